Source: an optimization exercise on an open RTL-to-GDS flow (aim: small area and a short achievable clock period). Production flows keep margins and buffers that such runs may drop. RTL that was checked went through simulation tests only; none was proved equivalent to the original. Order is by start time. A run may have started before the one above it ended, and the first run may already hold edits. The series may have gaps, and a smaller design here may also do less where the tests do not look. The RTL of runs 2 to 9, 16, 18 to 21, 23, 24 and 27 was laid out without a check of its function. The flow treats the clock pin as an ideal source, which a real chip does not have. No activity file was given, so power comes from the tool's default toggle rates.

==> design.v <==
module ffd #( parameter WIDTH = 32)
            ( input                  CLK, 
              input                  RESET,
              input                  EN,
              input      [WIDTH-1:0] D,
              output reg [WIDTH-1:0] Q );
always_ff @(posedge CLK)
  if (RESET)  Q <= 0;
  else if(EN) Q <= D;
endmodule
module mux2 #(parameter WIDTH = 32)
             ( input             S,
               input [WIDTH-1:0] D0,
               input [WIDTH-1:0] D1,
               output[WIDTH-1:0] Y);
assign Y = S ? D1 : D0;
endmodule
module mux4 #(parameter WIDTH = 32)
             ( input [1:0] S,
               input [WIDTH-1:0] D0, D1, D2, D3,
               output[WIDTH-1:0] Y);
assign Y = S[1] ? (S[0] ? D3 : D2)
                : (S[0] ? D1 : D0);
endmodule
module mux8 #(parameter WIDTH = 32)
             ( input [2:0]       S,
               input [WIDTH-1:0] D0, D1, D2, D3, D4, D5, D6, D7,
               output[WIDTH-1:0] Y);
assign Y = S[2] ? (S[1] ? (S[0] ? D7 : D6) :
                          (S[0] ? D5 : D4)):
                  (S[1] ? (S[0] ? D3 : D2) :
                          (S[0] ? D1 : D0));
endmodule
module signext( input  [15:0] a,
                output [31:0] y );
assign y = {{16{a[15]}}, a};
endmodule
module counter #(parameter SIZE = 8) (  input             CLK,
                                        input             RESET,
                                        input             EN,
                                        output [SIZE-1:0] OUT );
logic [SIZE-1:0] cnt;
always_ff@ (posedge CLK)
  if(RESET)
    cnt <= '0;
  else if(EN) cnt <= cnt + 1'b1;
assign OUT = cnt;
endmodule
module shift_reg_lf #(parameter SIZE = 8) ( input             CLK,
                                            input             RESET,
                                            input             IN,
                                            input             EN,
                                            output [SIZE-1:0] OUT );
logic [SIZE-1:0] sreg;
always_ff@ (posedge CLK)
  if(RESET)   sreg <= '0;
  else if(EN) sreg <= {IN, sreg[SIZE-1:1]}; 
assign OUT = sreg;
endmodule
module fpu_mul( input         CLK,
                input         RESET,
                input         EN,
                input  [31:0] A,
                input  [31:0] B,
                output [31:0] Z );
wire        a_sign, b_sign;
wire  [7:0] a_expt, b_expt;
wire [22:0] a_sig_part, b_sig_part;
wire [31:0] abin = A;  
wire [31:0] bbin = B;  
ffd #(32) areg(CLK, RESET, EN, A, {a_sign, a_expt, a_sig_part});
ffd #(32) breg(CLK, RESET, EN, B, {b_sign, b_expt, b_sig_part});
wire [23:0] a_sigd  = {1'b1, a_sig_part};               
wire [23:0] b_sigd  = {1'b1, b_sig_part};               
wire zero = ({a_expt, a_sig_part} == '0) | 
            ({b_expt, b_sig_part} == '0) ;
wire        new_sign  = a_sign ^ b_sign;
wire  [9:0] new_expt  = a_expt + b_expt - 7'd127;
wire [47:0] new_sigd  = a_sigd * b_sigd;
wire        zero_alu;
wire        sign_alu;
wire  [9:0] expt_alu;
wire [47:0] sigd_alu;
ffd #(60) cmp_reg(CLK, RESET, 1'b1, { zero,        
                                      new_sign,    
                                      new_expt,    
                                      new_sigd },  
                                    { zero_alu,
                                      sign_alu,
                                      expt_alu,
                                      sigd_alu });
wire zero_rnd = zero_alu;
wire sign_rnd = sign_alu;
wire  [9:0] expt_rnd = expt_alu;
wire [24:0] sigd_rnd;
round_mul the_roundm(sigd_alu, sigd_rnd );
wire zero_nrm = zero_rnd;
wire sign_nrm = sign_rnd;
wire  [9:0] expt_nrm = sigd_rnd[24] ? ( expt_rnd + 1'b1 ) : expt_rnd;
wire [23:0] sigd_nrm = sigd_rnd[24] ? sigd_rnd[24:1] : sigd_rnd[23:0]; 
wire [30:0] ret_val;          
wire ret_sign = sign_rnd;    
wire ret_zero = expt_nrm[9] | zero_rnd;
wire ret_inf = (expt_nrm[9:8] == 2'b01);
assign ret_val = ret_zero ? 31'd0          :
                  ret_inf ? {8'hFF, 23'h0} :
                            {expt_nrm[7:0], sigd_nrm[22:0]};
ffd #(32) zreg(CLK, RESET, 1'b1, {ret_sign, ret_val}, Z);
endmodule
module round_mul( input  [47:0] S_IN,
                  output [24:0] S_OUT );
wire [22:0] rndbits = S_IN[22:0];
logic [24:0] new_sig;
always_comb
  if(rndbits[22])
    begin
    if(rndbits[21:0] == '0)                       
      begin
      if(S_IN[23]) new_sig = S_IN[47:23] + 1'b1;   
      else         new_sig = S_IN[47:23];  
      end
    else new_sig = S_IN[47:23] + 1'b1;             
    end
  else new_sig = S_IN[47:23];              
assign S_OUT = new_sig;
endmodule
==> run.sh <==
#!/bin/bash
# synth_recipe.tcl (not shown) runs the flow's synth.tcl, then flattens the netlist and writes it again
# the make line also repeats each setting of config.mk as NAME=value (left out here)
make -C /OpenROAD-flow-scripts/flow DESIGN_CONFIG=/design/flow/config.mk WORK_HOME=/design/flow/orfs CLKGATE_MAP_FILE= SYNTH_SCRIPT=/design/flow/synth_recipe.tcl finish
==> config.mk <==
export PLATFORM = sky130hd
export DESIGN_NAME = fpu_mul
export DESIGN_NICKNAME = fpu_mul
export VERILOG_FILES = /design/flow/design.v
export SDC_FILE = /design/flow/constraint.sdc
export NUM_CORES = 4
export LEC_CHECK = 0
export CAP_MARGIN = 20
export CORE_MARGIN = 2
export CORE_UTILIZATION = 40
export SLEW_MARGIN = 20
==> constraint.sdc <==
create_clock -name core_clock -period 10.0 [get_ports {CLK}]
set_input_delay 2.0000 -clock core_clock [delete_from_list [all_inputs] [get_ports {CLK}]]
set_output_delay 2.0000 -clock core_clock [all_outputs]
set_load 0.01 [all_outputs]
==> results of run 1 <==
[final timing paths]
| check | start | to | slack (ns) |
|---|---|---|---|
| worst min register to register | cmp_reg.Q[58] | zreg.Q[31] | 0.44 |
| worst min-delay path | cmp_reg.Q[58] | zreg.Q[31] | 0.44 |
| worst max register to register | breg.Q[8] | cmp_reg.Q[46] | 1.81 |
| worst max-delay path | breg.Q[8] | cmp_reg.Q[46] | 1.81 |
[critical path: stages, from the launching register on]
cell	delay [ns]
dfxtp_1	0.84
clkinv_1	0.69
nor2_1	0.30
fa_1	0.47
fa_1	0.51
inv_1	0.05
fa_1	0.48
inv_1	0.05
fa_1	0.44
fa_1	0.52
fa_1	0.55
inv_1	0.05
fa_1	0.50
inv_1	0.05
ha_1	0.39
o211ai_1	0.12
a31oi_1	0.58
a311o_2	0.34
a31oi_1	0.13
o41ai_1	0.54
a21oi_1	0.15
mux2_2	0.31
[power breakdown]
group          internal [W]  switching [W]  leakage (nW)
clock network      0.000377       0.000333         0.295
logic              0.000587       0.000889          11.6
registers          0.000704      0.0000941          1.29
[state kept, by name (all words and copies together) (netlist names)]
signal and flops:
cmp_reg.Q 60, breg.Q 32, zreg.Q 32, areg.Q 32
[metrics by stage]
step                total power [W]  cells  instance area, sq um  hold WS (ns)
floorplan                   0.00179   2798                 24900         0.414
global route                0.00323   3667                 27300         0.463
global placement            0.00225   3636                 26700         0.420
CTS                         0.00301   3667                 27300         0.439
detailed placement          0.00228   3636                 26700         0.423
finish                      0.00298   3667                 27300         0.436
[cell type report]
type                    instances  area share (%)
multi-input cells            1902            69.6
flip-flops and latches        156            11.4
inverters                     604            8.29
repair buffers                137            4.64
well taps                     837            3.83
clock buffers                  17            1.56
clock inverters                14           0.650
[cells in the mapped netlist, types with 2 or more instances]
| master | n |
|---|---|
| inv_1 | 601 |
| fa_1 | 483 |
| nand2_1 | 294 |
| and2_1 | 261 |
| nor2_1 | 196 |
| ha_1 | 190 |
| dfxtp_1 | 156 |
| clkbuf_1 | 120 |
| a21oi_1 | 70 |
| mux2i_1 | 65 |
| xnor2_1 | 44 |
| o21ai_0 | 30 |
| xor2_1 | 28 |
| nand3_1 | 26 |
| nor2b_1 | 23 |
| nor4_1 | 21 |
| a21o_1 | 20 |
| a211oi_1 | 18 |
| nor3_1 | 17 |
| nand4_1 | 16 |
| and3_1 | 10 |
| o21bai_1 | 10 |
| a31oi_1 | 9 |
| buf_1 | 8 |
| and4_1 | 6 |
| mux2_2 | 6 |
| nand2b_1 | 6 |
| or3_1 | 6 |
| a211oi_2 | 5 |
| o211ai_1 | 5 |
| o22ai_1 | 4 |
| buf_2 | 3 |
| buf_6 | 3 |
| clkinv_1 | 3 |
| o31ai_1 | 3 |
| a21boi_0 | 2 |
| a41oi_1 | 2 |
| clkbuf_2 | 2 |
| nor3b_1 | 2 |
| o21a_1 | 2 |
| or2_2 | 2 |
[routing by layer]
layer  GRT usage, %  routed length, microns  vias up
met4           8.42                    2490        2
met3           4.37                    5410      113
met1           31.8                   31600     9286
met2           36.0                   31100      674
met5              0                      13        -
li1               -                       -     8432
[cell families (layout without fill, tap and decap cells)]
group / Yosys count / after routing / share of synthesized area, %
and+or+nand+nor: 890 / 890 / 17.3
DFF: 156 / 156 / 12.5
AOI/OAI and AO/OA: 195 / 195 / 5.12
buffers and inverters: 740 / 772 / 11.3
adders and majority gates: 673 / 673 / 48.3
xor gates and xnor gates: 73 / 73 / 2.59
muxes: 71 / 71 / 2.88
==> metrics.yaml, run 1 <==
outcome:
  status: "complete, no violations"
clock_tree:
  clkSinkCount: 156
  clk_pin_slew_ns: 0.07
  cts_setup_buffers: 0
  ctsHoldBuffers: 0
  htree_levels: 4
  clockBufferDepth: 2
  clockRootBuffer: "clkbuf_16"
  cts_tree: "yes"
  cts_resized: 0
  cts_buffers: 17
  clk_latency_ns: 0.49
logic_synthesis:
  syn_avg_cell_area_sq_um: 8.92
  yosysWarnings: 3
  synth-seq-area-share_pct: 12.5
  synth_cells: 2798
  synth_top_cells_by_area: "fa_1 39%, dfxtp_1 13%, ha_1 9.5%"
  yosysTopAreaCell: "fa_1"
  synth-seq-cells: 156
  syn_nets: 3538
  synth_ff_type: "dfxtp_1"
  synth_cell_type_count: 61
  yosysTopAreaCellShare_pct: 38.8
  ys_async_sr_fraction_pct: 0
  syn-cell-area_sq_um: 24900
  synth_edf_count: 0
layout:
  fin_util_pct: 44.3
  drive_above_1_share_pct: 3.46
  fill_cells: 6062
  regArea_sq_um: 3130
  final_common_cell: "inv_1"
  antennaDiodeCount: 0
  final_nets: 3558
  final_cell_mix: "601 x inv_1, 483 x fa_1, 294 x nand2_1"
  multiInputGateArea_sq_um: 19000
  syn_to_final_growth_pct: 9.64
global_route:
  antenna_found_initial: 1
  grt_pass1_wl_microns: 112000
  grt_pass1_vias: 19878
  globalRouteOverflowTotal: 0
  track_usage_pct: 23.0
  grt_max_degree: 83
job:
  drv_cap: 0
worst_hold_path:
  worstHoldPathCells: 1
  hold_path_class: "reg -> reg"
sta:
  worstMarginPinSlew_ns: 1.20
  setup_violations: 0
  finalCritPeriodShare_pct: 81.9
  rsz0062_at_grt: "no"
  finalWorstSetupSlack_ns: 1.81
  maxSlewHeadroom_pct: 20.0
  finalHoldViolations: 0
  max_freq_ghz: 0.122
  skew_ns: 0.0171
  tns_ns: 0
  slew_violations: 0
  fin_crit_ns: 8.19
floorplanning:
  fp.dieH_microns: 254
  die_x_microns: 254
  dieArea_sq_um: 64400
  start_util_pct: 40.4
  top_level_ports: 99
  rows: 91
  core_sq_um: 61700
pwr:
  power.density_nw_per_um2: 109
  power_leakage_nw: 13.2
  peakVddDrop_mv: 0.142
routing:
  drc: 0
  post_drt_wl_per_cell_microns: 19.3
  drt_first_iter_violations: 1133
  routed_wl_microns: 70600
  vias: 18507
  ant_nets: 0
  viasPerCell: 5.05
  first_pass_iters: 4
placement:
  io_buffers: 98
  place_ws_ns: 1.85
  dp_hpwl_microns: 54800
  place_congestion: 0.907
critical_path:
  critical_path_arrival_ns: 8.57
  worstSetupPathType: "reg -> reg"
  crit_path_end_kind: "flop"
  required_ns: 10.38
  reg2regPathDepth: 21
  cp-start-kind: "flop"
  crit_path_max_fanout: 18
==> run 2: changes to the inputs <==
==> design.v (replaced) <==
module fa ( input  a,
            input  b,
            input  ci,
            output s,
            output co );
assign s  = a ^ b ^ ci;
assign co = (a & b) | (ci & (a ^ b));
endmodule
module fpu_mul( input         CLK,
                input         RESET,
                input         EN,
                input  [31:0] A,
                input  [31:0] B,
                output [31:0] Z );
wire zero_in = (A[30:0] == 31'd0) | (B[30:0] == 31'd0);
reg        zero_r, sign_r;
reg [22:0] ma, mb;
reg  [7:0] ea, eb;
always_ff @(posedge CLK)
  if (RESET) begin
    zero_r <= 1'b1; sign_r <= 1'b0;
  end else if (EN) begin
    zero_r <= zero_in; sign_r <= A[31] ^ B[31];
  end
always_ff @(posedge CLK)
  if (EN) begin
    ma <= A[22:0]; mb <= B[22:0];
    ea <= A[30:23]; eb <= B[30:23];
  end
wire [9:0] e1 = {2'b00, ea} + {2'b00, eb} - 10'd127;
wire one0, two0, neg0;
wire [24:0] t0;
wire one1, two1, neg1;
wire [24:0] t1;
wire one2, two2, neg2;
wire [24:0] t2;
wire one3, two3, neg3;
wire [24:0] t3;
wire one4, two4, neg4;
wire [24:0] t4;
wire one5, two5, neg5;
wire [24:0] t5;
wire one6, two6, neg6;
wire [24:0] t6;
wire one7, two7, neg7;
wire [24:0] t7;
wire one8, two8, neg8;
wire [24:0] t8;
wire one9, two9, neg9;
wire [24:0] t9;
wire one10, two10, neg10;
wire [24:0] t10;
wire one11, two11, neg11;
wire [24:0] t11;
wire fs0, fc0;
wire hs0, hc0;
wire fs1, fc1;
wire fs2, fc2;
wire fs3, fc3;
wire hs1, hc1;
wire fs4, fc4;
wire fs5, fc5;
wire fs6, fc6;
wire fs7, fc7;
wire fs8, fc8;
wire fs9, fc9;
wire fs10, fc10;
wire fs11, fc11;
wire fs12, fc12;
wire hs2, hc2;
wire fs13, fc13;
wire fs14, fc14;
wire fs15, fc15;
wire fs16, fc16;
wire fs17, fc17;
wire fs18, fc18;
wire fs19, fc19;
wire fs20, fc20;
wire fs21, fc21;
wire fs22, fc22;
wire fs23, fc23;
wire fs24, fc24;
wire fs25, fc25;
wire hs3, hc3;
wire fs26, fc26;
wire fs27, fc27;
wire fs28, fc28;
wire fs29, fc29;
wire fs30, fc30;
wire fs31, fc31;
wire fs32, fc32;
wire fs33, fc33;
wire fs34, fc34;
wire fs35, fc35;
wire fs36, fc36;
wire hs4, hc4;
wire fs37, fc37;
wire fs38, fc38;
wire fs39, fc39;
wire fs40, fc40;
wire fs41, fc41;
wire fs42, fc42;
wire fs43, fc43;
wire fs44, fc44;
wire fs45, fc45;
wire fs46, fc46;
wire fs47, fc47;
wire fs48, fc48;
wire fs49, fc49;
wire hs5, hc5;
wire fs50, fc50;
wire fs51, fc51;
wire fs52, fc52;
wire fs53, fc53;
wire fs54, fc54;
wire fs55, fc55;
wire fs56, fc56;
wire fs57, fc57;
wire fs58, fc58;
wire fs59, fc59;
wire fs60, fc60;
wire fs61, fc61;
wire fs62, fc62;
wire fs63, fc63;
wire fs64, fc64;
wire hs6, hc6;
wire fs65, fc65;
wire fs66, fc66;
wire fs67, fc67;
wire fs68, fc68;
wire fs69, fc69;
wire fs70, fc70;
wire fs71, fc71;
wire fs72, fc72;
wire fs73, fc73;
wire fs74, fc74;
wire fs75, fc75;
wire fs76, fc76;
wire fs77, fc77;
wire fs78, fc78;
wire fs79, fc79;
wire fs80, fc80;
wire fs81, fc81;
wire fs82, fc82;
wire fs83, fc83;
wire fs84, fc84;
wire fs85, fc85;
wire fs86, fc86;
wire fs87, fc87;
wire fs88, fc88;
wire fs89, fc89;
wire fs90, fc90;
wire fs91, fc91;
wire hs7, hc7;
wire fs92, fc92;
wire fs93, fc93;
wire fs94, fc94;
wire fs95, fc95;
wire fs96, fc96;
wire fs97, fc97;
wire fs98, fc98;
wire fs99, fc99;
wire fs100, fc100;
wire fs101, fc101;
wire fs102, fc102;
wire fs103, fc103;
wire fs104, fc104;
wire fs105, fc105;
wire fs106, fc106;
wire fs107, fc107;
wire fs108, fc108;
wire fs109, fc109;
wire fs110, fc110;
wire fs111, fc111;
wire hs8, hc8;
wire fs112, fc112;
wire fs113, fc113;
wire fs114, fc114;
wire fs115, fc115;
wire fs116, fc116;
wire fs117, fc117;
wire fs118, fc118;
wire fs119, fc119;
wire fs120, fc120;
wire fs121, fc121;
wire fs122, fc122;
wire fs123, fc123;
wire fs124, fc124;
wire fs125, fc125;
wire fs126, fc126;
wire fs127, fc127;
wire fs128, fc128;
wire fs129, fc129;
wire fs130, fc130;
wire fs131, fc131;
wire fs132, fc132;
wire fs133, fc133;
wire fs134, fc134;
wire fs135, fc135;
wire fs136, fc136;
wire fs137, fc137;
wire fs138, fc138;
wire fs139, fc139;
wire fs140, fc140;
wire fs141, fc141;
wire fs142, fc142;
wire fs143, fc143;
wire fs144, fc144;
wire fs145, fc145;
wire fs146, fc146;
wire fs147, fc147;
wire fs148, fc148;
wire fs149, fc149;
wire fs150, fc150;
wire fs151, fc151;
wire fs152, fc152;
wire fs153, fc153;
wire fs154, fc154;
wire fs155, fc155;
wire fs156, fc156;
wire hs9, hc9;
wire fs157, fc157;
wire fs158, fc158;
wire fs159, fc159;
wire fs160, fc160;
wire fs161, fc161;
wire fs162, fc162;
wire fs163, fc163;
wire fs164, fc164;
wire fs165, fc165;
wire fs166, fc166;
wire fs167, fc167;
wire fs168, fc168;
wire fs169, fc169;
wire fs170, fc170;
wire fs171, fc171;
wire fs172, fc172;
wire fs173, fc173;
wire fs174, fc174;
wire fs175, fc175;
wire fs176, fc176;
wire fs177, fc177;
wire fs178, fc178;
wire fs179, fc179;
wire fs180, fc180;
wire fs181, fc181;
wire fs182, fc182;
wire fs183, fc183;
wire fs184, fc184;
wire fs185, fc185;
wire fs186, fc186;
wire fs187, fc187;
wire fs188, fc188;
wire fs189, fc189;
wire fs190, fc190;
wire fs191, fc191;
wire fs192, fc192;
wire fs193, fc193;
wire fs194, fc194;
wire fs195, fc195;
wire fs196, fc196;
wire fs197, fc197;
wire fs198, fc198;
wire fs199, fc199;
wire fs200, fc200;
wire fs201, fc201;
wire fs202, fc202;
wire fs203, fc203;
wire fs204, fc204;
wire fs205, fc205;
wire fs206, fc206;
wire fs207, fc207;
wire fs208, fc208;
wire fs209, fc209;
wire fs210, fc210;
wire fs211, fc211;
wire fs212, fc212;
wire fs213, fc213;
wire fs214, fc214;
wire fs215, fc215;
wire hs10, hc10;
wire fs216, fc216;
wire fs217, fc217;
wire fs218, fc218;
wire fs219, fc219;
wire fs220, fc220;
wire fs221, fc221;
wire fs222, fc222;
wire fs223, fc223;
wire fs224, fc224;
wire fs225, fc225;
wire fs226, fc226;
wire fs227, fc227;
wire fs228, fc228;
wire fs229, fc229;
wire fs230, fc230;
wire hs11, hc11;
wire fs231, fc231;
wire fs232, fc232;
wire fs233, fc233;
wire fs234, fc234;
wire fs235, fc235;
wire fs236, fc236;
wire fs237, fc237;
wire fs238, fc238;
wire fs239, fc239;
wire fs240, fc240;
wire fs241, fc241;
wire fs242, fc242;
wire fs243, fc243;
wire fs244, fc244;
wire fs245, fc245;
wire fs246, fc246;
wire fs247, fc247;
wire fs248, fc248;
wire fs249, fc249;
wire fs250, fc250;
wire fs251, fc251;
wire fs252, fc252;
wire fs253, fc253;
wire fs254, fc254;
wire fs255, fc255;
wire hs12, hc12;
wire fs256, fc256;
wire fs257, fc257;
wire fs258, fc258;
wire fs259, fc259;
wire fs260, fc260;
wire fs261, fc261;
wire fs262, fc262;
wire fs263, fc263;
wire fs264, fc264;
wire hs13, hc13;
wire fs265, fc265;
wire fs266, fc266;
wire fs267, fc267;
wire fs268, fc268;
wire fs269, fc269;
wire fs270, fc270;
wire fs271, fc271;
wire hs14, hc14;
wire fs272, fc272;
wire fs273, fc273;
wire fs274, fc274;
wire fs275, fc275;
wire fs276, fc276;
wire hs15, hc15;
wire fs277, fc277;
wire fs278, fc278;
wire fs279, fc279;
wire hs16, hc16;
wire hs17, hc17;
assign one0 = mb[0] ^ 1'b0;
assign two0 = (mb[1] & ~mb[0] & ~1'b0) | (~mb[1] & mb[0] & 1'b0);
assign neg0 = mb[1];
assign t0[0] = ((one0 & ma[0])) ^ neg0;
assign t0[1] = ((one0 & ma[1]) | (two0 & ma[0])) ^ neg0;
assign t0[2] = ((one0 & ma[2]) | (two0 & ma[1])) ^ neg0;
assign t0[3] = ((one0 & ma[3]) | (two0 & ma[2])) ^ neg0;
assign t0[4] = ((one0 & ma[4]) | (two0 & ma[3])) ^ neg0;
assign t0[5] = ((one0 & ma[5]) | (two0 & ma[4])) ^ neg0;
assign t0[6] = ((one0 & ma[6]) | (two0 & ma[5])) ^ neg0;
assign t0[7] = ((one0 & ma[7]) | (two0 & ma[6])) ^ neg0;
assign t0[8] = ((one0 & ma[8]) | (two0 & ma[7])) ^ neg0;
assign t0[9] = ((one0 & ma[9]) | (two0 & ma[8])) ^ neg0;
assign t0[10] = ((one0 & ma[10]) | (two0 & ma[9])) ^ neg0;
assign t0[11] = ((one0 & ma[11]) | (two0 & ma[10])) ^ neg0;
assign t0[12] = ((one0 & ma[12]) | (two0 & ma[11])) ^ neg0;
assign t0[13] = ((one0 & ma[13]) | (two0 & ma[12])) ^ neg0;
assign t0[14] = ((one0 & ma[14]) | (two0 & ma[13])) ^ neg0;
assign t0[15] = ((one0 & ma[15]) | (two0 & ma[14])) ^ neg0;
assign t0[16] = ((one0 & ma[16]) | (two0 & ma[15])) ^ neg0;
assign t0[17] = ((one0 & ma[17]) | (two0 & ma[16])) ^ neg0;
assign t0[18] = ((one0 & ma[18]) | (two0 & ma[17])) ^ neg0;
assign t0[19] = ((one0 & ma[19]) | (two0 & ma[18])) ^ neg0;
assign t0[20] = ((one0 & ma[20]) | (two0 & ma[19])) ^ neg0;
assign t0[21] = ((one0 & ma[21]) | (two0 & ma[20])) ^ neg0;
assign t0[22] = ((one0 & ma[22]) | (two0 & ma[21])) ^ neg0;
assign t0[23] = (one0 | (two0 & ma[22])) ^ neg0;
assign t0[24] = (two0) ^ neg0;
assign one1 = mb[2] ^ mb[1];
assign two1 = (mb[3] & ~mb[2] & ~mb[1]) | (~mb[3] & mb[2] & mb[1]);
assign neg1 = mb[3];
assign t1[0] = ((one1 & ma[0])) ^ neg1;
assign t1[1] = ((one1 & ma[1]) | (two1 & ma[0])) ^ neg1;
assign t1[2] = ((one1 & ma[2]) | (two1 & ma[1])) ^ neg1;
assign t1[3] = ((one1 & ma[3]) | (two1 & ma[2])) ^ neg1;
assign t1[4] = ((one1 & ma[4]) | (two1 & ma[3])) ^ neg1;
assign t1[5] = ((one1 & ma[5]) | (two1 & ma[4])) ^ neg1;
assign t1[6] = ((one1 & ma[6]) | (two1 & ma[5])) ^ neg1;
assign t1[7] = ((one1 & ma[7]) | (two1 & ma[6])) ^ neg1;
assign t1[8] = ((one1 & ma[8]) | (two1 & ma[7])) ^ neg1;
assign t1[9] = ((one1 & ma[9]) | (two1 & ma[8])) ^ neg1;
assign t1[10] = ((one1 & ma[10]) | (two1 & ma[9])) ^ neg1;
assign t1[11] = ((one1 & ma[11]) | (two1 & ma[10])) ^ neg1;
assign t1[12] = ((one1 & ma[12]) | (two1 & ma[11])) ^ neg1;
assign t1[13] = ((one1 & ma[13]) | (two1 & ma[12])) ^ neg1;
assign t1[14] = ((one1 & ma[14]) | (two1 & ma[13])) ^ neg1;
assign t1[15] = ((one1 & ma[15]) | (two1 & ma[14])) ^ neg1;
assign t1[16] = ((one1 & ma[16]) | (two1 & ma[15])) ^ neg1;
assign t1[17] = ((one1 & ma[17]) | (two1 & ma[16])) ^ neg1;
assign t1[18] = ((one1 & ma[18]) | (two1 & ma[17])) ^ neg1;
assign t1[19] = ((one1 & ma[19]) | (two1 & ma[18])) ^ neg1;
assign t1[20] = ((one1 & ma[20]) | (two1 & ma[19])) ^ neg1;
assign t1[21] = ((one1 & ma[21]) | (two1 & ma[20])) ^ neg1;
assign t1[22] = ((one1 & ma[22]) | (two1 & ma[21])) ^ neg1;
assign t1[23] = (one1 | (two1 & ma[22])) ^ neg1;
assign t1[24] = (two1) ^ neg1;
assign one2 = mb[4] ^ mb[3];
assign two2 = (mb[5] & ~mb[4] & ~mb[3]) | (~mb[5] & mb[4] & mb[3]);
assign neg2 = mb[5];
assign t2[0] = ((one2 & ma[0])) ^ neg2;
assign t2[1] = ((one2 & ma[1]) | (two2 & ma[0])) ^ neg2;
assign t2[2] = ((one2 & ma[2]) | (two2 & ma[1])) ^ neg2;
assign t2[3] = ((one2 & ma[3]) | (two2 & ma[2])) ^ neg2;
assign t2[4] = ((one2 & ma[4]) | (two2 & ma[3])) ^ neg2;
assign t2[5] = ((one2 & ma[5]) | (two2 & ma[4])) ^ neg2;
assign t2[6] = ((one2 & ma[6]) | (two2 & ma[5])) ^ neg2;
assign t2[7] = ((one2 & ma[7]) | (two2 & ma[6])) ^ neg2;
assign t2[8] = ((one2 & ma[8]) | (two2 & ma[7])) ^ neg2;
assign t2[9] = ((one2 & ma[9]) | (two2 & ma[8])) ^ neg2;
assign t2[10] = ((one2 & ma[10]) | (two2 & ma[9])) ^ neg2;
assign t2[11] = ((one2 & ma[11]) | (two2 & ma[10])) ^ neg2;
assign t2[12] = ((one2 & ma[12]) | (two2 & ma[11])) ^ neg2;
assign t2[13] = ((one2 & ma[13]) | (two2 & ma[12])) ^ neg2;
assign t2[14] = ((one2 & ma[14]) | (two2 & ma[13])) ^ neg2;
assign t2[15] = ((one2 & ma[15]) | (two2 & ma[14])) ^ neg2;
assign t2[16] = ((one2 & ma[16]) | (two2 & ma[15])) ^ neg2;
assign t2[17] = ((one2 & ma[17]) | (two2 & ma[16])) ^ neg2;
assign t2[18] = ((one2 & ma[18]) | (two2 & ma[17])) ^ neg2;
assign t2[19] = ((one2 & ma[19]) | (two2 & ma[18])) ^ neg2;
assign t2[20] = ((one2 & ma[20]) | (two2 & ma[19])) ^ neg2;
assign t2[21] = ((one2 & ma[21]) | (two2 & ma[20])) ^ neg2;
assign t2[22] = ((one2 & ma[22]) | (two2 & ma[21])) ^ neg2;
assign t2[23] = (one2 | (two2 & ma[22])) ^ neg2;
assign t2[24] = (two2) ^ neg2;
assign one3 = mb[6] ^ mb[5];
assign two3 = (mb[7] & ~mb[6] & ~mb[5]) | (~mb[7] & mb[6] & mb[5]);
assign neg3 = mb[7];
assign t3[0] = ((one3 & ma[0])) ^ neg3;
assign t3[1] = ((one3 & ma[1]) | (two3 & ma[0])) ^ neg3;
assign t3[2] = ((one3 & ma[2]) | (two3 & ma[1])) ^ neg3;
assign t3[3] = ((one3 & ma[3]) | (two3 & ma[2])) ^ neg3;
assign t3[4] = ((one3 & ma[4]) | (two3 & ma[3])) ^ neg3;
assign t3[5] = ((one3 & ma[5]) | (two3 & ma[4])) ^ neg3;
assign t3[6] = ((one3 & ma[6]) | (two3 & ma[5])) ^ neg3;
assign t3[7] = ((one3 & ma[7]) | (two3 & ma[6])) ^ neg3;
assign t3[8] = ((one3 & ma[8]) | (two3 & ma[7])) ^ neg3;
assign t3[9] = ((one3 & ma[9]) | (two3 & ma[8])) ^ neg3;
assign t3[10] = ((one3 & ma[10]) | (two3 & ma[9])) ^ neg3;
assign t3[11] = ((one3 & ma[11]) | (two3 & ma[10])) ^ neg3;
assign t3[12] = ((one3 & ma[12]) | (two3 & ma[11])) ^ neg3;
assign t3[13] = ((one3 & ma[13]) | (two3 & ma[12])) ^ neg3;
assign t3[14] = ((one3 & ma[14]) | (two3 & ma[13])) ^ neg3;
assign t3[15] = ((one3 & ma[15]) | (two3 & ma[14])) ^ neg3;
assign t3[16] = ((one3 & ma[16]) | (two3 & ma[15])) ^ neg3;
assign t3[17] = ((one3 & ma[17]) | (two3 & ma[16])) ^ neg3;
assign t3[18] = ((one3 & ma[18]) | (two3 & ma[17])) ^ neg3;
assign t3[19] = ((one3 & ma[19]) | (two3 & ma[18])) ^ neg3;
assign t3[20] = ((one3 & ma[20]) | (two3 & ma[19])) ^ neg3;
assign t3[21] = ((one3 & ma[21]) | (two3 & ma[20])) ^ neg3;
assign t3[22] = ((one3 & ma[22]) | (two3 & ma[21])) ^ neg3;
assign t3[23] = (one3 | (two3 & ma[22])) ^ neg3;
assign t3[24] = (two3) ^ neg3;
assign one4 = mb[8] ^ mb[7];
assign two4 = (mb[9] & ~mb[8] & ~mb[7]) | (~mb[9] & mb[8] & mb[7]);
assign neg4 = mb[9];
assign t4[0] = ((one4 & ma[0])) ^ neg4;
assign t4[1] = ((one4 & ma[1]) | (two4 & ma[0])) ^ neg4;
assign t4[2] = ((one4 & ma[2]) | (two4 & ma[1])) ^ neg4;
assign t4[3] = ((one4 & ma[3]) | (two4 & ma[2])) ^ neg4;
assign t4[4] = ((one4 & ma[4]) | (two4 & ma[3])) ^ neg4;
assign t4[5] = ((one4 & ma[5]) | (two4 & ma[4])) ^ neg4;
assign t4[6] = ((one4 & ma[6]) | (two4 & ma[5])) ^ neg4;
assign t4[7] = ((one4 & ma[7]) | (two4 & ma[6])) ^ neg4;
assign t4[8] = ((one4 & ma[8]) | (two4 & ma[7])) ^ neg4;
assign t4[9] = ((one4 & ma[9]) | (two4 & ma[8])) ^ neg4;
assign t4[10] = ((one4 & ma[10]) | (two4 & ma[9])) ^ neg4;
assign t4[11] = ((one4 & ma[11]) | (two4 & ma[10])) ^ neg4;
assign t4[12] = ((one4 & ma[12]) | (two4 & ma[11])) ^ neg4;
assign t4[13] = ((one4 & ma[13]) | (two4 & ma[12])) ^ neg4;
assign t4[14] = ((one4 & ma[14]) | (two4 & ma[13])) ^ neg4;
assign t4[15] = ((one4 & ma[15]) | (two4 & ma[14])) ^ neg4;
assign t4[16] = ((one4 & ma[16]) | (two4 & ma[15])) ^ neg4;
assign t4[17] = ((one4 & ma[17]) | (two4 & ma[16])) ^ neg4;
assign t4[18] = ((one4 & ma[18]) | (two4 & ma[17])) ^ neg4;
assign t4[19] = ((one4 & ma[19]) | (two4 & ma[18])) ^ neg4;
assign t4[20] = ((one4 & ma[20]) | (two4 & ma[19])) ^ neg4;
assign t4[21] = ((one4 & ma[21]) | (two4 & ma[20])) ^ neg4;
assign t4[22] = ((one4 & ma[22]) | (two4 & ma[21])) ^ neg4;
assign t4[23] = (one4 | (two4 & ma[22])) ^ neg4;
assign t4[24] = (two4) ^ neg4;
assign one5 = mb[10] ^ mb[9];
assign two5 = (mb[11] & ~mb[10] & ~mb[9]) | (~mb[11] & mb[10] & mb[9]);
assign neg5 = mb[11];
assign t5[0] = ((one5 & ma[0])) ^ neg5;
assign t5[1] = ((one5 & ma[1]) | (two5 & ma[0])) ^ neg5;
assign t5[2] = ((one5 & ma[2]) | (two5 & ma[1])) ^ neg5;
assign t5[3] = ((one5 & ma[3]) | (two5 & ma[2])) ^ neg5;
assign t5[4] = ((one5 & ma[4]) | (two5 & ma[3])) ^ neg5;
assign t5[5] = ((one5 & ma[5]) | (two5 & ma[4])) ^ neg5;
assign t5[6] = ((one5 & ma[6]) | (two5 & ma[5])) ^ neg5;
assign t5[7] = ((one5 & ma[7]) | (two5 & ma[6])) ^ neg5;
assign t5[8] = ((one5 & ma[8]) | (two5 & ma[7])) ^ neg5;
assign t5[9] = ((one5 & ma[9]) | (two5 & ma[8])) ^ neg5;
assign t5[10] = ((one5 & ma[10]) | (two5 & ma[9])) ^ neg5;
assign t5[11] = ((one5 & ma[11]) | (two5 & ma[10])) ^ neg5;
assign t5[12] = ((one5 & ma[12]) | (two5 & ma[11])) ^ neg5;
assign t5[13] = ((one5 & ma[13]) | (two5 & ma[12])) ^ neg5;
assign t5[14] = ((one5 & ma[14]) | (two5 & ma[13])) ^ neg5;
assign t5[15] = ((one5 & ma[15]) | (two5 & ma[14])) ^ neg5;
assign t5[16] = ((one5 & ma[16]) | (two5 & ma[15])) ^ neg5;
assign t5[17] = ((one5 & ma[17]) | (two5 & ma[16])) ^ neg5;
assign t5[18] = ((one5 & ma[18]) | (two5 & ma[17])) ^ neg5;
assign t5[19] = ((one5 & ma[19]) | (two5 & ma[18])) ^ neg5;
assign t5[20] = ((one5 & ma[20]) | (two5 & ma[19])) ^ neg5;
assign t5[21] = ((one5 & ma[21]) | (two5 & ma[20])) ^ neg5;
assign t5[22] = ((one5 & ma[22]) | (two5 & ma[21])) ^ neg5;
assign t5[23] = (one5 | (two5 & ma[22])) ^ neg5;
assign t5[24] = (two5) ^ neg5;
assign one6 = mb[12] ^ mb[11];
assign two6 = (mb[13] & ~mb[12] & ~mb[11]) | (~mb[13] & mb[12] & mb[11]);
assign neg6 = mb[13];
assign t6[0] = ((one6 & ma[0])) ^ neg6;
assign t6[1] = ((one6 & ma[1]) | (two6 & ma[0])) ^ neg6;
assign t6[2] = ((one6 & ma[2]) | (two6 & ma[1])) ^ neg6;
assign t6[3] = ((one6 & ma[3]) | (two6 & ma[2])) ^ neg6;
assign t6[4] = ((one6 & ma[4]) | (two6 & ma[3])) ^ neg6;
assign t6[5] = ((one6 & ma[5]) | (two6 & ma[4])) ^ neg6;
assign t6[6] = ((one6 & ma[6]) | (two6 & ma[5])) ^ neg6;
assign t6[7] = ((one6 & ma[7]) | (two6 & ma[6])) ^ neg6;
assign t6[8] = ((one6 & ma[8]) | (two6 & ma[7])) ^ neg6;
assign t6[9] = ((one6 & ma[9]) | (two6 & ma[8])) ^ neg6;
assign t6[10] = ((one6 & ma[10]) | (two6 & ma[9])) ^ neg6;
assign t6[11] = ((one6 & ma[11]) | (two6 & ma[10])) ^ neg6;
assign t6[12] = ((one6 & ma[12]) | (two6 & ma[11])) ^ neg6;
assign t6[13] = ((one6 & ma[13]) | (two6 & ma[12])) ^ neg6;
assign t6[14] = ((one6 & ma[14]) | (two6 & ma[13])) ^ neg6;
assign t6[15] = ((one6 & ma[15]) | (two6 & ma[14])) ^ neg6;
assign t6[16] = ((one6 & ma[16]) | (two6 & ma[15])) ^ neg6;
assign t6[17] = ((one6 & ma[17]) | (two6 & ma[16])) ^ neg6;
assign t6[18] = ((one6 & ma[18]) | (two6 & ma[17])) ^ neg6;
assign t6[19] = ((one6 & ma[19]) | (two6 & ma[18])) ^ neg6;
assign t6[20] = ((one6 & ma[20]) | (two6 & ma[19])) ^ neg6;
assign t6[21] = ((one6 & ma[21]) | (two6 & ma[20])) ^ neg6;
assign t6[22] = ((one6 & ma[22]) | (two6 & ma[21])) ^ neg6;
assign t6[23] = (one6 | (two6 & ma[22])) ^ neg6;
assign t6[24] = (two6) ^ neg6;
assign one7 = mb[14] ^ mb[13];
assign two7 = (mb[15] & ~mb[14] & ~mb[13]) | (~mb[15] & mb[14] & mb[13]);
assign neg7 = mb[15];
assign t7[0] = ((one7 & ma[0])) ^ neg7;
assign t7[1] = ((one7 & ma[1]) | (two7 & ma[0])) ^ neg7;
assign t7[2] = ((one7 & ma[2]) | (two7 & ma[1])) ^ neg7;
assign t7[3] = ((one7 & ma[3]) | (two7 & ma[2])) ^ neg7;
assign t7[4] = ((one7 & ma[4]) | (two7 & ma[3])) ^ neg7;
assign t7[5] = ((one7 & ma[5]) | (two7 & ma[4])) ^ neg7;
assign t7[6] = ((one7 & ma[6]) | (two7 & ma[5])) ^ neg7;
assign t7[7] = ((one7 & ma[7]) | (two7 & ma[6])) ^ neg7;
assign t7[8] = ((one7 & ma[8]) | (two7 & ma[7])) ^ neg7;
assign t7[9] = ((one7 & ma[9]) | (two7 & ma[8])) ^ neg7;
assign t7[10] = ((one7 & ma[10]) | (two7 & ma[9])) ^ neg7;
assign t7[11] = ((one7 & ma[11]) | (two7 & ma[10])) ^ neg7;
assign t7[12] = ((one7 & ma[12]) | (two7 & ma[11])) ^ neg7;
assign t7[13] = ((one7 & ma[13]) | (two7 & ma[12])) ^ neg7;
assign t7[14] = ((one7 & ma[14]) | (two7 & ma[13])) ^ neg7;
assign t7[15] = ((one7 & ma[15]) | (two7 & ma[14])) ^ neg7;
assign t7[16] = ((one7 & ma[16]) | (two7 & ma[15])) ^ neg7;
assign t7[17] = ((one7 & ma[17]) | (two7 & ma[16])) ^ neg7;
assign t7[18] = ((one7 & ma[18]) | (two7 & ma[17])) ^ neg7;
assign t7[19] = ((one7 & ma[19]) | (two7 & ma[18])) ^ neg7;
assign t7[20] = ((one7 & ma[20]) | (two7 & ma[19])) ^ neg7;
assign t7[21] = ((one7 & ma[21]) | (two7 & ma[20])) ^ neg7;
assign t7[22] = ((one7 & ma[22]) | (two7 & ma[21])) ^ neg7;
assign t7[23] = (one7 | (two7 & ma[22])) ^ neg7;
assign t7[24] = (two7) ^ neg7;
assign one8 = mb[16] ^ mb[15];
assign two8 = (mb[17] & ~mb[16] & ~mb[15]) | (~mb[17] & mb[16] & mb[15]);
assign neg8 = mb[17];
assign t8[0] = ((one8 & ma[0])) ^ neg8;
assign t8[1] = ((one8 & ma[1]) | (two8 & ma[0])) ^ neg8;
assign t8[2] = ((one8 & ma[2]) | (two8 & ma[1])) ^ neg8;
assign t8[3] = ((one8 & ma[3]) | (two8 & ma[2])) ^ neg8;
assign t8[4] = ((one8 & ma[4]) | (two8 & ma[3])) ^ neg8;
assign t8[5] = ((one8 & ma[5]) | (two8 & ma[4])) ^ neg8;
assign t8[6] = ((one8 & ma[6]) | (two8 & ma[5])) ^ neg8;
assign t8[7] = ((one8 & ma[7]) | (two8 & ma[6])) ^ neg8;
assign t8[8] = ((one8 & ma[8]) | (two8 & ma[7])) ^ neg8;
assign t8[9] = ((one8 & ma[9]) | (two8 & ma[8])) ^ neg8;
assign t8[10] = ((one8 & ma[10]) | (two8 & ma[9])) ^ neg8;
assign t8[11] = ((one8 & ma[11]) | (two8 & ma[10])) ^ neg8;
assign t8[12] = ((one8 & ma[12]) | (two8 & ma[11])) ^ neg8;
assign t8[13] = ((one8 & ma[13]) | (two8 & ma[12])) ^ neg8;
assign t8[14] = ((one8 & ma[14]) | (two8 & ma[13])) ^ neg8;
assign t8[15] = ((one8 & ma[15]) | (two8 & ma[14])) ^ neg8;
assign t8[16] = ((one8 & ma[16]) | (two8 & ma[15])) ^ neg8;
assign t8[17] = ((one8 & ma[17]) | (two8 & ma[16])) ^ neg8;
assign t8[18] = ((one8 & ma[18]) | (two8 & ma[17])) ^ neg8;
assign t8[19] = ((one8 & ma[19]) | (two8 & ma[18])) ^ neg8;
assign t8[20] = ((one8 & ma[20]) | (two8 & ma[19])) ^ neg8;
assign t8[21] = ((one8 & ma[21]) | (two8 & ma[20])) ^ neg8;
assign t8[22] = ((one8 & ma[22]) | (two8 & ma[21])) ^ neg8;
assign t8[23] = (one8 | (two8 & ma[22])) ^ neg8;
assign t8[24] = (two8) ^ neg8;
assign one9 = mb[18] ^ mb[17];
assign two9 = (mb[19] & ~mb[18] & ~mb[17]) | (~mb[19] & mb[18] & mb[17]);
assign neg9 = mb[19];
assign t9[0] = ((one9 & ma[0])) ^ neg9;
assign t9[1] = ((one9 & ma[1]) | (two9 & ma[0])) ^ neg9;
assign t9[2] = ((one9 & ma[2]) | (two9 & ma[1])) ^ neg9;
assign t9[3] = ((one9 & ma[3]) | (two9 & ma[2])) ^ neg9;
assign t9[4] = ((one9 & ma[4]) | (two9 & ma[3])) ^ neg9;
assign t9[5] = ((one9 & ma[5]) | (two9 & ma[4])) ^ neg9;
assign t9[6] = ((one9 & ma[6]) | (two9 & ma[5])) ^ neg9;
assign t9[7] = ((one9 & ma[7]) | (two9 & ma[6])) ^ neg9;
assign t9[8] = ((one9 & ma[8]) | (two9 & ma[7])) ^ neg9;
assign t9[9] = ((one9 & ma[9]) | (two9 & ma[8])) ^ neg9;
assign t9[10] = ((one9 & ma[10]) | (two9 & ma[9])) ^ neg9;
assign t9[11] = ((one9 & ma[11]) | (two9 & ma[10])) ^ neg9;
assign t9[12] = ((one9 & ma[12]) | (two9 & ma[11])) ^ neg9;
assign t9[13] = ((one9 & ma[13]) | (two9 & ma[12])) ^ neg9;
assign t9[14] = ((one9 & ma[14]) | (two9 & ma[13])) ^ neg9;
assign t9[15] = ((one9 & ma[15]) | (two9 & ma[14])) ^ neg9;
assign t9[16] = ((one9 & ma[16]) | (two9 & ma[15])) ^ neg9;
assign t9[17] = ((one9 & ma[17]) | (two9 & ma[16])) ^ neg9;
assign t9[18] = ((one9 & ma[18]) | (two9 & ma[17])) ^ neg9;
assign t9[19] = ((one9 & ma[19]) | (two9 & ma[18])) ^ neg9;
assign t9[20] = ((one9 & ma[20]) | (two9 & ma[19])) ^ neg9;
assign t9[21] = ((one9 & ma[21]) | (two9 & ma[20])) ^ neg9;
assign t9[22] = ((one9 & ma[22]) | (two9 & ma[21])) ^ neg9;
assign t9[23] = (one9 | (two9 & ma[22])) ^ neg9;
assign t9[24] = (two9) ^ neg9;
assign one10 = mb[20] ^ mb[19];
assign two10 = (mb[21] & ~mb[20] & ~mb[19]) | (~mb[21] & mb[20] & mb[19]);
assign neg10 = mb[21];
assign t10[0] = ((one10 & ma[0])) ^ neg10;
assign t10[1] = ((one10 & ma[1]) | (two10 & ma[0])) ^ neg10;
assign t10[2] = ((one10 & ma[2]) | (two10 & ma[1])) ^ neg10;
assign t10[3] = ((one10 & ma[3]) | (two10 & ma[2])) ^ neg10;
assign t10[4] = ((one10 & ma[4]) | (two10 & ma[3])) ^ neg10;
assign t10[5] = ((one10 & ma[5]) | (two10 & ma[4])) ^ neg10;
assign t10[6] = ((one10 & ma[6]) | (two10 & ma[5])) ^ neg10;
assign t10[7] = ((one10 & ma[7]) | (two10 & ma[6])) ^ neg10;
assign t10[8] = ((one10 & ma[8]) | (two10 & ma[7])) ^ neg10;
assign t10[9] = ((one10 & ma[9]) | (two10 & ma[8])) ^ neg10;
assign t10[10] = ((one10 & ma[10]) | (two10 & ma[9])) ^ neg10;
assign t10[11] = ((one10 & ma[11]) | (two10 & ma[10])) ^ neg10;
assign t10[12] = ((one10 & ma[12]) | (two10 & ma[11])) ^ neg10;
assign t10[13] = ((one10 & ma[13]) | (two10 & ma[12])) ^ neg10;
assign t10[14] = ((one10 & ma[14]) | (two10 & ma[13])) ^ neg10;
assign t10[15] = ((one10 & ma[15]) | (two10 & ma[14])) ^ neg10;
assign t10[16] = ((one10 & ma[16]) | (two10 & ma[15])) ^ neg10;
assign t10[17] = ((one10 & ma[17]) | (two10 & ma[16])) ^ neg10;
assign t10[18] = ((one10 & ma[18]) | (two10 & ma[17])) ^ neg10;
assign t10[19] = ((one10 & ma[19]) | (two10 & ma[18])) ^ neg10;
assign t10[20] = ((one10 & ma[20]) | (two10 & ma[19])) ^ neg10;
assign t10[21] = ((one10 & ma[21]) | (two10 & ma[20])) ^ neg10;
assign t10[22] = ((one10 & ma[22]) | (two10 & ma[21])) ^ neg10;
assign t10[23] = (one10 | (two10 & ma[22])) ^ neg10;
assign t10[24] = (two10) ^ neg10;
assign one11 = mb[22] ^ mb[21];
assign two11 = (1'b1 & ~mb[22] & ~mb[21]) | (~1'b1 & mb[22] & mb[21]);
assign neg11 = 1'b1;
assign t11[0] = ((one11 & ma[0])) ^ neg11;
assign t11[1] = ((one11 & ma[1]) | (two11 & ma[0])) ^ neg11;
assign t11[2] = ((one11 & ma[2]) | (two11 & ma[1])) ^ neg11;
assign t11[3] = ((one11 & ma[3]) | (two11 & ma[2])) ^ neg11;
assign t11[4] = ((one11 & ma[4]) | (two11 & ma[3])) ^ neg11;
assign t11[5] = ((one11 & ma[5]) | (two11 & ma[4])) ^ neg11;
assign t11[6] = ((one11 & ma[6]) | (two11 & ma[5])) ^ neg11;
assign t11[7] = ((one11 & ma[7]) | (two11 & ma[6])) ^ neg11;
assign t11[8] = ((one11 & ma[8]) | (two11 & ma[7])) ^ neg11;
assign t11[9] = ((one11 & ma[9]) | (two11 & ma[8])) ^ neg11;
assign t11[10] = ((one11 & ma[10]) | (two11 & ma[9])) ^ neg11;
assign t11[11] = ((one11 & ma[11]) | (two11 & ma[10])) ^ neg11;
assign t11[12] = ((one11 & ma[12]) | (two11 & ma[11])) ^ neg11;
assign t11[13] = ((one11 & ma[13]) | (two11 & ma[12])) ^ neg11;
assign t11[14] = ((one11 & ma[14]) | (two11 & ma[13])) ^ neg11;
assign t11[15] = ((one11 & ma[15]) | (two11 & ma[14])) ^ neg11;
assign t11[16] = ((one11 & ma[16]) | (two11 & ma[15])) ^ neg11;
assign t11[17] = ((one11 & ma[17]) | (two11 & ma[16])) ^ neg11;
assign t11[18] = ((one11 & ma[18]) | (two11 & ma[17])) ^ neg11;
assign t11[19] = ((one11 & ma[19]) | (two11 & ma[18])) ^ neg11;
assign t11[20] = ((one11 & ma[20]) | (two11 & ma[19])) ^ neg11;
assign t11[21] = ((one11 & ma[21]) | (two11 & ma[20])) ^ neg11;
assign t11[22] = ((one11 & ma[22]) | (two11 & ma[21])) ^ neg11;
assign t11[23] = (one11 | (two11 & ma[22])) ^ neg11;
assign t11[24] = (two11) ^ neg11;
fa u_fa0 (.a(neg1), .b(t0[2]), .ci(t1[0]), .s(fs0), .co(fc0));
assign hs0 = t0[3] ^ t1[1];
assign hc0 = t0[3] & t1[1];
fa u_fa1 (.a(neg2), .b(t0[4]), .ci(t1[2]), .s(fs1), .co(fc1));
fa u_fa2 (.a(t2[0]), .b(hc0), .ci(fs1), .s(fs2), .co(fc2));
fa u_fa3 (.a(t0[5]), .b(t1[3]), .ci(t2[1]), .s(fs3), .co(fc3));
assign hs1 = fc1 ^ fs3;
assign hc1 = fc1 & fs3;
fa u_fa4 (.a(neg3), .b(t0[6]), .ci(t1[4]), .s(fs4), .co(fc4));
fa u_fa5 (.a(t2[2]), .b(t3[0]), .ci(fc3), .s(fs5), .co(fc5));
fa u_fa6 (.a(fs4), .b(hc1), .ci(fs5), .s(fs6), .co(fc6));
fa u_fa7 (.a(t0[7]), .b(t1[5]), .ci(t2[3]), .s(fs7), .co(fc7));
fa u_fa8 (.a(t3[1]), .b(fc4), .ci(fs7), .s(fs8), .co(fc8));
fa u_fa9 (.a(fc5), .b(fs8), .ci(fc6), .s(fs9), .co(fc9));
fa u_fa10 (.a(neg4), .b(t0[8]), .ci(t1[6]), .s(fs10), .co(fc10));
fa u_fa11 (.a(t2[4]), .b(t3[2]), .ci(t4[0]), .s(fs11), .co(fc11));
fa u_fa12 (.a(fc7), .b(fs10), .ci(fs11), .s(fs12), .co(fc12));
assign hs2 = fc8 ^ fs12;
assign hc2 = fc8 & fs12;
fa u_fa13 (.a(t0[9]), .b(t1[7]), .ci(t2[5]), .s(fs13), .co(fc13));
fa u_fa14 (.a(t3[3]), .b(t4[1]), .ci(fc10), .s(fs14), .co(fc14));
fa u_fa15 (.a(fc11), .b(fs13), .ci(fc12), .s(fs15), .co(fc15));
fa u_fa16 (.a(fs14), .b(hc2), .ci(fs15), .s(fs16), .co(fc16));
fa u_fa17 (.a(neg5), .b(t0[10]), .ci(t1[8]), .s(fs17), .co(fc17));
fa u_fa18 (.a(t2[6]), .b(t3[4]), .ci(t4[2]), .s(fs18), .co(fc18));
fa u_fa19 (.a(t5[0]), .b(fc13), .ci(fs17), .s(fs19), .co(fc19));
fa u_fa20 (.a(fs18), .b(fc14), .ci(fs19), .s(fs20), .co(fc20));
fa u_fa21 (.a(fc15), .b(fs20), .ci(fc16), .s(fs21), .co(fc21));
fa u_fa22 (.a(t0[11]), .b(t1[9]), .ci(t2[7]), .s(fs22), .co(fc22));
fa u_fa23 (.a(t3[5]), .b(t4[3]), .ci(t5[1]), .s(fs23), .co(fc23));
fa u_fa24 (.a(fc17), .b(fc18), .ci(fs22), .s(fs24), .co(fc24));
fa u_fa25 (.a(fs23), .b(fc19), .ci(fs24), .s(fs25), .co(fc25));
assign hs3 = fc20 ^ fs25;
assign hc3 = fc20 & fs25;
fa u_fa26 (.a(neg6), .b(t0[12]), .ci(t1[10]), .s(fs26), .co(fc26));
fa u_fa27 (.a(t2[8]), .b(t3[6]), .ci(t4[4]), .s(fs27), .co(fc27));
fa u_fa28 (.a(t5[2]), .b(t6[0]), .ci(fc22), .s(fs28), .co(fc28));
fa u_fa29 (.a(fc23), .b(fs26), .ci(fs27), .s(fs29), .co(fc29));
fa u_fa30 (.a(fc24), .b(fs28), .ci(fs29), .s(fs30), .co(fc30));
fa u_fa31 (.a(fc25), .b(fs30), .ci(hc3), .s(fs31), .co(fc31));
fa u_fa32 (.a(t0[13]), .b(t1[11]), .ci(t2[9]), .s(fs32), .co(fc32));
fa u_fa33 (.a(t3[7]), .b(t4[5]), .ci(t5[3]), .s(fs33), .co(fc33));
fa u_fa34 (.a(t6[1]), .b(fc26), .ci(fc27), .s(fs34), .co(fc34));
fa u_fa35 (.a(fs32), .b(fs33), .ci(fc28), .s(fs35), .co(fc35));
fa u_fa36 (.a(fc29), .b(fs34), .ci(fs35), .s(fs36), .co(fc36));
assign hs4 = fc30 ^ fs36;
assign hc4 = fc30 & fs36;
fa u_fa37 (.a(neg7), .b(t0[14]), .ci(t1[12]), .s(fs37), .co(fc37));
fa u_fa38 (.a(t2[10]), .b(t3[8]), .ci(t4[6]), .s(fs38), .co(fc38));
fa u_fa39 (.a(t5[4]), .b(t6[2]), .ci(t7[0]), .s(fs39), .co(fc39));
fa u_fa40 (.a(fc32), .b(fc33), .ci(fs37), .s(fs40), .co(fc40));
fa u_fa41 (.a(fs38), .b(fs39), .ci(fc34), .s(fs41), .co(fc41));
fa u_fa42 (.a(fs40), .b(fc35), .ci(fs41), .s(fs42), .co(fc42));
fa u_fa43 (.a(fc36), .b(fs42), .ci(hc4), .s(fs43), .co(fc43));
fa u_fa44 (.a(t0[15]), .b(t1[13]), .ci(t2[11]), .s(fs44), .co(fc44));
fa u_fa45 (.a(t3[9]), .b(t4[7]), .ci(t5[5]), .s(fs45), .co(fc45));
fa u_fa46 (.a(t6[3]), .b(t7[1]), .ci(fc37), .s(fs46), .co(fc46));
fa u_fa47 (.a(fc38), .b(fc39), .ci(fs44), .s(fs47), .co(fc47));
fa u_fa48 (.a(fs45), .b(fc40), .ci(fs46), .s(fs48), .co(fc48));
fa u_fa49 (.a(fs47), .b(fc41), .ci(fs48), .s(fs49), .co(fc49));
assign hs5 = fc42 ^ fs49;
assign hc5 = fc42 & fs49;
fa u_fa50 (.a(neg8), .b(t0[16]), .ci(t1[14]), .s(fs50), .co(fc50));
fa u_fa51 (.a(t2[12]), .b(t3[10]), .ci(t4[8]), .s(fs51), .co(fc51));
fa u_fa52 (.a(t5[6]), .b(t6[4]), .ci(t7[2]), .s(fs52), .co(fc52));
fa u_fa53 (.a(t8[0]), .b(fc44), .ci(fc45), .s(fs53), .co(fc53));
fa u_fa54 (.a(fs50), .b(fs51), .ci(fs52), .s(fs54), .co(fc54));
fa u_fa55 (.a(fc46), .b(fc47), .ci(fs53), .s(fs55), .co(fc55));
fa u_fa56 (.a(fs54), .b(fc48), .ci(fs55), .s(fs56), .co(fc56));
fa u_fa57 (.a(fc49), .b(fs56), .ci(hc5), .s(fs57), .co(fc57));
fa u_fa58 (.a(t0[17]), .b(t1[15]), .ci(t2[13]), .s(fs58), .co(fc58));
fa u_fa59 (.a(t3[11]), .b(t4[9]), .ci(t5[7]), .s(fs59), .co(fc59));
fa u_fa60 (.a(t6[5]), .b(t7[3]), .ci(t8[1]), .s(fs60), .co(fc60));
fa u_fa61 (.a(fc50), .b(fc51), .ci(fc52), .s(fs61), .co(fc61));
fa u_fa62 (.a(fs58), .b(fs59), .ci(fs60), .s(fs62), .co(fc62));
fa u_fa63 (.a(fc53), .b(fc54), .ci(fs61), .s(fs63), .co(fc63));
fa u_fa64 (.a(fs62), .b(fc55), .ci(fs63), .s(fs64), .co(fc64));
assign hs6 = fc56 ^ fs64;
assign hc6 = fc56 & fs64;
fa u_fa65 (.a(neg9), .b(t0[18]), .ci(t1[16]), .s(fs65), .co(fc65));
fa u_fa66 (.a(t2[14]), .b(t3[12]), .ci(t4[10]), .s(fs66), .co(fc66));
fa u_fa67 (.a(t5[8]), .b(t6[6]), .ci(t7[4]), .s(fs67), .co(fc67));
fa u_fa68 (.a(t8[2]), .b(t9[0]), .ci(fc58), .s(fs68), .co(fc68));
fa u_fa69 (.a(fc59), .b(fc60), .ci(fs65), .s(fs69), .co(fc69));
fa u_fa70 (.a(fs66), .b(fs67), .ci(fc61), .s(fs70), .co(fc70));
fa u_fa71 (.a(fc62), .b(fs68), .ci(fs69), .s(fs71), .co(fc71));
fa u_fa72 (.a(fs70), .b(fc63), .ci(fs71), .s(fs72), .co(fc72));
fa u_fa73 (.a(fc64), .b(fs72), .ci(hc6), .s(fs73), .co(fc73));
fa u_fa74 (.a(t0[19]), .b(t1[17]), .ci(t2[15]), .s(fs74), .co(fc74));
fa u_fa75 (.a(t3[13]), .b(t4[11]), .ci(t5[9]), .s(fs75), .co(fc75));
fa u_fa76 (.a(t6[7]), .b(t7[5]), .ci(t8[3]), .s(fs76), .co(fc76));
fa u_fa77 (.a(t9[1]), .b(fc65), .ci(fc66), .s(fs77), .co(fc77));
fa u_fa78 (.a(fc67), .b(fs74), .ci(fs75), .s(fs78), .co(fc78));
fa u_fa79 (.a(fs76), .b(fc68), .ci(fc69), .s(fs79), .co(fc79));
fa u_fa80 (.a(fs77), .b(fs78), .ci(fc70), .s(fs80), .co(fc80));
fa u_fa81 (.a(fs79), .b(fc71), .ci(fs80), .s(fs81), .co(fc81));
fa u_fa82 (.a(fc72), .b(fs81), .ci(fc73), .s(fs82), .co(fc82));
fa u_fa83 (.a(neg10), .b(t0[20]), .ci(t1[18]), .s(fs83), .co(fc83));
fa u_fa84 (.a(t2[16]), .b(t3[14]), .ci(t4[12]), .s(fs84), .co(fc84));
fa u_fa85 (.a(t5[10]), .b(t6[8]), .ci(t7[6]), .s(fs85), .co(fc85));
fa u_fa86 (.a(t8[4]), .b(t9[2]), .ci(t10[0]), .s(fs86), .co(fc86));
fa u_fa87 (.a(fc74), .b(fc75), .ci(fc76), .s(fs87), .co(fc87));
fa u_fa88 (.a(fs83), .b(fs84), .ci(fs85), .s(fs88), .co(fc88));
fa u_fa89 (.a(fs86), .b(fc77), .ci(fc78), .s(fs89), .co(fc89));
fa u_fa90 (.a(fs87), .b(fs88), .ci(fc79), .s(fs90), .co(fc90));
fa u_fa91 (.a(fs89), .b(fc80), .ci(fs90), .s(fs91), .co(fc91));
assign hs7 = fc81 ^ fs91;
assign hc7 = fc81 & fs91;
fa u_fa92 (.a(t0[21]), .b(t1[19]), .ci(t2[17]), .s(fs92), .co(fc92));
fa u_fa93 (.a(t3[15]), .b(t4[13]), .ci(t5[11]), .s(fs93), .co(fc93));
fa u_fa94 (.a(t6[9]), .b(t7[7]), .ci(t8[5]), .s(fs94), .co(fc94));
fa u_fa95 (.a(t9[3]), .b(t10[1]), .ci(fc83), .s(fs95), .co(fc95));
fa u_fa96 (.a(fc84), .b(fc85), .ci(fc86), .s(fs96), .co(fc96));
fa u_fa97 (.a(fs92), .b(fs93), .ci(fs94), .s(fs97), .co(fc97));
fa u_fa98 (.a(fc87), .b(fc88), .ci(fs95), .s(fs98), .co(fc98));
fa u_fa99 (.a(fs96), .b(fs97), .ci(fc89), .s(fs99), .co(fc99));
fa u_fa100 (.a(fs98), .b(fc90), .ci(fs99), .s(fs100), .co(fc100));
fa u_fa101 (.a(fc91), .b(fs100), .ci(hc7), .s(fs101), .co(fc101));
assign fs102 = ~(t0[22] ^ t1[20]);
assign fc102 = t0[22] | t1[20];
fa u_fa103 (.a(t2[18]), .b(t3[16]), .ci(t4[14]), .s(fs103), .co(fc103));
fa u_fa104 (.a(t5[12]), .b(t6[10]), .ci(t7[8]), .s(fs104), .co(fc104));
fa u_fa105 (.a(t8[6]), .b(t9[4]), .ci(t10[2]), .s(fs105), .co(fc105));
fa u_fa106 (.a(t11[0]), .b(fs102), .ci(fc92), .s(fs106), .co(fc106));
fa u_fa107 (.a(fc93), .b(fc94), .ci(fs103), .s(fs107), .co(fc107));
fa u_fa108 (.a(fs104), .b(fs105), .ci(fc95), .s(fs108), .co(fc108));
fa u_fa109 (.a(fc96), .b(fc97), .ci(fs106), .s(fs109), .co(fc109));
fa u_fa110 (.a(fs107), .b(fs108), .ci(fc98), .s(fs110), .co(fc110));
fa u_fa111 (.a(fs109), .b(fc99), .ci(fs110), .s(fs111), .co(fc111));
assign hs8 = fc100 ^ fs111;
assign hc8 = fc100 & fs111;
fa u_fa112 (.a(t0[23]), .b(t1[21]), .ci(t2[19]), .s(fs112), .co(fc112));
fa u_fa113 (.a(t3[17]), .b(t4[15]), .ci(t5[13]), .s(fs113), .co(fc113));
fa u_fa114 (.a(t6[11]), .b(t7[9]), .ci(t8[7]), .s(fs114), .co(fc114));
fa u_fa115 (.a(t9[5]), .b(t10[3]), .ci(t11[1]), .s(fs115), .co(fc115));
fa u_fa116 (.a(fc102), .b(fc103), .ci(fc104), .s(fs116), .co(fc116));
fa u_fa117 (.a(fc105), .b(fs112), .ci(fs113), .s(fs117), .co(fc117));
fa u_fa118 (.a(fs114), .b(fs115), .ci(fc106), .s(fs118), .co(fc118));
fa u_fa119 (.a(fc107), .b(fs116), .ci(fs117), .s(fs119), .co(fc119));
fa u_fa120 (.a(fc108), .b(fs118), .ci(fc109), .s(fs120), .co(fc120));
fa u_fa121 (.a(fs119), .b(fc110), .ci(fs120), .s(fs121), .co(fc121));
fa u_fa122 (.a(fc111), .b(fs121), .ci(hc8), .s(fs122), .co(fc122));
fa u_fa123 (.a(ma[0]), .b(t0[24]), .ci(t1[22]), .s(fs123), .co(fc123));
fa u_fa124 (.a(t2[20]), .b(t3[18]), .ci(t4[16]), .s(fs124), .co(fc124));
fa u_fa125 (.a(t5[14]), .b(t6[12]), .ci(t7[10]), .s(fs125), .co(fc125));
fa u_fa126 (.a(t8[8]), .b(t9[6]), .ci(t10[4]), .s(fs126), .co(fc126));
fa u_fa127 (.a(t11[2]), .b(fc112), .ci(fc113), .s(fs127), .co(fc127));
fa u_fa128 (.a(fc114), .b(fc115), .ci(fs123), .s(fs128), .co(fc128));
fa u_fa129 (.a(fs124), .b(fs125), .ci(fs126), .s(fs129), .co(fc129));
fa u_fa130 (.a(fc116), .b(fc117), .ci(fs127), .s(fs130), .co(fc130));
fa u_fa131 (.a(fs128), .b(fs129), .ci(fc118), .s(fs131), .co(fc131));
fa u_fa132 (.a(fs130), .b(fc119), .ci(fc120), .s(fs132), .co(fc132));
fa u_fa133 (.a(fs131), .b(fc121), .ci(fs132), .s(fs133), .co(fc133));
assign fs134 = ~(ma[1] ^ ~neg0);
assign fc134 = ma[1] | ~neg0;
fa u_fa135 (.a(fs134), .b(t1[23]), .ci(t2[21]), .s(fs135), .co(fc135));
fa u_fa136 (.a(t3[19]), .b(t4[17]), .ci(t5[15]), .s(fs136), .co(fc136));
fa u_fa137 (.a(t6[13]), .b(t7[11]), .ci(t8[9]), .s(fs137), .co(fc137));
fa u_fa138 (.a(t9[7]), .b(t10[5]), .ci(t11[3]), .s(fs138), .co(fc138));
fa u_fa139 (.a(fc123), .b(fc124), .ci(fc125), .s(fs139), .co(fc139));
fa u_fa140 (.a(fc126), .b(fs135), .ci(fs136), .s(fs140), .co(fc140));
fa u_fa141 (.a(fs137), .b(fs138), .ci(fc127), .s(fs141), .co(fc141));
fa u_fa142 (.a(fc128), .b(fc129), .ci(fs139), .s(fs142), .co(fc142));
fa u_fa143 (.a(fs140), .b(fs141), .ci(fc130), .s(fs143), .co(fc143));
fa u_fa144 (.a(fs142), .b(fc131), .ci(fs143), .s(fs144), .co(fc144));
fa u_fa145 (.a(fc132), .b(fs144), .ci(fc133), .s(fs145), .co(fc145));
assign fs146 = ~(ma[2] ^ fc134);
assign fc146 = ma[2] | fc134;
fa u_fa147 (.a(t1[24]), .b(t2[22]), .ci(t3[20]), .s(fs147), .co(fc147));
fa u_fa148 (.a(t4[18]), .b(t5[16]), .ci(t6[14]), .s(fs148), .co(fc148));
fa u_fa149 (.a(t7[12]), .b(t8[10]), .ci(t9[8]), .s(fs149), .co(fc149));
fa u_fa150 (.a(t10[6]), .b(t11[4]), .ci(fs146), .s(fs150), .co(fc150));
fa u_fa151 (.a(fc135), .b(fc136), .ci(fc137), .s(fs151), .co(fc151));
fa u_fa152 (.a(fc138), .b(fs147), .ci(fs148), .s(fs152), .co(fc152));
fa u_fa153 (.a(fs149), .b(fs150), .ci(fc139), .s(fs153), .co(fc153));
fa u_fa154 (.a(fc140), .b(fs151), .ci(fs152), .s(fs154), .co(fc154));
fa u_fa155 (.a(fc141), .b(fs153), .ci(fc142), .s(fs155), .co(fc155));
fa u_fa156 (.a(fs154), .b(fc143), .ci(fs155), .s(fs156), .co(fc156));
assign hs9 = fc144 ^ fs156;
assign hc9 = fc144 & fs156;
fa u_fa157 (.a(ma[3]), .b(~neg1), .ci(t2[23]), .s(fs157), .co(fc157));
fa u_fa158 (.a(t3[21]), .b(t4[19]), .ci(t5[17]), .s(fs158), .co(fc158));
fa u_fa159 (.a(t6[15]), .b(t7[13]), .ci(t8[11]), .s(fs159), .co(fc159));
fa u_fa160 (.a(t9[9]), .b(t10[7]), .ci(t11[5]), .s(fs160), .co(fc160));
fa u_fa161 (.a(fc146), .b(fc147), .ci(fc148), .s(fs161), .co(fc161));
fa u_fa162 (.a(fc149), .b(fc150), .ci(fs157), .s(fs162), .co(fc162));
fa u_fa163 (.a(fs158), .b(fs159), .ci(fs160), .s(fs163), .co(fc163));
fa u_fa164 (.a(fc151), .b(fc152), .ci(fs161), .s(fs164), .co(fc164));
fa u_fa165 (.a(fs162), .b(fs163), .ci(fc153), .s(fs165), .co(fc165));
fa u_fa166 (.a(fs164), .b(fc154), .ci(fc155), .s(fs166), .co(fc166));
fa u_fa167 (.a(fs165), .b(fc156), .ci(fs166), .s(fs167), .co(fc167));
assign fs168 = ~(ma[4] ^ t2[24]);
assign fc168 = ma[4] | t2[24];
fa u_fa169 (.a(t3[22]), .b(t4[20]), .ci(t5[18]), .s(fs169), .co(fc169));
fa u_fa170 (.a(t6[16]), .b(t7[14]), .ci(t8[12]), .s(fs170), .co(fc170));
fa u_fa171 (.a(t9[10]), .b(t10[8]), .ci(t11[6]), .s(fs171), .co(fc171));
fa u_fa172 (.a(fs168), .b(fc157), .ci(fc158), .s(fs172), .co(fc172));
fa u_fa173 (.a(fc159), .b(fc160), .ci(fs169), .s(fs173), .co(fc173));
fa u_fa174 (.a(fs170), .b(fs171), .ci(fc161), .s(fs174), .co(fc174));
fa u_fa175 (.a(fc162), .b(fc163), .ci(fs172), .s(fs175), .co(fc175));
fa u_fa176 (.a(fs173), .b(fs174), .ci(fc164), .s(fs176), .co(fc176));
fa u_fa177 (.a(fs175), .b(fc165), .ci(fs176), .s(fs177), .co(fc177));
fa u_fa178 (.a(fc166), .b(fs177), .ci(fc167), .s(fs178), .co(fc178));
fa u_fa179 (.a(ma[5]), .b(~neg2), .ci(t3[23]), .s(fs179), .co(fc179));
fa u_fa180 (.a(t4[21]), .b(t5[19]), .ci(t6[17]), .s(fs180), .co(fc180));
fa u_fa181 (.a(t7[15]), .b(t8[13]), .ci(t9[11]), .s(fs181), .co(fc181));
fa u_fa182 (.a(t10[9]), .b(t11[7]), .ci(fc168), .s(fs182), .co(fc182));
fa u_fa183 (.a(fc169), .b(fc170), .ci(fc171), .s(fs183), .co(fc183));
fa u_fa184 (.a(fs179), .b(fs180), .ci(fs181), .s(fs184), .co(fc184));
fa u_fa185 (.a(fs182), .b(fc172), .ci(fc173), .s(fs185), .co(fc185));
fa u_fa186 (.a(fs183), .b(fs184), .ci(fc174), .s(fs186), .co(fc186));
fa u_fa187 (.a(fc175), .b(fs185), .ci(fc176), .s(fs187), .co(fc187));
fa u_fa188 (.a(fs186), .b(fc177), .ci(fs187), .s(fs188), .co(fc188));
assign fs189 = ~(ma[6] ^ t3[24]);
assign fc189 = ma[6] | t3[24];
fa u_fa190 (.a(t4[22]), .b(t5[20]), .ci(t6[18]), .s(fs190), .co(fc190));
fa u_fa191 (.a(t7[16]), .b(t8[14]), .ci(t9[12]), .s(fs191), .co(fc191));
fa u_fa192 (.a(t10[10]), .b(t11[8]), .ci(fs189), .s(fs192), .co(fc192));
fa u_fa193 (.a(fc179), .b(fc180), .ci(fc181), .s(fs193), .co(fc193));
fa u_fa194 (.a(fs190), .b(fs191), .ci(fc182), .s(fs194), .co(fc194));
fa u_fa195 (.a(fc183), .b(fs192), .ci(fc184), .s(fs195), .co(fc195));
fa u_fa196 (.a(fs193), .b(fs194), .ci(fc185), .s(fs196), .co(fc196));
fa u_fa197 (.a(fs195), .b(fc186), .ci(fs196), .s(fs197), .co(fc197));
fa u_fa198 (.a(fc187), .b(fs197), .ci(fc188), .s(fs198), .co(fc198));
fa u_fa199 (.a(ma[7]), .b(~neg3), .ci(t4[23]), .s(fs199), .co(fc199));
fa u_fa200 (.a(t5[21]), .b(t6[19]), .ci(t7[17]), .s(fs200), .co(fc200));
fa u_fa201 (.a(t8[15]), .b(t9[13]), .ci(t10[11]), .s(fs201), .co(fc201));
fa u_fa202 (.a(t11[9]), .b(fc189), .ci(fc190), .s(fs202), .co(fc202));
fa u_fa203 (.a(fc191), .b(fs199), .ci(fs200), .s(fs203), .co(fc203));
fa u_fa204 (.a(fs201), .b(fc192), .ci(fc193), .s(fs204), .co(fc204));
fa u_fa205 (.a(fs202), .b(fc194), .ci(fs203), .s(fs205), .co(fc205));
fa u_fa206 (.a(fs204), .b(fc195), .ci(fs205), .s(fs206), .co(fc206));
fa u_fa207 (.a(fc196), .b(fs206), .ci(fc197), .s(fs207), .co(fc207));
assign fs208 = ~(ma[8] ^ t4[24]);
assign fc208 = ma[8] | t4[24];
fa u_fa209 (.a(t5[22]), .b(t6[20]), .ci(t7[18]), .s(fs209), .co(fc209));
fa u_fa210 (.a(t8[16]), .b(t9[14]), .ci(t10[12]), .s(fs210), .co(fc210));
fa u_fa211 (.a(t11[10]), .b(fs208), .ci(fc199), .s(fs211), .co(fc211));
fa u_fa212 (.a(fc200), .b(fc201), .ci(fs209), .s(fs212), .co(fc212));
fa u_fa213 (.a(fs210), .b(fc202), .ci(fc203), .s(fs213), .co(fc213));
fa u_fa214 (.a(fs211), .b(fs212), .ci(fc204), .s(fs214), .co(fc214));
fa u_fa215 (.a(fs213), .b(fc205), .ci(fs214), .s(fs215), .co(fc215));
assign hs10 = fc206 ^ fs215;
assign hc10 = fc206 & fs215;
fa u_fa216 (.a(ma[9]), .b(~neg4), .ci(t5[23]), .s(fs216), .co(fc216));
fa u_fa217 (.a(t6[21]), .b(t7[19]), .ci(t8[17]), .s(fs217), .co(fc217));
fa u_fa218 (.a(t9[15]), .b(t10[13]), .ci(t11[11]), .s(fs218), .co(fc218));
fa u_fa219 (.a(fc208), .b(fc209), .ci(fc210), .s(fs219), .co(fc219));
fa u_fa220 (.a(fs216), .b(fs217), .ci(fs218), .s(fs220), .co(fc220));
fa u_fa221 (.a(fc211), .b(fc212), .ci(fs219), .s(fs221), .co(fc221));
fa u_fa222 (.a(fs220), .b(fc213), .ci(fs221), .s(fs222), .co(fc222));
fa u_fa223 (.a(fc214), .b(fs222), .ci(fc215), .s(fs223), .co(fc223));
assign fs224 = ~(ma[10] ^ t5[24]);
assign fc224 = ma[10] | t5[24];
fa u_fa225 (.a(t6[22]), .b(t7[20]), .ci(t8[18]), .s(fs225), .co(fc225));
fa u_fa226 (.a(t9[16]), .b(t10[14]), .ci(t11[12]), .s(fs226), .co(fc226));
fa u_fa227 (.a(fs224), .b(fc216), .ci(fc217), .s(fs227), .co(fc227));
fa u_fa228 (.a(fc218), .b(fs225), .ci(fs226), .s(fs228), .co(fc228));
fa u_fa229 (.a(fc219), .b(fc220), .ci(fs227), .s(fs229), .co(fc229));
fa u_fa230 (.a(fs228), .b(fc221), .ci(fs229), .s(fs230), .co(fc230));
assign hs11 = fc222 ^ fs230;
assign hc11 = fc222 & fs230;
fa u_fa231 (.a(ma[11]), .b(~neg5), .ci(t6[23]), .s(fs231), .co(fc231));
fa u_fa232 (.a(t7[21]), .b(t8[19]), .ci(t9[17]), .s(fs232), .co(fc232));
fa u_fa233 (.a(t10[15]), .b(t11[13]), .ci(fc224), .s(fs233), .co(fc233));
fa u_fa234 (.a(fc225), .b(fc226), .ci(fs231), .s(fs234), .co(fc234));
fa u_fa235 (.a(fs232), .b(fs233), .ci(fc227), .s(fs235), .co(fc235));
fa u_fa236 (.a(fc228), .b(fs234), .ci(fs235), .s(fs236), .co(fc236));
fa u_fa237 (.a(fc229), .b(fc230), .ci(fs236), .s(fs237), .co(fc237));
assign fs238 = ~(ma[12] ^ t6[24]);
assign fc238 = ma[12] | t6[24];
fa u_fa239 (.a(t7[22]), .b(t8[20]), .ci(t9[18]), .s(fs239), .co(fc239));
fa u_fa240 (.a(t10[16]), .b(t11[14]), .ci(fs238), .s(fs240), .co(fc240));
fa u_fa241 (.a(fc231), .b(fc232), .ci(fs239), .s(fs241), .co(fc241));
fa u_fa242 (.a(fc233), .b(fs240), .ci(fc234), .s(fs242), .co(fc242));
fa u_fa243 (.a(fs241), .b(fc235), .ci(fs242), .s(fs243), .co(fc243));
fa u_fa244 (.a(fc236), .b(fs243), .ci(fc237), .s(fs244), .co(fc244));
fa u_fa245 (.a(ma[13]), .b(~neg6), .ci(t7[23]), .s(fs245), .co(fc245));
fa u_fa246 (.a(t8[21]), .b(t9[19]), .ci(t10[17]), .s(fs246), .co(fc246));
fa u_fa247 (.a(t11[15]), .b(fc238), .ci(fc239), .s(fs247), .co(fc247));
fa u_fa248 (.a(fs245), .b(fs246), .ci(fc240), .s(fs248), .co(fc248));
fa u_fa249 (.a(fc241), .b(fs247), .ci(fs248), .s(fs249), .co(fc249));
fa u_fa250 (.a(fc242), .b(fs249), .ci(fc243), .s(fs250), .co(fc250));
assign fs251 = ~(ma[14] ^ t7[24]);
assign fc251 = ma[14] | t7[24];
fa u_fa252 (.a(t8[22]), .b(t9[20]), .ci(t10[18]), .s(fs252), .co(fc252));
fa u_fa253 (.a(t11[16]), .b(fs251), .ci(fc245), .s(fs253), .co(fc253));
fa u_fa254 (.a(fc246), .b(fs252), .ci(fc247), .s(fs254), .co(fc254));
fa u_fa255 (.a(fs253), .b(fc248), .ci(fs254), .s(fs255), .co(fc255));
assign hs12 = fc249 ^ fs255;
assign hc12 = fc249 & fs255;
fa u_fa256 (.a(ma[15]), .b(~neg7), .ci(t8[23]), .s(fs256), .co(fc256));
fa u_fa257 (.a(t9[21]), .b(t10[19]), .ci(t11[17]), .s(fs257), .co(fc257));
fa u_fa258 (.a(fc251), .b(fc252), .ci(fs256), .s(fs258), .co(fc258));
fa u_fa259 (.a(fs257), .b(fc253), .ci(fs258), .s(fs259), .co(fc259));
fa u_fa260 (.a(fc254), .b(fs259), .ci(fc255), .s(fs260), .co(fc260));
assign fs261 = ~(ma[16] ^ t8[24]);
assign fc261 = ma[16] | t8[24];
fa u_fa262 (.a(t9[22]), .b(t10[20]), .ci(t11[18]), .s(fs262), .co(fc262));
fa u_fa263 (.a(fs261), .b(fc256), .ci(fc257), .s(fs263), .co(fc263));
fa u_fa264 (.a(fs262), .b(fc258), .ci(fs263), .s(fs264), .co(fc264));
assign hs13 = fs264 ^ fc259;
assign hc13 = fs264 & fc259;
fa u_fa265 (.a(ma[17]), .b(~neg8), .ci(t9[23]), .s(fs265), .co(fc265));
fa u_fa266 (.a(t10[21]), .b(t11[19]), .ci(fc261), .s(fs266), .co(fc266));
fa u_fa267 (.a(fc262), .b(fs265), .ci(fs266), .s(fs267), .co(fc267));
fa u_fa268 (.a(fc263), .b(fs267), .ci(fc264), .s(fs268), .co(fc268));
assign fs269 = ~(ma[18] ^ t9[24]);
assign fc269 = ma[18] | t9[24];
fa u_fa270 (.a(t10[22]), .b(t11[20]), .ci(fs269), .s(fs270), .co(fc270));
fa u_fa271 (.a(fc265), .b(fc266), .ci(fs270), .s(fs271), .co(fc271));
assign hs14 = fc267 ^ fs271;
assign hc14 = fc267 & fs271;
fa u_fa272 (.a(ma[19]), .b(~neg9), .ci(t10[23]), .s(fs272), .co(fc272));
fa u_fa273 (.a(t11[21]), .b(fc269), .ci(fs272), .s(fs273), .co(fc273));
fa u_fa274 (.a(fc270), .b(fs273), .ci(fc271), .s(fs274), .co(fc274));
assign fs275 = ~(ma[20] ^ t10[24]);
assign fc275 = ma[20] | t10[24];
fa u_fa276 (.a(t11[22]), .b(fs275), .ci(fc272), .s(fs276), .co(fc276));
assign hs15 = fc273 ^ fs276;
assign hc15 = fc273 & fs276;
fa u_fa277 (.a(ma[21]), .b(~neg10), .ci(t11[23]), .s(fs277), .co(fc277));
fa u_fa278 (.a(fc275), .b(fs277), .ci(fc276), .s(fs278), .co(fc278));
assign fs279 = ~(ma[22] ^ t11[24]);
assign fc279 = ma[22] | t11[24];
assign hs16 = fs279 ^ fc277;
assign hc16 = fs279 & fc277;
assign hs17 = ~fc279;
assign hc17 = fc279;
wire [47:0] rowA = {hc16, fc278, hc15, fc274, hc14, fc268, hc13, fc260, hc12, fc250, fc244, fs244, hc11, fc223, hc10, fc207, fc198, fs198, fc178, fs178, hc9, fc145, fs145, fc122, fs122, fc101, fs101, fc82, fs82, fs73, fc57, fs57, fc43, fs43, fc31, fs31, fc21, fs21, fs16, fc9, fs9, fs6, fc2, fs2, fc0, fs0, t0[1], t0[0]};
wire [47:0] rowB = {hs17, hs16, fs278, hs15, fs274, hs14, fs268, hs13, fs260, hs12, fs250, 1'b0, fs237, hs11, fs223, hs10, fs207, 1'b0, fs188, 1'b0, fs167, hs9, 1'b0, fs133, 1'b0, hs8, 1'b0, hs7, 1'b0, 1'b0, hs6, 1'b0, hs5, 1'b0, hs4, 1'b0, hs3, 1'b0, 1'b0, hs2, 1'b0, 1'b0, hs1, 1'b0, hs0, 1'b0, 1'b0, neg0};
wire [22:0] lowsum = {1'b0, rowA[21:0]} + {1'b0, rowB[21:0]};
wire sticky1 = |lowsum[21:0];   
reg        zero2, sign2, c2, st2;
reg  [9:0] e2;
reg [47:22] hA, hB;
reg        rst_d;
always_ff @(posedge CLK) begin
  rst_d <= RESET;
  zero2 <= zero_r; sign2 <= sign_r; e2 <= e1; c2 <= lowsum[22]; st2 <= sticky1;
  hA <= rowA[47:22]; hB <= rowB[47:22];
end
wire [47:22] p = hA + hB + c2;
wire up = p[22] & (p[23] | st2);
wire [24:0] r = p[47:23] + up;
wire [9:0] en = r[24] ? e2 + 10'd1 : e2;
wire [22:0] f = r[24] ? r[23:1] : r[22:0];
wire ret_zero = en[9] | zero2;
wire ret_inf  = (en[9:8] == 2'b01);
wire [30:0] ret_val = ret_zero ? 31'd0 : ret_inf ? {8'hFF, 23'd0} : {en[7:0], f};
reg [31:0] z_r;
always_ff @(posedge CLK)
  if (RESET | rst_d) z_r <= 32'd0;
  else               z_r <= {sign2, ret_val};
assign Z = z_r;
endmodule
==> run 2 against run 1 <==
Compared with the run above: clock-buffer cell count unchanged; area after synthesis about the same; cell count up 6.4%; first-iteration DRC count rose to 2.8 times the previous value; synthesized cell count up 14%; wire length up 28%; via count up 32%; critical path depth up 4; sequential share of layout area up 2.6 points; die area about the same; still clean on timing, DRC and antenna.
==> metrics.yaml, run 2 <==
clock_tree:
  cts_resized: 0  # unchanged
  ctsHoldBuffers: 0  # unchanged
  cts_tree: "yes"
  clk_pin_slew_ns: 0.08  # about the same
  htree_levels: 4  # unchanged
  clockRootBuffer: "clkbuf_16"
  clk_latency_ns: 0.49  # about the same
  clkSinkCount: 158  # +1.3%
  cts_setup_buffers: 0  # unchanged
  clockBufferDepth: 2  # unchanged
  cts_buffers: 17  # unchanged
layout:
  final_cell_mix: "340 x a21oi_1, 295 x nor2_1, 292 x inv_1"
  final_common_cell: "a21oi_1"
  multiInputGateArea_sq_um: 18700  # -1.8%
  fin_util_pct: 43.6  # -0.74 points
  drive_above_1_share_pct: 5.19  # +1.7 points
  largest_register_ffs: 32  # -47%
  fill_cells: 6207  # +2.4%
  largest-register: "z_r"
  final_nets: 3467  # -2.6%
  syn_to_final_growth_pct: 7.71
  regArea_sq_um: 3780  # +21%
  top_regs: "z_r: 32 flops, hA: 26 flops"
logic_synthesis:
  synth.most_common_cell: "a21oi_1"
  synth_ff_type: "dfxtp_1"
  syn_nets: 3615  # +2.2%
  synth_fa_ha_area_share_pct: 27.9  # -20 points
  syn-cell-area_sq_um: 25000  # about the same
  yosysTopAreaCellShare_pct: 21.5  # -17 points
  synth_cell_type_count: 90  # +48%
  synthMuxAreaShare_pct: 0.611  # -2.3 points
  synth_top_cells_by_area: "fa_1 21%, dfxtp_1 7.7%, edfxtp_1 7.5%"
  synth_edf_count: 62  # +62
  ys_async_sr_fraction_pct: 0  # unchanged
  synthXorXnorAreaFrac_pct: 3.32  # +0.73 points
  synth-seq-area-share_pct: 15.2  # +2.6 points
  yosys-top-cells-count: "340 x a21oi_1, 297 x nor2_1, 292 x inv_1, 268 x fa_1, 261 x clkbuf_1"
  synth_top_family_by_area: "compound AO/OA/AOI/OAI gates"
  synthSimpleGateAreaFrac_pct: 14.2  # -3.1 points
  yosysTopAreaCell: "fa_1"
  syn_avg_cell_area_sq_um: 7.80  # -12%
  yosysWarnings: 1  # -2
  synth-seq-cells: 158  # +1.3%
  synth_cells: 3200  # +14%
  synth-compound-area-share_pct: 28.7  # +24 points
global_route:
  antenna_found_initial: 0  # -1
  track_usage_pct: 27.8  # +4.8 points
  grt_use_met2_pct: 41.2  # +5.2 points
  grtUsageMet1_pct: 39.0  # +7.2 points
  grt_max_degree: 103  # +24%
  globalRouteOverflowTotal: 0  # unchanged
  grt_pass1_vias: 22880  # +15%
  met3_usage_pct: 6.47  # +2.1 points
  grt_pass1_wl_microns: 138000  # +23%
  globalRoute.busiestLayer: "met2"
worst_hold_path:
  hold_path_class: "reg -> reg"
  worstHoldPathCells: 0  # -1
sta:
  skew_ns: 0.0154  # -0.00174 ns
  finalHoldViolations: 0  # unchanged
  setup_violations: 0  # unchanged
  rsz0062_at_grt: "no"
  finalCritPeriodShare_pct: 74.5  # -7.5 points
  max_freq_ghz: 0.134  # +10%
  worstMarginPinSlew_ns: 1.08  # -0.121 ns
  slew_violations: 0  # unchanged
  maxSlewHeadroom_pct: 28.2  # +8.2 points
  fin_crit_ns: 7.45  # -0.748 ns
  tns_ns: 0  # unchanged
routing:
  vias: 24495  # +32%
  ant_nets: 0  # unchanged
  viasPerCell: 6.28  # +24%
  drc: 0  # unchanged
  post_drt_wl_per_cell_microns: 23.1  # +20%
  routed_wl_microns: 90100  # +28%
  first_pass_iters: 6  # +2
  drt_first_iter_violations: 3147  # +180%
placement:
  io_buffers: 98  # unchanged
  dp_hpwl_microns: 62800  # +15%
  place_congestion: 0.935  # +3.1%
floorplanning:
  top_level_ports: 99  # unchanged
  start_util_pct: 40.5  # about the same
  core_sq_um: 61700  # unchanged
  dieArea_sq_um: 64400  # about the same
  die_x_microns: 254  # about the same
  fp.dieH_microns: 254  # about the same
  rows: 91  # unchanged
critical_path:
  cp-start-kind: "flop"
  reg2regPathDepth: 25  # +19%
  crit_path_end_kind: "flop"
  worstSetupPathType: "reg -> reg"
  crit_path_max_fanout: 26  # +8
  required_ns: 10.35  # -0.03 ns
  critical_path_arrival_ns: 7.80  # -0.77 ns
outcome:
  status: "complete, no violations"
job:
  drv_cap: 0  # unchanged
run 2: cell type report:
| cell class | count | area share [%] |
|---|---|---|
| Inverter | 313 | 4.37 |
| Antenna cell | 1 | 0.00931 |
| Clock inverter | 15 | 0.642 |
| Multi-Input combinational cell | 2384 | 69.5 |
| Sequential cell | 158 | 14.1 |
| Clock buffer | 17 | 1.58 |
| Timing Repair Buffer | 178 | 5.89 |
| Tap cell | 837 | 3.89 |
run 2: path summary, 6_finish.rpt:
check	start	end	slack [ns]
max reg2reg	mb[2]	st2	2.55
min reg2reg	sign_r	sign2	0.36
min	sign_r	sign2	0.36
max	mb[2]	st2	2.55
run 2: through the flow:
step,std cells,cell area (sq um),hold slack [ns],worst slack (ns)
global route,3902,26900,0.366,2.11
floorplan,3200,25000,0.326,3.92
detailed placement,3869,26300,0.341,2.69
CTS,3901,26900,0.357,2.69
global placement,3869,26300,0.337,3.02
finish,3903,26900,0.356,2.55
run 2: metal layers:
| metal | vias up | share of wire (%) |
|---|---|---|
| li1 | 11005 | - |
| met1 | 11785 | 42 |
| met2 | 1494 | 43 |
| met3 | 211 | 11 |
| met4 | 0 | 3.7 |
| met5 | - | 0 |
run 2: cell families (layout without fill, tap and decap cells):
logic type | after synthesis | after routing
AOI/OAI and AO/OA | 1098 | 1098
and+or+nand+nor | 770 | 770
buffers and inverters | 658 | 523
adders and majority gates | 408 | 408
DFF | 158 | 158
xor gates and xnor gates | 93 | 93
muxes | 15 | 15
other | 0 | 1
run 2: worst max-delay path: stages, from the launching register on:
cell and delay, ns:
edfxtp_1 0.92, clkinv_1 0.62, nor2_1 0.71, a22oi_1 0.15
o22ai_1 0.18, a21oi_1 0.11, fa_1 0.46, fa_1 0.49
inv_1 0.06, fa_1 0.51, inv_1 0.05, fa_1 0.46
fa_1 0.41, inv_1 0.09, fa_1 0.17, inv_1 0.04
ha_1 0.35, o21ai_0 0.11, nand3_1 0.11, o2111ai_1 0.11
a31oi_1 0.17, nand4_1 0.11, a211oi_1 0.21, o2111ai_1 0.14
nor4_1 0.37, o2111ai_1 0.17
Power of run 2 is not shown: the default activity estimate is doubtful for this run.
==> run 3: changes to the inputs <==
--- a/config.mk
+++ b/config.mk
@@ -5,7 +5,10 @@
 export SDC_FILE = /design/flow/constraint.sdc
 export NUM_CORES = 4
 export LEC_CHECK = 0
+export ABC_CLOCK_PERIOD_IN_PS = 4000
 export CAP_MARGIN = 20
 export CORE_MARGIN = 2
 export CORE_UTILIZATION = 40
+export SETUP_SLACK_MARGIN = 5
 export SLEW_MARGIN = 20
+export SYNTH_HIERARCHICAL = 1
==> run 3 against run 2 <==
Compared with the run above: still clean on timing, DRC and antenna; clock-buffer cell count stayed put; flip-flop and latch count unchanged; first-iteration DRC count is 7.5% higher; critical path depth is 4 lower; cell count decreased by 3.1%; worst setup slack improved by 1.4 ns; final area grew 9.3%; critical path type unchanged.
==> metrics.yaml, run 3 <==
outcome:
  status: "complete, no violations"
critical_path:
  cp-start-kind: "flop"
  crit_slowest_cell: "fa_1"
  required_ns: 10.33  # -0.02 ns
  crit_path_max_fanout: 46  # +77%
  critPathMaxStageDelay_ns: 0.50  # -0.42 ns
  reg2regPathDepth: 21  # -16%
  r2r-end: "st2"
  cp_top_family: "adder cells"
  critical_path_arrival_ns: 6.40  # -1.40 ns
  rr_startpoint: "ma[3]"
  crit_chain: "clkbuf_8, nor2_1, a211oi_1, nor2_1, a221oi_4, fa_1, fa_2, fa_1, fa_1, ha_2, fa_2, fa_2, ha_4, and3_1, o21ai_0, a32oi_1, nand4_1, nor4b_2, nand3_1, a2111oi_2, o2111ai_1"
  crit_buf_inv: 1  # -4
  worstSetupPathType: "reg -> reg"
  r2r_slack_ns: 3.93  # +1.37 ns
  crit_path_end_kind: "flop"
global_route:
  grt_pass1_vias: 23225  # +1.5%
  grt_use_met2_pct: 45.6  # +4.4 points
  globalRouteOverflowTotal: 0  # unchanged
  grt_pass1_wl_microns: 145000  # +5.4%
  met3_usage_pct: 6.70  # +0.23 points
  track_usage_pct: 30.3  # +2.5 points
  grt_max_degree: 56  # -46%
  antenna_found_initial: 1  # +1
  grtUsageMet1_pct: 40.4  # +1.4 points
  globalRoute.busiestLayer: "met2"
logic_synthesis:
  yosys-top-cells-count: "302 x a21oi_1, 277 x clkbuf_1, 272 x nand2_1, 269 x fa_1, 267 x nor2_1"
  syn_avg_cell_area_sq_um: 8.16  # +4.6%
  yosysWarnings: 7  # +6
  synth_cells: 2983  # -6.8%
  syn-cell-area_sq_um: 24300  # -2.5%
  yosysTopAreaCellShare_pct: 22.1  # +0.64 points
  yosysTopAreaCell: "fa_1"
  synth_cell_type_count: 92  # +2.2%
  synth_top_cells_by_area: "fa_1 22%, dfxtp_1 7.9%, edfxtp_1 7.6%"
  synth_edf_count: 62  # unchanged
  synth-seq-area-share_pct: 15.5  # +0.39 points
  synth-seq-cells: 158  # unchanged
  synth.most_common_cell: "a21oi_1"
  syn_nets: 3399  # -6.0%
  ys_async_sr_fraction_pct: 0  # unchanged
  synth_ff_type: "dfxtp_1"
routing:
  ant_nets: 0  # unchanged
  viasPerCell: 6.56  # +4.6%
  post_drt_wl_per_cell_microns: 25.8  # +12%
  vias: 24823  # +1.3%
  first_pass_iters: 8  # +2
  drt_first_iter_violations: 3384  # +7.5%
  drc: 0  # unchanged
  routed_wl_microns: 97600  # +8.3%
floorplanning:
  top_level_ports: 99  # unchanged
  rows: 90  # -1.1%
  start_util_pct: 40.4  # -0.058 points
  dieArea_sq_um: 62800  # -2.5%
  die_x_microns: 251  # -1.2%
  core_sq_um: 60200  # -2.4%
  fp.dieH_microns: 251  # -1.2%
layout:
  top_regs: "z_r: 32 flops, hA: 26 flops"
  largest_register_ffs: 32  # unchanged
  largest-register: "z_r"
  antennaDiodeCount: 0  # -1
  multiInputGateArea_sq_um: 19600  # +4.6%
  final_common_cell: "a21oi_1"
  design_area_sq_um: 29400  # +9.3%
  final_nets: 3404  # -1.8%
  final_cell_mix: "291 x a21oi_1, 258 x nand2_1, 241 x nor2_1"
  regArea_sq_um: 3780  # unchanged
  fill_cells: 5564  # -10%
  drive_above_1_share_pct: 15.4  # +10 points
  syn_to_final_growth_pct: 20.7
worst_hold_path:
  hp-start: "sign_r"
  hold_path_class: "reg -> reg"
  whs_endpoint: "sign2"
  worstHoldPathCells: 0  # unchanged
placement:
  dpl_cell_area_sq_um: 25700  # -2.2%
  dp_hpwl_microns: 61900  # -1.4%
  place_ws_ns: 2.99  # +0.299 ns
  place_congestion: 0.989  # +5.9%
  io_buffers: 98  # unchanged
clock_tree:
  cts_tree: "yes"
  cts_buffers: 17  # unchanged
  ctsHoldBuffers: 0  # unchanged
  clkSinkCount: 158  # unchanged
  clockBufferDepth: 2  # unchanged
  clk_pin_slew_ns: 0.08  # about the same
  clk_latency_ns: 0.46  # -0.03 ns
  clockRootBuffer: "clkbuf_16"
  htree_levels: 4  # unchanged
sta:
  finalCritPeriodShare_pct: 60.7  # -14 points
  skew_ns: 0.0180  # +0.00259 ns
  tns_ns: 0  # unchanged
  finalHoldViolations: 0  # unchanged
  rsz0062_at_grt: "yes"
  setup_violations: 0  # unchanged
  max_freq_ghz: 0.165  # +23%
  slew_violations: 0  # unchanged
  maxSlewHeadroom_pct: 36.2  # +8.0 points
  worstMarginPinSlew_ns: 0.952  # -0.125 ns
  finalWorstSetupSlack_ns: 3.93  # +1.37 ns
  fin_crit_ns: 6.07  # -1.37 ns
job:
  drv_cap: 0  # unchanged
[run 3: cell types whose count changed in the layout (fill, tap and decap cells not counted), sizes merged, moves of 30 or more]
cell,previous run,this run
a21oi,342,304
a221oi,63,93
buf,81,207
inv,304,70
maj3,60,104
o22a,0,32
[run 3: logic make-up (layout without fill, tap and decap cells)]
logic type               count (synthesis)  in the layout  share of synthesized area, %
XOR/XNOR                                78             78                          2.84
AO/OA/AOI/OAI                         1035           1035                          28.0
flip-flops                             158            158                          15.5
multiplexers                            38             38                          1.58
buffers and inverters                  435            452                          6.85
adder cells (fa/ha/maj)                453            453                          30.5
AND/OR/NAND/NOR                        786            787                          14.7
[run 3: per-layer routing]
layer | share of wire [%] | wire, microns | vias to the layer above
li1 | - | - | 10879
met4 | 6.7 | 6520 | 2
met5 | 0.010 | 10 | -
met3 | 11 | 10900 | 369
met1 | 39 | 38300 | 12010
met2 | 43 | 41900 | 1563
[run 3: how the worst max path moves through the flow]
stage | start | end | slack (ns) | cells past startpoint
CTS | mb[13] | st2 | 4.02 | 21
floorplan | mb[11] | st2 | 4.45 | 21
finish | ma[3] | st2 | 3.93 | 21
global placement | mb[7] | st2 | 3.16 | 23
detailed placement | mb[7] | st2 | 2.99 | 23
global route | ma[10] | st2 | 3.72 | 23
[run 3: per-module statistics from Yosys, one instance, submodules excluded]
module	cells	times used	flops+latches	area (sq um)
fa	1	267	0	20.0
fpu_mul	2716	1	158	19000
[run 3: layout make-up]
class	instances	area share, %
Multi-Input combinational cell	2391	66.5
Timing Repair Buffer	331	13.7
Timing Repair inverter	6	0.111
Clock buffer	17	1.45
Tap cell	782	3.33
Clock inverter	15	0.694
Inverter	83	1.34
Sequential cell	158	12.9
[run 3: per-stage QoR]
stage | util (%) | cells | hold WS, ns
finish | 48.8 | 3783 | 0.354
global route | 48.8 | 3783 | 0.365
CTS | 48.0 | 3757 | 0.355
detailed placement | 42.6 | 3588 | 0.339
global placement | 42.6 | 3588 | 0.337
floorplan | - | 2983 | 0.326
[run 3: repair_timing]
action,4_1_cts,5_1_grt
setup buffers,106,22
endpoints found under the hold margin,0,0
endpoints found under the setup margin,26,12
gates resized for setup,238,60
pin swaps,32,28
cloned,31,4
Power of run 3 is not shown: the default activity estimate is doubtful for this run.
==> run 4: changes to the inputs <==
--- a/config.mk
+++ b/config.mk
@@ -5,7 +5,7 @@
 export SDC_FILE = /design/flow/constraint.sdc
 export NUM_CORES = 4
 export LEC_CHECK = 0
-export ABC_CLOCK_PERIOD_IN_PS = 4000
+export ABC_AREA = 1
 export CAP_MARGIN = 20
 export CORE_MARGIN = 2
 export CORE_UTILIZATION = 40
==> run 4 against run 3 <==
Compared with the run above: still clean on timing, DRC and antenna; clock skew up 0.0049 ns; via count down 33%; die area down 21%; cell count down 22%; sequential share of layout area up 3.2 points; critical path depth down 3; critical endpoint unchanged; highest routed layer is now met4.
==> metrics.yaml, run 4 <==
logic_synthesis:
  synth_cell_type_count: 40  # -57%
  synth-seq-area-share_pct: 19.6  # +4.1 points
  ys_async_sr_fraction_pct: 0  # unchanged
  synth_cells: 2188  # -27%
  syn_nets: 2604  # -23%
  synth_ff_type: "dfxtp_1"
  syn-cell-area_sq_um: 19300  # -21%
  synth_edf_count: 62  # unchanged
  yosysTopAreaCellShare_pct: 27.9  # +5.8 points
  synth_top_cells_by_area: "fa_1 28%, xor2_1 13%, dfxtp_1 10%"
  synth.most_common_cell: "nand2_1"
  yosys-top-cells-count: "338 x nand2_1, 296 x xor2_1, 269 x fa_1, 264 x o22ai_1, 230 x inv_1"
  yosysWarnings: 7  # unchanged
  synth-seq-cells: 158  # unchanged
  yosysTopAreaCell: "fa_1"
  syn_avg_cell_area_sq_um: 8.81  # +7.9%
routing:
  viasPerCell: 5.67  # -14%
  ant_nets: 0  # unchanged
  vias: 16687  # -33%
  post_drt_wl_per_cell_microns: 21.7  # -16%
  drc: 0  # unchanged
  routed_wl_microns: 63900  # -35%
  drt_first_iter_violations: 1812  # -46%
  first_pass_iters: 6  # -2
job:
  drv_cap: 0  # unchanged
clock_tree:
  clockRootBuffer: "clkbuf_16"
  clkSinkCount: 158  # unchanged
  htree_levels: 4  # unchanged
  clk_pin_slew_ns: 0.08  # about the same
  cts_tree: "yes"
  cts_buffers: 17  # unchanged
  clk_latency_ns: 0.48  # +0.02 ns
  ctsHoldBuffers: 0  # unchanged
  clockBufferDepth: 2  # unchanged
critical_path:
  cp-start-kind: "flop"
  worstSetupPathType: "reg -> reg"
  critical_path_arrival_ns: 5.73  # -0.67 ns
  required_ns: 10.36  # +0.03 ns
  crit_path_max_fanout: 25  # -46%
  crit_path_end_kind: "flop"
global_route:
  grt_pass1_wl_microns: 96200  # -34%
  grtUsageMet1_pct: 34.2  # -6.3 points
  grt_max_degree: 66  # +18%
  track_usage_pct: 25.3  # -5.0 points
  antenna_found_initial: 0  # -1
  grt_use_met2_pct: 37.5  # -8.1 points
  globalRouteOverflowTotal: 0  # unchanged
  grt_pass1_vias: 16568  # -29%
  met3_usage_pct: 7.64  # +0.94 points
  globalRoute.busiestLayer: "met2"
floorplanning:
  start_util_pct: 40.4  # +0.042 points
  core_sq_um: 47600  # -21%
  top_level_ports: 99  # unchanged
  fp.dieH_microns: 223  # -11%
  die_x_microns: 223  # -11%
  rows: 80  # -11%
  dieArea_sq_um: 49900  # -21%
layout:
  final_cell_mix: "326 x nand2_1, 288 x xor2_1, 244 x o22ai_1"
  final_common_cell: "nand2_1"
  largest_register_ffs: 32  # unchanged
  multiInputGateArea_sq_um: 14700  # -25%
  syn_to_final_growth_pct: 21.8
  regArea_sq_um: 3780  # unchanged
  fill_cells: 4404  # -21%
  antennaDiodeCount: 0  # unchanged
  largest-register: "z_r"
  top_regs: "z_r: 32 flops, hA: 26 flops"
  drive_above_1_share_pct: 16.0  # +0.61 points
  final_nets: 2732  # -20%
placement:
  io_buffers: 98  # unchanged
  place_congestion: 0.872  # -12%
  dp_hpwl_microns: 42800  # -31%
sta:
  setup_violations: 0  # unchanged
  rsz0062_at_grt: "yes"
  fin_crit_ns: 5.36  # -0.711 ns
  skew_ns: 0.0229  # +0.00488 ns
  finalCritPeriodShare_pct: 53.6  # -7.1 points
  tns_ns: 0  # unchanged
  slew_violations: 0  # unchanged
  finalHoldViolations: 0  # unchanged
  worstMarginPinSlew_ns: 0.924  # -0.0278 ns
  max_freq_ghz: 0.186  # +13%
  maxSlewHeadroom_pct: 38.2  # +2.0 points
worst_hold_path:
  hold_path_class: "reg -> reg"
outcome:
  status: "complete, no violations"
==> run 4: cell types whose count changed after synthesis, moves of 93 or more <==
cell      change
a21oi_1     -266
a221oi_1     -93
clkbuf_1    -177
inv_1       +149
maj3_1      -104
nor2_1      -140
o21ai_0     -124
o22ai_1     +150
xor2_1      +261
==> run 4: metal layers <==
layer  share of wire, %  vias to the layer above  wire, microns
li1                   -                     7447              -
met4                4.3                        0           2730
met3                 11                      197           7060
met2                 43                     1005          27600
met1                 41                     8038          26500
met5                  0                        -              0
==> run 4: worst max-delay path, cell delays in order (launching register included) <==
cell and delay (ns):
edfxtp_1 0.38, inv_2 0.52, o22ai_1 0.24, xor2_1 0.23, fa_2 0.40, fa_2 0.56
fa_1 0.44, fa_1 0.50, fa_2 0.41, ha_4 0.29, nand4_1 0.15, nor2_2 0.16
nand4_1 0.12, nand3_2 0.16, nand3_2 0.08, xnor2_1 0.12, or2_2 0.30, nor2_2 0.10
nand3_1 0.07
==> run 4: metrics by stage <==
step,cells,hold slack [ns],instance area (sq um),setup slack (ns),util [%]
2_1_floorplan,2188,0.331,19600,4.94,-
3_3_place_gp,2800,0.335,20900,3.88,43.8
3_5_place_dp,2800,0.339,20900,3.76,43.8
4_1_cts,2908,0.353,22800,4.69,47.8
5_1_grt,2944,0.359,23500,4.39,49.3
6_report,2944,0.351,23500,4.64,49.3
==> run 4: final cells by class <==
class                      instances  share of cell area (%)
clock inverter                    12                   0.421
sequential                       158                    16.1
clock buffer                      20                    1.90
timing repair inverter            10                   0.277
inverter                         243                    4.13
tap                              615                    3.28
multi-input combinational       1657                    62.5
timing repair buffer             229                    11.3
==> run 4: repair_timing <==
action / in CTS / in global routing
setup endpoints to repair: 17 / 10
pin swaps: 33 / 56
gates cloned: 26 / 7
setup buffers: 50 / 29
resized for setup: 127 / 83
==> run 4: final timing paths <==
check	depth (start not counted)	slack, ns	startpoint	end
max	18	4.64	ma[6]	st2
min	0	0.35	zero_r	zero2
max reg2reg	18	4.64	ma[6]	st2
min reg2reg	0	0.35	zero_r	zero2
==> run 4: Yosys stat by module, one instance, submodules excluded <==
module / cell area, sq um / flops+latches
fa: 20.0 / 0
fpu_mul: 13900 / 158
==> run 4: logic make-up (layout without fill, tap and decap cells) <==
logic type,after synthesis,after routing,synth area share (%)
AO/OA/AOI/OAI,357,359,11.1
XOR/XNOR,315,315,14.4
adder cells (fa/ha/maj),349,349,33.1
buffers and inverters,379,514,7.60
flip-flops,158,158,19.6
AND/OR/NAND/NOR,630,634,14.2
Power of run 4 is left out: the tool's default activity adds up to more than one toggle a clock period on the data nets, which glitch-free logic cannot reach.
==> run 5: too many edits to list; what changed since run 4 <==
design.v: 1044 -> 1040 lines; modules unchanged: 1
  fpu_mul: edited, 1036 -> 1032 lines, shown in part
==> module fpu_mul, changes in run 5, first 58 of 1687 lines <==
@@ -4,10 +4,35 @@
                 input  [31:0] A,
                 input  [31:0] B,
                 output [31:0] Z );
+wire [22:0] ma_in = A[22:0];
+wire [22:0] mb_in = B[22:0];
 wire zero_in = (A[30:0] == 31'd0) | (B[30:0] == 31'd0);
-reg        zero_r, sign_r;
-reg [22:0] ma, mb;
-reg  [7:0] ea, eb;
+wire [8:0] esum_in = {1'b0, A[30:23]} + {1'b0, B[30:23]};
+wire [24:0] yb = {1'b1, mb_in, 1'b0};    
+wire [11:0] one_in, two_in, neg_in;
+genvar gj;
+generate for (gj = 0; gj < 12; gj = gj + 1) begin : benc
+  wire y2 = yb[2*gj+2], y1 = yb[2*gj+1], y0 = yb[2*gj];
+  assign one_in[gj] = y1 ^ y0;
+  assign two_in[gj] = (y2 & ~y1 & ~y0) | (~y2 & y1 & y0);
+  assign neg_in[gj] = y2;
+end endgenerate
+wire [22:0] za, zb;    
+assign za[0] = 1'b1;
+assign zb[0] = 1'b1;
+generate for (gj = 1; gj < 23; gj = gj + 1) begin : tz
+  assign za[gj] = (ma_in[gj-1:0] == 0);
+  assign zb[gj] = (mb_in[gj-1:0] == 0);
+end endgenerate
+wire [22:0] zpair;
+generate for (gj = 0; gj < 23; gj = gj + 1) begin : zp
+  assign zpair[gj] = za[gj] & zb[22-gj];
+end endgenerate
+wire sticky_in = ~(|zpair);
+reg        zero_r, sign_r, sticky_r;
+reg  [8:0] esum_r;
+reg [22:0] ma;
+reg [11:0] one_r, two_r, neg_r;
 always_ff @(posedge CLK)
   if (RESET) begin
     zero_r <= 1'b1; sign_r <= 1'b0;
@@ -16,81 +41,77 @@
   end
 always_ff @(posedge CLK)
   if (EN) begin
-    ma <= A[22:0]; mb <= B[22:0];
-    ea <= A[30:23]; eb <= B[30:23];
+    ma <= ma_in; esum_r <= esum_in; sticky_r <= sticky_in;
+    one_r <= one_in; two_r <= two_in; neg_r <= neg_in;
   end
-wire [9:0] e1 = {2'b00, ea} + {2'b00, eb} - 10'd127;
-wire one0, two0, neg0;
 wire [24:0] t0;
-wire one1, two1, neg1;
 wire [24:0] t1;
-wire one2, two2, neg2;
 wire [24:0] t2;
-wire one3, two3, neg3;
 wire [24:0] t3;
-wire one4, two4, neg4;
==> run 5 against run 4 <==
Compared with the run above: clock-buffer cell count up 3; worst setup slack better by 0.80 ns; register-to-register slack better by 0.80 ns; global-route usage down 1.6 points; non-clock buffer count down 103; worst hold slack better by 0.057 ns.
==> metrics.yaml, run 5 <==
outcome:
  status: "complete, no violations"
sta:
  slew_violations: 0  # unchanged
  holdWs_ns: 0.408  # +0.0567 ns
  rsz0062_at_grt: "no"
  finalCritPeriodShare_pct: 45.6  # -8.0 points
  max_freq_ghz: 0.219  # +18%
  tns_ns: 0  # unchanged
  setup_violations: 0  # unchanged
  fin_crit_ns: 4.56  # -0.801 ns
  maxSlewHeadroom_pct: 28.9  # -9.4 points
  worstMarginPinSlew_ns: 1.07  # +0.141 ns
  skew_ns: 0.0104  # -0.0125 ns
  finalHoldViolations: 0  # unchanged
logic_synthesis:
  ys_async_sr_fraction_pct: 0  # unchanged
  yosys-top-cells-count: "363 x nand2_1, 302 x xor2_1, 278 x inv_1, 264 x o22ai_1, 251 x fa_1"
  synth.most_common_cell: "nand2_1"
  synth_top_cells_by_area: "fa_1 24%, xor2_1 13%, dfxtp_1 12%"
  syn-cell-area_sq_um: 20600  # +6.7%
  syn_avg_cell_area_sq_um: 8.81  # about the same
  synth_cells: 2333  # +6.6%
  yosysTopAreaCellShare_pct: 24.4  # -3.5 points
  yosysTopAreaCell: "fa_1"
  synth_cell_type_count: 53  # +33%
  synth_edf_count: 68  # +9.7%
  synth_ff_type: "dfxtp_1"
  syn_nets: 2757  # +5.9%
  yosysWarnings: 7  # unchanged
  synth-seq-area-share_pct: 21.6  # +2.0 points
  synth-seq-cells: 188  # +19%
layout:
  final_cell_mix: "363 x nand2_1, 302 x xor2_1, 278 x inv_1"
  drive_above_1_share_pct: 6.79  # -9.2 points
  top_regs: "hA: 36 flops, hB: 36 flops, z_r: 32 flops"
  antennaDiodeCount: 0  # unchanged
  final_nets: 2767  # +1.3%
  syn_to_final_growth_pct: 10.2
  final_common_cell: "nand2_1"
routing:
  ant_nets: 0  # unchanged
  first_pass_iters: 5  # -1
  viasPerCell: 5.47  # -3.4%
  post_drt_wl_per_cell_microns: 20.2  # -6.8%
  drt_first_iter_violations: 1494  # -18%
  vias: 16619  # -0.41%
  routed_wl_microns: 61400  # -3.9%
  drc: 0  # unchanged
clock_tree:
  clk_latency_ns: 0.47  # about the same
  cts_setup_buffers: 0  # -100%
  ctsHoldBuffers: 0  # unchanged
  cts_buffers: 17  # unchanged
  htree_levels: 4  # unchanged
  cts_resized: 0  # -100%
  cts_tree: "yes"
  clockBufferDepth: 2  # unchanged
  clk_pin_slew_ns: 0.07  # about the same
  clkSinkCount: 188  # +19%
  clockRootBuffer: "clkbuf_16"
floorplanning:
  dieArea_sq_um: 53200  # +6.6%
  start_util_pct: 40.2  # -0.21 points
  die_x_microns: 231  # +3.2%
  rows: 83  # +3.8%
  core_sq_um: 51100  # +7.2%
  fp.dieH_microns: 231  # +3.2%
  top_level_ports: 99  # unchanged
worst_hold_path:
  hold_path_class: "reg -> reg"
  hp-start: "sign2"
  worstHoldPathCells: 2  # +2
  whs_endpoint: "z_r[31]"
job:
  drv_cap: 0  # unchanged
critical_path:
  reg2regPathDepth: 9  # -9
  critical_path_arrival_ns: 4.90  # -0.83 ns
  cp-start-kind: "flop"
  worstSetupPathType: "reg -> reg"
  crit_chain: "inv_1, o22ai_1, xor2_1, fa_1, fa_1, fa_1, fa_1, fa_1, fa_1"
  crit_buf_inv: 1  # unchanged
  rr_startpoint: "ma[13]"
  crit_path_max_fanout: 24  # -4.0%
  cp_top_family: "adder cells"
  crit_start: "ma[13]"
  required_ns: 10.34  # -0.02 ns
  r2r_slack_ns: 5.44  # +0.80 ns
  r2r-end: "hB[24]"
  cp_common_cell: "fa_1"
  crit_path_end_kind: "flop"
  critPathMaxStageDelay_ns: 0.79  # +0.23 ns
  crit_slowest_cell: "inv_1"
placement:
  place_congestion: 0.925  # +6.0%
  dp_hpwl_microns: 45100  # +5.4%
  io_buffers: 98  # unchanged
global_route:
  grt_max_degree: 71  # +7.6%
  grt_pass1_vias: 17207  # +3.9%
  grt_pass1_wl_microns: 96900  # +0.77%
  track_usage_pct: 23.7  # -1.6 points
  antenna_found_initial: 1  # +1
  globalRouteOverflowTotal: 0  # unchanged
-- run 5: changes by cell type after synthesis, moves of 19 or more --
cell / before / now
a21oi_1: 36 / 55
ha_1: 80 / 106
dfxtp_1: 96 / 120
inv_1: 230 / 278
nand2_1: 338 / 363
-- run 5: layout make-up --
cell class | count | area [sq um]
multi-input cells | 1714 | 14400
clock buffers | 23 | 532
repair buffers | 126 | 1190
inverters | 296 | 1110
clock inverters | 9 | 87.6
well taps | 680 | 851
flip-flops and latches | 188 | 4440
fillers | 4996 | 28400
-- run 5: per-module statistics from Yosys, one instance, submodules excluded --
module,times used,cells
fa,250,1
fpu_mul,1,2083
-- run 5: routing by layer --
| metal | vias to the layer above | wire length [microns] | global-route usage [%] |
|---|---|---|---|
| li1 | 7645 | - | - |
| met1 | 7956 | 25400 | 30.5 |
| met2 | 833 | 27300 | 36.9 |
| met5 | - | 0 | 0 |
| met3 | 185 | 5620 | 6.00 |
| met4 | 0 | 3120 | 12.2 |
-- run 5: metrics by stage --
step                      cells  worst slack (ns)  util, %  instance area [sq um]
after floorplan            2333              5.94        -                  20600
after global placement     3004              5.43     43.1                  22000
after detailed placement   3004              5.48     43.1                  22000
after CTS                  3036              5.49     44.3                  22700
after global routing       3036              5.26     44.3                  22700
final                      3036              5.44     44.3                  22700
-- run 5: tightest hold or removal path, delay by kind of cell (launching register included) --
kind,cells,cell delay (ns)
flip-flops,1,0.30
buffers and inverters,1,0.04
AND/OR/NAND/NOR,1,0.03
-- run 5: how the worst max path moves through the flow --
stage	end	depth (start not counted)	slack (ns)
global placement	sticky_r	12	5.43
global route	hB[24]	9	5.26
finish	hB[24]	9	5.44
CTS	hB[24]	9	5.49
detailed placement	sticky_r	10	5.48
floorplan	hB[24]	9	5.94
-- run 5: kinds of logic after synthesis --
kind of cell             synth area share (%)
AO/OA/AOI/OAI                            11.7
XOR/XNOR                                 13.5
adder cells (fa/ha/maj)                  30.9
AND/OR/NAND/NOR                          13.9
multiplexers                            0.274
flip-flops                               21.6
buffers and inverters                    8.13
Power of run 5 is not shown: the default activity estimate is doubtful for this run.
==> run 6: changes to the inputs <==
==> flow/run.sh (new file) <==
#!/bin/bash
set -euo pipefail
MARGIN=$(cat flow/margin.txt 2>/dev/null || echo 6)
sed -E "s/SETUP_SLACK_MARGIN=[0-9.+-]+/SETUP_SLACK_MARGIN=${MARGIN}/" standard.sh > standard_margin.sh
grep -q "SETUP_SLACK_MARGIN=${MARGIN} " standard_margin.sh
bash standard_margin.sh > standard.log 2>&1
==> flow/margin.txt (new file) <==
6.5
==> standard.sh (new file) <==
#!/bin/bash
# synth_recipe.tcl (not shown) runs the flow's synth.tcl, then flattens the netlist and writes it again
# the make line also repeats each setting of config.mk as NAME=value (left out here)
make -C /OpenROAD-flow-scripts/flow DESIGN_CONFIG=/design/flow/config.mk WORK_HOME=/design/flow/orfs CLKGATE_MAP_FILE= SYNTH_SCRIPT=/design/flow/synth_recipe.tcl "${@:-finish}"
removed: run.sh
==> run 6 against run 5 <==
Compared with the run above: still clean; flip-flop and latch count unchanged; first-iteration DRC count increased by 54%; sequential share of layout area shrank 2.6 points; register-to-register slack improved by 0.68 ns; non-clock buffer count is 160 higher; global-route usage up 3.6 points; worst setup slack gained 0.68 ns; critical path depth increased by 1; worst hold slack got worse by 0.0023 ns; via count up 10%; die area unchanged; clock skew up 0.0063 ns; critical path type unchanged.
==> metrics.yaml, run 6 <==
critical_path:
  reg2regPathDepth: 10  # +1
  critical_path_arrival_ns: 4.30  # -0.60 ns
  rr_startpoint: "two_r[2]"
  crit_path_max_fanout: 5  # -79%
  crit_path_end_kind: "flop"
  required_ns: 10.41  # +0.07 ns
  cp-start-kind: "flop"
  r2r_slack_ns: 6.11  # +0.68 ns
  worstSetupPathType: "reg -> reg"
  r2r-end: "hB[29]"
placement:
  io_buffers: 98  # unchanged
  dp_hpwl_microns: 44700  # -0.89%
  dpl_cell_area_sq_um: 22100  # +0.18%
  place_congestion: 0.917  # -0.87%
logic_synthesis:
  synth_cell_type_count: 53  # unchanged
  syn_nets: 2757  # unchanged
  synth_edf_count: 68  # unchanged
  synth_top_cells_by_area: "fa_1 24%, xor2_1 13%, dfxtp_1 12%"
  synth_cells: 2333  # unchanged
  yosysWarnings: 7  # unchanged
  synth_ff_type: "dfxtp_1"
  synth-seq-cells: 188  # unchanged
  yosysTopAreaCell: "fa_1"
  syn-cell-area_sq_um: 20600  # unchanged
  ys_async_sr_fraction_pct: 0  # unchanged
  yosys-top-cells-count: "363 x nand2_1, 302 x xor2_1, 278 x inv_1, 264 x o22ai_1, 251 x fa_1"
  yosysTopAreaCellShare_pct: 24.4  # unchanged
  synth-seq-area-share_pct: 21.6  # unchanged
  synth.most_common_cell: "nand2_1"
  syn_avg_cell_area_sq_um: 8.81  # unchanged
routing:
  first_pass_iters: 7  # +2
  viasPerCell: 5.66  # +3.3%
  ant_nets: 0  # unchanged
  vias: 18345  # +10%
  post_drt_wl_per_cell_microns: 22.5  # +11%
  drt_first_iter_violations: 2302  # +54%
  drc: 0  # unchanged
  routed_wl_microns: 72900  # +19%
sta:
  finalHoldViolations: 0  # unchanged
  fin_crit_ns: 3.89  # -0.676 ns
  finalCritPeriodShare_pct: 38.9  # -6.8 points
  skew_ns: 0.0167  # +0.00632 ns
  maxSlewHeadroom_pct: 37.4  # +8.5 points
  rsz0062_at_grt: "yes"
  worstMarginPinSlew_ns: 0.938  # -0.128 ns
  setup_violations: 0  # unchanged
  max_freq_ghz: 0.257  # +17%
  tns_ns: 0  # unchanged
  slew_violations: 0  # unchanged
global_route:
  grt_pass1_vias: 18596  # +8.1%
  track_usage_pct: 27.3  # +3.6 points
  antenna_found_initial: 2  # +1
  globalRouteOverflowTotal: 0  # unchanged
  grt_pass1_wl_microns: 109000  # +13%
  grt_max_degree: 71  # unchanged
layout:
  syn_to_final_growth_pct: 26.8
  antennaDiodeCount: 0  # unchanged
  design_area_sq_um: 26100  # +15%
  fill_cells: 4651  # -6.9%
  final_common_cell: "nand2_1"
  final_cell_mix: "347 x nand2_1, 278 x xor2_1, 241 x inv_1"
  final_nets: 2974  # +7.5%
  drive_above_1_share_pct: 25.9  # +19 points
  top_regs: "hA: 36 flops, hB: 36 flops, z_r: 32 flops"
floorplanning:
  start_util_pct: 40.2  # unchanged
  core_sq_um: 51100  # unchanged
  top_level_ports: 99  # unchanged
  die_x_microns: 231  # unchanged
  fp.dieH_microns: 231  # unchanged
  rows: 83  # unchanged
  dieArea_sq_um: 53200  # unchanged
job:
  drv_cap: 0  # unchanged
clock_tree:
  clk_pin_slew_ns: 0.07  # about the same
  ctsHoldBuffers: 0  # unchanged
  htree_levels: 4  # unchanged
  clkSinkCount: 188  # unchanged
  clockBufferDepth: 2  # unchanged
  cts_buffers: 17  # unchanged
  cts_tree: "yes"
  clockRootBuffer: "clkbuf_16"
  clk_latency_ns: 0.48  # about the same
worst_hold_path:
  hp-start: "sign2"
  worstHoldPathCells: 2  # unchanged
  whs_endpoint: "z_r[31]"
  hold_path_class: "reg -> reg"
outcome:
  status: "complete, no violations"
-- run 6: Yosys stat by module (local to each module, per instance) --
| module | cells | times used |
|---|---|---|
| fa | 1 | 250 |
| fpu_mul | 2083 | 1 |
-- run 6: cell families after synthesis --
| logic type | Yosys count | share of synthesized area, % |
|---|---|---|
| compound gates | 394 | 11.7 |
| xor+xnor | 317 | 13.5 |
| fa+ha+maj | 357 | 30.9 |
| buf+inv | 431 | 8.13 |
| flops | 188 | 21.6 |
| mux | 5 | 0.274 |
| simple gates | 641 | 13.9 |
-- run 6: repair_timing --
item / 4_1_cts / 5_1_grt
pin swaps: 56 / 55
gates cloned: 44 / 4
setup buffers: 137 / 37
setup endpoints to repair: 92 / 88
gates resized for setup: 302 / 141
hold endpoints to repair: 0 / 0
-- run 6: final cells by class --
type / count / area (sq um) / area share [%]
tap: 680 / 851 / 3.26
clock inverter: 14 / 144 / 0.552
inverter: 296 / 1400 / 5.38
clock buffer: 18 / 439 / 1.68
timing repair buffer: 286 / 2700 / 10.4
timing repair inverter: 42 / 288 / 1.10
multi-input combinational: 1719 / 15800 / 60.6
sequential: 188 / 4440 / 17.1
-- run 6: how the worst max path moves through the flow --
stage | slack, ns | startpoint | cells past startpoint | to
global route | 6.05 | two_r[0] | 9 | hB[24]
global placement | 5.62 | B[3] | 10 | sticky_r
detailed placement | 5.62 | B[3] | 10 | sticky_r
finish | 6.11 | two_r[2] | 10 | hB[29]
floorplan | 6.41 | ma[15] | 10 | hB[27]
CTS | 6.23 | one_r[2] | 10 | hB[27]
-- run 6: worst max-delay path, stage by stage, from the launching register on --
cell and delay (ns):
edfxtp_1 0.55, buf_4 0.22, inv_4 0.09, o22ai_2 0.08
xor2_1 0.22, fa_2 0.51, fa_2 0.38, fa_2 0.39
fa_1 0.47, fa_2 0.36, fa_2 0.53
-- run 6: per-layer routing --
metal | share of wire (%) | global-route usage (%)
met5 | 0 | 0
met4 | 7.6 | 17.6
met3 | 12 | 8.15
met2 | 43 | 41.9
met1 | 37 | 33.4
-- run 6: per-stage QoR --
| step | setup WS [ns] | instances | hold slack (ns) | utilization [%] |
|---|---|---|---|---|
| after floorplan | 6.41 | 2333 | 0.323 | - |
| after global placement | 5.62 | 2989 | 0.397 | 43.2 |
| after detailed placement | 5.62 | 2989 | 0.396 | 43.2 |
| after CTS | 6.23 | 3202 | 0.408 | 49.3 |
| after global routing | 6.05 | 3243 | 0.424 | 51.0 |
| final | 6.11 | 3243 | 0.406 | 51.0 |
Power of run 6 is not shown: the default activity estimate is doubtful for this run.
## Run 7: large edit since run 6, in outline
design.v: 1040 -> 1028 lines; modules unchanged: 1
  fpu_mul: edited, 1032 -> 1020 lines, shown in part
==> module fpu_mul, changes in run 7, first 99 of 947 lines <==
@@ -80,46 +80,49 @@
 wire fs13, fc13;
 wire fs14, fc14;
 wire fs15, fc15;
-wire hs8, hc8;
 wire fs16, fc16;
 wire fs17, fc17;
 wire fs18, fc18;
 wire fs19, fc19;
-wire hs9, hc9;
 wire fs20, fc20;
 wire fs21, fc21;
 wire fs22, fc22;
 wire fs23, fc23;
 wire fs24, fc24;
-wire hs10, hc10;
 wire fs25, fc25;
 wire fs26, fc26;
 wire fs27, fc27;
 wire fs28, fc28;
 wire fs29, fc29;
-wire hs11, hc11;
 wire fs30, fc30;
+wire hs8, hc8;
 wire fs31, fc31;
 wire fs32, fc32;
 wire fs33, fc33;
 wire fs34, fc34;
 wire fs35, fc35;
-wire hs12, hc12;
+wire hs9, hc9;
 wire fs36, fc36;
 wire fs37, fc37;
 wire fs38, fc38;
+wire hs10, hc10;
 wire fs39, fc39;
+wire hs11, hc11;
+wire hs12, hc12;
+wire hs13, hc13;
 wire fs40, fc40;
+wire hs14, hc14;
 wire fs41, fc41;
-wire hs13, hc13;
+wire hs15, hc15;
 wire fs42, fc42;
 wire fs43, fc43;
+wire hs16, hc16;
 wire fs44, fc44;
 wire fs45, fc45;
+wire hs17, hc17;
 wire fs46, fc46;
 wire fs47, fc47;
 wire fs48, fc48;
-wire hs14, hc14;
 wire fs49, fc49;
 wire fs50, fc50;
 wire fs51, fc51;
@@ -127,7 +130,6 @@
 wire fs53, fc53;
 wire fs54, fc54;
 wire fs55, fc55;
-wire hs15, hc15;
 wire fs56, fc56;
 wire fs57, fc57;
 wire fs58, fc58;
@@ -136,7 +138,6 @@
 wire fs61, fc61;
 wire fs62, fc62;
 wire fs63, fc63;
-wire hs16, hc16;
 wire fs64, fc64;
 wire fs65, fc65;
 wire fs66, fc66;
@@ -145,7 +146,6 @@
 wire fs69, fc69;
 wire fs70, fc70;
 wire fs71, fc71;
-wire hs17, hc17;
 wire fs72, fc72;
 wire fs73, fc73;
 wire fs74, fc74;
@@ -155,7 +155,6 @@
 wire fs78, fc78;
 wire fs79, fc79;
 wire fs80, fc80;
-wire hs18, hc18;
 wire fs81, fc81;
 wire fs82, fc82;
 wire fs83, fc83;
@@ -165,7 +164,6 @@
 wire fs87, fc87;
 wire fs88, fc88;
 wire fs89, fc89;
-wire hs19, hc19;
 wire fs90, fc90;
 wire fs91, fc91;
 wire fs92, fc92;
@@ -176,7 +174,6 @@
 wire fs97, fc97;
==> flow/margin.txt (replaced) <==
6.0
==> run 7 against run 6 <==
Compared with the run above: worst hold slack gained 0.0056 ns; sequential share of layout area grew 1.6 points; global-route usage shrank 2.7 points; critical endpoint is now hB[33]; still clean on timing, DRC and antenna; critical path depth shrank 3; wire length shrank 8.3%.
==> metrics.yaml, run 7 <==
worst_hold_path:
  hp-start: "sign2"
  hold_path_class: "reg -> reg"
clock_tree:
  clockRootBuffer: "clkbuf_16"
  cts_buffers: 17  # unchanged
  clockBufferDepth: 2  # unchanged
  clkSinkCount: 184  # -2.1%
  cts_tree: "yes"
  htree_levels: 4  # unchanged
  clk_pin_slew_ns: 0.08  # about the same
  clk_latency_ns: 0.47  # about the same
  ctsHoldBuffers: 0  # unchanged
sta:
  skew_ns: 0.0314  # +0.0147 ns
  tns_ns: 0  # unchanged
  finalHoldViolations: 0  # unchanged
  rsz0062_at_grt: "yes"
  slew_violations: 0  # unchanged
  max_freq_ghz: 0.245  # -4.9%
  worstMarginPinSlew_ns: 0.965  # +0.0270 ns
  maxSlewHeadroom_pct: 35.6  # -1.8 points
  fin_crit_ns: 4.09  # +0.201 ns
  setup_violations: 0  # unchanged
  finalCritPeriodShare_pct: 40.9  # +2.0 points
critical_path:
  rr_startpoint: "two_r[7]"
  worstSetupPathType: "reg -> reg"
  crit_path_end_kind: "flop"
  required_ns: 10.33  # -0.08 ns
  critical_path_arrival_ns: 4.42  # +0.12 ns
  crit_path_max_fanout: 11  # +6
  cp-start-kind: "flop"
  crit_start: "two_r[7]"
logic_synthesis:
  synth-seq-cells: 184  # -2.1%
  synth-seq-area-share_pct: 21.6  # about the same
  synth.most_common_cell: "nand2_1"
  syn-cell-area_sq_um: 20200  # -1.8%
  yosysTopAreaCell: "fa_1"
  synth_edf_count: 68  # unchanged
  synth_cells: 2299  # -1.5%
  yosys-top-cells-count: "354 x nand2_1, 299 x xor2_1, 265 x inv_1, 263 x o22ai_1, 257 x fa_1"
  synth_ff_type: "dfxtp_1"
  syn_nets: 2716  # -1.5%
  syn_avg_cell_area_sq_um: 8.78  # -0.35%
  synth_top_cells_by_area: "fa_1 25%, xor2_1 13%, dfxtp_1 12%"
  ys_async_sr_fraction_pct: 0  # unchanged
  yosysWarnings: 7  # unchanged
  synth_cell_type_count: 44  # -17%
  yosysTopAreaCellShare_pct: 25.5  # +1.0 points
routing:
  drc: 0  # unchanged
  ant_nets: 0  # unchanged
  wl_met1_microns: 26600  # -1.8%
  viasPerCell: 5.58  # -1.4%
  drt_first_iter_violations: 1810  # -21%
  first_pass_iters: 6  # -1
  post_drt_wl_per_cell_microns: 21.5  # -4.1%
  vias: 17282  # -5.8%
  top_layer: "met4"
  wl_met2_microns: 30200  # -4.5%
  route.met3.wl_microns: 6620  # -24%
  routed_wl_microns: 66800  # -8.3%
floorplanning:
  core_sq_um: 50000  # -2.2%
  fp.dieH_microns: 229  # -0.89%
  die_x_microns: 229  # -0.89%
  top_level_ports: 99  # unchanged
  start_util_pct: 40.4  # +0.17 points
  dieArea_sq_um: 52300  # -1.8%
  rows: 82  # -1.2%
layout:
  antennaDiodeCount: 0  # unchanged
  final_common_cell: "nand2_1"
  fill_cells: 4789  # +3.0%
  final_cell_mix: "345 x nand2_1, 297 x xor2_1, 262 x o22ai_1"
  drive_above_1_share_pct: 11.5  # -14 points
  fin_cells: 3099  # -4.4%
  regArea_sq_um: 4360  # -1.8%
  syn_to_final_growth_pct: 16.0
  multiInputGateArea_sq_um: 14500  # -8.2%
  final_nets: 2831  # -4.8%
  top_regs: "hA: 34 flops, hB: 34 flops, z_r: 32 flops"
global_route:
  antenna_found_initial: 0  # -2
  grt_pass1_vias: 17342  # -6.7%
  globalRouteOverflowTotal: 0  # unchanged
  track_usage_pct: 24.6  # -2.7 points
  grt_max_degree: 71  # unchanged
  grt_pass1_wl_microns: 99400  # -9.0%
placement:
  place_congestion: 0.952  # +3.8%
  dp_hpwl_microns: 44700  # about the same
  dp_cells: 2962  # -0.90%
  io_buffers: 98  # unchanged
job:
  drv_cap: 0  # unchanged
outcome:
  status: "complete, no violations"
run 7: repair_timing:
item,CTS,global route
buffers inserted,9,72
setup endpoints to repair,64,65
cloned,11,13
pin swaps,1,8
gates resized for setup,38,65
run 7: cell families (layout without fill, tap and decap cells):
group           count (synthesis)  in the layout  share of synthesized area, %
compound gates                396            396                          11.7
xor+xnor                      319            319                          13.9
fa+ha+maj                     350            350                          31.3
buf+inv                       414            537                          7.91
flops                         184            184                          21.6
mux                             3              3                         0.167
simple gates                  633            638                          13.4
run 7: layout make-up:
cell class                      count  share of cell area [%]
Timing Repair Buffer              207                    7.88
Clock inverter                     13                   0.662
Sequential cell                   184                    18.6
Clock buffer                       19                    1.89
Multi-Input combinational cell   1706                    61.9
Tap cell                          672                    3.59
Timing Repair inverter             19                   0.545
Inverter                          279                    4.92
run 7: per-layer routing:
layer	GRT usage [%]	vias to the layer above
met5	0	-
met4	12.1	0
met3	5.85	226
met2	39.4	996
met1	31.1	8274
li1	-	7786
run 7: per-stage QoR:
stage               area (sq um)  hold WS, ns  setup slack, ns  util [%]
floorplan                  20200        0.323             6.29         -
global placement           21700        0.391             5.43      43.4
detailed placement         21700        0.400             5.39      43.4
CTS                        22500        0.411             5.95      45.1
global route               23400        0.434             5.96      46.9
finish                     23400        0.411             5.91      46.9
run 7: path summary, 6_finish.rpt:
kind | end | slack, ns | depth (start not counted)
max | hB[33] | 5.91 | 7
min | z_r[31] | 0.41 | 2
max reg2reg | hB[33] | 5.91 | 7
min reg2reg | z_r[31] | 0.41 | 2
run 7: Yosys stat by module, one instance, submodules excluded:
module	times used	flops+latches	cell area [sq um]	cells inside
fa	256	0	20.0	1
fpu_mul	1	184	15100	2043
run 7: critical path, cell delays in order, from the launching register on:
cell,delay [ns]
edfxtp_1,0.59
clkinvlp_2,0.69
o22ai_1,0.42
xor2_1,0.27
fa_1,0.49
fa_1,0.50
fa_1,0.57
fa_1,0.41
Power of run 7 is not shown: the default activity estimate is doubtful for this run.
## Run 8: large edit since run 7, in outline
design.v: 1028 -> 1040 lines; modules unchanged: 1
  fpu_mul: edited, 1020 -> 1032 lines, shown in part
==> module fpu_mul, changes in run 8, first 55 of 863 lines <==
@@ -4,11 +4,9 @@
                 input  [31:0] A,
                 input  [31:0] B,
                 output [31:0] Z );
-wire [22:0] ma_in = A[22:0];
-wire [22:0] mb_in = B[22:0];
 wire zero_in = (A[30:0] == 31'd0) | (B[30:0] == 31'd0);
 wire [8:0] esum_in = {1'b0, A[30:23]} + {1'b0, B[30:23]};
-wire [24:0] yb = {1'b1, mb_in, 1'b0};    
+wire [24:0] yb = {1'b1, B[22:0], 1'b0};    
 wire [11:0] one_in, two_in, neg_in;
 genvar gj;
 generate for (gj = 0; gj < 12; gj = gj + 1) begin : benc
@@ -17,22 +15,10 @@
   assign two_in[gj] = (y2 & ~y1 & ~y0) | (~y2 & y1 & y0);
   assign neg_in[gj] = y2;
 end endgenerate
-wire [22:0] za, zb;    
-assign za[0] = 1'b1;
-assign zb[0] = 1'b1;
-generate for (gj = 1; gj < 23; gj = gj + 1) begin : tz
-  assign za[gj] = (ma_in[gj-1:0] == 0);
-  assign zb[gj] = (mb_in[gj-1:0] == 0);
-end endgenerate
-wire [22:0] zpair;
-generate for (gj = 0; gj < 23; gj = gj + 1) begin : zp
-  assign zpair[gj] = za[gj] & zb[22-gj];
-end endgenerate
-wire sticky_in = ~(|zpair);
-reg        zero_r, sign_r, sticky_r;
+reg        zero_r, sign_r;
 reg  [8:0] esum_r;
 reg [22:0] ma;
-reg [11:0] one_r, two_r, neg_r;
+reg [11:0] one, two, neg;
 always_ff @(posedge CLK)
   if (RESET) begin
     zero_r <= 1'b1; sign_r <= 1'b0;
@@ -41,8 +27,8 @@
   end
 always_ff @(posedge CLK)
   if (EN) begin
-    ma <= ma_in; esum_r <= esum_in; sticky_r <= sticky_in;
-    one_r <= one_in; two_r <= two_in; neg_r <= neg_in;
+    ma <= A[22:0]; esum_r <= esum_in;
+    one <= one_in; two <= two_in; neg <= neg_in;
   end
 wire [24:0] t0;
 wire [24:0] t1;
@@ -352,317 +338,317 @@
 wire fs261, fc261;
 wire fs262, fc262;
 wire hs32, hc32;
-assign t0[0] = ((one_r[0] & ma[0])) ^ neg_r[0];
-assign t0[1] = ((one_r[0] & ma[1]) | (two_r[0] & ma[0])) ^ neg_r[0];
==> run 8 against run 7 <==
Compared with the run above: still clean on timing, DRC and antenna; fmax down 3.1%; clock-buffer cell count down 2; synthesized cell count down 7.7%; non-clock buffer count up 42; first-iteration DRC count up 12%; die area down 1.6%; flip-flop and latch count down 5; critical path depth up 18; global-route usage up 0.90 points.
==> metrics.yaml, run 8 <==
outcome:
  status: "complete, no violations"
layout:
  top_regs: "hA: 32 flops, hB: 32 flops, z_r: 32 flops"
  fin_cells: 2961  # -4.5%
  drive_above_1_share_pct: 15.6  # +4.1 points
  final_cell_mix: "296 x xor2_1, 258 x fa_1, 257 x o22ai_1"
  final_common_cell: "xor2_1"
  syn_to_final_growth_pct: 18.5
  final_nets: 2725  # -3.7%
global_route:
  track_usage_pct: 25.5  # +0.90 points
  grt_pass1_wl_microns: 98800  # -0.53%
  grt_pass1_vias: 17293  # -0.28%
  globalRouteOverflowTotal: 0  # unchanged
  grt_max_degree: 70  # -1.4%
  antenna_found_initial: 1  # +1
critical_path:
  crit_slowest_cell: "fa_2"
  crit_path_max_fanout: 6  # -5
  required_ns: 10.38  # +0.05 ns
  critical_path_arrival_ns: 4.60  # +0.18 ns
  cp-start-kind: "flop"
  critPathMaxStageDelay_ns: 0.42  # -0.27 ns
  cp_top_family: "simple AND/OR/NAND/NOR gates"
  crit_path_end_kind: "flop"
  worstSetupPathType: "reg -> reg"
  crit_buf_inv: 3  # +2
clock_tree:
  htree_levels: 4  # unchanged
  clockBufferDepth: 2  # unchanged
  clk_pin_slew_ns: 0.08  # about the same
  clockRootBuffer: "clkbuf_16"
  ctsHoldBuffers: 0  # unchanged
  clkSinkCount: 179  # -2.7%
  cts_tree: "yes"
  cts_buffers: 17  # unchanged
  clk_latency_ns: 0.48  # about the same
sta:
  finalWorstSetupSlack_ns: 5.78  # -0.131 ns
  fin_crit_ns: 4.22  # +0.131 ns
  slew_violations: 0  # unchanged
  worstMarginPinSlew_ns: 0.903  # -0.0624 ns
  finalHoldViolations: 0  # unchanged
  finalCritPeriodShare_pct: 42.2  # +1.3 points
  tns_ns: 0  # unchanged
  maxSlewHeadroom_pct: 39.2  # +3.6 points
  rsz0062_at_grt: "yes"
  skew_ns: 0.0146  # -0.0168 ns
  setup_violations: 0  # unchanged
  max_freq_ghz: 0.237  # -3.1%
logic_synthesis:
  synth_top_cells_by_area: "fa_1 26%, xor2_1 13%, dfxtp_1 11%"
  yosysWarnings: 7  # unchanged
  yosysTopAreaCellShare_pct: 26.2  # +0.73 points
  synth_ff_type: "dfxtp_1"
  syn_avg_cell_area_sq_um: 9.35  # +6.5%
  synth-seq-area-share_pct: 21.4  # -0.19 points
  yosysTopAreaCell: "fa_1"
  synth-seq-cells: 179  # -2.7%
  syn-cell-area_sq_um: 19900  # -1.7%
  ys_async_sr_fraction_pct: 0  # unchanged
  yosys-top-cells-count: "298 x xor2_1, 260 x fa_1, 257 x o22ai_1, 256 x nand2_1, 209 x inv_1"
  synth_cells: 2123  # -7.7%
  syn_nets: 2565  # -5.6%
  synth_edf_count: 67  # -1.5%
  synth.most_common_cell: "xor2_1"
  synth_cell_type_count: 52  # +18%
placement:
  dp_cells: 2777  # -6.2%
  place_ws_ns: 5.02  # -0.366 ns
  place_congestion: 0.894  # -6.1%
  dp_hpwl_microns: 41700  # -6.8%
  io_buffers: 98  # unchanged
routing:
  viasPerCell: 5.71  # +2.5%
  routed_wl_microns: 65000  # -2.6%
  wl_met1_microns: 25800  # -3.0%
  wl_met2_microns: 28500  # -5.7%
  drt_first_iter_violations: 2022  # +12%
  vias: 16921  # -2.1%
  drc: 0  # unchanged
  top_layer: "met4"
  route.met3.wl_microns: 7240  # +9.4%
  ant_nets: 0  # unchanged
  first_pass_iters: 6  # unchanged
  post_drt_wl_per_cell_microns: 22.0  # +1.9%
floorplanning:
  fp.dieH_microns: 227  # -0.82%
  core_sq_um: 49000  # -2.0%
  die_x_microns: 227  # -0.82%
  rows: 81  # -1.2%
  start_util_pct: 40.6  # +0.16 points
  top_level_ports: 99  # unchanged
  dieArea_sq_um: 51400  # -1.6%
worst_hold_path:
  hold_path_class: "reg -> reg"
job:
  drv_cap: 0  # unchanged
==> run 8: cell count changes in the layout (fill, tap and decap cells not counted), moves of 10 or more <==
| cell | delta |
|---|---|
| a21oi_2 | +10 |
| nor2_2 | -17 |
| inv_1 | -59 |
| ha_1 | +21 |
| nand3_1 | -27 |
| o21ai_0 | -17 |
| nor2_1 | -32 |
| o21ai_1 | +10 |
| buf_4 | +33 |
| nor2_4 | +12 |
| a21oi_1 | -14 |
| nand2_1 | -97 |
==> run 8: area by class of cell <==
cell class	count	area, sq um
flip-flops and latches	179	4260
repair inverters	23	160
inverters	230	992
clock inverters	15	159
clock buffers	17	425
diodes	1	2.50
multi-input cells	1583	14500
fillers	4546	25400
repair buffers	249	2230
well taps	664	831
==> run 8: per-layer routing <==
metal / GRT usage (%) / up-vias
met3: 6.79 / 263
li1: - / 7405
met4: 13.8 / 0
met1: 32.8 / 8151
met2: 39.0 / 1102
met5: 0 / -
==> run 8: path summary, 6_finish.rpt <==
| path | start | to | slack (ns) | cells after the start |
|---|---|---|---|---|
| worst min register to register | sign2 | z_r[31] | 0.43 | 2 |
| worst min-delay path | sign2 | z_r[31] | 0.43 | 2 |
| worst max register to register | hB[16] | z_r[11] | 5.78 | 25 |
| worst max-delay path | hB[16] | z_r[11] | 5.78 | 25 |
==> run 8: kinds of logic after synthesis <==
| kind of cell | synth area share, % |
|---|---|
| buffers and inverters | 7.13 |
| XOR/XNOR | 13.9 |
| AO/OA/AOI/OAI | 11.6 |
| AND/OR/NAND/NOR | 11.9 |
| adder cells (fa/ha/maj) | 33.5 |
| multiplexers | 0.511 |
| flip-flops | 21.4 |
==> run 8: repair_timing <==
action	CTS	global route
gates resized for setup	100	42
cloned	23	5
pin swaps	22	12
endpoints found under the setup margin	70	74
buffers inserted	81	42
==> run 8: modules after synthesis, one instance, submodules excluded <==
module   copies in the design  area [sq um]  flops+latches
fa                        256          20.0              0
fpu_mul                     1         14700            179
==> run 8: per-stage QoR <==
stage / util, % / hold slack, ns / cell area (sq um)
6_report: 48.1 / 0.425 / 23500
5_1_grt: 48.1 / 0.441 / 23500
4_1_cts: 47.0 / 0.422 / 23000
3_5_place_dp: 43.5 / 0.411 / 21300
3_3_place_gp: 43.5 / 0.391 / 21300
2_1_floorplan: - / 0.388 / 19900
==> run 8: worst min-delay path, cell delays in order (launching register included) <==
cell,delay [ns]
dfxtp_1,0.30
inv_1,0.05
nor2_1,0.04
Power of run 8 is not shown: the default activity estimate is doubtful for this run.
==> run 9: changes to the inputs <==
--- a/design.v
+++ b/design.v
@@ -27,6 +27,8 @@
 reg  [8:0] esum_r;
 reg [22:0] ma;
 reg [11:0] one, two, neg;
+reg [11:0] one_n, two_n, neg_n;    
+wire [11:0] oneh = ~one_n, twoh = ~two_n, negh = ~neg_n;
 always_ff @(posedge CLK)
   if (RESET) begin
     zero_r <= 1'b1; sign_r <= 1'b0;
@@ -37,6 +39,7 @@
   if (EN) begin
     ma <= A[22:0]; esum_r <= esum_in;
     one <= one_in; two <= two_in; neg <= neg_in;
+    one_n <= ~one_in; two_n <= ~two_in; neg_n <= ~neg_in;
   end
 wire [24:0] t0;
 wire [24:0] t1;
@@ -359,18 +362,18 @@
 assign t0[10] = ((one[0] & ma[10]) | (two[0] & ma[9])) ^ neg[0];
 assign t0[11] = ((one[0] & ma[11]) | (two[0] & ma[10])) ^ neg[0];
 assign t0[12] = ((one[0] & ma[12]) | (two[0] & ma[11])) ^ neg[0];
-assign t0[13] = ((one[0] & ma[13]) | (two[0] & ma[12])) ^ neg[0];
-assign t0[14] = ((one[0] & ma[14]) | (two[0] & ma[13])) ^ neg[0];
-assign t0[15] = ((one[0] & ma[15]) | (two[0] & ma[14])) ^ neg[0];
-assign t0[16] = ((one[0] & ma[16]) | (two[0] & ma[15])) ^ neg[0];
-assign t0[17] = ((one[0] & ma[17]) | (two[0] & ma[16])) ^ neg[0];
-assign t0[18] = ((one[0] & ma[18]) | (two[0] & ma[17])) ^ neg[0];
-assign t0[19] = ((one[0] & ma[19]) | (two[0] & ma[18])) ^ neg[0];
-assign t0[20] = ((one[0] & ma[20]) | (two[0] & ma[19])) ^ neg[0];
-assign t0[21] = ((one[0] & ma[21]) | (two[0] & ma[20])) ^ neg[0];
-assign t0[22] = ((one[0] & ma[22]) | (two[0] & ma[21])) ^ neg[0];
-assign t0[23] = (one[0] | (two[0] & ma[22])) ^ neg[0];
-assign t0[24] = (two[0]) ^ neg[0];
+assign t0[13] = ((oneh[0] & ma[13]) | (twoh[0] & ma[12])) ^ negh[0];
+assign t0[14] = ((oneh[0] & ma[14]) | (twoh[0] & ma[13])) ^ negh[0];
+assign t0[15] = ((oneh[0] & ma[15]) | (twoh[0] & ma[14])) ^ negh[0];
+assign t0[16] = ((oneh[0] & ma[16]) | (twoh[0] & ma[15])) ^ negh[0];
+assign t0[17] = ((oneh[0] & ma[17]) | (twoh[0] & ma[16])) ^ negh[0];
+assign t0[18] = ((oneh[0] & ma[18]) | (twoh[0] & ma[17])) ^ negh[0];
+assign t0[19] = ((oneh[0] & ma[19]) | (twoh[0] & ma[18])) ^ negh[0];
+assign t0[20] = ((oneh[0] & ma[20]) | (twoh[0] & ma[19])) ^ negh[0];
+assign t0[21] = ((oneh[0] & ma[21]) | (twoh[0] & ma[20])) ^ negh[0];
+assign t0[22] = ((oneh[0] & ma[22]) | (twoh[0] & ma[21])) ^ negh[0];
+assign t0[23] = (oneh[0] | (twoh[0] & ma[22])) ^ negh[0];
+assign t0[24] = (twoh[0]) ^ negh[0];
 assign t1[0] = ((one[1] & ma[0])) ^ neg[1];
 assign t1[1] = ((one[1] & ma[1]) | (two[1] & ma[0])) ^ neg[1];
 assign t1[2] = ((one[1] & ma[2]) | (two[1] & ma[1])) ^ neg[1];
@@ -384,18 +387,18 @@
 assign t1[10] = ((one[1] & ma[10]) | (two[1] & ma[9])) ^ neg[1];
 assign t1[11] = ((one[1] & ma[11]) | (two[1] & ma[10])) ^ neg[1];
 assign t1[12] = ((one[1] & ma[12]) | (two[1] & ma[11])) ^ neg[1];
-assign t1[13] = ((one[1] & ma[13]) | (two[1] & ma[12])) ^ neg[1];
-assign t1[14] = ((one[1] & ma[14]) | (two[1] & ma[13])) ^ neg[1];
-assign t1[15] = ((one[1] & ma[15]) | (two[1] & ma[14])) ^ neg[1];
-assign t1[16] = ((one[1] & ma[16]) | (two[1] & ma[15])) ^ neg[1];
-assign t1[17] = ((one[1] & ma[17]) | (two[1] & ma[16])) ^ neg[1];
-assign t1[18] = ((one[1] & ma[18]) | (two[1] & ma[17])) ^ neg[1];
-assign t1[19] = ((one[1] & ma[19]) | (two[1] & ma[18])) ^ neg[1];
-assign t1[20] = ((one[1] & ma[20]) | (two[1] & ma[19])) ^ neg[1];
-assign t1[21] = ((one[1] & ma[21]) | (two[1] & ma[20])) ^ neg[1];
-assign t1[22] = ((one[1] & ma[22]) | (two[1] & ma[21])) ^ neg[1];
-assign t1[23] = (one[1] | (two[1] & ma[22])) ^ neg[1];
-assign t1[24] = (two[1]) ^ neg[1];
+assign t1[13] = ((oneh[1] & ma[13]) | (twoh[1] & ma[12])) ^ negh[1];
+assign t1[14] = ((oneh[1] & ma[14]) | (twoh[1] & ma[13])) ^ negh[1];
+assign t1[15] = ((oneh[1] & ma[15]) | (twoh[1] & ma[14])) ^ negh[1];
+assign t1[16] = ((oneh[1] & ma[16]) | (twoh[1] & ma[15])) ^ negh[1];
+assign t1[17] = ((oneh[1] & ma[17]) | (twoh[1] & ma[16])) ^ negh[1];
+assign t1[18] = ((oneh[1] & ma[18]) | (twoh[1] & ma[17])) ^ negh[1];
+assign t1[19] = ((oneh[1] & ma[19]) | (twoh[1] & ma[18])) ^ negh[1];
+assign t1[20] = ((oneh[1] & ma[20]) | (twoh[1] & ma[19])) ^ negh[1];
+assign t1[21] = ((oneh[1] & ma[21]) | (twoh[1] & ma[20])) ^ negh[1];
+assign t1[22] = ((oneh[1] & ma[22]) | (twoh[1] & ma[21])) ^ negh[1];
+assign t1[23] = (oneh[1] | (twoh[1] & ma[22])) ^ negh[1];
+assign t1[24] = (twoh[1]) ^ negh[1];
 assign t2[0] = ((one[2] & ma[0])) ^ neg[2];
 assign t2[1] = ((one[2] & ma[1]) | (two[2] & ma[0])) ^ neg[2];
 assign t2[2] = ((one[2] & ma[2]) | (two[2] & ma[1])) ^ neg[2];
@@ -409,18 +412,18 @@
 assign t2[10] = ((one[2] & ma[10]) | (two[2] & ma[9])) ^ neg[2];
 assign t2[11] = ((one[2] & ma[11]) | (two[2] & ma[10])) ^ neg[2];
 assign t2[12] = ((one[2] & ma[12]) | (two[2] & ma[11])) ^ neg[2];
-assign t2[13] = ((one[2] & ma[13]) | (two[2] & ma[12])) ^ neg[2];
-assign t2[14] = ((one[2] & ma[14]) | (two[2] & ma[13])) ^ neg[2];
-assign t2[15] = ((one[2] & ma[15]) | (two[2] & ma[14])) ^ neg[2];
-assign t2[16] = ((one[2] & ma[16]) | (two[2] & ma[15])) ^ neg[2];
-assign t2[17] = ((one[2] & ma[17]) | (two[2] & ma[16])) ^ neg[2];
-assign t2[18] = ((one[2] & ma[18]) | (two[2] & ma[17])) ^ neg[2];
-assign t2[19] = ((one[2] & ma[19]) | (two[2] & ma[18])) ^ neg[2];
-assign t2[20] = ((one[2] & ma[20]) | (two[2] & ma[19])) ^ neg[2];
-assign t2[21] = ((one[2] & ma[21]) | (two[2] & ma[20])) ^ neg[2];
-assign t2[22] = ((one[2] & ma[22]) | (two[2] & ma[21])) ^ neg[2];
-assign t2[23] = (one[2] | (two[2] & ma[22])) ^ neg[2];
-assign t2[24] = (two[2]) ^ neg[2];
+assign t2[13] = ((oneh[2] & ma[13]) | (twoh[2] & ma[12])) ^ negh[2];
+assign t2[14] = ((oneh[2] & ma[14]) | (twoh[2] & ma[13])) ^ negh[2];
+assign t2[15] = ((oneh[2] & ma[15]) | (twoh[2] & ma[14])) ^ negh[2];
+assign t2[16] = ((oneh[2] & ma[16]) | (twoh[2] & ma[15])) ^ negh[2];
+assign t2[17] = ((oneh[2] & ma[17]) | (twoh[2] & ma[16])) ^ negh[2];
+assign t2[18] = ((oneh[2] & ma[18]) | (twoh[2] & ma[17])) ^ negh[2];
+assign t2[19] = ((oneh[2] & ma[19]) | (twoh[2] & ma[18])) ^ negh[2];
+assign t2[20] = ((oneh[2] & ma[20]) | (twoh[2] & ma[19])) ^ negh[2];
+assign t2[21] = ((oneh[2] & ma[21]) | (twoh[2] & ma[20])) ^ negh[2];
+assign t2[22] = ((oneh[2] & ma[22]) | (twoh[2] & ma[21])) ^ negh[2];
+assign t2[23] = (oneh[2] | (twoh[2] & ma[22])) ^ negh[2];
+assign t2[24] = (twoh[2]) ^ negh[2];
 assign t3[0] = ((one[3] & ma[0])) ^ neg[3];
 assign t3[1] = ((one[3] & ma[1]) | (two[3] & ma[0])) ^ neg[3];
 assign t3[2] = ((one[3] & ma[2]) | (two[3] & ma[1])) ^ neg[3];
@@ -434,18 +437,18 @@
 assign t3[10] = ((one[3] & ma[10]) | (two[3] & ma[9])) ^ neg[3];
 assign t3[11] = ((one[3] & ma[11]) | (two[3] & ma[10])) ^ neg[3];
 assign t3[12] = ((one[3] & ma[12]) | (two[3] & ma[11])) ^ neg[3];
-assign t3[13] = ((one[3] & ma[13]) | (two[3] & ma[12])) ^ neg[3];
-assign t3[14] = ((one[3] & ma[14]) | (two[3] & ma[13])) ^ neg[3];
-assign t3[15] = ((one[3] & ma[15]) | (two[3] & ma[14])) ^ neg[3];
-assign t3[16] = ((one[3] & ma[16]) | (two[3] & ma[15])) ^ neg[3];
-assign t3[17] = ((one[3] & ma[17]) | (two[3] & ma[16])) ^ neg[3];
-assign t3[18] = ((one[3] & ma[18]) | (two[3] & ma[17])) ^ neg[3];
-assign t3[19] = ((one[3] & ma[19]) | (two[3] & ma[18])) ^ neg[3];
-assign t3[20] = ((one[3] & ma[20]) | (two[3] & ma[19])) ^ neg[3];
-assign t3[21] = ((one[3] & ma[21]) | (two[3] & ma[20])) ^ neg[3];
-assign t3[22] = ((one[3] & ma[22]) | (two[3] & ma[21])) ^ neg[3];
-assign t3[23] = (one[3] | (two[3] & ma[22])) ^ neg[3];
-assign t3[24] = (two[3]) ^ neg[3];
+assign t3[13] = ((oneh[3] & ma[13]) | (twoh[3] & ma[12])) ^ negh[3];
+assign t3[14] = ((oneh[3] & ma[14]) | (twoh[3] & ma[13])) ^ negh[3];
+assign t3[15] = ((oneh[3] & ma[15]) | (twoh[3] & ma[14])) ^ negh[3];
+assign t3[16] = ((oneh[3] & ma[16]) | (twoh[3] & ma[15])) ^ negh[3];
+assign t3[17] = ((oneh[3] & ma[17]) | (twoh[3] & ma[16])) ^ negh[3];
+assign t3[18] = ((oneh[3] & ma[18]) | (twoh[3] & ma[17])) ^ negh[3];
+assign t3[19] = ((oneh[3] & ma[19]) | (twoh[3] & ma[18])) ^ negh[3];
+assign t3[20] = ((oneh[3] & ma[20]) | (twoh[3] & ma[19])) ^ negh[3];
+assign t3[21] = ((oneh[3] & ma[21]) | (twoh[3] & ma[20])) ^ negh[3];
+assign t3[22] = ((oneh[3] & ma[22]) | (twoh[3] & ma[21])) ^ negh[3];
+assign t3[23] = (oneh[3] | (twoh[3] & ma[22])) ^ negh[3];
+assign t3[24] = (twoh[3]) ^ negh[3];
 assign t4[0] = ((one[4] & ma[0])) ^ neg[4];
 assign t4[1] = ((one[4] & ma[1]) | (two[4] & ma[0])) ^ neg[4];
 assign t4[2] = ((one[4] & ma[2]) | (two[4] & ma[1])) ^ neg[4];
@@ -459,18 +462,18 @@
 assign t4[10] = ((one[4] & ma[10]) | (two[4] & ma[9])) ^ neg[4];
 assign t4[11] = ((one[4] & ma[11]) | (two[4] & ma[10])) ^ neg[4];
 assign t4[12] = ((one[4] & ma[12]) | (two[4] & ma[11])) ^ neg[4];
-assign t4[13] = ((one[4] & ma[13]) | (two[4] & ma[12])) ^ neg[4];
-assign t4[14] = ((one[4] & ma[14]) | (two[4] & ma[13])) ^ neg[4];
-assign t4[15] = ((one[4] & ma[15]) | (two[4] & ma[14])) ^ neg[4];
-assign t4[16] = ((one[4] & ma[16]) | (two[4] & ma[15])) ^ neg[4];
-assign t4[17] = ((one[4] & ma[17]) | (two[4] & ma[16])) ^ neg[4];
-assign t4[18] = ((one[4] & ma[18]) | (two[4] & ma[17])) ^ neg[4];
-assign t4[19] = ((one[4] & ma[19]) | (two[4] & ma[18])) ^ neg[4];
-assign t4[20] = ((one[4] & ma[20]) | (two[4] & ma[19])) ^ neg[4];
-assign t4[21] = ((one[4] & ma[21]) | (two[4] & ma[20])) ^ neg[4];
-assign t4[22] = ((one[4] & ma[22]) | (two[4] & ma[21])) ^ neg[4];
-assign t4[23] = (one[4] | (two[4] & ma[22])) ^ neg[4];
-assign t4[24] = (two[4]) ^ neg[4];
+assign t4[13] = ((oneh[4] & ma[13]) | (twoh[4] & ma[12])) ^ negh[4];
+assign t4[14] = ((oneh[4] & ma[14]) | (twoh[4] & ma[13])) ^ negh[4];
+assign t4[15] = ((oneh[4] & ma[15]) | (twoh[4] & ma[14])) ^ negh[4];
+assign t4[16] = ((oneh[4] & ma[16]) | (twoh[4] & ma[15])) ^ negh[4];
+assign t4[17] = ((oneh[4] & ma[17]) | (twoh[4] & ma[16])) ^ negh[4];
+assign t4[18] = ((oneh[4] & ma[18]) | (twoh[4] & ma[17])) ^ negh[4];
+assign t4[19] = ((oneh[4] & ma[19]) | (twoh[4] & ma[18])) ^ negh[4];
+assign t4[20] = ((oneh[4] & ma[20]) | (twoh[4] & ma[19])) ^ negh[4];
+assign t4[21] = ((oneh[4] & ma[21]) | (twoh[4] & ma[20])) ^ negh[4];
+assign t4[22] = ((oneh[4] & ma[22]) | (twoh[4] & ma[21])) ^ negh[4];
+assign t4[23] = (oneh[4] | (twoh[4] & ma[22])) ^ negh[4];
+assign t4[24] = (twoh[4]) ^ negh[4];
 assign t5[0] = ((one[5] & ma[0])) ^ neg[5];
 assign t5[1] = ((one[5] & ma[1]) | (two[5] & ma[0])) ^ neg[5];
 assign t5[2] = ((one[5] & ma[2]) | (two[5] & ma[1])) ^ neg[5];
@@ -484,18 +487,18 @@
 assign t5[10] = ((one[5] & ma[10]) | (two[5] & ma[9])) ^ neg[5];
 assign t5[11] = ((one[5] & ma[11]) | (two[5] & ma[10])) ^ neg[5];
 assign t5[12] = ((one[5] & ma[12]) | (two[5] & ma[11])) ^ neg[5];
-assign t5[13] = ((one[5] & ma[13]) | (two[5] & ma[12])) ^ neg[5];
-assign t5[14] = ((one[5] & ma[14]) | (two[5] & ma[13])) ^ neg[5];
-assign t5[15] = ((one[5] & ma[15]) | (two[5] & ma[14])) ^ neg[5];
-assign t5[16] = ((one[5] & ma[16]) | (two[5] & ma[15])) ^ neg[5];
-assign t5[17] = ((one[5] & ma[17]) | (two[5] & ma[16])) ^ neg[5];
-assign t5[18] = ((one[5] & ma[18]) | (two[5] & ma[17])) ^ neg[5];
-assign t5[19] = ((one[5] & ma[19]) | (two[5] & ma[18])) ^ neg[5];
-assign t5[20] = ((one[5] & ma[20]) | (two[5] & ma[19])) ^ neg[5];
-assign t5[21] = ((one[5] & ma[21]) | (two[5] & ma[20])) ^ neg[5];
-assign t5[22] = ((one[5] & ma[22]) | (two[5] & ma[21])) ^ neg[5];
-assign t5[23] = (one[5] | (two[5] & ma[22])) ^ neg[5];
-assign t5[24] = (two[5]) ^ neg[5];
+assign t5[13] = ((oneh[5] & ma[13]) | (twoh[5] & ma[12])) ^ negh[5];
+assign t5[14] = ((oneh[5] & ma[14]) | (twoh[5] & ma[13])) ^ negh[5];
+assign t5[15] = ((oneh[5] & ma[15]) | (twoh[5] & ma[14])) ^ negh[5];
+assign t5[16] = ((oneh[5] & ma[16]) | (twoh[5] & ma[15])) ^ negh[5];
+assign t5[17] = ((oneh[5] & ma[17]) | (twoh[5] & ma[16])) ^ negh[5];
+assign t5[18] = ((oneh[5] & ma[18]) | (twoh[5] & ma[17])) ^ negh[5];
+assign t5[19] = ((oneh[5] & ma[19]) | (twoh[5] & ma[18])) ^ negh[5];
+assign t5[20] = ((oneh[5] & ma[20]) | (twoh[5] & ma[19])) ^ negh[5];
+assign t5[21] = ((oneh[5] & ma[21]) | (twoh[5] & ma[20])) ^ negh[5];
+assign t5[22] = ((oneh[5] & ma[22]) | (twoh[5] & ma[21])) ^ negh[5];
+assign t5[23] = (oneh[5] | (twoh[5] & ma[22])) ^ negh[5];
+assign t5[24] = (twoh[5]) ^ negh[5];
 assign t6[0] = ((one[6] & ma[0])) ^ neg[6];
 assign t6[1] = ((one[6] & ma[1]) | (two[6] & ma[0])) ^ neg[6];
 assign t6[2] = ((one[6] & ma[2]) | (two[6] & ma[1])) ^ neg[6];
@@ -509,18 +512,18 @@
 assign t6[10] = ((one[6] & ma[10]) | (two[6] & ma[9])) ^ neg[6];
 assign t6[11] = ((one[6] & ma[11]) | (two[6] & ma[10])) ^ neg[6];
 assign t6[12] = ((one[6] & ma[12]) | (two[6] & ma[11])) ^ neg[6];
-assign t6[13] = ((one[6] & ma[13]) | (two[6] & ma[12])) ^ neg[6];
-assign t6[14] = ((one[6] & ma[14]) | (two[6] & ma[13])) ^ neg[6];
-assign t6[15] = ((one[6] & ma[15]) | (two[6] & ma[14])) ^ neg[6];
-assign t6[16] = ((one[6] & ma[16]) | (two[6] & ma[15])) ^ neg[6];
-assign t6[17] = ((one[6] & ma[17]) | (two[6] & ma[16])) ^ neg[6];
-assign t6[18] = ((one[6] & ma[18]) | (two[6] & ma[17])) ^ neg[6];
-assign t6[19] = ((one[6] & ma[19]) | (two[6] & ma[18])) ^ neg[6];
-assign t6[20] = ((one[6] & ma[20]) | (two[6] & ma[19])) ^ neg[6];
-assign t6[21] = ((one[6] & ma[21]) | (two[6] & ma[20])) ^ neg[6];
-assign t6[22] = ((one[6] & ma[22]) | (two[6] & ma[21])) ^ neg[6];
-assign t6[23] = (one[6] | (two[6] & ma[22])) ^ neg[6];
-assign t6[24] = (two[6]) ^ neg[6];
+assign t6[13] = ((oneh[6] & ma[13]) | (twoh[6] & ma[12])) ^ negh[6];
+assign t6[14] = ((oneh[6] & ma[14]) | (twoh[6] & ma[13])) ^ negh[6];
+assign t6[15] = ((oneh[6] & ma[15]) | (twoh[6] & ma[14])) ^ negh[6];
+assign t6[16] = ((oneh[6] & ma[16]) | (twoh[6] & ma[15])) ^ negh[6];
+assign t6[17] = ((oneh[6] & ma[17]) | (twoh[6] & ma[16])) ^ negh[6];
+assign t6[18] = ((oneh[6] & ma[18]) | (twoh[6] & ma[17])) ^ negh[6];
+assign t6[19] = ((oneh[6] & ma[19]) | (twoh[6] & ma[18])) ^ negh[6];
+assign t6[20] = ((oneh[6] & ma[20]) | (twoh[6] & ma[19])) ^ negh[6];
+assign t6[21] = ((oneh[6] & ma[21]) | (twoh[6] & ma[20])) ^ negh[6];
+assign t6[22] = ((oneh[6] & ma[22]) | (twoh[6] & ma[21])) ^ negh[6];
+assign t6[23] = (oneh[6] | (twoh[6] & ma[22])) ^ negh[6];
+assign t6[24] = (twoh[6]) ^ negh[6];
 assign t7[0] = ((one[7] & ma[0])) ^ neg[7];
 assign t7[1] = ((one[7] & ma[1]) | (two[7] & ma[0])) ^ neg[7];
 assign t7[2] = ((one[7] & ma[2]) | (two[7] & ma[1])) ^ neg[7];
@@ -534,18 +537,18 @@
 assign t7[10] = ((one[7] & ma[10]) | (two[7] & ma[9])) ^ neg[7];
 assign t7[11] = ((one[7] & ma[11]) | (two[7] & ma[10])) ^ neg[7];
 assign t7[12] = ((one[7] & ma[12]) | (two[7] & ma[11])) ^ neg[7];
-assign t7[13] = ((one[7] & ma[13]) | (two[7] & ma[12])) ^ neg[7];
-assign t7[14] = ((one[7] & ma[14]) | (two[7] & ma[13])) ^ neg[7];
-assign t7[15] = ((one[7] & ma[15]) | (two[7] & ma[14])) ^ neg[7];
-assign t7[16] = ((one[7] & ma[16]) | (two[7] & ma[15])) ^ neg[7];
-assign t7[17] = ((one[7] & ma[17]) | (two[7] & ma[16])) ^ neg[7];
-assign t7[18] = ((one[7] & ma[18]) | (two[7] & ma[17])) ^ neg[7];
-assign t7[19] = ((one[7] & ma[19]) | (two[7] & ma[18])) ^ neg[7];
-assign t7[20] = ((one[7] & ma[20]) | (two[7] & ma[19])) ^ neg[7];
-assign t7[21] = ((one[7] & ma[21]) | (two[7] & ma[20])) ^ neg[7];
-assign t7[22] = ((one[7] & ma[22]) | (two[7] & ma[21])) ^ neg[7];
-assign t7[23] = (one[7] | (two[7] & ma[22])) ^ neg[7];
-assign t7[24] = (two[7]) ^ neg[7];
+assign t7[13] = ((oneh[7] & ma[13]) | (twoh[7] & ma[12])) ^ negh[7];
+assign t7[14] = ((oneh[7] & ma[14]) | (twoh[7] & ma[13])) ^ negh[7];
+assign t7[15] = ((oneh[7] & ma[15]) | (twoh[7] & ma[14])) ^ negh[7];
+assign t7[16] = ((oneh[7] & ma[16]) | (twoh[7] & ma[15])) ^ negh[7];
+assign t7[17] = ((oneh[7] & ma[17]) | (twoh[7] & ma[16])) ^ negh[7];
+assign t7[18] = ((oneh[7] & ma[18]) | (twoh[7] & ma[17])) ^ negh[7];
+assign t7[19] = ((oneh[7] & ma[19]) | (twoh[7] & ma[18])) ^ negh[7];
+assign t7[20] = ((oneh[7] & ma[20]) | (twoh[7] & ma[19])) ^ negh[7];
+assign t7[21] = ((oneh[7] & ma[21]) | (twoh[7] & ma[20])) ^ negh[7];
+assign t7[22] = ((oneh[7] & ma[22]) | (twoh[7] & ma[21])) ^ negh[7];
+assign t7[23] = (oneh[7] | (twoh[7] & ma[22])) ^ negh[7];
+assign t7[24] = (twoh[7]) ^ negh[7];
 assign t8[0] = ((one[8] & ma[0])) ^ neg[8];
 assign t8[1] = ((one[8] & ma[1]) | (two[8] & ma[0])) ^ neg[8];
 assign t8[2] = ((one[8] & ma[2]) | (two[8] & ma[1])) ^ neg[8];
@@ -559,18 +562,18 @@
 assign t8[10] = ((one[8] & ma[10]) | (two[8] & ma[9])) ^ neg[8];
 assign t8[11] = ((one[8] & ma[11]) | (two[8] & ma[10])) ^ neg[8];
 assign t8[12] = ((one[8] & ma[12]) | (two[8] & ma[11])) ^ neg[8];
-assign t8[13] = ((one[8] & ma[13]) | (two[8] & ma[12])) ^ neg[8];
-assign t8[14] = ((one[8] & ma[14]) | (two[8] & ma[13])) ^ neg[8];
-assign t8[15] = ((one[8] & ma[15]) | (two[8] & ma[14])) ^ neg[8];
-assign t8[16] = ((one[8] & ma[16]) | (two[8] & ma[15])) ^ neg[8];
-assign t8[17] = ((one[8] & ma[17]) | (two[8] & ma[16])) ^ neg[8];
-assign t8[18] = ((one[8] & ma[18]) | (two[8] & ma[17])) ^ neg[8];
-assign t8[19] = ((one[8] & ma[19]) | (two[8] & ma[18])) ^ neg[8];
-assign t8[20] = ((one[8] & ma[20]) | (two[8] & ma[19])) ^ neg[8];
-assign t8[21] = ((one[8] & ma[21]) | (two[8] & ma[20])) ^ neg[8];
-assign t8[22] = ((one[8] & ma[22]) | (two[8] & ma[21])) ^ neg[8];
-assign t8[23] = (one[8] | (two[8] & ma[22])) ^ neg[8];
-assign t8[24] = (two[8]) ^ neg[8];
+assign t8[13] = ((oneh[8] & ma[13]) | (twoh[8] & ma[12])) ^ negh[8];
+assign t8[14] = ((oneh[8] & ma[14]) | (twoh[8] & ma[13])) ^ negh[8];
+assign t8[15] = ((oneh[8] & ma[15]) | (twoh[8] & ma[14])) ^ negh[8];
+assign t8[16] = ((oneh[8] & ma[16]) | (twoh[8] & ma[15])) ^ negh[8];
+assign t8[17] = ((oneh[8] & ma[17]) | (twoh[8] & ma[16])) ^ negh[8];
+assign t8[18] = ((oneh[8] & ma[18]) | (twoh[8] & ma[17])) ^ negh[8];
+assign t8[19] = ((oneh[8] & ma[19]) | (twoh[8] & ma[18])) ^ negh[8];
+assign t8[20] = ((oneh[8] & ma[20]) | (twoh[8] & ma[19])) ^ negh[8];
+assign t8[21] = ((oneh[8] & ma[21]) | (twoh[8] & ma[20])) ^ negh[8];
+assign t8[22] = ((oneh[8] & ma[22]) | (twoh[8] & ma[21])) ^ negh[8];
+assign t8[23] = (oneh[8] | (twoh[8] & ma[22])) ^ negh[8];
+assign t8[24] = (twoh[8]) ^ negh[8];
 assign t9[0] = ((one[9] & ma[0])) ^ neg[9];
 assign t9[1] = ((one[9] & ma[1]) | (two[9] & ma[0])) ^ neg[9];
 assign t9[2] = ((one[9] & ma[2]) | (two[9] & ma[1])) ^ neg[9];
@@ -584,18 +587,18 @@
 assign t9[10] = ((one[9] & ma[10]) | (two[9] & ma[9])) ^ neg[9];
 assign t9[11] = ((one[9] & ma[11]) | (two[9] & ma[10])) ^ neg[9];
 assign t9[12] = ((one[9] & ma[12]) | (two[9] & ma[11])) ^ neg[9];
-assign t9[13] = ((one[9] & ma[13]) | (two[9] & ma[12])) ^ neg[9];
-assign t9[14] = ((one[9] & ma[14]) | (two[9] & ma[13])) ^ neg[9];
-assign t9[15] = ((one[9] & ma[15]) | (two[9] & ma[14])) ^ neg[9];
-assign t9[16] = ((one[9] & ma[16]) | (two[9] & ma[15])) ^ neg[9];
-assign t9[17] = ((one[9] & ma[17]) | (two[9] & ma[16])) ^ neg[9];
-assign t9[18] = ((one[9] & ma[18]) | (two[9] & ma[17])) ^ neg[9];
-assign t9[19] = ((one[9] & ma[19]) | (two[9] & ma[18])) ^ neg[9];
-assign t9[20] = ((one[9] & ma[20]) | (two[9] & ma[19])) ^ neg[9];
-assign t9[21] = ((one[9] & ma[21]) | (two[9] & ma[20])) ^ neg[9];
-assign t9[22] = ((one[9] & ma[22]) | (two[9] & ma[21])) ^ neg[9];
-assign t9[23] = (one[9] | (two[9] & ma[22])) ^ neg[9];
-assign t9[24] = (two[9]) ^ neg[9];
+assign t9[13] = ((oneh[9] & ma[13]) | (twoh[9] & ma[12])) ^ negh[9];
+assign t9[14] = ((oneh[9] & ma[14]) | (twoh[9] & ma[13])) ^ negh[9];
+assign t9[15] = ((oneh[9] & ma[15]) | (twoh[9] & ma[14])) ^ negh[9];
+assign t9[16] = ((oneh[9] & ma[16]) | (twoh[9] & ma[15])) ^ negh[9];
+assign t9[17] = ((oneh[9] & ma[17]) | (twoh[9] & ma[16])) ^ negh[9];
+assign t9[18] = ((oneh[9] & ma[18]) | (twoh[9] & ma[17])) ^ negh[9];
+assign t9[19] = ((oneh[9] & ma[19]) | (twoh[9] & ma[18])) ^ negh[9];
+assign t9[20] = ((oneh[9] & ma[20]) | (twoh[9] & ma[19])) ^ negh[9];
+assign t9[21] = ((oneh[9] & ma[21]) | (twoh[9] & ma[20])) ^ negh[9];
+assign t9[22] = ((oneh[9] & ma[22]) | (twoh[9] & ma[21])) ^ negh[9];
+assign t9[23] = (oneh[9] | (twoh[9] & ma[22])) ^ negh[9];
+assign t9[24] = (twoh[9]) ^ negh[9];
 assign t10[0] = ((one[10] & ma[0])) ^ neg[10];
 assign t10[1] = ((one[10] & ma[1]) | (two[10] & ma[0])) ^ neg[10];
 assign t10[2] = ((one[10] & ma[2]) | (two[10] & ma[1])) ^ neg[10];
@@ -609,18 +612,18 @@
 assign t10[10] = ((one[10] & ma[10]) | (two[10] & ma[9])) ^ neg[10];
 assign t10[11] = ((one[10] & ma[11]) | (two[10] & ma[10])) ^ neg[10];
 assign t10[12] = ((one[10] & ma[12]) | (two[10] & ma[11])) ^ neg[10];
-assign t10[13] = ((one[10] & ma[13]) | (two[10] & ma[12])) ^ neg[10];
-assign t10[14] = ((one[10] & ma[14]) | (two[10] & ma[13])) ^ neg[10];
-assign t10[15] = ((one[10] & ma[15]) | (two[10] & ma[14])) ^ neg[10];
-assign t10[16] = ((one[10] & ma[16]) | (two[10] & ma[15])) ^ neg[10];
-assign t10[17] = ((one[10] & ma[17]) | (two[10] & ma[16])) ^ neg[10];
-assign t10[18] = ((one[10] & ma[18]) | (two[10] & ma[17])) ^ neg[10];
-assign t10[19] = ((one[10] & ma[19]) | (two[10] & ma[18])) ^ neg[10];
-assign t10[20] = ((one[10] & ma[20]) | (two[10] & ma[19])) ^ neg[10];
-assign t10[21] = ((one[10] & ma[21]) | (two[10] & ma[20])) ^ neg[10];
-assign t10[22] = ((one[10] & ma[22]) | (two[10] & ma[21])) ^ neg[10];
-assign t10[23] = (one[10] | (two[10] & ma[22])) ^ neg[10];
-assign t10[24] = (two[10]) ^ neg[10];
+assign t10[13] = ((oneh[10] & ma[13]) | (twoh[10] & ma[12])) ^ negh[10];
+assign t10[14] = ((oneh[10] & ma[14]) | (twoh[10] & ma[13])) ^ negh[10];
+assign t10[15] = ((oneh[10] & ma[15]) | (twoh[10] & ma[14])) ^ negh[10];
+assign t10[16] = ((oneh[10] & ma[16]) | (twoh[10] & ma[15])) ^ negh[10];
+assign t10[17] = ((oneh[10] & ma[17]) | (twoh[10] & ma[16])) ^ negh[10];
+assign t10[18] = ((oneh[10] & ma[18]) | (twoh[10] & ma[17])) ^ negh[10];
+assign t10[19] = ((oneh[10] & ma[19]) | (twoh[10] & ma[18])) ^ negh[10];
+assign t10[20] = ((oneh[10] & ma[20]) | (twoh[10] & ma[19])) ^ negh[10];
+assign t10[21] = ((oneh[10] & ma[21]) | (twoh[10] & ma[20])) ^ negh[10];
+assign t10[22] = ((oneh[10] & ma[22]) | (twoh[10] & ma[21])) ^ negh[10];
+assign t10[23] = (oneh[10] | (twoh[10] & ma[22])) ^ negh[10];
+assign t10[24] = (twoh[10]) ^ negh[10];
 assign t11[0] = ~((one[11] & ma[0]));
 assign t11[1] = ~((one[11] & ma[1]) | (two[11] & ma[0]));
 assign t11[2] = ~((one[11] & ma[2]) | (two[11] & ma[1]));
@@ -634,18 +637,18 @@
 assign t11[10] = ~((one[11] & ma[10]) | (two[11] & ma[9]));
 assign t11[11] = ~((one[11] & ma[11]) | (two[11] & ma[10]));
 assign t11[12] = ~((one[11] & ma[12]) | (two[11] & ma[11]));
-assign t11[13] = ~((one[11] & ma[13]) | (two[11] & ma[12]));
-assign t11[14] = ~((one[11] & ma[14]) | (two[11] & ma[13]));
-assign t11[15] = ~((one[11] & ma[15]) | (two[11] & ma[14]));
-assign t11[16] = ~((one[11] & ma[16]) | (two[11] & ma[15]));
-assign t11[17] = ~((one[11] & ma[17]) | (two[11] & ma[16]));
-assign t11[18] = ~((one[11] & ma[18]) | (two[11] & ma[17]));
-assign t11[19] = ~((one[11] & ma[19]) | (two[11] & ma[18]));
-assign t11[20] = ~((one[11] & ma[20]) | (two[11] & ma[19]));
-assign t11[21] = ~((one[11] & ma[21]) | (two[11] & ma[20]));
-assign t11[22] = ~((one[11] & ma[22]) | (two[11] & ma[21]));
-assign t11[23] = ~(one[11] | (two[11] & ma[22]));
-assign t11[24] = ~(two[11]);
+assign t11[13] = ~((oneh[11] & ma[13]) | (twoh[11] & ma[12]));
+assign t11[14] = ~((oneh[11] & ma[14]) | (twoh[11] & ma[13]));
+assign t11[15] = ~((oneh[11] & ma[15]) | (twoh[11] & ma[14]));
+assign t11[16] = ~((oneh[11] & ma[16]) | (twoh[11] & ma[15]));
+assign t11[17] = ~((oneh[11] & ma[17]) | (twoh[11] & ma[16]));
+assign t11[18] = ~((oneh[11] & ma[18]) | (twoh[11] & ma[17]));
+assign t11[19] = ~((oneh[11] & ma[19]) | (twoh[11] & ma[18]));
+assign t11[20] = ~((oneh[11] & ma[20]) | (twoh[11] & ma[19]));
+assign t11[21] = ~((oneh[11] & ma[21]) | (twoh[11] & ma[20]));
+assign t11[22] = ~((oneh[11] & ma[22]) | (twoh[11] & ma[21]));
+assign t11[23] = ~(oneh[11] | (twoh[11] & ma[22]));
+assign t11[24] = ~(twoh[11]);
 assign hs0 = neg[8] ^ t0[16];
 assign hc0 = neg[8] & t0[16];
 assign hs1 = t0[17] ^ t1[15];
@@ -679,7 +682,7 @@
 fa u_fa13 (.a(t2[20]), .b(t3[18]), .ci(t4[16]), .s(fs13), .co(fc13));
 fa u_fa14 (.a(t5[14]), .b(t6[12]), .ci(t7[10]), .s(fs14), .co(fc14));
 fa u_fa15 (.a(t8[8]), .b(t9[6]), .ci(t10[4]), .s(fs15), .co(fc15));
-fa u_fa16 (.a(~neg[0]), .b(~ma[1]), .ci(t1[23]), .s(fs16), .co(fc16));
+fa u_fa16 (.a(~negh[0]), .b(~ma[1]), .ci(t1[23]), .s(fs16), .co(fc16));
 fa u_fa17 (.a(t2[21]), .b(t3[19]), .ci(t4[17]), .s(fs17), .co(fc17));
 fa u_fa18 (.a(t5[15]), .b(t6[13]), .ci(t7[11]), .s(fs18), .co(fc18));
 fa u_fa19 (.a(t8[9]), .b(t9[7]), .ci(t10[5]), .s(fs19), .co(fc19));
@@ -687,7 +690,7 @@
 fa u_fa21 (.a(t2[22]), .b(t3[20]), .ci(t4[18]), .s(fs21), .co(fc21));
 fa u_fa22 (.a(t5[16]), .b(t6[14]), .ci(t7[12]), .s(fs22), .co(fc22));
 fa u_fa23 (.a(t8[10]), .b(t9[8]), .ci(t10[6]), .s(fs23), .co(fc23));
-fa u_fa24 (.a(ma[3]), .b(ma[2]), .ci(~neg[1]), .s(fs24), .co(fc24));
+fa u_fa24 (.a(ma[3]), .b(ma[2]), .ci(~negh[1]), .s(fs24), .co(fc24));
 fa u_fa25 (.a(t2[23]), .b(t3[21]), .ci(t4[19]), .s(fs25), .co(fc25));
 fa u_fa26 (.a(t5[17]), .b(t6[15]), .ci(t7[13]), .s(fs26), .co(fc26));
 fa u_fa27 (.a(t8[11]), .b(t9[9]), .ci(t10[7]), .s(fs27), .co(fc27));
@@ -697,7 +700,7 @@
 fa u_fa30 (.a(t6[16]), .b(t7[14]), .ci(t8[12]), .s(fs30), .co(fc30));
 assign hs8 = t9[10] ^ t10[8];
 assign hc8 = t9[10] & t10[8];
-fa u_fa31 (.a(ma[5]), .b(~neg[2]), .ci(t3[23]), .s(fs31), .co(fc31));
+fa u_fa31 (.a(ma[5]), .b(~negh[2]), .ci(t3[23]), .s(fs31), .co(fc31));
 fa u_fa32 (.a(t4[21]), .b(t5[19]), .ci(t6[17]), .s(fs32), .co(fc32));
 fa u_fa33 (.a(t7[15]), .b(t8[13]), .ci(t9[11]), .s(fs33), .co(fc33));
 assign fs34 = ~(ma[6] ^ t3[24]);
@@ -705,13 +708,13 @@
 fa u_fa35 (.a(t4[22]), .b(t5[20]), .ci(t6[18]), .s(fs35), .co(fc35));
 assign hs9 = t7[16] ^ t8[14];
 assign hc9 = t7[16] & t8[14];
-fa u_fa36 (.a(ma[7]), .b(~neg[3]), .ci(t4[23]), .s(fs36), .co(fc36));
+fa u_fa36 (.a(ma[7]), .b(~negh[3]), .ci(t4[23]), .s(fs36), .co(fc36));
 fa u_fa37 (.a(t5[21]), .b(t6[19]), .ci(t7[17]), .s(fs37), .co(fc37));
 assign fs38 = ~(ma[8] ^ t4[24]);
 assign fc38 = ma[8] | t4[24];
 assign hs10 = t5[22] ^ t6[20];
 assign hc10 = t5[22] & t6[20];
-fa u_fa39 (.a(ma[9]), .b(~neg[4]), .ci(t5[23]), .s(fs39), .co(fc39));
+fa u_fa39 (.a(ma[9]), .b(~negh[4]), .ci(t5[23]), .s(fs39), .co(fc39));
 assign hs11 = ~ma[10];
 assign hc11 = ma[10];
 assign hs12 = neg[5] ^ t0[10];
@@ -789,7 +792,7 @@
 fa u_fa100 (.a(hs11), .b(t5[24]), .ci(t6[22]), .s(fs100), .co(fc100));
 fa u_fa101 (.a(t7[20]), .b(t8[18]), .ci(t9[16]), .s(fs101), .co(fc101));
 fa u_fa102 (.a(t10[14]), .b(t11[12]), .ci(fc39), .s(fs102), .co(fc102));
-fa u_fa103 (.a(hc11), .b(ma[11]), .ci(~neg[5]), .s(fs103), .co(fc103));
+fa u_fa103 (.a(hc11), .b(ma[11]), .ci(~negh[5]), .s(fs103), .co(fc103));
 fa u_fa104 (.a(t6[23]), .b(t7[21]), .ci(t8[19]), .s(fs104), .co(fc104));
 fa u_fa105 (.a(t9[17]), .b(t10[15]), .ci(t11[13]), .s(fs105), .co(fc105));
 assign fs106 = ~(ma[12] ^ t6[24]);
@@ -797,13 +800,13 @@
 fa u_fa107 (.a(t7[22]), .b(t8[20]), .ci(t9[18]), .s(fs107), .co(fc107));
 assign hs18 = t10[16] ^ t11[14];
 assign hc18 = t10[16] & t11[14];
-fa u_fa108 (.a(ma[13]), .b(~neg[6]), .ci(t7[23]), .s(fs108), .co(fc108));
+fa u_fa108 (.a(ma[13]), .b(~negh[6]), .ci(t7[23]), .s(fs108), .co(fc108));
 fa u_fa109 (.a(t8[21]), .b(t9[19]), .ci(t10[17]), .s(fs109), .co(fc109));
 assign fs110 = ~(ma[14] ^ t7[24]);
 assign fc110 = ma[14] | t7[24];
 assign hs19 = t8[22] ^ t9[20];
 assign hc19 = t8[22] & t9[20];
-fa u_fa111 (.a(ma[15]), .b(~neg[7]), .ci(t8[23]), .s(fs111), .co(fc111));
+fa u_fa111 (.a(ma[15]), .b(~negh[7]), .ci(t8[23]), .s(fs111), .co(fc111));
 assign hs20 = ~ma[16];
 assign hc20 = ma[16];
 assign hs21 = neg[3] ^ t0[6];
@@ -878,13 +881,13 @@
 fa u_fa173 (.a(fc110), .b(hc19), .ci(fs111), .s(fs173), .co(fc173));
 fa u_fa174 (.a(hs20), .b(t8[24]), .ci(t9[22]), .s(fs174), .co(fc174));
 fa u_fa175 (.a(t10[20]), .b(t11[18]), .ci(fc111), .s(fs175), .co(fc175));
-fa u_fa176 (.a(hc20), .b(ma[17]), .ci(~neg[8]), .s(fs176), .co(fc176));
+fa u_fa176 (.a(hc20), .b(ma[17]), .ci(~negh[8]), .s(fs176), .co(fc176));
 fa u_fa177 (.a(t9[23]), .b(t10[21]), .ci(t11[19]), .s(fs177), .co(fc177));
 assign fs178 = ~(ma[18] ^ t9[24]);
 assign fc178 = ma[18] | t9[24];
 assign hs25 = t10[22] ^ t11[20];
 assign hc25 = t10[22] & t11[20];
-fa u_fa179 (.a(ma[19]), .b(~neg[9]), .ci(t10[23]), .s(fs179), .co(fc179));
+fa u_fa179 (.a(ma[19]), .b(~negh[9]), .ci(t10[23]), .s(fs179), .co(fc179));
 assign hs26 = ~ma[20];
 assign hc26 = ma[20];
 assign hs27 = neg[2] ^ t0[4];
@@ -930,7 +933,7 @@
 fa u_fa216 (.a(fc176), .b(fs178), .ci(hs25), .s(fs216), .co(fc216));
 fa u_fa217 (.a(t11[21]), .b(fc178), .ci(hc25), .s(fs217), .co(fc217));
 fa u_fa218 (.a(hs26), .b(t10[24]), .ci(t11[22]), .s(fs218), .co(fc218));
-fa u_fa219 (.a(hc26), .b(ma[21]), .ci(~neg[10]), .s(fs219), .co(fc219));
+fa u_fa219 (.a(hc26), .b(ma[21]), .ci(~negh[10]), .s(fs219), .co(fc219));
 assign hs29 = ~ma[22];
 assign hc29 = ma[22];
 assign hs30 = neg[1] ^ t0[2];
==> run 9 against run 8 <==
Compared with the run above: wire length fell by 5.5%; area after synthesis is 5.1% higher; synthesized cell count up 4.0%; register-to-register slack better by 0.29 ns; core utilization decreased by 1.5 points; critical endpoint is now hB[25]; first-iteration DRC count down 16%; worst setup slack better by 0.29 ns.
==> metrics.yaml, run 9 <==
sta:
  max_freq_ghz: 0.254  # +7.3%
  tns_ns: 0  # unchanged
  slew_violations: 0  # unchanged
  maxSlewHeadroom_pct: 22.8  # -16 points
  finalHoldViolations: 0  # unchanged
  finalWorstSetupSlack_ns: 6.07  # +0.287 ns
  skew_ns: 0.0532  # +0.0386 ns
  fin_crit_ns: 3.93  # -0.287 ns
  worstMarginPinSlew_ns: 1.16  # +0.255 ns
  rsz0062_at_grt: "yes"
  finalCritPeriodShare_pct: 39.3  # -2.9 points
  holdWs_ns: 0.421  # -0.00429 ns
  setup_violations: 0  # unchanged
clock_tree:
  cts_tree: "yes"
  clockRootBuffer: "clkbuf_16"
  ctsHoldBuffers: 0  # unchanged
  clockBufferDepth: 3  # +1
  clkSinkCount: 214  # +20%
  htree_levels: 1  # -3
  cts_buffers: 24  # +7
  clk_pin_slew_ns: 0.08  # about the same
  clk_latency_ns: 0.58  # +0.10 ns
worst_hold_path:
  worstHoldPathCells: 2  # unchanged
  hp-start: "sign2"
  hold_path_class: "reg -> reg"
  whs_endpoint: "z_r[31]"
layout:
  fill_cells: 4797  # +5.5%
  design_area_sq_um: 23900  # +1.7%
  final_common_cell: "xor2_1"
  drive_above_1_share_pct: 9.49  # -6.1 points
  top_regs: "hA: 32 flops, hB: 32 flops, z_r: 32 flops"
  syn_to_final_growth_pct: 14.7
  antennaDiodeCount: 0  # -1
  final_nets: 2731  # +0.22%
  final_cell_mix: "289 x xor2_1, 283 x nand2_1, 259 x o22ai_1"
global_route:
  grt_pass1_vias: 16743  # -3.2%
  antenna_found_initial: 1  # unchanged
  grt_pass1_wl_microns: 94100  # -4.9%
  met3_usage_pct: 5.64  # -1.2 points
  globalRouteOverflowTotal: 0  # unchanged
  grt_use_met2_pct: 34.2  # -4.8 points
  track_usage_pct: 22.5  # -2.9 points
  globalRoute.busiestLayer: "met2"
  grt_max_degree: 80  # +14%
  grtUsageMet1_pct: 31.0  # -1.8 points
placement:
  place_congestion: 0.947  # +5.9%
  dpl_cell_area_sq_um: 22200  # +4.4%
  place_ws_ns: 5.53  # +0.506 ns
  dp_hpwl_microns: 45200  # +8.3%
  io_buffers: 98  # unchanged
critical_path:
  crit_path_max_fanout: 6  # unchanged
  worstSetupPathType: "reg -> reg"
  r2r-end: "hB[25]"
  cp-start-kind: "flop"
  reg2regPathDepth: 9  # -64%
  required_ns: 10.42  # +0.04 ns
  r2r_slack_ns: 6.07  # +0.29 ns
  crit_path_end_kind: "flop"
  rr_startpoint: "ma[11]"
  critical_path_arrival_ns: 4.35  # -0.25 ns
routing:
  ant_nets: 0  # unchanged
  post_drt_wl_per_cell_microns: 20.6  # -6.3%
  drc: 0  # unchanged
  vias: 16458  # -2.7%
  routed_wl_microns: 61500  # -5.5%
  first_pass_iters: 6  # unchanged
  viasPerCell: 5.51  # -3.6%
  drt_first_iter_violations: 1702  # -16%
floorplanning:
  die_x_microns: 232  # +2.5%
  top_level_ports: 99  # unchanged
  dieArea_sq_um: 54000  # +5.0%
  start_util_pct: 40.6  # about the same
  fp.dieH_microns: 232  # +2.5%
  core_sq_um: 51400  # +5.0%
  rows: 83  # +2.5%
outcome:
  status: "complete, no violations"
logic_synthesis:
  synth_edf_count: 102  # +52%
  ys_async_sr_fraction_pct: 0  # unchanged
  yosysTopAreaCell: "fa_1"
  yosysTopAreaCellShare_pct: 24.9  # -1.3 points
  synth-seq-cells: 214  # +20%
  yosys-top-cells-count: "289 x xor2_1, 286 x nand2_1, 260 x fa_1, 259 x o22ai_1, 255 x inv_1"
  syn_avg_cell_area_sq_um: 9.45  # +1.1%
  yosysWarnings: 7  # unchanged
  synth_top_cells_by_area: "fa_1 25%, edfxtp_1 15%, xor2_1 12%"
  syn-cell-area_sq_um: 20900  # +5.1%
  synth_ff_type: "dfxtp_1"
  synth-seq-area-share_pct: 25.4  # +4.0 points
  synth_cells: 2207  # +4.0%
  synth_cell_type_count: 49  # -5.8%
  syn_nets: 2649  # +3.3%
  synth.most_common_cell: "xor2_1"
job:
  drv_cap: 0  # unchanged
## run 9: per-stage QoR
step	util [%]	std cells
CTS	45.4	2924
finish	46.5	2987
global placement	43.3	2864
global route	46.5	2987
detailed placement	43.3	2864
floorplan	-	2207
## run 9: kinds of logic after synthesis
group / after synthesis / synth area share [%]
and+or+nand+nor: 511 / 10.8
AOI/OAI and AO/OA: 390 / 11.3
buffers and inverters: 402 / 7.46
DFF: 214 / 25.4
adders and majority gates: 375 / 31.8
xor gates and xnor gates: 315 / 13.3
## run 9: final cells by class
class	instances	area, sq um	area share, %
clock buffer	31	701	2.93
clock inverter	13	150	0.628
inverter	268	1100	4.61
multi-input combinational	1595	14100	59.0
sequential	214	5310	22.2
tap	680	851	3.56
timing repair buffer	180	1650	6.90
timing repair inverter	6	42.5	0.178
## run 9: worst max path at each step
| stage | startpoint | to | slack, ns | depth (start not counted) |
|---|---|---|---|---|
| 6_report | ma[11] | hB[25] | 6.07 | 9 |
| 3_5_place_dp | hA[16] | z_r[0] | 5.53 | 19 |
| 5_1_grt | hA[16] | z_r[18] | 5.95 | 19 |
| 2_1_floorplan | neg[4] | cl2 | 6.27 | 12 |
| 4_1_cts | hA[16] | z_r[0] | 6.00 | 18 |
| 3_3_place_gp | hA[16] | z_r[1] | 5.63 | 19 |
## run 9: modules after synthesis (local to each module, per instance)
module   flops+latches  cells inside
fa                   0             1
fpu_mul            214          1951
## run 9: routing by layer
metal	vias up	part of all wire, %	wire length (microns)
li1	7490	-	-
met1	7924	43	26300
met2	885	43	26300
met3	157	10	6420
met4	2	4.0	2450
met5	-	0.018	11
## run 9: repair_timing
| item | 4_1_cts | 5_1_grt |
|---|---|---|
| endpoints found under the setup margin | 66 | 56 |
| gates resized for setup | 27 | 40 |
| gates cloned | 9 | 1 |
| pin swaps | 2 | 4 |
| buffers inserted | 7 | 62 |
## run 9: worst max-delay path: stages, from the launching register on
cell        delay, ns
edfxtp_1         0.52
clkinvlp_4       0.24
buf_4            0.20
o22ai_1          0.16
xor2_1           0.29
fa_1             0.51
fa_1             0.50
fa_1             0.41
fa_1             0.53
fa_1             0.40
Power of run 9 is not shown: the default activity estimate is doubtful for this run.
--- run 10: outline of the changes from run 9 ---
design.v: 1043 -> 1028 lines; modules unchanged: 1
  fpu_mul: edited, 1035 -> 1020 lines, shown in part
==> module fpu_mul, changes in run 10, first 56 of 861 lines <==
@@ -4,9 +4,11 @@
                 input  [31:0] A,
                 input  [31:0] B,
                 output [31:0] Z );
+wire [22:0] ma_in = A[22:0];
+wire [22:0] mb_in = B[22:0];
 wire zero_in = (A[30:0] == 31'd0) | (B[30:0] == 31'd0);
 wire [8:0] esum_in = {1'b0, A[30:23]} + {1'b0, B[30:23]};
-wire [24:0] yb = {1'b1, B[22:0], 1'b0};    
+wire [24:0] yb = {1'b1, mb_in, 1'b0};    
 wire [11:0] one_in, two_in, neg_in;
 genvar gj;
 generate for (gj = 0; gj < 12; gj = gj + 1) begin : benc
@@ -15,12 +17,22 @@
   assign two_in[gj] = (y2 & ~y1 & ~y0) | (~y2 & y1 & y0);
   assign neg_in[gj] = y2;
 end endgenerate
-reg        zero_r, sign_r;
+wire [22:0] za, zb;    
+assign za[0] = 1'b1;
+assign zb[0] = 1'b1;
+generate for (gj = 1; gj < 23; gj = gj + 1) begin : tz
+  assign za[gj] = (ma_in[gj-1:0] == 0);
+  assign zb[gj] = (mb_in[gj-1:0] == 0);
+end endgenerate
+wire [22:0] zpair;
+generate for (gj = 0; gj < 23; gj = gj + 1) begin : zp
+  assign zpair[gj] = za[gj] & zb[22-gj];
+end endgenerate
+wire sticky_in = ~(|zpair);
+reg        zero_r, sign_r, sticky_r;
 reg  [8:0] esum_r;
 reg [22:0] ma;
-reg [11:0] one, two, neg;
-reg [11:0] one_n, two_n, neg_n;    
-wire [11:0] oneh = ~one_n, twoh = ~two_n, negh = ~neg_n;
+reg [11:0] one_r, two_r, neg_r;
 always_ff @(posedge CLK)
   if (RESET) begin
     zero_r <= 1'b1; sign_r <= 1'b0;
@@ -29,9 +41,8 @@
   end
 always_ff @(posedge CLK)
   if (EN) begin
-    ma <= A[22:0]; esum_r <= esum_in;
-    one <= one_in; two <= two_in; neg <= neg_in;
-    one_n <= ~one_in; two_n <= ~two_in; neg_n <= ~neg_in;
+    ma <= ma_in; esum_r <= esum_in; sticky_r <= sticky_in;
+    one_r <= one_in; two_r <= two_in; neg_r <= neg_in;
   end
 wire [24:0] t0;
 wire [24:0] t1;
@@ -341,317 +352,317 @@
 wire fs261, fc261;
 wire fs262, fc262;
 wire hs32, hc32;
==> run 10 against run 9 <==
Compared with the run above: final area shrank 4.4%; largest cell class unchanged; flip-flop and latch count shrank 34; synthesized cell count grew 3.2%; worst setup slack lost 0.093 ns; clock skew shrank 0.033 ns; worst hold slack lost 0.0092 ns; critical path type unchanged; wire length grew 2.9%; register-to-register slack lost 0.09 ns; fmax shrank 2.3%.
==> metrics.yaml, run 10 <==
layout:
  fin_util_pct: 46.5  # about the same
  antennaDiodeCount: 0  # unchanged
  regArea_sq_um: 4280  # -19%
  final_nets: 2778  # +1.7%
  final_common_cell: "nand2_1"
  fin_cells: 3038  # +1.7%
  top_regs: "hA: 32 flops, hB: 32 flops, z_r: 32 flops"
  multiInputGateArea_sq_um: 14300  # +1.0%
  syn_to_final_growth_pct: 14.2
  drive_above_1_share_pct: 9.86  # +0.36 points
  final_cell_mix: "359 x nand2_1, 297 x xor2_1, 259 x o22ai_1"
  fill_cells: 4690  # -2.2%
global_route:
  grt_pass1_wl_microns: 94400  # +0.41%
  track_usage_pct: 23.4  # +0.81 points
  globalRouteOverflowTotal: 0  # unchanged
  antenna_found_initial: 0  # -1
  grt_max_degree: 71  # -11%
  grt_pass1_vias: 16636  # -0.64%
sta:
  max_freq_ghz: 0.248  # -2.3%
  fin_crit_ns: 4.02  # +0.0927 ns
  tns_ns: 0  # unchanged
  worstMarginPinSlew_ns: 0.868  # -0.290 ns
  finalCritPeriodShare_pct: 40.2  # +0.93 points
  finalWorstSetupSlack_ns: 5.98  # -0.0927 ns
  maxSlewHeadroom_pct: 42.1  # +19 points
  setup_violations: 0  # unchanged
  finalHoldViolations: 0  # unchanged
  skew_ns: 0.0203  # -0.0329 ns
  rsz0062_at_grt: "yes"
  slew_violations: 0  # unchanged
routing:
  route.met3.wl_microns: 6520  # +1.5%
  top_layer: "met4"
  first_pass_iters: 8  # +2
  wl_met2_microns: 28300  # +7.5%
  drc: 0  # unchanged
  routed_wl_microns: 63200  # +2.9%
  drt_first_iter_violations: 1772  # +4.1%
  post_drt_wl_per_cell_microns: 20.8  # +1.1%
  ant_nets: 0  # unchanged
  wl_met1_microns: 25300  # -3.6%
  vias: 16878  # +2.6%
  viasPerCell: 5.56  # +0.83%
critical_path:
  crit_path_max_fanout: 11  # +5
  r2r_slack_ns: 5.98  # -0.09 ns
  cp-start-kind: "flop"
  reg2regPathDepth: 7  # -2
  critical_path_arrival_ns: 4.37  # +0.02 ns
  cp_common_cell: "fa_1"
  r2r-end: "hB[33]"
  crit_path_end_kind: "flop"
  critical_path_depth: 7  # -2
  cp_top_family: "adder cells"
  setup.worst_path.end: "hB[33]"
  crit_slowest_cell: "clkinvlp_2"
  crit_start: "one_r[8]"
  required_ns: 10.35  # -0.07 ns
  crit_buf_inv: 1  # -1
  worstSetupPathType: "reg -> reg"
  rr_startpoint: "one_r[8]"
  crit_chain: "clkinvlp_2, o22ai_1, xor2_1, fa_1, fa_1, fa_1, fa_1"
  critPathMaxStageDelay_ns: 0.69  # +0.16 ns
floorplanning:
  core_sq_um: 49200  # -4.4%
  die_x_microns: 228  # -2.0%
  start_util_pct: 40.7  # +0.15 points
  rows: 81  # -2.4%
  fp.dieH_microns: 228  # -2.0%
  top_level_ports: 99  # unchanged
  dieArea_sq_um: 51900  # -4.0%
clock_tree:
  cts_buffers: 17  # -29%
  clockRootBuffer: "clkbuf_16"
  clkSinkCount: 180  # -16%
  htree_levels: 4  # +3
  clk_latency_ns: 0.49  # -0.09 ns
  clk_pin_slew_ns: 0.07  # about the same
  cts_tree: "yes"
  clockBufferDepth: 2  # -1
  ctsHoldBuffers: 0  # unchanged
logic_synthesis:
  yosys-top-cells-count: "363 x nand2_1, 298 x xor2_1, 268 x inv_1, 263 x o22ai_1, 257 x fa_1"
  synth_cell_type_count: 46  # -6.1%
  synth-seq-area-share_pct: 21.4  # -4.0 points
  yosysTopAreaCell: "fa_1"
  syn_nets: 2694  # +1.7%
  syn-cell-area_sq_um: 20000  # -4.0%
  synth_top_cells_by_area: "fa_1 26%, xor2_1 13%, dfxtp_1 11%"
  synth-seq-cells: 180  # -16%
  synth_ff_type: "dfxtp_1"
  yosysWarnings: 7  # unchanged
  yosysTopAreaCellShare_pct: 25.7  # +0.75 points
  synth_cells: 2277  # +3.2%
  synth.most_common_cell: "nand2_1"
  syn_avg_cell_area_sq_um: 8.80  # -7.0%
  synth_edf_count: 68  # -33%
  ys_async_sr_fraction_pct: 0  # unchanged
placement:
  dp_cells: 2936  # +2.5%
  place_ws_ns: 5.53  # -0.00410 ns
  place_congestion: 0.935  # -1.3%
  io_buffers: 98  # unchanged
  dp_hpwl_microns: 44000  # -2.6%
job:
  drv_cap: 0  # unchanged
worst_hold_path:
  hold_path_class: "reg -> reg"
outcome:
  status: "complete, no violations"
## run 10: repair_timing
action,4_1_cts,5_1_grt
resized for setup,19,41
gates cloned,4,17
pin swaps,1,6
setup buffers,4,45
setup endpoints to repair,57,62
## run 10: stage by stage
stage,instance area [sq um],hold slack [ns]
global route,22900,0.450
detailed placement,21500,0.403
floorplan,20000,0.323
global placement,21500,0.400
CTS,22300,0.415
finish,22900,0.412
## run 10: Yosys stat by module, one instance, submodules excluded
module	flip-flops and latches	copies in the design	cell area (sq um)	cells inside
fa	0	256	20.0	1
fpu_mul	180	1	14900	2021
## run 10: cell type report
cell class / count / area share [%]
Clock inverter: 11 / 0.574
Tap cell: 664 / 3.63
Timing Repair Buffer: 179 / 6.98
Sequential cell: 180 / 18.7
Multi-Input combinational cell: 1680 / 62.4
Inverter: 284 / 4.99
Clock buffer: 21 / 2.20
Timing Repair inverter: 19 / 0.536
## run 10: worst min-delay path by stage
stage,startpoint,end,slack (ns),depth (start not counted)
finish,sign2,z_r[31],0.41,2
global route,sign2,z_r[31],0.45,2
CTS,sign2,z_r[31],0.41,2
detailed placement,sign2,z_r[31],0.40,2
global placement,sign2,z_r[31],0.40,2
floorplan,sticky_r,st2,0.32,0
## run 10: logic make-up after synthesis
logic type | share of synthesized area [%]
AOI/OAI and AO/OA | 11.2
xor gates and xnor gates | 14.2
adders and majority gates | 31.5
buffers and inverters | 8.05
DFF | 21.4
muxes | 0.225
and+or+nand+nor | 13.4
## run 10: worst register-to-register path: stages (launching register included)
cell and delay [ns]:
edfxtp_1 0.55, clkinvlp_2 0.69, o22ai_1 0.43, xor2_1 0.24
fa_1 0.47, fa_1 0.50, fa_1 0.60, fa_1 0.42
## run 10: metal layers
metal | vias up | track usage [%]
met2 | 1046 | 37.1
li1 | 7614 | -
met1 | 7988 | 30.1
met4 | 0 | 11.4
met3 | 230 | 5.31
met5 | - | 0
Power of run 10 is not shown: the default activity estimate is doubtful for this run.
--- run 11: outline of the changes from run 10 ---
design.v: 1028 -> 1313 lines; modules unchanged: 1
  fpu_mul: edited, 1020 -> 1038 lines, shown in part
  add_cmp24: new, 254 lines, not shown
  carry_pfx: new, 13 lines
==> module fpu_mul, changes in run 11, first 55 of 874 lines <==
@@ -4,11 +4,9 @@
                 input  [31:0] A,
                 input  [31:0] B,
                 output [31:0] Z );
-wire [22:0] ma_in = A[22:0];
-wire [22:0] mb_in = B[22:0];
 wire zero_in = (A[30:0] == 31'd0) | (B[30:0] == 31'd0);
 wire [8:0] esum_in = {1'b0, A[30:23]} + {1'b0, B[30:23]};
-wire [24:0] yb = {1'b1, mb_in, 1'b0};    
+wire [24:0] yb = {1'b1, B[22:0], 1'b0};    
 wire [11:0] one_in, two_in, neg_in;
 genvar gj;
 generate for (gj = 0; gj < 12; gj = gj + 1) begin : benc
@@ -17,22 +15,10 @@
   assign two_in[gj] = (y2 & ~y1 & ~y0) | (~y2 & y1 & y0);
   assign neg_in[gj] = y2;
 end endgenerate
-wire [22:0] za, zb;    
-assign za[0] = 1'b1;
-assign zb[0] = 1'b1;
-generate for (gj = 1; gj < 23; gj = gj + 1) begin : tz
-  assign za[gj] = (ma_in[gj-1:0] == 0);
-  assign zb[gj] = (mb_in[gj-1:0] == 0);
-end endgenerate
-wire [22:0] zpair;
-generate for (gj = 0; gj < 23; gj = gj + 1) begin : zp
-  assign zpair[gj] = za[gj] & zb[22-gj];
-end endgenerate
-wire sticky_in = ~(|zpair);
-reg        zero_r, sign_r, sticky_r;
+reg        zero_r, sign_r;
 reg  [8:0] esum_r;
 reg [22:0] ma;
-reg [11:0] one_r, two_r, neg_r;
+reg [11:0] one, two, neg;
 always_ff @(posedge CLK)
   if (RESET) begin
     zero_r <= 1'b1; sign_r <= 1'b0;
@@ -41,8 +27,8 @@
   end
 always_ff @(posedge CLK)
   if (EN) begin
-    ma <= ma_in; esum_r <= esum_in; sticky_r <= sticky_in;
-    one_r <= one_in; two_r <= two_in; neg_r <= neg_in;
+    ma <= A[22:0]; esum_r <= esum_in;
+    one <= one_in; two <= two_in; neg <= neg_in;
   end
 wire [24:0] t0;
 wire [24:0] t1;
@@ -352,317 +338,317 @@
 wire fs261, fc261;
 wire fs262, fc262;
 wire hs32, hc32;
-assign t0[0] = ((one_r[0] & ma[0])) ^ neg_r[0];
-assign t0[1] = ((one_r[0] & ma[1]) | (two_r[0] & ma[0])) ^ neg_r[0];
==> module carry_pfx as of run 11 <==
module carry_pfx
                 ( input  [5:0] a,
                   input  [5:0] b,
                   input          ci,
                   output         co );
wire [6:0] c;
assign c[0] = ci;
genvar i;
generate for (i = 0; i < 6; i = i + 1) begin : cc
  assign c[i+1] = (a[i] & b[i]) | ((a[i] | b[i]) & c[i]);
end endgenerate
assign co = c[6];
endmodule
==> run 11 against run 10 <==
Compared with the run above: die area fell by 2.2%; non-clock buffer count rose by 44; still clean; first-iteration DRC count fell by 0.40%; core utilization rose by 0.56 points; highest routed layer unchanged; cell count fell by 7.6%.
==> metrics.yaml, run 11 <==
placement:
  dp_cells: 2667  # -9.2%
  place_congestion: 0.930  # -0.51%
  dp_hpwl_microns: 40700  # -7.5%
  io_buffers: 98  # unchanged
worst_hold_path:
  hold_path_class: "reg -> reg"
floorplanning:
  rows: 81  # unchanged
  fp.dieH_microns: 225  # -1.1%
  core_sq_um: 48600  # -1.0%
  start_util_pct: 40.2  # -0.50 points
  dieArea_sq_um: 50700  # -2.2%
  top_level_ports: 99  # unchanged
  die_x_microns: 225  # -1.1%
sta:
  rsz0062_at_grt: "no"
  setup_violations: 0  # unchanged
  slew_violations: 0  # unchanged
  finalCritPeriodShare_pct: 39.6  # -0.65 points
  worstMarginPinSlew_ns: 1.21  # +0.344 ns
  maxSlewHeadroom_pct: 18.9  # -23 points
  tns_ns: 0  # unchanged
  finalHoldViolations: 0  # unchanged
  max_freq_ghz: 0.253  # +1.6%
  skew_ns: 0.0270  # +0.00672 ns
  fin_crit_ns: 3.96  # -0.0653 ns
clock_tree:
  cts_tree: "yes"
  htree_levels: 4  # unchanged
  clockRootBuffer: "clkbuf_16"
  clk_pin_slew_ns: 0.07  # about the same
  clockBufferDepth: 2  # unchanged
  clkSinkCount: 179  # -0.56%
  cts_buffers: 17  # unchanged
  clk_latency_ns: 0.50  # about the same
layout:
  drive_above_1_share_pct: 13.3  # +3.5 points
  syn_to_final_growth_pct: 17.0
  fin_cells: 2808  # -7.6%
  antennaDiodeCount: 0  # unchanged
  final_nets: 2613  # -5.9%
  final_common_cell: "xor2_1"
  top_regs: "hA: 32 flops, hB: 32 flops, z_r: 32 flops"
  final_cell_mix: "294 x xor2_1, 260 x fa_1, 250 x o22ai_1"
logic_synthesis:
  syn_nets: 2495  # -7.4%
  synth-seq-cells: 179  # -0.56%
  synth-seq-area-share_pct: 21.7  # +0.34 points
  yosys-top-cells-count: "295 x xor2_1, 264 x fa_1, 252 x o22ai_1, 251 x nand2_1, 173 x inv_1"
  synth_ff_type: "dfxtp_1"
  synth_cell_type_count: 48  # +4.3%
  syn_avg_cell_area_sq_um: 9.53  # +8.3%
  synth_top_cells_by_area: "fa_1 27%, xor2_1 13%, dfxtp_1 11%"
  yosysTopAreaCell: "fa_1"
  yosysTopAreaCellShare_pct: 27.0  # +1.3 points
  syn-cell-area_sq_um: 19600  # -2.2%
  yosysWarnings: 7  # unchanged
  synth.most_common_cell: "xor2_1"
  synth_edf_count: 67  # -1.5%
  ys_async_sr_fraction_pct: 0  # unchanged
  synth_cells: 2055  # -9.7%
routing:
  first_pass_iters: 6  # -2
  drc: 0  # unchanged
  ant_nets: 0  # unchanged
  viasPerCell: 5.75  # +3.5%
  post_drt_wl_per_cell_microns: 22.2  # +6.5%
  top_layer: "met4"
  route.met3.wl_microns: 6720  # +3.1%
  wl_met2_microns: 27000  # -4.8%
  drt_first_iter_violations: 1765  # -0.40%
  routed_wl_microns: 62200  # -1.6%
  vias: 16151  # -4.3%
  wl_met1_microns: 24800  # -2.0%
critical_path:
  critPathMaxStageDelay_ns: 0.60  # -0.09 ns
  critical_path_arrival_ns: 4.32  # -0.05 ns
  cp_top_family: "adder cells"
  required_ns: 10.36  # about the same
  worstSetupPathType: "reg -> reg"
  cp-start-kind: "flop"
  crit_slowest_cell: "edfxtp_1"
  crit_buf_inv: 2  # +1
  cp_common_cell: "fa_1"
  crit_path_max_fanout: 11  # unchanged
  crit_chain: "clkinvlp_4, buf_4, o21ai_0, xor2_1, fa_1, fa_1, fa_1, fa_1, fa_1"
  crit_path_end_kind: "flop"
global_route:
  grt_pass1_wl_microns: 94600  # +0.15%
  track_usage_pct: 24.6  # +1.3 points
  grt_max_degree: 70  # -1.4%
  globalRouteOverflowTotal: 0  # unchanged
  grt_pass1_vias: 16395  # -1.4%
  antenna_found_initial: 0  # unchanged
job:
  drv_cap: 0  # unchanged
outcome:
  status: "complete, no violations"
-- run 11: cells by family (layout without fill, tap and decap cells) --
| kind of cell | count (synthesis) | in the layout | share of synthesized area, % |
|---|---|---|---|
| buf+inv | 330 | 458 | 6.44 |
| simple gates | 458 | 461 | 10.8 |
| fa+ha+maj | 373 | 373 | 34.0 |
| compound gates | 394 | 394 | 12.6 |
| mux | 8 | 8 | 0.460 |
| xor+xnor | 313 | 313 | 14.0 |
| flops | 179 | 179 | 21.7 |
-- run 11: modules after synthesis, one instance, submodules excluded --
module,area (sq um),flip-flops and latches,copies in the design,cells
fpu_mul,12700,179,1,1497
fa,20.0,0,256,1
carry_pfx,108,0,1,26
add_cmp24,1670,0,1,276
-- run 11: stage by stage --
stage          hold WS, ns  worst slack, ns  util (%)  instance area (sq um)
2_1_floorplan        0.388             6.19         -                  19600
3_5_place_dp         0.407             5.13      43.3                  21000
3_3_place_gp         0.400             5.30      43.3                  21000
6_report             0.418             6.04      47.1                  22900
5_1_grt              0.450             5.96      47.1                  22900
4_1_cts              0.421             5.96      45.5                  22200
-- run 11: final timing paths --
path,from,to,slack (ns),depth (start not counted)
worst max-delay path,one[5],hB[23],6.04,9
worst min-delay path,sign2,z_r[31],0.42,2
worst max register to register,one[5],hB[23],6.04,9
worst min register to register,sign2,z_r[31],0.42,2
-- run 11: what timing repair did --
item,4_1_cts,5_1_grt
setup buffers,32,56
pin swaps,2,8
setup endpoints to repair,69,70
gates cloned,17,4
resized for setup,39,58
hold buffers,0,0
-- run 11: worst min-delay path, delay by kind of cell (launching register included) --
family | cells | cell delay (ns)
DFF | 1 | 0.30
buffers and inverters | 1 | 0.05
and+or+nand+nor | 1 | 0.03
-- run 11: per-layer routing --
layer	track usage, %	vias up
met4	15.4	0
met5	0	-
met2	36.8	1041
li1	-	7143
met3	6.69	248
met1	31.7	7719
-- run 11: layout make-up --
| class | instances | area [sq um] |
|---|---|---|
| inverters | 187 | 846 |
| clock inverters | 13 | 158 |
| well taps | 622 | 778 |
| repair inverters | 16 | 113 |
| flip-flops and latches | 179 | 4250 |
| fillers | 4547 | 25700 |
| clock buffers | 19 | 464 |
| multi-input cells | 1549 | 14200 |
| repair buffers | 223 | 2110 |
Power of run 11 is not shown: the default activity estimate is doubtful for this run.
==> run 12: changes to the inputs <==
==> flow/margin.txt (replaced) <==
6.5
==> run 12 against run 11 <==
Compared with the run above: register-to-register slack improved by 0.11 ns; synthesized cell count did not move; worst hold slack lost 0.0098 ns; critical endpoint is now hB[31]; global-route usage grew 2.9 points; clock skew is 0.0057 ns higher; area after synthesis unchanged; worst setup slack better by 0.11 ns.
==> metrics.yaml, run 12 <==
outcome:
  status: "complete, no violations"
logic_synthesis:
  yosysTopAreaCellShare_pct: 27.0  # unchanged
  synth_cell_type_count: 48  # unchanged
  yosys-top-cells-count: "295 x xor2_1, 264 x fa_1, 252 x o22ai_1, 251 x nand2_1, 173 x inv_1"
  synth.most_common_cell: "xor2_1"
  yosysWarnings: 7  # unchanged
  syn-cell-area_sq_um: 19600  # unchanged
  synth_edf_count: 67  # unchanged
  synth-seq-cells: 179  # unchanged
  synth-seq-area-share_pct: 21.7  # unchanged
  yosysTopAreaCell: "fa_1"
  syn_nets: 2495  # unchanged
  ys_async_sr_fraction_pct: 0  # unchanged
  synth_top_cells_by_area: "fa_1 27%, xor2_1 13%, dfxtp_1 11%"
  synth_cells: 2055  # unchanged
  synth_ff_type: "dfxtp_1"
  syn_avg_cell_area_sq_um: 9.53  # unchanged
layout:
  fin_cells: 2902  # +3.3%
  fin_util_pct: 51.6  # +4.5 points
  final_common_cell: "xor2_1"
  final_cell_mix: "277 x xor2_1, 245 x nand2_1, 202 x o22ai_1"
  top_regs: "hA: 32 flops, hB: 32 flops, z_r: 32 flops"
  fill_cells: 4285  # -5.8%
  syn_to_final_growth_pct: 28.3
  final_nets: 2706  # +3.6%
  drive_above_1_share_pct: 25.2  # +12 points
clock_tree:
  clk_pin_slew_ns: 0.08  # about the same
  ctsHoldBuffers: 0  # unchanged
  cts_buffers: 17  # unchanged
  cts_tree: "yes"
  clkSinkCount: 179  # unchanged
  clockBufferDepth: 2  # unchanged
  clk_latency_ns: 0.51  # about the same
  clockRootBuffer: "clkbuf_16"
  htree_levels: 4  # unchanged
sta:
  fin_crit_ns: 3.85  # -0.108 ns
  slew_violations: 0  # unchanged
  finalHoldViolations: 0  # unchanged
  rsz0062_at_grt: "yes"
  max_freq_ghz: 0.260  # +2.8%
  maxSlewHeadroom_pct: 30.6  # +12 points
  tns_ns: 0  # unchanged
  skew_ns: 0.0327  # +0.00567 ns
  setup_violations: 0  # unchanged
  worstMarginPinSlew_ns: 1.04  # -0.173 ns
  finalCritPeriodShare_pct: 38.5  # -1.1 points
floorplanning:
  fp.dieH_microns: 225  # unchanged
  top_level_ports: 99  # unchanged
  core_sq_um: 48600  # unchanged
  die_x_microns: 225  # unchanged
  start_util_pct: 40.2  # unchanged
  rows: 81  # unchanged
  dieArea_sq_um: 50700  # unchanged
global_route:
  track_usage_pct: 27.6  # +2.9 points
  antenna_found_initial: 3  # +3
  grt_max_degree: 70  # unchanged
  globalRouteOverflowTotal: 0  # unchanged
  grt_pass1_wl_microns: 104000  # +9.6%
  grt_pass1_vias: 17313  # +5.6%
routing:
  first_pass_iters: 7  # +1
  ant_nets: 0  # unchanged
  drt_first_iter_violations: 2071  # +17%
  post_drt_wl_per_cell_microns: 24.1  # +8.9%
  viasPerCell: 5.90  # +2.6%
  vias: 17128  # +6.0%
  routed_wl_microns: 70000  # +13%
  drc: 0  # unchanged
critical_path:
  critical_path_arrival_ns: 4.23  # -0.09 ns
  crit_path_end_kind: "flop"
  rr_startpoint: "two[6]"
  crit_start: "two[6]"
  cp-start-kind: "flop"
  crit_path_max_fanout: 7  # -4
  required_ns: 10.38  # +0.02 ns
  worstSetupPathType: "reg -> reg"
placement:
  io_buffers: 98  # unchanged
  dp_cells: 2660  # -0.26%
  dp_hpwl_microns: 40900  # +0.43%
  place_congestion: 0.908  # -2.4%
worst_hold_path:
  hp-start: "sign2"
  hold_path_class: "reg -> reg"
job:
  drv_cap: 0  # unchanged
==> run 12: cell counts after synthesis <==
No cell type changed its count.
==> run 12: critical path, cell delays in order (launching register included) <==
cell,delay [ns]
edfxtp_1,0.44
clkinvlp_4,0.21
buf_6,0.20
o22ai_2,0.17
xor2_1,0.25
fa_1,0.49
fa_1,0.55
fa_2,0.46
fa_2,0.55
fa_2,0.42
==> run 12: timing repair <==
action                                  in CTS  in global routing
pin swaps                                   55                 65
cloned                                      37                  3
endpoints found under the setup margin      84                 74
gates resized for setup                    254                155
endpoints found under the hold margin        0                  0
setup buffers                              136                 33
==> run 12: modules after synthesis, one instance, submodules excluded <==
module     flops+latches  area, sq um  times used
fpu_mul              179        12700           1
add_cmp24              0         1670           1
carry_pfx              0          108           1
fa                     0         20.0         256
==> run 12: metrics by stage <==
stage	area, sq um	hold slack (ns)	setup WS, ns
detailed placement	21000	0.400	5.20
floorplan	19800	0.388	6.49
global placement	21000	0.394	5.31
global route	25100	0.424	6.11
finish	25100	0.408	6.15
CTS	24000	0.407	6.33
==> run 12: routing by layer <==
layer	vias to the layer above	track usage (%)	wire length [microns]
li1	7318	-	-
met1	8161	33.9	25800
met2	1257	41.4	29700
met3	390	8.74	8750
met4	2	18.4	5700
met5	-	0	13
==> run 12: path summary, 6_finish.rpt <==
path,cells after the start,slack [ns],to
worst max-delay path,9,6.15,hB[31]
worst min-delay path,2,0.41,z_r[31]
worst min register to register,2,0.41,z_r[31]
worst max register to register,9,6.15,hB[31]
==> run 12: logic make-up after synthesis <==
kind of cell,Yosys count,share of synthesized area [%]
xor+xnor,313,14.0
buf+inv,330,6.44
flops,179,21.7
simple gates,458,10.8
compound gates,394,12.6
fa+ha+maj,373,34.0
mux,8,0.460
==> run 12: cell type report <==
class | instances | area (sq um) | share of cell area [%]
diodes | 1 | 2.50 | 0.00996
repair inverters | 27 | 196 | 0.782
clock buffers | 17 | 425 | 1.69
well taps | 622 | 778 | 3.10
flip-flops and latches | 179 | 4260 | 16.9
multi-input cells | 1550 | 15200 | 60.3
repair buffers | 304 | 3170 | 12.6
clock inverters | 15 | 189 | 0.752
inverters | 187 | 943 | 3.76
Power of run 12 is not shown: the default activity estimate is doubtful for this run.
==> run 13: changes to the inputs <==
==> flow/margin.txt (replaced) <==
5.5
==> run 13 against run 12 <==
Compared with the run above: largest cell class unchanged; still clean; clock skew down 0.010 ns; worst setup slack worse by 0.51 ns; register-to-register slack worse by 0.51 ns.
==> metrics.yaml, run 13 <==
outcome:
  status: "complete, no violations"
floorplanning:
  die_x_microns: 225  # unchanged
  top_level_ports: 99  # unchanged
  start_util_pct: 40.2  # unchanged
  fp.dieH_microns: 225  # unchanged
  dieArea_sq_um: 50700  # unchanged
  rows: 81  # unchanged
  core_sq_um: 48600  # unchanged
sta:
  finalCritPeriodShare_pct: 43.6  # +5.1 points
  skew_ns: 0.0223  # -0.0104 ns
  finalHoldViolations: 0  # unchanged
  fin_crit_ns: 4.36  # +0.506 ns
  worstMarginPinSlew_ns: 1.10  # +0.0560 ns
  max_freq_ghz: 0.230  # -12%
  maxSlewHeadroom_pct: 26.9  # -3.7 points
  setup_violations: 0  # unchanged
  tns_ns: 0  # unchanged
  rsz0062_at_grt: "yes"
  slew_violations: 0  # unchanged
global_route:
  grt_pass1_wl_microns: 90100  # -13%
  track_usage_pct: 23.3  # -4.3 points
  grtUsageMet1_pct: 30.3  # -3.7 points
  globalRouteOverflowTotal: 0  # unchanged
  globalRoute.busiestLayer: "met2"
  grt_pass1_vias: 16030  # -7.4%
  grt_use_met2_pct: 35.2  # -6.2 points
  antenna_found_initial: 1  # -2
  grt_max_degree: 70  # unchanged
  met3_usage_pct: 6.11  # -2.6 points
critical_path:
  crit_buf_inv: 1  # -1
  cp-start-kind: "flop"
  cp_top_family: "adder cells"
  crit_path_max_fanout: 24  # +17
  crit_chain: "inv_1, o21ai_0, xor2_1, fa_1, fa_1, fa_1, fa_1, fa_1"
  crit_path_end_kind: "flop"
  required_ns: 10.37  # about the same
  crit_slowest_cell: "inv_1"
  worstSetupPathType: "reg -> reg"
  cp_common_cell: "fa_1"
  critPathMaxStageDelay_ns: 0.83  # +0.28 ns
  critical_path_arrival_ns: 4.72  # +0.49 ns
logic_synthesis:
  synth_top_cells_by_area: "fa_1 27%, xor2_1 13%, dfxtp_1 11%"
  yosysTopAreaCell: "fa_1"
  synth_cells: 2055  # unchanged
  synth_cell_type_count: 48  # unchanged
  syn-cell-area_sq_um: 19600  # unchanged
  yosys-top-cells-count: "295 x xor2_1, 264 x fa_1, 252 x o22ai_1, 251 x nand2_1, 173 x inv_1"
  ys_async_sr_fraction_pct: 0  # unchanged
  syn_avg_cell_area_sq_um: 9.53  # unchanged
  synth_ff_type: "dfxtp_1"
  synth-seq-area-share_pct: 21.7  # unchanged
  synth-seq-cells: 179  # unchanged
  synth_edf_count: 67  # unchanged
  syn_nets: 2495  # unchanged
  yosysTopAreaCellShare_pct: 27.0  # unchanged
  synth.most_common_cell: "xor2_1"
  yosysWarnings: 7  # unchanged
layout:
  final_nets: 2513  # -7.1%
  final_common_cell: "xor2_1"
  multiInputGateArea_sq_um: 14100  # -6.9%
  drive_above_1_share_pct: 7.77  # -17 points
  final_cell_mix: "295 x xor2_1, 263 x fa_1, 252 x o22ai_1"
  antennaDiodeCount: 0  # -1
  fill_cells: 4656  # +8.7%
  syn_to_final_growth_pct: 11.3
  regArea_sq_um: 4250  # about the same
  top_regs: "hA: 32 flops, hB: 32 flops, z_r: 32 flops"
clock_tree:
  ctsHoldBuffers: 0  # unchanged
  clk_pin_slew_ns: 0.07  # about the same
  cts_buffers: 17  # unchanged
  cts_tree: "yes"
  clockRootBuffer: "clkbuf_16"
  clockBufferDepth: 2  # unchanged
  clk_latency_ns: 0.50  # about the same
  clkSinkCount: 179  # unchanged
  htree_levels: 4  # unchanged
routing:
  drt_first_iter_violations: 1480  # -29%
  routed_wl_microns: 57700  # -18%
  ant_nets: 0  # unchanged
  post_drt_wl_per_cell_microns: 21.3  # -12%
  viasPerCell: 5.69  # -3.7%
  vias: 15397  # -10%
  drc: 0  # unchanged
  first_pass_iters: 6  # -1
placement:
  io_buffers: 98  # unchanged
  place_congestion: 0.930  # +2.5%
  dp_hpwl_microns: 40700  # -0.43%
worst_hold_path:
  hold_path_class: "reg -> reg"
job:
  drv_cap: 0  # unchanged
[run 13: changes by cell type in the layout (fill, tap and decap cells not counted), sizes merged, moves of 4 or more]
cell / delta
clkinvlp: -27
buf: -155
inv: +5
bufinv: -4
bufbuf: -5
[run 13: Yosys stat by module, one instance, submodules excluded]
module,cells,area (sq um),flops+latches
carry_pfx,26,108,0
add_cmp24,276,1670,0
fpu_mul,1497,12700,179
fa,1,20.0,0
[run 13: area by class of cell]
cell class	instances	area share [%]
well taps	622	3.57
repair buffers	141	6.07
flip-flops and latches	179	19.5
clock inverters	13	0.723
clock buffers	19	2.13
inverters	187	3.28
multi-input cells	1547	64.7
[run 13: per-layer routing]
layer / routed length [microns] / up-vias
li1: - / 6943
met1: 24300 / 7456
met2: 25200 / 823
met3: 5500 / 173
met4: 2730 / 2
met5: 9 / -
[run 13: kinds of logic (layout without fill, tap and decap cells)]
kind of cell | Yosys count | in the layout | share of synthesized area [%]
multiplexers | 8 | 8 | 0.460
AND/OR/NAND/NOR | 458 | 459 | 10.8
buffers and inverters | 330 | 360 | 6.44
flip-flops | 179 | 179 | 21.7
AO/OA/AOI/OAI | 394 | 394 | 12.6
adder cells (fa/ha/maj) | 373 | 373 | 34.0
XOR/XNOR | 313 | 313 | 14.0
[run 13: repair_timing]
item                       in CTS  in global routing
buffers inserted                0                  7
pin swaps                       0                  1
cloned                          0                  1
resized for setup               2                  7
setup endpoints to repair      31                 55
[run 13: through the flow]
stage               instances  setup WS, ns  utilization, %  area [sq um]  hold slack, ns
floorplan                2055          6.19               -         19600           0.388
global placement         2667          5.30            43.3         21000           0.400
detailed placement       2667          5.13            43.3         21000           0.407
CTS                      2699          5.52            44.5         21700           0.421
global route             2708          5.45            44.8         21800           0.450
finish                   2708          5.64            44.8         21800           0.416
[run 13: path summary, 6_finish.rpt]
path | slack, ns | cells after the start | startpoint | end
min | 0.42 | 2 | sign2 | z_r[31]
max | 5.64 | 8 | ma[17] | hB[23]
max reg2reg | 5.64 | 8 | ma[17] | hB[23]
min reg2reg | 0.42 | 2 | sign2 | z_r[31]
[run 13: worst min-delay path, delay by kind of cell (launching register included)]
family | cells | cell delay, ns
buffers and inverters | 1 | 0.05
DFF | 1 | 0.30
and+or+nand+nor | 1 | 0.03
Power of run 13 is not shown: the default activity estimate is doubtful for this run.
==> run 14: changes to the inputs <==
==> flow/run.sh (replaced) <==
#!/bin/bash
# Layout flow: the standard flow (standard.sh, the ORFS make targets) with
#  - the port buffers that ORFS inserts on every input and output made with
#    sky130_fd_sc_hd__buf_1 (BUFFER_PORTS_ARGS) instead of the default choice.
# Synthesis, floorplan, placement, CTS and routing are otherwise unchanged.
# Each ORFS step writes its full log under orfs/logs/; make's own output goes
# to standard.log here.
set -euo pipefail
MARGIN=$(cat flow/margin.txt 2>/dev/null || echo 6)
BUF=$(cat flow/portbuf.txt 2>/dev/null || echo sky130_fd_sc_hd__buf_1)
sed -E "s/SETUP_SLACK_MARGIN=[0-9.+-]+/SETUP_SLACK_MARGIN=${MARGIN} 'BUFFER_PORTS_ARGS=-buffer_cell ${BUF}'/" standard.sh > standard_margin.sh
grep -q "SETUP_SLACK_MARGIN=${MARGIN} " standard_margin.sh
bash standard_margin.sh > standard.log 2>&1
==> flow/margin.txt (replaced) <==
6.0
==> run 14 against run 13 <==
Compared with the run above: fmax grew 9.5%; flip-flop and latch count is the same; clock skew shrank 0.0014 ns; non-clock buffer count grew 85; synthesized cell count is the same; sequential share of layout area shrank 0.51 points; cell count grew 3.9%; global-route usage grew 2.1 points; wire length grew 12%; first-iteration DRC count grew 26%; worst hold slack gained 0.0028 ns; area after synthesis is the same; critical path type unchanged; largest cell class unchanged.
==> metrics.yaml, run 14 <==
layout:
  final_cell_mix: "293 x xor2_1, 258 x fa_1, 249 x o22ai_1"
  fill_cells: 4611  # -0.97%
  final_nets: 2618  # +4.2%
  drive_above_1_share_pct: 14.1  # +6.3 points
  multiInputGateArea_sq_um: 14300  # +1.0%
  antennaDiodeCount: 0  # unchanged
  final_common_cell: "xor2_1"
  top_regs: "hA: 32 flops, hB: 32 flops, z_r: 32 flops"
  syn_to_final_growth_pct: 14.3
  regArea_sq_um: 4260  # about the same
clock_tree:
  clockBufferDepth: 2  # unchanged
  htree_levels: 4  # unchanged
  cts_tree: "yes"
  clk_latency_ns: 0.50  # about the same
  ctsHoldBuffers: 0  # unchanged
  clockRootBuffer: "clkbuf_16"
  clkSinkCount: 179  # unchanged
  cts_buffers: 17  # unchanged
  clk_pin_slew_ns: 0.08  # about the same
critical_path:
  critical_path_arrival_ns: 4.34  # -0.38 ns
  crit_path_max_fanout: 9  # -63%
  worstSetupPathType: "reg -> reg"
  cp-start-kind: "flop"
  required_ns: 10.36  # about the same
  crit_path_end_kind: "flop"
logic_synthesis:
  yosysWarnings: 7  # unchanged
  synth-seq-area-share_pct: 21.7  # unchanged
  syn_nets: 2495  # unchanged
  syn_avg_cell_area_sq_um: 9.53  # unchanged
  yosys-top-cells-count: "295 x xor2_1, 264 x fa_1, 252 x o22ai_1, 251 x nand2_1, 173 x inv_1"
  yosysTopAreaCellShare_pct: 27.0  # unchanged
  synth_edf_count: 67  # unchanged
  ys_async_sr_fraction_pct: 0  # unchanged
  syn-cell-area_sq_um: 19600  # unchanged
  synth.most_common_cell: "xor2_1"
  yosysTopAreaCell: "fa_1"
  synth_top_cells_by_area: "fa_1 27%, xor2_1 13%, dfxtp_1 11%"
  synth-seq-cells: 179  # unchanged
  synth_ff_type: "dfxtp_1"
  synth_cell_type_count: 48  # unchanged
  synth_cells: 2055  # unchanged
sta:
  skew_ns: 0.0209  # -0.00138 ns
  slew_violations: 0  # unchanged
  max_freq_ghz: 0.251  # +9.5%
  fin_crit_ns: 3.98  # -0.378 ns
  tns_ns: 0  # unchanged
  finalHoldViolations: 0  # unchanged
  finalWorstSetupSlack_ns: 6.02  # +0.378 ns
  rsz0062_at_grt: "yes"
  worstMarginPinSlew_ns: 1.15  # +0.0504 ns
  maxSlewHeadroom_pct: 23.3  # -3.6 points
  setup_violations: 0  # unchanged
  finalCritPeriodShare_pct: 39.8  # -3.8 points
  holdWs_ns: 0.419  # +0.00285 ns
global_route:
  track_usage_pct: 25.4  # +2.1 points
  globalRouteOverflowTotal: 0  # unchanged
  grt_max_degree: 70  # unchanged
  grt_pass1_vias: 16378  # +2.2%
  antenna_found_initial: 2  # +1
  grt_pass1_wl_microns: 96800  # +7.3%
placement:
  place_ws_ns: 5.14  # +0.0149 ns
  dp_hpwl_microns: 40900  # +0.48%
  place_congestion: 0.938  # +0.90%
  io_buffers: 98  # unchanged
routing:
  drc: 0  # unchanged
  ant_nets: 0  # unchanged
  first_pass_iters: 6  # unchanged
  viasPerCell: 5.81  # +2.3%
  drt_first_iter_violations: 1871  # +26%
  vias: 16354  # +6.2%
  post_drt_wl_per_cell_microns: 23.0  # +7.7%
  routed_wl_microns: 64600  # +12%
floorplanning:
  start_util_pct: 40.2  # unchanged
  fp.dieH_microns: 225  # unchanged
  core_sq_um: 48600  # unchanged
  rows: 81  # unchanged
  die_x_microns: 225  # unchanged
  dieArea_sq_um: 50700  # unchanged
  top_level_ports: 99  # unchanged
outcome:
  status: "complete, no violations"
worst_hold_path:
  hold_path_class: "reg -> reg"
job:
  drv_cap: 0  # unchanged
## run 14: cell counts after synthesis
Identical to the previous run, type by type.
## run 14: logic make-up (layout without fill, tap and decap cells)
group,count (synthesis),in the layout,synth area share [%]
compound gates,394,394,12.6
xor+xnor,313,313,14.0
fa+ha+maj,373,373,34.0
buf+inv,330,462,6.44
flops,179,179,21.7
mux,8,8,0.460
simple gates,458,462,10.8
## run 14: what timing repair did
action                     CTS  global route
pin swaps                    3            15
gates cloned                19             5
setup endpoints to repair   68            67
gates resized for setup     41            55
setup buffers               48            43
## run 14: per-stage QoR
step	instances	instance area, sq um	utilization (%)
floorplan	2055	19600	-
global placement	2666	20400	42.0
detailed placement	2666	20400	42.0
CTS	2765	21700	44.6
global route	2813	22400	46.0
finish	2813	22400	46.0
## run 14: final timing paths
kind         startpoint  endpoint  slack, ns  depth (start not counted)
min reg2reg       sign2   z_r[31]       0.42                          2
max reg2reg      two[9]    hB[27]       6.02                          9
max              two[9]    hB[27]       6.02                          9
min               sign2   z_r[31]       0.42                          2
## run 14: area by class of cell
class,count,share of cell area [%]
clock inverter,15,0.945
sequential,179,19.0
inverter,187,3.62
clock buffer,17,1.90
tap,622,3.48
multi-input combinational,1550,63.7
timing repair inverter,17,0.537
timing repair buffer,226,6.85
## run 14: per-layer routing
layer	wire (microns)	GRT usage, %	vias up	part of all wire [%]
li1	-	-	7155	-
met1	25600	32.9	7863	40
met2	28100	38.7	1074	44
met3	6910	6.43	260	11
met4	3910	14.5	2	6.1
met5	13	0	-	0.020
## run 14: critical path: stages, from the launching register on
cell and delay [ns]:
edfxtp_1 0.71, clkinvlp_4 0.17, buf_4 0.22, o22ai_1 0.18, xor2_1 0.24, fa_1 0.47, fa_1 0.48, fa_1 0.43
fa_1 0.53, fa_1 0.40
## run 14: Yosys stat by module, one instance, submodules excluded
module	cells inside	copies in the design
add_cmp24	276	1
carry_pfx	26	1
fa	1	256
fpu_mul	1497	1
Power of run 14 is not shown: the default activity estimate is doubtful for this run.
==> run 15: changes to the inputs <==
--- a/config.mk
+++ b/config.mk
@@ -8,7 +8,7 @@
 export ABC_AREA = 1
 export CAP_MARGIN = 20
 export CORE_MARGIN = 2
-export CORE_UTILIZATION = 40
+export CORE_UTILIZATION = 60
 export SETUP_SLACK_MARGIN = 5
 export SLEW_MARGIN = 20
 export SYNTH_HIERARCHICAL = 1
==> run 15 against run 14 <==
Compared with the run above: core utilization is 22 points higher; first-iteration DRC count is 7.4% higher; wire length is 6.4% lower; register-to-register slack worse by 0.04 ns; via count is 0.79% higher; global-route usage is 11 points higher; area after synthesis stayed put; critical path depth is 1 higher; critical endpoint unchanged.
==> metrics.yaml, run 15 <==
outcome:
  status: "complete, no violations"
global_route:
  globalRouteOverflowTotal: 0  # unchanged
  antenna_found_initial: 2  # unchanged
  grt_pass1_wl_microns: 92100  # -4.8%
  grt_max_degree: 70  # unchanged
  track_usage_pct: 36.3  # +11 points
  grt_pass1_vias: 16583  # +1.3%
floorplanning:
  dieArea_sq_um: 34100  # -33%
  die_x_microns: 185  # -18%
  start_util_pct: 60.5  # +20 points
  rows: 66  # -19%
  fp.dieH_microns: 185  # -18%
  core_sq_um: 32400  # -33%
  top_level_ports: 99  # unchanged
logic_synthesis:
  yosysWarnings: 7  # unchanged
  synth-seq-area-share_pct: 21.7  # unchanged
  synth_ff_type: "dfxtp_1"
  synth-seq-cells: 179  # unchanged
  synth_cells: 2055  # unchanged
  yosysTopAreaCellShare_pct: 27.0  # unchanged
  syn_nets: 2495  # unchanged
  synth.most_common_cell: "xor2_1"
  yosys-top-cells-count: "295 x xor2_1, 264 x fa_1, 252 x o22ai_1, 251 x nand2_1, 173 x inv_1"
  syn_avg_cell_area_sq_um: 9.53  # unchanged
  syn-cell-area_sq_um: 19600  # unchanged
  yosysTopAreaCell: "fa_1"
  ys_async_sr_fraction_pct: 0  # unchanged
  synth_top_cells_by_area: "fa_1 27%, xor2_1 13%, dfxtp_1 11%"
  synth_edf_count: 67  # unchanged
  synth_cell_type_count: 48  # unchanged
critical_path:
  crit_start: "one[2]"
  reg2regPathDepth: 10  # +1
  setup.worst_path.end: "hB[27]"
  r2r-end: "hB[27]"
  r2r_slack_ns: 5.98  # -0.04 ns
  required_ns: 10.34  # -0.02 ns
  crit_path_max_fanout: 6  # -3
  rr_startpoint: "one[2]"
  crit_path_end_kind: "flop"
  worstSetupPathType: "reg -> reg"
  critical_path_arrival_ns: 4.37  # +0.03 ns
  cp-start-kind: "flop"
clock_tree:
  clkSinkCount: 179  # unchanged
  htree_levels: 4  # unchanged
  clk_pin_slew_ns: 0.07  # about the same
  cts_buffers: 17  # unchanged
  ctsHoldBuffers: 0  # unchanged
  clockBufferDepth: 2  # unchanged
  clockRootBuffer: "clkbuf_16"
  clk_latency_ns: 0.48  # -0.02 ns
  cts_tree: "yes"
layout:
  syn_to_final_growth_pct: 12.3
  final_common_cell: "xor2_1"
  fin_cells: 2619  # -6.9%
  final_cell_mix: "293 x xor2_1, 254 x fa_1, 249 x nand2_1, 249 x o22ai_1, 151 x inv_1"
  drive_above_1_share_pct: 13.4  # -0.69 points
  fill_cells: 2620  # -43%
  fin_util_pct: 67.9  # +22 points
  top_regs: "hA: 32 flops, hB: 32 flops, z_r: 32 flops"
  antennaDiodeCount: 0  # unchanged
  final_nets: 2604  # -0.53%
sta:
  skew_ns: 0.0328  # +0.0119 ns
  rsz0062_at_grt: "yes"
  maxSlewHeadroom_pct: 16.3  # -7.0 points
  worstMarginPinSlew_ns: 1.25  # +0.104 ns
  holdWs_ns: 0.407  # -0.0122 ns
  finalHoldViolations: 0  # unchanged
  fin_crit_ns: 4.02  # +0.0440 ns
  finalCritPeriodShare_pct: 40.2  # +0.44 points
  slew_violations: 0  # unchanged
  tns_ns: 0  # unchanged
  max_freq_ghz: 0.249  # -1.1%
  setup_violations: 0  # unchanged
placement:
  dp_cells: 2486  # -6.8%
  place_congestion: 0.951  # +1.4%
  dp_hpwl_microns: 39900  # -2.4%
  io_buffers: 98  # unchanged
job:
  drv_cap: 0  # unchanged
routing:
  drc: 0  # unchanged
  drt_first_iter_violations: 2009  # +7.4%
  routed_wl_microns: 60400  # -6.4%
  vias: 16483  # +0.79%
  first_pass_iters: 6  # unchanged
  post_drt_wl_per_cell_microns: 23.1  # +0.52%
  viasPerCell: 6.29  # +8.3%
  ant_nets: 0  # unchanged
worst_hold_path:
  hold_path_class: "reg -> reg"
-- run 15: cell types whose count changed in the layout (fill, tap and decap cells not counted), sizes merged, moves of 2 or more --
cell / before / now
buf: 222 / 208
bufinv: 0 / 2
clkinvlp: 38 / 42
inv: 169 / 164
nand2: 271 / 269
-- run 15: per-layer routing --
layer  GRT usage [%]  vias up  share of wire, %
li1                -     7130                 -
met1            47.0     7956                39
met2            55.3     1129                44
met3            12.1      266                13
met4            16.7        2               4.6
met5               0        -             0.022
-- run 15: layout make-up --
type	instances	area, sq um	area share (%)
timing repair inverter	19	133	0.603
sequential	179	4250	19.3
multi-input combinational	1549	14200	64.7
clock buffer	17	425	1.93
clock inverter	15	195	0.887
tap	442	553	2.51
timing repair buffer	211	1400	6.36
inverter	187	808	3.67
-- run 15: how the worst min path moves through the flow --
stage,startpoint,end,cells past startpoint
finish,sign2,z_r[31],2
floorplan,sign2,z_r[31],2
global route,sign2,z_r[31],2
CTS,sign2,z_r[31],2
global placement,sign2,z_r[31],2
detailed placement,sign2,z_r[31],2
-- run 15: critical path: stages (launching register included) --
cell	delay, ns
edfxtp_1	0.49
clkinvlp_4	0.30
buf_6	0.20
buf_12	0.12
o22ai_1	0.19
xor2_1	0.25
fa_1	0.51
fa_1	0.45
fa_1	0.42
fa_1	0.57
fa_1	0.40
-- run 15: cells by family (layout without fill, tap and decap cells) --
| logic type | count (synthesis) | after routing | synth area share [%] |
|---|---|---|---|
| mux | 8 | 8 | 0.460 |
| compound gates | 394 | 394 | 12.6 |
| xor+xnor | 313 | 313 | 14.0 |
| flops | 179 | 179 | 21.7 |
| simple gates | 458 | 461 | 10.8 |
| buf+inv | 330 | 449 | 6.44 |
| fa+ha+maj | 373 | 373 | 34.0 |
-- run 15: Yosys stat by module, one instance, submodules excluded --
module	cells	area, sq um	copies in the design
add_cmp24	276	1670	1
carry_pfx	26	108	1
fa	1	20.0	256
fpu_mul	1497	12700	1
-- run 15: per-stage QoR --
stage / setup slack [ns] / area [sq um]
final: 5.98 / 22000
after global placement: 5.70 / 20200
after detailed placement: 5.67 / 20200
after CTS: 5.98 / 21400
after global routing: 5.90 / 22000
after floorplan: 6.19 / 19600
-- run 15: repair_timing --
item,CTS,global route
pin swaps,2,15
setup buffers,32,45
setup endpoints to repair,62,63
gates resized for setup,41,53
gates cloned,19,5
Power of run 15 is not shown: the default activity estimate is doubtful for this run.
==> run 16: changes to the inputs <==
--- a/design.v
+++ b/design.v
@@ -1037,12 +1037,22 @@
 wire ret_zero = r24 ? zero_b : zero_a;
 wire ret_inf  = r24 ? inf_b : inf_a;
 wire [7:0] en = r24 ? e2p[7:0] : e2[7:0];
-wire [30:0] ret_val = ret_zero ? 31'd0 : ret_inf ? {8'hFF, 23'd0} : {en, f};
-reg [31:0] z_r;
+reg        zs_r;        
+reg        kz_r;        
+reg        fi_r;        
+reg        km_r;        
+reg  [7:0] ze_r;
+reg [22:0] zm_r;
 always_ff @(posedge CLK)
-  if (RESET) z_r <= 32'd0;
-  else       z_r <= {sign2, ret_val};
-assign Z = z_r;
+  if (RESET) begin
+    zs_r <= 1'b0; kz_r <= 1'b0; fi_r <= 1'b0; km_r <= 1'b0;
+  end else begin
+    zs_r <= sign2; kz_r <= ~ret_zero; fi_r <= ret_inf & ~ret_zero; km_r <= ~(ret_zero | ret_inf);
+  end
+always_ff @(posedge CLK) begin
+  ze_r <= en; zm_r <= f;
+end
+assign Z = {zs_r, {8{fi_r}} | ({8{kz_r}} & ze_r), {23{km_r}} & zm_r};
 endmodule
 module add_cmp24( input  [23:0] a,
                   input  [23:0] b,
--- a/config.mk
+++ b/config.mk
@@ -8,7 +8,7 @@
 export ABC_AREA = 1
 export CAP_MARGIN = 20
 export CORE_MARGIN = 2
-export CORE_UTILIZATION = 60
+export CORE_UTILIZATION = 40
 export SETUP_SLACK_MARGIN = 5
 export SLEW_MARGIN = 20
 export SYNTH_HIERARCHICAL = 1
==> run 16 against run 15 <==
Compared with the run above: synthesized cell count grew 1.6%; critical path depth is the same; register-to-register slack improved by 0.06 ns; critical path type unchanged.
==> metrics.yaml, run 16 <==
global_route:
  grt_pass1_vias: 15896  # -4.1%
  grt_pass1_wl_microns: 91600  # -0.58%
  antenna_found_initial: 0  # -2
  track_usage_pct: 23.7  # -13 points
  grt_max_degree: 70  # unchanged
  globalRouteOverflowTotal: 0  # unchanged
critical_path:
  cp_top_family: "adder cells"
  crit_start: "two[1]"
  cp_common_cell: "fa_1"
  crit_path_end_kind: "flop"
  critical_path_arrival_ns: 4.32  # -0.05 ns
  worstSetupPathType: "reg -> reg"
  cp-start-kind: "flop"
  crit_chain: "buf_4, clkinvlp_2, o22ai_1, xor2_1, ha_1, inv_1, fa_1, fa_1, fa_1, fa_1"
  critPathMaxStageDelay_ns: 0.59  # +0.02 ns
  crit_buf_inv: 3  # unchanged
  crit_path_max_fanout: 10  # +4
  crit_slowest_cell: "fa_1"
  required_ns: 10.36  # +0.02 ns
  rr_startpoint: "two[1]"
floorplanning:
  fp.dieH_microns: 226  # +22%
  core_sq_um: 48700  # +51%
  die_x_microns: 226  # +22%
  rows: 81  # +23%
  start_util_pct: 40.3  # -20 points
  top_level_ports: 99  # unchanged
  dieArea_sq_um: 50900  # +49%
clock_tree:
  htree_levels: 4  # unchanged
  clk_pin_slew_ns: 0.08  # about the same
  clockRootBuffer: "clkbuf_16"
  clockBufferDepth: 2  # unchanged
  cts_buffers: 17  # unchanged
  cts_tree: "yes"
  ctsHoldBuffers: 0  # unchanged
  clk_latency_ns: 0.49  # about the same
  clkSinkCount: 182  # +1.7%
placement:
  place_congestion: 0.909  # -4.4%
  dp_hpwl_microns: 40900  # +2.6%
  io_buffers: 98  # unchanged
logic_synthesis:
  synth_top_cells_by_area: "fa_1 27%, xor2_1 13%, dfxtp_1 12%"
  synth_cell_type_count: 43  # -10%
  syn_nets: 2528  # +1.3%
  ys_async_sr_fraction_pct: 0  # unchanged
  synthXorXnorAreaFrac_pct: 13.9  # -0.096 points
  syn_avg_cell_area_sq_um: 9.42  # -1.2%
  yosysTopAreaCell: "fa_1"
  synth_edf_count: 67  # unchanged
  synthSimpleGateAreaFrac_pct: 10.3  # -0.49 points
  synth.most_common_cell: "xor2_1"
  synthMuxAreaShare_pct: 0.573  # +0.11 points
  synth-compound-area-share_pct: 12.4  # -0.17 points
  yosysWarnings: 7  # unchanged
  synth-seq-cells: 182  # +1.7%
  syn-cell-area_sq_um: 19700  # +0.42%
  synth_cells: 2088  # +1.6%
  yosysTopAreaCellShare_pct: 26.9  # -0.11 points
  synth-seq-area-share_pct: 21.9  # +0.22 points
  synth_fa_ha_area_share_pct: 33.8  # -0.14 points
  synth_top_family_by_area: "adder cells"
  synth_ff_type: "dfxtp_1"
  yosys-top-cells-count: "299 x xor2_1, 274 x o22ai_1, 264 x fa_1, 218 x nand2_1, 202 x inv_1"
layout:
  fin_util_pct: 45.5  # -22 points
  syn_to_final_growth_pct: 12.9
  final_nets: 2647  # +1.7%
  multiInputGateArea_sq_um: 14000  # -1.5%
  final_cell_mix: "297 x xor2_1, 273 x o22ai_1, 263 x fa_1"
  fill_cells: 4690  # +79%
  drive_above_1_share_pct: 12.3  # -1.1 points
  final_common_cell: "xor2_1"
  antennaDiodeCount: 0  # unchanged
  top_regs: "hA: 32 flops, hB: 32 flops"
  regArea_sq_um: 4310  # +1.4%
routing:
  viasPerCell: 5.59  # -11%
  ant_nets: 0  # unchanged
  post_drt_wl_per_cell_microns: 21.3  # -7.6%
  drt_first_iter_violations: 1885  # -6.2%
  first_pass_iters: 7  # +1
  vias: 16128  # -2.2%
  drc: 0  # unchanged
  routed_wl_microns: 61500  # +1.7%
sta:
  finalCritPeriodShare_pct: 39.6  # -0.63 points
  finalHoldViolations: 0  # unchanged
  fin_crit_ns: 3.96  # -0.0629 ns
  worstMarginPinSlew_ns: 0.983  # -0.267 ns
  skew_ns: 0.0197  # -0.0131 ns
  maxSlewHeadroom_pct: 34.4  # +18 points
  max_freq_ghz: 0.253  # +1.6%
  rsz0062_at_grt: "yes"
  slew_violations: 0  # unchanged
  tns_ns: 0  # unchanged
  setup_violations: 0  # unchanged
worst_hold_path:
  hp-start: "sign2"
  hold_path_class: "reg -> reg"
outcome:
  status: "complete, no violations"
job:
  drv_cap: 0  # unchanged
==> run 16: kinds of logic (layout without fill, tap and decap cells) <==
family | count (synthesis) | in the layout
flops | 182 | 182
mux | 10 | 10
compound gates | 408 | 408
xor+xnor | 313 | 313
fa+ha+maj | 373 | 373
buf+inv | 358 | 489
simple gates | 444 | 445
==> run 16: worst reg2reg max path: cells and delay by family, from the launching register on <==
| family | cells | cell delay [ns] |
|---|---|---|
| buf+inv | 3 | 0.66 |
| compound gates | 1 | 0.31 |
| flops | 1 | 0.49 |
| fa+ha+maj | 5 | 2.27 |
| xor+xnor | 1 | 0.11 |
==> run 16: per-module statistics from Yosys, one instance, submodules excluded <==
module | times used | flip-flops and latches | area, sq um
carry_pfx | 1 | 0 | 108
fa | 256 | 0 | 20.0
add_cmp24 | 1 | 0 | 1670
fpu_mul | 1 | 182 | 12800
==> run 16: final timing paths <==
path                            cells after the start     end  slack, ns
worst max-delay path                               10  hB[24]       6.04
worst min-delay path                                2    zs_r       0.43
worst max register to register                     10  hB[24]       6.04
worst min register to register                      2    zs_r       0.43
==> run 16: final cells by class <==
type / count / area share, %
multi-input combinational: 1549 / 63.1
sequential: 182 / 19.4
timing repair buffer: 221 / 6.20
inverter: 215 / 4.17
tap: 664 / 3.74
clock buffer: 17 / 1.92
clock inverter: 15 / 0.750
timing repair inverter: 21 / 0.643
==> run 16: what timing repair did <==
item / 4_1_cts / 5_1_grt
buffers inserted: 19 / 78
pin swaps: 0 / 4
cloned: 11 / 11
gates resized for setup: 34 / 39
setup endpoints to repair: 38 / 51
==> run 16: stage by stage <==
step	hold WS (ns)	cells	area [sq um]	setup WS (ns)
final	0.430	2884	22200	6.04
after global routing	0.472	2884	22200	5.90
after CTS	0.441	2795	21400	5.89
after detailed placement	0.424	2733	20500	5.54
after global placement	0.415	2733	20500	5.59
after floorplan	0.388	2088	19700	6.25
==> run 16: layer usage <==
| metal | vias to the layer above | share of wire (%) | track usage, % |
|---|---|---|---|
| li1 | 7192 | - | - |
| met1 | 7746 | 41 | 31.4 |
| met2 | 995 | 43 | 36.0 |
| met3 | 195 | 11 | 6.04 |
| met4 | 0 | 5.0 | 12.1 |
| met5 | - | 0 | 0 |
Power of run 16 is not shown: the default activity estimate is doubtful for this run.
==> run 17: changes to the inputs <==
--- a/design.v
+++ b/design.v
@@ -1037,22 +1037,12 @@
 wire ret_zero = r24 ? zero_b : zero_a;
 wire ret_inf  = r24 ? inf_b : inf_a;
 wire [7:0] en = r24 ? e2p[7:0] : e2[7:0];
-reg        zs_r;        
-reg        kz_r;        
-reg        fi_r;        
-reg        km_r;        
-reg  [7:0] ze_r;
-reg [22:0] zm_r;
+wire [30:0] ret_val = ret_zero ? 31'd0 : ret_inf ? {8'hFF, 23'd0} : {en, f};
+reg [31:0] z_r;
 always_ff @(posedge CLK)
-  if (RESET) begin
-    zs_r <= 1'b0; kz_r <= 1'b0; fi_r <= 1'b0; km_r <= 1'b0;
-  end else begin
-    zs_r <= sign2; kz_r <= ~ret_zero; fi_r <= ret_inf & ~ret_zero; km_r <= ~(ret_zero | ret_inf);
-  end
-always_ff @(posedge CLK) begin
-  ze_r <= en; zm_r <= f;
-end
-assign Z = {zs_r, {8{fi_r}} | ({8{kz_r}} & ze_r), {23{km_r}} & zm_r};
+  if (RESET) z_r <= 32'd0;
+  else       z_r <= {sign2, ret_val};
+assign Z = z_r;
 endmodule
 module add_cmp24( input  [23:0] a,
                   input  [23:0] b,
--- a/config.mk
+++ b/config.mk
@@ -12,3 +12,4 @@
 export SETUP_SLACK_MARGIN = 5
 export SLEW_MARGIN = 20
 export SYNTH_HIERARCHICAL = 1
+export TNS_END_PERCENT = 10
==> run 17 against run 16 <==
Compared with the run above: worst setup slack got worse by 0.036 ns; flip-flop and latch count decreased by 3; non-clock buffer count decreased by 13; via count increased by 0.64%; highest routed layer unchanged; global-route usage increased by 1.5 points; sequential share of layout area decreased by 0.23 points; die area decreased by 0.41%; clock-buffer cell count unchanged; final area decreased by 0.21%; critical path depth decreased by 1; critical endpoint is now hB[31].
==> metrics.yaml, run 17 <==
outcome:
  status: "complete, no violations"
routing:
  ant_nets: 0  # unchanged
  vias: 16232  # +0.64%
  post_drt_wl_per_cell_microns: 22.8  # +7.2%
  drt_first_iter_violations: 1808  # -4.1%
  routed_wl_microns: 63800  # +3.8%
  first_pass_iters: 6  # -1
  viasPerCell: 5.81  # +3.9%
  drc: 0  # unchanged
global_route:
  grt_max_degree: 70  # unchanged
  antenna_found_initial: 0  # unchanged
  grt_pass1_wl_microns: 96000  # +4.9%
  grt_pass1_vias: 16379  # +3.0%
  track_usage_pct: 25.2  # +1.5 points
  globalRouteOverflowTotal: 0  # unchanged
critical_path:
  r2r_slack_ns: 6.00  # -0.04 ns
  crit_path_max_fanout: 9  # -1
  cp_top_family: "adder cells"
  crit_path_end_kind: "flop"
  required_ns: 10.37  # about the same
  crit_start: "two[8]"
  worstSetupPathType: "reg -> reg"
  crit_chain: "clkinvlp_4, buf_4, o22ai_1, xor2_1, fa_1, fa_1, fa_1, fa_1, fa_1"
  r2r-end: "hB[31]"
  rr_startpoint: "two[8]"
  cp-start-kind: "flop"
  critPathMaxStageDelay_ns: 0.71  # +0.12 ns
  critical_path_arrival_ns: 4.36  # +0.04 ns
  crit_buf_inv: 2  # -1
  crit_slowest_cell: "edfxtp_1"
  critical_path_depth: 9  # -1
  reg2regPathDepth: 9  # -1
  cp_common_cell: "fa_1"
  setup.worst_path.end: "hB[31]"
sta:
  skew_ns: 0.0216  # +0.00183 ns
  slew_violations: 0  # unchanged
  worstMarginPinSlew_ns: 1.15  # +0.171 ns
  fin_crit_ns: 4.00  # +0.0356 ns
  tns_ns: 0  # unchanged
  finalCritPeriodShare_pct: 40.0  # +0.36 points
  setup_violations: 0  # unchanged
  max_freq_ghz: 0.250  # -0.89%
  finalWorstSetupSlack_ns: 6.00  # -0.0356 ns
  maxSlewHeadroom_pct: 22.8  # -12 points
  finalHoldViolations: 0  # unchanged
  rsz0062_at_grt: "yes"
clock_tree:
  ctsHoldBuffers: 0  # unchanged
  clk_latency_ns: 0.50  # about the same
  clockBufferDepth: 2  # unchanged
  clkSinkCount: 179  # -1.6%
  cts_tree: "yes"
  clk_pin_slew_ns: 0.08  # about the same
  htree_levels: 4  # unchanged
  cts_buffers: 17  # unchanged
  clockRootBuffer: "clkbuf_16"
logic_synthesis:
  synth.most_common_cell: "xor2_1"
  yosysTopAreaCellShare_pct: 27.0  # +0.11 points
  yosysWarnings: 7  # unchanged
  syn_nets: 2495  # -1.3%
  synth-seq-cells: 179  # -1.6%
  synth_ff_type: "dfxtp_1"
  synth_edf_count: 67  # unchanged
  yosysTopAreaCell: "fa_1"
  ys_async_sr_fraction_pct: 0  # unchanged
  synth_cells: 2055  # -1.6%
  synth_top_cells_by_area: "fa_1 27%, xor2_1 13%, dfxtp_1 11%"
  synth_cell_type_count: 48  # +12%
  yosys-top-cells-count: "295 x xor2_1, 264 x fa_1, 252 x o22ai_1, 251 x nand2_1, 173 x inv_1"
  syn_avg_cell_area_sq_um: 9.53  # +1.2%
  synth-seq-area-share_pct: 21.7  # -0.22 points
  syn-cell-area_sq_um: 19600  # -0.41%
layout:
  syn_to_final_growth_pct: 13.1
  final_cell_mix: "294 x xor2_1, 261 x fa_1, 251 x o22ai_1"
  antennaDiodeCount: 0  # unchanged
  fill_cells: 4630  # -1.3%
  top_regs: "hA: 32 flops, hB: 32 flops, z_r: 32 flops"
  final_nets: 2599  # -1.8%
  final_common_cell: "xor2_1"
  drive_above_1_share_pct: 12.9  # +0.59 points
  fin_util_pct: 45.5  # about the same
placement:
  place_congestion: 0.938  # +3.2%
  io_buffers: 98  # unchanged
  dp_hpwl_microns: 40900  # about the same
  place_ws_ns: 5.14  # -0.397 ns
job:
  drv_cap: 0  # unchanged
floorplanning:
  fp.dieH_microns: 225  # -0.20%
  rows: 81  # unchanged
  top_level_ports: 99  # unchanged
  start_util_pct: 40.2  # -0.083 points
  dieArea_sq_um: 50700  # -0.41%
  core_sq_um: 48600  # -0.21%
  die_x_microns: 225  # -0.20%
worst_hold_path:
  hold_path_class: "reg -> reg"
-- run 17: cell families after synthesis --
kind of cell / after synthesis / synth area share, %
AND/OR/NAND/NOR: 458 / 10.8
XOR/XNOR: 313 / 14.0
flip-flops: 179 / 21.7
multiplexers: 8 / 0.460
AO/OA/AOI/OAI: 394 / 12.6
adder cells (fa/ha/maj): 373 / 34.0
buffers and inverters: 330 / 6.44
-- run 17: metal layers --
metal / track usage, % / vias to the layer above / wire (microns)
li1: - / 7121 / -
met1: 32.7 / 7784 / 25500
met2: 37.6 / 1086 / 27500
met3: 6.48 / 241 / 6800
met4: 15.4 / 0 / 4050
met5: 0 / - / 0
-- run 17: tightest hold or removal path, cell delays in order, from the launching register on --
cell and delay (ns):
dfxtp_1 0.31, inv_1 0.04, nor2_1 0.03
-- run 17: worst min-delay path by stage --
stage               startpoint  endpoint  slack, ns  cells past startpoint
finish                   sign2   z_r[31]       0.42                      2
global route             sign2   z_r[31]       0.45                      2
CTS                      sign2   z_r[31]       0.42                      2
detailed placement       sign2   z_r[31]       0.40                      2
global placement         sign2   z_r[31]       0.40                      2
floorplan                sign2   z_r[31]       0.39                      2
-- run 17: layout make-up --
| type | instances | area (sq um) | area share, % |
|---|---|---|---|
| well taps | 622 | 778 | 3.51 |
| clock buffers | 17 | 425 | 1.92 |
| inverters | 187 | 806 | 3.64 |
| clock inverters | 15 | 211 | 0.955 |
| repair buffers | 208 | 1350 | 6.08 |
| repair inverters | 17 | 120 | 0.542 |
| flip-flops and latches | 179 | 4250 | 19.2 |
| multi-input cells | 1549 | 14200 | 64.1 |
-- run 17: through the flow --
stage	cell area (sq um)	instances	hold slack (ns)
4_1_cts	21600	2754	0.418
6_report	22100	2794	0.418
5_1_grt	22100	2794	0.453
2_1_floorplan	19600	2055	0.388
3_5_place_dp	20400	2666	0.401
3_3_place_gp	20400	2666	0.403
-- run 17: modules after synthesis, one instance, submodules excluded --
module | copies in the design | cells | flip-flops and latches | area, sq um
fpu_mul | 1 | 1497 | 179 | 12700
add_cmp24 | 1 | 276 | 0 | 1670
carry_pfx | 1 | 26 | 0 | 108
fa | 256 | 1 | 0 | 20.0
-- run 17: repair_timing --
action,CTS,global route
gates resized for setup,37,50
endpoints found under the setup margin,68,75
setup buffers,39,35
pin swaps,3,6
cloned,17,5
endpoints found under the hold margin,0,0
Power of run 17 is not shown: the default activity estimate is doubtful for this run.
==> run 18: changes to the inputs <==
--- a/design.v
+++ b/design.v
@@ -33,11 +33,14 @@
   end else if (EN) begin
     zero_r <= zero_in; sign_r <= A[31] ^ B[31];
   end
-always_ff @(posedge CLK)
-  if (EN) begin
-    ma <= A[22:0]; esum_r <= esum_in;
-    one <= one_in; two <= two_in; neg <= neg_in;
+always_ff @(posedge CLK) begin
+  if (EN) esum_r <= esum_in;
+  if (RESET) begin
+    ma <= 23'd0; one <= 12'd0; two <= 12'd0; neg <= 12'd0;
+  end else if (EN) begin
+    ma <= A[22:0]; one <= one_in; two <= two_in; neg <= neg_in;
   end
+end
 wire [24:0] t0;
 wire [24:0] t1;
 wire [24:0] t2;
@@ -1037,12 +1040,22 @@
 wire ret_zero = r24 ? zero_b : zero_a;
 wire ret_inf  = r24 ? inf_b : inf_a;
 wire [7:0] en = r24 ? e2p[7:0] : e2[7:0];
-wire [30:0] ret_val = ret_zero ? 31'd0 : ret_inf ? {8'hFF, 23'd0} : {en, f};
-reg [31:0] z_r;
+reg        zs_r;        
+reg        kz_r;        
+reg        fi_r;        
+reg        km_r;        
+reg  [7:0] ze_r;
+reg [22:0] zm_r;
 always_ff @(posedge CLK)
-  if (RESET) z_r <= 32'd0;
-  else       z_r <= {sign2, ret_val};
-assign Z = z_r;
+  if (RESET) begin
+    zs_r <= 1'b0; kz_r <= 1'b0; fi_r <= 1'b0; km_r <= 1'b0;
+  end else begin
+    zs_r <= sign2; kz_r <= ~ret_zero; fi_r <= ret_inf & ~ret_zero; km_r <= ~(ret_zero | ret_inf);
+  end
+always_ff @(posedge CLK) begin
+  ze_r <= en; zm_r <= f;
+end
+assign Z = {zs_r, {8{fi_r}} | ({8{kz_r}} & ze_r), {23{km_r}} & zm_r};
 endmodule
 module add_cmp24( input  [23:0] a,
                   input  [23:0] b,
==> run 18 against run 17 <==
Compared with the run above: still clean on timing, DRC and antenna; synthesized cell count grew 9.1%; wire length grew 1.3%; cell count grew 6.7%; core utilization shrank 0.65 points; fmax shrank 0.35%; via count grew 5.0%; die area grew 1.0%; first-iteration DRC count grew 1.2%; final area shrank 1.0%; clock skew is essentially flat; non-clock buffer count shrank 24; critical endpoint unchanged; largest cell class unchanged; highest routed layer is now met5.
==> metrics.yaml, run 18 <==
outcome:
  status: "complete, no violations"
clock_tree:
  htree_levels: 4  # unchanged
  cts_tree: "yes"
  cts_buffers: 17  # unchanged
  clkSinkCount: 182  # +1.7%
  ctsHoldBuffers: 0  # unchanged
  clk_pin_slew_ns: 0.09  # about the same
  clockRootBuffer: "clkbuf_16"
  clk_latency_ns: 0.50  # about the same
  clockBufferDepth: 2  # unchanged
layout:
  final_cell_mix: "299 x xor2_1, 274 x o22ai_1, 263 x fa_1"
  final_common_cell: "xor2_1"
  syn_to_final_growth_pct: 10.8
  fin_cells: 2980  # +6.7%
  top_regs: "hA: 32 flops, hB: 32 flops"
  antennaDiodeCount: 0  # unchanged
  final_nets: 2743  # +5.5%
  fin_util_pct: 44.9  # -0.65 points
  drive_above_1_share_pct: 11.0  # -1.9 points
floorplanning:
  top_level_ports: 99  # unchanged
  fp.dieH_microns: 226  # +0.50%
  dieArea_sq_um: 51200  # +1.0%
  core_sq_um: 48800  # +0.42%
  start_util_pct: 40.5  # +0.25 points
  die_x_microns: 226  # +0.50%
  rows: 81  # unchanged
logic_synthesis:
  synth_fa_ha_area_share_pct: 33.6  # -0.35 points
  yosysWarnings: 7  # unchanged
  syn_avg_cell_area_sq_um: 8.82  # -7.4%
  yosys-top-cells-count: "299 x xor2_1, 274 x o22ai_1, 264 x fa_1, 240 x nand2_1, 206 x inv_1"
  syn-cell-area_sq_um: 19800  # +1.0%
  ys_async_sr_fraction_pct: 0  # unchanged
  synth_top_family_by_area: "adder cells"
  syn_nets: 2683  # +7.5%
  synth_edf_count: 9  # -87%
  synthMuxAreaShare_pct: 0.0569  # -0.40 points
  synth-seq-area-share_pct: 18.9  # -2.9 points
  synth.most_common_cell: "xor2_1"
  synthSimpleGateAreaFrac_pct: 10.9  # +0.11 points
  yosysTopAreaCellShare_pct: 26.7  # -0.27 points
  synth-compound-area-share_pct: 15.2  # +2.6 points
  synth_top_cells_by_area: "fa_1 27%, dfxtp_1 18%, xor2_1 13%"
  synth_ff_type: "dfxtp_1"
  synthXorXnorAreaFrac_pct: 13.9  # -0.18 points
  synth-seq-cells: 182  # +1.7%
  synth_cells: 2243  # +9.1%
  yosysTopAreaCell: "fa_1"
  synth_cell_type_count: 44  # -8.3%
sta:
  max_freq_ghz: 0.249  # -0.35%
  finalCritPeriodShare_pct: 40.1  # +0.14 points
  fin_crit_ns: 4.01  # +0.0140 ns
  rsz0062_at_grt: "yes"
  finalWorstSetupSlack_ns: 5.99  # -0.0140 ns
  setup_violations: 0  # unchanged
  worstMarginPinSlew_ns: 1.08  # -0.0702 ns
  tns_ns: 0  # unchanged
  slew_violations: 0  # unchanged
  skew_ns: 0.0219  # +0.000350 ns
  maxSlewHeadroom_pct: 27.6  # +4.9 points
  finalHoldViolations: 0  # unchanged
critical_path:
  critical_path_arrival_ns: 4.37  # about the same
  rr_startpoint: "ma[21]"
  crit_chain: "inv_1, buf_4, o22ai_1, xor2_1, fa_1, fa_1, fa_1, fa_1, fa_1"
  critical_path_depth: 9  # unchanged
  crit_path_end_kind: "flop"
  crit_buf_inv: 2  # unchanged
  crit_start: "ma[21]"
  cp_common_cell: "fa_1"
  r2r-end: "hB[31]"
  critPathMaxStageDelay_ns: 0.65  # -0.06 ns
  crit_path_max_fanout: 17  # +8
  reg2regPathDepth: 9  # unchanged
  required_ns: 10.36  # about the same
  crit_slowest_cell: "fa_1"
  worstSetupPathType: "reg -> reg"
  cp-start-kind: "flop"
  r2r_slack_ns: 5.99  # about the same
  setup.worst_path.end: "hB[31]"
  cp_top_family: "adder cells"
global_route:
  grt_pass1_vias: 16818  # +2.7%
  track_usage_pct: 25.3  # +0.098 points
  grt_max_degree: 84  # +20%
  grt_pass1_wl_microns: 98100  # +2.2%
  globalRouteOverflowTotal: 0  # unchanged
  antenna_found_initial: 1  # +1
placement:
  dp_hpwl_microns: 43200  # +5.7%
  place_congestion: 0.927  # -1.2%
  io_buffers: 98  # unchanged
  place_ws_ns: 5.52  # +0.377 ns
  dp_cells: 2869  # +7.6%
pwr:
  peakVddDrop_mv: 0.137
  power.density_nw_per_um2: 303
  power_leakage_nw: 10.2
routing:
  drt_first_iter_violations: 1829  # +1.2%
  routed_wl_microns: 64700  # +1.3%
  viasPerCell: 5.72  # -1.5%
  first_pass_iters: 8  # +2
  vias: 17051  # +5.0%
  ant_nets: 0  # unchanged
  drc: 0  # unchanged
  post_drt_wl_per_cell_microns: 21.7  # -5.0%
job:
  drv_cap: 0  # unchanged
worst_hold_path:
  hold_path_class: "reg -> reg"
[run 18: final cells by class]
type	instances	area [sq um]
clock buffers	18	439
well taps	664	831
inverters	226	953
clock inverters	14	170
multi-input cells	1672	14600
repair inverters	20	133
flip-flops and latches	182	3760
repair buffers	184	1050
fillers	4857	26900
[run 18: stage by stage]
stage	hold WS (ns)	area (sq um)	total power (W)
final	0.425	21900	0.00664
after global placement	0.410	20600	0.00564
after floorplan	0.388	19800	0.00465
after global routing	0.457	21900	0.00736
after CTS	0.431	21500	0.00652
after detailed placement	0.414	20600	0.00575
[run 18: worst reg2reg max path, delay by kind of cell, from the launching register on]
family                   cells  cell delay (ns)
AO/OA/AOI/OAI                1             0.21
XOR/XNOR                     1             0.12
adder cells (fa/ha/maj)      5             2.45
buffers and inverters        2             0.58
flip-flops                   1             0.52
[run 18: metal layers]
layer | wire length (microns) | part of all wire, % | GRT usage [%]
met1 | 26200 | 41 | 33.9
met2 | 28000 | 43 | 37.4
met3 | 6850 | 11 | 6.49
met4 | 3600 | 5.6 | 13.5
met5 | 13 | 0.020 | 0
[run 18: timing repair]
| item | in CTS | in global routing |
|---|---|---|
| gates resized for setup | 31 | 42 |
| setup buffers | 20 | 38 |
| cloned | 13 | 8 |
| pin swaps | 0 | 3 |
| endpoints found under the setup margin | 40 | 40 |
[run 18: worst min path at each step]
stage          startpoint     to  slack, ns  cells past startpoint
4_1_cts             sign2   zs_r       0.43                      2
2_1_floorplan       sign2   zs_r       0.39                      2
3_5_place_dp        sign2   zs_r       0.41                      2
6_report            sign2   zs_r       0.43                      2
5_1_grt            sign_r  sign2       0.46                      2
3_3_place_gp        sign2   zs_r       0.41                      2
[run 18: cells by family (layout without fill, tap and decap cells)]
group,after synthesis,in the layout
and+or+nand+nor,473,474
DFF,182,182
muxes,1,1
xor gates and xnor gates,313,313
AOI/OAI and AO/OA,511,511
adders and majority gates,373,373
buffers and inverters,390,462
[run 18: power breakdown]
group / switching (W) / internal (W)
clock network: 0.000355 / 0.000346
logic: 0.00287 / 0.00191
registers: 0.000111 / 0.00105
[run 18: modules after synthesis, one instance, submodules excluded]
| module | cells inside | area (sq um) | copies in the design |
|---|---|---|---|
| fpu_mul | 1685 | 12900 | 1 |
| add_cmp24 | 276 | 1670 | 1 |
| carry_pfx | 26 | 108 | 1 |
| fa | 1 | 20.0 | 256 |
==> run 19: changes to the inputs <==
==> flow/margin.txt (replaced) <==
6.4
==> run 19 against run 18 <==
Compared with the run above: clock-buffer cell count is 1 higher; clock skew is 0.0056 ns lower; area after synthesis stayed put.
==> metrics.yaml, run 19 <==
routing:
  vias: 17377  # +1.9%
  viasPerCell: 5.75  # +0.46%
  drc: 0  # unchanged
  first_pass_iters: 5  # -3
  ant_nets: 0  # unchanged
  drt_first_iter_violations: 2122  # +16%
  post_drt_wl_per_cell_microns: 22.3  # +2.9%
  routed_wl_microns: 67500  # +4.4%
sta:
  max_freq_ghz: 0.259  # +4.0%
  worstMarginPinSlew_ns: 1.07  # -0.0111 ns
  finalHoldViolations: 0  # unchanged
  slew_violations: 0  # unchanged
  setup_violations: 0  # unchanged
  rsz0062_at_grt: "yes"
  maxSlewHeadroom_pct: 28.4  # +0.74 points
  skew_ns: 0.0163  # -0.00561 ns
  tns_ns: 0  # unchanged
  finalCritPeriodShare_pct: 38.5  # -1.5 points
  fin_crit_ns: 3.85  # -0.155 ns
layout:
  final_nets: 2786  # +1.6%
  final_cell_mix: "293 x xor2_1, 266 x o22ai_1, 246 x fa_1"
  antennaDiodeCount: 0  # unchanged
  syn_to_final_growth_pct: 14.7
  final_common_cell: "xor2_1"
  design_area_sq_um: 22700  # +3.5%
  top_regs: "hA: 32 flops, hB: 32 flops"
  drive_above_1_share_pct: 15.3  # +4.3 points
logic_synthesis:
  synth_ff_type: "dfxtp_1"
  syn-cell-area_sq_um: 19800  # unchanged
  synth.most_common_cell: "xor2_1"
  ys_async_sr_fraction_pct: 0  # unchanged
  synth_top_cells_by_area: "fa_1 27%, dfxtp_1 18%, xor2_1 13%"
  yosysWarnings: 7  # unchanged
  synth-seq-area-share_pct: 18.9  # unchanged
  synth_edf_count: 9  # unchanged
  yosys-top-cells-count: "299 x xor2_1, 274 x o22ai_1, 264 x fa_1, 240 x nand2_1, 206 x inv_1"
  yosysTopAreaCell: "fa_1"
  syn_avg_cell_area_sq_um: 8.82  # unchanged
  synth_cells: 2243  # unchanged
  syn_nets: 2683  # unchanged
  synth_cell_type_count: 44  # unchanged
  yosysTopAreaCellShare_pct: 26.7  # unchanged
  synth-seq-cells: 182  # unchanged
global_route:
  grt_max_degree: 84  # unchanged
  track_usage_pct: 26.8  # +1.6 points
  antenna_found_initial: 0  # -1
  grt_pass1_vias: 17411  # +3.5%
  grt_pass1_wl_microns: 103000  # +5.1%
  globalRouteOverflowTotal: 0  # unchanged
critical_path:
  reg2regPathDepth: 10  # +1
  crit_path_max_fanout: 8  # -9
  worstSetupPathType: "reg -> reg"
  critical_path_arrival_ns: 4.23  # -0.14 ns
  cp-start-kind: "flop"
  rr_startpoint: "one[3]"
  crit_path_end_kind: "flop"
  required_ns: 10.37  # about the same
  r2r_slack_ns: 6.15  # +0.15 ns
  r2r-end: "hB[22]"
clock_tree:
  cts_buffers: 17  # unchanged
  clockBufferDepth: 2  # unchanged
  cts_tree: "yes"
  ctsHoldBuffers: 0  # unchanged
  clkSinkCount: 182  # unchanged
  clockRootBuffer: "clkbuf_16"
  clk_latency_ns: 0.50  # about the same
  htree_levels: 4  # unchanged
  clk_pin_slew_ns: 0.08  # about the same
job:
  drv_cap: 0  # unchanged
pwr:
  power_leakage_nw: 10.5  # +2.7%
  peakVddDrop_mv: 0.225  # +64%
  power.density_nw_per_um2: 298  # -1.5%
worst_hold_path:
  whs_endpoint: "zs_r"
  hold_path_class: "reg -> reg"
  hp-start: "sign2"
  worstHoldPathCells: 2  # unchanged
outcome:
  status: "complete, no violations"
placement:
  dpl_cell_area_sq_um: 20500  # -0.13%
  dp_hpwl_microns: 43100  # -0.19%
  io_buffers: 98  # unchanged
  place_congestion: 0.910  # -1.8%
floorplanning:
  fp.dieH_microns: 226  # unchanged
  die_x_microns: 226  # unchanged
  start_util_pct: 40.5  # unchanged
  rows: 81  # unchanged
  dieArea_sq_um: 51200  # unchanged
  top_level_ports: 99  # unchanged
  core_sq_um: 48800  # unchanged
run 19: cell counts after synthesis:
Identical to the previous run, type by type.
run 19: metal layers:
| metal | part of all wire [%] | global-route usage (%) |
|---|---|---|
| met3 | 12 | 9.07 |
| met2 | 42 | 39.0 |
| met1 | 40 | 34.8 |
| met4 | 6.0 | 15.2 |
| met5 | 0 | 0 |
run 19: logic make-up after synthesis:
family	count (synthesis)	share of synthesized area, %
flip-flops	182	18.9
AND/OR/NAND/NOR	473	10.9
AO/OA/AOI/OAI	511	15.2
XOR/XNOR	313	13.9
buffers and inverters	390	7.52
multiplexers	1	0.0569
adder cells (fa/ha/maj)	373	33.6
run 19: layout make-up:
type                            count  area, sq um
Timing Repair inverter             26          173
Multi-Input combinational cell   1672        14700
Timing Repair Buffer              221         1490
Fill cell                        4718        26200
Inverter                          226         1010
Sequential cell                   182         3850
Clock buffer                       19          453
Clock inverter                     13          149
Tap cell                          664          831
run 19: worst max-delay path by stage:
stage,end,slack [ns],start
2_1_floorplan,hB[25],6.37,neg[6]
3_3_place_gp,cl2,5.52,ma[11]
3_5_place_dp,cl2,5.46,ma[11]
4_1_cts,Z[15],6.18,km_r
5_1_grt,cl2,6.07,one[1]
6_report,hB[22],6.15,one[3]
run 19: through the flow:
step / util, % / power, W / setup slack [ns] / hold slack [ns] / std cells
5_1_grt: 46.5 / 0.00755 / 6.07 / 0.438 / 3023
2_1_floorplan: - / 0.00465 / 6.37 / 0.388 / 2243
3_3_place_gp: 42.0 / 0.00563 / 5.52 / 0.404 / 2865
3_5_place_dp: 42.0 / 0.00574 / 5.46 / 0.409 / 2865
4_1_cts: 45.8 / 0.00674 / 6.18 / 0.421 / 3008
6_report: 46.5 / 0.00677 / 6.15 / 0.416 / 3023
run 19: Yosys stat by module (local to each module, per instance):
module | cells | flip-flops and latches | cell area, sq um | copies in the design
fpu_mul | 1685 | 182 | 12900 | 1
fa | 1 | 0 | 20.0 | 256
add_cmp24 | 276 | 0 | 1670 | 1
carry_pfx | 26 | 0 | 108 | 1
run 19: where the power goes:
| group | switching, W | internal, W | total [W] | leakage [nW] |
|---|---|---|---|---|
| Combinational | 0.00293 | 0.00198 | 0.00491 | 8.63 |
| Sequential | 0.000111 | 0.00105 | 0.00116 | 1.56 |
| Clock | 0.000352 | 0.000349 | 0.000701 | 0.297 |
| Total | 0.00339 | 0.00338 | 0.00677 | 10.5 |
run 19: critical path: stages (launching register included):
cell,delay (ns)
dfxtp_4,0.40
clkinvlp_4,0.20
buf_4,0.19
buf_6,0.14
o21ai_1,0.16
xor2_1,0.31
fa_1,0.46
fa_1,0.50
fa_1,0.40
fa_1,0.54
fa_1,0.41
run 19: repair_timing:
item                                    CTS  global route
gates resized for setup                 159            55
setup buffers                            85            13
gates cloned                             26             2
pin swaps                                 7            11
endpoints found under the setup margin  106            90
==> run 20: changes to the inputs <==
==> flow/margin.txt (replaced) <==
6.3
--- a/config.mk
+++ b/config.mk
@@ -8,7 +8,7 @@
 export ABC_AREA = 1
 export CAP_MARGIN = 20
 export CORE_MARGIN = 2
-export CORE_UTILIZATION = 40
+export CORE_UTILIZATION = 55
 export SETUP_SLACK_MARGIN = 5
 export SLEW_MARGIN = 20
 export SYNTH_HIERARCHICAL = 1
==> run 20 against run 19 <==
Compared with the run above: still clean; sequential power hardly changed; global-route usage is 7.0 points higher; clock-buffer cell count is 1 lower; via count is 0.69% lower; highest routed layer is now met5; largest cell class unchanged; clock skew is 0.0027 ns higher; non-clock buffer count is 19 lower.
==> metrics.yaml, run 20 <==
layout:
  final_cell_mix: "288 x xor2_1, 257 x o22ai_1, 250 x fa_1"
  regArea_sq_um: 3850  # about the same
  syn_to_final_growth_pct: 13.3
  fill_cells: 3052  # -35%
  final_common_cell: "xor2_1"
  final_nets: 2763  # -0.83%
  fin_cells: 2798  # -7.4%
  multiInputGateArea_sq_um: 14900  # +0.76%
  design_area_sq_um: 22400  # -1.3%
  drive_above_1_share_pct: 15.0  # -0.24 points
  top_regs: "hA: 32 flops, hB: 32 flops"
worst_hold_path:
  hold_path_class: "reg -> reg"
  hp-start: "sign2"
  worstHoldPathCells: 2  # unchanged
sta:
  tns_ns: 0  # unchanged
  finalHoldViolations: 0  # unchanged
  skew_ns: 0.0190  # +0.00270 ns
  finalCritPeriodShare_pct: 37.4  # -1.1 points
  rsz0062_at_grt: "yes"
  worstMarginPinSlew_ns: 1.02  # -0.0489 ns
  maxSlewHeadroom_pct: 31.6  # +3.3 points
  setup_violations: 0  # unchanged
  holdWs_ns: 0.434  # +0.0177 ns
  fin_crit_ns: 3.74  # -0.110 ns
  max_freq_ghz: 0.267  # +2.9%
  slew_violations: 0  # unchanged
pwr:
  peakVddDrop_mv: 0.370  # +64%
  p_total_w: 0.00681  # +0.72%
  power_leakage_nw: 10.4  # -0.61%
  power.density_nw_per_um2: 304  # +2.0%
clock_tree:
  cts_tree: "yes"
  clk_pin_slew_ns: 0.08  # about the same
  htree_levels: 4  # unchanged
  clkSinkCount: 182  # unchanged
  clockRootBuffer: "clkbuf_16"
  clockBufferDepth: 2  # unchanged
  clk_latency_ns: 0.47  # -0.03 ns
  cts_buffers: 17  # unchanged
routing:
  routed_wl_microns: 64000  # -5.1%
  drc: 0  # unchanged
  viasPerCell: 6.17  # +7.3%
  ant_nets: 0  # unchanged
  post_drt_wl_per_cell_microns: 22.9  # +2.5%
  first_pass_iters: 7  # +2
  vias: 17257  # -0.69%
  drt_first_iter_violations: 1897  # -11%
critical_path:
  critical_path_arrival_ns: 4.08  # -0.15 ns
  worstSetupPathType: "reg -> reg"
  reg2regPathDepth: 9  # -1
  crit_chain: "clkinvlp_4, buf_4, o21ai_0, xor2_1, fa_1, fa_1, fa_1, fa_1, fa_1"
  cp_common_cell: "fa_1"
  critPathMaxStageDelay_ns: 0.53  # about the same
  required_ns: 10.33  # -0.04 ns
  crit_path_max_fanout: 8  # unchanged
  crit_path_end_kind: "flop"
  crit_start: "one[2]"
  rr_startpoint: "one[2]"
  cp-start-kind: "flop"
  crit_slowest_cell: "fa_1"
  r2r_slack_ns: 6.26  # +0.11 ns
logic_synthesis:
  synth_cells: 2243  # unchanged
  synth_cell_type_count: 44  # unchanged
  synth.most_common_cell: "xor2_1"
  synth-seq-cells: 182  # unchanged
  synth_edf_count: 9  # unchanged
  yosysWarnings: 7  # unchanged
  synth-seq-area-share_pct: 18.9  # unchanged
  yosysTopAreaCellShare_pct: 26.7  # unchanged
  yosys-top-cells-count: "299 x xor2_1, 274 x o22ai_1, 264 x fa_1, 240 x nand2_1, 206 x inv_1"
  syn_nets: 2683  # unchanged
  synth_top_cells_by_area: "fa_1 27%, dfxtp_1 18%, xor2_1 13%"
  syn-cell-area_sq_um: 19800  # unchanged
  ys_async_sr_fraction_pct: 0  # unchanged
  yosysTopAreaCell: "fa_1"
  synth_ff_type: "dfxtp_1"
  syn_avg_cell_area_sq_um: 8.82  # unchanged
global_route:
  track_usage_pct: 33.8  # +7.0 points
  grt_pass1_wl_microns: 98200  # -4.8%
  antenna_found_initial: 2  # +2
  globalRouteOverflowTotal: 0  # unchanged
  grt_max_degree: 58  # -31%
  grt_pass1_vias: 17034  # -2.2%
outcome:
  status: "complete, no violations"
placement:
  dp_cells: 2668  # -6.9%
  io_buffers: 98  # unchanged
  dpl_cell_area_sq_um: 20300  # -1.0%
  place_congestion: 0.977  # +7.4%
  dp_hpwl_microns: 42300  # -2.1%
floorplanning:
  core_sq_um: 35500  # -27%
  rows: 69  # -15%
  die_x_microns: 194  # -14%
  fp.dieH_microns: 194  # -14%
  dieArea_sq_um: 37500  # -27%
  start_util_pct: 55.7  # +15 points
  top_level_ports: 99  # unchanged
job:
  drv_cap: 0  # unchanged
==> run 20: what timing repair did <==
action                     CTS  global route
setup buffers               50            23
setup endpoints to repair   67            88
gates resized for setup    103           127
hold buffers                 0             0
pin swaps                    3            19
gates cloned                19             5
==> run 20: kinds of logic after synthesis <==
logic type	synth area share [%]
simple gates	10.9
xor+xnor	13.9
compound gates	15.2
buf+inv	7.52
flops	18.9
fa+ha+maj	33.6
mux	0.0569
==> run 20: metrics by stage <==
stage	setup WS, ns	util, %
after floorplan	6.31	-
after CTS	6.20	61.2
after global placement	5.65	57.2
after detailed placement	5.54	57.2
after global routing	6.12	63.1
final	6.26	63.1
==> run 20: critical path: cells and delay by family (launching register included) <==
| kind | cells | cell delay (ns) |
|---|---|---|
| buffers and inverters | 2 | 0.38 |
| flip-flops | 1 | 0.43 |
| AO/OA/AOI/OAI | 1 | 0.20 |
| adder cells (fa/ha/maj) | 5 | 2.39 |
| XOR/XNOR | 1 | 0.22 |
==> run 20: per-layer routing <==
layer / vias up / track usage [%] / part of all wire (%)
met2: 1138 / 50.0 / 42
met3: 256 / 8.51 / 12
met4: 2 / 17.3 / 6.3
met5: - / 0 / 0.020
li1: 7636 / - / -
met1: 8225 / 46.1 / 40
==> run 20: final timing paths <==
| path | endpoint |
|---|---|
| setup / recovery | hB[22] |
| hold / removal | zs_r |
| setup reg to reg | hB[22] |
| hold reg to reg | zs_r |
==> run 20: final cells by class <==
cell class	count	share of cell area, %
antenna	1	0.0112
timing repair inverter	23	0.681
tap	461	2.57
multi-input combinational	1671	66.3
clock inverter	14	0.748
clock buffer	18	1.96
timing repair buffer	202	6.03
inverter	226	4.53
sequential	182	17.2
==> run 20: Yosys stat by module (local to each module, per instance) <==
module / flip-flops and latches / cells inside / cell area (sq um)
fpu_mul: 182 / 1685 / 12900
add_cmp24: 0 / 276 / 1670
carry_pfx: 0 / 26 / 108
fa: 0 / 1 / 20.0
==> run 20: power by group <==
part / internal, W / total (W) / switching [W]
Clock: 0.000345 / 0.000703 / 0.000358
Combinational: 0.00202 / 0.00496 / 0.00294
Sequential: 0.00104 / 0.00115 / 0.000106
Total: 0.00341 / 0.00681 / 0.00340
==> run 21: changes to the inputs <==
==> flow/margin.txt (replaced) <==
6.2
--- a/config.mk
+++ b/config.mk
@@ -8,7 +8,7 @@
 export ABC_AREA = 1
 export CAP_MARGIN = 20
 export CORE_MARGIN = 2
-export CORE_UTILIZATION = 55
+export CORE_UTILIZATION = 40
 export SETUP_SLACK_MARGIN = 5
 export SLEW_MARGIN = 20
 export SYNTH_HIERARCHICAL = 1
==> run 21 against run 20 <==
Compared with the run above: critical endpoint is now hB[23]; synthesized cell count is the same; sequential power is essentially flat; non-clock buffer count down 4; global-route usage is 7.9 points lower; final area increased by 0.11%; highest routed layer unchanged; largest power group unchanged; still clean on timing, DRC and antenna.
==> metrics.yaml, run 21 <==
layout:
  final_nets: 2756  # -0.25%
  syn_to_final_growth_pct: 13.4
  final_cell_mix: "291 x xor2_1, 265 x o22ai_1, 259 x fa_1"
  top_regs: "hA: 32 flops, hB: 32 flops"
  drive_above_1_share_pct: 13.5  # -1.5 points
  antennaDiodeCount: 0  # -1
  final_common_cell: "xor2_1"
  fin_util_pct: 45.9  # -17 points
  design_area_sq_um: 22400  # +0.11%
  fin_cells: 2993  # +7.0%
outcome:
  status: "complete, no violations"
critical_path:
  worstSetupPathType: "reg -> reg"
  critical_path_arrival_ns: 4.17  # +0.09 ns
  rr_startpoint: "one[2]"
  crit_path_max_fanout: 7  # -1
  setup.worst_path.end: "hB[23]"
  crit_start: "one[2]"
  required_ns: 10.36  # +0.03 ns
  r2r_slack_ns: 6.19  # -0.07 ns
  crit_path_end_kind: "flop"
  reg2regPathDepth: 9  # unchanged
  cp-start-kind: "flop"
  r2r-end: "hB[23]"
floorplanning:
  dieArea_sq_um: 51200  # +37%
  rows: 81  # +17%
  top_level_ports: 99  # unchanged
  start_util_pct: 40.5  # -15 points
  core_sq_um: 48800  # +38%
  die_x_microns: 226  # +17%
  fp.dieH_microns: 226  # +17%
placement:
  place_congestion: 0.927  # -5.2%
  dp_cells: 2869  # +7.5%
  io_buffers: 98  # unchanged
  dp_hpwl_microns: 43200  # +2.3%
  dpl_cell_area_sq_um: 20600  # +1.2%
logic_synthesis:
  synth_cell_type_count: 44  # unchanged
  synth_ff_type: "dfxtp_1"
  yosysTopAreaCell: "fa_1"
  synth_edf_count: 9  # unchanged
  yosys-top-cells-count: "299 x xor2_1, 274 x o22ai_1, 264 x fa_1, 240 x nand2_1, 206 x inv_1"
  synth-seq-cells: 182  # unchanged
  syn_nets: 2683  # unchanged
  ys_async_sr_fraction_pct: 0  # unchanged
  synth-seq-area-share_pct: 18.9  # unchanged
  synth_cells: 2243  # unchanged
  syn_avg_cell_area_sq_um: 8.82  # unchanged
  synth_top_cells_by_area: "fa_1 27%, dfxtp_1 18%, xor2_1 13%"
  yosysWarnings: 7  # unchanged
  syn-cell-area_sq_um: 19800  # unchanged
  yosysTopAreaCellShare_pct: 26.7  # unchanged
  synth.most_common_cell: "xor2_1"
clock_tree:
  clk_pin_slew_ns: 0.09  # about the same
  clkSinkCount: 182  # unchanged
  cts_buffers: 17  # unchanged
  ctsHoldBuffers: 0  # unchanged
  clockBufferDepth: 2  # unchanged
  cts_tree: "yes"
  clockRootBuffer: "clkbuf_16"
  htree_levels: 4  # unchanged
  clk_latency_ns: 0.49  # +0.02 ns
routing:
  drc: 0  # unchanged
  viasPerCell: 5.74  # -7.0%
  drt_first_iter_violations: 1767  # -6.9%
  post_drt_wl_per_cell_microns: 21.8  # -4.6%
  vias: 17176  # -0.47%
  routed_wl_microns: 65300  # +2.0%
  first_pass_iters: 5  # -2
  ant_nets: 0  # unchanged
sta:
  max_freq_ghz: 0.262  # -1.8%
  setup_violations: 0  # unchanged
  maxSlewHeadroom_pct: 29.8  # -1.8 points
  holdWs_ns: 0.427  # -0.00659 ns
  finalCritPeriodShare_pct: 38.1  # +0.70 points
  finalHoldViolations: 0  # unchanged
  tns_ns: 0  # unchanged
  slew_violations: 0  # unchanged
  skew_ns: 0.0174  # -0.00163 ns
  fin_crit_ns: 3.81  # +0.0703 ns
  worstMarginPinSlew_ns: 1.05  # +0.0275 ns
  rsz0062_at_grt: "yes"
global_route:
  globalRouteOverflowTotal: 0  # unchanged
  grt_pass1_vias: 17253  # +1.3%
  grt_max_degree: 84  # +45%
  grt_pass1_wl_microns: 100000  # +2.1%
  track_usage_pct: 25.9  # -7.9 points
  antenna_found_initial: 2  # unchanged
pwr:
  power_leakage_nw: 10.4  # -0.33%
  peakVddDrop_mv: 0.200  # -46%
  power.density_nw_per_um2: 301  # -1.2%
job:
  drv_cap: 0  # unchanged
worst_hold_path:
  hold_path_class: "reg -> reg"
  worstHoldPathCells: 2  # unchanged
-- run 21: through the flow --
step                worst slack (ns)  power [W]
finish                          6.19    0.00674
detailed placement              5.52    0.00575
global route                    6.13    0.00747
CTS                             6.14    0.00661
floorplan                       6.22    0.00465
global placement                5.55    0.00564
-- run 21: layout make-up --
class                           count  area [sq um]
Timing Repair Buffer              198          1280
Inverter                          226          1010
Clock buffer                       18           439
Clock inverter                     14           170
Multi-Input combinational cell   1672         14700
Sequential cell                   182          3830
Tap cell                          664           831
Fill cell                        4809         26400
Timing Repair inverter             19           133
-- run 21: metal layers --
metal  wire length, microns  global-route usage [%]  vias up  part of all wire, %
met5                     49                       0        -                0.075
met4                   4080                    15.0        4                  6.2
met3                   7390                    7.23      267                   11
met2                  27700                    38.3     1112                   42
met1                  26100                    33.9     8167                   40
li1                       -                       -     7626                    -
-- run 21: what timing repair did --
item,CTS,global route
cloned,20,2
endpoints found under the setup margin,89,61
resized for setup,86,87
buffers inserted,46,24
pin swaps,3,6
-- run 21: how the worst min path moves through the flow --
stage	slack, ns	startpoint	end
floorplan	0.39	sign2	zs_r
global placement	0.41	sign2	zs_r
detailed placement	0.41	sign2	zs_r
CTS	0.43	sign2	zs_r
global route	0.46	sign_r	sign2
finish	0.43	sign2	zs_r
-- run 21: cells by family after synthesis --
logic type / count (synthesis) / share of synthesized area (%)
AO/OA/AOI/OAI: 511 / 15.2
AND/OR/NAND/NOR: 473 / 10.9
buffers and inverters: 390 / 7.52
adder cells (fa/ha/maj): 373 / 33.6
XOR/XNOR: 313 / 13.9
flip-flops: 182 / 18.9
multiplexers: 1 / 0.0569
-- run 21: worst max-delay path: stages, from the launching register on --
cell        delay [ns]
dfxtp_4           0.43
clkinvlp_4        0.19
buf_4             0.22
o21ai_0           0.21
xor2_1            0.24
fa_1              0.49
fa_1              0.50
fa_1              0.47
fa_1              0.52
fa_1              0.42
-- run 21: report_power, final --
part	switching [W]	internal, W
Sequential	0.000110	0.00105
Combinational	0.00292	0.00197
Clock	0.000352	0.000346
-- run 21: per-module statistics from Yosys, one instance, submodules excluded --
| module | cells inside | flip-flops and latches |
|---|---|---|
| fpu_mul | 1685 | 182 |
| add_cmp24 | 276 | 0 |
| carry_pfx | 26 | 0 |
| fa | 1 | 0 |
==> run 22: changes to the inputs <==
--- a/design.v
+++ b/design.v
@@ -988,7 +988,6 @@
 wire [47:0] rowA = {fc262, fc261, fc260, fc259, fc258, fc257, fc256, fc255, fc254, fc253, fc252, fc251, fc250, fc249, fc248, fc247, fc246, fc245, fc244, fc243, fc242, fc241, fc240, fc239, fc238, fc237, fc236, fc235, fc234, fc233, fc232, fc231, fc230, fc229, fc228, fc227, fc226, fc225, fc224, fc223, fc222, fc221, fc220, hc31, hc30, hs30, t0[1], neg[0]};
 wire [47:0] rowB = {hs32, fs262, fs261, fs260, fs259, fs258, fs257, fs256, fs255, fs254, fs253, fs252, fs251, fs250, fs249, fs248, fs247, fs246, fs245, fs244, fs243, fs242, fs241, fs240, fs239, fs238, fs237, fs236, fs235, fs234, fs233, fs232, fs231, fs230, fs229, fs228, fs227, fs226, fs225, fs224, fs223, fs222, fs221, fs220, hs31, t1[0], 1'b0, t0[0]};
 wire [16:0] lowsum = {1'b0, rowA[15:0]} + {1'b0, rowB[15:0]};
-wire [9:0] e1 = {1'b0, esum_r} - 10'd127;
 wire [22:0] za, zb;
 assign za[0] = 1'b1;
 assign zb[0] = 1'b1;
@@ -1005,7 +1004,7 @@
 end endgenerate
 wire sticky1 = ~(|zpair);
 reg        zero2, sign2, cl2, st2;
-reg  [9:0] e2;
+reg  [8:0] es2;    
 reg [47:16] hA, hB;
 always_ff @(posedge CLK) begin
   if (RESET) begin
@@ -1013,7 +1012,7 @@
   end else begin
     zero2 <= zero_r; sign2 <= sign_r;
   end
-  e2 <= e1; cl2 <= lowsum[16]; st2 <= sticky1;
+  es2 <= esum_r; cl2 <= lowsum[16]; st2 <= sticky1;
   hA <= rowA[47:16]; hB <= rowB[47:16];
 end
 wire c22;    
@@ -1034,7 +1033,8 @@
 wire [22:0] F1 = T1[23] ? T1[22:0] : {T1[21:0], r0};
 wire [22:0] f = m ? F1 : F0;
 wire r24 = m ? T1[23] : T0[23];
-wire [9:0] e2p = e2 + 10'd1;
+wire [9:0] e2 = {1'b0, es2} - 10'd127;
+wire [9:0] e2p = {1'b0, es2} - 10'd126;
 wire zero_a = e2[9] | zero2,  inf_a = (e2[9:8] == 2'b01);
 wire zero_b = e2p[9] | zero2, inf_b = (e2p[9:8] == 2'b01);
 wire ret_zero = r24 ? zero_b : zero_a;
==> run 22 against run 21 <==
Compared with the run above: cell count decreased by 1.1%; critical path depth shrank 1; clock skew shrank 0.0044 ns; core utilization rose by 0.13 points; critical path type unchanged; largest cell class unchanged.
==> metrics.yaml, run 22 <==
outcome:
  status: "complete, no violations"
routing:
  drt_first_iter_violations: 2039  # +15%
  ant_nets: 0  # unchanged
  first_pass_iters: 6  # +1
  routed_wl_microns: 66900  # +2.4%
  vias: 17312  # +0.79%
  viasPerCell: 5.85  # +1.9%
  post_drt_wl_per_cell_microns: 22.6  # +3.6%
  drc: 0  # unchanged
global_route:
  grt_max_degree: 84  # unchanged
  antenna_found_initial: 0  # -2
  grt_pass1_vias: 17255  # +0.012%
  track_usage_pct: 26.2  # +0.27 points
  grt_pass1_wl_microns: 99900  # -0.34%
  globalRouteOverflowTotal: 0  # unchanged
clock_tree:
  clockRootBuffer: "clkbuf_16"
  cts_tree: "yes"
  cts_buffers: 17  # unchanged
  clockBufferDepth: 2  # unchanged
  htree_levels: 4  # unchanged
  clkSinkCount: 181  # -0.55%
  clk_pin_slew_ns: 0.08  # about the same
  clk_latency_ns: 0.50  # about the same
layout:
  final_nets: 2764  # +0.29%
  syn_to_final_growth_pct: 14.1
  top_regs: "hA: 32 flops, hB: 32 flops"
  drive_above_1_share_pct: 14.8  # +1.3 points
  fin_util_pct: 46.0  # +0.13 points
  final_cell_mix: "284 x xor2_1, 262 x o22ai_1, 256 x fa_1"
  final_common_cell: "xor2_1"
  design_area_sq_um: 22400  # -0.13%
  antennaDiodeCount: 0  # unchanged
pwr:
  power_leakage_nw: 10.4  # about the same
  peakVddDrop_mv: 0.199  # -0.47%
  power.density_nw_per_um2: 300  # -0.32%
sta:
  maxSlewHeadroom_pct: 34.4  # +4.5 points
  slew_violations: 0  # unchanged
  fin_crit_ns: 3.81  # -0.00383 ns
  finalCritPeriodShare_pct: 38.1  # -0.038 points
  rsz0062_at_grt: "yes"
  skew_ns: 0.0130  # -0.00440 ns
  setup_violations: 0  # unchanged
  worstMarginPinSlew_ns: 0.985  # -0.0669 ns
  finalHoldViolations: 0  # unchanged
  max_freq_ghz: 0.262  # +0.10%
  tns_ns: 0  # unchanged
placement:
  dp_hpwl_microns: 43700  # +1.2%
  dpl_cell_area_sq_um: 20400  # -0.86%
  place_congestion: 0.954  # +2.9%
  io_buffers: 98  # unchanged
floorplanning:
  start_util_pct: 40.4  # -0.13 points
  fp.dieH_microns: 226  # -0.36%
  rows: 81  # unchanged
  core_sq_um: 48600  # -0.41%
  dieArea_sq_um: 50900  # -0.72%
  die_x_microns: 226  # -0.36%
  top_level_ports: 99  # unchanged
worst_hold_path:
  worstHoldPathCells: 0  # -2
  hold_path_class: "reg -> reg"
logic_synthesis:
  synth-compound-area-share_pct: 15.2  # +0.036 points
  synthMuxAreaShare_pct: 0  # -0.057 points
  synth_ff_type: "dfxtp_1"
  yosysTopAreaCell: "fa_1"
  synth.most_common_cell: "xor2_1"
  synth_cells: 2225  # -0.80%
  ys_async_sr_fraction_pct: 0  # unchanged
  synthXorXnorAreaFrac_pct: 13.6  # -0.25 points
  yosys-top-cells-count: "289 x xor2_1, 272 x o22ai_1, 264 x fa_1, 246 x nand2_1, 202 x inv_1"
  synth_fa_ha_area_share_pct: 33.9  # +0.25 points
  synth_top_cells_by_area: "fa_1 27%, dfxtp_1 18%, xor2_1 13%"
  synth-seq-cells: 181  # -0.55%
  synth_cell_type_count: 45  # +2.3%
  synth_edf_count: 9  # unchanged
  yosysTopAreaCellShare_pct: 26.9  # +0.20 points
  syn_nets: 2665  # -0.67%
  synth-seq-area-share_pct: 18.9  # +0.038 points
  syn-cell-area_sq_um: 19600  # -0.73%
  syn_avg_cell_area_sq_um: 8.82  # about the same
  yosysWarnings: 7  # unchanged
  synthSimpleGateAreaFrac_pct: 10.9  # -0.015 points
  synth_top_family_by_area: "adder cells"
critical_path:
  crit_path_end_kind: "flop"
  r2r-end: "hB[35]"
  rr_startpoint: "neg[5]"
  setup.worst_path.end: "hB[35]"
  crit_path_max_fanout: 25  # +18
  r2r_slack_ns: 6.19  # about the same
  worstSetupPathType: "reg -> reg"
  critical_path_arrival_ns: 4.19  # +0.02 ns
  reg2regPathDepth: 8  # -1
  crit_start: "neg[5]"
  cp-start-kind: "flop"
  required_ns: 10.38  # +0.02 ns
job:
  drv_cap: 0  # unchanged
==> run 22: changes by cell type after synthesis, moves of 3 or more <==
cell      change
nand3_2       +3
nand3_1       -4
inv_1         -4
buf_1         -3
buf_2        +13
nand2_1       +6
clkbuf_1     -10
xor2_1       -10
==> run 22: kinds of logic after synthesis <==
| kind of cell | after synthesis |
|---|---|
| compound gates | 509 |
| buf+inv | 384 |
| xor+xnor | 305 |
| flops | 181 |
| simple gates | 473 |
| fa+ha+maj | 373 |
==> run 22: area by class of cell <==
| class | count | area, sq um |
|---|---|---|
| Clock inverter | 14 | 135 |
| Sequential cell | 181 | 3820 |
| Multi-Input combinational cell | 1661 | 14700 |
| Inverter | 221 | 981 |
| Timing Repair inverter | 21 | 143 |
| Clock buffer | 18 | 429 |
| Fill cell | 4654 | 26200 |
| Tap cell | 622 | 778 |
| Timing Repair Buffer | 221 | 1460 |
==> run 22: worst min path at each step <==
stage               endpoint       from
global placement      es2[0]  esum_r[0]
detailed placement    es2[0]  esum_r[0]
finish                es2[7]  esum_r[7]
floorplan             es2[0]  esum_r[0]
CTS                   es2[0]  esum_r[0]
global route          es2[1]  esum_r[1]
==> run 22: modules after synthesis (local to each module, per instance) <==
module	cells	times used	flip-flops and latches	area (sq um)
carry_pfx	26	1	0	108
add_cmp24	276	1	0	1670
fpu_mul	1667	1	181	12700
fa	1	256	0	20.0
==> run 22: timing repair <==
item                                    in CTS  in global routing
gates resized for setup                     92                107
pin swaps                                    3                 15
hold buffers                                 0                  0
endpoints found under the setup margin      51                 59
buffers inserted                            45                 44
endpoints found under the hold margin        0                  0
gates cloned                                21                  3
==> run 22: report_power, final <==
| part | total [W] | internal [W] | switching [W] |
|---|---|---|---|
| clock | 0.000677 | 0.000329 | 0.000348 |
| sequential | 0.00115 | 0.00104 | 0.000112 |
| combinational | 0.00488 | 0.00196 | 0.00292 |
==> run 22: critical path, cell delays in order (launching register included) <==
cell and delay, ns:
dfxtp_1 0.31, buf_4 0.46, inv_1 0.26, xor2_1 0.25, fa_1 0.49, fa_1 0.42
fa_1 0.43, fa_1 0.61, fa_1 0.44
==> run 22: metal layers <==
metal / routed length, microns / GRT usage [%] / vias to the layer above
met4: 4240 / 15.7 / 2
met5: 55 / 0 / -
met2: 28100 / 38.5 / 1164
met1: 26600 / 34.4 / 8258
met3: 7850 / 6.99 / 269
li1: - / - / 7619
==> run 22: through the flow <==
| step | worst slack (ns) | total power [W] | cells | hold slack (ns) |
|---|---|---|---|---|
| 6_report | 6.19 | 0.00671 | 2959 | 0.338 |
| 5_1_grt | 6.11 | 0.00744 | 2959 | 0.354 |
| 4_1_cts | 6.08 | 0.00653 | 2912 | 0.347 |
| 3_5_place_dp | 5.54 | 0.00574 | 2814 | 0.328 |
| 3_3_place_gp | 5.55 | 0.00559 | 2814 | 0.324 |
| 2_1_floorplan | 6.23 | 0.00460 | 2225 | 0.323 |
==> run 23: changes to the inputs <==
--- a/design.v
+++ b/design.v
@@ -1018,17 +1018,13 @@
 wire c22;    
 carry_pfx u_c22 (.a(hA[21:16]), .b(hB[21:16]), .ci(cl2), .co(c22));
 wire x22 = hA[22], y22 = hB[22];
-wire p22 = x22 ^ y22 ^ c22;
-wire c23 = (x22 & y22) | (c22 & (x22 ^ y22));
 wire [24:0] X = hA[47:23], Y = hB[47:23];
 wire [24:0] S = X ^ Y;
 wire [24:0] C = {X[23:0] & Y[23:0], 1'b0};
-wire p23 = S[0] ^ c23;
-wire up = p22 & (p23 | st2);
-wire m = (S[0] & c23) | (up & (S[0] ^ c23));
+wire m, r0;    
+round_sel u_rnd (.x22(x22), .y22(y22), .s0(S[0]), .st(st2), .c22(c22), .m(m), .r0(r0));
 wire [23:0] T0, T1;    
 add_cmp24 u_cmp (.a(S[24:1]), .b(C[24:1]), .s0(T0), .s1(T1));
-wire r0 = p23 ^ up;
 wire [22:0] F0 = T0[23] ? T0[22:0] : {T0[21:0], r0};
 wire [22:0] F1 = T1[23] ? T1[22:0] : {T1[21:0], r0};
 wire [22:0] f = m ? F1 : F0;
@@ -1316,11 +1312,28 @@
                    input  [5:0] b,
                    input          ci,
                    output         co );
-wire [6:0] c;
-assign c[0] = ci;
-genvar i;
-generate for (i = 0; i < 6; i = i + 1) begin : cc
-  assign c[i+1] = (a[i] & b[i]) | ((a[i] | b[i]) & c[i]);
-end endgenerate
-assign co = c[6];
+wire [5:0] g = a & b;
+wire [5:0] p = a | b;
+wire Gl1_0 = g[1] | (p[1] & g[0]);
+wire Pl1_0 = p[1] & p[0];
+wire Gl1_1 = g[3] | (p[3] & g[2]);
+wire Pl1_1 = p[3] & p[2];
+wire Gl1_2 = g[5] | (p[5] & g[4]);
+wire Pl1_2 = p[5] & p[4];
+wire Gl2_0 = Gl1_1 | (Pl1_1 & Gl1_0);
+wire Pl2_0 = Pl1_1 & Pl1_0;
+wire Gl3_0 = Gl1_2 | (Pl1_2 & Gl2_0);
+wire Pl3_0 = Pl1_2 & Pl2_0;
+assign co = Gl3_0 | (Pl3_0 & ci);
+endmodule
+module round_sel( input  x22, y22, s0, st, c22,
+                  output m, r0 );
+wire p22_0 = x22 ^ y22,        p22_1 = ~(x22 ^ y22);
+wire c23_0 = x22 & y22,        c23_1 = x22 | y22;
+wire p23_0 = s0 ^ c23_0,       p23_1 = s0 ^ c23_1;
+wire up_0  = p22_0 & (p23_0 | st), up_1 = p22_1 & (p23_1 | st);
+wire m_0 = (s0 & c23_0) | (up_0 & (s0 ^ c23_0));
+wire m_1 = (s0 & c23_1) | (up_1 & (s0 ^ c23_1));
+assign m  = c22 ? m_1 : m_0;
+assign r0 = c22 ? (p23_1 ^ up_1) : (p23_0 ^ up_0);
 endmodule
==> flow/margin.txt (replaced) <==
6.3
--- a/config.mk
+++ b/config.mk
@@ -8,7 +8,7 @@
 export ABC_AREA = 1
 export CAP_MARGIN = 20
 export CORE_MARGIN = 2
-export CORE_UTILIZATION = 40
+export CORE_UTILIZATION = 55
 export SETUP_SLACK_MARGIN = 5
 export SLEW_MARGIN = 20
 export SYNTH_HIERARCHICAL = 1
==> run 23 against run 22 <==
Compared with the run above: via count about the same; critical path depth unchanged; fmax fell by 0.45%; global-route usage grew 7.5 points; clock-buffer cell count stayed put; non-clock buffer count fell by 14; register-to-register slack worse by 0.02 ns; first-iteration DRC count decreased by 0.59%.
==> metrics.yaml, run 23 <==
global_route:
  globalRouteOverflowTotal: 0  # unchanged
  track_usage_pct: 33.7  # +7.5 points
  grt_pass1_vias: 17030  # -1.3%
  grt_pass1_wl_microns: 97400  # -2.5%
  grt_max_degree: 80  # -4.8%
  antenna_found_initial: 0  # unchanged
logic_synthesis:
  synth-seq-cells: 181  # unchanged
  synth-seq-area-share_pct: 18.8  # -0.11 points
  yosysTopAreaCellShare_pct: 26.8  # -0.16 points
  synth_top_cells_by_area: "fa_1 27%, dfxtp_1 17%, xor2_1 13%"
  ys_async_sr_fraction_pct: 0  # unchanged
  syn-cell-area_sq_um: 19800  # +0.61%
  synth_cell_type_count: 40  # -11%
  syn_avg_cell_area_sq_um: 8.78  # -0.56%
  synth_cells: 2251  # +1.2%
  synth.most_common_cell: "xor2_1"
  yosysWarnings: 7  # unchanged
  synth_ff_type: "dfxtp_1"
  yosys-top-cells-count: "288 x xor2_1, 273 x o22ai_1, 264 x fa_1, 246 x nand2_1, 208 x inv_1"
  synth_edf_count: 9  # unchanged
  syn_nets: 2694  # +1.1%
  yosysTopAreaCell: "fa_1"
clock_tree:
  cts_tree: "yes"
  clockRootBuffer: "clkbuf_16"
  cts_buffers: 17  # unchanged
  htree_levels: 4  # unchanged
  clkSinkCount: 181  # unchanged
  clockBufferDepth: 2  # unchanged
  clk_pin_slew_ns: 0.08  # about the same
  clk_latency_ns: 0.46  # -0.04 ns
critical_path:
  rr_startpoint: "neg[5]"
  worstSetupPathType: "reg -> reg"
  setup.worst_path.end: "hB[34]"
  crit_start: "neg[5]"
  reg2regPathDepth: 8  # unchanged
  r2r-end: "hB[34]"
  crit_chain: "buf_4, inv_1, xor2_1, fa_1, fa_1, fa_1, fa_1, fa_1"
  critical_path_arrival_ns: 4.16  # -0.03 ns
  crit_slowest_cell: "fa_1"
  required_ns: 10.34  # -0.04 ns
  critPathMaxStageDelay_ns: 0.56  # -0.05 ns
  crit_buf_inv: 2  # unchanged
  cp_common_cell: "fa_1"
  crit_path_end_kind: "flop"
  crit_path_max_fanout: 25  # unchanged
  r2r_slack_ns: 6.17  # -0.02 ns
  critical_path_depth: 8  # unchanged
  cp_top_family: "adder cells"
  cp-start-kind: "flop"
routing:
  top_layer: "met4"
  post_drt_wl_per_cell_microns: 23.0  # +1.5%
  vias: 17295  # -0.098%
  first_pass_iters: 6  # unchanged
  drt_first_iter_violations: 2027  # -0.59%
  ant_nets: 0  # unchanged
  drc: 0  # unchanged
  viasPerCell: 6.15  # +5.2%
  route.met3.wl_microns: 7550  # -3.8%
  wl_met1_microns: 26600  # about the same
  routed_wl_microns: 64500  # -3.6%
  wl_met2_microns: 27100  # -3.7%
sta:
  rsz0062_at_grt: "yes"
  fin_crit_ns: 3.83  # +0.0173 ns
  slew_violations: 0  # unchanged
  setup_violations: 0  # unchanged
  max_freq_ghz: 0.261  # -0.45%
  finalHoldViolations: 0  # unchanged
  worstMarginPinSlew_ns: 1.05  # +0.0667 ns
  finalCritPeriodShare_pct: 38.3  # +0.17 points
  skew_ns: 0.0168  # +0.00384 ns
  maxSlewHeadroom_pct: 29.8  # -4.5 points
  tns_ns: 0  # unchanged
floorplanning:
  start_util_pct: 55.7  # +15 points
  top_level_ports: 99  # unchanged
  fp.dieH_microns: 194  # -14%
  dieArea_sq_um: 37400  # -26%
  rows: 69  # -15%
  die_x_microns: 194  # -14%
  core_sq_um: 35500  # -27%
placement:
  dpl_cell_area_sq_um: 20300  # -0.52%
  dp_hpwl_microns: 43000  # -1.7%
  dp_cells: 2676  # -4.9%
  place_congestion: 0.954  # about the same
  io_buffers: 98  # unchanged
pwr:
  p_total_w: 0.00681  # +1.4%
  power.density_nw_per_um2: 304  # +1.6%
  internal-power_w: 0.00341  # +2.4%
  swShare_pct: 49.9  # -0.48 points
  p_clk_share_pct: 11.3  # +1.2 points
  p_seq_share_pct: 16.8  # -0.3 points
  switchingPower_w: 0.00340  # +0.45%
  power_leakage_nw: 10.5  # +1.1%
  peakVddDrop_mv: 0.359  # +80%
  combinationalPowerShare_pct: 71.9  # -0.9 points
job:
  drv_cap: 0  # unchanged
layout:
  drive_above_1_share_pct: 14.4  # -0.34 points
  final_nets: 2780  # +0.58%
  final_common_cell: "xor2_1"
  antennaDiodeCount: 0  # unchanged
  final_cell_mix: "283 x xor2_1, 258 x fa_1, 257 x o22ai_1"
  fin_cells: 2811  # -5.0%
  fin_util_pct: 63.0  # +17 points
  top_regs: "hA: 32 flops, hB: 32 flops"
  syn_to_final_growth_pct: 13.2
  design_area_sq_um: 22400  # -0.18%
outcome:
  status: "complete, no violations"
worst_hold_path:
  hold_path_class: "reg -> reg"
## run 23: worst min path at each step
| stage | from | slack, ns | cells after the start | end |
|---|---|---|---|---|
| 6_report | esum_r[5] | 0.34 | 0 | es2[5] |
| 5_1_grt | esum_r[3] | 0.35 | 0 | es2[3] |
| 4_1_cts | esum_r[3] | 0.35 | 0 | es2[3] |
| 3_5_place_dp | esum_r[3] | 0.33 | 0 | es2[3] |
| 3_3_place_gp | esum_r[3] | 0.33 | 0 | es2[3] |
| 2_1_floorplan | esum_r[0] | 0.32 | 0 | es2[0] |
## run 23: layer usage
metal  up-vias  global-route usage [%]
li1       7650                       -
met1      8345                    45.7
met2      1068                    50.1
met3       232                    9.85
met4         0                    14.8
met5         -                       0
## run 23: power groups by stage
stage / sequential, W / clock, W / combinational [W]
after floorplan: 0.00112 / 0 / 0.00350
after global placement: 0.00114 / 0 / 0.00453
after detailed placement: 0.00115 / 0 / 0.00464
after CTS: 0.00114 / 0.000779 / 0.00471
after global routing: 0.00116 / 0.000806 / 0.00558
final: 0.00114 / 0.000768 / 0.00490
## run 23: cells by family (layout without fill, tap and decap cells)
kind of cell,after synthesis,count (layout),share of synthesized area (%)
simple gates,487,488,11.1
buf+inv,395,493,7.68
fa+ha+maj,376,376,33.9
compound gates,508,508,15.1
xor+xnor,304,304,13.5
flops,181,181,18.8
## run 23: stage by stage
step	worst slack, ns	hold slack [ns]
2_1_floorplan	6.32	0.323
3_3_place_gp	5.57	0.326
3_5_place_dp	5.47	0.327
4_1_cts	6.11	0.345
5_1_grt	6.11	0.349
6_report	6.17	0.343
## run 23: area by class of cell
cell class / instances / area, sq um
flip-flops and latches: 181 / 3820
inverters: 232 / 1030
fillers: 3071 / 13100
multi-input cells: 1676 / 14700
clock buffers: 18 / 439
repair inverters: 22 / 145
clock inverters: 14 / 230
repair buffers: 207 / 1380
well taps: 461 / 577
## run 23: per-module statistics from Yosys (local to each module, per instance)
module     flops+latches  copies in the design  cell area, sq um  cells
add_cmp24              0                     1              1670    276
carry_pfx              0                     1               146     35
fa                     0                   256              20.0      1
fpu_mul              181                     1             12700   1661
round_sel              0                     1               155     23
## run 23: what timing repair did
action                                  in CTS  in global routing
pin swaps                                    0                 14
cloned                                      18                  5
hold buffers                                 0                  0
gates resized for setup                     98                 98
buffers inserted                            41                 39
endpoints found under the hold margin        0                  0
endpoints found under the setup margin      86                 72
==> run 24: changes to the inputs <==
--- a/design.v
+++ b/design.v
@@ -952,40 +952,7 @@
 fa u_fa229 (.a(fs121), .b(fc186), .ci(fs187), .s(fs229), .co(fc229));
 fa u_fa230 (.a(fs123), .b(fc187), .ci(fs188), .s(fs230), .co(fc230));
 fa u_fa231 (.a(fs125), .b(fc188), .ci(fs189), .s(fs231), .co(fc231));
-fa u_fa232 (.a(fs127), .b(fc189), .ci(fs190), .s(fs232), .co(fc232));
-fa u_fa233 (.a(fs129), .b(fc190), .ci(fs191), .s(fs233), .co(fc233));
-fa u_fa234 (.a(fs131), .b(fc191), .ci(fs192), .s(fs234), .co(fc234));
-fa u_fa235 (.a(fs133), .b(fc192), .ci(fs193), .s(fs235), .co(fc235));
-fa u_fa236 (.a(fs135), .b(fc193), .ci(fs194), .s(fs236), .co(fc236));
-fa u_fa237 (.a(fs137), .b(fc194), .ci(fs195), .s(fs237), .co(fc237));
-fa u_fa238 (.a(fs139), .b(fc195), .ci(fs196), .s(fs238), .co(fc238));
-fa u_fa239 (.a(fs141), .b(fc196), .ci(fs197), .s(fs239), .co(fc239));
-fa u_fa240 (.a(fs143), .b(fc197), .ci(fs198), .s(fs240), .co(fc240));
-fa u_fa241 (.a(fs145), .b(fc198), .ci(fs199), .s(fs241), .co(fc241));
-fa u_fa242 (.a(fs147), .b(fc199), .ci(fs200), .s(fs242), .co(fc242));
-fa u_fa243 (.a(fs149), .b(fc200), .ci(fs201), .s(fs243), .co(fc243));
-fa u_fa244 (.a(fs151), .b(fc201), .ci(fs202), .s(fs244), .co(fc244));
-fa u_fa245 (.a(fs153), .b(fc202), .ci(fs203), .s(fs245), .co(fc245));
-fa u_fa246 (.a(fs155), .b(fc203), .ci(fs204), .s(fs246), .co(fc246));
-fa u_fa247 (.a(fs157), .b(fc204), .ci(fs205), .s(fs247), .co(fc247));
-fa u_fa248 (.a(fs159), .b(fc205), .ci(fs206), .s(fs248), .co(fc248));
-fa u_fa249 (.a(fs161), .b(fs207), .ci(fc206), .s(fs249), .co(fc249));
-fa u_fa250 (.a(fs163), .b(fc207), .ci(fs208), .s(fs250), .co(fc250));
-fa u_fa251 (.a(fs165), .b(fs209), .ci(fc208), .s(fs251), .co(fc251));
-fa u_fa252 (.a(fc165), .b(fs210), .ci(fc209), .s(fs252), .co(fc252));
-fa u_fa253 (.a(fs169), .b(fc210), .ci(fs211), .s(fs253), .co(fc253));
-fa u_fa254 (.a(fs171), .b(fc211), .ci(fs212), .s(fs254), .co(fc254));
-fa u_fa255 (.a(fs173), .b(fc212), .ci(fs213), .s(fs255), .co(fc255));
-fa u_fa256 (.a(fs175), .b(fc213), .ci(fs214), .s(fs256), .co(fc256));
-fa u_fa257 (.a(fc175), .b(fs215), .ci(fc214), .s(fs257), .co(fc257));
-fa u_fa258 (.a(fc177), .b(fs216), .ci(fc215), .s(fs258), .co(fc258));
-fa u_fa259 (.a(fs179), .b(fs217), .ci(fc216), .s(fs259), .co(fc259));
-fa u_fa260 (.a(fc179), .b(fs218), .ci(fc217), .s(fs260), .co(fc260));
-fa u_fa261 (.a(t11[23]), .b(fs219), .ci(fc218), .s(fs261), .co(fc261));
-fa u_fa262 (.a(hs29), .b(t11[24]), .ci(fc219), .s(fs262), .co(fc262));
-assign hs32 = ~hc29;
-assign hc32 = hc29;
-wire [47:0] rowA = {fc262, fc261, fc260, fc259, fc258, fc257, fc256, fc255, fc254, fc253, fc252, fc251, fc250, fc249, fc248, fc247, fc246, fc245, fc244, fc243, fc242, fc241, fc240, fc239, fc238, fc237, fc236, fc235, fc234, fc233, fc232, fc231, fc230, fc229, fc228, fc227, fc226, fc225, fc224, fc223, fc222, fc221, fc220, hc31, hc30, hs30, t0[1], neg[0]};
+wire [47:0] rowA = {fc262, fc261, fc260, fc259, fc258, fc257, fc256, fc255, fc254, fc253, fc252, fc251, fc250, fc249, fc248, fc247, fc246, fc245, fc244, fc243, fc242, fc241, fc240, fc239, fc238, fc237, fc236, fc235, fc234, fc233, fc232, qc16_0, fc230, fc229, fc228, fc227, fc226, fc225, fc224, fc223, fc222, fc221, fc220, hc31, hc30, hs30, t0[1], neg[0]};
 wire [47:0] rowB = {hs32, fs262, fs261, fs260, fs259, fs258, fs257, fs256, fs255, fs254, fs253, fs252, fs251, fs250, fs249, fs248, fs247, fs246, fs245, fs244, fs243, fs242, fs241, fs240, fs239, fs238, fs237, fs236, fs235, fs234, fs233, fs232, fs231, fs230, fs229, fs228, fs227, fs226, fs225, fs224, fs223, fs222, fs221, fs220, hs31, t1[0], 1'b0, t0[0]};
 wire [16:0] lowsum = {1'b0, rowA[15:0]} + {1'b0, rowB[15:0]};
 wire [22:0] za, zb;
@@ -1005,7 +972,101 @@
 wire sticky1 = ~(|zpair);
 reg        zero2, sign2, cl2, st2;
 reg  [8:0] es2;    
-reg [47:16] hA, hB;
+reg qc16_0;
+reg q16_0;
+reg q16_1;
+reg q16_2;
+reg q17_0;
+reg q17_1;
+reg q17_2;
+reg q18_0;
+reg q18_1;
+reg q18_2;
+reg q19_0;
+reg q19_1;
+reg q19_2;
+reg q20_0;
+reg q20_1;
+reg q20_2;
+reg q21_0;
+reg q21_1;
+reg q21_2;
+reg q22_0;
+reg q22_1;
+reg q22_2;
+reg q23_0;
+reg q23_1;
+reg q23_2;
+reg q24_0;
+reg q24_1;
+reg q24_2;
+reg q25_0;
+reg q25_1;
+reg q25_2;
+reg q26_0;
+reg q26_1;
+reg q26_2;
+reg q27_0;
+reg q27_1;
+reg q27_2;
+reg q28_0;
+reg q28_1;
+reg q28_2;
+reg q29_0;
+reg q29_1;
+reg q29_2;
+reg q30_0;
+reg q30_1;
+reg q30_2;
+reg q31_0;
+reg q31_1;
+reg q31_2;
+reg q32_0;
+reg q32_1;
+reg q32_2;
+reg q33_0;
+reg q33_1;
+reg q33_2;
+reg q34_0;
+reg q34_1;
+reg q34_2;
+reg q35_0;
+reg q35_1;
+reg q35_2;
+reg q36_0;
+reg q36_1;
+reg q36_2;
+reg q37_0;
+reg q37_1;
+reg q37_2;
+reg q38_0;
+reg q38_1;
+reg q38_2;
+reg q39_0;
+reg q39_1;
+reg q39_2;
+reg q40_0;
+reg q40_1;
+reg q40_2;
+reg q41_0;
+reg q41_1;
+reg q41_2;
+reg q42_0;
+reg q42_1;
+reg q42_2;
+reg q43_0;
+reg q43_1;
+reg q43_2;
+reg q44_0;
+reg q44_1;
+reg q44_2;
+reg q45_0;
+reg q45_1;
+reg q45_2;
+reg q46_0;
+reg q46_1;
+reg q46_2;
+reg q47_1;
 always_ff @(posedge CLK) begin
   if (RESET) begin
     zero2 <= 1'b1; sign2 <= 1'b0;
@@ -1013,8 +1074,137 @@
     zero2 <= zero_r; sign2 <= sign_r;
   end
   es2 <= esum_r; cl2 <= lowsum[16]; st2 <= sticky1;
-  hA <= rowA[47:16]; hB <= rowB[47:16];
+  qc16_0 <= fc231;
+  q16_0 <= fs127;
+  q16_1 <= fc189;
+  q16_2 <= fs190;
+  q17_0 <= fs129;
+  q17_1 <= fc190;
+  q17_2 <= fs191;
+  q18_0 <= fs131;
+  q18_1 <= fc191;
+  q18_2 <= fs192;
+  q19_0 <= fs133;
+  q19_1 <= fc192;
+  q19_2 <= fs193;
+  q20_0 <= fs135;
+  q20_1 <= fc193;
+  q20_2 <= fs194;
+  q21_0 <= fs137;
+  q21_1 <= fc194;
+  q21_2 <= fs195;
+  q22_0 <= fs139;
+  q22_1 <= fc195;
+  q22_2 <= fs196;
+  q23_0 <= fs141;
+  q23_1 <= fc196;
+  q23_2 <= fs197;
+  q24_0 <= fs143;
+  q24_1 <= fc197;
+  q24_2 <= fs198;
+  q25_0 <= fs145;
+  q25_1 <= fc198;
+  q25_2 <= fs199;
+  q26_0 <= fs147;
+  q26_1 <= fc199;
+  q26_2 <= fs200;
+  q27_0 <= fs149;
+  q27_1 <= fc200;
+  q27_2 <= fs201;
+  q28_0 <= fs151;
+  q28_1 <= fc201;
+  q28_2 <= fs202;
+  q29_0 <= fs153;
+  q29_1 <= fc202;
+  q29_2 <= fs203;
+  q30_0 <= fs155;
+  q30_1 <= fc203;
+  q30_2 <= fs204;
+  q31_0 <= fs157;
+  q31_1 <= fc204;
+  q31_2 <= fs205;
+  q32_0 <= fs159;
+  q32_1 <= fc205;
+  q32_2 <= fs206;
+  q33_0 <= fs161;
+  q33_1 <= fs207;
+  q33_2 <= fc206;
+  q34_0 <= fs163;
+  q34_1 <= fc207;
+  q34_2 <= fs208;
+  q35_0 <= fs165;
+  q35_1 <= fs209;
+  q35_2 <= fc208;
+  q36_0 <= fc165;
+  q36_1 <= fs210;
+  q36_2 <= fc209;
+  q37_0 <= fs169;
+  q37_1 <= fc210;
+  q37_2 <= fs211;
+  q38_0 <= fs171;
+  q38_1 <= fc211;
+  q38_2 <= fs212;
+  q39_0 <= fs173;
+  q39_1 <= fc212;
+  q39_2 <= fs213;
+  q40_0 <= fs175;
+  q40_1 <= fc213;
+  q40_2 <= fs214;
+  q41_0 <= fc175;
+  q41_1 <= fs215;
+  q41_2 <= fc214;
+  q42_0 <= fc177;
+  q42_1 <= fs216;
+  q42_2 <= fc215;
+  q43_0 <= fs179;
+  q43_1 <= fs217;
+  q43_2 <= fc216;
+  q44_0 <= fc179;
+  q44_1 <= fs218;
+  q44_2 <= fc217;
+  q45_0 <= t11[23];
+  q45_1 <= fs219;
+  q45_2 <= fc218;
+  q46_0 <= hs29;
+  q46_1 <= t11[24];
+  q46_2 <= fc219;
+  q47_1 <= hc29;
 end
+fa u_fa232 (.a(q16_0), .b(q16_1), .ci(q16_2), .s(fs232), .co(fc232));
+fa u_fa233 (.a(q17_0), .b(q17_1), .ci(q17_2), .s(fs233), .co(fc233));
+fa u_fa234 (.a(q18_0), .b(q18_1), .ci(q18_2), .s(fs234), .co(fc234));
+fa u_fa235 (.a(q19_0), .b(q19_1), .ci(q19_2), .s(fs235), .co(fc235));
+fa u_fa236 (.a(q20_0), .b(q20_1), .ci(q20_2), .s(fs236), .co(fc236));
+fa u_fa237 (.a(q21_0), .b(q21_1), .ci(q21_2), .s(fs237), .co(fc237));
+fa u_fa238 (.a(q22_0), .b(q22_1), .ci(q22_2), .s(fs238), .co(fc238));
+fa u_fa239 (.a(q23_0), .b(q23_1), .ci(q23_2), .s(fs239), .co(fc239));
+fa u_fa240 (.a(q24_0), .b(q24_1), .ci(q24_2), .s(fs240), .co(fc240));
+fa u_fa241 (.a(q25_0), .b(q25_1), .ci(q25_2), .s(fs241), .co(fc241));
+fa u_fa242 (.a(q26_0), .b(q26_1), .ci(q26_2), .s(fs242), .co(fc242));
+fa u_fa243 (.a(q27_0), .b(q27_1), .ci(q27_2), .s(fs243), .co(fc243));
+fa u_fa244 (.a(q28_0), .b(q28_1), .ci(q28_2), .s(fs244), .co(fc244));
+fa u_fa245 (.a(q29_0), .b(q29_1), .ci(q29_2), .s(fs245), .co(fc245));
+fa u_fa246 (.a(q30_0), .b(q30_1), .ci(q30_2), .s(fs246), .co(fc246));
+fa u_fa247 (.a(q31_0), .b(q31_1), .ci(q31_2), .s(fs247), .co(fc247));
+fa u_fa248 (.a(q32_0), .b(q32_1), .ci(q32_2), .s(fs248), .co(fc248));
+fa u_fa249 (.a(q33_0), .b(q33_1), .ci(q33_2), .s(fs249), .co(fc249));
+fa u_fa250 (.a(q34_0), .b(q34_1), .ci(q34_2), .s(fs250), .co(fc250));
+fa u_fa251 (.a(q35_0), .b(q35_1), .ci(q35_2), .s(fs251), .co(fc251));
+fa u_fa252 (.a(q36_0), .b(q36_1), .ci(q36_2), .s(fs252), .co(fc252));
+fa u_fa253 (.a(q37_0), .b(q37_1), .ci(q37_2), .s(fs253), .co(fc253));
+fa u_fa254 (.a(q38_0), .b(q38_1), .ci(q38_2), .s(fs254), .co(fc254));
+fa u_fa255 (.a(q39_0), .b(q39_1), .ci(q39_2), .s(fs255), .co(fc255));
+fa u_fa256 (.a(q40_0), .b(q40_1), .ci(q40_2), .s(fs256), .co(fc256));
+fa u_fa257 (.a(q41_0), .b(q41_1), .ci(q41_2), .s(fs257), .co(fc257));
+fa u_fa258 (.a(q42_0), .b(q42_1), .ci(q42_2), .s(fs258), .co(fc258));
+fa u_fa259 (.a(q43_0), .b(q43_1), .ci(q43_2), .s(fs259), .co(fc259));
+fa u_fa260 (.a(q44_0), .b(q44_1), .ci(q44_2), .s(fs260), .co(fc260));
+fa u_fa261 (.a(q45_0), .b(q45_1), .ci(q45_2), .s(fs261), .co(fc261));
+fa u_fa262 (.a(q46_0), .b(q46_1), .ci(q46_2), .s(fs262), .co(fc262));
+assign hs32 = ~q47_1;
+assign hc32 = q47_1;
+wire [47:16] hA = rowA[47:16];
+wire [47:16] hB = rowB[47:16];
 wire c22;    
 carry_pfx u_c22 (.a(hA[21:16]), .b(hB[21:16]), .ci(cl2), .co(c22));
 wire x22 = hA[22], y22 = hB[22];
==> flow/margin.txt (replaced) <==
6.6
==> run 24 against run 23 <==
Compared with the run above: still clean on timing, DRC and antenna; via count increased by 2.7%; clock skew up 0.0050 ns; first-iteration DRC count decreased by 14%; die area up 3.1%; final area grew 6.9%; worst hold slack got worse by 0.0015 ns; non-clock buffer count down 4; wire length up 6.7%; area after synthesis up 3.2%; register-to-register slack better by 0.22 ns; sequential share of layout area increased by 1.6 points; critical path type unchanged; highest routed layer is now met5.
==> metrics.yaml, run 24 <==
logic_synthesis:
  synthSimpleGateAreaFrac_pct: 10.7  # -0.41 points
  synth_fa_ha_area_share_pct: 32.8  # -1.0 points
  synth_cells: 2277  # +1.2%
  synth_cell_type_count: 43  # +7.5%
  synth_top_family_by_area: "adder cells"
  syn_nets: 2720  # +0.97%
  synthXorXnorAreaFrac_pct: 13.1  # -0.37 points
  synth-seq-cells: 212  # +17%
  syn_avg_cell_area_sq_um: 8.95  # +2.0%
  synth-compound-area-share_pct: 14.6  # -0.46 points
  synth_ff_type: "dfxtp_1"
  synth.most_common_cell: "xor2_1"
  yosysTopAreaCell: "fa_1"
  syn-cell-area_sq_um: 20400  # +3.2%
  synth_edf_count: 9  # unchanged
  yosys-top-cells-count: "289 x xor2_1, 273 x o22ai_1, 264 x fa_1, 246 x nand2_1, 211 x inv_1"
  yosysTopAreaCellShare_pct: 25.9  # -0.82 points
  ys_async_sr_fraction_pct: 0  # unchanged
  synth_top_cells_by_area: "fa_1 26%, dfxtp_1 20%, xor2_1 12%"
  synth-seq-area-share_pct: 21.3  # +2.5 points
  yosysWarnings: 7  # unchanged
  synthMuxAreaShare_pct: 0.0553  # +0.055 points
critical_path:
  crit_slowest_cell: "clkinvlp_2"
  worstSetupPathType: "reg -> reg"
  cp_top_family: "adder cells"
  crit_path_max_fanout: 10  # -60%
  critPathMaxStageDelay_ns: 0.61  # +0.05 ns
  crit_path_end_kind: "flop"
  cp-start-kind: "flop"
  cp_common_cell: "fa_1"
  required_ns: 10.42  # +0.08 ns
  critical_path_arrival_ns: 4.03  # -0.13 ns
  crit_buf_inv: 1  # -1
  crit_chain: "clkinvlp_2, o22ai_1, xor2_1, fa_1, fa_1, fa_1, fa_1"
worst_hold_path:
  hold_path_class: "reg -> reg"
sta:
  skew_ns: 0.0218  # +0.00497 ns
  finalCritPeriodShare_pct: 36.1  # -2.2 points
  holdWs_ns: 0.341  # -0.00151 ns
  fin_crit_ns: 3.61  # -0.220 ns
  finalHoldViolations: 0  # unchanged
  maxSlewHeadroom_pct: 31.4  # +1.6 points
  worstMarginPinSlew_ns: 1.03  # -0.0236 ns
  rsz0062_at_grt: "yes"
  max_freq_ghz: 0.277  # +6.1%
  slew_violations: 0  # unchanged
  tns_ns: 0  # unchanged
  setup_violations: 0  # unchanged
floorplanning:
  die_x_microns: 197  # +1.5%
  rows: 70  # +1.4%
  start_util_pct: 55.8  # +0.13 points
  dieArea_sq_um: 38600  # +3.1%
  top_level_ports: 99  # unchanged
  core_sq_um: 36500  # +2.9%
  fp.dieH_microns: 197  # +1.5%
routing:
  viasPerCell: 6.21  # +0.97%
  first_pass_iters: 7  # +1
  drt_first_iter_violations: 1747  # -14%
  post_drt_wl_per_cell_microns: 24.1  # +5.0%
  routed_wl_microns: 68900  # +6.7%
  ant_nets: 0  # unchanged
  drc: 0  # unchanged
  vias: 17754  # +2.7%
clock_tree:
  clk_latency_ns: 0.57  # +0.11 ns
  clockBufferDepth: 3  # +1
  clkSinkCount: 212  # +17%
  cts_buffers: 25  # +8
  htree_levels: 1  # -3
  clockRootBuffer: "clkbuf_16"
  clk_pin_slew_ns: 0.06  # -0.02 ns
  cts_tree: "yes"
layout:
  fin_util_pct: 65.5  # +2.5 points
  final_cell_mix: "282 x xor2_1, 258 x o22ai_1, 254 x fa_1"
  syn_to_final_growth_pct: 17.3
  final_common_cell: "xor2_1"
  fill_cells: 3027  # -1.4%
  final_nets: 2814  # +1.2%
  top_regs: "ma: 23 flops, zm_r: 23 flops"
  drive_above_1_share_pct: 17.5  # +3.1 points
  design_area_sq_um: 23900  # +6.9%
global_route:
  grt_pass1_wl_microns: 105000  # +7.4%
  track_usage_pct: 35.7  # +2.0 points
  grt_max_degree: 48  # -40%
  antenna_found_initial: 2  # +2
  globalRouteOverflowTotal: 0  # unchanged
  grtUsageMet1_pct: 47.2  # +1.5 points
  met3_usage_pct: 10.9  # +1.0 points
  globalRoute.busiestLayer: "met2"
  grt_pass1_vias: 17686  # +3.9%
  grt_use_met2_pct: 52.2  # +2.2 points
job:
  drv_cap: 0  # unchanged
placement:
  dp_hpwl_microns: 43000  # about the same
  place_congestion: 0.915  # -4.0%
  dpl_cell_area_sq_um: 21000  # +3.5%
  io_buffers: 98  # unchanged
outcome:
  status: "complete, no violations"
## run 24: cell families after synthesis
| logic type | count (synthesis) |
|---|---|
| xor+xnor | 305 |
| buf+inv | 395 |
| simple gates | 482 |
| compound gates | 506 |
| mux | 1 |
| flops | 212 |
| fa+ha+maj | 376 |
## run 24: path summary, 6_finish.rpt
kind / slack (ns) / to / cells past startpoint / from
worst min register to register: 0.34 / es2[5] / 0 / esum_r[5]
worst max-delay path: 6.39 / q33_1 / 7 / two[6]
worst max register to register: 6.39 / q33_1 / 7 / two[6]
worst min-delay path: 0.34 / es2[5] / 0 / esum_r[5]
## run 24: final cells by class
| class | count | area, sq um | share of cell area (%) |
|---|---|---|---|
| repair inverters | 25 | 158 | 0.659 |
| well taps | 468 | 586 | 2.45 |
| inverters | 231 | 1130 | 4.71 |
| clock inverters | 16 | 210 | 0.879 |
| diodes | 2 | 5.00 | 0.0209 |
| repair buffers | 203 | 1330 | 5.58 |
| clock buffers | 28 | 637 | 2.66 |
| flip-flops and latches | 212 | 4460 | 18.7 |
| multi-input cells | 1673 | 15400 | 64.4 |
## run 24: timing repair
| action | CTS | global route |
|---|---|---|
| pin swaps | 37 | 39 |
| gates cloned | 24 | 5 |
| endpoints found under the hold margin | 0 | 0 |
| endpoints found under the setup margin | 132 | 115 |
| hold buffers | 0 | 0 |
| buffers inserted | 53 | 26 |
| resized for setup | 187 | 88 |
## run 24: per-module statistics from Yosys (local to each module, per instance)
module	times used	cells inside	area (sq um)
round_sel	1	23	155
add_cmp24	1	276	1670
fa	256	1	20.0
carry_pfx	1	35	146
fpu_mul	1	1687	13300
## run 24: metal layers
layer / share of wire [%] / up-vias
li1: - / 7741
met1: 40 / 8521
met2: 41 / 1141
met3: 12 / 345
met4: 7.1 / 6
met5: 0.10 / -
## run 24: metrics by stage
stage	setup WS, ns	std cells
2_1_floorplan	6.57	2277
4_1_cts	6.44	2825
6_report	6.39	2858
3_5_place_dp	5.62	2704
3_3_place_gp	5.71	2704
5_1_grt	6.27	2856
Power of run 24 is not shown: the default activity estimate is doubtful for this run.
==> run 25: changes to the inputs <==
==> design.v: back to that of run 22 <==
==> flow/margin.txt (replaced) <==
6.3
==> run 25 against run 24 <==
Compared with the run above: non-clock buffer count is 16 higher; global-route usage fell by 1.0 points; clock-buffer cell count shrank 9; critical path depth up 4; flip-flop and latch count decreased by 31; synthesized cell count down 2.3%; worst hold slack worse by 0.0014 ns; core utilization is 2.5 points lower; critical endpoint is now cl2.
==> metrics.yaml, run 25 <==
sta:
  rsz0062_at_grt: "yes"
  max_freq_ghz: 0.267  # -3.7%
  maxSlewHeadroom_pct: 33.9  # +2.5 points
  slew_violations: 0  # unchanged
  holdWs_ns: 0.340  # -0.00136 ns
  skew_ns: 0.0168  # -0.00499 ns
  tns_ns: 0  # unchanged
  finalCritPeriodShare_pct: 37.5  # +1.4 points
  finalHoldViolations: 0  # unchanged
  fin_crit_ns: 3.75  # +0.140 ns
  setup_violations: 0  # unchanged
  worstMarginPinSlew_ns: 0.991  # -0.0368 ns
layout:
  design_area_sq_um: 22300  # -6.8%
  fin_util_pct: 63.0  # -2.5 points
  final_cell_mix: "280 x xor2_1, 260 x o22ai_1, 253 x fa_1"
  fin_cells: 2799  # -2.1%
  multiInputGateArea_sq_um: 14700  # -4.5%
  syn_to_final_growth_pct: 13.5
  final_nets: 2764  # -1.8%
  fill_cells: 3072  # +1.5%
  top_regs: "hA: 32 flops, hB: 32 flops"
  drive_above_1_share_pct: 15.4  # -2.1 points
  regArea_sq_um: 3820  # -14%
  final_common_cell: "xor2_1"
critical_path:
  cp-start-kind: "flop"
  required_ns: 10.36  # -0.06 ns
  crit_path_end_kind: "flop"
  reg2regPathDepth: 11  # +4
  crit_start: "neg[7]"
  r2r-end: "cl2"
  r2r_slack_ns: 6.25  # -0.14 ns
  worstSetupPathType: "reg -> reg"
  critical_path_arrival_ns: 4.10  # +0.07 ns
  crit_path_max_fanout: 25  # +15
  rr_startpoint: "neg[7]"
pwr:
  peakVddDrop_mv: 0.266
  combinationalPowerShare_pct: 72.5
  swShare_pct: 50.2
  switchingPower_w: 0.00340
  p_seq_share_pct: 16.7
  power.density_nw_per_um2: 304
  p_clk_share_pct: 10.7
  internal-power_w: 0.00337
  power_leakage_nw: 10.4
clock_tree:
  ctsHoldBuffers: 0  # unchanged
  htree_levels: 4  # +3
  clk_latency_ns: 0.46  # -0.11 ns
  cts_buffers: 17  # -32%
  clkSinkCount: 181  # -15%
  clockRootBuffer: "clkbuf_16"
  cts_tree: "yes"
  clockBufferDepth: 2  # -1
  clk_pin_slew_ns: 0.08  # +0.02 ns
logic_synthesis:
  synth-seq-area-share_pct: 18.9  # -2.4 points
  syn-cell-area_sq_um: 19600  # -3.7%
  yosysWarnings: 7  # unchanged
  syn_nets: 2665  # -2.0%
  ys_async_sr_fraction_pct: 0  # unchanged
  synth_top_cells_by_area: "fa_1 27%, dfxtp_1 18%, xor2_1 13%"
  synth-seq-cells: 181  # -15%
  yosys-top-cells-count: "289 x xor2_1, 272 x o22ai_1, 264 x fa_1, 246 x nand2_1, 202 x inv_1"
  syn_avg_cell_area_sq_um: 8.82  # -1.4%
  synth_ff_type: "dfxtp_1"
  synth.most_common_cell: "xor2_1"
  synth_cells: 2225  # -2.3%
  synth_edf_count: 9  # unchanged
  yosysTopAreaCellShare_pct: 26.9  # +0.99 points
  yosysTopAreaCell: "fa_1"
  synth_cell_type_count: 45  # +4.7%
placement:
  dp_cells: 2652  # -1.9%
  place_congestion: 0.923  # +0.80%
  dp_hpwl_microns: 42500  # -1.1%
  dpl_cell_area_sq_um: 20200  # -3.9%
  io_buffers: 98  # unchanged
routing:
  first_pass_iters: 7  # unchanged
  post_drt_wl_per_cell_microns: 23.0  # -4.5%
  ant_nets: 0  # unchanged
  vias: 17130  # -3.5%
  drc: 0  # unchanged
  routed_wl_microns: 64400  # -6.5%
  drt_first_iter_violations: 2093  # +20%
  viasPerCell: 6.12  # -1.5%
floorplanning:
  rows: 69  # -1.4%
  top_level_ports: 99  # unchanged
  core_sq_um: 35400  # -3.1%
  die_x_microns: 193  # -1.8%
  fp.dieH_microns: 193  # -1.8%
  start_util_pct: 55.5  # -0.33 points
  dieArea_sq_um: 37200  # -3.6%
global_route:
  globalRouteOverflowTotal: 0  # unchanged
  antenna_found_initial: 1  # -1
  track_usage_pct: 34.7  # -1.0 points
  grt_pass1_vias: 16423  # -7.1%
  grt_pass1_wl_microns: 96600  # -7.7%
  grt_max_degree: 82  # +71%
worst_hold_path:
  hp-start: "esum_r[7]"
  hold_path_class: "reg -> reg"
  whs_endpoint: "es2[7]"
  worstHoldPathCells: 0  # unchanged
job:
  drv_cap: 0  # unchanged
outcome:
  status: "complete, no violations"
## run 25: cell types whose count changed after synthesis, moves of 3 or more
cell      before  now
inv_1        211  202
clkbuf_1     122  117
nor2_1       103  100
dfxtp_1      203  172
a21oi_1       94   98
buf_1         16   20
ha_1         112  109
nand2_2       13    9
## run 25: repair_timing
item,in CTS,in global routing
endpoints found under the setup margin,81,48
pin swaps,3,18
hold endpoints to repair,0,0
gates resized for setup,111,107
buffers inserted,48,42
cloned,21,3
## run 25: worst max path at each step
stage,endpoint,slack (ns),cells past startpoint
final,cl2,6.25,11
after global routing,cl2,6.15,11
after CTS,cl2,6.14,12
after detailed placement,cl2,5.45,12
after global placement,cl2,5.58,12
after floorplan,cl2,6.30,13
## run 25: kinds of logic after synthesis
group / synth area share (%)
AOI/OAI and AO/OA: 15.2
DFF: 18.9
buffers and inverters: 7.52
xor gates and xnor gates: 13.6
and+or+nand+nor: 10.9
adders and majority gates: 33.9
## run 25: area by class of cell
cell class / count / area share (%)
clock buffers: 19 / 2.03
well taps: 461 / 2.59
diodes: 1 / 0.0112
clock inverters: 13 / 0.808
repair inverters: 23 / 0.685
repair buffers: 219 / 6.34
inverters: 221 / 4.44
multi-input cells: 1661 / 65.9
flip-flops and latches: 181 / 17.2
## run 25: stage by stage
stage | total power (W) | setup WS (ns)
2_1_floorplan | 0.00460 | 6.30
3_3_place_gp | 0.00565 | 5.58
3_5_place_dp | 0.00576 | 5.45
4_1_cts | 0.00663 | 6.14
5_1_grt | 0.00751 | 6.15
6_report | 0.00678 | 6.25
## run 25: worst max-delay path, stage by stage, from the launching register on
cell and delay [ns]:
dfxtp_1 0.31, buf_4 0.43, inv_1 0.27, xor2_2 0.45, fa_1 0.50, fa_2 0.56, fa_1 0.42, ha_1 0.30
nand4_1 0.12, inv_1 0.05, a21oi_1 0.14, nand2_1 0.07
## run 25: power groups by stage
stage / logic [W] / registers (W) / clock network (W)
4_1_cts: 0.00475 / 0.00114 / 0.000740
5_1_grt: 0.00558 / 0.00116 / 0.000765
6_report: 0.00492 / 0.00114 / 0.000728
3_3_place_gp: 0.00451 / 0.00114 / 0
2_1_floorplan: 0.00348 / 0.00112 / 0
3_5_place_dp: 0.00462 / 0.00115 / 0
## run 25: per-module statistics from Yosys, one instance, submodules excluded
module / cell area [sq um] / flip-flops and latches / cells inside
carry_pfx: 108 / 0 / 26
add_cmp24: 1670 / 0 / 276
fpu_mul: 12700 / 181 / 1667
fa: 20.0 / 0 / 1
## run 25: metal layers
layer / share of wire (%) / vias up / GRT usage [%]
li1: - / 7603 / -
met1: 41 / 8116 / 47.7
met2: 42 / 1125 / 50.8
met3: 11 / 286 / 7.73
met4: 6.5 / 0 / 19.3
met5: 0 / - / 0
==> run 26: changes to the inputs <==
--- a/config.mk
+++ b/config.mk
@@ -9,6 +9,7 @@
 export CAP_MARGIN = 20
 export CORE_MARGIN = 2
 export CORE_UTILIZATION = 55
+export CTS_BUF_LIST = sky130_fd_sc_hd__clkbuf_8
 export SETUP_SLACK_MARGIN = 5
 export SLEW_MARGIN = 20
 export SYNTH_HIERARCHICAL = 1
==> run 26 against run 25 <==
Compared with the run above: still clean; area after synthesis did not move; final area down 0.97%; sequential share of layout area rose by 0.22 points; flip-flop and latch count is the same; synthesized cell count stayed put; worst setup slack got worse by 0.019 ns; core utilization is 0.61 points lower; fmax is 0.49% lower; via count is 0.12% lower; total power down 2.6%.
==> metrics.yaml, run 26 <==
outcome:
  status: "complete, no violations"
layout:
  final_cell_mix: "276 x xor2_1, 260 x o22ai_1, 252 x fa_1"
  fin_cells: 2790  # -0.32%
  syn_to_final_growth_pct: 12.4
  fin_util_pct: 62.4  # -0.61 points
  final_common_cell: "xor2_1"
  final_nets: 2756  # -0.29%
  top_regs: "hA: 32 flops, hB: 32 flops"
  antennaDiodeCount: 0  # -1
  drive_above_1_share_pct: 15.2  # -0.12 points
  design_area_sq_um: 22100  # -0.97%
sta:
  finalCritPeriodShare_pct: 37.7  # +0.19 points
  finalWorstSetupSlack_ns: 6.23  # -0.0185 ns
  finalHoldViolations: 0  # unchanged
  max_freq_ghz: 0.265  # -0.49%
  worstMarginPinSlew_ns: 1.01  # +0.0228 ns
  slew_violations: 0  # unchanged
  skew_ns: 0.0242  # +0.00735 ns
  fin_crit_ns: 3.77  # +0.0185 ns
  rsz0062_at_grt: "yes"
  maxSlewHeadroom_pct: 32.3  # -1.5 points
  tns_ns: 0  # unchanged
  setup_violations: 0  # unchanged
logic_synthesis:
  synth-seq-area-share_pct: 18.9  # unchanged
  synth-seq-cells: 181  # unchanged
  syn_nets: 2665  # unchanged
  yosysWarnings: 7  # unchanged
  synth_top_cells_by_area: "fa_1 27%, dfxtp_1 18%, xor2_1 13%"
  yosysTopAreaCell: "fa_1"
  synth_cells: 2225  # unchanged
  ys_async_sr_fraction_pct: 0  # unchanged
  yosys-top-cells-count: "289 x xor2_1, 272 x o22ai_1, 264 x fa_1, 246 x nand2_1, 202 x inv_1"
  syn_avg_cell_area_sq_um: 8.82  # unchanged
  syn-cell-area_sq_um: 19600  # unchanged
  synth_cell_type_count: 45  # unchanged
  synth_ff_type: "dfxtp_1"
  synth_edf_count: 9  # unchanged
  yosysTopAreaCellShare_pct: 26.9  # unchanged
  synth.most_common_cell: "xor2_1"
floorplanning:
  die_x_microns: 193  # unchanged
  start_util_pct: 55.5  # unchanged
  top_level_ports: 99  # unchanged
  rows: 69  # unchanged
  core_sq_um: 35400  # unchanged
  fp.dieH_microns: 193  # unchanged
  dieArea_sq_um: 37200  # unchanged
pwr:
  internal-power_w: 0.00322  # -4.5%
  swShare_pct: 51.2  # +0.99 points
  power_leakage_nw: 10.3  # -1.1%
  p_clk_share_pct: 8.5  # -2.2 points
  peakVddDrop_mv: 0.281  # +5.6%
  p_seq_share_pct: 17.2  # +0.5 points
  combinationalPowerShare_pct: 74.3  # +1.8 points
  switchingPower_w: 0.00338  # -0.69%
  power.density_nw_per_um2: 299  # -1.6%
placement:
  dp_cells: 2652  # unchanged
  place_congestion: 0.923  # unchanged
  dpl_cell_area_sq_um: 20200  # unchanged
  io_buffers: 98  # unchanged
  dp_hpwl_microns: 42500  # unchanged
  place_ws_ns: 5.45  # unchanged
critical_path:
  crit_path_end_kind: "flop"
  required_ns: 10.41  # +0.05 ns
  critical_path_arrival_ns: 4.18  # +0.08 ns
  worstSetupPathType: "reg -> reg"
  cp-start-kind: "flop"
  crit_path_max_fanout: 5  # -80%
global_route:
  grt_pass1_vias: 16442  # +0.12%
  track_usage_pct: 34.4  # -0.32 points
  globalRouteOverflowTotal: 0  # unchanged
  antenna_found_initial: 0  # -1
  grt_pass1_wl_microns: 95800  # -0.76%
  grt_max_degree: 82  # unchanged
clock_tree:
  clk_pin_slew_ns: 0.11  # +0.03 ns
  clockBufferDepth: 2  # unchanged
  clockRootBuffer: "clkbuf_8"
  clkSinkCount: 181  # unchanged
  htree_levels: 4  # unchanged
  cts_tree: "yes"
  clk_latency_ns: 0.52  # +0.06 ns
  cts_buffers: 17  # unchanged
routing:
  vias: 17110  # -0.12%
  drt_first_iter_violations: 1819  # -13%
  wl_met2_microns: 26700  # -0.30%
  routed_wl_microns: 64200  # -0.31%
  ant_nets: 0  # unchanged
  post_drt_wl_per_cell_microns: 23.0  # about the same
  route.met3.wl_microns: 7090  # -2.1%
  viasPerCell: 6.13  # +0.21%
  top_layer: "met5"
  wl_met1_microns: 26400  # +1.0%
  first_pass_iters: 6  # -1
  drc: 0  # unchanged
worst_hold_path:
  hold_path_class: "reg -> reg"
job:
  drv_cap: 0  # unchanged
==> run 26: path summary, 6_finish.rpt <==
| kind | slack [ns] | endpoint | cells past startpoint | startpoint |
|---|---|---|---|---|
| max | 6.23 | cl2 | 13 | two[1] |
| min reg2reg | 0.34 | es2[7] | 0 | esum_r[7] |
| max reg2reg | 6.23 | cl2 | 13 | two[1] |
| min | 0.34 | es2[7] | 0 | esum_r[7] |
==> run 26: layout make-up <==
cell class                      count  area (sq um)
Clock buffer                       19           262
Clock inverter                     13           180
Fill cell                        3097         13300
Inverter                          221           993
Multi-Input combinational cell   1661         14700
Sequential cell                   181          3840
Tap cell                          461           577
Timing Repair Buffer              211          1360
Timing Repair inverter             23           150
==> run 26: repair_timing <==
action | CTS | global route
setup buffers | 49 | 33
pin swaps | 3 | 21
cloned | 19 | 5
resized for setup | 108 | 119
hold buffers | 0 | 0
hold endpoints to repair | 0 | 0
setup endpoints to repair | 81 | 51
==> run 26: layer usage <==
| metal | track usage, % | vias up |
|---|---|---|
| met3 | 7.60 | 265 |
| met5 | 0 | - |
| li1 | - | 7589 |
| met1 | 47.6 | 8141 |
| met4 | 19.0 | 2 |
| met2 | 50.1 | 1113 |
==> run 26: power by group through the flow <==
| stage | Clock (W) | Combinational (W) | Sequential (W) |
|---|---|---|---|
| after detailed placement | 0 | 0.00462 | 0.00115 |
| final | 0.000560 | 0.00491 | 0.00113 |
| after CTS | 0.000570 | 0.00474 | 0.00114 |
| after global placement | 0 | 0.00451 | 0.00114 |
| after global routing | 0.000595 | 0.00558 | 0.00116 |
| after floorplan | 0 | 0.00348 | 0.00112 |
==> run 26: worst max-delay path: stages (launching register included) <==
cell and delay [ns]:
dfxtp_4 0.39, clkinvlp_4 0.13, buf_4 0.17, o22ai_1 0.17
xor2_1 0.26, fa_1 0.48, fa_1 0.40, fa_1 0.50
fa_1 0.43, ha_1 0.31, nand4_1 0.14, inv_1 0.05
a21oi_1 0.14, nand2_1 0.07
==> run 26: stage by stage <==
| stage | hold WS [ns] | total power (W) |
|---|---|---|
| final | 0.342 | 0.00660 |
| after CTS | 0.344 | 0.00645 |
| after global routing | 0.348 | 0.00734 |
| after global placement | 0.325 | 0.00565 |
| after detailed placement | 0.327 | 0.00576 |
| after floorplan | 0.323 | 0.00460 |
==> run 26: Yosys stat by module, one instance, submodules excluded <==
| module | flops+latches | cell area, sq um | cells inside | copies in the design |
|---|---|---|---|---|
| add_cmp24 | 0 | 1670 | 276 | 1 |
| carry_pfx | 0 | 108 | 26 | 1 |
| fa | 0 | 20.0 | 1 | 256 |
| fpu_mul | 181 | 12700 | 1667 | 1 |
==> run 26: kinds of logic after synthesis <==
| kind of cell | after synthesis | synth area share [%] |
|---|---|---|
| compound gates | 509 | 15.2 |
| xor+xnor | 305 | 13.6 |
| fa+ha+maj | 373 | 33.9 |
| buf+inv | 384 | 7.52 |
| flops | 181 | 18.9 |
| simple gates | 473 | 10.9 |
==> run 27: changes to the inputs <==
--- a/design.v
+++ b/design.v
@@ -987,7 +987,7 @@
 assign hc32 = hc29;
 wire [47:0] rowA = {fc262, fc261, fc260, fc259, fc258, fc257, fc256, fc255, fc254, fc253, fc252, fc251, fc250, fc249, fc248, fc247, fc246, fc245, fc244, fc243, fc242, fc241, fc240, fc239, fc238, fc237, fc236, fc235, fc234, fc233, fc232, fc231, fc230, fc229, fc228, fc227, fc226, fc225, fc224, fc223, fc222, fc221, fc220, hc31, hc30, hs30, t0[1], neg[0]};
 wire [47:0] rowB = {hs32, fs262, fs261, fs260, fs259, fs258, fs257, fs256, fs255, fs254, fs253, fs252, fs251, fs250, fs249, fs248, fs247, fs246, fs245, fs244, fs243, fs242, fs241, fs240, fs239, fs238, fs237, fs236, fs235, fs234, fs233, fs232, fs231, fs230, fs229, fs228, fs227, fs226, fs225, fs224, fs223, fs222, fs221, fs220, hs31, t1[0], 1'b0, t0[0]};
-wire [16:0] lowsum = {1'b0, rowA[15:0]} + {1'b0, rowB[15:0]};
+wire [14:0] lowsum = {1'b0, rowA[13:0]} + {1'b0, rowB[13:0]};
 wire [22:0] za, zb;
 assign za[0] = 1'b1;
 assign zb[0] = 1'b1;
@@ -1005,18 +1005,18 @@
 wire sticky1 = ~(|zpair);
 reg        zero2, sign2, cl2, st2;
 reg  [8:0] es2;    
-reg [47:16] hA, hB;
+reg [47:14] hA, hB;
 always_ff @(posedge CLK) begin
   if (RESET) begin
     zero2 <= 1'b1; sign2 <= 1'b0;
   end else begin
     zero2 <= zero_r; sign2 <= sign_r;
   end
-  es2 <= esum_r; cl2 <= lowsum[16]; st2 <= sticky1;
-  hA <= rowA[47:16]; hB <= rowB[47:16];
+  es2 <= esum_r; cl2 <= lowsum[14]; st2 <= sticky1;
+  hA <= rowA[47:14]; hB <= rowB[47:14];
 end
 wire c22;    
-carry_pfx u_c22 (.a(hA[21:16]), .b(hB[21:16]), .ci(cl2), .co(c22));
+carry_pfx u_c22 (.a(hA[21:14]), .b(hB[21:14]), .ci(cl2), .co(c22));
 wire x22 = hA[22], y22 = hB[22];
 wire p22 = x22 ^ y22 ^ c22;
 wire c23 = (x22 & y22) | (c22 & (x22 ^ y22));
@@ -1312,15 +1312,15 @@
 assign s1 = p ^ {G5[22:0] | P5[22:0], 1'b1};
 endmodule
 module carry_pfx
-                 ( input  [5:0] a,
-                   input  [5:0] b,
+                 ( input  [7:0] a,
+                   input  [7:0] b,
                    input          ci,
                    output         co );
-wire [6:0] c;
+wire [8:0] c;
 assign c[0] = ci;
 genvar i;
-generate for (i = 0; i < 6; i = i + 1) begin : cc
+generate for (i = 0; i < 8; i = i + 1) begin : cc
   assign c[i+1] = (a[i] & b[i]) | ((a[i] | b[i]) & c[i]);
 end endgenerate
-assign co = c[6];
+assign co = c[8];
 endmodule
--- a/config.mk
+++ b/config.mk
@@ -9,7 +9,6 @@
 export CAP_MARGIN = 20
 export CORE_MARGIN = 2
 export CORE_UTILIZATION = 55
-export CTS_BUF_LIST = sky130_fd_sc_hd__clkbuf_8
 export SETUP_SLACK_MARGIN = 5
 export SLEW_MARGIN = 20
 export SYNTH_HIERARCHICAL = 1
==> run 27 against run 26 <==
Compared with the run above: die area rose by 0.38%; first-iteration DRC count rose by 1.5%; critical endpoint is now hB[26]; largest cell class unchanged; clock skew fell by 0.0069 ns; register-to-register slack barely moved; global-route usage barely moved; area after synthesis rose by 0.39%; flip-flop and latch count rose by 4; still clean; worst hold slack improved by 0.0018 ns; fmax barely moved; sequential power rose by 4%.
==> metrics.yaml, run 27 <==
outcome:
  status: "complete, no violations"
global_route:
  antenna_found_initial: 1  # +1
  track_usage_pct: 34.4  # about the same
  globalRouteOverflowTotal: 0  # unchanged
  grt_pass1_vias: 17108  # +4.1%
  grt_max_degree: 82  # unchanged
  grt_pass1_wl_microns: 99000  # +3.3%
logic_synthesis:
  synth_top_cells_by_area: "fa_1 27%, dfxtp_1 18%, xor2_1 13%"
  synth_edf_count: 9  # unchanged
  synth_cells: 2224  # -0.045%
  yosysWarnings: 7  # unchanged
  syn_nets: 2662  # -0.11%
  syn_avg_cell_area_sq_um: 8.86  # +0.43%
  yosysTopAreaCell: "fa_1"
  yosysTopAreaCellShare_pct: 26.8  # -0.10 points
  synth-seq-cells: 185  # +2.2%
  synth-seq-area-share_pct: 19.2  # +0.33 points
  ys_async_sr_fraction_pct: 0  # unchanged
  syn-cell-area_sq_um: 19700  # +0.39%
  yosys-top-cells-count: "291 x xor2_1, 273 x o22ai_1, 264 x fa_1, 244 x nand2_1, 197 x inv_1"
  synth.most_common_cell: "xor2_1"
  synth_cell_type_count: 47  # +4.4%
  synth_ff_type: "dfxtp_1"
placement:
  place_congestion: 0.948  # +2.8%
  place_ws_ns: 5.52  # +0.0690 ns
  io_buffers: 98  # unchanged
  dp_hpwl_microns: 42800  # +0.68%
  dpl_cell_area_sq_um: 20200  # +0.40%
critical_path:
  r2r_slack_ns: 6.23  # about the same
  crit_path_end_kind: "flop"
  cp-start-kind: "flop"
  critical_path_arrival_ns: 4.11  # -0.07 ns
  rr_startpoint: "neg[1]"
  r2r-end: "hB[26]"
  crit_path_max_fanout: 25  # +20
  reg2regPathDepth: 8  # -5
  required_ns: 10.34  # -0.07 ns
  worstSetupPathType: "reg -> reg"
pwr:
  combinationalPowerShare_pct: 72.2  # -2.1 points
  peakVddDrop_mv: 0.332  # +18%
  switchingPower_w: 0.00336  # -0.53%
  p_clk_share_pct: 10.5  # +2.0 points
  p_seq_share_pct: 17.3  # about the same
  swShare_pct: 49.6  # -1.6 points
  internal-power_w: 0.00341  # +6.0%
  power_leakage_nw: 10.3  # +0.27%
  power.density_nw_per_um2: 307  # +2.5%
sta:
  fin_crit_ns: 3.77  # +0.00252 ns
  slew_violations: 0  # unchanged
  rsz0062_at_grt: "yes"
  skew_ns: 0.0173  # -0.00689 ns
  max_freq_ghz: 0.265  # about the same
  setup_violations: 0  # unchanged
  maxSlewHeadroom_pct: 35.7  # +3.4 points
  finalCritPeriodShare_pct: 37.7  # about the same
  finalHoldViolations: 0  # unchanged
  holdWs_ns: 0.344  # +0.00183 ns
  worstMarginPinSlew_ns: 0.963  # -0.0511 ns
  finalWorstSetupSlack_ns: 6.23  # -0.00252 ns
  tns_ns: 0  # unchanged
floorplanning:
  fp.dieH_microns: 193  # +0.19%
  dieArea_sq_um: 37400  # +0.38%
  rows: 69  # unchanged
  top_level_ports: 99  # unchanged
  core_sq_um: 35400  # unchanged
  die_x_microns: 193  # +0.19%
  start_util_pct: 55.7  # +0.22 points
worst_hold_path:
  hp-start: "esum_r[3]"
  hold_path_class: "reg -> reg"
  whs_endpoint: "es2[3]"
  worstHoldPathCells: 0  # unchanged
routing:
  routed_wl_microns: 63700  # -0.70%
  first_pass_iters: 5  # -1
  vias: 17079  # -0.18%
  ant_nets: 0  # unchanged
  drt_first_iter_violations: 1847  # +1.5%
  viasPerCell: 6.15  # +0.32%
  drc: 0  # unchanged
  post_drt_wl_per_cell_microns: 23.0  # -0.20%
layout:
  final_cell_mix: "287 x xor2_1, 269 x o22ai_1, 259 x fa_1"
  syn_to_final_growth_pct: 12.1
  final_nets: 2739  # -0.62%
  fin_util_pct: 62.4  # about the same
  final_common_cell: "xor2_1"
  design_area_sq_um: 22100  # about the same
  top_regs: "hA: 34 flops, hB: 34 flops"
  drive_above_1_share_pct: 13.2  # -2.1 points
  fill_cells: 3065  # -1.0%
clock_tree:
  clockRootBuffer: "clkbuf_16"
  clk_pin_slew_ns: 0.08  # -0.03 ns
  ctsHoldBuffers: 0  # unchanged
  clk_latency_ns: 0.47  # -0.05 ns
  clockBufferDepth: 2  # unchanged
  cts_tree: "yes"
  htree_levels: 4  # unchanged
  clkSinkCount: 185  # +2.2%
  cts_buffers: 17  # unchanged
job:
  drv_cap: 0  # unchanged
-- run 27: power by group through the flow --
| stage | Sequential, W | Combinational [W] | Clock, W |
|---|---|---|---|
| detailed placement | 0.00118 | 0.00460 | 0 |
| finish | 0.00117 | 0.00489 | 0.000713 |
| global route | 0.00119 | 0.00555 | 0.000755 |
| global placement | 0.00118 | 0.00449 | 0 |
| CTS | 0.00117 | 0.00476 | 0.000728 |
| floorplan | 0.00114 | 0.00349 | 0 |
-- run 27: critical path: stages (launching register included) --
cell     delay, ns
dfxtp_1       0.33
buf_4         0.42
inv_1         0.20
xor2_1        0.22
fa_1          0.60
fa_1          0.48
fa_1          0.43
fa_1          0.54
fa_1          0.41
-- run 27: area by class of cell --
| cell class | instances | area [sq um] | area share (%) |
|---|---|---|---|
| Timing Repair inverter | 19 | 125 | 0.566 |
| Clock buffer | 17 | 425 | 1.93 |
| Clock inverter | 15 | 201 | 0.912 |
| Inverter | 218 | 971 | 4.39 |
| Sequential cell | 185 | 3880 | 17.6 |
| Timing Repair Buffer | 204 | 1360 | 6.17 |
| Tap cell | 461 | 577 | 2.61 |
| Multi-Input combinational cell | 1656 | 14600 | 65.9 |
| Antenna cell | 1 | 2.50 | 0.0113 |
-- run 27: per-module statistics from Yosys (local to each module, per instance) --
module,flip-flops and latches,times used,area (sq um),cells inside
carry_pfx,0,1,151,35
add_cmp24,0,1,1670,276
fpu_mul,185,1,12800,1657
fa,0,256,20.0,1
-- run 27: cell families (layout without fill, tap and decap cells) --
kind of cell	after synthesis	after routing	share of synthesized area (%)
AOI/OAI and AO/OA	515	515	15.4
other	0	1	0
adders and majority gates	371	371	33.6
buffers and inverters	383	473	7.59
DFF	185	185	19.2
and+or+nand+nor	463	463	10.5
xor gates and xnor gates	307	307	13.6
-- run 27: worst max-delay path by stage --
stage                   to  slack [ns]  startpoint
CTS                   km_r        6.24      hA[14]
global route        hB[26]        6.16      neg[1]
global placement       cl2        5.57       ma[9]
floorplan              cl2        6.39      ma[10]
detailed placement     cl2        5.52       ma[9]
finish              hB[26]        6.23      neg[1]
-- run 27: per-stage QoR --
step / std cells / total power [W]
2_1_floorplan: 2224 / 0.00463
3_3_place_gp: 2654 / 0.00567
3_5_place_dp: 2654 / 0.00577
4_1_cts: 2747 / 0.00666
5_1_grt: 2775 / 0.00750
6_report: 2776 / 0.00678
-- run 27: metal layers --
metal | up-vias | wire, microns | track usage [%]
met5 | - | 0 | 0
met4 | 0 | 4040 | 20.6
met3 | 255 | 6500 | 7.55
met2 | 1060 | 27300 | 51.0
met1 | 8192 | 25900 | 46.2
li1 | 7572 | - | -
-- run 27: repair_timing --
item / in CTS / in global routing
cloned: 19 / 1
setup buffers: 42 / 27
endpoints found under the setup margin: 66 / 71
gates resized for setup: 101 / 62
pin swaps: 2 / 14
==> run 28: changes to the inputs <==
--- a/design.v
+++ b/design.v
@@ -987,7 +987,7 @@
 assign hc32 = hc29;
 wire [47:0] rowA = {fc262, fc261, fc260, fc259, fc258, fc257, fc256, fc255, fc254, fc253, fc252, fc251, fc250, fc249, fc248, fc247, fc246, fc245, fc244, fc243, fc242, fc241, fc240, fc239, fc238, fc237, fc236, fc235, fc234, fc233, fc232, fc231, fc230, fc229, fc228, fc227, fc226, fc225, fc224, fc223, fc222, fc221, fc220, hc31, hc30, hs30, t0[1], neg[0]};
 wire [47:0] rowB = {hs32, fs262, fs261, fs260, fs259, fs258, fs257, fs256, fs255, fs254, fs253, fs252, fs251, fs250, fs249, fs248, fs247, fs246, fs245, fs244, fs243, fs242, fs241, fs240, fs239, fs238, fs237, fs236, fs235, fs234, fs233, fs232, fs231, fs230, fs229, fs228, fs227, fs226, fs225, fs224, fs223, fs222, fs221, fs220, hs31, t1[0], 1'b0, t0[0]};
-wire [14:0] lowsum = {1'b0, rowA[13:0]} + {1'b0, rowB[13:0]};
+wire [16:0] lowsum = {1'b0, rowA[15:0]} + {1'b0, rowB[15:0]};
 wire [22:0] za, zb;
 assign za[0] = 1'b1;
 assign zb[0] = 1'b1;
@@ -1005,18 +1005,18 @@
 wire sticky1 = ~(|zpair);
 reg        zero2, sign2, cl2, st2;
 reg  [8:0] es2;    
-reg [47:14] hA, hB;
+reg [47:16] hA, hB;
 always_ff @(posedge CLK) begin
   if (RESET) begin
     zero2 <= 1'b1; sign2 <= 1'b0;
   end else begin
     zero2 <= zero_r; sign2 <= sign_r;
   end
-  es2 <= esum_r; cl2 <= lowsum[14]; st2 <= sticky1;
-  hA <= rowA[47:14]; hB <= rowB[47:14];
+  es2 <= esum_r; cl2 <= lowsum[16]; st2 <= sticky1;
+  hA <= rowA[47:16]; hB <= rowB[47:16];
 end
 wire c22;    
-carry_pfx u_c22 (.a(hA[21:14]), .b(hB[21:14]), .ci(cl2), .co(c22));
+carry_pfx u_c22 (.a(hA[21:16]), .b(hB[21:16]), .ci(cl2), .co(c22));
 wire x22 = hA[22], y22 = hB[22];
 wire p22 = x22 ^ y22 ^ c22;
 wire c23 = (x22 & y22) | (c22 & (x22 ^ y22));
@@ -1312,15 +1312,15 @@
 assign s1 = p ^ {G5[22:0] | P5[22:0], 1'b1};
 endmodule
 module carry_pfx
-                 ( input  [7:0] a,
-                   input  [7:0] b,
+                 ( input  [5:0] a,
+                   input  [5:0] b,
                    input          ci,
                    output         co );
-wire [8:0] c;
+wire [6:0] c;
 assign c[0] = ci;
 genvar i;
-generate for (i = 0; i < 8; i = i + 1) begin : cc
+generate for (i = 0; i < 6; i = i + 1) begin : cc
   assign c[i+1] = (a[i] & b[i]) | ((a[i] | b[i]) & c[i]);
 end endgenerate
-assign co = c[8];
+assign co = c[6];
 endmodule
==> flow/run.sh (replaced) <==
#!/bin/bash
# Layout flow: the standard flow (standard.sh, the ORFS make targets) with
#  - the port buffers that ORFS inserts on every input and output made with
#    sky130_fd_sc_hd__buf_1 (BUFFER_PORTS_ARGS) instead of the default choice;
#  - a POST_CTS hook (flow/skew.tcl) that clocks the second pipeline register,
#    which has no port connections, through one extra clock buffer per
#    clock-tree leaf (useful skew between internal register stages only).
# Synthesis, floorplan, placement, CTS and routing are otherwise unchanged.
# Each ORFS step writes its full log under orfs/logs/; make's own output goes
# to standard.log here.
set -euo pipefail
MARGIN=$(cat flow/margin.txt 2>/dev/null || echo 6)
BUF=$(cat flow/portbuf.txt 2>/dev/null || echo sky130_fd_sc_hd__buf_1)
HOOK=$(pwd)/flow/skew.tcl
export R2_SKEW_BUF=$(cat flow/skewbuf.txt 2>/dev/null || echo sky130_fd_sc_hd__clkbuf_2)
sed -E "s#SETUP_SLACK_MARGIN=[0-9.+-]+#SETUP_SLACK_MARGIN=${MARGIN} 'BUFFER_PORTS_ARGS=-buffer_cell ${BUF}' POST_CTS_TCL=${HOOK}#" standard.sh > standard_flow.sh
grep -q "SETUP_SLACK_MARGIN=${MARGIN} " standard_flow.sh
bash standard_flow.sh > standard.log 2>&1
==> flow/skew.tcl (new file) <==
# POST_CTS hook: give the second pipeline register (hA, hB, cl2, st2, es2:
# registers whose inputs and outputs are all internal, no port and no reset
# in their fan-in or fan-out) its
# clock through one extra clock buffer per clock-tree leaf, so it is clocked a
# little later than the first and third registers.  This moves slack from the
# stage after it to the stage before it.  Registers that take inputs from the
# ports or drive the output ports keep their clock unchanged.
set block [ord::get_db_block]
set db [ord::get_db]
set bufname [expr {[info exists ::env(R2_SKEW_BUF)] ? $::env(R2_SKEW_BUF) : "sky130_fd_sc_hd__clkbuf_2"}]
set master [$db findMaster $bufname]
set pat {^(hA|hB|cl2|st2|es2)(\\|\[|\$)}
array set groups {}
foreach inst [$block getInsts] {
  set name [$inst getName]
  if {![regexp $pat $name]} continue
  set it [$inst findITerm CLK]
  if {$it eq "NULL" || $it eq ""} continue
  set net [$it getNet]
  if {$net eq "NULL" || $net eq ""} continue
  lappend groups([$net getName]) $inst
}
set k 0
set total 0
foreach netname [lsort [array names groups]] {
  set net [$block findNet $netname]
  set insts $groups($netname)
  set sx 0; set sy 0
  foreach i $insts {
    set bb [$i getBBox]
    set sx [expr {$sx + ([$bb xMin] + [$bb xMax]) / 2}]
    set sy [expr {$sy + ([$bb yMin] + [$bb yMax]) / 2}]
  }
  set n [llength $insts]
  set cx [expr {$sx / $n}]; set cy [expr {$sy / $n}]
  set buf [odb::dbInst_create $block $master "r2skew_buf_$k"]
  set nn [odb::dbNet_create $block "r2skew_net_$k"]
  $nn setSigType CLOCK
  [$buf findITerm A] connect $net
  [$buf findITerm X] connect $nn
  foreach i $insts {
    set it [$i findITerm CLK]
    $it disconnect
    $it connect $nn
  }
  $buf setLocation $cx $cy
  $buf setPlacementStatus PLACED
  incr k
  incr total $n
}
puts "r2skew: inserted $k $bufname buffers for $total registers"
global_connect
detailed_placement
check_placement -verbose
estimate_parasitics -placement
report_checks -path_delay max -format end -group_path_count 5
==> flow/skewbuf.txt (new file) <==
sky130_fd_sc_hd__clkbuf_4
==> run 28 against run 27 <==
Compared with the run above: still clean; combinational power grew 1%; clock power grew 13%; area after synthesis shrank 0.39%; fmax grew 0.80%; worst setup slack gained 0.030 ns; core utilization shrank 0.68 points; clock skew grew 0.16 ns; critical path type unchanged; largest cell class unchanged; largest power group unchanged.
==> metrics.yaml, run 28 <==
logic_synthesis:
  yosysWarnings: 7  # unchanged
  ys_async_sr_fraction_pct: 0  # unchanged
  synth_edf_count: 9  # unchanged
  syn_avg_cell_area_sq_um: 8.82  # -0.43%
  yosysTopAreaCellShare_pct: 26.9  # +0.10 points
  synth.most_common_cell: "xor2_1"
  synth_cells: 2225  # +0.045%
  synth-seq-cells: 181  # -2.2%
  syn_nets: 2665  # +0.11%
  synth_cell_type_count: 45  # -4.3%
  synth_top_cells_by_area: "fa_1 27%, dfxtp_1 18%, xor2_1 13%"
  synth-seq-area-share_pct: 18.9  # -0.33 points
  yosys-top-cells-count: "289 x xor2_1, 272 x o22ai_1, 264 x fa_1, 246 x nand2_1, 202 x inv_1"
  syn-cell-area_sq_um: 19600  # -0.39%
  yosysTopAreaCell: "fa_1"
  synth_ff_type: "dfxtp_1"
layout:
  drive_above_1_share_pct: 13.0  # -0.20 points
  fill_cells: 3130  # +2.1%
  syn_to_final_growth_pct: 11.3
  top_regs: "hA: 32 flops, hB: 32 flops"
  antennaDiodeCount: 0  # -1
  final_nets: 2739  # unchanged
  final_common_cell: "xor2_1"
  design_area_sq_um: 21900  # -1.1%
  final_cell_mix: "289 x xor2_1, 271 x o22ai_1, 260 x fa_1"
critical_path:
  cp_top_family: "adder cells"
  crit_path_end_kind: "flop"
  crit_path_max_fanout: 12  # -52%
  crit_chain: "clkinvlp_2, o22ai_1, xor2_1, fa_1, fa_1, fa_1, ha_1, a21oi_1, o21ai_0, a21oi_1, nand2_1"
  worstSetupPathType: "reg -> reg"
  crit_slowest_cell: "clkinvlp_2"
  cp_common_cell: "fa_1"
  required_ns: 10.49  # +0.15 ns
  critPathMaxStageDelay_ns: 0.58  # -0.02 ns
  crit_buf_inv: 1  # -1
  cp-start-kind: "flop"
  critical_path_arrival_ns: 4.23  # +0.12 ns
clock_tree:
  clk_pin_slew_ns: 0.08  # about the same
  clkSinkCount: 181  # -2.2%
  clk_latency_ns: 0.63  # +0.16 ns
  cts_tree: "yes"
global_route:
  track_usage_pct: 34.8  # +0.45 points
  antenna_found_initial: 0  # -1
  grt_pass1_vias: 16554  # -3.2%
  globalRouteOverflowTotal: 0  # unchanged
  grt_pass1_wl_microns: 96900  # -2.1%
  grt_max_degree: 82  # unchanged
sta:
  max_freq_ghz: 0.267  # +0.80%
  finalHoldViolations: 0  # unchanged
  fin_crit_ns: 3.74  # -0.0298 ns
  tns_ns: 0  # unchanged
  slew_violations: 0  # unchanged
  skew_ns: 0.182  # +0.164 ns
  maxSlewHeadroom_pct: 29.7  # -6.1 points
  finalCritPeriodShare_pct: 37.4  # -0.30 points
  worstMarginPinSlew_ns: 1.05  # +0.0908 ns
  rsz0062_at_grt: "yes"
  setup_violations: 0  # unchanged
floorplanning:
  top_level_ports: 99  # unchanged
  core_sq_um: 35400  # unchanged
  dieArea_sq_um: 37200  # -0.38%
  die_x_microns: 193  # -0.19%
  start_util_pct: 55.5  # -0.22 points
  fp.dieH_microns: 193  # -0.19%
  rows: 69  # unchanged
job:
  drv_cap: 0  # unchanged
routing:
  drc: 0  # unchanged
  viasPerCell: 6.11  # -0.70%
  ant_nets: 0  # unchanged
  first_pass_iters: 6  # +1
  drt_first_iter_violations: 1775  # -3.9%
  post_drt_wl_per_cell_microns: 22.9  # about the same
  routed_wl_microns: 63600  # -0.18%
  vias: 16941  # -0.81%
placement:
  dp_hpwl_microns: 42500  # -0.68%
  dpl_cell_area_sq_um: 20200  # -0.40%
  place_congestion: 0.923  # -2.7%
  io_buffers: 98  # unchanged
outcome:
  status: "complete, no violations"
pwr:
  power_leakage_nw: 10.3  # -0.49%
  power.density_nw_per_um2: 315  # +2.8%
  peakVddDrop_mv: 0.302  # -9.1%
worst_hold_path:
  hold_path_class: "reg -> reg"
==> run 28: changes by cell type after synthesis, sizes merged, moves of 3 or more <==
cell     change
o2111ai      +3
clkbuf       +3
nand3       +13
o211ai       +4
buf          -5
nor2        -17
a221oi       -9
dfxtp        -4
or2         +12
inv          +3
==> run 28: through the flow <==
stage	cells	utilization, %	setup WS, ns	power, W	hold WS [ns]
5_1_grt	2773	61.8	6.20	0.00763	0.176
3_5_place_dp	2652	57.0	5.45	0.00576	0.327
6_report	2773	61.8	6.26	0.00689	0.180
2_1_floorplan	2225	-	6.30	0.00460	0.323
3_3_place_gp	2652	57.0	5.58	0.00565	0.325
==> run 28: cell type report, without the clock buffers <==
cell class | count | area [sq um] | share of cell area [%]
clock inverter | 13 | 180 | 0.824
timing repair inverter | 21 | 138 | 0.630
timing repair buffer | 182 | 1050 | 4.79
inverter | 221 | 975 | 4.46
tap | 461 | 577 | 2.64
buffer | 13 | 97.6 | 0.446
sequential | 181 | 3790 | 17.3
multi-input combinational | 1662 | 14600 | 66.8
==> run 28: modules after synthesis, one instance, submodules excluded <==
module / cell area [sq um] / flip-flops and latches
add_cmp24: 1670 / 0
fa: 20.0 / 0
fpu_mul: 12700 / 181
carry_pfx: 108 / 0
==> run 28: cell families (layout without fill, tap and decap cells) <==
| kind of cell | Yosys count | in the layout | synth area share [%] |
|---|---|---|---|
| adders and majority gates | 373 | 373 | 33.9 |
| xor gates and xnor gates | 305 | 305 | 13.6 |
| DFF | 181 | 181 | 18.9 |
| and+or+nand+nor | 473 | 475 | 10.9 |
| AOI/OAI and AO/OA | 509 | 509 | 15.2 |
| buffers and inverters | 384 | 469 | 7.52 |
==> run 28: power by group <==
part	leakage [nW]	internal [W]	switching, W
Sequential	1.54	0.00104	0.000104
Clock	0.368	0.000432	0.000372
Combinational	8.38	0.00197	0.00297
Total	10.3	0.00344	0.00345
==> run 28: metal layers <==
metal / vias to the layer above / part of all wire (%) / track usage (%)
met5: - / 0 / 0
met2: 997 / 42 / 50.9
met4: 0 / 6.5 / 19.7
met3: 271 / 10 / 8.20
met1: 8111 / 41 / 47.5
li1: 7562 / - / -
==> run 28: path summary, 6_finish.rpt <==
check | start | endpoint | slack, ns | depth (start not counted)
max | one[1] | cl2 | 6.26 | 11
min | esum_r[8] | es2[8] | 0.18 | 0
max reg2reg | one[1] | cl2 | 6.26 | 11
min reg2reg | esum_r[8] | es2[8] | 0.18 | 0
==> run 29: changes to the inputs <==
==> flow/skewbuf.txt (replaced) <==
sky130_fd_sc_hd__clkbuf_8
==> run 29 against run 28 <==
Compared with the run above: global-route usage about the same; die area unchanged; critical endpoint unchanged; first-iteration DRC count up 11%; area after synthesis unchanged; critical path depth unchanged; synthesized cell count unchanged; flip-flop and latch count unchanged.
==> metrics.yaml, run 29 <==
outcome:
  status: "complete, no violations"
logic_synthesis:
  synth_cell_type_count: 45  # unchanged
  yosysWarnings: 7  # unchanged
  yosys-top-cells-count: "289 x xor2_1, 272 x o22ai_1, 264 x fa_1, 246 x nand2_1, 202 x inv_1"
  syn_nets: 2665  # unchanged
  synth-seq-area-share_pct: 18.9  # unchanged
  synth_cells: 2225  # unchanged
  yosysTopAreaCellShare_pct: 26.9  # unchanged
  syn_avg_cell_area_sq_um: 8.82  # unchanged
  synth-seq-cells: 181  # unchanged
  syn-cell-area_sq_um: 19600  # unchanged
  synth.most_common_cell: "xor2_1"
  ys_async_sr_fraction_pct: 0  # unchanged
  yosysTopAreaCell: "fa_1"
  synth_ff_type: "dfxtp_1"
  synth_edf_count: 9  # unchanged
  synth_top_cells_by_area: "fa_1 27%, dfxtp_1 18%, xor2_1 13%"
routing:
  post_drt_wl_per_cell_microns: 23.0  # +0.29%
  drt_first_iter_violations: 1968  # +11%
  ant_nets: 0  # unchanged
  viasPerCell: 6.10  # -0.16%
  routed_wl_microns: 63800  # +0.25%
  vias: 16908  # -0.19%
  first_pass_iters: 6  # unchanged
  drc: 0  # unchanged
critical_path:
  required_ns: 10.47  # -0.02 ns
  critical_path_arrival_ns: 4.22  # about the same
  cp-start-kind: "flop"
  crit_path_max_fanout: 25  # +13
  crit_path_end_kind: "flop"
  worstSetupPathType: "reg -> reg"
layout:
  drive_above_1_share_pct: 12.8  # -0.21 points
  antennaDiodeCount: 0  # unchanged
  final_cell_mix: "289 x xor2_1, 271 x o22ai_1, 260 x fa_1"
  top_regs: "hA: 32 flops, hB: 32 flops"
  final_common_cell: "xor2_1"
  final_nets: 2738  # -0.037%
  fill_cells: 3136  # +0.19%
  syn_to_final_growth_pct: 11.4  # about the same
pwr:
  p_total_w: 0.00691  # +0.26%
  power.density_nw_per_um2: 316  # +0.20%
  power_leakage_nw: 10.3  # about the same
  peakVddDrop_mv: 0.305  # +1.2%
floorplanning:
  core_sq_um: 35400  # unchanged
  top_level_ports: 99  # unchanged
  start_util_pct: 55.5  # unchanged
  rows: 69  # unchanged
  dieArea_sq_um: 37200  # unchanged
  fp.dieH_microns: 193  # unchanged
  die_x_microns: 193  # unchanged
global_route:
  track_usage_pct: 34.8  # about the same
  grt_max_degree: 82  # unchanged
  globalRouteOverflowTotal: 0  # unchanged
  grt_pass1_wl_microns: 97000  # +0.11%
  antenna_found_initial: 0  # unchanged
  grt_pass1_vias: 16571  # +0.10%
sta:
  tns_ns: 0  # unchanged
  max_freq_ghz: 0.267  # -0.15%
  finalHoldViolations: 0  # unchanged
  holdWs_ns: 0.205  # +0.0252 ns
  finalCritPeriodShare_pct: 37.5  # +0.055 points
  worstMarginPinSlew_ns: 0.993  # -0.0607 ns
  maxSlewHeadroom_pct: 33.7  # +4.1 points
  skew_ns: 0.149  # -0.0329 ns
  slew_violations: 0  # unchanged
  rsz0062_at_grt: "yes"
  fin_crit_ns: 3.75  # +0.00550 ns
  setup_violations: 0  # unchanged
placement:
  io_buffers: 98  # unchanged
  place_congestion: 0.923  # unchanged
  dp_hpwl_microns: 42500  # unchanged
clock_tree:
  clk_pin_slew_ns: 0.08  # about the same
  clkSinkCount: 181  # unchanged
  clk_latency_ns: 0.59  # -0.04 ns
  cts_tree: "yes"
job:
  drv_cap: 0  # unchanged
worst_hold_path:
  hold_path_class: "reg -> reg"
==> run 29: changes by cell type in the layout (fill, tap and decap cells not counted), moves of 2 or more <==
cell / before / now
ha_1: 104 / 107
clkbuf_8: 2 / 15
buf_4: 75 / 73
ha_4: 3 / 1
clkbuf_4: 13 / 0
==> run 29: worst paths after layout <==
kind | startpoint | endpoint | slack [ns] | depth (start not counted)
worst max-delay path | neg[7] | cl2 | 6.25 | 11
worst min-delay path | esum_r[8] | es2[8] | 0.21 | 0
worst max register to register | neg[7] | cl2 | 6.25 | 11
worst min register to register | esum_r[8] | es2[8] | 0.21 | 0
==> run 29: Yosys stat by module (local to each module, per instance) <==
| module | times used | cells inside | cell area [sq um] |
|---|---|---|---|
| carry_pfx | 1 | 26 | 108 |
| fa | 256 | 1 | 20.0 |
| fpu_mul | 1 | 1667 | 12700 |
| add_cmp24 | 1 | 276 | 1670 |
==> run 29: cells by family (layout without fill, tap and decap cells) <==
kind of cell    Yosys count  count (layout)  share of synthesized area [%]
simple gates            473             475                           10.9
xor+xnor                305             305                           13.6
fa+ha+maj               373             373                           33.9
flops                   181             181                           18.9
buf+inv                 384             468                           7.52
compound gates          509             509                           15.2
==> run 29: power breakdown <==
group          internal (W)  total (W)  switching (W)
combinational       0.00194    0.00489        0.00295
sequential          0.00104    0.00114       0.000102
clock              0.000486   0.000869       0.000383
total               0.00347    0.00691        0.00344
==> run 29: metrics by stage <==
step | instance area, sq um | util, % | setup slack (ns) | cells
2_1_floorplan | 19600 | - | 6.30 | 2225
3_3_place_gp | 20200 | 57.0 | 5.58 | 2652
5_1_grt | 21900 | 61.8 | 6.19 | 2772
3_5_place_dp | 20200 | 57.0 | 5.45 | 2652
6_report | 21900 | 61.8 | 6.25 | 2772
==> run 29: layout make-up, without the clock buffers <==
cell class	count	area, sq um	share of cell area, %
buffer	13	179	0.818
timing repair inverter	22	143	0.652
inverter	221	972	4.45
tap	461	577	2.64
timing repair buffer	180	1030	4.71
sequential	181	3790	17.3
clock inverter	13	180	0.824
multi-input combinational	1662	14500	66.5
==> run 29: worst max-delay path: stages, from the launching register on <==
cell	delay, ns
dfxtp_1	0.31
buf_4	0.42
inv_1	0.25
xor2_1	0.56
fa_1	0.52
fa_1	0.49
fa_1	0.39
ha_1	0.34
a21oi_1	0.16
o21ai_0	0.10
a21oi_1	0.13
nand2_1	0.07
==> run 29: per-layer routing <==
layer	part of all wire, %	global-route usage (%)
met5	0	0
met4	6.5	19.9
met3	11	8.38
met2	42	50.8
met1	41	47.5
==> run 30: changes to the inputs <==
==> flow/margin.txt (replaced) <==
6.6
==> run 30 against run 29 <==
Compared with the run above: still clean on timing, DRC and antenna; worst setup slack improved by 0.15 ns; synthesized cell count did not move; worst hold slack improved by 0.011 ns; die area did not move; core utilization rose by 4.1 points; register-to-register slack improved by 0.15 ns; flip-flop and latch count did not move; first-iteration DRC count barely moved; combinational power rose by 12%; critical path depth did not move; largest cell class unchanged; largest power group unchanged.
==> metrics.yaml, run 30 <==
outcome:
  status: "complete, no violations"
critical_path:
  cp-start-kind: "flop"
  crit_start: "neg[1]"
  crit_path_max_fanout: 18  # -28%
  required_ns: 10.52  # +0.05 ns
  crit_path_end_kind: "flop"
  rr_startpoint: "neg[1]"
  critical_path_arrival_ns: 4.12  # -0.10 ns
  worstSetupPathType: "reg -> reg"
sta:
  rsz0062_at_grt: "yes"
  fin_crit_ns: 3.59  # -0.154 ns
  finalHoldViolations: 0  # unchanged
  finalWorstSetupSlack_ns: 6.41  # +0.154 ns
  max_freq_ghz: 0.278  # +4.3%
  setup_violations: 0  # unchanged
  finalCritPeriodShare_pct: 35.9  # -1.5 points
  skew_ns: 0.163  # +0.0139 ns
  maxSlewHeadroom_pct: 33.4  # -0.37 points
  worstMarginPinSlew_ns: 1.00  # +0.00665 ns
  tns_ns: 0  # unchanged
  holdWs_ns: 0.216  # +0.0107 ns
  slew_violations: 0  # unchanged
pwr:
  power.density_nw_per_um2: 318  # +0.74%
  power_leakage_nw: 10.8  # +5.0%
  peakVddDrop_mv: 0.370  # +21%
logic_synthesis:
  yosysTopAreaCell: "fa_1"
  synth-seq-area-share_pct: 18.9  # unchanged
  synth_ff_type: "dfxtp_1"
  ys_async_sr_fraction_pct: 0  # unchanged
  syn-cell-area_sq_um: 19600  # unchanged
  synth_cell_type_count: 45  # unchanged
  syn_avg_cell_area_sq_um: 8.82  # unchanged
  synth_cells: 2225  # unchanged
  synth_top_cells_by_area: "fa_1 27%, dfxtp_1 18%, xor2_1 13%"
  synth-seq-cells: 181  # unchanged
  yosys-top-cells-count: "289 x xor2_1, 272 x o22ai_1, 264 x fa_1, 246 x nand2_1, 202 x inv_1"
  yosysWarnings: 7  # unchanged
  synth_edf_count: 9  # unchanged
  syn_nets: 2665  # unchanged
  synth.most_common_cell: "xor2_1"
  yosysTopAreaCellShare_pct: 26.9  # unchanged
routing:
  top_layer: "met4"
  route.met3.wl_microns: 9010  # +28%
  drt_first_iter_violations: 1969  # +0.051%
  routed_wl_microns: 70900  # +11%
  ant_nets: 0  # unchanged
  post_drt_wl_per_cell_microns: 24.8  # +7.8%
  vias: 17861  # +5.6%
  wl_met1_microns: 27600  # +5.9%
  first_pass_iters: 7  # +1
  drc: 0  # unchanged
  viasPerCell: 6.25  # +2.5%
  wl_met2_microns: 29400  # +11%
placement:
  place_congestion: 0.988  # +7.0%
  dp_hpwl_microns: 43200  # +1.5%
  dp_cells: 2641  # -0.41%
  io_buffers: 98  # unchanged
  place_ws_ns: 5.71  # +0.259 ns
worst_hold_path:
  hold_path_class: "reg -> reg"
  hp-start: "esum_r[8]"
layout:
  fin_util_pct: 65.9  # +4.1 points
  final_cell_mix: "279 x xor2_1, 242 x o22ai_1, 236 x nand2_1"
  final_common_cell: "xor2_1"
  drive_above_1_share_pct: 20.4  # +7.6 points
  antennaDiodeCount: 0  # unchanged
  syn_to_final_growth_pct: 18.8
  fin_cells: 2857  # +3.1%
  top_regs: "hA: 32 flops, hB: 32 flops"
  final_nets: 2823  # +3.1%
global_route:
  grt_pass1_vias: 17215  # +3.9%
  grt_pass1_wl_microns: 103000  # +6.5%
  grt_max_degree: 84  # +2.4%
  track_usage_pct: 37.7  # +2.9 points
  globalRouteOverflowTotal: 0  # unchanged
  antenna_found_initial: 1  # +1
floorplanning:
  fp.dieH_microns: 193  # unchanged
  rows: 69  # unchanged
  start_util_pct: 55.5  # unchanged
  top_level_ports: 99  # unchanged
  core_sq_um: 35400  # unchanged
  dieArea_sq_um: 37200  # unchanged
  die_x_microns: 193  # unchanged
clock_tree:
  cts_tree: "yes"
  clkSinkCount: 181  # unchanged
  clk_latency_ns: 0.59  # about the same
  clk_pin_slew_ns: 0.08  # about the same
job:
  drv_cap: 0  # unchanged
==> run 30: changes by cell type in the layout (fill, tap and decap cells not counted), moves of 18 or more <==
cell and change:
o22ai_2 +27, fa_1 -35, fa_2 +35, o22ai_1 -29, buf_4 +57, dfxtp_4 +18
==> run 30: critical path: stages (launching register included) <==
cell and delay, ns:
dfxtp_2 0.51, buf_6 0.31, xor2_1 0.28, fa_1 0.50, fa_2 0.39, fa_1 0.52
fa_1 0.46, ha_4 0.30, nand4_1 0.10, nor3_1 0.15, nand2_1 0.07, nand2_1 0.06
==> run 30: logic make-up (layout without fill, tap and decap cells) <==
family                     after synthesis  count (layout)  synth area share (%)
xor gates and xnor gates               305             305                  13.6
adders and majority gates              373             373                  33.9
buffers and inverters                  384             553                  7.52
and+or+nand+nor                        473             475                  10.9
AOI/OAI and AO/OA                      509             509                  15.2
DFF                                    181             181                  18.9
==> run 30: metrics by stage <==
stage / cell area (sq um) / power, W
2_1_floorplan: 19900 / 0.00461
3_3_place_gp: 20200 / 0.00574
5_1_grt: 23300 / 0.00812
6_report: 23300 / 0.00742
3_5_place_dp: 20200 / 0.00586
==> run 30: path summary, 6_finish.rpt <==
check	end	slack, ns	cells after the start
setup / recovery	cl2	6.41	11
hold / removal	es2[8]	0.22	0
setup reg to reg	cl2	6.41	11
hold reg to reg	es2[8]	0.22	0
==> run 30: per-module statistics from Yosys (local to each module, per instance) <==
| module | area, sq um | flip-flops and latches |
|---|---|---|
| add_cmp24 | 1670 | 0 |
| carry_pfx | 108 | 0 |
| fa | 20.0 | 0 |
| fpu_mul | 12700 | 181 |
==> run 30: final cells by class, without the clock buffers <==
type	instances	area, sq um
plain buffers	12	165
clock inverters	12	114
fillers	3010	12100
inverters	221	1110
multi-input cells	1662	15000
flip-flops and latches	181	3860
well taps	461	577
repair buffers	257	1790
repair inverters	31	220
==> run 30: per-layer routing <==
metal  global-route usage, %  vias to the layer above
li1                        -                     7738
met1                    50.2                     8523
met2                    54.8                     1261
met3                    11.2                      339
met4                    21.4                        0
met5                       0                        -
==> run 30: where the power goes <==
group          switching, W  leakage, nW  internal, W  total (W)
sequential         0.000104         1.55      0.00104    0.00114
combinational       0.00323         8.89      0.00225    0.00548
clock              0.000353        0.369     0.000444   0.000798
==> run 31: changes to the inputs <==
==> flow/margin.txt (replaced) <==
6.45
==> run 31 against run 30 <==
Compared with the run above: synthesized cell count did not move; highest routed layer is now met5; largest cell class unchanged; critical path depth fell by 3; still clean on timing, DRC and antenna; via count fell by 0.74%; first-iteration DRC count rose by 9.0%; critical endpoint is now hB[34].
==> metrics.yaml, run 31 <==
outcome:
  status: "complete, no violations"
floorplanning:
  dieArea_sq_um: 37200  # unchanged
  core_sq_um: 35400  # unchanged
  die_x_microns: 193  # unchanged
  start_util_pct: 55.5  # unchanged
  top_level_ports: 99  # unchanged
  fp.dieH_microns: 193  # unchanged
  rows: 69  # unchanged
global_route:
  grt_pass1_vias: 17460  # +1.4%
  globalRouteOverflowTotal: 0  # unchanged
  grt_max_degree: 84  # unchanged
  grt_pass1_wl_microns: 104000  # +0.76%
  track_usage_pct: 37.9  # +0.17 points
  antenna_found_initial: 1  # unchanged
layout:
  syn_to_final_growth_pct: 16.5
  final_cell_mix: "282 x xor2_1, 268 x o22ai_1, 247 x fa_1"
  final_common_cell: "xor2_1"
  fin_cells: 2839  # -0.63%
  drive_above_1_share_pct: 17.2  # -3.3 points
  antennaDiodeCount: 0  # unchanged
  fill_cells: 3051  # +1.4%
  final_nets: 2805  # -0.64%
  top_regs: "hA: 32 flops, hB: 32 flops"
routing:
  ant_nets: 0  # unchanged
  viasPerCell: 6.24  # -0.12%
  drt_first_iter_violations: 2146  # +9.0%
  first_pass_iters: 7  # unchanged
  drc: 0  # unchanged
  post_drt_wl_per_cell_microns: 24.5  # -1.4%
  vias: 17728  # -0.74%
  routed_wl_microns: 69400  # -2.0%
logic_synthesis:
  synth_edf_count: 9  # unchanged
  syn-cell-area_sq_um: 19600  # unchanged
  synth-seq-area-share_pct: 18.9  # unchanged
  synth_ff_type: "dfxtp_1"
  synth_cells: 2225  # unchanged
  yosysTopAreaCellShare_pct: 26.9  # unchanged
  yosys-top-cells-count: "289 x xor2_1, 272 x o22ai_1, 264 x fa_1, 246 x nand2_1, 202 x inv_1"
  syn_nets: 2665  # unchanged
  synth_top_cells_by_area: "fa_1 27%, dfxtp_1 18%, xor2_1 13%"
  yosysTopAreaCell: "fa_1"
  yosysWarnings: 7  # unchanged
  synth_cell_type_count: 45  # unchanged
  syn_avg_cell_area_sq_um: 8.82  # unchanged
  synth-seq-cells: 181  # unchanged
  ys_async_sr_fraction_pct: 0  # unchanged
  synth.most_common_cell: "xor2_1"
critical_path:
  crit_path_max_fanout: 25  # +7
  crit_chain: "buf_4, inv_1, xor2_1, fa_1, fa_1, fa_1, fa_1, fa_1"
  cp_common_cell: "fa_1"
  crit_path_end_kind: "flop"
  crit_start: "neg[5]"
  crit_slowest_cell: "fa_1"
  rr_startpoint: "neg[5]"
  required_ns: 10.47  # -0.05 ns
  worstSetupPathType: "reg -> reg"
  critical_path_arrival_ns: 4.14  # +0.02 ns
  cp-start-kind: "flop"
  critPathMaxStageDelay_ns: 0.53  # about the same
placement:
  dp_hpwl_microns: 42400  # -1.7%
  io_buffers: 98  # unchanged
  place_congestion: 0.968  # -2.0%
  dp_cells: 2643  # +0.076%
worst_hold_path:
  hp-start: "esum_r[4]"
  hold_path_class: "reg -> reg"
sta:
  finalCritPeriodShare_pct: 36.7  # +0.78 points
  rsz0062_at_grt: "yes"
  slew_violations: 0  # unchanged
  tns_ns: 0  # unchanged
  setup_violations: 0  # unchanged
  max_freq_ghz: 0.272  # -2.1%
  skew_ns: 0.162  # -0.000502 ns
  finalHoldViolations: 0  # unchanged
  worstMarginPinSlew_ns: 1.05  # +0.0484 ns
  maxSlewHeadroom_pct: 30.1  # -3.3 points
  fin_crit_ns: 3.67  # +0.0784 ns
clock_tree:
  clk_latency_ns: 0.60  # about the same
  clk_pin_slew_ns: 0.09  # about the same
  cts_tree: "yes"
  clkSinkCount: 181  # unchanged
pwr:
  power.density_nw_per_um2: 317  # -0.34%
  power_leakage_nw: 10.7  # -1.1%
  peakVddDrop_mv: 0.402  # +8.5%
job:
  drv_cap: 0  # unchanged
run 31: cell types whose count changed in the layout (fill, tap and decap cells not counted), sizes merged:
cell      before  now
buf          252  238
clkinvlp      45   44
inv          192  196
clkbuf        37   31
nand2        264  263
run 31: worst max-delay path, delay by kind of cell, from the launching register on:
kind                     cells  cell delay, ns
adder cells (fa/ha/maj)      5            2.37
flip-flops                   1            0.31
buffers and inverters        2            0.75
XOR/XNOR                     1            0.23
run 31: kinds of logic after synthesis:
| logic type | count (synthesis) | synth area share, % |
|---|---|---|
| AOI/OAI and AO/OA | 509 | 15.2 |
| adders and majority gates | 373 | 33.9 |
| buffers and inverters | 384 | 7.52 |
| and+or+nand+nor | 473 | 10.9 |
| DFF | 181 | 18.9 |
| xor gates and xnor gates | 305 | 13.6 |
run 31: per-layer routing:
layer	vias to the layer above	wire (microns)	GRT usage [%]	share of wire, %
li1	7692	-	-	-
met1	8428	27000	50.0	39
met2	1280	28800	54.4	41
met3	326	8990	12.6	13
met4	2	4670	21.8	6.7
met5	-	13	0	0.019
run 31: power by group:
group	internal, W	switching (W)
Clock	0.000466	0.000406
Sequential	0.00104	0.0000983
Combinational	0.00215	0.00309
Total	0.00366	0.00360
run 31: through the flow:
stage / utilization, % / area (sq um) / power (W) / setup slack, ns / hold slack [ns]
floorplan: - / 19700 / 0.00460 / 6.47 / 0.323
global placement: 56.8 / 20100 / 0.00567 / 5.62 / 0.327
detailed placement: 56.8 / 20100 / 0.00578 / 5.56 / 0.327
global route: 64.6 / 22900 / 0.00798 / 6.29 / 0.200
finish: 64.6 / 22900 / 0.00725 / 6.33 / 0.206
run 31: layout make-up, without the clock buffers:
class,instances,area [sq um],area share (%)
Buffer,11,151,0.662
Clock inverter,15,213,0.930
Inverter,221,1060,4.63
Multi-Input combinational cell,1661,14800,64.5
Sequential cell,181,3840,16.8
Tap cell,461,577,2.52
Timing Repair Buffer,241,1640,7.16
Timing Repair inverter,31,210,0.919
run 31: path summary, 6_finish.rpt:
| check | endpoint | slack, ns | cells past startpoint |
|---|---|---|---|
| worst max-delay path | hB[34] | 6.33 | 8 |
| worst min-delay path | es2[4] | 0.21 | 0 |
| worst max register to register | hB[34] | 6.33 | 8 |
| worst min register to register | es2[4] | 0.21 | 0 |
run 31: Yosys stat by module, one instance, submodules excluded:
module     cells inside  flops+latches
fa                    1              0
add_cmp24           276              0
carry_pfx            26              0
fpu_mul            1667            181
==> run 32: changes to the inputs <==
==> flow/run.sh (replaced) <==
#!/bin/bash
# Layout flow: the standard flow (standard.sh, the ORFS make targets) with
#  - the port buffers that ORFS inserts on every input and output made with
#    sky130_fd_sc_hd__buf_1 (BUFFER_PORTS_ARGS) instead of the default choice.
# Synthesis, floorplan, placement, CTS and routing are otherwise unchanged.
# Each ORFS step writes its full log under orfs/logs/; make's own output goes
# to standard.log here.
set -euo pipefail
MARGIN=$(cat flow/margin.txt 2>/dev/null || echo 6)
BUF=$(cat flow/portbuf.txt 2>/dev/null || echo sky130_fd_sc_hd__buf_1)
sed -E "s/SETUP_SLACK_MARGIN=[0-9.+-]+/SETUP_SLACK_MARGIN=${MARGIN} 'BUFFER_PORTS_ARGS=-buffer_cell ${BUF}'/" standard.sh > standard_margin.sh
grep -q "SETUP_SLACK_MARGIN=${MARGIN} " standard_margin.sh
bash standard_margin.sh > standard.log 2>&1
==> flow/margin.txt (replaced) <==
6.3
--- a/config.mk
+++ b/config.mk
@@ -9,6 +9,7 @@
 export CAP_MARGIN = 20
 export CORE_MARGIN = 2
 export CORE_UTILIZATION = 55
+export PLACE_DENSITY = 0.88
 export SETUP_SLACK_MARGIN = 5
 export SLEW_MARGIN = 20
 export SYNTH_HIERARCHICAL = 1
removed: flow/skew.tcl
removed: flow/skewbuf.txt
==> run 32 against run 31 <==
Compared with the run above: critical endpoint is now hB[29]; total power shrank 5.0%; final area down 1.1%; largest power group unchanged; worst setup slack worse by 0.23 ns; core utilization shrank 0.70 points; clock skew shrank 0.14 ns; largest cell class unchanged.
==> metrics.yaml, run 32 <==
pwr:
  power.density_nw_per_um2: 304  # -4.0%
  p_clk_share_pct: 10.5  # -1.5 points
  power_leakage_nw: 10.5  # -1.7%
  combinationalPowerShare_pct: 72.8  # +0.5 points
  swShare_pct: 50.8  # +1.2 points
  internal-power_w: 0.00339  # -7.3%
  switchingPower_w: 0.00350  # -2.7%
  peakVddDrop_mv: 0.222  # -45%
  p_seq_share_pct: 16.8  # +1.1 points
sta:
  maxSlewHeadroom_pct: 27.7  # -2.4 points
  skew_ns: 0.0250  # -0.137 ns
  worstMarginPinSlew_ns: 1.08  # +0.0359 ns
  tns_ns: 0  # unchanged
  finalCritPeriodShare_pct: 39.0  # +2.3 points
  holdWs_ns: 0.346  # +0.140 ns
  slew_violations: 0  # unchanged
  finalHoldViolations: 0  # unchanged
  fin_crit_ns: 3.90  # +0.226 ns
  setup_violations: 0  # unchanged
  rsz0062_at_grt: "yes"
  max_freq_ghz: 0.257  # -5.8%
logic_synthesis:
  syn-cell-area_sq_um: 19600  # unchanged
  synth_edf_count: 9  # unchanged
  synth_ff_type: "dfxtp_1"
  synth.most_common_cell: "xor2_1"
  yosysWarnings: 7  # unchanged
  ys_async_sr_fraction_pct: 0  # unchanged
  synth_cell_type_count: 45  # unchanged
  synth_top_cells_by_area: "fa_1 27%, dfxtp_1 18%, xor2_1 13%"
  synth-seq-cells: 181  # unchanged
  yosys-top-cells-count: "289 x xor2_1, 272 x o22ai_1, 264 x fa_1, 246 x nand2_1, 202 x inv_1"
  syn_avg_cell_area_sq_um: 8.82  # unchanged
  synth_cells: 2225  # unchanged
  synth-seq-area-share_pct: 18.9  # unchanged
  yosysTopAreaCellShare_pct: 26.9  # unchanged
  yosysTopAreaCell: "fa_1"
  syn_nets: 2665  # unchanged
routing:
  vias: 18636  # +5.1%
  post_drt_wl_per_cell_microns: 24.8  # +1.4%
  first_pass_iters: 13  # +6
  ant_nets: 0  # unchanged
  routed_wl_microns: 69800  # +0.55%
  drt_first_iter_violations: 3267  # +52%
  drc: 0  # unchanged
  viasPerCell: 6.62  # +6.0%
layout:
  final_cell_mix: "277 x xor2_1, 252 x o22ai_1, 243 x fa_1"
  design_area_sq_um: 22600  # -1.1%
  top_regs: "hA: 32 flops, hB: 32 flops"
  fill_cells: 2603  # -15%
  final_nets: 2780  # -0.89%
  fin_cells: 2815  # -0.85%
  final_common_cell: "xor2_1"
  multiInputGateArea_sq_um: 14800  # +0.36%
  regArea_sq_um: 3830  # -0.33%
  syn_to_final_growth_pct: 15.3
  drive_above_1_share_pct: 16.8  # -0.37 points
outcome:
  status: "complete, no violations"
critical_path:
  r2r_slack_ns: 6.10  # -0.23 ns
  cp-start-kind: "flop"
  rr_startpoint: "two[4]"
  worstSetupPathType: "reg -> reg"
  cp_common_cell: "fa_1"
  crit_path_max_fanout: 8  # -68%
  crit_slowest_cell: "fa_1"
  r2r-end: "hB[29]"
  required_ns: 10.35  # -0.12 ns
  crit_path_end_kind: "flop"
  critical_path_arrival_ns: 4.24  # +0.10 ns
  reg2regPathDepth: 10  # +2
  critPathMaxStageDelay_ns: 0.52  # about the same
  crit_chain: "clkinvlp_4, buf_4, buf_8, o22ai_2, xor2_1, fa_1, fa_1, fa_1, fa_1, fa_1"
worst_hold_path:
  worstHoldPathCells: 0  # unchanged
  hp-start: "esum_r[7]"
  whs_endpoint: "es2[7]"
  hold_path_class: "reg -> reg"
clock_tree:
  clk_pin_slew_ns: 0.08  # about the same
  clkSinkCount: 181  # unchanged
  clk_latency_ns: 0.48  # -0.12 ns
  cts_tree: "yes"
  htree_levels: 4
  clockBufferDepth: 2
  ctsHoldBuffers: 0
  cts_buffers: 17
  clockRootBuffer: "clkbuf_16"
floorplanning:
  top_level_ports: 99  # unchanged
  rows: 69  # unchanged
  die_x_microns: 193  # unchanged
  fp.dieH_microns: 193  # unchanged
  core_sq_um: 35400  # unchanged
  start_util_pct: 55.5  # unchanged
  dieArea_sq_um: 37200  # unchanged
global_route:
  globalRouteOverflowTotal: 0  # unchanged
  grt_max_degree: 81  # -3.6%
  antenna_found_initial: 4  # +3
  grt_pass1_wl_microns: 104000  # about the same
  track_usage_pct: 37.2  # -0.64 points
  grt_pass1_vias: 18539  # +6.2%
placement:
  dp_cells: 2647  # +0.15%
  place_congestion: 1.03  # +6.1%
  io_buffers: 98  # unchanged
  dp_hpwl_microns: 43000  # +1.4%
  dpl_cell_area_sq_um: 20100  # about the same
job:
  drv_cap: 0  # unchanged
==> run 32: per-layer routing <==
layer | global-route usage (%) | wire length [microns]
met2 | 55.5 | 29600
met1 | 44.0 | 23400
met4 | 25.9 | 6160
met3 | 14.9 | 10600
met5 | 0 | 97
==> run 32: per-module statistics from Yosys, one instance, submodules excluded <==
module | flops+latches | cells
fa | 0 | 1
fpu_mul | 181 | 1667
add_cmp24 | 0 | 276
carry_pfx | 0 | 26
==> run 32: worst max path at each step <==
| stage | start | to | slack [ns] |
|---|---|---|---|
| 4_1_cts | one[6] | cl2 | 6.28 |
| 2_1_floorplan | ma[7] | cl2 | 6.30 |
| 5_1_grt | two[4] | cl2 | 6.01 |
| 6_report | two[4] | hB[29] | 6.10 |
| 3_3_place_gp | ma[5] | cl2 | 5.59 |
| 3_5_place_dp | ma[5] | cl2 | 5.53 |
==> run 32: power by group through the flow <==
| stage | registers, W | logic (W) | clock network [W] |
|---|---|---|---|
| CTS | 0.00115 | 0.00477 | 0.000720 |
| global route | 0.00117 | 0.00557 | 0.000749 |
| floorplan | 0.00112 | 0.00348 | 0 |
| global placement | 0.00115 | 0.00430 | 0 |
| detailed placement | 0.00116 | 0.00460 | 0 |
| finish | 0.00115 | 0.00501 | 0.000722 |
==> run 32: what timing repair did <==
item,4_1_cts,5_1_grt
buffers inserted,63,48
resized for setup,155,88
pin swaps,9,28
cloned,24,0
setup endpoints to repair,55,72
==> run 32: kinds of logic (layout without fill, tap and decap cells) <==
family / after synthesis / in the layout / share of synthesized area [%]
and+or+nand+nor: 473 / 474 / 10.9
xor gates and xnor gates: 305 / 305 / 13.6
adders and majority gates: 373 / 373 / 33.9
DFF: 181 / 181 / 18.9
other: 0 / 1 / 0
AOI/OAI and AO/OA: 509 / 509 / 15.2
buffers and inverters: 384 / 511 / 7.52
==> run 32: cell type report <==
class | count | area share [%]
multi-input cells | 1661 | 65.5
flip-flops and latches | 181 | 16.9
repair buffers | 235 | 7.28
inverters | 221 | 4.35
well taps | 461 | 2.55
clock buffers | 17 | 1.88
clock inverters | 15 | 0.885
repair inverters | 23 | 0.663
diodes | 1 | 0.0111
==> run 32: critical path: cells and delay by family (launching register included) <==
| kind | cells | cell delay (ns) |
|---|---|---|
| XOR/XNOR | 1 | 0.26 |
| adder cells (fa/ha/maj) | 5 | 2.34 |
| buffers and inverters | 3 | 0.59 |
| AO/OA/AOI/OAI | 1 | 0.18 |
| flip-flops | 1 | 0.40 |
==> run 32: stage by stage <==
step / utilization (%) / worst slack, ns / power (W)
4_1_cts: 61.6 / 6.28 / 0.00664
2_1_floorplan: - / 6.30 / 0.00460
5_1_grt: 63.9 / 6.01 / 0.00749
3_5_place_dp: 56.9 / 5.53 / 0.00576
3_3_place_gp: 56.9 / 5.59 / 0.00545
6_report: 63.9 / 6.10 / 0.00689
==> run 33: changes to the inputs <==
--- a/config.mk
+++ b/config.mk
@@ -9,7 +9,7 @@
 export CAP_MARGIN = 20
 export CORE_MARGIN = 2
 export CORE_UTILIZATION = 55
-export PLACE_DENSITY = 0.88
+export PLACE_DENSITY = 0.75
 export SETUP_SLACK_MARGIN = 5
 export SLEW_MARGIN = 20
 export SYNTH_HIERARCHICAL = 1
==> run 33 against run 32 <==
Compared with the run above: synthesized cell count did not move; critical endpoint is now hB[28]; still clean; largest power group unchanged; highest routed layer is now met4; register-to-register slack improved by 0.096 ns; combinational power rose by 0.8%.
==> metrics.yaml, run 33 <==
clock_tree:
  ctsHoldBuffers: 0  # unchanged
  clkSinkCount: 181  # unchanged
  cts_buffers: 17  # unchanged
  clockBufferDepth: 2  # unchanged
  clk_pin_slew_ns: 0.08  # about the same
  cts_tree: "yes"
  clk_latency_ns: 0.48  # about the same
  htree_levels: 4  # unchanged
  clockRootBuffer: "clkbuf_16"
logic_synthesis:
  syn-cell-area_sq_um: 19600  # unchanged
  syn_avg_cell_area_sq_um: 8.82  # unchanged
  synth_fa_ha_area_share_pct: 33.9  # unchanged
  synthSimpleGateAreaFrac_pct: 10.9  # unchanged
  synthXorXnorAreaFrac_pct: 13.6  # unchanged
  yosysTopAreaCell: "fa_1"
  synth_top_cells_by_area: "fa_1 27%, dfxtp_1 18%, xor2_1 13%"
  yosys-top-cells-count: "289 x xor2_1, 272 x o22ai_1, 264 x fa_1, 246 x nand2_1, 202 x inv_1"
  syn_nets: 2665  # unchanged
  synth-seq-cells: 181  # unchanged
  synth.most_common_cell: "xor2_1"
  yosysTopAreaCellShare_pct: 26.9  # unchanged
  yosysWarnings: 7  # unchanged
  synth_edf_count: 9  # unchanged
  synth_top_family_by_area: "adder cells"
  synthMuxAreaShare_pct: 0  # unchanged
  ys_async_sr_fraction_pct: 0  # unchanged
  synth_ff_type: "dfxtp_1"
  synth-seq-area-share_pct: 18.9  # unchanged
  synth_cell_type_count: 45  # unchanged
  synth_cells: 2225  # unchanged
  synth-compound-area-share_pct: 15.2  # unchanged
sta:
  fin_crit_ns: 3.80  # -0.0959 ns
  setup_violations: 0  # unchanged
  finalHoldViolations: 0  # unchanged
  skew_ns: 0.0196  # -0.00543 ns
  maxSlewHeadroom_pct: 26.5  # -1.2 points
  finalCritPeriodShare_pct: 38.0  # -0.96 points
  max_freq_ghz: 0.263  # +2.5%
  slew_violations: 0  # unchanged
  worstMarginPinSlew_ns: 1.10  # +0.0176 ns
  finalWorstSetupSlack_ns: 6.20  # +0.0959 ns
  tns_ns: 0  # unchanged
  rsz0062_at_grt: "yes"
layout:
  antennaDiodeCount: 0  # -1
  top_regs: "hA: 32 flops, hB: 32 flops"
  final_nets: 2755  # -0.90%
  drive_above_1_share_pct: 14.8  # -2.0 points
  final_cell_mix: "287 x xor2_1, 262 x o22ai_1, 250 x fa_1"
  syn_to_final_growth_pct: 13.4
  fin_util_pct: 62.9  # -1.0 points
  final_common_cell: "xor2_1"
floorplanning:
  rows: 69  # unchanged
  start_util_pct: 55.5  # unchanged
  die_x_microns: 193  # unchanged
  fp.dieH_microns: 193  # unchanged
  core_sq_um: 35400  # unchanged
  top_level_ports: 99  # unchanged
  dieArea_sq_um: 37200  # unchanged
pwr:
  p_total_w: 0.00689  # about the same
  power_leakage_nw: 10.4  # -0.87%
  peakVddDrop_mv: 0.292  # +31%
  power.density_nw_per_um2: 309  # +1.6%
critical_path:
  crit_path_end_kind: "flop"
  crit_path_max_fanout: 25  # +17
  cp-start-kind: "flop"
  required_ns: 10.35  # about the same
  critical_path_arrival_ns: 4.15  # -0.09 ns
  worstSetupPathType: "reg -> reg"
routing:
  post_drt_wl_per_cell_microns: 23.3  # -6.2%
  ant_nets: 0  # unchanged
  vias: 17700  # -5.0%
  drt_first_iter_violations: 2394  # -27%
  viasPerCell: 6.35  # -4.1%
  drc: 0  # unchanged
  first_pass_iters: 8  # -5
  routed_wl_microns: 64900  # -7.1%
global_route:
  track_usage_pct: 35.5  # -1.8 points
  grt_pass1_vias: 17706  # -4.5%
  antenna_found_initial: 0  # -4
  grt_pass1_wl_microns: 99300  # -4.6%
  globalRouteOverflowTotal: 0  # unchanged
  grt_max_degree: 84  # +3.7%
placement:
  dp_hpwl_microns: 42100  # -2.0%
  place_ws_ns: 5.57  # +0.0342 ns
  place_congestion: 0.977  # -4.8%
  io_buffers: 98  # unchanged
worst_hold_path:
  hold_path_class: "reg -> reg"
outcome:
  status: "complete, no violations"
job:
  drv_cap: 0  # unchanged
[run 33: cells by family (layout without fill, tap and decap cells)]
family,count (synthesis),after routing
compound gates,509,509
buf+inv,384,486
xor+xnor,305,305
flops,181,181
fa+ha+maj,373,373
simple gates,473,474
[run 33: worst max-delay path, cell delays in order (launching register included)]
cell,delay (ns)
dfxtp_1,0.33
buf_6,0.32
inv_1,0.22
xor2_1,0.45
fa_1,0.52
fa_1,0.51
fa_1,0.40
fa_1,0.51
fa_1,0.40
[run 33: final timing paths]
check,start,to,slack (ns),cells after the start
worst max-delay path,neg[2],hB[28],6.20,8
worst min-delay path,esum_r[7],es2[7],0.34,0
worst max register to register,neg[2],hB[28],6.20,8
worst min register to register,esum_r[7],es2[7],0.34,0
[run 33: through the flow]
stage | hold slack [ns] | area [sq um] | cells
5_1_grt | 0.351 | 22300 | 2789
4_1_cts | 0.346 | 21700 | 2756
2_1_floorplan | 0.323 | 19600 | 2225
6_report | 0.345 | 22300 | 2789
3_5_place_dp | 0.327 | 20200 | 2651
3_3_place_gp | 0.325 | 20200 | 2651
[run 33: area by class of cell]
class,count,area [sq um]
repair buffers,212,1480
inverters,221,977
clock buffers,17,425
well taps,461,577
multi-input cells,1661,14700
flip-flops and latches,181,3820
fillers,2969,13100
clock inverters,15,170
repair inverters,21,145
[run 33: per-module statistics from Yosys (local to each module, per instance)]
module     cells inside  flops+latches  copies in the design
fpu_mul            1667            181                     1
add_cmp24           276              0                     1
carry_pfx            26              0                     1
fa                    1              0                   256
[run 33: report_power, final]
group / internal, W / switching [W]
sequential: 0.00104 / 0.000105
clock: 0.000338 / 0.000350
combinational: 0.00206 / 0.00299
total: 0.00344 / 0.00344
[run 33: what timing repair did]
action,in CTS,in global routing
endpoints found under the setup margin,56,83
cloned,20,4
gates resized for setup,121,92
pin swaps,2,22
endpoints found under the hold margin,0,0
buffers inserted,53,29
[run 33: metal layers]
| layer | up-vias | GRT usage (%) | part of all wire, % |
|---|---|---|---|
| li1 | 7602 | - | - |
| met1 | 8343 | 44.5 | 37 |
| met2 | 1381 | 53.1 | 43 |
| met3 | 374 | 11.4 | 13 |
| met4 | 0 | 22.3 | 7.2 |
| met5 | - | 0 | 0 |
==> run 34: changes to the inputs <==
--- a/design.v
+++ b/design.v
@@ -1018,21 +1018,15 @@
 wire c22;    
 carry_pfx u_c22 (.a(hA[21:16]), .b(hB[21:16]), .ci(cl2), .co(c22));
 wire x22 = hA[22], y22 = hB[22];
-wire p22 = x22 ^ y22 ^ c22;
-wire c23 = (x22 & y22) | (c22 & (x22 ^ y22));
 wire [24:0] X = hA[47:23], Y = hB[47:23];
 wire [24:0] S = X ^ Y;
 wire [24:0] C = {X[23:0] & Y[23:0], 1'b0};
-wire p23 = S[0] ^ c23;
-wire up = p22 & (p23 | st2);
-wire m = (S[0] & c23) | (up & (S[0] ^ c23));
-wire [23:0] T0, T1;    
-add_cmp24 u_cmp (.a(S[24:1]), .b(C[24:1]), .s0(T0), .s1(T1));
-wire r0 = p23 ^ up;
-wire [22:0] F0 = T0[23] ? T0[22:0] : {T0[21:0], r0};
-wire [22:0] F1 = T1[23] ? T1[22:0] : {T1[21:0], r0};
-wire [22:0] f = m ? F1 : F0;
-wire r24 = m ? T1[23] : T0[23];
+wire m, r0;    
+round_sel u_rnd (.x22(x22), .y22(y22), .s0(S[0]), .st(st2), .c22(c22), .m(m), .r0(r0));
+wire [23:0] T;    
+add_cin24 u_add (.a(S[24:1]), .b(C[24:1]), .ci(m), .s(T));
+wire [22:0] f = T[23] ? T[22:0] : {T[21:0], r0};
+wire r24 = T[23];
 wire [9:0] e2 = {1'b0, es2} - 10'd127;
 wire [9:0] e2p = {1'b0, es2} - 10'd126;
 wire zero_a = e2[9] | zero2,  inf_a = (e2[9:8] == 2'b01);
@@ -1057,10 +1051,10 @@
 end
 assign Z = {zs_r, {8{fi_r}} | ({8{kz_r}} & ze_r), {23{km_r}} & zm_r};
 endmodule
-module add_cmp24( input  [23:0] a,
+module add_cin24( input  [23:0] a,
                   input  [23:0] b,
-                  output [23:0] s0,
-                  output [23:0] s1 );
+                  input         ci,
+                  output [23:0] s );
 wire [23:0] p = a ^ b;
 wire [23:0] g = a & b;
 wire [23:0] G1, P1;
@@ -1308,19 +1302,35 @@
 assign P5[22] = P4[22] & P4[15];
 assign G5[23] = G4[23] | (P4[23] & G4[15]);
 assign P5[23] = P4[23] & P4[15];
-assign s0 = p ^ {G5[22:0], 1'b0};
-assign s1 = p ^ {G5[22:0] | P5[22:0], 1'b1};
+assign s = p ^ {G5[22:0] | (P5[22:0] & {23{ci}}), ci};
 endmodule
 module carry_pfx
                  ( input  [5:0] a,
                    input  [5:0] b,
                    input          ci,
                    output         co );
-wire [6:0] c;
-assign c[0] = ci;
-genvar i;
-generate for (i = 0; i < 6; i = i + 1) begin : cc
-  assign c[i+1] = (a[i] & b[i]) | ((a[i] | b[i]) & c[i]);
-end endgenerate
-assign co = c[6];
+wire [5:0] g = a & b;
+wire [5:0] p = a | b;
+wire Gl1_0 = g[1] | (p[1] & g[0]);
+wire Pl1_0 = p[1] & p[0];
+wire Gl1_1 = g[3] | (p[3] & g[2]);
+wire Pl1_1 = p[3] & p[2];
+wire Gl1_2 = g[5] | (p[5] & g[4]);
+wire Pl1_2 = p[5] & p[4];
+wire Gl2_0 = Gl1_1 | (Pl1_1 & Gl1_0);
+wire Pl2_0 = Pl1_1 & Pl1_0;
+wire Gl3_0 = Gl1_2 | (Pl1_2 & Gl2_0);
+wire Pl3_0 = Pl1_2 & Pl2_0;
+assign co = Gl3_0 | (Pl3_0 & ci);
+endmodule
+module round_sel( input  x22, y22, s0, st, c22,
+                  output m, r0 );
+wire p22_0 = x22 ^ y22,        p22_1 = ~(x22 ^ y22);
+wire c23_0 = x22 & y22,        c23_1 = x22 | y22;
+wire p23_0 = s0 ^ c23_0,       p23_1 = s0 ^ c23_1;
+wire up_0  = p22_0 & (p23_0 | st), up_1 = p22_1 & (p23_1 | st);
+wire m_0 = (s0 & c23_0) | (up_0 & (s0 ^ c23_0));
+wire m_1 = (s0 & c23_1) | (up_1 & (s0 ^ c23_1));
+assign m  = c22 ? m_1 : m_0;
+assign r0 = c22 ? (p23_1 ^ up_1) : (p23_0 ^ up_0);
 endmodule
==> flow/margin.txt (replaced) <==
6.2
--- a/config.mk
+++ b/config.mk
@@ -9,7 +9,6 @@
 export CAP_MARGIN = 20
 export CORE_MARGIN = 2
 export CORE_UTILIZATION = 55
-export PLACE_DENSITY = 0.75
 export SETUP_SLACK_MARGIN = 5
 export SLEW_MARGIN = 20
 export SYNTH_HIERARCHICAL = 1
==> run 34 against run 33 <==
Compared with the run above: synthesized cell count decreased by 5.0%; largest power group unchanged; sequential share of layout area increased by 0.78 points; via count decreased by 9.9%; total power decreased by 19%; cell count decreased by 4.6%; first-iteration DRC count decreased by 28%; global-route usage decreased by 0.96 points; worst hold slack about the same; wire length decreased by 6.0%.
==> metrics.yaml, run 34 <==
outcome:
  status: "complete, no violations"
sta:
  finalCritPeriodShare_pct: 38.5  # +0.54 points
  tns_ns: 0  # unchanged
  skew_ns: 0.0139  # -0.00569 ns
  rsz0062_at_grt: "yes"
  worstMarginPinSlew_ns: 1.03  # -0.0749 ns
  max_freq_ghz: 0.259  # -1.4%
  slew_violations: 0  # unchanged
  setup_violations: 0  # unchanged
  finalWorstSetupSlack_ns: 6.15  # -0.0540 ns
  finalHoldViolations: 0  # unchanged
  fin_crit_ns: 3.85  # +0.0540 ns
  maxSlewHeadroom_pct: 31.5  # +5.0 points
logic_synthesis:
  yosysTopAreaCell: "fa_1"
  syn_avg_cell_area_sq_um: 9.00  # +2.0%
  synth_cell_type_count: 47  # +4.4%
  synth_cells: 2114  # -5.0%
  yosysWarnings: 7  # unchanged
  synth_top_cells_by_area: "fa_1 27%, dfxtp_1 18%, xor2_1 13%"
  synth.most_common_cell: "xor2_1"
  yosys-top-cells-count: "289 x xor2_1, 280 x nand2_1, 260 x fa_1, 251 x o22ai_1, 198 x inv_1"
  synth-seq-area-share_pct: 19.5  # +0.60 points
  synth_edf_count: 9  # unchanged
  synth_ff_type: "dfxtp_1"
  yosysTopAreaCellShare_pct: 27.4  # +0.44 points
  syn_nets: 2552  # -4.2%
  syn-cell-area_sq_um: 19000  # -3.1%
  ys_async_sr_fraction_pct: 0  # unchanged
  synth-seq-cells: 181  # unchanged
job:
  drv_cap: 0  # unchanged
layout:
  final_cell_mix: "286 x xor2_1, 279 x nand2_1, 255 x fa_1"
  fill_cells: 3060  # +3.1%
  design_area_sq_um: 21200  # -5.0%
  top_regs: "hA: 32 flops, hB: 32 flops"
  drive_above_1_share_pct: 13.0  # -1.8 points
  syn_to_final_growth_pct: 11.2
  final_common_cell: "xor2_1"
  antennaDiodeCount: 0  # unchanged
  final_nets: 2630  # -4.5%
  fin_util_pct: 61.7  # -1.2 points
routing:
  first_pass_iters: 6  # -2
  wl_met1_microns: 24900  # +2.7%
  post_drt_wl_per_cell_microns: 22.9  # -1.4%
  drt_first_iter_violations: 1724  # -28%
  drc: 0  # unchanged
  ant_nets: 0  # unchanged
  route.met3.wl_microns: 6840  # -17%
  wl_met2_microns: 25600  # -7.8%
  top_layer: "met5"
  routed_wl_microns: 61000  # -6.0%
  viasPerCell: 6.00  # -5.5%
  vias: 15952  # -9.9%
floorplanning:
  core_sq_um: 34300  # -3.1%
  rows: 68  # -1.4%
  die_x_microns: 190  # -1.5%
  start_util_pct: 55.5  # about the same
  dieArea_sq_um: 36100  # -3.0%
  top_level_ports: 99  # unchanged
  fp.dieH_microns: 190  # -1.5%
critical_path:
  required_ns: 10.34  # about the same
  crit_path_end_kind: "flop"
  rr_startpoint: "neg[4]"
  reg2regPathDepth: 8  # unchanged
  r2r-end: "hB[32]"
  worstSetupPathType: "reg -> reg"
  crit_path_max_fanout: 25  # unchanged
  cp-start-kind: "flop"
  critical_path_arrival_ns: 4.19  # +0.04 ns
  r2r_slack_ns: 6.15  # -0.05 ns
placement:
  dpl_cell_area_sq_um: 19500  # -3.1%
  place_congestion: 0.934  # -4.5%
  dp_hpwl_microns: 40200  # -4.6%
  io_buffers: 98  # unchanged
  place_ws_ns: 5.53  # -0.0328 ns
pwr:
  swShare_pct: 48.2  # -1.8 points
  power.density_nw_per_um2: 264  # -15%
  p_total_w: 0.00558  # -19%
  p_seq_share_pct: 20.3  # +3.7 points
  switchingPower_w: 0.00269  # -22%
  power_leakage_nw: 9.96  # -4.5%
  p_clk_share_pct: 12.5  # +2.5 points
  internal-power_w: 0.00289  # -16%
  peakVddDrop_mv: 0.205  # -30%
  combinationalPowerShare_pct: 67.2  # -6.2 points
worst_hold_path:
  hp-start: "esum_r[4]"
  worstHoldPathCells: 0  # unchanged
  whs_endpoint: "es2[4]"
  hold_path_class: "reg -> reg"
global_route:
  track_usage_pct: 34.5  # -0.96 points
  grt_max_degree: 56  # -33%
  grt_pass1_wl_microns: 93400  # -5.9%
  globalRouteOverflowTotal: 0  # unchanged
  grt_pass1_vias: 15876  # -10%
  antenna_found_initial: 1  # +1
clock_tree:
  clk_latency_ns: 0.47  # about the same
  htree_levels: 4  # unchanged
  ctsHoldBuffers: 0  # unchanged
  clockRootBuffer: "clkbuf_16"
  cts_buffers: 17  # unchanged
  cts_tree: "yes"
  clockBufferDepth: 2  # unchanged
  clk_pin_slew_ns: 0.08  # about the same
  clkSinkCount: 181  # unchanged
## run 34: cell count changes after synthesis, sizes merged, moves of 4 or more
cell,change
nor2,-55
o21ai,-46
nand2,+30
o22ai,-21
clkbuf,-9
buf,+4
fa,-4
or2,-4
## run 34: how the worst max path moves through the flow
stage,depth (start not counted),endpoint,from,slack [ns]
final,8,hB[32],neg[4],6.15
after detailed placement,12,cl2,ma[11],5.53
after floorplan,13,cl2,ma[10],6.32
after CTS,12,cl2,ma[11],5.97
after global routing,13,cl2,one[1],6.07
after global placement,12,cl2,ma[11],5.61
## run 34: layout make-up
class / count / area [sq um] / share of cell area, %
Multi-Input combinational cell: 1558 / 13900 / 65.8
Sequential cell: 181 / 3800 / 17.9
Timing Repair Buffer: 195 / 1170 / 5.54
Inverter: 217 / 956 / 4.52
Tap cell: 455 / 569 / 2.69
Clock buffer: 18 / 439 / 2.08
Clock inverter: 14 / 156 / 0.739
Timing Repair inverter: 22 / 155 / 0.733
## run 34: repair_timing
item,4_1_cts,5_1_grt
pin swaps,0,7
resized for setup,66,76
cloned,22,0
setup endpoints to repair,47,89
buffers inserted,45,23
## run 34: metrics by stage
stage	hold WS [ns]	cells
2_1_floorplan	0.323	2114
3_3_place_gp	0.324	2537
3_5_place_dp	0.327	2538
4_1_cts	0.346	2637
5_1_grt	0.351	2660
6_report	0.345	2660
## run 34: power groups by stage
stage	Sequential [W]	Clock [W]	Combinational (W)
floorplan	0.00111	0	0.00278
global route	0.00115	0.000735	0.00431
CTS	0.00114	0.000712	0.00374
global placement	0.00114	0	0.00356
detailed placement	0.00114	0	0.00365
finish	0.00113	0.000699	0.00375
## run 34: per-layer routing
layer  global-route usage [%]  vias to the layer above
li1                         -                     7147
met1                     47.2                     7554
met2                     49.7                      999
met3                     9.67                      250
met4                     18.3                        2
met5                        0                        -
## run 34: per-module statistics from Yosys, one instance, submodules excluded
module / copies in the design / flip-flops and latches / cells / area (sq um)
fpu_mul: 1 / 181 / 1597 / 12400
fa: 256 / 0 / 1 / 20.0
add_cin24: 1 / 0 / 203 / 1230
carry_pfx: 1 / 0 / 35 / 146
round_sel: 1 / 0 / 23 / 155
## run 34: logic make-up after synthesis
| group | count (synthesis) | share of synthesized area, % |
|---|---|---|
| AO/OA/AOI/OAI | 441 | 13.7 |
| XOR/XNOR | 305 | 14.0 |
| adder cells (fa/ha/maj) | 371 | 34.7 |
| buffers and inverters | 375 | 7.75 |
| flip-flops | 181 | 19.5 |
| AND/OR/NAND/NOR | 441 | 10.3 |
## run 34: worst max-delay path: stages (launching register included)
cell	delay, ns
dfxtp_1	0.31
buf_4	0.45
inv_1	0.26
xor2_1	0.26
fa_1	0.51
fa_1	0.51
fa_1	0.47
fa_1	0.52
fa_1	0.41
==> run 35: changes to the inputs <==
==> flow/margin.txt (replaced) <==
6.3
==> run 35 against run 34 <==
Compared with the run above: sequential share of layout area down 0.22 points; via count increased by 1.2%; largest cell class unchanged; clock-buffer cell count unchanged; fmax up 2.3%.
==> metrics.yaml, run 35 <==
outcome:
  status: "complete, no violations"
critical_path:
  critical_path_arrival_ns: 4.11  # -0.08 ns
  critPathMaxStageDelay_ns: 0.56  # +0.04 ns
  required_ns: 10.34  # about the same
  cp-start-kind: "flop"
  cp_top_family: "adder cells"
  crit_chain: "buf_4, inv_1, xor2_1, fa_1, fa_1, fa_1, fa_1, fa_1"
  cp_common_cell: "fa_1"
  critical_path_depth: 8  # unchanged
  crit_path_max_fanout: 25  # unchanged
  reg2regPathDepth: 8  # unchanged
  crit_path_end_kind: "flop"
  crit_slowest_cell: "fa_1"
  r2r_slack_ns: 6.23  # +0.09 ns
  crit_buf_inv: 2  # unchanged
  worstSetupPathType: "reg -> reg"
placement:
  dpl_cell_area_sq_um: 19500  # unchanged
  io_buffers: 98  # unchanged
  dp_hpwl_microns: 40200  # unchanged
  place_congestion: 0.934  # unchanged
  place_ws_ns: 5.53  # unchanged
routing:
  drc: 0  # unchanged
  vias: 16151  # +1.2%
  first_pass_iters: 8  # +2
  post_drt_wl_per_cell_microns: 23.1  # +0.55%
  ant_nets: 0  # unchanged
  drt_first_iter_violations: 1807  # +4.8%
  routed_wl_microns: 61800  # +1.3%
  viasPerCell: 6.02  # +0.45%
floorplanning:
  top_level_ports: 99  # unchanged
  die_x_microns: 190  # unchanged
  dieArea_sq_um: 36100  # unchanged
  fp.dieH_microns: 190  # unchanged
  core_sq_um: 34300  # unchanged
  start_util_pct: 55.5  # unchanged
  rows: 68  # unchanged
logic_synthesis:
  synth_edf_count: 9  # unchanged
  syn-cell-area_sq_um: 19000  # unchanged
  ys_async_sr_fraction_pct: 0  # unchanged
  synth_cells: 2114  # unchanged
  syn_nets: 2552  # unchanged
  synth_cell_type_count: 47  # unchanged
  yosysTopAreaCell: "fa_1"
  yosysTopAreaCellShare_pct: 27.4  # unchanged
  yosys-top-cells-count: "289 x xor2_1, 280 x nand2_1, 260 x fa_1, 251 x o22ai_1, 198 x inv_1"
  yosysWarnings: 7  # unchanged
  synth.most_common_cell: "xor2_1"
  synth-seq-cells: 181  # unchanged
  synth-seq-area-share_pct: 19.5  # unchanged
  synth_ff_type: "dfxtp_1"
  synth_top_cells_by_area: "fa_1 27%, dfxtp_1 18%, xor2_1 13%"
  syn_avg_cell_area_sq_um: 9.00  # unchanged
clock_tree:
  cts_tree: "yes"
  clk_pin_slew_ns: 0.08  # about the same
  htree_levels: 4  # unchanged
  cts_buffers: 17  # unchanged
  clkSinkCount: 181  # unchanged
  clockBufferDepth: 2  # unchanged
  ctsHoldBuffers: 0  # unchanged
  clk_latency_ns: 0.47  # about the same
  clockRootBuffer: "clkbuf_16"
sta:
  slew_violations: 0  # unchanged
  skew_ns: 0.0170  # +0.00312 ns
  worstMarginPinSlew_ns: 1.05  # +0.0217 ns
  maxSlewHeadroom_pct: 30.0  # -1.4 points
  max_freq_ghz: 0.265  # +2.3%
  fin_crit_ns: 3.77  # -0.0860 ns
  finalHoldViolations: 0  # unchanged
  tns_ns: 0  # unchanged
  finalWorstSetupSlack_ns: 6.23  # +0.0860 ns
  setup_violations: 0  # unchanged
  rsz0062_at_grt: "yes"
  finalCritPeriodShare_pct: 37.7  # -0.86 points
pwr:
  peakVddDrop_mv: 0.207  # +1.0%
  power_leakage_nw: 10.1  # +1.3%
  switchingPower_w: 0.00270  # +0.50%
  internal-power_w: 0.00292  # +1.1%
  combinationalPowerShare_pct: 67.5  # +0.3 points
  power.density_nw_per_um2: 261  # -1.1%
  p_clk_share_pct: 12.4  # about the same
  swShare_pct: 48.1  # -0.16 points
  p_seq_share_pct: 20.1  # -0.2 points
  p_total_w: 0.00563  # +0.82%
layout:
  fill_cells: 3038  # -0.72%
  syn_to_final_growth_pct: 13.3
  fin_util_pct: 62.9  # +1.2 points
  final_nets: 2651  # +0.80%
  final_common_cell: "xor2_1"
  design_area_sq_um: 21600  # +1.9%
  final_cell_mix: "284 x xor2_1, 279 x nand2_1, 236 x fa_1"
  drive_above_1_share_pct: 15.5  # +2.5 points
  antennaDiodeCount: 0  # unchanged
  top_regs: "hA: 32 flops, hB: 32 flops"
global_route:
  grt_max_degree: 56  # unchanged
  globalRouteOverflowTotal: 0  # unchanged
  antenna_found_initial: 1  # unchanged
  grt_pass1_vias: 15954  # +0.49%
  track_usage_pct: 34.9  # +0.37 points
  grt_pass1_wl_microns: 94200  # +0.86%
worst_hold_path:
  hold_path_class: "reg -> reg"
  worstHoldPathCells: 0  # unchanged
job:
  drv_cap: 0  # unchanged
## run 35: cell counts after synthesis
No cell type changed its count.
## run 35: routing by layer
metal | vias to the layer above | wire [microns] | GRT usage, %
met5 | - | 13 | 0
met3 | 249 | 6960 | 9.76
met1 | 7673 | 25100 | 47.4
met2 | 1031 | 25700 | 50.0
li1 | 7196 | - | -
met4 | 2 | 4030 | 19.7
## run 35: final cells by class
cell class	instances	area, sq um	share of cell area [%]
multi-input cells	1558	14100	65.2
flip-flops and latches	181	3820	17.7
repair buffers	214	1360	6.32
inverters	217	987	4.58
well taps	455	569	2.64
clock buffers	18	439	2.04
repair inverters	24	165	0.766
clock inverters	14	156	0.725
## run 35: through the flow
stage,std cells,hold WS [ns]
2_1_floorplan,2114,0.323
3_3_place_gp,2537,0.324
3_5_place_dp,2538,0.327
4_1_cts,2656,0.346
5_1_grt,2681,0.351
6_report,2681,0.345
## run 35: cell families (layout without fill, tap and decap cells)
logic type               count (synthesis)  in the layout  synth area share (%)
adder cells (fa/ha/maj)                371            371                  34.7
flip-flops                             181            181                  19.5
XOR/XNOR                               305            305                  14.0
AO/OA/AOI/OAI                          441            441                  13.7
AND/OR/NAND/NOR                        441            441                  10.3
buffers and inverters                  375            487                  7.75
## run 35: final timing paths
check,startpoint,endpoint
worst max-delay path,neg[5],hB[34]
worst min-delay path,esum_r[4],es2[4]
worst max register to register,neg[5],hB[34]
worst min register to register,esum_r[4],es2[4]
## run 35: Yosys stat by module, one instance, submodules excluded
module     cell area, sq um  copies in the design  flip-flops and latches  cells
round_sel               155                     1                       0     23
fpu_mul               12400                     1                     181   1597
fa                     20.0                   256                       0      1
add_cin24              1230                     1                       0    203
carry_pfx               146                     1                       0     35
## run 35: power by group through the flow
| stage | logic [W] | clock network (W) | registers, W |
|---|---|---|---|
| after CTS | 0.00375 | 0.000712 | 0.00114 |
| after floorplan | 0.00278 | 0 | 0.00111 |
| final | 0.00380 | 0.000699 | 0.00113 |
| after global routing | 0.00437 | 0.000735 | 0.00115 |
| after global placement | 0.00356 | 0 | 0.00114 |
| after detailed placement | 0.00365 | 0 | 0.00114 |
## run 35: worst reg2reg max path: stages (launching register included)
cell,delay [ns]
dfxtp_1,0.31
buf_4,0.43
inv_1,0.27
xor2_1,0.23
fa_1,0.56
fa_1,0.45
fa_1,0.44
fa_1,0.54
fa_1,0.41
## run 35: timing repair
item | CTS | global route
pin swaps | 0 | 17
cloned | 22 | 2
buffers inserted | 64 | 23
endpoints found under the setup margin | 93 | 101
resized for setup | 105 | 93
==> run 36: changes to the inputs <==
==> flow/run.sh (replaced) <==
#!/bin/bash
# Layout flow: the standard flow (standard.sh, the ORFS make targets) with
#  - the port buffers that ORFS inserts on every input and output made with
#    sky130_fd_sc_hd__buf_1 (BUFFER_PORTS_ARGS) instead of the default choice;
#  - a POST_CTS hook (flow/skew.tcl) that clocks the second pipeline register,
#    which has no port connections, through one extra clock buffer per
#    clock-tree leaf (useful skew between internal register stages only).
# Synthesis, floorplan, placement, CTS and routing are otherwise unchanged.
# Each ORFS step writes its full log under orfs/logs/; make's own output goes
# to standard.log here.
set -euo pipefail
MARGIN=$(cat flow/margin.txt 2>/dev/null || echo 6)
BUF=$(cat flow/portbuf.txt 2>/dev/null || echo sky130_fd_sc_hd__buf_1)
HOOK=$(pwd)/flow/skew.tcl
export R2_SKEW_BUF=$(cat flow/skewbuf.txt 2>/dev/null || echo sky130_fd_sc_hd__clkbuf_2)
sed -E "s#SETUP_SLACK_MARGIN=[0-9.+-]+#SETUP_SLACK_MARGIN=${MARGIN} 'BUFFER_PORTS_ARGS=-buffer_cell ${BUF}' POST_CTS_TCL=${HOOK}#" standard.sh > standard_flow.sh
grep -q "SETUP_SLACK_MARGIN=${MARGIN} " standard_flow.sh
bash standard_flow.sh > standard.log 2>&1
==> flow/margin.txt (replaced) <==
6.35
==> flow/skew.tcl (new file) <==
# POST_CTS hook: give the second pipeline register (hA, hB, cl2, st2, es2:
# registers whose inputs and outputs are all internal, no port and no reset
# in their fan-in or fan-out) its
# clock through one extra clock buffer per clock-tree leaf, so it is clocked a
# little later than the first and third registers.  This moves slack from the
# stage after it to the stage before it.  Registers that take inputs from the
# ports or drive the output ports keep their clock unchanged.
set block [ord::get_db_block]
set db [ord::get_db]
set bufname [expr {[info exists ::env(R2_SKEW_BUF)] ? $::env(R2_SKEW_BUF) : "sky130_fd_sc_hd__clkbuf_2"}]
set master [$db findMaster $bufname]
set pat {^(hA|hB|cl2|st2|es2)(\\|\[|\$)}
array set groups {}
foreach inst [$block getInsts] {
  set name [$inst getName]
  if {![regexp $pat $name]} continue
  set it [$inst findITerm CLK]
  if {$it eq "NULL" || $it eq ""} continue
  set net [$it getNet]
  if {$net eq "NULL" || $net eq ""} continue
  lappend groups([$net getName]) $inst
}
set k 0
set total 0
foreach netname [lsort [array names groups]] {
  set net [$block findNet $netname]
  set insts $groups($netname)
  set sx 0; set sy 0
  foreach i $insts {
    set bb [$i getBBox]
    set sx [expr {$sx + ([$bb xMin] + [$bb xMax]) / 2}]
    set sy [expr {$sy + ([$bb yMin] + [$bb yMax]) / 2}]
  }
  set n [llength $insts]
  set cx [expr {$sx / $n}]; set cy [expr {$sy / $n}]
  set buf [odb::dbInst_create $block $master "r2skew_buf_$k"]
  set nn [odb::dbNet_create $block "r2skew_net_$k"]
  $nn setSigType CLOCK
  [$buf findITerm A] connect $net
  [$buf findITerm X] connect $nn
  foreach i $insts {
    set it [$i findITerm CLK]
    $it disconnect
    $it connect $nn
  }
  $buf setLocation $cx $cy
  $buf setPlacementStatus PLACED
  incr k
  incr total $n
}
puts "r2skew: inserted $k $bufname buffers for $total registers"
global_connect
detailed_placement
check_placement -verbose
estimate_parasitics -placement
report_checks -path_delay max -format end -group_path_count 5
==> flow/skewbuf.txt (new file) <==
sky130_fd_sc_hd__clkbuf_8
==> run 36 against run 35 <==
Compared with the run above: cell count increased by 1.3%; critical path type unchanged; wire length is 1.9% higher; combinational power is 4% higher; still clean on timing, DRC and antenna; critical path depth did not move; worst hold slack worse by 0.13 ns; largest cell class unchanged; register-to-register slack gained 0.12 ns; first-iteration DRC count is 15% higher; area after synthesis unchanged; core utilization up 1.1 points; final area grew 1.8%; die area unchanged; largest power group unchanged.
==> metrics.yaml, run 36 <==
layout:
  syn_to_final_growth_pct: 15.4
  fill_cells: 2922  # -3.8%
  regArea_sq_um: 3830  # +0.13%
  multiInputGateArea_sq_um: 14000  # -0.68%
  final_common_cell: "xor2_1"
  antennaDiodeCount: 0  # unchanged
  final_nets: 2687  # +1.4%
  drive_above_1_share_pct: 16.2  # +0.68 points
  final_cell_mix: "288 x xor2_1, 278 x nand2_1, 254 x fa_1"
  top_regs: "hA: 32 flops, hB: 32 flops"
sta:
  worstMarginPinSlew_ns: 1.05  # -0.000726 ns
  setup_violations: 0  # unchanged
  tns_ns: 0  # unchanged
  fin_crit_ns: 3.64  # -0.124 ns
  finalCritPeriodShare_pct: 36.4  # -1.2 points
  skew_ns: 0.165  # +0.148 ns
  max_freq_ghz: 0.274  # +3.4%
  slew_violations: 0  # unchanged
  maxSlewHeadroom_pct: 30.1  # +0.048 points
  finalHoldViolations: 0  # unchanged
  rsz0062_at_grt: "yes"
floorplanning:
  top_level_ports: 99  # unchanged
  rows: 68  # unchanged
  dieArea_sq_um: 36100  # unchanged
  core_sq_um: 34300  # unchanged
  start_util_pct: 55.5  # unchanged
  fp.dieH_microns: 190  # unchanged
  die_x_microns: 190  # unchanged
placement:
  io_buffers: 98  # unchanged
  place_congestion: 0.985  # +5.4%
  dp_hpwl_microns: 40300  # +0.29%
critical_path:
  cp_top_family: "adder cells"
  crit_start: "neg[5]"
  r2r-end: "hB[34]"
  cp_common_cell: "fa_1"
  crit_path_end_kind: "flop"
  cp-start-kind: "flop"
  required_ns: 10.49  # +0.15 ns
  r2r_slack_ns: 6.36  # +0.12 ns
  crit_path_max_fanout: 25  # unchanged
  reg2regPathDepth: 8  # unchanged
  critPathMaxStageDelay_ns: 0.56  # about the same
  rr_startpoint: "neg[5]"
  crit_chain: "buf_4, inv_1, xor2_1, fa_1, fa_1, fa_1, fa_1, fa_1"
  setup.worst_path.end: "hB[34]"
  worstSetupPathType: "reg -> reg"
  critical_path_arrival_ns: 4.14  # +0.03 ns
  crit_slowest_cell: "fa_1"
  crit_buf_inv: 2  # unchanged
  critical_path_depth: 8  # unchanged
logic_synthesis:
  synth_ff_type: "dfxtp_1"
  synthSimpleGateAreaFrac_pct: 10.3  # unchanged
  synth_fa_ha_area_share_pct: 34.7  # unchanged
  synth_cells: 2114  # unchanged
  yosysTopAreaCell: "fa_1"
  yosysWarnings: 7  # unchanged
  synth-compound-area-share_pct: 13.7  # unchanged
  synthXorXnorAreaFrac_pct: 14.0  # unchanged
  synth-seq-cells: 181  # unchanged
  synthMuxAreaShare_pct: 0  # unchanged
  yosysTopAreaCellShare_pct: 27.4  # unchanged
  synth_top_cells_by_area: "fa_1 27%, dfxtp_1 18%, xor2_1 13%"
  synth.most_common_cell: "xor2_1"
  ys_async_sr_fraction_pct: 0  # unchanged
  yosys-top-cells-count: "289 x xor2_1, 280 x nand2_1, 260 x fa_1, 251 x o22ai_1, 198 x inv_1"
  syn-cell-area_sq_um: 19000  # unchanged
  syn_avg_cell_area_sq_um: 9.00  # unchanged
  synth-seq-area-share_pct: 19.5  # unchanged
  synth_cell_type_count: 47  # unchanged
  syn_nets: 2552  # unchanged
  synth_top_family_by_area: "adder cells"
  synth_edf_count: 9  # unchanged
routing:
  first_pass_iters: 10  # +2
  post_drt_wl_per_cell_microns: 23.2  # +0.58%
  ant_nets: 0  # unchanged
  routed_wl_microns: 63000  # +1.9%
  vias: 16524  # +2.3%
  drt_first_iter_violations: 2085  # +15%
  viasPerCell: 6.08  # +0.95%
  drc: 0  # unchanged
pwr:
  swShare_pct: 47.1  # -1.0 points
  combinationalPowerShare_pct: 66.6  # -0.9 points
  p_total_w: 0.00596  # +5.9%
  peakVddDrop_mv: 0.265  # +28%
  power.density_nw_per_um2: 272  # +4.0%
  power_leakage_nw: 10.4  # +2.8%
  switchingPower_w: 0.00280  # +3.7%
  p_seq_share_pct: 19.0  # -1.1 points
  p_clk_share_pct: 14.4  # +2.0 points
  internal-power_w: 0.00316  # +8.0%
job:
  drv_cap: 0  # unchanged
global_route:
  grt_pass1_wl_microns: 95200  # +1.1%
  grt_pass1_vias: 16001  # +0.29%
  antenna_found_initial: 0  # -1
  globalRouteOverflowTotal: 0  # unchanged
  track_usage_pct: 35.3  # +0.39 points
  grt_max_degree: 70  # +25%
clock_tree:
  cts_tree: "yes"
  clk_pin_slew_ns: 0.09  # about the same
  clk_latency_ns: 0.61  # +0.14 ns
  clkSinkCount: 181  # unchanged
outcome:
  status: "complete, no violations"
worst_hold_path:
  worstHoldPathCells: 0  # unchanged
  hold_path_class: "reg -> reg"
run 36: cell counts after synthesis:
Identical to the previous run, type by type.
run 36: cells by family (layout without fill, tap and decap cells):
group                    after synthesis  in the layout
AO/OA/AOI/OAI                        441            441
flip-flops                           181            181
adder cells (fa/ha/maj)              371            371
XOR/XNOR                             305            305
buffers and inverters                375            523
AND/OR/NAND/NOR                      441            441
run 36: worst min-delay path by stage:
| stage | start | to | slack (ns) |
|---|---|---|---|
| final | esum_r[6] | es2[6] | 0.21 |
| after floorplan | esum_r[0] | es2[0] | 0.32 |
| after detailed placement | esum_r[0] | es2[0] | 0.33 |
| after global routing | esum_r[4] | es2[4] | 0.21 |
| after global placement | esum_r[6] | es2[6] | 0.32 |
run 36: metal layers:
metal	global-route usage, %	wire [microns]	vias to the layer above	share of wire [%]
met1	48.6	25400	7849	40
met4	17.6	3980	0	6.3
met5	0	0	-	0
met3	8.52	7170	281	11
met2	51.9	26500	1126	42
li1	-	-	7268	-
run 36: power by group through the flow:
stage / sequential [W] / combinational (W) / clock (W)
after global placement: 0.00114 / 0.00358 / 0
after detailed placement: 0.00114 / 0.00365 / 0
after floorplan: 0.00111 / 0.00278 / 0
final: 0.00113 / 0.00397 / 0.000861
after global routing: 0.00115 / 0.00453 / 0.000908
run 36: layout make-up, without the clock buffers:
class / instances / area share [%]
timing repair buffer: 241 / 7.60
clock inverter: 14 / 0.849
tap: 455 / 2.59
buffer: 12 / 0.752
sequential: 181 / 17.4
multi-input combinational: 1558 / 63.6
inverter: 217 / 4.46
timing repair inverter: 21 / 0.695
run 36: Yosys stat by module (local to each module, per instance):
module	flops+latches	area, sq um	times used
fpu_mul	181	12400	1
fa	0	20.0	256
add_cin24	0	1230	1
carry_pfx	0	146	1
round_sel	0	155	1
run 36: worst reg2reg max path, delay by kind of cell (launching register included):
kind / cells / cell delay [ns]
fa+ha+maj: 5 / 2.41
buf+inv: 2 / 0.72
flops: 1 / 0.32
xor+xnor: 1 / 0.23
run 36: through the flow:
step	hold slack (ns)	utilization, %	instances	setup WS [ns]	area, sq um
after global routing	0.210	64.0	2717	6.27	21900
after detailed placement	0.327	57.0	2540	5.56	19500
after global placement	0.324	57.0	2540	5.56	19500
after floorplan	0.323	-	2114	6.35	19000
final	0.213	64.0	2717	6.36	21900
==> run 37: changes to the inputs <==
==> flow/margin.txt (replaced) <==
6.5
==> run 37 against run 36 <==
Compared with the run above: critical endpoint is now hB[31]; largest cell class unchanged; total power is 3.4% higher; flip-flop and latch count stayed put; die area unchanged; via count increased by 1.6%; clock skew is 0.0075 ns lower; first-iteration DRC count down 1.6%; sequential power barely moved; still clean.
==> metrics.yaml, run 37 <==
outcome:
  status: "complete, no violations"
layout:
  antennaDiodeCount: 0  # unchanged
  top_regs: "hA: 32 flops, hB: 32 flops"
  final_cell_mix: "276 x xor2_1, 273 x nand2_1, 228 x o22ai_1"
  fill_cells: 2832  # -3.1%
  final_nets: 2712  # +0.93%
  drive_above_1_share_pct: 20.6  # +4.4 points
  final_common_cell: "xor2_1"
  fin_cells: 2741  # +0.88%
  syn_to_final_growth_pct: 19.2
critical_path:
  critical_path_arrival_ns: 4.11  # -0.03 ns
  crit_path_max_fanout: 25  # unchanged
  r2r_slack_ns: 6.35  # about the same
  cp-start-kind: "flop"
  required_ns: 10.46  # -0.03 ns
  crit_start: "neg[3]"
  setup.worst_path.end: "hB[31]"
  crit_path_end_kind: "flop"
  rr_startpoint: "neg[3]"
  reg2regPathDepth: 8  # unchanged
  worstSetupPathType: "reg -> reg"
  r2r-end: "hB[31]"
floorplanning:
  rows: 68  # unchanged
  start_util_pct: 55.5  # unchanged
  dieArea_sq_um: 36100  # unchanged
  die_x_microns: 190  # unchanged
  fp.dieH_microns: 190  # unchanged
  core_sq_um: 34300  # unchanged
  top_level_ports: 99  # unchanged
clock_tree:
  clkSinkCount: 181  # unchanged
  clk_pin_slew_ns: 0.07  # -0.02 ns
  cts_tree: "yes"
  clk_latency_ns: 0.60  # about the same
routing:
  drt_first_iter_violations: 2052  # -1.6%
  ant_nets: 0  # unchanged
  drc: 0  # unchanged
  vias: 16796  # +1.6%
  routed_wl_microns: 65900  # +4.5%
  post_drt_wl_per_cell_microns: 24.0  # +3.6%
  viasPerCell: 6.13  # +0.76%
  first_pass_iters: 10  # unchanged
placement:
  io_buffers: 98  # unchanged
  place_ws_ns: 5.54  # -0.0152 ns
  place_congestion: 0.961  # -2.4%
  dp_hpwl_microns: 39500  # -2.0%
  dp_cells: 2533  # -0.28%
logic_synthesis:
  synth-seq-area-share_pct: 19.5  # unchanged
  synth_edf_count: 9  # unchanged
  synth_cell_type_count: 47  # unchanged
  synth-compound-area-share_pct: 13.7  # unchanged
  synth_fa_ha_area_share_pct: 34.7  # unchanged
  synth_cells: 2114  # unchanged
  synth.most_common_cell: "xor2_1"
  synthXorXnorAreaFrac_pct: 14.0  # unchanged
  synthSimpleGateAreaFrac_pct: 10.3  # unchanged
  synthMuxAreaShare_pct: 0  # unchanged
  yosysTopAreaCell: "fa_1"
  synth-seq-cells: 181  # unchanged
  yosysTopAreaCellShare_pct: 27.4  # unchanged
  synth_top_family_by_area: "adder cells"
  synth_top_cells_by_area: "fa_1 27%, dfxtp_1 18%, xor2_1 13%"
  ys_async_sr_fraction_pct: 0  # unchanged
  yosysWarnings: 7  # unchanged
  syn-cell-area_sq_um: 19000  # unchanged
  syn_avg_cell_area_sq_um: 9.00  # unchanged
  synth_ff_type: "dfxtp_1"
  yosys-top-cells-count: "289 x xor2_1, 280 x nand2_1, 260 x fa_1, 251 x o22ai_1, 198 x inv_1"
  syn_nets: 2552  # unchanged
sta:
  finalCritPeriodShare_pct: 36.5  # about the same
  slew_violations: 0  # unchanged
  holdWs_ns: 0.211  # -0.00185 ns
  finalHoldViolations: 0  # unchanged
  rsz0062_at_grt: "yes"
  fin_crit_ns: 3.65  # +0.00128 ns
  finalWorstSetupSlack_ns: 6.35  # -0.00128 ns
  maxSlewHeadroom_pct: 34.3  # +4.2 points
  skew_ns: 0.157  # -0.00749 ns
  tns_ns: 0  # unchanged
  setup_violations: 0  # unchanged
  max_freq_ghz: 0.274  # about the same
  worstMarginPinSlew_ns: 0.984  # -0.0634 ns
global_route:
  track_usage_pct: 37.0  # +1.8 points
  globalRouteOverflowTotal: 0  # unchanged
  grt_max_degree: 54  # -23%
  grt_pass1_vias: 16729  # +4.5%
  antenna_found_initial: 0  # unchanged
  grt_pass1_wl_microns: 99700  # +4.6%
pwr:
  power_leakage_nw: 10.5  # +1.6%
  p_total_w: 0.00616  # +3.4%
  peakVddDrop_mv: 0.216  # -18%
  power.density_nw_per_um2: 272  # about the same
worst_hold_path:
  hold_path_class: "reg -> reg"
job:
  drv_cap: 0  # unchanged
## run 37: how the worst min path moves through the flow
stage / start / end / slack [ns] / cells after the start
after floorplan: esum_r[0] / es2[0] / 0.32 / 0
after global placement: esum_r[6] / es2[6] / 0.32 / 0
after detailed placement: esum_r[5] / es2[5] / 0.33 / 0
after global routing: esum_r[2] / es2[2] / 0.21 / 0
final: esum_r[1] / es2[1] / 0.21 / 0
## run 37: through the flow
step | instance area (sq um) | util, %
finish | 22700 | 66.2
global route | 22700 | 66.2
floorplan | 19100 | -
detailed placement | 19500 | 56.9
global placement | 19500 | 56.9
## run 37: worst max-delay path, cell delays in order, from the launching register on
cell and delay, ns:
dfxtp_1 0.33, buf_6 0.32, inv_1 0.25, xor2_1 0.29, fa_1 0.55, fa_1 0.49, fa_1 0.50, fa_1 0.52
fa_1 0.40
## run 37: area by class of cell, without the clock buffers
| type | instances | area, sq um | area share [%] |
|---|---|---|---|
| multi-input cells | 1559 | 14400 | 63.6 |
| flip-flops and latches | 181 | 3850 | 17.0 |
| repair buffers | 258 | 1880 | 8.31 |
| inverters | 217 | 1030 | 4.55 |
| well taps | 455 | 569 | 2.51 |
| repair inverters | 28 | 196 | 0.866 |
| plain buffers | 12 | 165 | 0.728 |
| clock inverters | 12 | 113 | 0.496 |
## run 37: kinds of logic after synthesis
logic type,count (synthesis)
buffers and inverters,375
AOI/OAI and AO/OA,441
adders and majority gates,371
and+or+nand+nor,441
DFF,181
xor gates and xnor gates,305
## run 37: per-module statistics from Yosys, one instance, submodules excluded
module	area (sq um)	cells inside
add_cin24	1230	203
carry_pfx	146	35
fa	20.0	1
fpu_mul	12400	1597
round_sel	155	23
## run 37: routing by layer
layer | routed length, microns | GRT usage [%] | share of wire, % | vias up
li1 | - | - | - | 7298
met5 | 0 | 0 | 0 | -
met1 | 25600 | 48.9 | 39 | 7991
met3 | 8470 | 12.9 | 13 | 347
met4 | 4950 | 23.5 | 7.5 | 0
met2 | 26900 | 51.6 | 41 | 1160
## run 37: where the power goes
group / total (W) / switching, W / leakage, nW / internal [W]
Clock: 0.000807 / 0.000370 / 0.358 / 0.000437
Sequential: 0.00114 / 0.000114 / 1.55 / 0.00103
Combinational: 0.00421 / 0.00241 / 8.62 / 0.00180
Total: 0.00616 / 0.00290 / 10.5 / 0.00327
==> run 38: changes to the inputs <==
==> flow/margin.txt (replaced) <==
6.2
==> run 38 against run 37 <==
Compared with the run above: global-route usage down 2.4 points; fmax down 3.2%; critical path depth up 1; final area down 6.4%; register-to-register slack worse by 0.12 ns; total power down 6.3%; wire length down 6.7%.
==> metrics.yaml, run 38 <==
outcome:
  status: "complete, no violations"
logic_synthesis:
  synth_cell_type_count: 47  # unchanged
  synth.most_common_cell: "xor2_1"
  yosysTopAreaCell: "fa_1"
  synth-seq-cells: 181  # unchanged
  yosys-top-cells-count: "289 x xor2_1, 280 x nand2_1, 260 x fa_1, 251 x o22ai_1, 198 x inv_1"
  yosysWarnings: 7  # unchanged
  synth_top_cells_by_area: "fa_1 27%, dfxtp_1 18%, xor2_1 13%"
  ys_async_sr_fraction_pct: 0  # unchanged
  syn_avg_cell_area_sq_um: 9.00  # unchanged
  syn_nets: 2552  # unchanged
  synth-seq-area-share_pct: 19.5  # unchanged
  synth_cells: 2114  # unchanged
  synth_edf_count: 9  # unchanged
  yosysTopAreaCellShare_pct: 27.4  # unchanged
  syn-cell-area_sq_um: 19000  # unchanged
  synth_ff_type: "dfxtp_1"
sta:
  rsz0062_at_grt: "yes"
  maxSlewHeadroom_pct: 32.0  # -2.3 points
  slew_violations: 0  # unchanged
  finalHoldViolations: 0  # unchanged
  fin_crit_ns: 3.77  # +0.122 ns
  skew_ns: 0.171  # +0.0132 ns
  max_freq_ghz: 0.265  # -3.2%
  holdWs_ns: 0.215  # +0.00388 ns
  setup_violations: 0  # unchanged
  worstMarginPinSlew_ns: 1.02  # +0.0347 ns
  tns_ns: 0  # unchanged
  finalWorstSetupSlack_ns: 6.23  # -0.122 ns
  finalCritPeriodShare_pct: 37.7  # +1.2 points
global_route:
  met3_usage_pct: 9.35  # -3.6 points
  globalRoute.busiestLayer: "met2"
  grt_pass1_vias: 15958  # -4.6%
  track_usage_pct: 34.7  # -2.4 points
  grt_max_degree: 56  # +3.7%
  globalRouteOverflowTotal: 0  # unchanged
  grt_pass1_wl_microns: 93900  # -5.8%
  grtUsageMet1_pct: 47.3  # -1.6 points
  grt_use_met2_pct: 50.1  # -1.5 points
  antenna_found_initial: 1  # +1
floorplanning:
  core_sq_um: 34300  # unchanged
  rows: 68  # unchanged
  fp.dieH_microns: 190  # unchanged
  dieArea_sq_um: 36100  # unchanged
  top_level_ports: 99  # unchanged
  start_util_pct: 55.5  # unchanged
  die_x_microns: 190  # unchanged
layout:
  final_cell_mix: "288 x xor2_1, 278 x nand2_1, 260 x fa_1"
  top_regs: "hA: 32 flops, hB: 32 flops"
  final_nets: 2638  # -2.7%
  final_common_cell: "xor2_1"
  syn_to_final_growth_pct: 11.6
  fill_cells: 3051  # +7.7%
  regArea_sq_um: 3770  # -2.0%
  multiInputGateArea_sq_um: 13900  # -3.8%
  design_area_sq_um: 21200  # -6.4%
  drive_above_1_share_pct: 12.9  # -7.7 points
  antennaDiodeCount: 0  # unchanged
critical_path:
  r2r-end: "hB[23]"
  critical_path_arrival_ns: 4.24  # +0.13 ns
  crit_slowest_cell: "fa_1"
  cp-start-kind: "flop"
  crit_path_end_kind: "flop"
  worstSetupPathType: "reg -> reg"
  rr_startpoint: "one[2]"
  r2r_slack_ns: 6.23  # -0.12 ns
  critPathMaxStageDelay_ns: 0.53  # -0.02 ns
  required_ns: 10.48  # +0.02 ns
  cp_common_cell: "fa_1"
  crit_chain: "clkinvlp_4, buf_4, o21ai_0, xor2_1, fa_1, fa_1, fa_1, fa_1, fa_1"
  reg2regPathDepth: 9  # +1
  crit_path_max_fanout: 7  # -72%
placement:
  io_buffers: 98  # unchanged
  place_congestion: 0.934  # -2.8%
  dpl_cell_area_sq_um: 19500  # +0.12%
  place_ws_ns: 5.53  # -0.00969 ns
  dp_hpwl_microns: 40200  # +1.7%
routing:
  routed_wl_microns: 61400  # -6.7%
  drt_first_iter_violations: 1725  # -16%
  drc: 0  # unchanged
  post_drt_wl_per_cell_microns: 23.0  # -4.2%
  ant_nets: 0  # unchanged
  viasPerCell: 6.04  # -1.5%
  vias: 16110  # -4.1%
  first_pass_iters: 5  # -5
job:
  drv_cap: 0  # unchanged
worst_hold_path:
  worstHoldPathCells: 0  # unchanged
  hp-start: "esum_r[7]"
  hold_path_class: "reg -> reg"
  whs_endpoint: "es2[7]"
clock_tree:
  cts_tree: "yes"
  clk_pin_slew_ns: 0.09  # +0.02 ns
  clk_latency_ns: 0.60  # about the same
  clkSinkCount: 181  # unchanged
pwr:
  power.density_nw_per_um2: 272  # about the same
  peakVddDrop_mv: 0.199  # -8.1%
  power_leakage_nw: 10.0  # -4.8%
-- run 38: cell types whose count changed in the layout (fill, tap and decap cells not counted), moves of 11 or more --
cell / change
buf_4: -42
buf_6: -11
dfxtp_1: +16
dfxtp_4: -23
fa_1: +37
fa_2: -37
o22ai_1: +20
o22ai_2: -17
xor2_1: +12
xor2_2: -11
-- run 38: kinds of logic (layout without fill, tap and decap cells) --
logic type / count (synthesis) / count (layout) / share of synthesized area, %
adders and majority gates: 371 / 371 / 34.7
DFF: 181 / 181 / 19.5
and+or+nand+nor: 441 / 441 / 10.3
AOI/OAI and AO/OA: 441 / 441 / 13.7
buffers and inverters: 375 / 474 / 7.75
xor gates and xnor gates: 305 / 305 / 14.0
-- run 38: critical path: cells and delay by family (launching register included) --
family          cells  cell delay, ns
fa+ha+maj           5            2.39
buf+inv             2            0.43
flops               1            0.45
xor+xnor            1            0.22
compound gates      1            0.28
-- run 38: per-layer routing --
metal	share of wire [%]	routed length, microns	up-vias
met5	0.021	13	-
met4	6.1	3770	2
met3	11	6810	239
met2	42	25700	1004
met1	41	25200	7698
li1	-	-	7167
-- run 38: final cells by class, without the clock buffers --
| class | count | share of cell area (%) |
|---|---|---|
| Inverter | 217 | 4.49 |
| Clock inverter | 14 | 0.737 |
| Buffer | 12 | 0.778 |
| Tap cell | 455 | 2.68 |
| Sequential cell | 181 | 17.8 |
| Timing Repair inverter | 22 | 0.731 |
| Multi-Input combinational cell | 1558 | 65.4 |
| Timing Repair Buffer | 191 | 5.39 |
-- run 38: worst max path at each step --
stage           start      to  slack (ns)  cells after the start
5_1_grt        neg[7]     cl2        6.11                     11
2_1_floorplan  ma[10]     cl2        6.32                     13
6_report       one[2]  hB[23]        6.23                      9
3_3_place_gp   ma[11]     cl2        5.61                     12
3_5_place_dp   ma[11]     cl2        5.53                     12
-- run 38: per-stage QoR --
stage / util [%] / cells / power (W)
2_1_floorplan: - / 2114 / 0.00389
3_3_place_gp: 56.9 / 2537 / 0.00470
3_5_place_dp: 57.0 / 2538 / 0.00479
5_1_grt: 61.9 / 2668 / 0.00640
6_report: 61.9 / 2668 / 0.00577
-- run 38: Yosys stat by module (local to each module, per instance) --
module	flops+latches	copies in the design
add_cin24	0	1
fa	0	256
carry_pfx	0	1
fpu_mul	181	1
round_sel	0	1
-- run 38: where the power goes --
part           total (W)  internal, W  switching, W
clock           0.000829     0.000445      0.000385
sequential       0.00114      0.00103      0.000107
combinational    0.00381      0.00155       0.00226
total            0.00577      0.00303       0.00275

separate check: timing with driven ports:
Ports are ideal in the flow. The routed layouts listed here were re-timed in OpenROAD. Step 1 sets driving cells, clkbuf_16 on the clock port and buf_2 on the other inputs (assumed; they add their load-dependent delay and slew). Step 2 moves the port delays by t, midway between the first and last clock arrival at a register: inputs arrive t later, outputs are due t later. That takes back most of the time a late clock gives input paths. Slacks: ideal / step 1 / step 2; pairs: ideal / step 1.
| run | shift t [ns] | setup slack, ns | worst data-port slew with drivers (ns) |
|---|---|---|---|
| run 1 | 0.542 | 1.807 / 1.807 / 1.807 | 0.07 |
| run 2 | 0.540 | 2.555 / 2.555 / 2.555 | 0.04 |
| run 3 | 0.516 | 3.925 / 3.925 / 3.925 | 0.05 |
| run 4 | 0.517 | 4.636 / 4.636 / 4.636 | 0.06 |
| run 5 | 0.522 | 5.437 / 5.437 / 5.437 | 0.05 |
| run 6 | 0.526 | 6.113 / 6.113 / 6.045 | 0.06 |
| run 7 | 0.516 | 5.912 / 5.912 / 5.683 | 0.05 |
| run 8 | 0.530 | 5.781 / 5.781 / 5.781 | 0.05 |
| run 9 | 0.612 | 6.068 / 6.068 / 5.859 | 0.05 |
| run 10 | 0.532 | 5.976 / 5.976 / 5.758 | 0.05 |
| run 11 | 0.549 | 6.041 / 6.041 / 5.788 | 0.05 |
| run 12 | 0.556 | 6.149 / 6.149 / 6.134 | 0.05 |
| run 13 | 0.555 | 5.643 / 5.643 / 5.643 | 0.05 |
| run 14 | 0.548 | 6.022 / 6.022 / 6.022 | 0.06 |
| run 15 | 0.520 | 5.977 / 5.977 / 5.977 | 0.04 |
| run 16 | 0.537 | 6.040 / 6.040 / 6.040 | 0.05 |
| run 17 | 0.540 | 6.005 / 6.005 / 6.005 | 0.05 |
| run 18 | 0.547 | 5.991 / 5.991 / 5.991 | 0.05 |
| run 19 | 0.547 | 6.146 / 6.146 / 5.882 | 0.05 |
| run 20 | 0.516 | 6.256 / 6.227 / 6.083 | 0.04 |
| run 21 | 0.541 | 6.185 / 6.185 / 6.162 | 0.05 |
| run 22 | 0.552 | 6.189 / 6.189 / 6.026 | 0.07 |
| run 23 | 0.511 | 6.172 / 6.172 / 5.820 | 0.04 |
| run 24 | 0.623 | 6.392 / 6.392 / 6.035 | 0.03 |
| run 25 | 0.512 | 6.251 / 6.251 / 6.251 | 0.04 |
| run 26 | 0.560 | 6.233 / 6.233 / 6.233 | 0.04 |
| run 27 | 0.521 | 6.230 / 6.230 / 6.214 | 0.05 |
| run 28 | 0.595 | 6.260 / 6.260 / 6.191 | 0.04 |
| run 29 | 0.577 | 6.255 / 6.255 / 6.207 | 0.04 |
| run 30 | 0.569 | 6.408 / 6.408 / 6.016 | 0.03 |
| run 31 | 0.578 | 6.330 / 6.330 / 6.023 | 0.04 |
| run 32 | 0.520 | 6.104 / 6.104 / 5.804 | 0.05 |
| run 33 | 0.522 | 6.200 / 6.200 / 6.082 | 0.06 |
| run 34 | 0.519 | 6.146 / 6.146 / 5.788 | 0.05 |
| run 35 | 0.516 | 6.232 / 6.232 / 5.789 | 0.05 |
| run 36 | 0.581 | 6.355 / 6.355 / 6.011 | 0.05 |
| run 37 | 0.576 | 6.354 / 6.354 / 5.985 | 0.04 |
| run 38 | 0.574 | 6.232 / 6.232 / 5.755 | 0.05 |
After both steps setup and hold are still met in every run listed. For run 38, which loses most, drivers alone change the setup slack by 0.000 ns; drivers and shift together by -0.477 ns.
